This is an optimization exercise on Yosys and OpenROAD, whose aim is small area, a short achievable clock period and few clock cycles per item, not a production implementation.
At most, simulation tests tie the RTL to the original design; equivalence was not proved.
The runs stand in the order in which they began. Some may have run side by side, so a run need not build on the results above it, and the first need not be the original design.
Not every run is shown, and edits may drop behaviour that the tests do not exercise.
Only the layout flow was run in runs 3 to 10, 14 to 18, 29 to 31, 34 and 35; the RTL was not checked for function there.

`run.sh`:
```
#!/bin/bash
# synth_recipe.tcl (not shown) runs the flow's synth.tcl, then flattens the netlist and writes it again
# the make line also repeats each setting of config.mk as NAME=value (left out here)
make -C /OpenROAD-flow-scripts/flow DESIGN_CONFIG=/design/flow/config.mk WORK_HOME=/design/flow/orfs CLKGATE_MAP_FILE= SYNTH_SCRIPT=/design/flow/synth_recipe.tcl finish
```
`config.mk`:
```
export PLATFORM = sky130hd
export DESIGN_NAME = SQRTLOG
export DESIGN_NICKNAME = SQRTLOG
export VERILOG_FILES = /design/flow/design.v
export SDC_FILE = /design/flow/constraint.sdc
export NUM_CORES = 4
export LEC_CHECK = 0
export CAP_MARGIN = 20
export CORE_MARGIN = 2
export CORE_UTILIZATION = 40
export SLEW_MARGIN = 20
```
`constraint.sdc`:
```
create_clock -name core_clock -period 8.0 [get_ports {clock}]
set_input_delay 1.6000 -clock core_clock [delete_from_list [all_inputs] [get_ports {clock}]]
set_output_delay 1.6000 -clock core_clock [all_outputs]
set_load 0.01 [all_outputs]
```
`design.v`:
```
module sqrt #(parameter NBITS = 20, PRECISION = 20)
                (input logic [NBITS-1:0] A,
                 input logic clock, reset, oReady, iValid,
                 output logic iReady, oValid,
                 output logic [NBITS-1:0]result);
    enum logic [1:0] {INIT, SET, CALC, SEND} state; 
    logic [NBITS+NBITS-1:0] A_aux, Y, P;
    logic [6:0] m;
    always_ff @(posedge clock)begin
        if(reset)begin
            A_aux <= '0;
            result <= '0;
            m <= NBITS-1;
            state <= INIT;
            iReady <= 0;
            oValid <= 0;
        end
        else begin
            case(state)
                INIT: begin
                        iReady <= 1;
                        oValid <= 0;
                        A_aux <= A<<<PRECISION;
                        Y <= '0;
                        P <= '0;
                        m <= NBITS-1;
                        state <= SET;       
                end
                SET: begin
                       if(m < NBITS)begin
                         Y <= ((P<<<(m+1)) + (1 <<< (m+m)));
                         state <= CALC;
                       end
                       else begin
                         oValid <= 1;
                         state <= SEND;
                       end
                end
                CALC: begin
                    if(Y < A_aux || Y == A_aux)begin
                        A_aux <= A_aux - Y;
                        P <= P + (1 <<< m);
                        result[m] <= 1;
                    end  
                    else result[m] <= 0;
                        m <= m-1;
                        state <= SET;
                end
                SEND: begin
                    if(oReady)begin
                        result <= result >>>(PRECISION-1);
                        oValid <= 0;
                        state <= INIT;
                    end
                end
            endcase
        end
    end
endmodule
module LOG2 #(parameter M=10,
                       N=10) 
            (output logic [M+N: 0] logNumber,
             output logic iReady, oValid, 
             input logic [M+N-1: 0] number, 
             input logic reset, clock, oReady, iValid
             );
    logic signed [M+N-1: 0] floorNumber, index;
    logic [M+M+N+N-1:0] x, a, b; 
    logic [5:0] count;
    enum logic [2:0] {INIT,WAIT_AND_PREPARE,SCALE,PEASANT_PREP,PEASANT,CALC,SEND} state;
    always_ff @(posedge clock)
        if(reset) begin
            iReady <= 0;
            logNumber <= '0;
            oValid <= 0;
            state <= INIT;
        end
        else case(state)
                INIT: begin
                    logNumber <= '0;
                    iReady <= 1;
                    oValid <= 0;
                    count <= N-1;
                    index <= 0;
                    state <= WAIT_AND_PREPARE;
                end
                WAIT_AND_PREPARE: begin
                    if(iValid) begin
                        iReady <= 0;
                        x <= number; 
                        state <= SCALE;
                    end
                    else begin
                        state <= WAIT_AND_PREPARE;
                    end
                end
                SCALE: begin
                    if((x>>N) > 1) begin
                        x <= x >> 1;
                        index <= index+1;
                    end
                    else if(!(x>>N)) begin
                        x <= x << 1;
                        index <= index-1;
                    end
                    else begin
                        index <= index<<<N; 
                        state <= PEASANT_PREP;                     
                    end
                end
                PEASANT_PREP: begin
                    a <= x;
                    b <= x;
                    x <= 0;
                    state <= PEASANT;
                end
                PEASANT: begin
                    if(a>=1) begin
                        x <= (a[0])?(x+b):x;
                        a <= a >> 1;
                        b <= b << 1;
                    end
                    else begin
                        x <= x>>N; 
                        state <= CALC;
                    end
                end
                CALC: begin
                  if(count<=N-1) begin
                        if((x>>N) >= 2) begin
                            logNumber[count] <= 1;
                            x <= x>>1;
                        end
                        else logNumber[count] <= 0;
                        count <= count-1;
                        state <= PEASANT_PREP;
                    end
                    else begin 
                        state <= SEND;
                        logNumber <= index+logNumber;
                        oValid <= 1;
                    end
                end
                SEND: begin
                    if(oReady) begin
                        oValid <= 0;
                        state <= INIT;
                    end
                    else state <= SEND;
                end
        endcase
endmodule: LOG2
module SQRTLOG #(parameter NBITS = 20, M = 10, N = 10)
              (input logic clock, reset,
               input logic [1:0] op,
                 input logic [NBITS-1:0] data_in,
                 output logic done,
                 output logic [NBITS-1:0] data_out);
        logic [NBITS-1:0] A;
        logic [NBITS-1:0]result;
        logic iReady, iValid, oReady, oValid;
        logic iReady2, iValid2, oReady2, oValid2;
        enum logic [1:0]{S1, S2, S3} state;
  logic signed [M+N: 0] number, logNumber, base;
        sqrt #(NBITS) SQRT(.clock(clock), .reset(reset), .iReady(iReady), .iValid(iValid), 
                           .oReady(oReady), .oValid(oValid), .A(data_in), .result(result));
        LOG2#(M,N) myLog(.clock(clock), .reset(reset), .iReady(iReady2), .iValid(iValid2), 
                          .oReady(oReady2), .oValid(oValid2), .number(data_in), .logNumber(logNumber));
         always_ff @(posedge clock)begin
           if(reset)begin
             iValid <= 0;
             oReady <= 0;
             iValid2 <= 0;
             oReady2 <= 0;
             done <= 0;
             state <= S1;
           end
           else case(state)
             S1: begin
               case(op)
                 0: begin
                   A = data_in;
                   iValid <= 1;
                   oReady <= 1;    
                   if(iReady)
                     state <= S2;
                 end
                 1: begin
                   number = data_in;
                   iValid2 <= 1;
                   oReady2 <= 1;    
                   if(iReady2)
                     state <= S2;
                 end
                 2: begin
                   number = data_in;
                   iValid2 <= 1;
                   oReady2 <= 1;    
                   if(iReady2)
                     state <= S2;
                 end
                 3: begin
                   number = data_in;
                   iValid2 <= 1;
                   oReady2 <= 1;    
                   if(iReady2)
                     state <= S2;
                 end
               endcase
             end
             S2: begin
               case(op)
                 0: begin
                   if(oValid)begin
                     data_out <= (result>>5);
                     state <= S3;
                   end
                 end
                 1: begin
                   if(oValid2)begin
                     data_out <= logNumber;
                     state <= S3;
                   end
                 end
                 2: begin
                   if(oValid2)begin
                     data_out <= ((308*$signed(logNumber[M+N-1:0]))>>>10);
                     state <= S3;
                   end
                 end
                 3: begin
                   if(oValid2)begin
                     data_out <= ((710*$signed(logNumber[M+N-1:0]))>>>10);
                     state <= S3;
                   end
                 end
               endcase
             end
             S3: begin
               done <= 1;
             end
           endcase
         end
endmodule                          
```
==> results of run 1 <==
[layout make-up]
type                    instances  area [sq um]  share of cell area
clock inverters                25           300             0.00833
repair buffers                 86           753              0.0209
multi-input cells            3021         21900               0.608
inverters                     302          1130              0.0314
flip-flops and latches        342          9310               0.258
clock buffers                  61          1300              0.0361
well taps                    1070          1340              0.0371
[worst paths after layout]
check / start / endpoint / slack (ps) / cells past startpoint
setup / recovery: myLog.logNumber[8] / data_out[19] / 990 / 19
hold / removal: SQRT.A_aux[6] / SQRT.A_aux[6] / 450 / 2
setup reg to reg: myLog.logNumber[8] / data_out[19] / 990 / 19
hold reg to reg: SQRT.A_aux[6] / SQRT.A_aux[6] / 450 / 2
[flip-flops by register name (all words and copies together) (netlist names), 2 cells and up]
signal / count
data_out: 20
myLog.a: 40
myLog.logNumber: 20
SQRT.A_aux: 40
SQRT.m: 7
SQRT.P: 40
myLog.b: 40
SQRT.state: 2
SQRT.Y: 40
SQRT.result: 15
state: 2
myLog.x: 40
myLog.count: 6
myLog.state: 3
myLog.index: 20
[cells in the mapped netlist, drive strengths merged, types with 14 or more instances]
master	n
nand2	475
nor2	407
ha	316
inv	300
a21oi	290
edfxtp	246
o21ai	190
clkbuf	135
xnor2	117
nor3	102
dfxtp	96
fa	95
xor2	93
a21o	84
mux2i	73
a211oi	68
nand3	62
mux4	48
buf	44
a31oi	40
nand2b	39
and2	38
and3	37
nor4	34
nor2b	33
o21a	32
nand4	28
a22oi	22
or3	20
a221oi	19
or2	19
o211ai	17
a2111oi	14
a311oi	14
[metrics by stage]
stage / setup slack [ps] / area, sq um / hold slack, ps / utilization / instances
floorplan: 1390 / 33000 / 436 / - / 3844
global placement: 1130 / 34500 / 444 / 0.421 / 4821
detailed placement: 1130 / 34500 / 448 / 0.421 / 4821
CTS: 1080 / 36100 / 456 / 0.441 / 4907
global route: 557 / 36100 / 471 / 0.441 / 4907
finish: 987 / 36100 / 452 / 0.441 / 4907
[critical path: cells and delay by family (launching register included)]
| family | cells | cell delay (ps) |
|---|---|---|
| buffers and inverters | 2 | 90 |
| AO/OA/AOI/OAI | 7 | 2780 |
| AND/OR/NAND/NOR | 3 | 440 |
| flip-flops | 1 | 700 |
| XOR/XNOR | 1 | 140 |
| adder cells (fa/ha/maj) | 6 | 2600 |
[per-layer routing]
layer	up-vias	wire length, um	global-route usage
met5	-	0	0
met2	820	42800	0.348
met4	0	3620	0.0811
met3	172	5470	0.0305
li1	13700	-	-
met1	13325	43600	0.311
[kinds of logic (layout without fill, tap and decap cells)]
kind of cell               after synthesis  count (layout)  share of synthesized area
AOI/OAI and AO/OA                      929             929                      0.184
and+or+nand+nor                       1337            1337                      0.184
adders and majority gates              411             411                      0.177
muxes                                  134             134                     0.0598
DFF                                    342             342                      0.282
buffers and inverters                  481             474                     0.0575
xor gates and xnor gates               210             210                     0.0559
==> results.ini, run 1 <==
[global_route]
track_usage=0.222
grt_pass1_vias=26821
antenna_found_initial=0
grt_pass1_wl_um=152000
grt_max_degree=85
grt_overflow=0

[timing]
tns_ps=0
maxClockFrequency_ghz=0.143
worst_slew_pin_slew_ps=1100
timing.slew.headroom=0.263
skew_ps=29.3
report.final.slew_viol_count=0
final-setup-viol-count=0
min_period_over_period=0.877
rsz0062_at_grt=false
hold_viol_final=0
final.min_clock_period_ps=7010

[detailed_routing]
dr.first_iter.drc_count=2241
route.detailed.drc=0
wirelength_um=95500
firstDrtPassIters=6
drt-vias-per-instance=5.71
wire_per_inst_um=19.5
vias=28017
antenna_left=0

[clocking]
htree_num_levels=2
cts-root-buf=clkbuf_16
post_cts_buffers=0
clk_pin_slew_worst_paths_ps=60
cts_tree=done
hold_buffers=0
cts_made_buffers=46
cts.sinks=342
worstSkewPairLatency_ps=610
cts_resized=0
clk_path_buf_depth=3

[synth]
yosysWarnings=3
synth_edf_count=246
synthFlopType=edfxtp_1
synth-seq-cells=342
avgSynthCellArea_sq_um=8.59
netlist_instances=3844
yosys-top-cells-area=edfxtp_1 (22%), ha_1 (12%), dfxtp_1 (5.8%)
yosysTopAreaCellShare=0.224
synth_cell_types=101
synth_top_area_cell=edfxtp_1
netlist_area_sq_um=33000
synth-seq-area-share=0.282
synthesis.nets=4279
synthArstFlopShare=0

[die]
row_count=105
die_x_um=291
core_area_sq_um=81800
io-pin-count=45
die_area_sq_um=84900
die_height_um=291
initial_core_util=0.403

[critical_path]
start_kind=register
arrival_ps=7360
cp_max_fo=11
worst_setup_path_end_kind=register
path_cells=ha_1 > ha_1 > fa_1 > fa_1 > inv_1 > fa_1 > inv_1 > ha_1 > and3_1 > and2_1 > a311oi_1 > a21oi_1 > a2111oi_1 > a21oi_1 > a211oi_1 > o21ai_1 > xnor2_1 > nor2_1 > a211o_1
cpPeakStageDelay_ps=960
cp.required_ps=8350
cp_slowest_cell=a2111oi_1
worstSetupPathType=register to register

[finish]
final_common_cell=nand2_1
fin_nets=4234
mostFrequentLayoutCells=nand2_1 (472), nor2_1 (403), ha_1 (314)
n_antenna_cell=0
area_delta_synth_final_pct=9.22
drive_above_1_share=0.0639
fillers=8114

[placement]
hpwl_um=71100
numPortBuffers=44
gp_congestion=0.938

[status]
outcome=finished clean

[run]
maxCapViolations=0

[hold_path]
hold_class=register to register

Testbench counts, summed over its fixed seeds: cycles 257,490, ops 1,920.
Power of run 1 is not shown: the default activity estimate is doubtful for this run.
==> run 2, diff against run 1 <==
==> design.v (replaced) <==
module SQRTLOG #(parameter NBITS = 20, M = 10, N = 10)
              (input logic clock, reset,
               input logic [1:0] op,
               input logic [NBITS-1:0] data_in,
               output logic done,
               output logic [NBITS-1:0] data_out);
  logic [9:0]  f;       
  logic [3:0]  ext;     
  logic [16:0] r;       
  logic [3:0]  cnt;     
  logic [4:0] p;
  always_comb begin
    p = '0;
    for (int i = 0; i < 20; i++)
      if (data_in[i]) p = i[4:0];
  end
  logic [29:0] win;
  logic [9:0]  f0;
  assign win = {data_in, 10'b0} >> p;
  assign f0  = win[9:0];                        
  logic signed [5:0]  e0;
  logic signed [23:0] a0;
  assign e0 = $signed({1'b0, p}) - 6'sd10;
  always_comb begin
    case (op)
      2'd2:    a0 = 24'(e0 * 12'sd308);
      2'd3:    a0 = 24'(e0 * 12'sd710);
      default: a0 = 24'(e0);
    endcase
  end
  logic [3:0] cnt_sq0;
  assign cnt_sq0 = 4'd4 + {1'b0, p[4:1]};          
  logic        nz;
  assign nz = |data_in;
  logic [16:0] r0;
  assign r0 = p[0] ? {15'd0, f0[9], ~f0[9]} : 17'd0;
  logic [4:0]  jj;
  logic [1:0]  pair;
  logic [18:0] cur, diff;
  logic        qb;
  assign jj   = {1'b0, cnt} - 5'd5;
  assign pair = (cnt >= 4'd5) ? data_in[2*jj +: 2] : 2'b00;
  assign cur  = {r, pair};
  assign diff = cur - {data_out[16:0], 2'b01};
  assign qb   = ~diff[18];
  logic [21:0] sq;
  logic [11:0] s;
  logic        b;
  logic [9:0]  fn;
  assign sq = f * f + {1'b0, f, 11'b0};
  assign s  = sq[21:10];
  assign b  = s[11] | s[10];
  assign fn = b ? {s[11], s[9:1]} : s[9:0];
  logic [23:0] acc, a2, a2k, an;
  logic [9:0]  kk;
  assign kk  = (op == 2'd2) ? 10'd308 : (op == 2'd3) ? 10'd710 : 10'd1;
  assign acc = {ext, data_out};
  assign a2  = {acc[22:0], 1'b0};
  assign a2k = a2 + {14'd0, kk};
  assign an  = b ? a2k : a2;
  always_ff @(posedge clock) begin
    if (reset) begin
      done <= 1'b0;
      if (op == 2'd0) begin
        data_out <= {19'd0, nz};
        r        <= r0;
        cnt      <= cnt_sq0;
      end else begin
        {ext, data_out} <= a0;
        f        <= f0;
        cnt      <= 4'd9;
      end
    end else if (!done) begin
      cnt <= cnt - 4'd1;
      if (cnt == 4'd0) done <= 1'b1;
      if (op == 2'd0) begin
        data_out <= {data_out[18:0], qb};
        r        <= qb ? diff[16:0] : cur[16:0];
      end else begin
        f <= fn;
        if (cnt == 4'd0)
          data_out <= (op == 2'd1) ? an[19:0] : {{6{an[23]}}, an[23:10]};
        else
          {ext, data_out} <= an;
      end
    end
  end
endmodule
==> run 2 against run 1 <==
- still clean
- clock skew decreased by 21 ps
- count of clock-buffer cells in the layout decreased by 55
- wire length decreased by 72%
- non-clock buffer count decreased by 10
- synthesized cell count decreased by 71%
- global-route usage decreased by 1.7 points
- worst setup slack got worse by 570 ps
- first-iteration DRC count decreased by 71%
==> results.ini, run 2 <==
[timing]
skew_ps=8.29  ; -21.0 ps
final-setup-viol-count=0  ; unchanged
maxClockFrequency_ghz=0.132  ; -7.5%
worst_slew_pin_slew_ps=1010  ; -91.5 ps
hold_viol_final=0  ; unchanged
rsz0062_at_grt=false
final.min_clock_period_ps=7580  ; +569 ps
tns_ps=0  ; unchanged
timing.slew.headroom=0.325  ; +0.0612
min_period_over_period=0.948  ; +0.0711
report.final.slew_viol_count=0  ; unchanged

[critical_path]
worstSetupPathType=input port to register
critical_path.startpoint=data_in[2]
worst_setup_path_end_kind=register
cp.required_ps=8040  ; -310 ps
reg2reg_to=data_out[14]
start_kind=input port
arrival_ps=7620  ; +260 ps
crit_family=adder cells
crit_path_end=data_out[16]
cpPeakStageDelay_ps=580  ; -380 ps
r2r_cells=19  ; unchanged
cp_max_fo=7  ; -4
r2r-start=f[6]
cp.depth=26  ; +7
cp_common_cell=ha_1
reg2reg_slack_ps=1170  ; +180 ps
cp_slowest_cell=clkdlybuf4s50_1
cp_num_buf_inv=5  ; +3

[die]
initial_core_util=0.406  ; +0.00228
die_area_sq_um=26800  ; -68%
die_x_um=164  ; -44%
die_height_um=164  ; -44%
core_area_sq_um=25100  ; -69%
io-pin-count=45  ; unchanged
row_count=58  ; -45%

[synth]
synth_top_area_cell=ha_1
yosysMostFrequentCell=inv_1
synthesis.nets=1356  ; -68%
synth_edf_count=54  ; -78%
yosys-top-cells-area=ha_1 (16%), edfxtp_1 (16%), fa_1 (14%)
netlist_area_sq_um=10200  ; -69%
synth-seq-cells=55  ; -84%
yosys-top-cells-count=inv_1 (134), ha_1 (132), nor2_1 (82)
synth-seq-area-share=0.161  ; -0.121
synthArstFlopShare=0  ; unchanged
synth_cell_types=98  ; -3.0%
netlist_instances=1131  ; -71%
yosysWarnings=1  ; -2
synthFlopType=edfxtp_1
avgSynthCellArea_sq_um=9.01  ; +4.9%
yosysTopAreaCellShare=0.162  ; -0.0616

[finish]
largest_reg_flops=20
fin_nets=1379  ; -67%
utilization=0.442  ; +0.00166
largestRegisters=data_out: 20 flops, r: 17 flops, f: 10 flops
multi_input_comb_area_sq_um=7690  ; -65%
drive_above_1_share=0.0952  ; +0.0314
fillers=2532  ; -69%
n_antenna_cell=0  ; unchanged
final-seq-area_sq_um=1640  ; -82%
regMostFlops=data_out
mostFrequentLayoutCells=inv_1 (134), ha_1 (132), nor2_1 (82)
final_common_cell=inv_1
area_delta_synth_final_pct=9.02

[detailed_routing]
drt-vias-per-instance=5.71  ; about the same
route.detailed.drc=0  ; unchanged
firstDrtPassIters=5  ; -1
wire_per_inst_um=17.7  ; -8.8%
dr.first_iter.drc_count=656  ; -71%
wirelength_um=26300  ; -72%
vias=8473  ; -70%
antenna_left=0  ; unchanged

[clocking]
worstSkewPairLatency_ps=310  ; -300 ps
cts-root-buf=clkbuf_16
clk_pin_slew_worst_paths_ps=80  ; +20 ps
cts_made_buffers=5  ; -89%
htree_num_levels=2  ; unchanged
post_cts_buffers=0  ; unchanged
hold_buffers=0  ; unchanged
cts_tree=done
clk_path_buf_depth=2  ; -1
cts.sinks=55  ; -84%
cts_resized=0  ; unchanged

[status]
outcome=finished clean

[placement]
numPortBuffers=44  ; unchanged
hpwl_um=20800  ; -71%
gp_congestion=0.940  ; +0.21%

[run]
maxCapViolations=0  ; unchanged

[global_route]
grt_pass1_vias=8512  ; -68%
track_usage=0.205  ; -0.0167
antenna_found_initial=0  ; unchanged
grt_overflow=0  ; unchanged
grt_pass1_wl_um=43800  ; -71%
grt_max_degree=65  ; -24%

[hold_path]
hold_class=register to register

run 2: cell types whose count changed after synthesis, moves of 76 or more:
cell / before / now
edfxtp_1: 246 / 54
nor2_1: 407 / 82
ha_1: 316 / 132
a21oi_1: 287 / 50
inv_1: 299 / 134
xnor2_1: 116 / 38
dfxtp_1: 96 / 1
nand2_1: 473 / 81
nor3_1: 100 / 20
clkbuf_1: 135 / 26
xor2_1: 93 / 17
o21ai_0: 186 / 57
run 2: metal layers:
| metal | track usage | share of wire | vias to the layer above |
|---|---|---|---|
| met4 | 0.0431 | 0.014 | 0 |
| met5 | 0 | 0 | - |
| met3 | 0.0193 | 0.040 | 29 |
| li1 | - | - | 4079 |
| met2 | 0.346 | 0.48 | 234 |
| met1 | 0.286 | 0.47 | 4131 |
run 2: tightest hold or removal path, cell delays in order (launching register included):
cell     delay [ps]
dfxtp_1         360
nor2_1          110
nor2_1           40
run 2: per-stage QoR:
stage / hold WS, ps / instance area (sq um) / std cells / setup slack, ps
6_report: 547 / 11100 / 1485 / 418
5_1_grt: 562 / 11100 / 1485 / 15.1
4_1_cts: 551 / 11100 / 1484 / 372
3_5_place_dp: 537 / 10900 / 1476 / 76.1
3_3_place_gp: 530 / 10900 / 1476 / 214
2_1_floorplan: 512 / 10200 / 1131 / 649
run 2: area by class of cell:
type / count / share of cell area
Timing Repair Buffer: 76 / 0.0626
Multi-Input combinational cell: 877 / 0.692
Inverter: 139 / 0.0474
Clock buffer: 6 / 0.0116
Tap cell: 330 / 0.0372
Sequential cell: 55 / 0.148
Clock inverter: 2 / 0.00113
run 2: kinds of logic after synthesis:
logic type      after synthesis  share of synthesized area
fa+ha+maj                   201                      0.298
mux                          49                     0.0700
flops                        55                      0.161
buf+inv                     199                     0.0855
xor+xnor                     55                     0.0473
simple gates                300                      0.149
compound gates              272                      0.190
run 2: worst min-delay path by stage:
stage / startpoint / endpoint / slack, ps / cells after the start
CTS: done / done / 550 / 2
detailed placement: done / done / 540 / 2
global placement: done / done / 530 / 2
finish: done / done / 550 / 2
global route: done / done / 560 / 2
floorplan: done / done / 510 / 2
Testbench counts for the RTL of run 2, summed over its fixed seeds: cycles 20,952, ops 1,920.
Power of run 2 is left out: the tool's default activity adds up to more than one toggle a clock period on the data nets, which glitch-free logic cannot reach.
==> run 3, diff against run 2 <==
==> design.v (replaced) <==
module SQRTLOG #(parameter NBITS = 20, M = 10, N = 10)
              (input logic clock, reset,
               input logic [1:0] op,
               input logic [NBITS-1:0] data_in,
               output logic done,
               output logic [NBITS-1:0] data_out);
  logic [9:0]  f;       
  logic [3:0]  ext;     
  logic [16:0] r;       
  logic [1:0]  pr;      
  logic [3:0]  cnt;     
  logic [19:0] n16, n8, n4, n2, n1;
  logic [4:0]  lz;
  always_comb begin
    lz[4] = ~|data_in[19:4];
    n16   = lz[4] ? {data_in[3:0], 16'd0} : data_in;
    lz[3] = ~|n16[19:12];
    n8    = lz[3] ? {n16[11:0], 8'd0} : n16;
    lz[2] = ~|n8[19:16];
    n4    = lz[2] ? {n8[15:0], 4'd0} : n8;
    lz[1] = ~|n4[19:18];
    n2    = lz[1] ? {n4[17:0], 2'd0} : n4;
    lz[0] = ~n2[19];
    n1    = lz[0] ? {n2[18:0], 1'b0} : n2;
  end
  logic [9:0] f0;
  assign f0 = n1[18:9];                         
  logic [23:0] a0;
  logic [13:0] t308, t710;
  always_comb begin
    case (lz)
      5'd0: begin t308 = 14'h0ad4; t710 = 14'h18f6; end
      5'd1: begin t308 = 14'h09a0; t710 = 14'h1630; end
      5'd2: begin t308 = 14'h086c; t710 = 14'h136a; end
      5'd3: begin t308 = 14'h0738; t710 = 14'h10a4; end
      5'd4: begin t308 = 14'h0604; t710 = 14'h0dde; end
      5'd5: begin t308 = 14'h04d0; t710 = 14'h0b18; end
      5'd6: begin t308 = 14'h039c; t710 = 14'h0852; end
      5'd7: begin t308 = 14'h0268; t710 = 14'h058c; end
      5'd8: begin t308 = 14'h0134; t710 = 14'h02c6; end
      5'd9: begin t308 = 14'h0000; t710 = 14'h0000; end
      5'd10: begin t308 = 14'h3ecc; t710 = 14'h3d3a; end
      5'd11: begin t308 = 14'h3d98; t710 = 14'h3a74; end
      5'd12: begin t308 = 14'h3c64; t710 = 14'h37ae; end
      5'd13: begin t308 = 14'h3b30; t710 = 14'h34e8; end
      5'd14: begin t308 = 14'h39fc; t710 = 14'h3222; end
      5'd15: begin t308 = 14'h38c8; t710 = 14'h2f5c; end
      5'd16: begin t308 = 14'h3794; t710 = 14'h2c96; end
      5'd17: begin t308 = 14'h3660; t710 = 14'h29d0; end
      5'd18: begin t308 = 14'h352c; t710 = 14'h270a; end
      5'd19: begin t308 = 14'h33f8; t710 = 14'h2444; end
      default: begin t308 = 'x; t710 = 'x; end
    endcase
    case (op)
      2'd2:    a0 = {{10{t308[13]}}, t308};
      2'd3:    a0 = {{10{t710[13]}}, t710};
      default: a0 = 24'($signed(6'sd9 - $signed({1'b0, lz})));
    endcase
  end
  logic        podd, nz;
  logic [3:0]  cnt_sq0;
  assign podd    = ~lz[0];
  assign nz      = n1[19];
  logic [4:0]  pos;
  assign pos     = 5'd19 - lz;
  assign cnt_sq0 = 4'd4 + {1'b0, pos[4:2], pos[1]};
  logic [18:0] cur, diff;
  logic        qb;
  assign cur  = {r, pr};
  assign diff = cur - {data_out[16:0], 2'b01};
  assign qb   = ~diff[18];
  logic [1:0] prn;
  always_comb begin
    prn = 2'b00;
    for (int j = 5; j < 15; j++)
      if (cnt == 4'(j + 1)) prn = data_in[2*j-9 -: 2];
  end
  logic [11:0] s;
  logic        b;
  logic [9:0]  fn;
  sqstep u_sq (.f(f), .s(s));
  assign b  = s[11] | s[10];
  assign fn = b ? {s[11], s[9:1]} : s[9:0];
  logic [23:0] acc, a2, a2k, an;
  logic [9:0]  kk;
  logic [10:0] c;
  logic [24:10] ic;
  assign kk  = (op == 2'd2) ? 10'd308 : (op == 2'd3) ? 10'd710 : 10'd1;
  assign acc = {ext, data_out};
  assign a2  = {acc[22:0], 1'b0};
  always_comb begin
    c[0] = 1'b0;
    for (int i = 0; i < 10; i++) begin
      a2k[i] = a2[i] ^ kk[i] ^ c[i];
      c[i+1] = kk[i] ? (a2[i] | c[i]) : (a2[i] & c[i]);
    end
    ic[10] = c[10];
    for (int i = 10; i < 24; i++) begin
      a2k[i] = a2[i] ^ ic[i];
      ic[i+1] = ic[i] & a2[i];
    end
  end
  assign an = b ? a2k : a2;
  always_ff @(posedge clock) begin
    if (reset) begin
      done <= 1'b0;
      f    <= f0;
      r    <= podd ? {15'd0, f0[9], ~f0[9]} : 17'd0;
      pr   <= podd ? f0[8:7] : f0[9:8];
      if (op == 2'd0) begin
        data_out <= {19'd0, nz};
        cnt      <= cnt_sq0;
      end else begin
        {ext, data_out} <= a0;
        cnt      <= 4'd9;
      end
    end else begin
      cnt <= cnt - 4'd1;
      pr  <= prn;
      f   <= fn;
      r   <= qb ? diff[16:0] : cur[16:0];
      ext <= an[23:20];
      if (!done) begin
        if (cnt == 4'd0) done <= 1'b1;
        if (op == 2'd0)
          data_out <= {data_out[18:0], qb};
        else if (cnt == 4'd0)
          data_out <= (op == 2'd1) ? an[19:0] : {{6{an[23]}}, an[23:10]};
        else
          data_out <= an[19:0];
      end
    end
  end
endmodule
module sqstep (input logic [9:0] f, output logic [11:0] s);
  logic t1;
  logic t2;
  logic t3;
  logic t4;
  logic t5;
  logic t6;
  logic t7;
  logic t8;
  logic t9;
  logic t10;
  logic t11;
  logic t12;
  logic t13;
  logic t14;
  logic t15;
  logic t16;
  logic t17;
  logic t18;
  logic t19;
  logic t20;
  logic t21;
  logic t22;
  logic t23;
  logic t24;
  logic t25;
  logic t26;
  logic t27;
  logic t28;
  logic t29;
  logic t30;
  logic t31;
  logic t32;
  logic t33;
  logic t34;
  logic t35;
  logic t36;
  logic t37;
  logic t38;
  logic t39;
  logic t40;
  logic t41;
  logic t42;
  logic t43;
  logic t44;
  logic t45;
  logic t46;
  logic t47;
  logic t48;
  logic t49;
  logic t50;
  logic t51;
  logic t52;
  logic t53;
  logic t54;
  logic t55;
  logic t56;
  logic t57;
  logic t58;
  logic t59;
  logic t60;
  logic t61;
  logic t62;
  logic t63;
  logic t64;
  logic t65;
  logic t66;
  logic t67;
  logic t68;
  logic t69;
  logic t70;
  logic t71;
  logic t72;
  assign t1 = (f[0] & f[7]) ^ (f[1] & f[6]);
  assign t2 = (f[0] & f[7]) & (f[1] & f[6]);
  assign t3 = (f[0] & f[8]) ^ (f[1] & f[7]);
  assign t4 = (f[0] & f[8]) & (f[1] & f[7]);
  assign t5 = (f[0] & f[9]) ^ (f[1] & f[8]) ^ (f[2] & f[7]);
  assign t6 = ((f[0] & f[9]) & (f[1] & f[8])) | ((f[0] & f[9]) & (f[2] & f[7])) | ((f[1] & f[8]) & (f[2] & f[7]));
  assign t7 = (f[3] & f[6]) ^ (f[4] & f[5]);
  assign t8 = (f[3] & f[6]) & (f[4] & f[5]);
  assign t9 = f[0] ^ (f[1] & f[9]) ^ (f[2] & f[8]);
  assign t10 = (f[0] & (f[1] & f[9])) | (f[0] & (f[2] & f[8])) | ((f[1] & f[9]) & (f[2] & f[8]));
  assign t11 = (f[3] & f[7]) ^ (f[4] & f[6]);
  assign t12 = (f[3] & f[7]) & (f[4] & f[6]);
  assign t13 = f[1] ^ (f[2] & f[9]) ^ (f[3] & f[8]);
  assign t14 = (f[1] & (f[2] & f[9])) | (f[1] & (f[3] & f[8])) | ((f[2] & f[9]) & (f[3] & f[8]));
  assign t15 = (f[4] & f[7]) ^ (f[5] & f[6]) ^ f[6];
  assign t16 = ((f[4] & f[7]) & (f[5] & f[6])) | ((f[4] & f[7]) & f[6]) | ((f[5] & f[6]) & f[6]);
  assign t17 = f[2] ^ (f[3] & f[9]) ^ (f[4] & f[8]);
  assign t18 = (f[2] & (f[3] & f[9])) | (f[2] & (f[4] & f[8])) | ((f[3] & f[9]) & (f[4] & f[8]));
  assign t19 = f[3] ^ (f[4] & f[9]) ^ (f[5] & f[8]);
  assign t20 = (f[3] & (f[4] & f[9])) | (f[3] & (f[5] & f[8])) | ((f[4] & f[9]) & (f[5] & f[8]));
  assign t21 = (f[0] & f[5]) ^ (f[1] & f[4]);
  assign t22 = (f[0] & f[5]) & (f[1] & f[4]);
  assign t23 = (f[0] & f[6]) ^ (f[1] & f[5]);
  assign t24 = (f[0] & f[6]) & (f[1] & f[5]);
  assign t25 = t1 ^ (f[2] & f[5]) ^ (f[3] & f[4]);
  assign t26 = (t1 & (f[2] & f[5])) | (t1 & (f[3] & f[4])) | ((f[2] & f[5]) & (f[3] & f[4]));
  assign t27 = t3 ^ (f[2] & f[6]) ^ (f[3] & f[5]);
  assign t28 = (t3 & (f[2] & f[6])) | (t3 & (f[3] & f[5])) | ((f[2] & f[6]) & (f[3] & f[5]));
  assign t29 = t5 ^ t7 ^ f[5];
  assign t30 = (t5 & t7) | (t5 & f[5]) | (t7 & f[5]);
  assign t31 = t9 ^ t11 ^ t6;
  assign t32 = (t9 & t11) | (t9 & t6) | (t11 & t6);
  assign t33 = t13 ^ t15 ^ t10;
  assign t34 = (t13 & t15) | (t13 & t10) | (t15 & t10);
  assign t35 = t17 ^ (f[5] & f[7]) ^ t14;
  assign t36 = (t17 & (f[5] & f[7])) | (t17 & t14) | ((f[5] & f[7]) & t14);
  assign t37 = t19 ^ (f[6] & f[7]) ^ f[7];
  assign t38 = (t19 & (f[6] & f[7])) | (t19 & f[7]) | ((f[6] & f[7]) & f[7]);
  assign t39 = f[4] ^ (f[5] & f[9]) ^ (f[6] & f[8]);
  assign t40 = (f[4] & (f[5] & f[9])) | (f[4] & (f[6] & f[8])) | ((f[5] & f[9]) & (f[6] & f[8]));
  assign t41 = f[5] ^ (f[6] & f[9]) ^ (f[7] & f[8]);
  assign t42 = (f[5] & (f[6] & f[9])) | (f[5] & (f[7] & f[8])) | ((f[6] & f[9]) & (f[7] & f[8]));
  assign t43 = (f[0] & f[3]) ^ (f[1] & f[2]);
  assign t44 = (f[0] & f[3]) & (f[1] & f[2]);
  assign t45 = (f[0] & f[4]) ^ (f[1] & f[3]);
  assign t46 = (f[0] & f[4]) & (f[1] & f[3]);
  assign t47 = t21 ^ (f[2] & f[3]) ^ f[3];
  assign t48 = (t21 & (f[2] & f[3])) | (t21 & f[3]) | ((f[2] & f[3]) & f[3]);
  assign t49 = t23 ^ (f[2] & f[4]) ^ t22;
  assign t50 = (t23 & (f[2] & f[4])) | (t23 & t22) | ((f[2] & f[4]) & t22);
  assign t51 = t25 ^ f[4] ^ t24;
  assign t52 = (t25 & f[4]) | (t25 & t24) | (f[4] & t24);
  assign t53 = t27 ^ t2 ^ t26;
  assign t54 = (t27 & t2) | (t27 & t26) | (t2 & t26);
  assign t55 = t29 ^ t4 ^ t28;
  assign t56 = (t29 & t4) | (t29 & t28) | (t4 & t28);
  assign t57 = t31 ^ t8 ^ t30;
  assign t58 = (t31 & t8) | (t31 & t30) | (t8 & t30);
  assign t59 = t33 ^ t12 ^ t32;
  assign t60 = (t33 & t12) | (t33 & t32) | (t12 & t32);
  assign t61 = t35 ^ t16 ^ t34;
  assign t62 = (t35 & t16) | (t35 & t34) | (t16 & t34);
  assign t63 = t37 ^ t18 ^ t36;
  assign t64 = (t37 & t18) | (t37 & t36) | (t18 & t36);
  assign t65 = t39 ^ t20 ^ t38;
  assign t66 = (t39 & t20) | (t39 & t38) | (t20 & t38);
  assign t67 = t41 ^ f[8] ^ t40;
  assign t68 = (t41 & f[8]) | (t41 & t40) | (f[8] & t40);
  assign t69 = f[6] ^ (f[7] & f[9]) ^ t42;
  assign t70 = (f[6] & (f[7] & f[9])) | (f[6] & t42) | ((f[7] & f[9]) & t42);
  assign t71 = f[7] ^ (f[8] & f[9]) ^ f[9];
  assign t72 = (f[7] & (f[8] & f[9])) | (f[7] & f[9]) | ((f[8] & f[9]) & f[9]);
  logic [20:0] ra, rb;
  logic [21:0] sum;
  assign ra = {f[9], f[8], t71, t69, t67, t65, t63, t61, t59, t57, t55, t53, t51, t49, t47, t45, t43, (f[0] & f[2]), (f[0] & f[1]), 1'b0, f[0]};
  assign rb = {1'b0, t72, t70, t68, t66, t64, t62, t60, t58, t56, t54, t52, t50, t48, t46, t44, f[2], 1'b0, f[1], 1'b0, 1'b0};
  assign sum = ra + rb;
  assign s = sum[21:10];
endmodule
--- a/config.mk
+++ b/config.mk
@@ -6,6 +6,8 @@
 export NUM_CORES = 4
 export LEC_CHECK = 0
+export ABC_CLOCK_PERIOD_IN_PS = 3000
 export CAP_MARGIN = 20
 export CORE_MARGIN = 2
 export CORE_UTILIZATION = 40
+export SETUP_SLACK_MARGIN = 5
 export SLEW_MARGIN = 20
==> run 3 against run 2 <==
- still clean on timing, DRC and antenna
- cell count fell by 5.3%
- global-route usage rose by 5.6 points
- critical path depth is 5 higher
- first-iteration DRC count grew 21%
- clock skew hardly changed
- core utilization is 12 points higher
- flip-flop and latch count up 2
- non-clock buffer count up 118
- area after synthesis shrank 22%
- largest cell class unchanged
==> results.ini, run 3 <==
[timing]
hold_viol_final=0  ; unchanged
worst_slew_pin_slew_ps=1170  ; +159 ps
tns_ps=0  ; unchanged
final.min_clock_period_ps=6010  ; -1570 ps
report.final.slew_viol_count=0  ; unchanged
skew_ps=8.57  ; +0.281 ps
timing.slew.headroom=0.218  ; -0.106
rsz0062_at_grt=true
min_period_over_period=0.752  ; -0.196
final-setup-viol-count=0  ; unchanged
maxClockFrequency_ghz=0.166  ; +26%

[critical_path]
start_kind=input port
r2r_cells=28  ; +9
cp_max_fo=7  ; unchanged
worstSetupPathType=input port to register
cpPeakStageDelay_ps=340  ; -240 ps
worst_setup_path_end_kind=register
arrival_ps=6060  ; -1560 ps
cp_common_cell=ha_4
cp_slowest_cell=maj3_2
cp.required_ps=8050  ; about the same

[die]
die_height_um=145  ; -12%
core_area_sq_um=19400  ; -23%
initial_core_util=0.408  ; +0.00190
die_x_um=145  ; -12%
row_count=51  ; -12%
io-pin-count=45  ; unchanged
die_area_sq_um=20900  ; -22%

[synth]
netlist_area_sq_um=7910  ; -22%
yosysTopAreaCellShare=0.123  ; -0.0387
yosysWarnings=1  ; unchanged
synth-seq-cells=57  ; +3.6%
synthArstFlopShare=0  ; unchanged
synth-seq-area-share=0.173  ; +0.0123
synth_cell_types=93  ; -5.1%
yosys-top-cells-count=nand2_1 (90), ha_1 (78), a21oi_1 (73)
avgSynthCellArea_sq_um=7.82  ; -13%
yosysMostFrequentCell=nand2_1
yosys-top-cells-area=ha_1 (12%), edfxtp_1 (8.7%), dfxtp_1 (8.6%)
netlist_instances=1011  ; -11%
synth_top_area_cell=ha_1
synthFlopType=dfxtp_1
synth_edf_count=23  ; -57%
synthesis.nets=1137  ; -16%

[global_route]
grt_pass1_wl_um=42700  ; -2.5%
grt_overflow=0  ; unchanged
track_usage=0.261  ; +0.0561
grt_pass1_vias=7989  ; -6.1%
grt_max_degree=64  ; -1.5%
antenna_found_initial=0  ; unchanged

[detailed_routing]
route.detailed.drc=0  ; unchanged
antenna_left=0  ; unchanged
vias=8325  ; -1.7%
drt-vias-per-instance=5.92  ; +3.8%
wirelength_um=27200  ; +3.2%
firstDrtPassIters=6  ; +1
wire_per_inst_um=19.3  ; +9.0%
dr.first_iter.drc_count=796  ; +21%

[run]
maxCapViolations=0  ; unchanged

[clocking]
hold_buffers=0  ; unchanged
worstSkewPairLatency_ps=340  ; +30 ps
cts-root-buf=clkbuf_16
htree_num_levels=3  ; +1
cts.sinks=57  ; +3.6%
cts_made_buffers=9  ; +4
clk_pin_slew_worst_paths_ps=60  ; -20 ps
clk_path_buf_depth=2  ; unchanged
cts_tree=done

[finish]
final_common_cell=buf_4
largest_reg_flops=20  ; unchanged
fillers=1741  ; -31%
fin_nets=1262  ; -8.5%
regMostFlops=data_out
mostFrequentLayoutCells=buf_4 (114), nand2_1 (85), nor2_1 (65)
area_delta_synth_final_pct=38.5
design_area_sq_um=11000  ; -1.4%
n_antenna_cell=0  ; unchanged
largestRegisters=data_out: 20 flops, r: 17 flops, f: 10 flops
drive_above_1_share=0.320  ; +0.225

[hold_path]
hold_path_depth=2  ; unchanged
hold_class=register to register

[placement]
numPortBuffers=44  ; unchanged
gp_congestion=0.930  ; -1.1%
hpwl_um=17400  ; -16%
place_area_sq_um=8740  ; -20%

[status]
outcome=finished clean

-- run 3: final timing paths --
path / from / end / slack, ps
hold reg to reg: r[1] / r[3] / 460
setup / recovery: op[0] / data_out[15] / 1990
hold / removal: r[1] / r[3] / 460
setup reg to reg: data_out[0] / data_out[15] / 2970
-- run 3: logic make-up (layout without fill, tap and decap cells) --
family / after synthesis / count (layout) / share of synthesized area
and+or+nand+nor: 319 / 320 / 0.210
AOI/OAI and AO/OA: 322 / 322 / 0.274
buffers and inverters: 149 / 278 / 0.0842
muxes: 23 / 23 / 0.0312
DFF: 57 / 57 / 0.173
adders and majority gates: 103 / 103 / 0.185
xor gates and xnor gates: 38 / 38 / 0.0421
-- run 3: final cells by class --
class,count,area [sq um],area share
Tap cell,265,332,0.0303
Clock inverter,6,58.8,0.00537
Timing Repair inverter,1,3.75,0.000343
Multi-Input combinational cell,806,6910,0.631
Clock buffer,10,229,0.0209
Sequential cell,57,1410,0.128
Timing Repair Buffer,194,1720,0.157
Inverter,67,294,0.0268
-- run 3: routing by layer --
metal,vias up,track usage,wire [um],part of all wire
met1,3940,0.364,12200,0.45
li1,3927,-,-,-
met3,64,0.0510,1990,0.073
met4,0,0.0746,667,0.025
met2,394,0.411,12400,0.45
met5,-,0,0,0
-- run 3: what timing repair did --
item                                    CTS  global route
resized for setup                       260            61
endpoints found under the setup margin   95            50
buffers inserted                        108            31
pin swaps                                73            58
cloned                                    4             0
-- run 3: metrics by stage --
step	utilization	hold slack [ps]	worst slack (ps)	cells
2_1_floorplan	-	436	1840	1011
3_3_place_gp	0.451	444	1090	1247
3_5_place_dp	0.451	450	1010	1247
4_1_cts	0.540	458	1940	1375
5_1_grt	0.565	471	1860	1406
6_report	0.565	457	1990	1406
-- run 3: worst max-delay path, delay by kind of cell --
kind / cells / cell delay [ps]
fa+ha+maj: 16 / 2660
compound gates: 10 / 1270
simple gates: 2 / 250
buf+inv: 2 / 130
xor+xnor: 1 / 100
Power of run 3 is left out for the same reason.
==> run 4, diff against run 3 <==
--- a/config.mk
+++ b/config.mk
@@ -6,8 +6,8 @@
 export NUM_CORES = 4
 export LEC_CHECK = 0
-export ABC_CLOCK_PERIOD_IN_PS = 3000
+export ABC_CLOCK_PERIOD_IN_PS = 4000
 export CAP_MARGIN = 20
 export CORE_MARGIN = 2
 export CORE_UTILIZATION = 40
-export SETUP_SLACK_MARGIN = 5
+export SETUP_SLACK_MARGIN = 3.5
 export SLEW_MARGIN = 20
==> run 4 against run 3 <==
- global-route usage fell by 1.9 points
- area after synthesis unchanged
- highest routed layer unchanged
- wire length decreased by 7.3%
- critical path depth unchanged
- maximum frequency down 0.48%
- clock skew rose by 2.1 ps
==> results.ini, run 4 <==
[synth]
synth_cell_types=93  ; unchanged
netlist_instances=1011  ; unchanged
synth_top_family_by_area=compound AO/OA/AOI/OAI gates
synthesis.nets=1137  ; unchanged
netlist_area_sq_um=7910  ; unchanged
synth_xor_area_frac=0.0421  ; unchanged
yosys-top-cells-area=ha_1 (12%), edfxtp_1 (8.7%), dfxtp_1 (8.6%)
synthAdderAreaFrac=0.185  ; unchanged
yosys.area_share.simple=0.210  ; unchanged
synth_edf_count=23  ; unchanged
avgSynthCellArea_sq_um=7.82  ; unchanged
synthArstFlopShare=0  ; unchanged
synth_compound_area_frac=0.274  ; unchanged
synth_top_area_cell=ha_1
synth-seq-area-share=0.173  ; unchanged
yosysMostFrequentCell=nand2_1
yosys-top-cells-count=nand2_1 (90), ha_1 (78), a21oi_1 (73)
synth-seq-cells=57  ; unchanged
yosysTopAreaCellShare=0.123  ; unchanged
yosysWarnings=1  ; unchanged
synth_mux_area_frac=0.0312  ; unchanged
synthFlopType=dfxtp_1

[die]
core_area_sq_um=19400  ; unchanged
row_count=51  ; unchanged
io-pin-count=45  ; unchanged
die_x_um=145  ; unchanged
die_height_um=145  ; unchanged
initial_core_util=0.408  ; unchanged
die_area_sq_um=20900  ; unchanged

[critical_path]
cp.required_ps=8050  ; about the same
cpPeakStageDelay_ps=340  ; about the same
arrival_ps=6090  ; +30 ps
start_kind=input port
reg2reg_to=data_out[15]
worstSetupPathType=input port to register
r2r_cells=28  ; unchanged
reg2reg_slack_ps=2810  ; -160 ps
cp_slowest_cell=maj3_2
r2r-start=data_out[0]
worst_setup_path_end_kind=register
cp_common_cell=ha_4
cp_max_fo=7  ; unchanged

[detailed_routing]
route.detailed.drc=0  ; unchanged
wire_per_inst_um=19.0  ; -1.7%
vias=7850  ; -5.7%
firstDrtPassIters=6  ; unchanged
dr.first_iter.drc_count=723  ; -9.2%
antenna_left=0  ; unchanged
drt-vias-per-instance=5.92  ; about the same
wirelength_um=25200  ; -7.3%

[timing]
timing.slew.headroom=0.215  ; -0.00390
rsz0062_at_grt=true
final.min_clock_period_ps=6040  ; +29.2 ps
skew_ps=10.7  ; +2.14 ps
worst_slack_ps=1960  ; -29.2 ps
report.final.slew_viol_count=0  ; unchanged
final-setup-viol-count=0  ; unchanged
tns_ps=0  ; unchanged
worst_slew_pin_slew_ps=1170  ; +5.83 ps
min_period_over_period=0.755  ; +0.00365
maxClockFrequency_ghz=0.166  ; -0.48%
hold_viol_final=0  ; unchanged

[placement]
pre_cts_ws_ps=973  ; -34.2 ps
gp_congestion=0.931  ; +0.12%
hpwl_um=17400  ; about the same
numPortBuffers=44  ; unchanged

[clocking]
clk_pin_slew_worst_paths_ps=50  ; about the same
worstSkewPairLatency_ps=350  ; about the same
cts_tree=done
htree_num_levels=3  ; unchanged
clk_path_buf_depth=2  ; unchanged
cts-root-buf=clkbuf_16
cts.sinks=57  ; unchanged
cts_made_buffers=9  ; unchanged

[global_route]
grt_overflow=0  ; unchanged
grt_max_degree=42  ; -34%
grt_pass1_wl_um=39600  ; -7.4%
track_usage=0.242  ; -0.0188
grt_pass1_vias=7415  ; -7.2%
antenna_found_initial=0  ; unchanged

[finish]
drive_above_1_share=0.209  ; -0.111
fin_nets=1182  ; -6.3%
mostFrequentLayoutCells=nand2_1 (87), nor2_1 (67), a21oi_1 (64)
largest_reg_flops=20  ; unchanged
regMostFlops=data_out
largestRegisters=data_out: 20 flops, r: 17 flops, f: 10 flops
n_antenna_cell=0  ; unchanged
fillers=1851  ; +6.3%
final_common_cell=nand2_1
multi_input_comb_area_sq_um=6590  ; -4.5%
final-seq-area_sq_um=1400  ; -0.36%
area_delta_synth_final_pct=25.4

[run]
maxCapViolations=0  ; unchanged

[hold_path]
min_to=r[3]
hold_class=register to register
hold_start=r[1]
hold_path_depth=2  ; unchanged

[status]
outcome=finished clean

run 4: kinds of logic after synthesis:
kind of cell | Yosys count
buffers and inverters | 149
xor gates and xnor gates | 38
adders and majority gates | 103
AOI/OAI and AO/OA | 322
muxes | 23
and+or+nand+nor | 319
DFF | 57
run 4: repair_timing:
item                                    in CTS  in global routing
gates resized for setup                     94                 62
pin swaps                                   39                 35
hold buffers                                 0                  0
cloned                                       1                  1
setup buffers                               37                 24
hold endpoints to repair                     0                  0
endpoints found under the setup margin      38                 31
run 4: how the worst max path moves through the flow:
stage          slack (ps)  depth (start not counted)  startpoint      endpoint
6_report             1960                         31       op[1]  data_out[15]
5_1_grt              1800                         31       op[1]  data_out[15]
3_3_place_gp         1110                         28       op[0]  data_out[14]
2_1_floorplan        1840                         29       op[1]  data_out[14]
4_1_cts              1920                         31       op[1]  data_out[15]
3_5_place_dp          970                         28       op[0]  data_out[15]
run 4: cell type report:
cell class	instances	share of cell area
Timing Repair Buffer	115	0.106
Multi-Input combinational cell	806	0.665
Tap cell	265	0.0334
Sequential cell	57	0.141
Clock inverter	7	0.00379
Clock buffer	9	0.0227
Inverter	67	0.0274
run 4: worst max-delay path, delay by kind of cell:
kind            cells  cell delay [ps]
compound gates      9             1130
xor+xnor            1              100
fa+ha+maj          16             2720
buf+inv             2              140
simple gates        3              360
run 4: metrics by stage:
step                hold slack (ps)  cell area [sq um]  utilization  cells
finish                          458               9920        0.511   1326
global route                    471               9920        0.511   1326
CTS                             460               9440        0.486   1301
detailed placement              450               8660        0.447   1247
global placement                444               8660        0.447   1247
floorplan                       436               8330            -   1011
run 4: per-layer routing:
| metal | track usage | wire, um |
|---|---|---|
| met1 | 0.345 | 11500 |
| met2 | 0.379 | 11400 |
| met3 | 0.0394 | 1770 |
| met5 | 0 | 0 |
| met4 | 0.0669 | 533 |
Power of run 4 is left out for the same reason.
==> run 5, diff against run 4 <==
--- a/design.v
+++ b/design.v
@@ -5,8 +5,13 @@
                output logic done,
                output logic [NBITS-1:0] data_out);
-  logic [9:0]  f;       
-  logic [3:0]  ext;     
-  logic [16:0] r;       
+  logic [16:0] w;
+  logic [9:0]  f;
+  logic [4:0]  ext;
+  logic [16:0] r;
+  assign f   = w[9:0];
+  assign ext = w[14:10];
+  assign r   = w;
   logic [1:0]  pr;      
+  logic [1:0]  opr;     
   logic [3:0]  cnt;     
   logic [19:0] n16, n8, n4, n2, n1;
@@ -26,5 +31,5 @@
   logic [9:0] f0;
   assign f0 = n1[18:9];                         
-  logic [23:0] a0;
+  logic [24:0] a0;
   logic [13:0] t308, t710;
   always_comb begin
@@ -53,7 +58,7 @@
     endcase
     case (op)
-      2'd2:    a0 = {{10{t308[13]}}, t308};
-      2'd3:    a0 = {{10{t710[13]}}, t710};
-      default: a0 = 24'($signed(6'sd9 - $signed({1'b0, lz})));
+      2'd2:    a0 = {{11{t308[13]}}, t308};
+      2'd3:    a0 = {{11{t710[13]}}, t710};
+      default: a0 = {15'($signed(6'sd9 - $signed({1'b0, lz}))), 10'd0};
     endcase
   end
@@ -82,11 +87,11 @@
   assign b  = s[11] | s[10];
   assign fn = b ? {s[11], s[9:1]} : s[9:0];
-  logic [23:0] acc, a2, a2k, an;
+  logic [24:0] acc, a2, a2k, an;
   logic [9:0]  kk;
   logic [10:0] c;
-  logic [24:10] ic;
-  assign kk  = (op == 2'd2) ? 10'd308 : (op == 2'd3) ? 10'd710 : 10'd1;
+  logic [10:10] ic;
+  assign kk  = (opr == 2'd2) ? 10'd308 : (opr == 2'd3) ? 10'd710 : 10'd0;
   assign acc = {ext, data_out};
-  assign a2  = {acc[22:0], 1'b0};
+  assign a2  = {acc[23:0], 1'b0};
   always_comb begin
     c[0] = 1'b0;
@@ -95,22 +100,21 @@
       c[i+1] = kk[i] ? (a2[i] | c[i]) : (a2[i] & c[i]);
     end
-    ic[10] = c[10];
-    for (int i = 10; i < 24; i++) begin
-      a2k[i] = a2[i] ^ ic[i];
-      ic[i+1] = ic[i] & a2[i];
-    end
+    ic[10] = c[10] | (opr == 2'd1);
+    for (int i = 10; i < 25; i++)
+      a2k[i] = a2[i] ^ (ic[10] & (&(a2[24:10] | (15'h7fff << (i - 10)))));
   end
   assign an = b ? a2k : a2;
   always_ff @(posedge clock) begin
     if (reset) begin
-      done <= 1'b0;
-      f    <= f0;
-      r    <= podd ? {15'd0, f0[9], ~f0[9]} : 17'd0;
+      done <= (op != 2'd0) && (f0 == 10'd0);
       pr   <= podd ? f0[8:7] : f0[9:8];
+      opr  <= op;
       if (op == 2'd0) begin
+        w        <= podd ? {15'd0, f0[9], ~f0[9]} : 17'd0;
         data_out <= {19'd0, nz};
         cnt      <= cnt_sq0;
       end else begin
-        {ext, data_out} <= a0;
+        w        <= {2'b00, a0[24:20], f0};
+        data_out <= a0[19:0];
         cnt      <= 4'd9;
       end
@@ -118,13 +122,14 @@
       cnt <= cnt - 4'd1;
       pr  <= prn;
-      f   <= fn;
-      r   <= qb ? diff[16:0] : cur[16:0];
-      ext <= an[23:20];
+      if (opr == 2'd0)
+        w <= qb ? diff[16:0] : cur[16:0];
+      else
+        w <= {2'b00, an[24:20], fn};
       if (!done) begin
         if (cnt == 4'd0) done <= 1'b1;
-        if (op == 2'd0)
+        if (opr == 2'd0)
           data_out <= {data_out[18:0], qb};
         else if (cnt == 4'd0)
-          data_out <= (op == 2'd1) ? an[19:0] : {{6{an[23]}}, an[23:10]};
+          data_out <= {{5{an[24]}}, an[24:10]};
         else
           data_out <= an[19:0];
--- a/config.mk
+++ b/config.mk
@@ -10,4 +10,4 @@
 export CORE_MARGIN = 2
 export CORE_UTILIZATION = 40
-export SETUP_SLACK_MARGIN = 3.5
+export SETUP_SLACK_MARGIN = 4
 export SLEW_MARGIN = 20
==> run 5 against run 4 <==
- synthesized cell count is the same
- clock skew is essentially flat
- worst hold slack gained 94 ps
- register-to-register slack gained 540 ps
- area after synthesis shrank 3.0%
- worst setup slack gained 1400 ps
- critical path type is now register to register
==> results.ini, run 5 <==
[clocking]
clk_path_buf_depth=2  ; unchanged
cts-root-buf=clkbuf_16
htree_num_levels=2  ; -1
cts_tree=done
clk_pin_slew_worst_paths_ps=80  ; +30 ps
worstSkewPairLatency_ps=310  ; -40 ps
cts_made_buffers=5  ; -4
hold_buffers=0  ; unchanged
cts.sinks=46  ; -19%

[timing]
min_period_over_period=0.581  ; -0.174
report.final.slew_viol_count=0  ; unchanged
rsz0062_at_grt=true
skew_ps=10.9  ; +0.169 ps
final-setup-viol-count=0  ; unchanged
hold_viol_final=0  ; unchanged
final.min_clock_period_ps=4650  ; -1390 ps
worst_slew_pin_slew_ps=944  ; -230 ps
timing.slew.headroom=0.369  ; +0.155
tns_ps=0  ; unchanged
maxClockFrequency_ghz=0.215  ; +30%

[detailed_routing]
drt-vias-per-instance=6.36  ; +7.5%
wire_per_inst_um=21.3  ; +12%
firstDrtPassIters=6  ; unchanged
antenna_left=0  ; unchanged
wirelength_um=28500  ; +13%
dr.first_iter.drc_count=852  ; +18%
vias=8494  ; +8.2%
route.detailed.drc=0  ; unchanged

[die]
core_area_sq_um=18800  ; -3.3%
die_x_um=142  ; -1.4%
row_count=50  ; -2.0%
initial_core_util=0.409  ; +0.00123
die_area_sq_um=20300  ; -2.9%
die_height_um=142  ; -1.4%
io-pin-count=45  ; unchanged

[synth]
synth-seq-cells=46  ; -19%
avgSynthCellArea_sq_um=7.59  ; -3.0%
yosysWarnings=1  ; unchanged
synth_top_area_cell=ha_1
synth_edf_count=22  ; -4.3%
synth-seq-area-share=0.149  ; -0.0247
netlist_area_sq_um=7670  ; -3.0%
synth_xor_area_frac=0.0491  ; +0.00699
yosys.area_share.simple=0.223  ; +0.0131
synth_cell_types=80  ; -14%
synthFlopType=dfxtp_1
yosys-top-cells-count=nand2_1 (102), nor2_1 (75), inv_1 (67)
netlist_instances=1011  ; unchanged
yosysTopAreaCellShare=0.0995  ; -0.0240
synthesis.nets=1120  ; -1.5%
synthArstFlopShare=0  ; unchanged
yosysMostFrequentCell=nand2_1
yosys-top-cells-area=ha_1 (9.9%), edfxtp_1 (8.6%), dfxtp_1 (6.3%)
synth_top_family_by_area=compound AO/OA/AOI/OAI gates
synthAdderAreaFrac=0.163  ; -0.0221
synth_compound_area_frac=0.290  ; +0.0165
synth_mux_area_frac=0.0426  ; +0.0114

[finish]
final-seq-area_sq_um=1180  ; -16%
design_area_sq_um=10200  ; +2.5%
final_common_cell=nand2_1
n_antenna_cell=0  ; unchanged
fin_nets=1209  ; +2.3%
largest_reg_flops=20  ; unchanged
area_delta_synth_final_pct=32.5
regMostFlops=data_out
fillers=1738  ; -6.1%
largestRegisters=data_out: 20 flops, w: 17 flops, cnt: 4 flops
mostFrequentLayoutCells=nand2_1 (94), buf_4 (86), nor2_1 (68)
drive_above_1_share=0.270  ; +0.0605
multi_input_comb_area_sq_um=6780  ; +2.8%

[hold_path]
min_to=w[16]
hold_path_depth=2  ; unchanged
hold_start=w[14]
hold_class=register to register

[global_route]
grt_pass1_wl_um=45000  ; +14%
grt_overflow=0  ; unchanged
grt_util_met2=0.446  ; +0.0670
grtUsageMet1=0.383  ; +0.0384
grt_busiest_layer=met2
antenna_found_initial=0  ; unchanged
gr-usage-met3=0.0367  ; -0.00273
grt_pass1_vias=8118  ; +9.5%
grt_max_degree=28  ; -33%
track_usage=0.277  ; +0.0344

[critical_path]
r2r_cells=18  ; -36%
arrival_ps=4690  ; -1400 ps
reg2reg_to=data_out[12]
r2r-start=w[3]
cpPeakStageDelay_ps=490  ; +150 ps
start_kind=register
reg2reg_slack_ps=3350  ; +540 ps
cp_max_fo=9  ; +2
path_cells=clkinvlp_4 > fa_1 > inv_1 > ha_4 > xor2_1 > fa_1 > ha_4 > and2_4 > a221o_1 > a21o_1 > a21oi_2 > nor3b_4 > a211oi_2 > buf_6 > nand3_1 > xor2_2 > nor2_1 > or4_1
cp.required_ps=8040  ; about the same
worstSetupPathType=register to register
cp_slowest_cell=fa_1
worst_setup_path_end_kind=register

[placement]
gp_congestion=0.941  ; +1.1%
hpwl_um=18800  ; +7.8%
place_area_sq_um=8270  ; -4.5%
numPortBuffers=44  ; unchanged

[status]
outcome=finished clean

[run]
maxCapViolations=0  ; unchanged

-- run 5: changes by cell type in the layout (fill, tap and decap cells not counted), sizes merged, moves of 9 or more --
cell	previous run	this run
a221oi	3	13
a31oi	21	11
a21oi	73	59
ha	78	61
nand2	92	103
dfxtp	34	24
nand3	31	21
o221ai	8	17
buf	73	124
-- run 5: how the worst max path moves through the flow --
stage                          start            to  slack [ps]  cells past startpoint
after floorplan                 w[9]  data_out[13]        3440                     20
after global placement    data_in[5]  data_out[10]        1890                     15
after detailed placement  data_in[7]  data_out[10]        1700                     15
after CTS                       w[3]  data_out[18]        3410                     19
after global routing            w[9]  data_out[16]        3170                     20
final                           w[3]  data_out[12]        3350                     18
-- run 5: area by class of cell --
class | count | share of cell area
repair buffers | 157 | 0.146
clock buffers | 5 | 0.0123
inverters | 69 | 0.0276
well taps | 234 | 0.0288
multi-input cells | 821 | 0.667
flip-flops and latches | 46 | 0.116
clock inverters | 3 | 0.00246
-- run 5: cell families after synthesis --
kind of cell             count (synthesis)
AND/OR/NAND/NOR                        341
adder cells (fa/ha/maj)                 86
flip-flops                              46
XOR/XNOR                                43
multiplexers                            31
buffers and inverters                  145
AO/OA/AOI/OAI                          319
-- run 5: routing by layer --
| layer | vias to the layer above | share of wire |
|---|---|---|
| met5 | - | 0 |
| met4 | 0 | 0.031 |
| met3 | 83 | 0.075 |
| met2 | 461 | 0.46 |
| met1 | 4052 | 0.43 |
| li1 | 3898 | - |
-- run 5: through the flow --
step / util / instances / setup WS (ps) / hold WS [ps]
after global placement: 0.441 / 1223 / 1890 / 533
after CTS: 0.516 / 1314 / 3410 / 556
after floorplan: - / 1011 / 3440 / 468
after detailed placement: 0.441 / 1223 / 1700 / 544
after global routing: 0.542 / 1335 / 3170 / 578
final: 0.542 / 1335 / 3350 / 552
-- run 5: worst max-delay path, delay by kind of cell, from the launching register on --
family          cells  cell delay (ps)
xor+xnor            2              360
compound gates      4              760
buf+inv             3              400
fa+ha+maj           4             1470
flops               1              390
simple gates        5             1000
-- run 5: timing repair --
action / 4_1_cts / 5_1_grt
pin swaps: 58 / 34
endpoints found under the setup margin: 41 / 38
resized for setup: 228 / 70
cloned: 7 / 1
setup buffers: 76 / 20
Power of run 5 is not shown: the default activity estimate is doubtful for this run.
==> run 6, diff against run 5 <==
--- a/config.mk
+++ b/config.mk
@@ -6,5 +6,4 @@
 export NUM_CORES = 4
 export LEC_CHECK = 0
-export ABC_CLOCK_PERIOD_IN_PS = 4000
 export CAP_MARGIN = 20
 export CORE_MARGIN = 2
==> run 6 against run 5 <==
- still clean on timing, DRC and antenna
- critical endpoint unchanged
- wire length did not move
- largest cell class unchanged
- cell count did not move
- non-clock buffer count did not move
- highest routed layer unchanged
- core utilization did not move
- count of clock-buffer cells in the layout did not move
==> results.ini, run 6 <==
[finish]
largest_reg_flops=20  ; unchanged
regMostFlops=data_out
final_common_cell=nand2_1
n_antenna_cell=0  ; unchanged
area_delta_synth_final_pct=32.5  ; unchanged
largestRegisters=data_out: 20 flops, w: 17 flops, cnt: 4 flops
utilization=0.542  ; unchanged
drive_above_1_share=0.270  ; unchanged
fin_nets=1209  ; unchanged
mostFrequentLayoutCells=nand2_1 (94), buf_4 (86), nor2_1 (68)

[synth]
yosys-top-cells-area=ha_1 (9.9%), edfxtp_1 (8.6%), dfxtp_1 (6.3%)
synth_top_area_cell=ha_1
synth-seq-cells=46  ; unchanged
yosys-top-cells-count=nand2_1 (102), nor2_1 (75), inv_1 (67)
netlist_area_sq_um=7670  ; unchanged
synthesis.nets=1120  ; unchanged
yosysWarnings=1  ; unchanged
synth_edf_count=22  ; unchanged
yosysMostFrequentCell=nand2_1
synthFlopType=dfxtp_1
synthArstFlopShare=0  ; unchanged
netlist_instances=1011  ; unchanged
synth_cell_types=80  ; unchanged
avgSynthCellArea_sq_um=7.59  ; unchanged
yosysTopAreaCellShare=0.0995  ; unchanged
synth-seq-area-share=0.149  ; unchanged

[timing]
hold_viol_final=0  ; unchanged
min_period_over_period=0.581  ; unchanged
timing.slew.headroom=0.369  ; unchanged
report.final.slew_viol_count=0  ; unchanged
final-setup-viol-count=0  ; unchanged
worst_slew_pin_slew_ps=944  ; unchanged
rsz0062_at_grt=true
final.min_clock_period_ps=4650  ; unchanged
skew_ps=10.9  ; unchanged
tns_ps=0  ; unchanged
maxClockFrequency_ghz=0.215  ; unchanged
whs_ps=552  ; unchanged

[clocking]
htree_num_levels=2  ; unchanged
cts_made_buffers=5  ; unchanged
clk_path_buf_depth=2  ; unchanged
clk_pin_slew_worst_paths_ps=80  ; about the same
worstSkewPairLatency_ps=310  ; about the same
cts.sinks=46  ; unchanged
hold_buffers=0  ; unchanged
cts_tree=done
cts-root-buf=clkbuf_16

[die]
die_height_um=142  ; unchanged
io-pin-count=45  ; unchanged
die_x_um=142  ; unchanged
die_area_sq_um=20300  ; unchanged
row_count=50  ; unchanged
core_area_sq_um=18800  ; unchanged
initial_core_util=0.409  ; unchanged

[global_route]
antenna_found_initial=0  ; unchanged
grt_pass1_vias=8118  ; unchanged
grt_pass1_wl_um=45000  ; unchanged
grt_overflow=0  ; unchanged
grt_max_degree=28  ; unchanged
track_usage=0.277  ; unchanged

[status]
outcome=finished clean

[placement]
numPortBuffers=44  ; unchanged
hpwl_um=18800  ; unchanged
gp_congestion=0.941  ; unchanged

[critical_path]
cp_num_buf_inv=3  ; unchanged
cpPeakStageDelay_ps=490  ; about the same
cp_max_fo=9  ; unchanged
cp_slowest_cell=fa_1
path_cells=clkinvlp_4 > fa_1 > inv_1 > ha_4 > xor2_1 > fa_1 > ha_4 > and2_4 > a221o_1 > a21o_1 > a21oi_2 > nor3b_4 > a211oi_2 > buf_6 > nand3_1 > xor2_2 > nor2_1 > or4_1
worst_setup_path_end_kind=register
worstSetupPathType=register to register
cp.required_ps=8040  ; about the same
arrival_ps=4690  ; about the same
crit_family=adder cells
start_kind=register

[detailed_routing]
antenna_left=0  ; unchanged
wirelength_um=28500  ; unchanged
dr.first_iter.drc_count=852  ; unchanged
drt-vias-per-instance=6.36  ; unchanged
firstDrtPassIters=6  ; unchanged
vias=8494  ; unchanged
route.detailed.drc=0  ; unchanged
wire_per_inst_um=21.3  ; unchanged

[hold_path]
hold_class=register to register

[run]
maxCapViolations=0  ; unchanged

==> run 6: worst paths after layout <==
check        startpoint  cells after the start           end  slack, ps
max                w[3]                     18  data_out[12]       3350
min               w[14]                      2         w[16]        550
max reg2reg        w[3]                     18  data_out[12]       3350
min reg2reg       w[14]                      2         w[16]        550
==> run 6: worst reg2reg max path: cells and delay by family (launching register included) <==
family                     cells  cell delay [ps]
adders and majority gates      4             1480
buffers and inverters          3              400
and+or+nand+nor                5             1000
xor gates and xnor gates       2              360
AOI/OAI and AO/OA              4              760
DFF                            1              390
==> run 6: what timing repair did <==
action                     CTS  global route
setup endpoints to repair   41            38
setup buffers               76            20
pin swaps                   58            34
resized for setup          228            70
cloned                       7             1
==> run 6: final cells by class <==
cell class                 instances  area [sq um]
clock buffer                       5           125
sequential                        46          1180
fill                            1738          8600
multi-input combinational        821          6780
timing repair buffer             157          1480
tap                              234           293
clock inverter                     3          25.0
inverter                          69           280
==> run 6: layer usage <==
metal,global-route usage,routed length (um),part of all wire
met4,0.0875,889,0.031
met3,0.0367,2140,0.075
met5,0,0,0
met2,0.446,13200,0.46
met1,0.383,12200,0.43
==> run 6: stage by stage <==
| stage | cell area [sq um] | worst slack [ps] | instances |
|---|---|---|---|
| floorplan | 7920 | 3440 | 1011 |
| global placement | 8270 | 1890 | 1223 |
| detailed placement | 8270 | 1700 | 1223 |
| CTS | 9690 | 3410 | 1314 |
| global route | 10200 | 3170 | 1335 |
| finish | 10200 | 3350 | 1335 |
==> run 6: kinds of logic after synthesis <==
logic type      count (synthesis)  synth area share
xor+xnor                       43            0.0491
buf+inv                       145            0.0830
flops                          46             0.149
compound gates                319             0.290
mux                            31            0.0426
simple gates                  341             0.223
fa+ha+maj                      86             0.163
Power of run 6 is not shown: the default activity estimate is doubtful for this run.
==> run 7, diff against run 6 <==
--- a/config.mk
+++ b/config.mk
@@ -9,4 +9,3 @@
 export CORE_MARGIN = 2
 export CORE_UTILIZATION = 40
-export SETUP_SLACK_MARGIN = 4
 export SLEW_MARGIN = 20
==> run 7 against run 6 <==
- cell count fell by 7.7%
- die area did not move
- highest routed layer unchanged
- flip-flop and latch count did not move
- critical endpoint is now data_out[10]
- first-iteration DRC count fell by 22%
- global-route usage fell by 2.8 points
==> results.ini, run 7 <==
[status]
outcome=finished clean

[detailed_routing]
wire_per_inst_um=20.2  ; -5.2%
vias=7668  ; -9.7%
maxUsedRoutingLayer=met4
wl_met2_um=11000  ; -17%
drt-vias-per-instance=6.22  ; -2.2%
route.detailed.drc=0  ; unchanged
wirelength_um=24900  ; -13%
firstDrtPassIters=5  ; -1
antenna_left=0  ; unchanged
met3_length_um=1830  ; -15%
met1_length_um=11700  ; -4.4%
dr.first_iter.drc_count=665  ; -22%

[clocking]
htree_num_levels=2  ; unchanged
clk_path_buf_depth=2  ; unchanged
post_cts_buffers=0  ; -100%
cts_tree=done
worstSkewPairLatency_ps=300  ; about the same
cts_made_buffers=5  ; unchanged
clk_pin_slew_worst_paths_ps=70  ; about the same
cts-root-buf=clkbuf_16
cts.sinks=46  ; unchanged
cts_resized=0  ; -100%
hold_buffers=0  ; unchanged

[timing]
skew_ps=6.24  ; -4.64 ps
report.final.slew_viol_count=0  ; unchanged
hold_viol_final=0  ; unchanged
maxClockFrequency_ghz=0.158  ; -26%
rsz0062_at_grt=false
final.min_clock_period_ps=6320  ; +1670 ps
worst_slew_pin_slew_ps=920  ; -24.3 ps
final-setup-viol-count=0  ; unchanged
min_period_over_period=0.790  ; +0.209
tns_ps=0  ; unchanged
timing.slew.headroom=0.382  ; +0.0130

[finish]
final_common_cell=nand2_1
utilization=0.441  ; -0.100
n_antenna_cell=0  ; unchanged
regMostFlops=data_out
fin_nets=1106  ; -8.5%
design_area_sq_um=8280  ; -19%
largest_reg_flops=20  ; unchanged
largestRegisters=data_out: 20 flops, w: 17 flops, cnt: 4 flops
fin_cells=1232  ; -7.7%
area_delta_synth_final_pct=7.91
drive_above_1_share=0.0471  ; -0.223
mostFrequentLayoutCells=nand2_1 (102), nor2_1 (75), inv_1 (67)

[critical_path]
arrival_ps=6360  ; +1670 ps
start_kind=input port
cp_max_fo=16  ; +7
worst_setup_path_end_kind=register
cp.required_ps=8040  ; about the same
worstSetupPathType=input port to register

[synth]
synth_top_area_cell=ha_1
synth_cell_types=80  ; unchanged
synth-seq-area-share=0.149  ; unchanged
synthAdderAreaFrac=0.163  ; unchanged
avgSynthCellArea_sq_um=7.59  ; unchanged
yosysWarnings=1  ; unchanged
synthesis.nets=1120  ; unchanged
synth-seq-cells=46  ; unchanged
synth_top_family_by_area=compound AO/OA/AOI/OAI gates
synth_edf_count=22  ; unchanged
synth_compound_area_frac=0.290  ; unchanged
netlist_area_sq_um=7670  ; unchanged
yosys-top-cells-count=nand2_1 (102), nor2_1 (75), inv_1 (67)
yosysMostFrequentCell=nand2_1
netlist_instances=1011  ; unchanged
yosys-top-cells-area=ha_1 (9.9%), edfxtp_1 (8.6%), dfxtp_1 (6.3%)
yosys.area_share.simple=0.223  ; unchanged
yosysTopAreaCellShare=0.0995  ; unchanged
synth_mux_area_frac=0.0426  ; unchanged
synthArstFlopShare=0  ; unchanged
synthFlopType=dfxtp_1
synth_xor_area_frac=0.0491  ; unchanged

[global_route]
grt_max_degree=33  ; +18%
grt_pass1_vias=7133  ; -12%
antenna_found_initial=0  ; unchanged
grt_pass1_wl_um=40100  ; -11%
track_usage=0.249  ; -0.0275
grt_overflow=0  ; unchanged

[die]
row_count=50  ; unchanged
die_height_um=142  ; unchanged
core_area_sq_um=18800  ; unchanged
initial_core_util=0.409  ; unchanged
io-pin-count=45  ; unchanged
die_area_sq_um=20300  ; unchanged
die_x_um=142  ; unchanged

[placement]
numPortBuffers=44  ; unchanged
dp.cells=1224  ; +0.082%
place_area_sq_um=8110  ; -2.0%
hpwl_um=19300  ; +2.7%
gp_congestion=0.946  ; +0.58%

[run]
maxCapViolations=0  ; unchanged

[hold_path]
hold_class=register to register

-- run 7: kinds of logic (layout without fill, tap and decap cells) --
group / after synthesis / count (layout)
AO/OA/AOI/OAI: 319 / 319
XOR/XNOR: 43 / 43
adder cells (fa/ha/maj): 86 / 86
buffers and inverters: 145 / 132
flip-flops: 46 / 46
multiplexers: 31 / 31
AND/OR/NAND/NOR: 341 / 341
-- run 7: path summary, 6_finish.rpt --
| kind | startpoint | slack (ps) | to | cells past startpoint |
|---|---|---|---|---|
| setup / recovery | data_in[9] | 1680 | data_out[10] | 15 |
| hold / removal | w[14] | 530 | w[16] | 2 |
| setup reg to reg | w[2] | 2000 | data_out[18] | 16 |
| hold reg to reg | w[14] | 530 | w[16] | 2 |
-- run 7: layer usage --
| layer | up-vias | GRT usage |
|---|---|---|
| met1 | 3632 | 0.361 |
| met4 | 0 | 0.0500 |
| met5 | - | 0 |
| met3 | 37 | 0.0340 |
| met2 | 322 | 0.396 |
| li1 | 3677 | - |
-- run 7: area by class of cell --
cell class              count  area (sq um)
clock buffers               5           125
clock inverters             3          43.8
fillers                  1931         10500
inverters                  69           259
multi-input cells         820          5890
flip-flops and latches     46          1140
well taps                 234           293
repair buffers             55           523
-- run 7: worst max-delay path: stages --
cell             delay, ps
clkdlybuf4s50_1        630
nor4_2                 600
and4_1                 750
a211oi_2               250
a31oi_1                500
o31ai_2                160
a21oi_4                490
inv_2                  240
ha_1                   300
nand2_1                100
nand2_1                 90
a22oi_1                210
a221oi_1               100
o221ai_1               200
o211ai_1               110
-- run 7: metrics by stage --
step / hold WS [ps] / setup slack, ps
after floorplan: 468 / 2790
after global placement: 513 / 1620
after detailed placement: 513 / 1510
after CTS: 526 / 1830
after global routing: 591 / 1390
final: 526 / 1680
Power of run 7 is not shown: the default activity estimate is doubtful for this run.
==> run 8, diff against run 7 <==
--- a/design.v
+++ b/design.v
@@ -6,10 +6,4 @@
                output logic [NBITS-1:0] data_out);
   logic [16:0] w;
-  logic [9:0]  f;
-  logic [4:0]  ext;
-  logic [16:0] r;
-  assign f   = w[9:0];
-  assign ext = w[14:10];
-  assign r   = w;
   logic [1:0]  pr;      
   logic [1:0]  opr;     
@@ -64,15 +58,28 @@
   end
   logic        podd, nz;
+  logic [3:0]  top4, cur2;
+  logic [4:0]  pos;
   logic [3:0]  cnt_sq0;
+  logic [16:0] r0;
+  logic [19:0] q0;
   assign podd    = ~lz[0];
   assign nz      = n1[19];
-  logic [4:0]  pos;
+  assign top4    = podd ? {1'b1, f0[9:7]} : {2'b01, f0[9:8]};
+  assign cur2    = {top4[3:2] - 2'd1, top4[1:0]};
   assign pos     = 5'd19 - lz;
-  assign cnt_sq0 = 4'd4 + {1'b0, pos[4:2], pos[1]};
-  logic [18:0] cur, diff;
+  assign cnt_sq0 = 4'd3 + {1'b0, pos[4:2], pos[1]};
+  always_comb begin
+    if (!nz) begin
+      r0 = '0; q0 = '0;
+    end else if (cur2 >= 4'd5) begin
+      r0 = {13'd0, cur2 - 4'd5}; q0 = 20'd3;
+    end else begin
+      r0 = {13'd0, cur2}; q0 = 20'd2;
+    end
+  end
+  logic [16:0] rn;
   logic        qb;
-  assign cur  = {r, pr};
-  assign diff = cur - {data_out[16:0], 2'b01};
-  assign qb   = ~diff[18];
+  assign rn = {w[14:0], pr} + {data_out[14:0] ^ {15{~w[16]}}, 2'b11};
+  assign qb = ~rn[16];
   logic [1:0] prn;
   always_comb begin
@@ -83,15 +90,12 @@
   logic [11:0] s;
   logic        b;
-  logic [9:0]  fn;
-  sqstep u_sq (.f(f), .s(s));
-  assign b  = s[11] | s[10];
-  assign fn = b ? {s[11], s[9:1]} : s[9:0];
-  logic [24:0] acc, a2, a2k, an;
+  sqstep u_sq (.f(w[9:0]), .s(s));
+  assign b = s[11] | s[10];
+  logic [24:0] a2, a2k;
   logic [9:0]  kk;
   logic [10:0] c;
-  logic [10:10] ic;
-  assign kk  = (opr == 2'd2) ? 10'd308 : (opr == 2'd3) ? 10'd710 : 10'd0;
-  assign acc = {ext, data_out};
-  assign a2  = {acc[23:0], 1'b0};
+  logic        ci;
+  assign kk = (opr == 2'd2) ? 10'd308 : (opr == 2'd3) ? 10'd710 : 10'd0;
+  assign a2 = {w[13:10], data_out, 1'b0};
   always_comb begin
     c[0] = 1'b0;
@@ -100,39 +104,52 @@
       c[i+1] = kk[i] ? (a2[i] | c[i]) : (a2[i] & c[i]);
     end
-    ic[10] = c[10] | (opr == 2'd1);
+    ci = c[10] | (opr == 2'd1);
     for (int i = 10; i < 25; i++)
-      a2k[i] = a2[i] ^ (ic[10] & (&(a2[24:10] | (15'h7fff << (i - 10)))));
-  end
-  assign an = b ? a2k : a2;
+      a2k[i] = a2[i] ^ (ci & (&(a2[24:10] | (15'h7fff << (i - 10)))));
+  end
+  logic [19:0] d0, d1;
+  logic [16:0] w0, w1;
+  always_comb begin
+    if (reset) begin
+      if (op == 2'd0) begin
+        w0 = r0;
+        d0 = q0;
+      end else begin
+        w0 = {2'b00, a0[24:20], f0};
+        d0 = a0[19:0];
+      end
+      w1 = w0; d1 = d0;
+    end else if (opr == 2'd0) begin
+      w0 = rn;
+      w1 = rn;
+      d0 = done ? data_out : {data_out[18:0], qb};
+      d1 = d0;
+    end else begin
+      w0 = {2'b00, a2[24:20],  s[9:0]};
+      w1 = {2'b00, a2k[24:20], s[11], s[9:1]};
+      if (done) begin
+        d0 = data_out;
+        d1 = data_out;
+      end else if (cnt == 4'd0) begin
+        d0 = {{5{a2[24]}}, a2[24:10]};
+        d1 = {{5{a2k[24]}}, a2k[24:10]};
+      end else begin
+        d0 = a2[19:0];
+        d1 = a2k[19:0];
+      end
+    end
+  end
   always_ff @(posedge clock) begin
+    w        <= b ? w1 : w0;
+    data_out <= b ? d1 : d0;
     if (reset) begin
       done <= (op != 2'd0) && (f0 == 10'd0);
-      pr   <= podd ? f0[8:7] : f0[9:8];
+      pr   <= podd ? f0[6:5] : f0[7:6];
       opr  <= op;
-      if (op == 2'd0) begin
-        w        <= podd ? {15'd0, f0[9], ~f0[9]} : 17'd0;
-        data_out <= {19'd0, nz};
-        cnt      <= cnt_sq0;
-      end else begin
-        w        <= {2'b00, a0[24:20], f0};
-        data_out <= a0[19:0];
-        cnt      <= 4'd9;
-      end
+      cnt  <= (op == 2'd0) ? cnt_sq0 : 4'd9;
     end else begin
       cnt <= cnt - 4'd1;
       pr  <= prn;
-      if (opr == 2'd0)
-        w <= qb ? diff[16:0] : cur[16:0];
-      else
-        w <= {2'b00, an[24:20], fn};
-      if (!done) begin
-        if (cnt == 4'd0) done <= 1'b1;
-        if (opr == 2'd0)
-          data_out <= {data_out[18:0], qb};
-        else if (cnt == 4'd0)
-          data_out <= {{5{an[24]}}, an[24:10]};
-        else
-          data_out <= an[19:0];
-      end
+      if (cnt == 4'd0) done <= 1'b1;
     end
   end
--- a/config.mk
+++ b/config.mk
@@ -9,3 +9,4 @@
 export CORE_MARGIN = 2
 export CORE_UTILIZATION = 40
+export SETUP_SLACK_MARGIN = 4
 export SLEW_MARGIN = 20
==> run 8 against run 7 <==
- via count grew 21%
- final area increased by 35%
- critical path depth increased by 2
- critical endpoint is now w[0]
- highest routed layer unchanged
==> results.ini, run 8 <==
[critical_path]
cp_common_cell=nor4_4
path_cells=buf_8 > or4_4 > nor4_4 > buf_6 > a221o_2 > nor4_4 > buf_4 > nor3_4 > and2_4 > mux2i_4 > a221o_1 > inv_2 > ha_4 > nor2b_4 > a41oi_4 > xnor2_1 > o211ai_1
cp_max_fo=6  ; -10
cp.required_ps=8180  ; +140 ps
cpPeakStageDelay_ps=570  ; -180 ps
worst_setup_path_end_kind=register
reg2reg_slack_ps=3300  ; +1300 ps
arrival_ps=4930  ; -1430 ps
worstSetupPathType=input port to register
cp_slowest_cell=or4_4
start_kind=input port

[timing]
hold_viol_final=0  ; unchanged
timing.slew.headroom=0.388  ; +0.00549
worst_slew_pin_slew_ps=916  ; -3.38 ps
maxClockFrequency_ghz=0.211  ; +33%
worst_slack_ps=3250  ; +1570 ps
tns_ps=0  ; unchanged
final-setup-viol-count=0  ; unchanged
min_period_over_period=0.593  ; -0.197
rsz0062_at_grt=true
skew_ps=7.46  ; +1.22 ps
final.min_clock_period_ps=4750  ; -1570 ps
report.final.slew_viol_count=0  ; unchanged

[synth]
netlist_area_sq_um=8150  ; +6.2%
synthArstFlopShare=0  ; unchanged
synthesis.nets=1192  ; +6.4%
synth-seq-area-share=0.139  ; -0.00995
yosysMostFrequentCell=nor2_1
synth_edf_count=23  ; +4.5%
avgSynthCellArea_sq_um=7.52  ; -0.92%
yosys-top-cells-area=ha_1 (9.2%), edfxtp_1 (8.5%), fa_1 (5.9%)
synth-seq-cells=45  ; -2.2%
netlist_instances=1084  ; +7.2%
yosysWarnings=1  ; unchanged
synthFlopType=edfxtp_1
yosysTopAreaCellShare=0.0921  ; -0.00737
synth_cell_types=93  ; +16%
synth_top_area_cell=ha_1
yosys-top-cells-count=nor2_1 (100), nand2_1 (94), a21oi_1 (79)

[clocking]
htree_num_levels=2  ; unchanged
cts.sinks=45  ; -2.2%
cts_tree=done
hold_buffers=0  ; unchanged
clk_path_buf_depth=2  ; unchanged
clk_pin_slew_worst_paths_ps=80  ; about the same
cts_made_buffers=5  ; unchanged
worstSkewPairLatency_ps=310  ; about the same
cts-root-buf=clkbuf_16

[detailed_routing]
wire_per_inst_um=21.6  ; +6.6%
drt-vias-per-instance=6.36  ; +2.2%
firstDrtPassIters=6  ; +1
dr.first_iter.drc_count=1133  ; +70%
route.detailed.drc=0  ; unchanged
vias=9244  ; +21%
wirelength_um=31300  ; +26%
antenna_left=0  ; unchanged

[finish]
largest_reg_flops=20  ; unchanged
drive_above_1_share=0.308  ; +0.261
regMostFlops=data_out
design_area_sq_um=11100  ; +35%
largestRegisters=data_out: 20 flops, w: 16 flops, cnt: 4 flops
mostFrequentLayoutCells=buf_4 (99), nand2_1 (90), nor2_1 (86)
area_delta_synth_final_pct=36.7
n_antenna_cell=0  ; unchanged
final_common_cell=buf_4
fin_cells=1453  ; +18%
fin_nets=1290  ; +17%

[global_route]
grt_max_degree=32  ; -3.0%
antenna_found_initial=0  ; unchanged
grt_overflow=0  ; unchanged
track_usage=0.276  ; +0.0267
grt_pass1_vias=8568  ; +20%
grt_pass1_wl_um=47500  ; +18%

[placement]
pre_cts_ws_ps=1620  ; +110 ps
numPortBuffers=44  ; unchanged
gp_congestion=0.927  ; -2.1%
dp.cells=1311  ; +7.1%
hpwl_um=20400  ; +6.0%
place_area_sq_um=8650  ; +6.6%

[die]
die_x_um=147  ; +3.0%
core_area_sq_um=20100  ; +7.1%
row_count=52  ; +4.0%
io-pin-count=45  ; unchanged
die_area_sq_um=21500  ; +6.1%
die_height_um=147  ; +3.0%
initial_core_util=0.405  ; -0.00340

[status]
outcome=finished clean

[hold_path]
hold_class=register to register

[run]
maxCapViolations=0  ; unchanged

## run 8: final cells by class
class	count	area (sq um)
Timing Repair Buffer	186	1780
Multi-Input combinational cell	895	7490
Clock buffer	6	139
Clock inverter	2	36.3
Tap cell	270	338
Sequential cell	45	1170
Fill cell	1736	8960
Inverter	49	199
## run 8: worst max-delay path, delay by kind of cell
| kind | cells | cell delay, ps |
|---|---|---|
| compound gates | 4 | 790 |
| xor+xnor | 1 | 160 |
| fa+ha+maj | 1 | 160 |
| buf+inv | 4 | 480 |
| mux | 1 | 280 |
| simple gates | 6 | 1450 |
## run 8: logic make-up (layout without fill, tap and decap cells)
group	Yosys count	after routing	synth area share
AO/OA/AOI/OAI	312	312	0.263
XOR/XNOR	73	73	0.0784
adder cells (fa/ha/maj)	85	85	0.152
buffers and inverters	146	243	0.0817
flip-flops	45	45	0.139
multiplexers	33	33	0.0418
AND/OR/NAND/NOR	390	392	0.244
## run 8: path summary, 6_finish.rpt
check	endpoint	from	cells after the start
worst min register to register	cnt[0]	cnt[0]	2
worst min-delay path	cnt[0]	cnt[0]	2
worst max-delay path	w[0]	data_in[12]	17
worst max register to register	data_out[8]	w[8]	16
## run 8: layer usage
metal	wire, um	track usage
met4	1530	0.101
met3	3010	0.0553
met2	14000	0.445
met5	0	0
met1	12700	0.367
## run 8: timing repair
action / CTS / global route
gates resized for setup: 255 / 121
cloned: 6 / 1
setup endpoints to repair: 42 / 41
setup buffers: 94 / 33
pin swaps: 80 / 81
## run 8: per-stage QoR
stage	hold slack (ps)	utilization
final	618	0.554
after global routing	635	0.554
after CTS	625	0.516
after detailed placement	608	0.430
after global placement	599	0.430
after floorplan	550	-
Power of run 8 is not shown: the default activity estimate is doubtful for this run.
==> run 9, diff against run 8 <==
--- a/design.v
+++ b/design.v
@@ -6,7 +6,6 @@
                output logic [NBITS-1:0] data_out);
   logic [16:0] w;
-  logic [1:0]  pr;      
   logic [1:0]  opr;     
-  logic [3:0]  cnt;     
+  logic [2:0]  cnt;     
   logic [19:0] n16, n8, n4, n2, n1;
   logic [4:0]  lz;
@@ -57,101 +56,95 @@
     endcase
   end
-  logic        podd, nz;
-  logic [3:0]  top4, cur2;
-  logic [4:0]  pos;
-  logic [3:0]  cnt_sq0;
-  logic [16:0] r0;
-  logic [19:0] q0;
-  assign podd    = ~lz[0];
-  assign nz      = n1[19];
-  assign top4    = podd ? {1'b1, f0[9:7]} : {2'b01, f0[9:8]};
-  assign cur2    = {top4[3:2] - 2'd1, top4[1:0]};
-  assign pos     = 5'd19 - lz;
-  assign cnt_sq0 = 4'd3 + {1'b0, pos[4:2], pos[1]};
+  logic [2:0] cnt_sq0;
   always_comb begin
-    if (!nz) begin
-      r0 = '0; q0 = '0;
-    end else if (cur2 >= 4'd5) begin
-      r0 = {13'd0, cur2 - 4'd5}; q0 = 20'd3;
-    end else begin
-      r0 = {13'd0, cur2}; q0 = 20'd2;
-    end
+    case (lz)
+      5'd0, 5'd1, 5'd2, 5'd3, 5'd4, 5'd5:     cnt_sq0 = 3'd4;
+      5'd6, 5'd7, 5'd8, 5'd9, 5'd10, 5'd11:   cnt_sq0 = 3'd3;
+      5'd12, 5'd13, 5'd14, 5'd15, 5'd16, 5'd17: cnt_sq0 = 3'd2;
+      default:                                cnt_sq0 = 3'd1;
+    endcase
   end
-  logic [16:0] rn;
-  logic        qb;
-  assign rn = {w[14:0], pr} + {data_out[14:0] ^ {15{~w[16]}}, 2'b11};
-  assign qb = ~rn[16];
-  logic [1:0] prn;
-  always_comb begin
-    prn = 2'b00;
-    for (int j = 5; j < 15; j++)
-      if (cnt == 4'(j + 1)) prn = data_in[2*j-9 -: 2];
-  end
-  logic [11:0] s;
-  logic        b;
-  sqstep u_sq (.f(w[9:0]), .s(s));
-  assign b = s[11] | s[10];
-  logic [24:0] a2, a2k;
-  logic [9:0]  kk;
-  logic [10:0] c;
-  logic        ci;
-  assign kk = (opr == 2'd2) ? 10'd308 : (opr == 2'd3) ? 10'd710 : 10'd0;
-  assign a2 = {w[13:10], data_out, 1'b0};
+  logic [5:0] prs;
   always_comb begin
+    prs = '0;
+    for (int c = 0; c < 5; c++)
+      if (cnt == 3'(c))
+        for (int k = 0; k < 3; k++)
+          if (3*c + k >= 5)
+            prs[2*k +: 2] = data_in[2*(3*c+k)-10 +: 2];
+  end
+  function automatic logic [16:0] nrstep(input logic [16:0] r, input logic [1:0] pair,
+                                         input logic [14:0] q);
+    nrstep = {r[14:0], pair} + {q ^ {15{~r[16]}}, 2'b11};
+  endfunction
+  logic [16:0] r1, r2, r3;
+  logic [19:0] q1, q2, q3;
+  assign r1 = nrstep(w,  prs[5:4], data_out[14:0]);
+  assign q1 = {data_out[18:0], ~r1[16]};
+  assign r2 = nrstep(r1, prs[3:2], q1[14:0]);
+  assign q2 = {q1[18:0], ~r2[16]};
+  assign r3 = nrstep(r2, prs[1:0], q2[14:0]);
+  assign q3 = {q2[18:0], ~r3[16]};
+  logic [9:0] kk;
+  logic       k10;
+  assign kk  = (opr == 2'd2) ? 10'd308 : (opr == 2'd3) ? 10'd710 : 10'd0;
+  assign k10 = (opr == 2'd1);
+  function automatic logic [24:0] addk(input logic [24:0] a);
+    logic [10:0] c;
+    logic        ci;
+    logic [24:0] y;
     c[0] = 1'b0;
     for (int i = 0; i < 10; i++) begin
-      a2k[i] = a2[i] ^ kk[i] ^ c[i];
-      c[i+1] = kk[i] ? (a2[i] | c[i]) : (a2[i] & c[i]);
+      y[i]   = a[i] ^ kk[i] ^ c[i];
+      c[i+1] = kk[i] ? (a[i] | c[i]) : (a[i] & c[i]);
     end
-    ci = c[10] | (opr == 2'd1);
+    ci = c[10] | k10;
     for (int i = 10; i < 25; i++)
-      a2k[i] = a2[i] ^ (ci & (&(a2[24:10] | (15'h7fff << (i - 10)))));
-  end
-  logic [19:0] d0, d1;
-  logic [16:0] w0, w1;
-  always_comb begin
+      y[i] = a[i] ^ (ci & (&(a[24:10] | (15'h7fff << (i - 10)))));
+    addk = y;
+  endfunction
+  logic [11:0] s1, s2;
+  logic        b1, b2;
+  logic [9:0]  fm;
+  logic [24:0] a2, t1, t2, an;
+  sqstep u_sq1 (.f(w[9:0]), .s(s1));
+  assign b1 = s1[11] | s1[10];
+  assign fm = b1 ? {s1[11], s1[9:1]} : s1[9:0];
+  sqstep u_sq2 (.f(fm), .s(s2));
+  assign b2 = s2[11] | s2[10];
+  assign a2 = {w[13:10], data_out, 1'b0};
+  assign t1 = b1 ? addk(a2) : a2;
+  assign t2 = {t1[23:0], 1'b0};
+  assign an = b2 ? addk(t2) : t2;
+  always_ff @(posedge clock) begin
     if (reset) begin
+      done <= (op != 2'd0) && (f0 == 10'd0);
+      opr  <= op;
       if (op == 2'd0) begin
-        w0 = r0;
-        d0 = q0;
+        w        <= '0;
+        data_out <= '0;
+        cnt      <= cnt_sq0;
       end else begin
-        w0 = {2'b00, a0[24:20], f0};
-        d0 = a0[19:0];
+        w        <= {2'b00, a0[24:20], f0};
+        data_out <= a0[19:0];
+        cnt      <= 3'd4;
       end
-      w1 = w0; d1 = d0;
-    end else if (opr == 2'd0) begin
-      w0 = rn;
-      w1 = rn;
-      d0 = done ? data_out : {data_out[18:0], qb};
-      d1 = d0;
     end else begin
-      w0 = {2'b00, a2[24:20],  s[9:0]};
-      w1 = {2'b00, a2k[24:20], s[11], s[9:1]};
-      if (done) begin
-        d0 = data_out;
-        d1 = data_out;
-      end else if (cnt == 4'd0) begin
-        d0 = {{5{a2[24]}}, a2[24:10]};
-        d1 = {{5{a2k[24]}}, a2k[24:10]};
-      end else begin
-        d0 = a2[19:0];
-        d1 = a2k[19:0];
+      cnt <= cnt - 3'd1;
+      if (opr == 2'd0)
+        w <= r3;
+      else
+        w <= {2'b00, an[24:20], b2 ? {s2[11], s2[9:1]} : s2[9:0]};
+      if (!done) begin
+        if (cnt == 3'd0) done <= 1'b1;
+        if (opr == 2'd0)
+          data_out <= q3;
+        else if (cnt == 3'd0)
+          data_out <= {{5{an[24]}}, an[24:10]};
+        else
+          data_out <= an[19:0];
       end
     end
   end
-  always_ff @(posedge clock) begin
-    w        <= b ? w1 : w0;
-    data_out <= b ? d1 : d0;
-    if (reset) begin
-      done <= (op != 2'd0) && (f0 == 10'd0);
-      pr   <= podd ? f0[6:5] : f0[7:6];
-      opr  <= op;
-      cnt  <= (op == 2'd0) ? cnt_sq0 : 4'd9;
-    end else begin
-      cnt <= cnt - 4'd1;
-      pr  <= prn;
-      if (cnt == 4'd0) done <= 1'b1;
-    end
-  end
 endmodule
 module sqstep (input logic [9:0] f, output logic [11:0] s);
--- a/config.mk
+++ b/config.mk
@@ -9,4 +9,3 @@
 export CORE_MARGIN = 2
 export CORE_UTILIZATION = 40
-export SETUP_SLACK_MARGIN = 4
 export SLEW_MARGIN = 20
==> run 9 against run 8 <==
- the layout now fails its checks (negative setup slack)
- critical path depth increased by 23
- final area grew 41%
- wire length increased by 30%
- area after synthesis up 40%
- sequential share of layout area decreased by 3.5 points
- worst hold slack worse by 120 ps
- count of clock-buffer cells in the layout rose by 1
- clock skew rose by 7.7 ps
- global-route usage decreased by 0.93 points
- critical endpoint is now data_out[0]
- largest cell class unchanged
==> results.ini, run 9 <==
[status]
outcome=complete, but fails checks
so.violations=negative setup slack

[timing]
skew_ps=15.2  ; +7.74 ps
report.final.slew_viol_count=0  ; unchanged
min_period_over_period=1.11  ; +0.515
maxClockFrequency_ghz=0.113  ; -46%
rsz0062_at_grt=true
timing.slew.headroom=0.274  ; -0.114
worst_slack_ps=-865  ; -4120 ps
whs_ps=498  ; -120 ps
worst_slew_pin_slew_ps=1090  ; +173 ps
final.min_clock_period_ps=8870  ; +4120 ps
hold_viol_final=0  ; unchanged
final-setup-viol-count=33  ; +33

[synth]
avgSynthCellArea_sq_um=7.50  ; -0.20%
yosys-top-cells-count=nor2_1 (146), nand2_1 (129), ha_1 (113)
synthesis.nets=1701  ; +43%
synth_top_family_by_area=compound AO/OA/AOI/OAI gates
netlist_area_sq_um=11400  ; +40%
yosysTopAreaCellShare=0.124  ; +0.0322
synth_xor_area_frac=0.106  ; +0.0280
synthFlopType=edfxtp_1
synthArstFlopShare=0  ; unchanged
synth-seq-area-share=0.0933  ; -0.0455
synth_edf_count=22  ; -4.3%
synth_mux_area_frac=0.0224  ; -0.0193
synthAdderAreaFrac=0.210  ; +0.0573
synth_cell_types=104  ; +12%
synth_top_area_cell=ha_1
yosysWarnings=1  ; unchanged
yosys-top-cells-area=ha_1 (12%), fa_1 (8.4%), xnor2_1 (6.9%)
synth_compound_area_frac=0.278  ; +0.0143
synth-seq-cells=42  ; -6.7%
netlist_instances=1516  ; +40%
yosys.area_share.simple=0.215  ; -0.0283
yosysMostFrequentCell=nor2_1

[clocking]
clk_path_buf_depth=2  ; unchanged
htree_num_levels=2  ; unchanged
cts-root-buf=clkbuf_16
cts_tree=done
clk_pin_slew_worst_paths_ps=70  ; about the same
worstSkewPairLatency_ps=300  ; about the same
cts_made_buffers=5  ; unchanged
cts.sinks=42  ; -6.7%

[finish]
mostFrequentLayoutCells=buf_4 (291), nor2_1 (128), nand2_1 (124)
final_common_cell=buf_4
largest_reg_flops=20  ; unchanged
area_delta_synth_final_pct=37.7
regMostFlops=data_out
n_antenna_cell=0  ; unchanged
fin_nets=1979  ; +53%
largestRegisters=data_out: 20 flops, w: 16 flops, cnt: 3 flops
drive_above_1_share=0.309  ; +0.000943
fillers=2540  ; +46%

[global_route]
grt_pass1_vias=12410  ; +45%
track_usage=0.266  ; -0.00934
grt_pass1_wl_um=65200  ; +37%
grt_overflow=0  ; unchanged
antenna_found_initial=0  ; unchanged
grt_max_degree=44  ; +38%

[critical_path]
arrival_ps=8870  ; +3940 ps
r2r-start=w[0]
worstSetupPathType=input port to register
cp.required_ps=8010  ; -170 ps
worst_setup_path_end_kind=register
reg2reg_to=data_out[15]
cpPeakStageDelay_ps=490  ; -80 ps
cp_slowest_cell=or4_4
r2r_cells=33  ; +17
critical_path.startpoint=data_in[1]
start_kind=input port
reg2reg_slack_ps=-640  ; -3940 ps
crit_path_end=data_out[0]
cp_max_fo=6  ; unchanged

[hold_path]
hold_class=register to register

[die]
io-pin-count=45  ; unchanged
die_height_um=173  ; +18%
initial_core_util=0.408  ; +0.00295
core_area_sq_um=27900  ; +39%
die_x_um=173  ; +18%
row_count=61  ; +17%
die_area_sq_um=29800  ; +38%

[detailed_routing]
dr.first_iter.drc_count=1023  ; -9.7%
wire_per_inst_um=18.8  ; -13%
wirelength_um=40800  ; +30%
vias=12496  ; +35%
route.detailed.drc=0  ; unchanged
antenna_left=0  ; unchanged
drt-vias-per-instance=5.75  ; -9.6%
firstDrtPassIters=5  ; -1

[run]
maxCapViolations=0  ; unchanged

[placement]
hpwl_um=31100  ; +52%
numPortBuffers=44  ; unchanged
gp_congestion=0.955  ; +3.0%

-- run 9: stage by stage --
step                      setup slack [ps]  setup TNS (ps)   util  area [sq um]  std cells
after global routing                 -1200          -24720  0.562         15700       2173
final                                 -865          -14340  0.562         15700       2173
after floorplan                       -776           -9980      -         11700       1516
after detailed placement             -1590          -30420  0.502         14000       2095
after global placement               -1450          -29000  0.502         14000       2095
after CTS                             -886          -12060  0.547         15300       2152
-- run 9: worst min path at each step --
stage / start / end / cells after the start
6_report: cnt[0] / cnt[0] / 1
3_3_place_gp: cnt[0] / cnt[0] / 1
4_1_cts: cnt[0] / cnt[0] / 1
5_1_grt: cnt[0] / cnt[0] / 1
3_5_place_dp: cnt[0] / cnt[0] / 1
2_1_floorplan: cnt[0] / cnt[0] / 1
-- run 9: final cells by class --
type	instances	area, sq um	area share
clock buffers	7	175	0.0112
clock inverters	1	8.76	0.000559
inverters	93	352	0.0224
multi-input cells	1276	10400	0.667
flip-flops and latches	42	1100	0.0701
well taps	378	473	0.0302
repair buffers	376	3110	0.199
-- run 9: kinds of logic (layout without fill, tap and decap cells) --
kind of cell               after synthesis  in the layout
AOI/OAI and AO/OA                      448            448
adders and majority gates              162            162
xor gates and xnor gates               135            135
DFF                                     42             42
muxes                                   25             25
buffers and inverters                  198            477
and+or+nand+nor                        506            506
-- run 9: critical path: cells and delay by family --
family                   cells  cell delay, ps
AO/OA/AOI/OAI               20            3810
XOR/XNOR                     7             980
adder cells (fa/ha/maj)      3             710
buffers and inverters        6             810
AND/OR/NAND/NOR              4             940
-- run 9: timing repair --
| action | CTS | global route |
|---|---|---|
| cloned | 1 | 0 |
| hold buffers | 0 | 0 |
| endpoints found under the setup margin | 36 | 36 |
| resized for setup | 180 | 49 |
| pin swaps | 130 | 82 |
| buffers inserted | 54 | 22 |
-- run 9: metal layers --
metal,vias up,wire length [um],track usage,share of wire
met2,369,19800,0.473,0.49
met4,0,1200,0.0730,0.030
li1,5999,-,-,-
met1,6043,18000,0.345,0.44
met3,85,1810,0.0235,0.044
met5,-,0,0,0
Power of run 9 is not shown: default switching activity piles up to over one toggle a cycle in this logic, so the estimate is an artifact.
==> run 10, diff against run 9 <==
--- a/config.mk
+++ b/config.mk
@@ -9,3 +9,4 @@
 export CORE_MARGIN = 2
 export CORE_UTILIZATION = 40
+export SETUP_SLACK_MARGIN = 1
 export SLEW_MARGIN = 20
==> run 10 against run 9 <==
- still fails the layout checks on negative setup slack
- flip-flop and latch count stayed put
- register-to-register slack better by 200 ps
- sequential share of layout area is 0.081 points lower
- die area stayed put
- worst setup slack better by 15 ps
- critical path type unchanged
- largest cell class unchanged
==> results.ini, run 10 <==
[status]
outcome=complete, but fails checks
so.violations=negative setup slack

[detailed_routing]
wirelength_um=41100  ; +0.65%
wire_per_inst_um=18.8  ; +0.33%
vias=12597  ; +0.81%
drt-vias-per-instance=5.78  ; +0.48%
route.detailed.drc=0  ; unchanged
antenna_left=0  ; unchanged
dr.first_iter.drc_count=1209  ; +18%
firstDrtPassIters=6  ; +1

[synth]
netlist_area_sq_um=11400  ; unchanged
synthFlopType=edfxtp_1
synthesis.nets=1701  ; unchanged
netlist_instances=1516  ; unchanged
synth-seq-cells=42  ; unchanged
synth_top_area_cell=ha_1
synth_cell_types=104  ; unchanged
yosys-top-cells-area=ha_1 (12%), fa_1 (8.4%), xnor2_1 (6.9%)
synthArstFlopShare=0  ; unchanged
yosysTopAreaCellShare=0.124  ; unchanged
synth-seq-area-share=0.0933  ; unchanged
synth_edf_count=22  ; unchanged
avgSynthCellArea_sq_um=7.50  ; unchanged
yosysWarnings=1  ; unchanged
yosys-top-cells-count=nor2_1 (146), nand2_1 (129), ha_1 (113)
yosysMostFrequentCell=nor2_1

[die]
row_count=61  ; unchanged
die_area_sq_um=29800  ; unchanged
die_x_um=173  ; unchanged
die_height_um=173  ; unchanged
core_area_sq_um=27900  ; unchanged
io-pin-count=45  ; unchanged
initial_core_util=0.408  ; unchanged

[global_route]
grt_pass1_wl_um=64900  ; -0.45%
grt_pass1_vias=12420  ; +0.081%
grt_overflow=0  ; unchanged
gr-usage-met3=0.0193  ; -0.00418
grt_busiest_layer=met2
grt_max_degree=44  ; unchanged
grt_util_met2=0.471  ; -0.00201
track_usage=0.265  ; -0.00162
grtUsageMet1=0.342  ; -0.00298
antenna_found_initial=0  ; unchanged

[critical_path]
cpPeakStageDelay_ps=490  ; about the same
cp_slowest_cell=or4_4
start_kind=input port
r2r_cells=33  ; unchanged
r2r-start=w[2]
arrival_ps=8870  ; about the same
reg2reg_to=data_out[19]
cp_common_cell=a21oi_2
worstSetupPathType=input port to register
reg2reg_slack_ps=-440  ; +200 ps
cp.required_ps=8020  ; about the same
worst_setup_path_end_kind=register
cp_max_fo=6  ; unchanged

[finish]
regMostFlops=data_out
largestRegisters=data_out: 20 flops, w: 16 flops, cnt: 3 flops
final_common_cell=buf_4
drive_above_1_share=0.316  ; +0.00713
fillers=2542  ; +0.079%
area_delta_synth_final_pct=38.7
largest_reg_flops=20  ; unchanged
fin_cells=2180  ; +0.32%
n_antenna_cell=0  ; unchanged
multi_input_comb_area_sq_um=10500  ; +0.71%
final-seq-area_sq_um=1090  ; -0.46%
design_area_sq_um=15800  ; +0.70%
mostFrequentLayoutCells=buf_4 (290), nor2_1 (132), nand2_1 (121)
fin_nets=1986  ; +0.35%

[placement]
hpwl_um=31200  ; +0.34%
place_area_sq_um=14000  ; about the same
gp_congestion=0.954  ; about the same
dp.cells=2093  ; -0.095%
numPortBuffers=44  ; unchanged

[timing]
timing.slew.headroom=0.233  ; -0.0408
report.final.slew_viol_count=0  ; unchanged
whs_ps=495  ; -2.43 ps
rsz0062_at_grt=true
final-setup-viol-count=33  ; unchanged
worst_slack_ps=-851  ; +14.6 ps
final.min_clock_period_ps=8850  ; -14.6 ps
maxClockFrequency_ghz=0.113  ; +0.16%
min_period_over_period=1.11  ; -0.00182
hold_viol_final=0  ; unchanged
skew_ps=5.02  ; -10.2 ps
worst_slew_pin_slew_ps=1150  ; +61.2 ps

[clocking]
hold_buffers=0  ; unchanged
clk_pin_slew_worst_paths_ps=70  ; about the same
cts_tree=done
clk_path_buf_depth=2  ; unchanged
cts_made_buffers=5  ; unchanged
worstSkewPairLatency_ps=290  ; about the same
cts.sinks=42  ; unchanged
htree_num_levels=2  ; unchanged
cts-root-buf=clkbuf_16

[hold_path]
hold_path_depth=1  ; unchanged
hold_start=cnt[0]
min_to=cnt[0]
hold_class=register to register

[run]
maxCapViolations=0  ; unchanged

run 10: cell counts after synthesis:
No cell type changed its count.
run 10: layout make-up:
class                      instances  area share
clock buffer                       5     0.00793
clock inverter                     3     0.00143
inverter                          93      0.0221
multi-input combinational       1276       0.667
sequential                        42      0.0693
tap                              378      0.0300
timing repair buffer             383       0.202
run 10: cell families after synthesis:
family | after synthesis | synth area share
and+or+nand+nor | 506 | 0.215
AOI/OAI and AO/OA | 448 | 0.278
buffers and inverters | 198 | 0.0751
adders and majority gates | 162 | 0.210
xor gates and xnor gates | 135 | 0.106
DFF | 42 | 0.0933
muxes | 25 | 0.0224
run 10: per-layer routing:
metal	vias up	part of all wire
li1	6012	-
met1	6038	0.43
met2	457	0.48
met3	90	0.054
met4	0	0.031
met5	-	0
run 10: per-stage QoR:
step / setup TNS [ps] / setup slack, ps / utilization
floorplan: -10010 / -776 / -
global placement: -25130 / -1480 / 0.503
detailed placement: -26430 / -1620 / 0.503
CTS: -11280 / -851 / 0.552
global route: -24290 / -1160 / 0.566
finish: -12270 / -851 / 0.566
run 10: worst max-delay path, delay by kind of cell:
family / cells / cell delay, ps
xor gates and xnor gates: 7 / 1060
and+or+nand+nor: 5 / 1090
buffers and inverters: 3 / 360
AOI/OAI and AO/OA: 22 / 3930
adders and majority gates: 3 / 820
run 10: worst max path at each step:
stage               start           to  depth (start not counted)
6_report       data_in[1]  data_out[0]                         40
4_1_cts        data_in[1]  data_out[0]                         40
2_1_floorplan  data_in[1]  data_out[0]                         37
3_3_place_gp   data_in[1]  data_out[0]                         40
5_1_grt        data_in[1]  data_out[0]                         41
3_5_place_dp   data_in[1]  data_out[0]                         38
run 10: what timing repair did:
item,4_1_cts,5_1_grt
gates resized for setup,184,64
pin swaps,114,80
gates cloned,1,0
endpoints found under the setup margin,36,36
setup buffers,67,11
Power of run 10 is left out for the same reason.
==> run 11, diff against run 10 <==
--- a/design.v
+++ b/design.v
@@ -6,6 +6,13 @@
                output logic [NBITS-1:0] data_out);
   logic [16:0] w;
+  logic [9:0]  f;
+  logic [4:0]  ext;
+  logic [16:0] r;
+  assign f   = w[9:0];
+  assign ext = w[14:10];
+  assign r   = w;
+  logic [1:0]  pr;      
   logic [1:0]  opr;     
-  logic [2:0]  cnt;     
+  logic [3:0]  cnt;     
   logic [19:0] n16, n8, n4, n2, n1;
   logic [4:0]  lz;
@@ -56,89 +63,85 @@
     endcase
   end
-  logic [2:0] cnt_sq0;
+  logic        podd, nz;
+  logic [3:0]  top4, cur2;
+  logic [4:0]  pos;
+  logic [3:0]  cnt_sq0;
+  logic [16:0] r0;
+  logic [19:0] q0;
+  assign podd    = ~lz[0];
+  assign nz      = n1[19];
+  assign top4    = podd ? {1'b1, f0[9:7]} : {2'b01, f0[9:8]};
+  assign cur2    = {top4[3:2] - 2'd1, top4[1:0]};
+  assign pos     = 5'd19 - lz;
+  assign cnt_sq0 = 4'd3 + {1'b0, pos[4:2], pos[1]};
   always_comb begin
-    case (lz)
-      5'd0, 5'd1, 5'd2, 5'd3, 5'd4, 5'd5:     cnt_sq0 = 3'd4;
-      5'd6, 5'd7, 5'd8, 5'd9, 5'd10, 5'd11:   cnt_sq0 = 3'd3;
-      5'd12, 5'd13, 5'd14, 5'd15, 5'd16, 5'd17: cnt_sq0 = 3'd2;
-      default:                                cnt_sq0 = 3'd1;
-    endcase
+    if (!nz) begin
+      r0 = '0; q0 = '0;
+    end else if (cur2 >= 4'd5) begin
+      r0 = {13'd0, cur2 - 4'd5}; q0 = 20'd3;
+    end else begin
+      r0 = {13'd0, cur2}; q0 = 20'd2;
+    end
   end
-  logic [5:0] prs;
+  logic [16:0] rn;
+  logic        qb;
+  assign rn = {r[14:0], pr} + {data_out[14:0] ^ {15{~r[16]}}, 2'b11};
+  assign qb = ~rn[16];
+  logic [1:0] prn;
   always_comb begin
-    prs = '0;
-    for (int c = 0; c < 5; c++)
-      if (cnt == 3'(c))
-        for (int k = 0; k < 3; k++)
-          if (3*c + k >= 5)
-            prs[2*k +: 2] = data_in[2*(3*c+k)-10 +: 2];
+    prn = 2'b00;
+    for (int j = 5; j < 15; j++)
+      if (cnt == 4'(j + 1)) prn = data_in[2*j-9 -: 2];
   end
-  function automatic logic [16:0] nrstep(input logic [16:0] r, input logic [1:0] pair,
-                                         input logic [14:0] q);
-    nrstep = {r[14:0], pair} + {q ^ {15{~r[16]}}, 2'b11};
-  endfunction
-  logic [16:0] r1, r2, r3;
-  logic [19:0] q1, q2, q3;
-  assign r1 = nrstep(w,  prs[5:4], data_out[14:0]);
-  assign q1 = {data_out[18:0], ~r1[16]};
-  assign r2 = nrstep(r1, prs[3:2], q1[14:0]);
-  assign q2 = {q1[18:0], ~r2[16]};
-  assign r3 = nrstep(r2, prs[1:0], q2[14:0]);
-  assign q3 = {q2[18:0], ~r3[16]};
-  logic [9:0] kk;
-  logic       k10;
+  logic [11:0] s;
+  logic        b;
+  logic [9:0]  fn;
+  sqstep u_sq (.f(f), .s(s));
+  assign b  = s[11] | s[10];
+  assign fn = b ? {s[11], s[9:1]} : s[9:0];
+  logic [24:0] acc, a2, a2k, an;
+  logic [9:0]  kk;
+  logic [10:0] c;
+  logic [10:10] ic;
   assign kk  = (opr == 2'd2) ? 10'd308 : (opr == 2'd3) ? 10'd710 : 10'd0;
-  assign k10 = (opr == 2'd1);
-  function automatic logic [24:0] addk(input logic [24:0] a);
-    logic [10:0] c;
-    logic        ci;
-    logic [24:0] y;
+  assign acc = {ext, data_out};
+  assign a2  = {acc[23:0], 1'b0};
+  always_comb begin
     c[0] = 1'b0;
     for (int i = 0; i < 10; i++) begin
-      y[i]   = a[i] ^ kk[i] ^ c[i];
-      c[i+1] = kk[i] ? (a[i] | c[i]) : (a[i] & c[i]);
+      a2k[i] = a2[i] ^ kk[i] ^ c[i];
+      c[i+1] = kk[i] ? (a2[i] | c[i]) : (a2[i] & c[i]);
     end
-    ci = c[10] | k10;
+    ic[10] = c[10] | (opr == 2'd1);
     for (int i = 10; i < 25; i++)
-      y[i] = a[i] ^ (ci & (&(a[24:10] | (15'h7fff << (i - 10)))));
-    addk = y;
-  endfunction
-  logic [11:0] s1, s2;
-  logic        b1, b2;
-  logic [9:0]  fm;
-  logic [24:0] a2, t1, t2, an;
-  sqstep u_sq1 (.f(w[9:0]), .s(s1));
-  assign b1 = s1[11] | s1[10];
-  assign fm = b1 ? {s1[11], s1[9:1]} : s1[9:0];
-  sqstep u_sq2 (.f(fm), .s(s2));
-  assign b2 = s2[11] | s2[10];
-  assign a2 = {w[13:10], data_out, 1'b0};
-  assign t1 = b1 ? addk(a2) : a2;
-  assign t2 = {t1[23:0], 1'b0};
-  assign an = b2 ? addk(t2) : t2;
+      a2k[i] = a2[i] ^ (ic[10] & (&(a2[24:10] | (15'h7fff << (i - 10)))));
+  end
+  assign an = b ? a2k : a2;
   always_ff @(posedge clock) begin
     if (reset) begin
       done <= (op != 2'd0) && (f0 == 10'd0);
+      pr   <= podd ? f0[6:5] : f0[7:6];
       opr  <= op;
       if (op == 2'd0) begin
-        w        <= '0;
-        data_out <= '0;
+        w        <= r0;
+        data_out <= q0;
         cnt      <= cnt_sq0;
       end else begin
         w        <= {2'b00, a0[24:20], f0};
         data_out <= a0[19:0];
-        cnt      <= 3'd4;
+        cnt      <= 4'd9;
       end
     end else begin
-      cnt <= cnt - 3'd1;
+      cnt <= cnt - 4'd1;
+      pr  <= prn;
       if (opr == 2'd0)
-        w <= r3;
+        w <= rn;
       else
-        w <= {2'b00, an[24:20], b2 ? {s2[11], s2[9:1]} : s2[9:0]};
+        w <= {2'b00, an[24:20], fn};
       if (!done) begin
-        if (cnt == 3'd0) done <= 1'b1;
+        if (cnt == 4'd0) done <= 1'b1;
         if (opr == 2'd0)
-          data_out <= q3;
-        else if (cnt == 3'd0)
+          data_out <= {data_out[18:0], qb};
+        else if (cnt == 4'd0)
           data_out <= {{5{an[24]}}, an[24:10]};
         else
--- a/config.mk
+++ b/config.mk
@@ -9,4 +9,4 @@
 export CORE_MARGIN = 2
 export CORE_UTILIZATION = 40
-export SETUP_SLACK_MARGIN = 1
+export SETUP_SLACK_MARGIN = 4
 export SLEW_MARGIN = 20
==> run 11 against run 10 <==
- now clean on timing, DRC and antenna
- largest cell class unchanged
- worst setup slack improved by 4200 ps
- count of clock-buffer cells in the layout stayed put
- critical path depth shrank 25
- area after synthesis down 32%
- non-clock buffer count decreased by 207
- cell count shrank 37%
==> results.ini, run 11 <==
[finish]
design_area_sq_um=10400  ; -34%
mostFrequentLayoutCells=buf_4 (114), nand2_1 (75), nor2_1 (73)
fin_nets=1224  ; -38%
regMostFlops=data_out
drive_above_1_share=0.304  ; -0.0115
fillers=1779  ; -30%
final_common_cell=buf_4
n_antenna_cell=0  ; unchanged
area_delta_synth_final_pct=34.0
largest_reg_flops=20  ; unchanged
largestRegisters=data_out: 20 flops, w: 16 flops, cnt: 4 flops

[clocking]
cts-root-buf=clkbuf_16
cts.sinks=45  ; +7.1%
worstSkewPairLatency_ps=300  ; about the same
cts_made_buffers=5  ; unchanged
clk_path_buf_depth=2  ; unchanged
clk_pin_slew_worst_paths_ps=70  ; about the same
htree_num_levels=2  ; unchanged
hold_buffers=0  ; unchanged
cts_tree=done

[timing]
tns_ps=0  ; +12,270 ps
skew_ps=9.44  ; +4.42 ps
worst_slew_pin_slew_ps=978  ; -172 ps
min_period_over_period=0.582  ; -0.525
rsz0062_at_grt=true
report.final.slew_viol_count=0  ; unchanged
maxClockFrequency_ghz=0.215  ; +90%
hold_viol_final=0  ; unchanged
final-setup-viol-count=0  ; -100%
final.min_clock_period_ps=4650  ; -4200 ps
timing.slew.headroom=0.346  ; +0.113

[detailed_routing]
met1_length_um=12400  ; -30%
met3_length_um=2050  ; -6.9%
maxUsedRoutingLayer=met4
antenna_left=0  ; unchanged
wire_per_inst_um=21.0  ; +12%
firstDrtPassIters=7  ; +1
route.detailed.drc=0  ; unchanged
wl_met2_um=13600  ; -31%
dr.first_iter.drc_count=870  ; -28%
wirelength_um=28900  ; -30%
drt-vias-per-instance=6.26  ; +8.4%
vias=8605  ; -32%

[global_route]
antenna_found_initial=0  ; unchanged
grt_pass1_wl_um=44800  ; -31%
grt_pass1_vias=8159  ; -34%
track_usage=0.276  ; +0.0113
grt_max_degree=41  ; -6.8%
grt_overflow=0  ; unchanged

[critical_path]
worstSetupPathType=register to register
cp_slowest_cell=fa_2
path_cells=and2_4 > fa_2 > fa_1 > fa_2 > ha_4 > or2_4 > or3_4 > nor4_4 > or4_4 > and2_4 > buf_6 > nor3_4 > xor2_2 > a221o_1 > o311a_1
start_kind=register
cp.required_ps=8050  ; +30 ps
crit_family=adder cells
cpPeakStageDelay_ps=580  ; +90 ps
worst_setup_path_end_kind=register
arrival_ps=4710  ; -4160 ps
cp_max_fo=7  ; +1
cp_num_buf_inv=1  ; -2

[synth]
synthesis.nets=1119  ; -34%
synthFlopType=dfxtp_1
yosysWarnings=1  ; unchanged
synth_top_area_cell=ha_1
netlist_instances=1008  ; -34%
synth_edf_count=22  ; unchanged
synth_cell_types=99  ; -4.8%
yosys-top-cells-area=ha_1 (10%), edfxtp_1 (8.5%), fa_1 (6.2%)
yosysMostFrequentCell=nand2_1
yosysTopAreaCellShare=0.101  ; -0.0228
synth-seq-cells=45  ; +7.1%
synthArstFlopShare=0  ; unchanged
yosys-top-cells-count=nand2_1 (82), nor2_1 (78), a21oi_1 (77)
avgSynthCellArea_sq_um=7.71  ; +2.7%
netlist_area_sq_um=7770  ; -32%
synth-seq-area-share=0.144  ; +0.0511

[placement]
place_area_sq_um=8540  ; -39%
numPortBuffers=44  ; unchanged
hpwl_um=19100  ; -39%
gp_congestion=0.941  ; -1.4%

[hold_path]
hold_class=register to register

[run]
maxCapViolations=0  ; unchanged

[die]
io-pin-count=45  ; unchanged
initial_core_util=0.411  ; +0.00277
die_area_sq_um=20500  ; -31%
core_area_sq_um=18900  ; -32%
die_x_um=143  ; -17%
die_height_um=143  ; -17%
row_count=50  ; -18%

[status]
outcome=finished clean

## run 11: cell types whose count changed after synthesis, sizes merged, moves of 24 or more
cell   delta
nand2    -48
fa       -24
nor2     -68
inv      -44
ha       -50
a21oi    -25
xnor2    -54
o21ai    -28
## run 11: worst paths after layout
kind,start,to,slack [ps],cells past startpoint
min,cnt[0],cnt[0],550,1
max,w[9],data_out[10],3350,15
min reg2reg,cnt[0],cnt[0],550,1
max reg2reg,w[9],data_out[10],3350,15
## run 11: logic make-up (layout without fill, tap and decap cells)
kind of cell / after synthesis / count (layout) / share of synthesized area
AO/OA/AOI/OAI: 324 / 325 / 0.289
XOR/XNOR: 59 / 59 / 0.0665
adder cells (fa/ha/maj): 89 / 89 / 0.166
buffers and inverters: 131 / 235 / 0.0780
flip-flops: 45 / 45 / 0.144
multiplexers: 20 / 20 / 0.0292
AND/OR/NAND/NOR: 340 / 341 / 0.227
## run 11: cell type report
class	count	area [sq um]	share of cell area
Sequential cell	45	1160	0.111
Inverter	50	218	0.0209
Tap cell	260	325	0.0313
Timing Repair inverter	1	3.75	0.000361
Clock buffer	5	125	0.0120
Clock inverter	3	21.3	0.00204
Timing Repair Buffer	176	1550	0.148
Multi-Input combinational cell	834	7010	0.674
## run 11: per-layer routing
metal,vias up,track usage
li1,3954,-
met1,4160,0.382
met2,412,0.463
met3,79,0.0250
met4,0,0.0712
met5,-,0
## run 11: timing repair
item,in CTS,in global routing
pin swaps,61,51
hold endpoints to repair,0,0
gates cloned,3,0
gates resized for setup,217,66
setup buffers,97,26
setup endpoints to repair,42,58
## run 11: per-stage QoR
stage                     std cells  setup slack, ps   util  hold WS (ps)
after CTS                      1348             3450  0.526           554
after global routing           1374             3230  0.551           574
after detailed placement       1240             1960  0.452           541
final                          1374             3350  0.551           553
after floorplan                1008             3390      -           488
after global placement         1240             2000  0.452           546
Testbench counts for the RTL of run 11, summed over its fixed seeds: cycles 19,259, ops 1,920.
Power of run 11 is not shown: the default activity estimate is doubtful for this run.
==> run 12, diff against run 11 <==
--- a/config.mk
+++ b/config.mk
@@ -9,4 +9,4 @@
 export CORE_MARGIN = 2
 export CORE_UTILIZATION = 40
-export SETUP_SLACK_MARGIN = 4
+export SETUP_SLACK_MARGIN = 3
 export SLEW_MARGIN = 20
==> run 12 against run 11 <==
- first-iteration DRC count shrank 18%
- critical path type is now input port to register
- flip-flop and latch count is the same
- cell count shrank 6.5%
- critical path depth shrank 2
- highest routed layer unchanged
- final area shrank 13%
- worst hold slack lost 8.8 ps
==> results.ini, run 12 <==
[status]
outcome=finished clean

[synth]
synth_edf_count=22  ; unchanged
netlist_instances=1008  ; unchanged
netlist_area_sq_um=7770  ; unchanged
synth-seq-area-share=0.144  ; unchanged
synth_cell_types=99  ; unchanged
synth-seq-cells=45  ; unchanged
synth_top_area_cell=ha_1
synthesis.nets=1119  ; unchanged
synthFlopType=dfxtp_1
yosys-top-cells-count=nand2_1 (82), nor2_1 (78), a21oi_1 (77)
yosys-top-cells-area=ha_1 (10%), edfxtp_1 (8.5%), fa_1 (6.2%)
yosysWarnings=1  ; unchanged
avgSynthCellArea_sq_um=7.71  ; unchanged
yosysMostFrequentCell=nand2_1
yosysTopAreaCellShare=0.101  ; unchanged
synthArstFlopShare=0  ; unchanged

[placement]
dp.cells=1240  ; unchanged
hpwl_um=18600  ; -2.6%
numPortBuffers=44  ; unchanged
gp_congestion=0.954  ; +1.4%

[detailed_routing]
vias=8058  ; -6.4%
dr.first_iter.drc_count=710  ; -18%
drt-vias-per-instance=6.27  ; +0.13%
antenna_left=0  ; unchanged
wire_per_inst_um=20.5  ; -2.6%
firstDrtPassIters=5  ; -2
wirelength_um=26300  ; -8.9%
route.detailed.drc=0  ; unchanged

[finish]
drive_above_1_share=0.144  ; -0.160
fillers=1904  ; +7.0%
fin_cells=1285  ; -6.5%
largestRegisters=data_out: 20 flops, w: 16 flops, cnt: 4 flops
regMostFlops=data_out
area_delta_synth_final_pct=16.4
utilization=0.479  ; -0.0721
n_antenna_cell=0  ; unchanged
mostFrequentLayoutCells=nand2_1 (81), nor2_1 (77), a21oi_1 (73)
largest_reg_flops=20  ; unchanged
fin_nets=1135  ; -7.3%
final_common_cell=nand2_1

[critical_path]
crit_family=compound AO/OA/AOI/OAI gates
cp_num_buf_inv=3  ; +2
start_kind=input port
cpPeakStageDelay_ps=690  ; +110 ps
cp_slowest_cell=nor3_1
cp_max_fo=10  ; +3
worst_setup_path_end_kind=register
path_cells=dlygate4sd2_1 > nor3_1 > o211ai_1 > a2111o_1 > and3_4 > inv_4 > ha_1 > inv_1 > ha_1 > a21oi_2 > a21oi_4 > a21oi_4 > a21bo_1
cp.required_ps=8070  ; +20 ps
arrival_ps=4980  ; +270 ps
worstSetupPathType=input port to register
reg2reg_slack_ps=3130  ; -220 ps

[run]
maxCapViolations=0  ; unchanged

[timing]
final.min_clock_period_ps=4910  ; +253 ps
report.final.slew_viol_count=0  ; unchanged
timing.slew.headroom=0.288  ; -0.0576
final-setup-viol-count=0  ; unchanged
maxClockFrequency_ghz=0.204  ; -5.2%
tns_ps=0  ; unchanged
hold_viol_final=0  ; unchanged
min_period_over_period=0.613  ; +0.0316
worst_slew_pin_slew_ps=1060  ; +83.6 ps
skew_ps=11.3  ; +1.87 ps
rsz0062_at_grt=true

[die]
die_area_sq_um=20500  ; unchanged
die_height_um=143  ; unchanged
core_area_sq_um=18900  ; unchanged
die_x_um=143  ; unchanged
io-pin-count=45  ; unchanged
initial_core_util=0.411  ; unchanged
row_count=50  ; unchanged

[clocking]
cts_made_buffers=5  ; unchanged
clk_pin_slew_worst_paths_ps=70  ; about the same
cts_tree=done
worstSkewPairLatency_ps=310  ; about the same
htree_num_levels=2  ; unchanged
cts-root-buf=clkbuf_16
hold_buffers=0  ; unchanged
clk_path_buf_depth=2  ; unchanged
cts.sinks=45  ; unchanged

[global_route]
grt_overflow=0  ; unchanged
grt_max_degree=41  ; unchanged
grt_pass1_wl_um=41500  ; -7.3%
grt_pass1_vias=7543  ; -7.5%
track_usage=0.253  ; -0.0230
antenna_found_initial=0  ; unchanged

[hold_path]
hold_class=register to register

## run 12: cell types whose count changed in the layout (fill, tap and decap cells not counted), sizes merged
cell           before  now
dlymetal6s2s        0    4
clkdlybuf4s50      24   27
inv                49   50
and2               39   40
dlygate4sd2         2   13
nand2              83   82
buf               147   42
clkdlybuf4s15       1    0
clkinvlp            3    1
## run 12: layer usage
layer,vias up,part of all wire,GRT usage
li1,3763,-,-
met1,3835,0.46,0.359
met2,386,0.45,0.399
met3,74,0.069,0.0370
met4,0,0.030,0.0753
met5,-,0,0
## run 12: area by class of cell
| class | count | area, sq um | area share |
|---|---|---|---|
| multi-input combinational | 834 | 6420 | 0.709 |
| sequential | 45 | 1160 | 0.128 |
| timing repair buffer | 88 | 796 | 0.0880 |
| tap | 260 | 325 | 0.0360 |
| inverter | 50 | 203 | 0.0224 |
| clock buffer | 5 | 125 | 0.0138 |
| clock inverter | 3 | 21.3 | 0.00235 |
## run 12: kinds of logic after synthesis
family | share of synthesized area
and+or+nand+nor | 0.227
AOI/OAI and AO/OA | 0.289
DFF | 0.144
buffers and inverters | 0.0780
muxes | 0.0292
xor gates and xnor gates | 0.0665
adders and majority gates | 0.166
## run 12: timing repair
action / in CTS / in global routing
gates cloned: 1 / 2
resized for setup: 57 / 55
endpoints found under the setup margin: 41 / 22
pin swaps: 8 / 16
setup buffers: 18 / 16
## run 12: per-stage QoR
stage               setup slack, ps  cell area, sq um  hold WS (ps)
finish                         3090              9040           544
global route                   2990              9040           573
CTS                            3010              8630           552
detailed placement             1310              8190           541
global placement               1470              8190           537
floorplan                      3050              7770           488
## run 12: final timing paths
path	startpoint	to	cells past startpoint
max	data_in[16]	data_out[18]	13
min reg2reg	cnt[0]	cnt[0]	1
min	cnt[0]	cnt[0]	1
max reg2reg	w[1]	data_out[18]	15
Power of run 12 is not shown: the default activity estimate is doubtful for this run.
==> run 13, diff against run 12 <==
--- a/config.mk
+++ b/config.mk
@@ -9,4 +9,4 @@
 export CORE_MARGIN = 2
 export CORE_UTILIZATION = 40
-export SETUP_SLACK_MARGIN = 3
+export SETUP_SLACK_MARGIN = 2.5
 export SLEW_MARGIN = 20
==> run 13 against run 12 <==
- worst hold slack better by 1.3 ps
- count of clock-buffer cells in the layout unchanged
- first-iteration DRC count is 17% higher
- synthesized cell count unchanged
- worst setup slack lost 460 ps
- core utilization decreased by 2.6 points
- sequential share of layout area grew 0.36 points
- highest routed layer unchanged
==> results.ini, run 13 <==
[clocking]
worstSkewPairLatency_ps=310  ; about the same
cts.sinks=45  ; unchanged
htree_num_levels=2  ; unchanged
hold_buffers=0  ; unchanged
cts_tree=done
clk_pin_slew_worst_paths_ps=80  ; about the same
cts-root-buf=clkbuf_16
clk_path_buf_depth=2  ; unchanged
cts_made_buffers=5  ; unchanged

[timing]
min_period_over_period=0.671  ; +0.0580
worst_slack_ps=2630  ; -464 ps
report.final.slew_viol_count=0  ; unchanged
final-setup-viol-count=0  ; unchanged
maxClockFrequency_ghz=0.186  ; -8.6%
hold_viol_final=0  ; unchanged
final.min_clock_period_ps=5370  ; +464 ps
worst_slew_pin_slew_ps=1010  ; -54.9 ps
tns_ps=0  ; unchanged
timing.slew.headroom=0.325  ; +0.0368
rsz0062_at_grt=true
skew_ps=17.4  ; +6.04 ps

[finish]
mostFrequentLayoutCells=nand2_1 (82), nor2_1 (78), a21oi_1 (76)
fin_nets=1116  ; -1.7%
area_delta_synth_final_pct=10.2
regMostFlops=data_out
largest_reg_flops=20  ; unchanged
design_area_sq_um=8560  ; -5.4%
largestRegisters=data_out: 20 flops, w: 16 flops, cnt: 4 flops
final_common_cell=nand2_1
drive_above_1_share=0.0875  ; -0.0569
n_antenna_cell=0  ; unchanged

[die]
io-pin-count=45  ; unchanged
initial_core_util=0.411  ; unchanged
die_height_um=143  ; unchanged
row_count=50  ; unchanged
die_x_um=143  ; unchanged
core_area_sq_um=18900  ; unchanged
die_area_sq_um=20500  ; unchanged

[synth]
netlist_instances=1008  ; unchanged
synthAdderAreaFrac=0.166  ; unchanged
synth_xor_area_frac=0.0665  ; unchanged
synth_edf_count=22  ; unchanged
synth_compound_area_frac=0.289  ; unchanged
yosysMostFrequentCell=nand2_1
synth_mux_area_frac=0.0292  ; unchanged
synth-seq-area-share=0.144  ; unchanged
synthesis.nets=1119  ; unchanged
yosysTopAreaCellShare=0.101  ; unchanged
synth-seq-cells=45  ; unchanged
avgSynthCellArea_sq_um=7.71  ; unchanged
synth_top_area_cell=ha_1
synthArstFlopShare=0  ; unchanged
yosys-top-cells-count=nand2_1 (82), nor2_1 (78), a21oi_1 (77)
synthFlopType=dfxtp_1
netlist_area_sq_um=7770  ; unchanged
yosys.area_share.simple=0.227  ; unchanged
synth_cell_types=99  ; unchanged
yosys-top-cells-area=ha_1 (10%), edfxtp_1 (8.5%), fa_1 (6.2%)
yosysWarnings=1  ; unchanged
synth_top_family_by_area=compound AO/OA/AOI/OAI gates

[critical_path]
cp_slowest_cell=clkdlybuf4s50_1
crit_family=compound AO/OA/AOI/OAI gates
cp.required_ps=8050  ; -20 ps
start_kind=input port
path_cells=clkdlybuf4s50_1 > nor4_4 > nand4_1 > o211ai_1 > a2111o_1 > o211ai_2 > a21oi_4 > inv_4 > ha_1 > a221oi_1 > a2111oi_0 > a211oi_1 > o22ai_1
r2r-start=w[1]
cp_max_fo=20  ; +10
worst_setup_path_end_kind=register
critical_path.startpoint=data_in[5]
arrival_ps=5420  ; +440 ps
worstSetupPathType=input port to register
cp_num_buf_inv=2  ; -1
cpPeakStageDelay_ps=580  ; -110 ps

[detailed_routing]
wire_per_inst_um=20.0  ; -2.3%
antenna_left=0  ; unchanged
wirelength_um=25300  ; -3.8%
drt-vias-per-instance=6.21  ; -1.0%
dr.first_iter.drc_count=829  ; +17%
vias=7856  ; -2.5%
route.detailed.drc=0  ; unchanged
firstDrtPassIters=6  ; +1

[status]
outcome=finished clean

[global_route]
track_usage=0.249  ; -0.00382
antenna_found_initial=0  ; unchanged
grt_overflow=0  ; unchanged
grt_pass1_vias=7402  ; -1.9%
grt_pass1_wl_um=40800  ; -1.7%
grt_max_degree=41  ; unchanged

[placement]
pre_cts_ws_ps=1590  ; +281 ps
place_area_sq_um=8200  ; about the same
hpwl_um=19100  ; +2.4%
gp_congestion=0.959  ; +0.57%
numPortBuffers=44  ; unchanged

[hold_path]
hold_start=cnt[0]
hold_class=register to register

[run]
maxCapViolations=0  ; unchanged

-- run 13: cell types whose count changed in the layout (fill, tap and decap cells not counted), sizes merged --
| cell | change |
|---|---|
| and2 | -1 |
| buf | -16 |
| clkbuf | -2 |
| clkdlybuf4s50 | +12 |
| dlygate4sd2 | -12 |
-- run 13: path summary, 6_finish.rpt --
path            endpoint  slack [ps]  cells past startpoint
min reg2reg       cnt[0]         550                      1
min               cnt[0]         550                      1
max reg2reg  data_out[7]        2710                     14
max          data_out[9]        2630                     13
-- run 13: layer usage --
layer | GRT usage | part of all wire | vias to the layer above
li1 | - | - | 3740
met1 | 0.358 | 0.46 | 3673
met2 | 0.395 | 0.45 | 380
met3 | 0.0283 | 0.072 | 63
met4 | 0.0702 | 0.026 | 0
met5 | 0 | 0 | -
-- run 13: stage by stage --
| step | util | instances | hold slack [ps] |
|---|---|---|---|
| global placement | 0.434 | 1241 | 535 |
| global route | 0.453 | 1266 | 575 |
| finish | 0.453 | 1266 | 545 |
| CTS | 0.447 | 1256 | 551 |
| floorplan | - | 1008 | 488 |
| detailed placement | 0.434 | 1241 | 539 |
-- run 13: repair_timing --
action / CTS / global route
buffers inserted: 6 / 10
pin swaps: 4 / 4
cloned: 1 / 0
setup endpoints to repair: 31 / 16
gates resized for setup: 10 / 13
-- run 13: worst reg2reg max path: cells and delay by family, from the launching register on --
family	cells	cell delay [ps]
adder cells (fa/ha/maj)	4	1740
AND/OR/NAND/NOR	6	1430
AO/OA/AOI/OAI	4	1370
flip-flops	1	620
-- run 13: cells by family (layout without fill, tap and decap cells) --
| kind of cell | Yosys count | in the layout |
|---|---|---|
| fa+ha+maj | 89 | 89 |
| mux | 20 | 20 |
| simple gates | 340 | 340 |
| flops | 45 | 45 |
| buf+inv | 131 | 128 |
| xor+xnor | 59 | 59 |
| compound gates | 324 | 325 |
-- run 13: layout make-up --
type,count,area (sq um)
Tap cell,260,325
Clock inverter,3,25.0
Timing Repair Buffer,70,644
Inverter,50,193
Fill cell,1984,10300
Sequential cell,45,1130
Multi-Input combinational cell,833,6120
Clock buffer,5,125
Power of run 13 is not shown: the default activity estimate is doubtful for this run.
==> run 14, diff against run 13 <==
--- a/design.v
+++ b/design.v
@@ -31,8 +31,14 @@
   logic [9:0] f0;
   assign f0 = n1[18:9];                         
+  logic [4:0] lzp;
+  always_comb begin
+    lzp = 5'd31;
+    for (int i = 0; i < 20; i++)
+      if (data_in[i]) lzp = 5'(19 - i);
+  end
   logic [24:0] a0;
   logic [13:0] t308, t710;
   always_comb begin
-    case (lz)
+    case (lzp)
       5'd0: begin t308 = 14'h0ad4; t710 = 14'h18f6; end
       5'd1: begin t308 = 14'h09a0; t710 = 14'h1630; end
@@ -60,19 +66,26 @@
       2'd2:    a0 = {{11{t308[13]}}, t308};
       2'd3:    a0 = {{11{t710[13]}}, t710};
-      default: a0 = {15'($signed(6'sd9 - $signed({1'b0, lz}))), 10'd0};
+      default: a0 = {15'($signed(6'sd9 - $signed({1'b0, lzp}))), 10'd0};
     endcase
   end
-  logic        podd, nz;
+  logic [21:0] dx;
   logic [3:0]  top4, cur2;
-  logic [4:0]  pos;
+  logic [1:0]  pr0;
   logic [3:0]  cnt_sq0;
   logic [16:0] r0;
   logic [19:0] q0;
-  assign podd    = ~lz[0];
-  assign nz      = n1[19];
-  assign top4    = podd ? {1'b1, f0[9:7]} : {2'b01, f0[9:8]};
-  assign cur2    = {top4[3:2] - 2'd1, top4[1:0]};
-  assign pos     = 5'd19 - lz;
-  assign cnt_sq0 = 4'd3 + {1'b0, pos[4:2], pos[1]};
+  logic        nz;
+  assign dx = {data_in, 2'b00};                 
+  always_comb begin
+    top4 = '0; pr0 = '0; cnt_sq0 = 4'd3;
+    for (int k = 0; k < 10; k++)
+      if (data_in[2*k+1 -: 2] != 2'b00) begin
+        top4    = dx[2*k+3 -: 4];
+        pr0     = (k >= 2) ? dx[2*k-1 -: 2] : 2'b00;
+        cnt_sq0 = 4'(3 + k);
+      end
+  end
+  assign nz   = |data_in;
+  assign cur2 = {top4[3:2] - 2'd1, top4[1:0]};
   always_comb begin
     if (!nz) begin
@@ -121,5 +134,5 @@
     if (reset) begin
       done <= (op != 2'd0) && (f0 == 10'd0);
-      pr   <= podd ? f0[6:5] : f0[7:6];
+      pr   <= pr0;
       opr  <= op;
       if (op == 2'd0) begin
--- a/config.mk
+++ b/config.mk
@@ -9,4 +9,4 @@
 export CORE_MARGIN = 2
 export CORE_UTILIZATION = 40
-export SETUP_SLACK_MARGIN = 2.5
+export SETUP_SLACK_MARGIN = 3
 export SLEW_MARGIN = 20
==> run 14 against run 13 <==
- core utilization is 0.56 points lower
- final area increased by 5.4%
- non-clock buffer count down 3
- via count increased by 9.6%
- largest cell class unchanged
- die area rose by 5.0%
- first-iteration DRC count decreased by 10%
- sequential share of layout area down 0.42 points
- cell count rose by 7.5%
==> results.ini, run 14 <==
[critical_path]
start_kind=register
cp_max_fo=12  ; -40%
path_cells=buf_4 > and2_1 > fa_1 > inv_1 > fa_1 > inv_1 > fa_1 > ha_1 > nand2_1 > o21a_1 > a311oi_4 > o211ai_1 > xor2_2 > and2_4 > o21ai_0 > a211o_1
cp_slowest_cell=fa_1
cp_common_cell=fa_1
arrival_ps=4970  ; -450 ps
cpPeakStageDelay_ps=490  ; -90 ps
cp.required_ps=8050  ; about the same
worstSetupPathType=register to register
r2r_cells=16  ; +2
cp_num_buf_inv=3  ; +1
reg2reg_slack_ps=3080  ; +370 ps
crit_family=adder cells
cp.depth=16  ; +3
worst_setup_path_end_kind=register

[finish]
final_common_cell=nand2_1
regMostFlops=data_out
drive_above_1_share=0.0917  ; +0.00418
area_delta_synth_final_pct=10.5
mostFrequentLayoutCells=nand2_1 (101), a21oi_1 (92), nor2_1 (84)
largestRegisters=data_out: 20 flops, w: 16 flops, cnt: 4 flops
n_antenna_cell=0  ; unchanged
fin_nets=1198  ; +7.3%
largest_reg_flops=20  ; unchanged

[synth]
yosys-top-cells-area=ha_1 (9.2%), edfxtp_1 (8.1%), fa_1 (5.9%)
netlist_area_sq_um=8170  ; +5.2%
synth_top_family_by_area=compound AO/OA/AOI/OAI gates
synth_compound_area_frac=0.291  ; +0.00156
synth-seq-cells=45  ; unchanged
synthArstFlopShare=0  ; unchanged
yosys-top-cells-count=nand2_1 (102), a21oi_1 (92), nor2_1 (88)
synth_cell_types=84  ; -15%
netlist_instances=1119  ; +11%
synthAdderAreaFrac=0.151  ; -0.0152
synth_mux_area_frac=0.0340  ; +0.00485
synth_edf_count=22  ; unchanged
yosysTopAreaCellShare=0.0919  ; -0.00958
synth_xor_area_frac=0.0611  ; -0.00542
yosysMostFrequentCell=nand2_1
synth_top_area_cell=ha_1
synthesis.nets=1227  ; +9.7%
synthFlopType=dfxtp_1
synth-seq-area-share=0.137  ; -0.00710
avgSynthCellArea_sq_um=7.30  ; -5.3%
yosys.area_share.simple=0.237  ; +0.0101
yosysWarnings=1  ; unchanged

[timing]
min_period_over_period=0.615  ; -0.0566
timing.slew.headroom=0.317  ; -0.00755
hold_viol_final=0  ; unchanged
report.final.slew_viol_count=0  ; unchanged
whs_ps=604  ; +58.4 ps
final.min_clock_period_ps=4920  ; -452 ps
skew_ps=11.0  ; -6.39 ps
worst_slew_pin_slew_ps=1020  ; +14.9 ps
final-setup-viol-count=0  ; unchanged
rsz0062_at_grt=true
maxClockFrequency_ghz=0.203  ; +9.2%
tns_ps=0  ; unchanged

[clocking]
cts_made_buffers=5  ; unchanged
cts-root-buf=clkbuf_16
clk_pin_slew_worst_paths_ps=70  ; about the same
worstSkewPairLatency_ps=300  ; about the same
htree_num_levels=2  ; unchanged
cts.sinks=45  ; unchanged
cts_tree=done
clk_path_buf_depth=2  ; unchanged

[global_route]
track_usage=0.256  ; +0.00675
grt_pass1_wl_um=44500  ; +9.0%
grt_pass1_vias=7951  ; +7.4%
grt_max_degree=44  ; +7.3%
grt_overflow=0  ; unchanged
antenna_found_initial=0  ; unchanged

[die]
core_area_sq_um=20200  ; +6.8%
io-pin-count=45  ; unchanged
die_height_um=147  ; +2.5%
die_x_um=147  ; +2.5%
initial_core_util=0.405  ; -0.00610
die_area_sq_um=21600  ; +5.0%
row_count=52  ; +4.0%

[detailed_routing]
antenna_left=0  ; unchanged
vias=8610  ; +9.6%
firstDrtPassIters=5  ; -1
wirelength_um=28400  ; +12%
wire_per_inst_um=20.9  ; +4.5%
drt-vias-per-instance=6.33  ; +1.9%
route.detailed.drc=0  ; unchanged
dr.first_iter.drc_count=745  ; -10%

[placement]
gp_congestion=0.974  ; +1.6%
numPortBuffers=44  ; unchanged
hpwl_um=20600  ; +7.8%

[status]
outcome=finished clean

[hold_path]
hold_class=register to register
hold_path_depth=2  ; +1

[run]
maxCapViolations=0  ; unchanged

-- run 14: cell count changes in the layout (fill, tap and decap cells not counted), sizes merged, moves of 6 or more --
cell | previous run | this run
o21ai | 57 | 89
or2 | 4 | 13
a31oi | 12 | 18
a21oi | 79 | 92
inv | 50 | 59
o31ai | 5 | 12
mux2i | 15 | 21
nand2 | 82 | 102
or3 | 4 | 15
and3 | 6 | 15
nor3 | 30 | 22
nor2 | 79 | 88
-- run 14: cell type report --
class	count	area [sq um]
fill	2091	11100
multi-input combinational	913	6500
sequential	45	1150
timing repair buffer	67	643
tap	270	338
inverter	58	220
clock buffer	5	125
clock inverter	3	43.8
-- run 14: worst paths after layout --
path         startpoint            to
min                done          done
min reg2reg        done          done
max reg2reg        w[9]  data_out[19]
max                w[9]  data_out[19]
-- run 14: per-stage QoR --
stage               instances   util  worst slack (ps)  area, sq um
floorplan                1119      -              3230         8170
finish                   1361  0.447              3080         9020
CTS                      1346  0.436              2910         8780
detailed placement       1337  0.422              2050         8510
global placement         1337  0.422              2170         8510
global route             1361  0.447              2880         9020
-- run 14: worst reg2reg max path, delay by kind of cell (launching register included) --
| family | cells | cell delay [ps] |
|---|---|---|
| and+or+nand+nor | 3 | 430 |
| xor gates and xnor gates | 1 | 360 |
| buffers and inverters | 3 | 250 |
| adders and majority gates | 4 | 1820 |
| DFF | 1 | 390 |
| AOI/OAI and AO/OA | 5 | 1440 |
-- run 14: timing repair --
action | CTS | global route
setup endpoints to repair | 33 | 25
cloned | 1 | 1
buffers inserted | 0 | 14
hold buffers | 0 | 0
gates resized for setup | 31 | 28
pin swaps | 3 | 7
-- run 14: cell families (layout without fill, tap and decap cells) --
kind of cell / count (synthesis) / in the layout
buf+inv: 163 / 133
simple gates: 383 / 385
mux: 27 / 27
fa+ha+maj: 84 / 84
compound gates: 360 / 360
xor+xnor: 57 / 57
flops: 45 / 45
-- run 14: metal layers --
layer  part of all wire  GRT usage  wire (um)  vias up
met3              0.084     0.0351       2380       56
li1                   -          -          -     3997
met1               0.44      0.362      12600     4139
met2               0.45      0.409      12800      418
met5                  0          0          0        -
met4              0.023     0.0731        641        0
Power of run 14 is not shown: the default activity estimate is doubtful for this run.
==> run 15, diff against run 14 <==
--- a/design.v
+++ b/design.v
@@ -6,9 +6,9 @@
                output logic [NBITS-1:0] data_out);
   logic [16:0] w;
-  logic [9:0]  f;
+  logic [11:0] sr;
   logic [4:0]  ext;
   logic [16:0] r;
-  assign f   = w[9:0];
-  assign ext = w[14:10];
+  assign sr  = w[11:0];
+  assign ext = w[16:12];
   assign r   = w;
   logic [1:0]  pr;      
@@ -38,33 +38,29 @@
   end
   logic [24:0] a0;
-  logic [13:0] t308, t710;
+  logic [4:0]  lzr;
+  assign lzr = data_out[4:0];
   always_comb begin
-    case (lzp)
-      5'd0: begin t308 = 14'h0ad4; t710 = 14'h18f6; end
-      5'd1: begin t308 = 14'h09a0; t710 = 14'h1630; end
-      5'd2: begin t308 = 14'h086c; t710 = 14'h136a; end
-      5'd3: begin t308 = 14'h0738; t710 = 14'h10a4; end
-      5'd4: begin t308 = 14'h0604; t710 = 14'h0dde; end
-      5'd5: begin t308 = 14'h04d0; t710 = 14'h0b18; end
-      5'd6: begin t308 = 14'h039c; t710 = 14'h0852; end
-      5'd7: begin t308 = 14'h0268; t710 = 14'h058c; end
-      5'd8: begin t308 = 14'h0134; t710 = 14'h02c6; end
-      5'd9: begin t308 = 14'h0000; t710 = 14'h0000; end
-      5'd10: begin t308 = 14'h3ecc; t710 = 14'h3d3a; end
-      5'd11: begin t308 = 14'h3d98; t710 = 14'h3a74; end
-      5'd12: begin t308 = 14'h3c64; t710 = 14'h37ae; end
-      5'd13: begin t308 = 14'h3b30; t710 = 14'h34e8; end
-      5'd14: begin t308 = 14'h39fc; t710 = 14'h3222; end
-      5'd15: begin t308 = 14'h38c8; t710 = 14'h2f5c; end
-      5'd16: begin t308 = 14'h3794; t710 = 14'h2c96; end
-      5'd17: begin t308 = 14'h3660; t710 = 14'h29d0; end
-      5'd18: begin t308 = 14'h352c; t710 = 14'h270a; end
-      5'd19: begin t308 = 14'h33f8; t710 = 14'h2444; end
-      default: begin t308 = 'x; t710 = 'x; end
-    endcase
-    case (op)
-      2'd2:    a0 = {{11{t308[13]}}, t308};
-      2'd3:    a0 = {{11{t710[13]}}, t710};
-      default: a0 = {15'($signed(6'sd9 - $signed({1'b0, lzp}))), 10'd0};
+    case (lzr)
+      5'd0: a0 = (opr == 2'd2) ? 25'h0000ad4 : (opr == 2'd3) ? 25'h00018f6 : 25'h0002400;
+      5'd1: a0 = (opr == 2'd2) ? 25'h00009a0 : (opr == 2'd3) ? 25'h0001630 : 25'h0002000;
+      5'd2: a0 = (opr == 2'd2) ? 25'h000086c : (opr == 2'd3) ? 25'h000136a : 25'h0001c00;
+      5'd3: a0 = (opr == 2'd2) ? 25'h0000738 : (opr == 2'd3) ? 25'h00010a4 : 25'h0001800;
+      5'd4: a0 = (opr == 2'd2) ? 25'h0000604 : (opr == 2'd3) ? 25'h0000dde : 25'h0001400;
+      5'd5: a0 = (opr == 2'd2) ? 25'h00004d0 : (opr == 2'd3) ? 25'h0000b18 : 25'h0001000;
+      5'd6: a0 = (opr == 2'd2) ? 25'h000039c : (opr == 2'd3) ? 25'h0000852 : 25'h0000c00;
+      5'd7: a0 = (opr == 2'd2) ? 25'h0000268 : (opr == 2'd3) ? 25'h000058c : 25'h0000800;
+      5'd8: a0 = (opr == 2'd2) ? 25'h0000134 : (opr == 2'd3) ? 25'h00002c6 : 25'h0000400;
+      5'd9: a0 = (opr == 2'd2) ? 25'h0000000 : (opr == 2'd3) ? 25'h0000000 : 25'h0000000;
+      5'd10: a0 = (opr == 2'd2) ? 25'h1fffecc : (opr == 2'd3) ? 25'h1fffd3a : 25'h1fffc00;
+      5'd11: a0 = (opr == 2'd2) ? 25'h1fffd98 : (opr == 2'd3) ? 25'h1fffa74 : 25'h1fff800;
+      5'd12: a0 = (opr == 2'd2) ? 25'h1fffc64 : (opr == 2'd3) ? 25'h1fff7ae : 25'h1fff400;
+      5'd13: a0 = (opr == 2'd2) ? 25'h1fffb30 : (opr == 2'd3) ? 25'h1fff4e8 : 25'h1fff000;
+      5'd14: a0 = (opr == 2'd2) ? 25'h1fff9fc : (opr == 2'd3) ? 25'h1fff222 : 25'h1ffec00;
+      5'd15: a0 = (opr == 2'd2) ? 25'h1fff8c8 : (opr == 2'd3) ? 25'h1ffef5c : 25'h1ffe800;
+      5'd16: a0 = (opr == 2'd2) ? 25'h1fff794 : (opr == 2'd3) ? 25'h1ffec96 : 25'h1ffe400;
+      5'd17: a0 = (opr == 2'd2) ? 25'h1fff660 : (opr == 2'd3) ? 25'h1ffe9d0 : 25'h1ffe000;
+      5'd18: a0 = (opr == 2'd2) ? 25'h1fff52c : (opr == 2'd3) ? 25'h1ffe70a : 25'h1ffdc00;
+      5'd19: a0 = (opr == 2'd2) ? 25'h1fff3f8 : (opr == 2'd3) ? 25'h1ffe444 : 25'h1ffd800;
+      default: a0 = 'x;
     endcase
   end
@@ -109,9 +105,9 @@
   logic [11:0] s;
   logic        b;
-  logic [9:0]  fn;
+  logic [9:0]  f;
+  assign b = sr[11] | sr[10];
+  assign f = b ? {sr[11], sr[9:1]} : sr[9:0];
   sqstep u_sq (.f(f), .s(s));
-  assign b  = s[11] | s[10];
-  assign fn = b ? {s[11], s[9:1]} : s[9:0];
-  logic [24:0] acc, a2, a2k, an;
+  logic [24:0] acc, a2, a2k, an, anx;
   logic [9:0]  kk;
   logic [10:0] c;
@@ -130,8 +126,9 @@
       a2k[i] = a2[i] ^ (ic[10] & (&(a2[24:10] | (15'h7fff << (i - 10)))));
   end
-  assign an = b ? a2k : a2;
+  assign an  = b ? a2k : a2;
+  assign anx = (cnt == 4'd10) ? a0 : an;
   always_ff @(posedge clock) begin
     if (reset) begin
-      done <= (op != 2'd0) && (f0 == 10'd0);
+      done <= 1'b0;
       pr   <= pr0;
       opr  <= op;
@@ -141,7 +138,7 @@
         cnt      <= cnt_sq0;
       end else begin
-        w        <= {2'b00, a0[24:20], f0};
-        data_out <= a0[19:0];
-        cnt      <= 4'd9;
+        w        <= {7'd0, f0};
+        data_out <= {15'd0, lzp};
+        cnt      <= 4'd10;
       end
     end else begin
@@ -151,7 +148,8 @@
         w <= rn;
       else
-        w <= {2'b00, an[24:20], fn};
+        w <= {anx[24:20], s};
       if (!done) begin
-        if (cnt == 4'd0) done <= 1'b1;
+        if (cnt == 4'd0 || (opr != 2'd0 && cnt == 4'd10 && sr == 12'd0))
+          done <= 1'b1;
         if (opr == 2'd0)
           data_out <= {data_out[18:0], qb};
@@ -159,5 +157,5 @@
           data_out <= {{5{an[24]}}, an[24:10]};
         else
-          data_out <= an[19:0];
+          data_out <= anx[19:0];
       end
     end
--- a/config.mk
+++ b/config.mk
@@ -9,4 +9,4 @@
 export CORE_MARGIN = 2
 export CORE_UTILIZATION = 40
-export SETUP_SLACK_MARGIN = 3
+export SETUP_SLACK_MARGIN = 3.5
 export SLEW_MARGIN = 20
==> run 15 against run 14 <==
- core utilization rose by 1.8 points
- register-to-register slack better by 400 ps
- global-route usage down 0.71 points
- synthesized cell count increased by 2.6%
- clock skew decreased by 4.0 ps
==> results.ini, run 15 <==
[finish]
final_common_cell=nor2_1
regMostFlops=data_out
fin_nets=1240  ; +3.5%
largestRegisters=data_out: 20 flops, w: 17 flops, cnt: 4 flops
fillers=2024  ; -3.2%
drive_above_1_share=0.114  ; +0.0222
n_antenna_cell=0  ; unchanged
mostFrequentLayoutCells=nor2_1 (120), nand2_1 (98), a21oi_1 (88)
area_delta_synth_final_pct=13.5
fin_cells=1412  ; +3.7%
largest_reg_flops=20  ; unchanged

[global_route]
grt_pass1_wl_um=44400  ; -0.19%
track_usage=0.249  ; -0.00707
grt_max_degree=43  ; -2.3%
grt_overflow=0  ; unchanged
grt_pass1_vias=8247  ; +3.7%
antenna_found_initial=0  ; unchanged

[placement]
pre_cts_ws_ps=2700  ; +651 ps
hpwl_um=20000  ; -2.7%
numPortBuffers=44  ; unchanged
dp.cells=1374  ; +2.8%
gp_congestion=0.937  ; -3.9%

[timing]
whs_ps=534  ; -69.5 ps
skew_ps=6.97  ; -3.99 ps
tns_ps=0  ; unchanged
maxClockFrequency_ghz=0.222  ; +8.9%
report.final.slew_viol_count=0  ; unchanged
min_period_over_period=0.564  ; -0.0504
final.min_clock_period_ps=4510  ; -403 ps
final-setup-viol-count=0  ; unchanged
timing.slew.headroom=0.243  ; -0.0746
hold_viol_final=0  ; unchanged
worst_slew_pin_slew_ps=1120  ; +103 ps
worst_slack_ps=3490  ; +403 ps
rsz0062_at_grt=true

[synth]
synthArstFlopShare=0  ; unchanged
yosysWarnings=1  ; unchanged
synth_xor_area_frac=0.0747  ; +0.0136
synthesis.nets=1247  ; +1.6%
synth_mux_area_frac=0.0244  ; -0.00964
synth-seq-cells=46  ; +2.2%
yosysTopAreaCellShare=0.0794  ; -0.0125
synthAdderAreaFrac=0.136  ; -0.0148
yosys-top-cells-count=nor2_1 (123), nand2_1 (101), a21oi_1 (96)
netlist_area_sq_um=8320  ; +1.9%
yosys.area_share.simple=0.233  ; -0.00360
synth_top_area_cell=edfxtp_1
synth_top_family_by_area=compound AO/OA/AOI/OAI gates
synth_edf_count=22  ; unchanged
synth_compound_area_frac=0.308  ; +0.0177
synth_cell_types=87  ; +3.6%
synthFlopType=dfxtp_1
yosysMostFrequentCell=nor2_1
netlist_instances=1148  ; +2.6%
yosys-top-cells-area=edfxtp_1 (7.9%), ha_1 (7.8%), a21oi_1 (5.8%)
avgSynthCellArea_sq_um=7.25  ; -0.70%
synth-seq-area-share=0.137  ; about the same

[hold_path]
hold_class=register to register
hold_start=done
hold_path_depth=2  ; unchanged
min_to=done

[clocking]
clk_pin_slew_worst_paths_ps=70  ; about the same
cts_tree=done
htree_num_levels=2  ; unchanged
clk_path_buf_depth=2  ; unchanged
cts_made_buffers=5  ; unchanged
cts.sinks=46  ; +2.2%
cts-root-buf=clkbuf_16
worstSkewPairLatency_ps=300  ; about the same

[critical_path]
cp_max_fo=7  ; -5
critical_path.startpoint=w[11]
cpPeakStageDelay_ps=520  ; +30 ps
cp.required_ps=8190  ; +140 ps
path_cells=nor2_4 > buf_12 > buf_12 > mux2i_4 > buf_6 > nor2_1 > fa_1 > ha_1 > xnor2_2 > fa_1 > ha_4 > a21o_1 > a21o_1 > a21o_1 > a21oi_2 > o211a_1 > o21a_1 > a21oi_2 > a221oi_2
cp.depth=19  ; +3
worstSetupPathType=register to register
reg2reg_to=w[10]
worst_setup_path_end_kind=register
r2r-start=w[11]
start_kind=register
cp_common_cell=a21o_1
r2r_cells=19  ; +3
cp_slowest_cell=fa_1
reg2reg_slack_ps=3490  ; +400 ps
crit_family=adder cells
cp_num_buf_inv=3  ; unchanged
arrival_ps=4710  ; -260 ps

[detailed_routing]
met1_length_um=11900  ; -5.4%
met3_length_um=2180  ; -8.3%
firstDrtPassIters=5  ; unchanged
dr.first_iter.drc_count=850  ; +14%
wirelength_um=27800  ; -2.3%
wl_met2_um=12800  ; -0.72%
antenna_left=0  ; unchanged
wire_per_inst_um=19.7  ; -5.8%
route.detailed.drc=0  ; unchanged
maxUsedRoutingLayer=met4
drt-vias-per-instance=6.32  ; -0.15%
vias=8919  ; +3.6%

[run]
maxCapViolations=0  ; unchanged

[die]
die_area_sq_um=22000  ; +1.8%
io-pin-count=45  ; unchanged
row_count=52  ; unchanged
initial_core_util=0.410  ; +0.00492
die_x_um=148  ; +0.90%
die_height_um=148  ; +0.90%
core_area_sq_um=20300  ; +0.65%

[status]
outcome=finished clean

-- run 15: changes by cell type in the layout (fill, tap and decap cells not counted), moves of 7 or more --
cell and delta:
o21ai_1 -9, mux2i_1 -9, a211oi_1 +7, nor2b_1 +7, buf_4 +16, o22ai_1 +10
and2_1 -37, ha_1 -8, xor2_1 +8, a21o_1 +8, nor2_1 +36, dfxtp_1 +8
nor4_1 +8
-- run 15: cells by family after synthesis --
| kind of cell | count (synthesis) |
|---|---|
| AND/OR/NAND/NOR | 396 |
| AO/OA/AOI/OAI | 380 |
| buffers and inverters | 158 |
| adder cells (fa/ha/maj) | 77 |
| XOR/XNOR | 71 |
| flip-flops | 46 |
| multiplexers | 20 |
-- run 15: area by class of cell --
type	instances	area, sq um	share of cell area
Sequential cell	46	1150	0.122
Multi-Input combinational cell	944	6750	0.714
Inverter	57	219	0.0232
Clock inverter	3	43.8	0.00464
Clock buffer	5	125	0.0132
Tap cell	270	338	0.0358
Timing Repair Buffer	87	822	0.0870
-- run 15: worst max path at each step --
| stage | end | slack (ps) |
|---|---|---|
| after floorplan | w[10] | 3490 |
| after global placement | w[7] | 2850 |
| after detailed placement | w[7] | 2700 |
| after CTS | w[10] | 3460 |
| after global routing | w[10] | 3320 |
| final | w[10] | 3490 |
-- run 15: layer usage --
layer	global-route usage	up-vias
met5	0	-
met4	0.0929	0
met3	0.0291	71
met2	0.404	432
met1	0.341	4234
li1	-	4182
-- run 15: worst min-delay path: cells and delay by family (launching register included) --
family           cells  cell delay [ps]
flip-flops           1              330
AND/OR/NAND/NOR      1              100
AO/OA/AOI/OAI        1               60
-- run 15: per-stage QoR --
stage / area [sq um] / util
2_1_floorplan: 8370 / -
3_3_place_gp: 8740 / 0.430
3_5_place_dp: 8740 / 0.430
4_1_cts: 9210 / 0.454
5_1_grt: 9450 / 0.465
6_report: 9450 / 0.465
-- run 15: repair_timing --
action,4_1_cts,5_1_grt
pin swaps,2,19
endpoints found under the setup margin,13,15
resized for setup,25,45
buffers inserted,21,9
hold buffers,0,0
Power of run 15 is not shown: the default activity estimate is doubtful for this run.
==> run 16, diff against run 15 <==
==> design.v: back to that of run 14 <==
==> run 16 against run 15 <==
- clock skew is 3.0 ps lower
- die area is 1.8% lower
- maximum frequency is 2.4% lower
- worst hold slack better by 77 ps
- sequential share of layout area is 0.39 points lower
- final area is 4.1% higher
- first-iteration DRC count is 1.4% lower
- highest routed layer unchanged
- register-to-register slack worse by 110 ps
- critical path depth is 3 lower
- wire length is 5.9% higher
- cell count hardly changed
==> results.ini, run 16 <==
[finish]
n_antenna_cell=0  ; unchanged
fillers=1990  ; -1.7%
final_common_cell=nand2_1
regMostFlops=data_out
largest_reg_flops=20  ; unchanged
mostFrequentLayoutCells=nand2_1 (97), a21oi_1 (85), nor2_1 (74)
drive_above_1_share=0.196  ; +0.0825
largestRegisters=data_out: 20 flops, w: 16 flops, cnt: 4 flops
area_delta_synth_final_pct=20.4
fin_nets=1248  ; +0.65%

[synth]
yosys-top-cells-area=ha_1 (9.2%), edfxtp_1 (8.1%), fa_1 (5.9%)
synthArstFlopShare=0  ; unchanged
synth-seq-area-share=0.137  ; about the same
synthesis.nets=1227  ; -1.6%
synth_edf_count=22  ; unchanged
synth-seq-cells=45  ; -2.2%
synthFlopType=dfxtp_1
netlist_area_sq_um=8170  ; -1.8%
avgSynthCellArea_sq_um=7.30  ; +0.71%
synth_top_area_cell=ha_1
synth_cell_types=84  ; -3.4%
yosys-top-cells-count=nand2_1 (102), a21oi_1 (92), nor2_1 (88)
yosysWarnings=1  ; unchanged
yosysMostFrequentCell=nand2_1
yosysTopAreaCellShare=0.0919  ; +0.0125
netlist_instances=1119  ; -2.5%

[detailed_routing]
route.detailed.drc=0  ; unchanged
antenna_left=0  ; unchanged
wire_per_inst_um=20.9  ; +6.0%
drt-vias-per-instance=6.29  ; -0.47%
vias=8871  ; -0.54%
wirelength_um=29400  ; +5.9%
firstDrtPassIters=8  ; +3
dr.first_iter.drc_count=838  ; -1.4%

[global_route]
grt_max_degree=44  ; +2.3%
antenna_found_initial=0  ; unchanged
grt_pass1_vias=8278  ; +0.38%
track_usage=0.264  ; +0.0148
grt_pass1_wl_um=45900  ; +3.4%
grt_overflow=0  ; unchanged

[placement]
hpwl_um=20100  ; +0.69%
gp_congestion=0.977  ; +4.3%
numPortBuffers=44  ; unchanged

[timing]
final-setup-viol-count=0  ; unchanged
hold_viol_final=0  ; unchanged
final.min_clock_period_ps=4620  ; +110 ps
rsz0062_at_grt=true
min_period_over_period=0.578  ; +0.0137
report.final.slew_viol_count=0  ; unchanged
timing.slew.headroom=0.312  ; +0.0688
maxClockFrequency_ghz=0.216  ; -2.4%
worst_slew_pin_slew_ps=1030  ; -93.9 ps
tns_ps=0  ; unchanged
skew_ps=4.00  ; -2.97 ps

[die]
die_height_um=147  ; -0.89%
die_x_um=147  ; -0.89%
row_count=52  ; unchanged
initial_core_util=0.405  ; -0.00492
die_area_sq_um=21600  ; -1.8%
io-pin-count=45  ; unchanged
core_area_sq_um=20200  ; -0.64%

[clocking]
clk_path_buf_depth=2  ; unchanged
clk_pin_slew_worst_paths_ps=70  ; about the same
worstSkewPairLatency_ps=300  ; about the same
htree_num_levels=2  ; unchanged
cts-root-buf=clkbuf_16
cts_made_buffers=5  ; unchanged
cts.sinks=45  ; -2.2%
cts_tree=done

[run]
maxCapViolations=0  ; unchanged

[critical_path]
cp_num_buf_inv=3  ; unchanged
cp_slowest_cell=fa_1
cp_max_fo=5  ; -2
arrival_ps=4680  ; -30 ps
cpPeakStageDelay_ps=550  ; +30 ps
path_cells=buf_6 > nand2_4 > fa_2 > inv_2 > fa_1 > fa_1 > ha_4 > a21oi_2 > o21a_2 > a311oi_4 > buf_12 > or2_4 > nand4_1 > xor2_1 > nand2_1 > a32o_1
worst_setup_path_end_kind=register
worstSetupPathType=register to register
cp_common_cell=fa_1
start_kind=register
cp.required_ps=8060  ; -130 ps
crit_family=adder cells

[hold_path]
hold_class=register to register

[status]
outcome=finished clean

-- run 16: changes by cell type after synthesis, sizes merged, moves of 8 or more --
| cell | delta |
|---|---|
| a211oi | -8 |
| a21o | -8 |
| and2 | +39 |
| clkbuf | +9 |
| ha | +8 |
| nor2 | -36 |
| nor4 | -9 |
| o21ai | +12 |
| o22ai | -11 |
-- run 16: path summary, 6_finish.rpt --
| path | startpoint | end | slack, ps | depth (start not counted) |
|---|---|---|---|---|
| setup reg to reg | w[2] | data_out[11] | 3380 | 16 |
| setup / recovery | w[2] | data_out[11] | 3380 | 16 |
| hold reg to reg | pr[0] | w[0] | 610 | 3 |
| hold / removal | pr[0] | w[0] | 610 | 3 |
-- run 16: cell type report --
cell class | count | area, sq um | area share
clock inverters | 2 | 13.8 | 0.00140
well taps | 270 | 338 | 0.0344
inverters | 58 | 228 | 0.0232
flip-flops and latches | 45 | 1160 | 0.118
multi-input cells | 914 | 6910 | 0.703
clock buffers | 6 | 139 | 0.0141
repair buffers | 116 | 1050 | 0.107
-- run 16: logic make-up after synthesis --
family                     synth area share
muxes                                0.0340
buffers and inverters                0.0891
AOI/OAI and AO/OA                     0.291
xor gates and xnor gates             0.0611
DFF                                   0.137
and+or+nand+nor                       0.237
adders and majority gates             0.151
-- run 16: tightest hold or removal path, delay by kind of cell, from the launching register on --
kind               cells  cell delay (ps)
DFF                    1              330
AOI/OAI and AO/OA      2              150
and+or+nand+nor        1              110
-- run 16: timing repair --
action / in CTS / in global routing
endpoints found under the setup margin: 36 / 32
cloned: 3 / 2
hold buffers: 0 / 0
gates resized for setup: 94 / 87
pin swaps: 29 / 44
buffers inserted: 43 / 20
-- run 16: stage by stage --
| stage | hold WS, ps | util | cell area [sq um] | setup WS [ps] | std cells |
|---|---|---|---|---|---|
| 2_1_floorplan | 552 | - | 8240 | 3500 | 1119 |
| 3_3_place_gp | 591 | 0.422 | 8510 | 2270 | 1335 |
| 3_5_place_dp | 589 | 0.422 | 8510 | 2120 | 1335 |
| 4_1_cts | 612 | 0.463 | 9350 | 3490 | 1389 |
| 5_1_grt | 643 | 0.488 | 9830 | 3180 | 1411 |
| 6_report | 611 | 0.488 | 9830 | 3380 | 1411 |
-- run 16: routing by layer --
layer	part of all wire	global-route usage	wire length, um
met1	0.43	0.373	12600
met2	0.47	0.421	13700
met3	0.082	0.0422	2420
met4	0.025	0.0688	744
met5	0	0	0
Power of run 16 is not shown: the default activity estimate is doubtful for this run.
==> run 17, diff against run 16 <==
--- a/config.mk
+++ b/config.mk
@@ -8,5 +8,6 @@
 export CAP_MARGIN = 20
 export CORE_MARGIN = 2
-export CORE_UTILIZATION = 40
-export SETUP_SLACK_MARGIN = 3.5
+export CORE_UTILIZATION = 70
+export PLACE_DENSITY = 0.8
+export SETUP_SLACK_MARGIN = 3
 export SLEW_MARGIN = 20
==> run 17 against run 16 <==
- still clean
- register-to-register slack worse by 300 ps
- maximum frequency is 6.2% lower
- core utilization is 28 points higher
- clock skew is 0.70 ps higher
- global-route usage is 13 points higher
- worst hold slack worse by 13 ps
- die area is 42% lower
- wire length is 14% lower
- worst setup slack worse by 300 ps
- critical endpoint unchanged
==> results.ini, run 17 <==
[status]
outcome=finished clean

[synth]
synth_compound_area_frac=0.291  ; unchanged
yosysTopAreaCellShare=0.0919  ; unchanged
synth_cell_types=84  ; unchanged
synthAdderAreaFrac=0.151  ; unchanged
yosys-top-cells-count=nand2_1 (102), a21oi_1 (92), nor2_1 (88)
yosysMostFrequentCell=nand2_1
synth_top_area_cell=ha_1
synthArstFlopShare=0  ; unchanged
synth_edf_count=22  ; unchanged
synth-seq-cells=45  ; unchanged
synth-seq-area-share=0.137  ; unchanged
synth_mux_area_frac=0.0340  ; unchanged
synthesis.nets=1227  ; unchanged
synth_top_family_by_area=compound AO/OA/AOI/OAI gates
yosys.area_share.simple=0.237  ; unchanged
yosys-top-cells-area=ha_1 (9.2%), edfxtp_1 (8.1%), fa_1 (5.9%)
netlist_instances=1119  ; unchanged
yosysWarnings=1  ; unchanged
synth_xor_area_frac=0.0611  ; unchanged
synthFlopType=dfxtp_1
netlist_area_sq_um=8170  ; unchanged
avgSynthCellArea_sq_um=7.30  ; unchanged

[finish]
final-seq-area_sq_um=1140  ; -1.3%
fillers=903  ; -55%
mostFrequentLayoutCells=nand2_1 (101), a21oi_1 (92), nor2_1 (86)
area_delta_synth_final_pct=6.72
multi_input_comb_area_sq_um=6450  ; -6.7%
final_common_cell=nand2_1
largestRegisters=data_out: 20 flops, w: 16 flops, cnt: 4 flops
fin_nets=1193  ; -4.4%
n_antenna_cell=0  ; unchanged
largest_reg_flops=20  ; unchanged
regMostFlops=data_out
drive_above_1_share=0.0829  ; -0.113
design_area_sq_um=8720  ; -11%

[critical_path]
arrival_ps=4990  ; +310 ps
path_cells=clkdlybuf4s50_1 > or4_4 > a21boi_1 > o21a_2 > inv_4 > a211oi_4 > a211oi_1 > o21ai_0 > o311ai_0 > a32o_1
worstSetupPathType=input port to register
cpPeakStageDelay_ps=660  ; +110 ps
worst_setup_path_end_kind=register
start_kind=input port
cp.required_ps=8060  ; about the same
cp_max_fo=35  ; +30
cp_slowest_cell=or4_4

[placement]
numPortBuffers=44  ; unchanged
gp_congestion=0.964  ; -1.3%
place_area_sq_um=8340  ; -2.1%
pre_cts_ws_ps=2210  ; +82.1 ps
hpwl_um=18200  ; -9.6%

[detailed_routing]
firstDrtPassIters=8  ; unchanged
wire_per_inst_um=20.7  ; -0.77%
dr.first_iter.drc_count=1311  ; +56%
drt-vias-per-instance=7.03  ; +12%
wirelength_um=25400  ; -14%
antenna_left=0  ; unchanged
vias=8638  ; -2.6%
route.detailed.drc=0  ; unchanged

[global_route]
track_usage=0.395  ; +0.131
grt_pass1_vias=7759  ; -6.3%
grt_max_degree=44  ; unchanged
grt_pass1_wl_um=40100  ; -13%
antenna_found_initial=0  ; unchanged
grt_overflow=0  ; unchanged

[die]
die_x_um=112  ; -24%
io-pin-count=45  ; unchanged
row_count=39  ; -25%
core_area_sq_um=11400  ; -43%
die_height_um=112  ; -24%
die_area_sq_um=12600  ; -42%
initial_core_util=0.715  ; +0.310

[timing]
worst_slew_pin_slew_ps=1120  ; +94.9 ps
timing.slew.headroom=0.247  ; -0.0644
tns_ps=0  ; unchanged
rsz0062_at_grt=true
maxClockFrequency_ghz=0.203  ; -6.2%
skew_ps=4.71  ; +0.704 ps
worst_slack_ps=3070  ; -303 ps
final.min_clock_period_ps=4930  ; +303 ps
hold_viol_final=0  ; unchanged
final-setup-viol-count=0  ; unchanged
report.final.slew_viol_count=0  ; unchanged
min_period_over_period=0.616  ; +0.0379

[clocking]
clk_pin_slew_worst_paths_ps=70  ; about the same
hold_buffers=0  ; unchanged
cts_made_buffers=5  ; unchanged
cts-root-buf=clkbuf_16
cts_tree=done
clk_path_buf_depth=2  ; unchanged
cts.sinks=45  ; unchanged
worstSkewPairLatency_ps=300  ; about the same
htree_num_levels=2  ; unchanged

[run]
maxCapViolations=0  ; unchanged

[hold_path]
hold_class=register to register

==> run 17: area by class of cell <==
type | instances | area share
sequential | 45 | 0.131
clock inverter | 3 | 0.00244
clock buffer | 5 | 0.0144
inverter | 58 | 0.0253
timing repair buffer | 62 | 0.0667
tap | 143 | 0.0205
multi-input combinational | 913 | 0.740
==> run 17: stage by stage <==
stage | instances | utilization | hold slack, ps
4_1_cts | 1218 | 0.748 | 596
5_1_grt | 1229 | 0.764 | 645
2_1_floorplan | 1119 | - | 552
3_3_place_gp | 1208 | 0.730 | 572
3_5_place_dp | 1208 | 0.730 | 576
6_report | 1229 | 0.764 | 598
==> run 17: logic make-up after synthesis <==
| group | count (synthesis) |
|---|---|
| AND/OR/NAND/NOR | 383 |
| AO/OA/AOI/OAI | 360 |
| buffers and inverters | 163 |
| adder cells (fa/ha/maj) | 84 |
| XOR/XNOR | 57 |
| flip-flops | 45 |
| multiplexers | 27 |
==> run 17: repair_timing <==
action | CTS | global route
cloned | 0 | 2
pin swaps | 1 | 6
buffers inserted | 2 | 9
resized for setup | 18 | 26
setup endpoints to repair | 27 | 32
==> run 17: worst paths after layout <==
path / start / to / slack (ps) / cells after the start
min reg2reg: pr[0] / w[0] / 600 / 3
max: data_in[3] / data_out[11] / 3070 / 10
max reg2reg: w[3] / data_out[14] / 3080 / 16
min: pr[0] / w[0] / 600 / 3
==> run 17: worst max-delay path: cells and delay by family <==
kind / cells / cell delay [ps]
AND/OR/NAND/NOR: 1 / 660
AO/OA/AOI/OAI: 7 / 1820
buffers and inverters: 2 / 870
==> run 17: routing by layer <==
metal | vias to the layer above | routed length [um] | GRT usage
met3 | 113 | 3370 | 0.125
met4 | 0 | 1060 | 0.152
met1 | 3944 | 10100 | 0.535
met2 | 592 | 11000 | 0.591
li1 | 3989 | - | -
met5 | - | 0 | 0.0235
Power of run 17 is not shown: the default activity estimate is doubtful for this run.
==> run 18, diff against run 17 <==
--- a/design.v
+++ b/design.v
@@ -12,5 +12,5 @@
   assign ext = w[14:10];
   assign r   = w;
-  logic [1:0]  pr;      
+  logic [3:0]  pr;      
   logic [1:0]  opr;     
   logic [3:0]  cnt;     
@@ -69,26 +69,31 @@
     endcase
   end
-  logic [21:0] dx;
-  logic [3:0]  top4, cur2;
-  logic [1:0]  pr0;
+  logic [25:0] dx;
+  logic [7:0]  win;
+  logic        kodd;
+  logic [3:0]  cur2;
+  logic [3:0]  pr0;
   logic [3:0]  cnt_sq0;
   logic [16:0] r0;
   logic [19:0] q0;
   logic        nz;
-  assign dx = {data_in, 2'b00};                 
+  assign dx = {data_in, 6'b00};                 
   always_comb begin
-    top4 = '0; pr0 = '0; cnt_sq0 = 4'd3;
+    win = '0; kodd = 1'b0; cnt_sq0 = 4'd1;
     for (int k = 0; k < 10; k++)
       if (data_in[2*k+1 -: 2] != 2'b00) begin
-        top4    = dx[2*k+3 -: 4];
-        pr0     = (k >= 2) ? dx[2*k-1 -: 2] : 2'b00;
-        cnt_sq0 = 4'(3 + k);
+        win     = dx[2*k+7 -: 8];                 
+        kodd    = k[0];
+        cnt_sq0 = 4'((k + 2 + k % 2) / 2);
       end
   end
   assign nz   = |data_in;
-  assign cur2 = {top4[3:2] - 2'd1, top4[1:0]};
+  assign cur2 = {win[7:6] - 2'd1, win[5:4]};
+  assign pr0  = kodd ? win[5:2] : win[3:0];
   always_comb begin
     if (!nz) begin
       r0 = '0; q0 = '0;
+    end else if (kodd) begin
+      r0 = {15'd0, win[7:6] - 2'd1}; q0 = 20'd1;
     end else if (cur2 >= 4'd5) begin
       r0 = {13'd0, cur2 - 4'd5}; q0 = 20'd3;
@@ -97,13 +102,22 @@
     end
   end
-  logic [16:0] rn;
-  logic        qb;
-  assign rn = {r[14:0], pr} + {data_out[14:0] ^ {15{~r[16]}}, 2'b11};
-  assign qb = ~rn[16];
-  logic [1:0] prn;
-  always_comb begin
-    prn = 2'b00;
-    for (int j = 5; j < 15; j++)
-      if (cnt == 4'(j + 1)) prn = data_in[2*j-9 -: 2];
+  function automatic logic [16:0] nrstep(input logic [16:0] rr, input logic [1:0] pair,
+                                         input logic [14:0] q);
+    nrstep = {rr[14:0], pair} + {q ^ {15{~rr[16]}}, 2'b11};
+  endfunction
+  logic [16:0] r1, r2;
+  logic        qb1, qb2;
+  assign r1  = nrstep(r, pr[3:2], data_out[14:0]);
+  assign qb1 = ~r1[16];
+  assign r2  = nrstep(r1, pr[1:0], {data_out[13:0], qb1});
+  assign qb2 = ~r2[16];
+  logic [3:0] prn;
+  always_comb begin
+    prn = 4'b0000;
+    for (int c = 1; c < 8; c++)
+      if (cnt == 4'(c)) begin
+        if (2*c - 1 >= 5) prn[3:2] = data_in[2*(2*c-1)-9 -: 2];
+        if (2*c - 2 >= 5) prn[1:0] = data_in[2*(2*c-2)-9 -: 2];
+      end
   end
   logic [11:0] s;
@@ -149,5 +163,5 @@
       pr  <= prn;
       if (opr == 2'd0)
-        w <= rn;
+        w <= r2;
       else
         w <= {2'b00, an[24:20], fn};
@@ -155,5 +169,5 @@
         if (cnt == 4'd0) done <= 1'b1;
         if (opr == 2'd0)
-          data_out <= {data_out[18:0], qb};
+          data_out <= {data_out[17:0], qb1, qb2};
         else if (cnt == 4'd0)
           data_out <= {{5{an[24]}}, an[24:10]};
--- a/config.mk
+++ b/config.mk
@@ -8,6 +8,5 @@
 export CAP_MARGIN = 20
 export CORE_MARGIN = 2
-export CORE_UTILIZATION = 70
-export PLACE_DENSITY = 0.8
+export CORE_UTILIZATION = 40
 export SETUP_SLACK_MARGIN = 3
 export SLEW_MARGIN = 20
==> run 18 against run 17 <==
- still clean on timing, DRC and antenna
- via count up 6.6%
- worst setup slack worse by 320 ps
- cell count grew 21%
- global-route usage fell by 15 points
- count of clock-buffer cells in the layout did not move
- core utilization is 31 points lower
- flip-flop and latch count increased by 2
- maximum frequency decreased by 6.1%
- wire length increased by 17%
- critical endpoint is now data_out[0]
- largest cell class unchanged
- highest routed layer is now met5
==> results.ini, run 18 <==
[hold_path]
hold_class=register to register
hold_path_depth=2  ; -1

[critical_path]
arrival_ps=5290  ; +300 ps
cp_common_cell=o21ai_2
r2r_cells=23  ; +7
cpPeakStageDelay_ps=540  ; -120 ps
cp_slowest_cell=or4_4
cp_max_fo=6  ; -83%
worst_setup_path_end_kind=register
start_kind=register
path_cells=xnor2_1 > ha_1 > nor2b_4 > o31a_1 > o31a_1 > o21ai_2 > a31oi_2 > o21ai_2 > o21ai_2 > xnor2_2 > buf_6 > xnor2_2 > ha_1 > or4_4 > o21ai_2 > a31oi_2 > a41o_1 > a221o_1 > a21o_1 > a21oi_2 > xnor2_1 > xnor2_1 > a221o_1
reg2reg_slack_ps=2760  ; -320 ps
worstSetupPathType=register to register
cp.required_ps=8050  ; about the same

[synth]
synth_edf_count=22  ; unchanged
netlist_area_sq_um=8900  ; +8.9%
synth_top_family_by_area=compound AO/OA/AOI/OAI gates
yosysWarnings=1  ; unchanged
yosys.area_share.simple=0.207  ; -0.0297
yosys-top-cells-count=nand2_1 (120), a21oi_1 (100), nor2_1 (100)
synthesis.nets=1343  ; +9.5%
synth-seq-cells=47  ; +4.4%
synth_compound_area_frac=0.301  ; +0.0101
synth_mux_area_frac=0.0184  ; -0.0156
synth_xor_area_frac=0.0953  ; +0.0342
yosysTopAreaCellShare=0.104  ; +0.0122
avgSynthCellArea_sq_um=7.29  ; -0.17%
yosysMostFrequentCell=nand2_1
netlist_instances=1221  ; +9.1%
synth-seq-area-share=0.130  ; -0.00675
synthFlopType=dfxtp_1
yosys-top-cells-area=ha_1 (10%), edfxtp_1 (7.4%), xnor2_1 (6.1%)
synthAdderAreaFrac=0.160  ; +0.00958
synth_top_area_cell=ha_1
synthArstFlopShare=0  ; unchanged
synth_cell_types=84  ; unchanged

[clocking]
hold_buffers=0  ; unchanged
cts_tree=done
worstSkewPairLatency_ps=300  ; about the same
clk_pin_slew_worst_paths_ps=70  ; about the same
htree_num_levels=2  ; unchanged
cts-root-buf=clkbuf_16
clk_path_buf_depth=2  ; unchanged
cts_made_buffers=5  ; unchanged
cts.sinks=47  ; +4.4%

[timing]
rsz0062_at_grt=true
final-setup-viol-count=0  ; unchanged
timing.slew.headroom=0.333  ; +0.0857
final.min_clock_period_ps=5240  ; +317 ps
report.final.slew_viol_count=0  ; unchanged
worst_slew_pin_slew_ps=998  ; -127 ps
tns_ps=0  ; unchanged
maxClockFrequency_ghz=0.191  ; -6.1%
min_period_over_period=0.656  ; +0.0397
hold_viol_final=0  ; unchanged
skew_ps=7.11  ; +2.40 ps

[placement]
hpwl_um=21300  ; +17%
dp.cells=1443  ; +19%
gp_congestion=0.888  ; -7.9%
numPortBuffers=44  ; unchanged

[detailed_routing]
route.detailed.drc=0  ; unchanged
drt-vias-per-instance=6.17  ; -12%
antenna_left=0  ; unchanged
wire_per_inst_um=19.9  ; -3.7%
firstDrtPassIters=6  ; -2
vias=9212  ; +6.6%
dr.first_iter.drc_count=913  ; -30%
wirelength_um=29800  ; +17%

[finish]
largestRegisters=data_out: 20 flops, w: 16 flops
mostFrequentLayoutCells=nand2_1 (120), a21oi_1 (95), nor2_1 (94)
final_common_cell=nand2_1
fillers=2230  ; +150%
area_delta_synth_final_pct=12.4
fin_cells=1493  ; +21%
fin_nets=1334  ; +12%
drive_above_1_share=0.122  ; +0.0391
regMostFlops=data_out
n_antenna_cell=0  ; unchanged
largest_reg_flops=20  ; unchanged

[global_route]
antenna_found_initial=1  ; +1
grt_pass1_wl_um=46500  ; +16%
track_usage=0.243  ; -0.153
grt_pass1_vias=8359  ; +7.7%
grt_max_degree=28  ; -36%
grt_overflow=0  ; unchanged

[die]
core_area_sq_um=21800  ; +91%
die_area_sq_um=23500  ; +87%
die_height_um=153  ; +37%
initial_core_util=0.408  ; -0.308
row_count=54  ; +38%
io-pin-count=45  ; unchanged
die_x_um=153  ; +37%

[status]
outcome=finished clean

[run]
maxCapViolations=0  ; unchanged

-- run 18: routing by layer --
layer  wire length [um]  vias to the layer above  track usage
li1                   -                     4380            -
met1              13700                     4400        0.351
met2              13300                      385        0.386
met3               2190                       45       0.0320
met5                  8                        -            0
met4                555                        2       0.0511
-- run 18: what timing repair did --
action,CTS,global route
resized for setup,43,42
pin swaps,5,9
endpoints found under the setup margin,36,29
buffers inserted,18,21
cloned,1,2
-- run 18: worst paths after layout --
| kind | from | endpoint |
|---|---|---|
| min | done | done |
| min reg2reg | done | done |
| max reg2reg | data_out[0] | data_out[0] |
| max | data_out[0] | data_out[0] |
-- run 18: stage by stage --
step                worst slack [ps]  cell area [sq um]  hold WS (ps)  utilization
floorplan                       2740               8910           574            -
global placement                2140               9250           601        0.424
detailed placement              2070               9250           602        0.424
CTS                             2770               9660           621        0.443
global route                    2500              10000           636        0.458
finish                          2760              10000           626        0.458
-- run 18: critical path, delay by kind of cell, from the launching register on --
kind                     cells  cell delay [ps]
buffers and inverters        1              140
XOR/XNOR                     5              690
flip-flops                   1              440
AND/OR/NAND/NOR              2              670
adder cells (fa/ha/maj)      2              600
AO/OA/AOI/OAI               13             2420
-- run 18: cells by family (layout without fill, tap and decap cells) --
kind of cell / after synthesis / count (layout)
buffers and inverters: 176 / 166
multiplexers: 16 / 16
adder cells (fa/ha/maj): 100 / 100
XOR/XNOR: 96 / 96
flip-flops: 47 / 47
AND/OR/NAND/NOR: 384 / 386
AO/OA/AOI/OAI: 402 / 402
-- run 18: area by class of cell --
cell class / instances / area, sq um / share of cell area
Timing Repair Buffer: 95 / 870 / 0.0869
Multi-Input combinational cell: 1000 / 7200 / 0.720
Sequential cell: 47 / 1190 / 0.119
Timing Repair inverter: 1 / 7.51 / 0.000750
Tap cell: 280 / 350 / 0.0350
Clock inverter: 3 / 15.0 / 0.00150
Clock buffer: 5 / 125 / 0.0125
Inverter: 62 / 239 / 0.0239
Power of run 18 is not shown: default switching activity piles up to over one toggle a cycle in this logic, so the estimate is an artifact.
==> run 19, diff against run 18 <==
--- a/design.v
+++ b/design.v
@@ -12,5 +12,5 @@
   assign ext = w[14:10];
   assign r   = w;
-  logic [3:0]  pr;      
+  logic [1:0]  pr;      
   logic [1:0]  opr;     
   logic [3:0]  cnt;     
@@ -39,110 +39,116 @@
   logic [24:0] a0;
   logic [13:0] t308, t710;
+  logic [14:0] te;
   always_comb begin
     case (lzp)
-      5'd0: begin t308 = 14'h0ad4; t710 = 14'h18f6; end
-      5'd1: begin t308 = 14'h09a0; t710 = 14'h1630; end
-      5'd2: begin t308 = 14'h086c; t710 = 14'h136a; end
-      5'd3: begin t308 = 14'h0738; t710 = 14'h10a4; end
-      5'd4: begin t308 = 14'h0604; t710 = 14'h0dde; end
-      5'd5: begin t308 = 14'h04d0; t710 = 14'h0b18; end
-      5'd6: begin t308 = 14'h039c; t710 = 14'h0852; end
-      5'd7: begin t308 = 14'h0268; t710 = 14'h058c; end
-      5'd8: begin t308 = 14'h0134; t710 = 14'h02c6; end
-      5'd9: begin t308 = 14'h0000; t710 = 14'h0000; end
-      5'd10: begin t308 = 14'h3ecc; t710 = 14'h3d3a; end
-      5'd11: begin t308 = 14'h3d98; t710 = 14'h3a74; end
-      5'd12: begin t308 = 14'h3c64; t710 = 14'h37ae; end
-      5'd13: begin t308 = 14'h3b30; t710 = 14'h34e8; end
-      5'd14: begin t308 = 14'h39fc; t710 = 14'h3222; end
-      5'd15: begin t308 = 14'h38c8; t710 = 14'h2f5c; end
-      5'd16: begin t308 = 14'h3794; t710 = 14'h2c96; end
-      5'd17: begin t308 = 14'h3660; t710 = 14'h29d0; end
-      5'd18: begin t308 = 14'h352c; t710 = 14'h270a; end
-      5'd19: begin t308 = 14'h33f8; t710 = 14'h2444; end
-      default: begin t308 = 'x; t710 = 'x; end
+      5'd0: begin te = 15'h0009; t308 = 14'h0ad4; t710 = 14'h18f6; end
+      5'd1: begin te = 15'h0008; t308 = 14'h09a0; t710 = 14'h1630; end
+      5'd2: begin te = 15'h0007; t308 = 14'h086c; t710 = 14'h136a; end
+      5'd3: begin te = 15'h0006; t308 = 14'h0738; t710 = 14'h10a4; end
+      5'd4: begin te = 15'h0005; t308 = 14'h0604; t710 = 14'h0dde; end
+      5'd5: begin te = 15'h0004; t308 = 14'h04d0; t710 = 14'h0b18; end
+      5'd6: begin te = 15'h0003; t308 = 14'h039c; t710 = 14'h0852; end
+      5'd7: begin te = 15'h0002; t308 = 14'h0268; t710 = 14'h058c; end
+      5'd8: begin te = 15'h0001; t308 = 14'h0134; t710 = 14'h02c6; end
+      5'd9: begin te = 15'h0000; t308 = 14'h0000; t710 = 14'h0000; end
+      5'd10: begin te = 15'h7fff; t308 = 14'h3ecc; t710 = 14'h3d3a; end
+      5'd11: begin te = 15'h7ffe; t308 = 14'h3d98; t710 = 14'h3a74; end
+      5'd12: begin te = 15'h7ffd; t308 = 14'h3c64; t710 = 14'h37ae; end
+      5'd13: begin te = 15'h7ffc; t308 = 14'h3b30; t710 = 14'h34e8; end
+      5'd14: begin te = 15'h7ffb; t308 = 14'h39fc; t710 = 14'h3222; end
+      5'd15: begin te = 15'h7ffa; t308 = 14'h38c8; t710 = 14'h2f5c; end
+      5'd16: begin te = 15'h7ff9; t308 = 14'h3794; t710 = 14'h2c96; end
+      5'd17: begin te = 15'h7ff8; t308 = 14'h3660; t710 = 14'h29d0; end
+      5'd18: begin te = 15'h7ff7; t308 = 14'h352c; t710 = 14'h270a; end
+      5'd19: begin te = 15'h7ff6; t308 = 14'h33f8; t710 = 14'h2444; end
+      default: begin te = 'x; t308 = 'x; t710 = 'x; end
     endcase
     case (op)
       2'd2:    a0 = {{11{t308[13]}}, t308};
       2'd3:    a0 = {{11{t710[13]}}, t710};
-      default: a0 = {15'($signed(6'sd9 - $signed({1'b0, lzp}))), 10'd0};
+      default: a0 = {te, 10'd0};
     endcase
   end
-  logic [25:0] dx;
-  logic [7:0]  win;
-  logic        kodd;
-  logic [3:0]  cur2;
-  logic [3:0]  pr0;
+  logic [21:0] dx;
+  logic [3:0]  top4;
+  logic [1:0]  pr0;
   logic [3:0]  cnt_sq0;
   logic [16:0] r0;
   logic [19:0] q0;
   logic        nz;
-  assign dx = {data_in, 6'b00};                 
+  assign dx = {data_in, 2'b00};                 
   always_comb begin
-    win = '0; kodd = 1'b0; cnt_sq0 = 4'd1;
+    top4 = '0; pr0 = '0; cnt_sq0 = 4'd3;
     for (int k = 0; k < 10; k++)
       if (data_in[2*k+1 -: 2] != 2'b00) begin
-        win     = dx[2*k+7 -: 8];                 
-        kodd    = k[0];
-        cnt_sq0 = 4'((k + 2 + k % 2) / 2);
+        top4    = dx[2*k+3 -: 4];
+        pr0     = (k >= 2) ? dx[2*k-1 -: 2] : 2'b00;
+        cnt_sq0 = 4'(3 + k);
       end
   end
   assign nz   = |data_in;
-  assign cur2 = {win[7:6] - 2'd1, win[5:4]};
-  assign pr0  = kodd ? win[5:2] : win[3:0];
+  logic [4:0] rq;
   always_comb begin
-    if (!nz) begin
-      r0 = '0; q0 = '0;
-    end else if (kodd) begin
-      r0 = {15'd0, win[7:6] - 2'd1}; q0 = 20'd1;
-    end else if (cur2 >= 4'd5) begin
-      r0 = {13'd0, cur2 - 4'd5}; q0 = 20'd3;
-    end else begin
-      r0 = {13'd0, cur2}; q0 = 20'd2;
-    end
+    case (top4)
+      4'd0: rq = 5'bxxxxx;
+      4'd1: rq = 5'bxxxxx;
+      4'd2: rq = 5'bxxxxx;
+      4'd3: rq = 5'bxxxxx;
+      4'd4: rq = 5'd0;
+      4'd5: rq = 5'd2;
+      4'd6: rq = 5'd4;
+      4'd7: rq = 5'd6;
+      4'd8: rq = 5'd8;
+      4'd9: rq = 5'd1;
+      4'd10: rq = 5'd3;
+      4'd11: rq = 5'd5;
+      4'd12: rq = 5'd7;
+      4'd13: rq = 5'd9;
+      4'd14: rq = 5'd11;
+      4'd15: rq = 5'd13;
+    endcase
+    r0 = nz ? {13'd0, rq[4:1]} : 17'd0;
+    q0 = nz ? {18'd0, 1'b1, rq[0]} : 20'd0;
   end
-  function automatic logic [16:0] nrstep(input logic [16:0] rr, input logic [1:0] pair,
-                                         input logic [14:0] q);
-    nrstep = {rr[14:0], pair} + {q ^ {15{~rr[16]}}, 2'b11};
-  endfunction
-  logic [16:0] r1, r2;
-  logic        qb1, qb2;
-  assign r1  = nrstep(r, pr[3:2], data_out[14:0]);
-  assign qb1 = ~r1[16];
-  assign r2  = nrstep(r1, pr[1:0], {data_out[13:0], qb1});
-  assign qb2 = ~r2[16];
-  logic [3:0] prn;
-  always_comb begin
-    prn = 4'b0000;
-    for (int c = 1; c < 8; c++)
-      if (cnt == 4'(c)) begin
-        if (2*c - 1 >= 5) prn[3:2] = data_in[2*(2*c-1)-9 -: 2];
-        if (2*c - 2 >= 5) prn[1:0] = data_in[2*(2*c-2)-9 -: 2];
-      end
+  logic [16:0] rn;
+  logic        qb;
+  assign rn = {r[14:0], pr} + {data_out[14:0] ^ {15{~r[16]}}, 2'b11};
+  assign qb = ~rn[16];
+  logic [1:0] prn;
+  always_comb begin
+    prn = 2'b00;
+    for (int j = 5; j < 15; j++)
+      if (cnt == 4'(j + 1)) prn = data_in[2*j-9 -: 2];
   end
+  logic        b, b0;
   logic [11:0] s;
-  logic        b;
   logic [9:0]  fn;
+  assign b  = f >= 10'd425;
+  assign b0 = b ? (f >= 10'd699) : (f >= 10'd195);
   sqstep u_sq (.f(f), .s(s));
-  assign b  = s[11] | s[10];
   assign fn = b ? {s[11], s[9:1]} : s[9:0];
-  logic [24:0] acc, a2, a2k, an;
-  logic [9:0]  kk;
-  logic [10:0] c;
-  logic [10:10] ic;
+  logic [9:0] kk;
+  logic       k10;
   assign kk  = (opr == 2'd2) ? 10'd308 : (opr == 2'd3) ? 10'd710 : 10'd0;
-  assign acc = {ext, data_out};
-  assign a2  = {acc[23:0], 1'b0};
-  always_comb begin
+  assign k10 = (opr == 2'd1);
+  function automatic logic [24:0] addk(input logic [24:0] a);
+    logic [10:0] c;
+    logic        ci;
+    logic [24:0] y;
     c[0] = 1'b0;
     for (int i = 0; i < 10; i++) begin
-      a2k[i] = a2[i] ^ kk[i] ^ c[i];
-      c[i+1] = kk[i] ? (a2[i] | c[i]) : (a2[i] & c[i]);
+      y[i]   = a[i] ^ kk[i] ^ c[i];
+      c[i+1] = kk[i] ? (a[i] | c[i]) : (a[i] & c[i]);
     end
-    ic[10] = c[10] | (opr == 2'd1);
+    ci = c[10] | k10;
     for (int i = 10; i < 25; i++)
-      a2k[i] = a2[i] ^ (ic[10] & (&(a2[24:10] | (15'h7fff << (i - 10)))));
-  end
-  assign an = b ? a2k : a2;
+      y[i] = a[i] ^ (ci & (&(a[24:10] | (15'h7fff << (i - 10)))));
+    addk = y;
+  endfunction
+  logic [24:0] a2, an, a4, af;
+  assign a2 = {ext[3:0], data_out, 1'b0};
+  assign an = b ? addk(a2) : a2;
+  assign a4 = {an[23:0], 1'b0};
+  assign af = b0 ? addk(a4) : a4;
   always_ff @(posedge clock) begin
     if (reset) begin
@@ -157,5 +163,5 @@
         w        <= {2'b00, a0[24:20], f0};
         data_out <= a0[19:0];
-        cnt      <= 4'd9;
+        cnt      <= 4'd8;
       end
     end else begin
@@ -163,5 +169,5 @@
       pr  <= prn;
       if (opr == 2'd0)
-        w <= r2;
+        w <= rn;
       else
         w <= {2'b00, an[24:20], fn};
@@ -169,7 +175,7 @@
         if (cnt == 4'd0) done <= 1'b1;
         if (opr == 2'd0)
-          data_out <= {data_out[17:0], qb1, qb2};
+          data_out <= {data_out[18:0], qb};
         else if (cnt == 4'd0)
-          data_out <= {{5{an[24]}}, an[24:10]};
+          data_out <= {{5{af[24]}}, af[24:10]};
         else
           data_out <= an[19:0];
==> run 19 against run 18 <==
- worst hold slack got worse by 82 ps
- global-route usage grew 0.32 points
- highest routed layer is now met4
- first-iteration DRC count is 8.1% lower
- clock skew grew 3.4 ps
- via count decreased by 2.8%
- maximum frequency grew 9.6%
==> results.ini, run 19 <==
[timing]
skew_ps=10.5  ; +3.43 ps
report.final.slew_viol_count=0  ; unchanged
min_period_over_period=0.598  ; -0.0576
timing.slew.headroom=0.299  ; -0.0342
final-setup-viol-count=0  ; unchanged
tns_ps=0  ; unchanged
rsz0062_at_grt=true
maxClockFrequency_ghz=0.209  ; +9.6%
final.min_clock_period_ps=4780  ; -461 ps
hold_viol_final=0  ; unchanged
worst_slew_pin_slew_ps=1050  ; +53.8 ps

[global_route]
track_usage=0.246  ; +0.00322
grt_pass1_wl_um=44400  ; -4.5%
grtUsageMet1=0.357  ; +0.00556
grt_overflow=0  ; unchanged
grt_max_degree=41  ; +46%
grt_busiest_layer=met2
gr-usage-met3=0.0312  ; -0.000826
antenna_found_initial=0  ; -1
grt_util_met2=0.390  ; +0.00460
grt_pass1_vias=8113  ; -2.9%

[finish]
largestRegisters=data_out: 20 flops, w: 16 flops, cnt: 4 flops
mostFrequentLayoutCells=nand2_1 (116), a21oi_1 (96), nor2_1 (94)
final_common_cell=nand2_1
fin_cells=1436  ; -3.8%
utilization=0.442  ; -0.0163
regMostFlops=data_out
fillers=2183  ; -2.1%
area_delta_synth_final_pct=8.30
largest_reg_flops=20  ; unchanged
drive_above_1_share=0.0655  ; -0.0565
fin_nets=1271  ; -4.7%

[synth]
yosysTopAreaCellShare=0.0933  ; -0.0107
avgSynthCellArea_sq_um=7.10  ; -2.6%
synth_cell_types=82  ; -2.4%
yosysWarnings=1  ; unchanged
synth_top_area_cell=ha_1
synth_edf_count=22  ; unchanged
yosys-top-cells-area=ha_1 (9.3%), edfxtp_1 (7.7%), a21oi_1 (5.6%)
yosysMostFrequentCell=nand2_1
synth-seq-cells=45  ; -4.3%
netlist_instances=1209  ; -0.98%
synthArstFlopShare=0  ; unchanged
netlist_area_sq_um=8580  ; -3.6%
synth-seq-area-share=0.131  ; +0.000148
synthFlopType=dfxtp_1
synthesis.nets=1321  ; -1.6%
yosys-top-cells-count=nand2_1 (116), nor2_1 (98), a21oi_1 (96)

[critical_path]
cpPeakStageDelay_ps=660  ; +120 ps
crit_family=compound AO/OA/AOI/OAI gates
r2r-start=w[1]
cp_common_cell=o21ai_0
worstSetupPathType=input port to register
worst_setup_path_end_kind=register
cp_max_fo=14  ; +8
path_cells=clkdlybuf4s50_1 > nor4_2 > and3_2 > nand3_2 > a31oi_1 > o21ai_0 > o21ai_0 > mux2i_1 > a221oi_1 > o21ai_0
cp_slowest_cell=clkdlybuf4s50_1
arrival_ps=4940  ; -350 ps
cp_num_buf_inv=1  ; unchanged
cp.required_ps=8160  ; +110 ps
start_kind=input port
critical_path.startpoint=data_in[16]

[detailed_routing]
drt-vias-per-instance=6.23  ; +1.0%
firstDrtPassIters=6  ; unchanged
vias=8952  ; -2.8%
wire_per_inst_um=19.7  ; -0.95%
dr.first_iter.drc_count=839  ; -8.1%
antenna_left=0  ; unchanged
wirelength_um=28400  ; -4.7%
route.detailed.drc=0  ; unchanged

[placement]
dp.cells=1422  ; -1.5%
numPortBuffers=44  ; unchanged
hpwl_um=20500  ; -3.9%
gp_congestion=0.937  ; +5.6%

[status]
outcome=finished clean

[hold_path]
hold_start=cnt[0]
hold_class=register to register

[clocking]
htree_num_levels=2  ; unchanged
clk_path_buf_depth=2  ; unchanged
cts_tree=done
cts-root-buf=clkbuf_16
clk_pin_slew_worst_paths_ps=60  ; about the same
cts_made_buffers=5  ; unchanged
cts.sinks=45  ; -4.3%
worstSkewPairLatency_ps=290  ; about the same
hold_buffers=0  ; unchanged

[die]
die_area_sq_um=22600  ; -3.5%
io-pin-count=45  ; unchanged
core_area_sq_um=21000  ; -3.7%
die_x_um=150  ; -1.7%
initial_core_util=0.408  ; +0.000498
row_count=53  ; -1.9%
die_height_um=150  ; -1.7%

[run]
maxCapViolations=0  ; unchanged

## run 19: area by class of cell
cell class / count / area (sq um) / area share
timing repair inverter: 1 / 5.00 / 0.000539
clock buffer: 5 / 125 / 0.0135
multi-input combinational: 987 / 6830 / 0.735
clock inverter: 3 / 41.3 / 0.00444
timing repair buffer: 59 / 578 / 0.0622
sequential: 45 / 1130 / 0.122
antenna: 1 / 2.50 / 0.000269
inverter: 60 / 233 / 0.0250
tap: 275 / 344 / 0.0370
## run 19: metal layers
metal  wire, um  vias to the layer above
li1           -                     4305
met1      13100                     4197
met2      12600                      410
met3       2180                       40
met4        457                        0
met5          0                        -
## run 19: metrics by stage
| step | cell area, sq um | worst slack, ps | hold WS (ps) |
|---|---|---|---|
| finish | 9290 | 3220 | 544 |
| global route | 9290 | 2940 | 585 |
| CTS | 9170 | 3000 | 546 |
| detailed placement | 8940 | 2390 | 532 |
| global placement | 8940 | 2350 | 528 |
| floorplan | 8580 | 3300 | 494 |
## run 19: path summary, 6_finish.rpt
check / end / slack [ps] / cells past startpoint
min reg2reg: cnt[0] / 540 / 1
max: w[2] / 3220 / 10
min: cnt[0] / 540 / 1
max reg2reg: w[8] / 3310 / 17
## run 19: what timing repair did
item,4_1_cts,5_1_grt
resized for setup,11,33
buffers inserted,2,1
cloned,0,2
pin swaps,0,2
endpoints found under the setup margin,21,32
## run 19: cells by family after synthesis
| kind of cell | Yosys count | share of synthesized area |
|---|---|---|
| AND/OR/NAND/NOR | 417 | 0.239 |
| flip-flops | 45 | 0.131 |
| AO/OA/AOI/OAI | 394 | 0.301 |
| buffers and inverters | 178 | 0.0875 |
| multiplexers | 26 | 0.0308 |
| XOR/XNOR | 61 | 0.0623 |
| adder cells (fa/ha/maj) | 88 | 0.149 |
Testbench counts for the RTL of run 19, summed over its fixed seeds: cycles 17,952, ops 1,920.
Power of run 19 is not shown: the default activity estimate is doubtful for this run.
==> run 20, diff against run 19 <==
--- a/config.mk
+++ b/config.mk
@@ -9,4 +9,4 @@
 export CORE_MARGIN = 2
 export CORE_UTILIZATION = 40
-export SETUP_SLACK_MARGIN = 3
+export SETUP_SLACK_MARGIN = 4
 export SLEW_MARGIN = 20
==> run 20 against run 19 <==
- worst setup slack improved by 420 ps
- critical path depth rose by 7
- first-iteration DRC count rose by 2.1%
- maximum frequency rose by 9.7%
- synthesized cell count unchanged
- worst hold slack improved by 21 ps
- sequential share of layout area is 1.2 points lower
- via count increased by 6.2%
==> results.ini, run 20 <==
[status]
outcome=finished clean

[detailed_routing]
antenna_left=0  ; unchanged
wirelength_um=30000  ; +5.9%
wire_per_inst_um=19.8  ; about the same
route.detailed.drc=0  ; unchanged
drt-vias-per-instance=6.26  ; +0.42%
vias=9509  ; +6.2%
firstDrtPassIters=5  ; -1
dr.first_iter.drc_count=857  ; +2.1%

[synth]
yosys-top-cells-count=nand2_1 (116), nor2_1 (98), a21oi_1 (96)
synth-seq-area-share=0.131  ; unchanged
synth_edf_count=22  ; unchanged
synth-seq-cells=45  ; unchanged
synthArstFlopShare=0  ; unchanged
yosysWarnings=1  ; unchanged
netlist_area_sq_um=8580  ; unchanged
synthFlopType=dfxtp_1
synth_cell_types=82  ; unchanged
netlist_instances=1209  ; unchanged
yosys-top-cells-area=ha_1 (9.3%), edfxtp_1 (7.7%), a21oi_1 (5.6%)
avgSynthCellArea_sq_um=7.10  ; unchanged
synthesis.nets=1321  ; unchanged
yosysMostFrequentCell=nand2_1
synth_top_area_cell=ha_1
yosysTopAreaCellShare=0.0933  ; unchanged

[timing]
hold_viol_final=0  ; unchanged
report.final.slew_viol_count=0  ; unchanged
tns_ps=0  ; unchanged
final-setup-viol-count=0  ; unchanged
min_period_over_period=0.545  ; -0.0528
worst_slew_pin_slew_ps=1280  ; +224 ps
timing.slew.headroom=0.147  ; -0.152
final.min_clock_period_ps=4360  ; -423 ps
maxClockFrequency_ghz=0.229  ; +9.7%
skew_ps=13.7  ; +3.18 ps
rsz0062_at_grt=true

[critical_path]
worstSetupPathType=register to register
worst_setup_path_end_kind=register
cp_num_buf_inv=2  ; +1
reg2reg_slack_ps=3640  ; +330 ps
arrival_ps=4520  ; -420 ps
cp.required_ps=8160  ; about the same
r2r_cells=17  ; unchanged
reg2reg_to=w[8]
path_cells=and2_4 > fa_1 > inv_1 > fa_1 > inv_2 > fa_1 > ha_4 > o21a_1 > o21a_1 > o21a_1 > o31a_1 > o311a_4 > o31a_1 > nor2_2 > mux2i_1 > o211ai_1 > o221ai_2
cpPeakStageDelay_ps=530  ; -130 ps
r2r-start=w[1]
cp_max_fo=5  ; -9
cp.depth=17  ; +7
crit_family=adder cells
cp_slowest_cell=fa_1
start_kind=register
crit_path_end=w[8]
critical_path.startpoint=w[1]

[placement]
place_area_sq_um=9050  ; +1.2%
numPortBuffers=44  ; unchanged
hpwl_um=20200  ; -1.6%
gp_congestion=0.942  ; +0.54%

[finish]
fin_nets=1353  ; +6.5%
design_area_sq_um=10600  ; +14%
utilization=0.504  ; +0.0616
regMostFlops=data_out
drive_above_1_share=0.216  ; +0.150
final-seq-area_sq_um=1160  ; +2.3%
final_common_cell=nand2_1
multi_input_comb_area_sq_um=7460  ; +9.2%
fillers=2000  ; -8.4%
largestRegisters=data_out: 20 flops, w: 16 flops, cnt: 4 flops
area_delta_synth_final_pct=23.4
largest_reg_flops=20  ; unchanged
mostFrequentLayoutCells=nand2_1 (113), buf_4 (88), a21oi_1 (87)

[clocking]
clk_path_buf_depth=2  ; unchanged
hold_buffers=0  ; unchanged
htree_num_levels=2  ; unchanged
clk_pin_slew_worst_paths_ps=70  ; about the same
worstSkewPairLatency_ps=310  ; +20 ps
cts_made_buffers=5  ; unchanged
cts_tree=done
cts.sinks=45  ; unchanged
cts-root-buf=clkbuf_16

[die]
row_count=53  ; unchanged
die_area_sq_um=22600  ; unchanged
die_height_um=150  ; unchanged
io-pin-count=45  ; unchanged
die_x_um=150  ; unchanged
initial_core_util=0.408  ; unchanged
core_area_sq_um=21000  ; unchanged

[global_route]
grt_max_degree=41  ; unchanged
grt_overflow=0  ; unchanged
track_usage=0.259  ; +0.0129
antenna_found_initial=2  ; +2
grt_pass1_vias=8373  ; +3.2%
grt_pass1_wl_um=46200  ; +3.9%

[hold_path]
hold_class=register to register

[run]
maxCapViolations=0  ; unchanged

==> run 20: area by class of cell <==
class,instances,share of cell area
multi-input cells,987,0.704
repair buffers,142,0.115
flip-flops and latches,45,0.110
well taps,275,0.0325
inverters,60,0.0240
clock buffers,5,0.0118
clock inverters,3,0.00272
diodes,2,0.000473
==> run 20: worst min-delay path by stage <==
stage,from,endpoint,cells after the start
floorplan,cnt[0],cnt[0],1
global placement,cnt[0],cnt[0],1
detailed placement,cnt[0],cnt[0],1
CTS,cnt[0],cnt[0],1
global route,cnt[0],cnt[0],1
finish,cnt[0],cnt[0],1
==> run 20: cell families (layout without fill, tap and decap cells) <==
family | after synthesis | in the layout | share of synthesized area
and+or+nand+nor | 417 | 418 | 0.239
AOI/OAI and AO/OA | 394 | 394 | 0.301
buffers and inverters | 178 | 210 | 0.0875
adders and majority gates | 88 | 88 | 0.149
xor gates and xnor gates | 61 | 61 | 0.0623
DFF | 45 | 45 | 0.131
muxes | 26 | 26 | 0.0308
other | 0 | 2 | 0
==> run 20: repair_timing <==
action | CTS | global route
buffers inserted | 55 | 33
resized for setup | 152 | 114
pin swaps | 25 | 43
cloned | 1 | 1
setup endpoints to repair | 38 | 34
==> run 20: metrics by stage <==
| stage | cells | hold slack, ps | setup slack [ps] |
|---|---|---|---|
| finish | 1519 | 565 | 3640 |
| global route | 1517 | 576 | 3500 |
| CTS | 1483 | 562 | 3620 |
| detailed placement | 1419 | 546 | 2320 |
| global placement | 1419 | 537 | 2390 |
| floorplan | 1209 | 494 | 3640 |
==> run 20: per-layer routing <==
metal / vias to the layer above / wire length, um / track usage
met4: 0 / 718 / 0.0642
met2: 480 / 13300 / 0.389
met1: 4499 / 13200 / 0.378
li1: 4461 / - / -
met3: 69 / 2810 / 0.0497
met5: - / 0 / 0
==> run 20: worst reg2reg max path: cells and delay by family, from the launching register on <==
family	cells	cell delay, ps
flip-flops	1	370
buffers and inverters	2	90
adder cells (fa/ha/maj)	4	1740
multiplexers	1	90
AND/OR/NAND/NOR	2	280
AO/OA/AOI/OAI	8	1660
Power of run 20 is not shown: the default activity estimate is doubtful for this run.
==> run 21, diff against run 20 <==
--- a/config.mk
+++ b/config.mk
@@ -9,4 +9,4 @@
 export CORE_MARGIN = 2
 export CORE_UTILIZATION = 40
-export SETUP_SLACK_MARGIN = 4
+export SETUP_SLACK_MARGIN = 4.5
 export SLEW_MARGIN = 20
==> run 21 against run 20 <==
- register-to-register slack improved by 150 ps
- cell count increased by 4.5%
- maximum frequency increased by 3.5%
- synthesized cell count unchanged
- die area unchanged
- still clean on timing, DRC and antenna
- non-clock buffer count rose by 67
- clock skew fell by 1.7 ps
- core utilization grew 6.3 points
- worst setup slack gained 150 ps
- count of clock-buffer cells in the layout unchanged
==> results.ini, run 21 <==
[synth]
synth_compound_area_frac=0.301  ; unchanged
synth-seq-cells=45  ; unchanged
synth_mux_area_frac=0.0308  ; unchanged
synth_edf_count=22  ; unchanged
netlist_area_sq_um=8580  ; unchanged
yosys-top-cells-area=ha_1 (9.3%), edfxtp_1 (7.7%), a21oi_1 (5.6%)
synth_xor_area_frac=0.0623  ; unchanged
netlist_instances=1209  ; unchanged
synthArstFlopShare=0  ; unchanged
yosysWarnings=1  ; unchanged
yosys.area_share.simple=0.239  ; unchanged
synth-seq-area-share=0.131  ; unchanged
synthesis.nets=1321  ; unchanged
avgSynthCellArea_sq_um=7.10  ; unchanged
yosys-top-cells-count=nand2_1 (116), nor2_1 (98), a21oi_1 (96)
synth_top_family_by_area=compound AO/OA/AOI/OAI gates
yosysMostFrequentCell=nand2_1
synthAdderAreaFrac=0.149  ; unchanged
synth_cell_types=82  ; unchanged
synth_top_area_cell=ha_1
yosysTopAreaCellShare=0.0933  ; unchanged
synthFlopType=dfxtp_1

[critical_path]
start_kind=register
arrival_ps=4370  ; -150 ps
reg2reg_to=w[8]
worst_setup_path_end_kind=register
worstSetupPathType=register to register
cp.required_ps=8150  ; about the same
reg2reg_slack_ps=3780  ; +150 ps
r2r_cells=15  ; -2
cp_max_fo=6  ; +1
r2r-start=w[9]

[placement]
dp.cells=1419  ; unchanged
gp_congestion=0.942  ; about the same
hpwl_um=20700  ; +2.7%
numPortBuffers=44  ; unchanged

[die]
core_area_sq_um=21000  ; unchanged
row_count=53  ; unchanged
die_height_um=150  ; unchanged
initial_core_util=0.408  ; unchanged
die_x_um=150  ; unchanged
die_area_sq_um=22600  ; unchanged
io-pin-count=45  ; unchanged

[detailed_routing]
wire_per_inst_um=21.4  ; +8.2%
drt-vias-per-instance=6.36  ; +1.6%
route.detailed.drc=0  ; unchanged
vias=10098  ; +6.2%
antenna_left=0  ; unchanged
wirelength_um=33900  ; +13%
dr.first_iter.drc_count=1146  ; +34%
firstDrtPassIters=6  ; +1

[clocking]
htree_num_levels=2  ; unchanged
cts_made_buffers=5  ; unchanged
clk_pin_slew_worst_paths_ps=70  ; about the same
cts-root-buf=clkbuf_16
worstSkewPairLatency_ps=300  ; about the same
hold_buffers=0  ; unchanged
clk_path_buf_depth=2  ; unchanged
cts_tree=done
cts.sinks=45  ; unchanged

[global_route]
track_usage=0.288  ; +0.0288
grt_max_degree=41  ; unchanged
antenna_found_initial=0  ; -2
grt_overflow=0  ; unchanged
grt_pass1_vias=9228  ; +10%
grt_pass1_wl_um=51800  ; +12%

[finish]
fin_nets=1424  ; +5.2%
largest_reg_flops=20  ; unchanged
mostFrequentLayoutCells=buf_4 (143), nand2_1 (108), nor2_1 (76)
n_antenna_cell=0  ; -2
drive_above_1_share=0.311  ; +0.0950
largestRegisters=data_out: 20 flops, w: 16 flops, cnt: 4 flops
final_common_cell=buf_4
fin_cells=1588  ; +4.5%
area_delta_synth_final_pct=38.8
regMostFlops=data_out

[timing]
hold_viol_final=0  ; unchanged
maxClockFrequency_ghz=0.237  ; +3.5%
worst_slew_pin_slew_ps=1030  ; -244 ps
skew_ps=12.0  ; -1.72 ps
tns_ps=0  ; unchanged
rsz0062_at_grt=true
final-setup-viol-count=0  ; unchanged
min_period_over_period=0.527  ; -0.0183
report.final.slew_viol_count=0  ; unchanged
timing.slew.headroom=0.312  ; +0.165
final.min_clock_period_ps=4220  ; -146 ps

[hold_path]
hold_start=cnt[0]
hold_path_depth=1  ; unchanged
hold_class=register to register
min_to=cnt[0]

[status]
outcome=finished clean

[run]
maxCapViolations=0  ; unchanged

run 21: worst max-delay path by stage:
stage               startpoint      endpoint  cells after the start
floorplan                 w[9]          w[8]                     20
global placement    data_in[6]  data_out[10]                     15
detailed placement  data_in[6]  data_out[10]                     15
CTS                       w[2]          w[8]                     17
global route              w[4]          w[8]                     14
finish                    w[9]          w[8]                     15
run 21: final cells by class:
cell class	count	area (sq um)
Tap cell	275	344
Fill cell	1850	9110
Clock buffer	5	125
Inverter	60	263
Multi-Input combinational cell	990	8080
Timing Repair Buffer	209	1910
Clock inverter	3	25.0
Sequential cell	45	1160
Timing Repair inverter	1	3.75
run 21: per-layer routing:
layer  track usage  vias to the layer above  wire (um)
li1              -                     4611          -
met1         0.416                     4824      14600
met2         0.458                      565      15400
met3        0.0276                       98       2910
met4        0.0712                        0       1040
met5             0                        -          0
run 21: timing repair:
item	4_1_cts	5_1_grt
buffers inserted	113	41
gates resized for setup	302	92
cloned	7	0
endpoints found under the setup margin	40	33
pin swaps	75	68
run 21: metrics by stage:
stage	worst slack (ps)	hold WS, ps	instance area (sq um)	utilization
detailed placement	2490	548	9280	0.441
CTS	3730	563	11200	0.532
global route	3620	602	11900	0.567
floorplan	3640	494	9240	-
finish	3780	565	11900	0.567
global placement	2490	548	9280	0.441
run 21: cells by family (layout without fill, tap and decap cells):
kind of cell,after synthesis,count (layout)
multiplexers,26,26
buffers and inverters,178,278
XOR/XNOR,61,61
AO/OA/AOI/OAI,394,396
flip-flops,45,45
adder cells (fa/ha/maj),88,88
AND/OR/NAND/NOR,417,419
run 21: critical path, cell delays in order (launching register included):
cell,delay (ps)
dfxtp_4,370
buf_4,150
inv_2,110
nor2_2,60
fa_1,490
ha_1,340
xor2_2,160
fa_1,490
ha_2,210
or4_4,490
o311a_4,380
o31a_1,270
nor2_2,110
mux2i_1,90
o211ai_1,200
o221ai_1,130
Power of run 21 is not shown: the default activity estimate is doubtful for this run.
==> run 22, diff against run 21 <==
--- a/config.mk
+++ b/config.mk
@@ -9,4 +9,4 @@
 export CORE_MARGIN = 2
 export CORE_UTILIZATION = 40
-export SETUP_SLACK_MARGIN = 4.5
+export SETUP_SLACK_MARGIN = 3.5
 export SLEW_MARGIN = 20
==> run 22 against run 21 <==
- maximum frequency decreased by 2.5%
- final area decreased by 18%
- sequential share of layout area increased by 2.1 points
- flip-flop and latch count unchanged
- wire length decreased by 15%
- first-iteration DRC count decreased by 14%
- core utilization decreased by 10 points
- still clean
==> results.ini, run 22 <==
[clocking]
worstSkewPairLatency_ps=300  ; about the same
htree_num_levels=2  ; unchanged
hold_buffers=0  ; unchanged
cts-root-buf=clkbuf_16
clk_path_buf_depth=2  ; unchanged
cts_made_buffers=5  ; unchanged
cts.sinks=45  ; unchanged
clk_pin_slew_worst_paths_ps=70  ; about the same
cts_tree=done

[detailed_routing]
antenna_left=0  ; unchanged
wirelength_um=29000  ; -15%
dr.first_iter.drc_count=988  ; -14%
met1_length_um=13400  ; -8.0%
met3_length_um=2380  ; -18%
route.detailed.drc=0  ; unchanged
wire_per_inst_um=19.6  ; -8.4%
vias=9125  ; -9.6%
drt-vias-per-instance=6.17  ; -3.0%
maxUsedRoutingLayer=met4
wl_met2_um=12600  ; -18%
firstDrtPassIters=5  ; -1

[die]
core_area_sq_um=21000  ; unchanged
io-pin-count=45  ; unchanged
row_count=53  ; unchanged
die_area_sq_um=22600  ; unchanged
die_x_um=150  ; unchanged
initial_core_util=0.408  ; unchanged
die_height_um=150  ; unchanged

[critical_path]
arrival_ps=4360  ; about the same
cp_common_cell=nor2_1
worst_setup_path_end_kind=register
path_cells=dlygate4sd2_1 > or2_2 > a21oi_1 > o31a_1 > o21ai_4 > buf_4 > ha_1 > nor2_1 > a2111oi_1 > nor2_1 > a22oi_1 > o2bb2ai_1
cp_num_buf_inv=2  ; unchanged
cp_max_fo=9  ; +3
worstSetupPathType=input port to register
cp_slowest_cell=dlygate4sd2_1
cpPeakStageDelay_ps=520  ; +30 ps
cp.required_ps=8040  ; -110 ps
reg2reg_slack_ps=3680  ; -110 ps
start_kind=input port
crit_family=compound AO/OA/AOI/OAI gates

[finish]
area_delta_synth_final_pct=14.3
mostFrequentLayoutCells=nand2_1 (115), a21oi_1 (95), o21ai_0 (89)
largest_reg_flops=20  ; unchanged
fin_nets=1314  ; -7.7%
largestRegisters=data_out: 20 flops, w: 16 flops, cnt: 4 flops
final_common_cell=nand2_1
drive_above_1_share=0.126  ; -0.185
regMostFlops=data_out

[timing]
final.min_clock_period_ps=4320  ; +110 ps
skew_ps=8.23  ; -3.78 ps
report.final.slew_viol_count=0  ; unchanged
min_period_over_period=0.541  ; +0.0137
final-setup-viol-count=0  ; unchanged
hold_viol_final=0  ; unchanged
rsz0062_at_grt=false
tns_ps=0  ; unchanged
maxClockFrequency_ghz=0.231  ; -2.5%
timing.slew.headroom=0.290  ; -0.0224
worst_slew_pin_slew_ps=1070  ; +33.6 ps

[synth]
synth_top_area_cell=ha_1
netlist_area_sq_um=8580  ; unchanged
yosysTopAreaCellShare=0.0933  ; unchanged
synth_edf_count=22  ; unchanged
yosys-top-cells-count=nand2_1 (116), nor2_1 (98), a21oi_1 (96)
synth_cell_types=82  ; unchanged
synthesis.nets=1321  ; unchanged
yosys-top-cells-area=ha_1 (9.3%), edfxtp_1 (7.7%), a21oi_1 (5.6%)
yosysMostFrequentCell=nand2_1
synth-seq-area-share=0.131  ; unchanged
synthFlopType=dfxtp_1
yosysWarnings=1  ; unchanged
synth-seq-cells=45  ; unchanged
netlist_instances=1209  ; unchanged
avgSynthCellArea_sq_um=7.10  ; unchanged
synthArstFlopShare=0  ; unchanged

[placement]
hpwl_um=20400  ; -1.5%
numPortBuffers=44  ; unchanged
gp_congestion=0.933  ; -0.99%

[run]
maxCapViolations=0  ; unchanged

[global_route]
grt_max_degree=41  ; unchanged
grt_overflow=0  ; unchanged
track_usage=0.252  ; -0.0354
antenna_found_initial=1  ; +1
grt_pass1_wl_um=45800  ; -12%
grt_pass1_vias=8300  ; -10%

[status]
outcome=finished clean

[hold_path]
hold_class=register to register

## run 22: kinds of logic (layout without fill, tap and decap cells)
logic type	count (synthesis)	after routing	share of synthesized area
flip-flops	45	45	0.131
AO/OA/AOI/OAI	394	394	0.301
AND/OR/NAND/NOR	417	418	0.239
adder cells (fa/ha/maj)	88	88	0.149
buffers and inverters	178	171	0.0875
multiplexers	26	26	0.0308
XOR/XNOR	61	61	0.0623
other	0	1	0
## run 22: worst register-to-register path, cell delays in order (launching register included)
cell,delay [ps]
dfxtp_4,360
and2_1,170
fa_1,500
inv_1,50
fa_1,530
inv_1,60
fa_1,530
ha_4,240
o21a_1,170
o21a_1,160
o21a_1,190
o31a_1,250
o311a_4,140
o21a_4,210
or2_2,270
a31oi_1,170
o211ai_1,110
o221ai_1,100
## run 22: what timing repair did
| item | CTS | global route |
|---|---|---|
| buffers inserted | 20 | 25 |
| resized for setup | 61 | 68 |
| pin swaps | 2 | 12 |
| endpoints found under the hold margin | 0 | 0 |
| endpoints found under the setup margin | 37 | 33 |
| cloned | 2 | 1 |
## run 22: cell type report
class                   count  area (sq um)
flip-flops and latches     45          1160
well taps                 275           344
clock inverters             2          33.8
repair inverters            2          12.5
inverters                  60           239
repair buffers            101           851
multi-input cells         987          7040
clock buffers               6           129
diodes                      1          2.50
fillers                  2093         11200
## run 22: through the flow
step | utilization | hold slack [ps] | worst slack, ps | cells | area, sq um
final | 0.467 | 548 | 3680 | 1479 | 9810
after global routing | 0.467 | 593 | 3480 | 1478 | 9810
after CTS | 0.449 | 554 | 3440 | 1452 | 9440
after detailed placement | 0.425 | 543 | 2260 | 1422 | 8940
after global placement | 0.425 | 541 | 2050 | 1422 | 8940
after floorplan | - | 494 | 3500 | 1209 | 8630
## run 22: routing by layer
layer,vias up,GRT usage
li1,4377,-
met1,4295,0.374
met2,402,0.381
met3,51,0.0424
met4,0,0.0552
met5,-,0
## run 22: worst paths after layout
path | startpoint | end | cells past startpoint
hold reg to reg | cnt[0] | cnt[0] | 1
hold / removal | cnt[0] | cnt[0] | 1
setup reg to reg | w[1] | w[8] | 17
setup / recovery | data_in[11] | data_out[6] | 12
Power of run 22 is not shown: the default activity estimate is doubtful for this run.
==> run 23, diff against run 22 <==
--- a/config.mk
+++ b/config.mk
@@ -8,5 +8,6 @@
 export CAP_MARGIN = 20
 export CORE_MARGIN = 2
-export CORE_UTILIZATION = 40
+export CORE_UTILIZATION = 60
+export PLACE_DENSITY = 0.7
 export SETUP_SLACK_MARGIN = 3.5
 export SLEW_MARGIN = 20
==> run 23 against run 22 <==
- clock skew is 5.5 ps higher
- global-route usage is 11 points higher
- via count is 3.2% higher
- count of clock-buffer cells in the layout is 1 lower
- non-clock buffer count is 1 higher
- critical path depth is 3 higher
- die area is 33% lower
- synthesized cell count stayed put
- first-iteration DRC count is 7.6% higher
- largest cell class unchanged
==> results.ini, run 23 <==
[status]
outcome=finished clean

[critical_path]
reg2reg_slack_ps=3620  ; -60 ps
worst_setup_path_end_kind=register
critical_path.startpoint=data_in[9]
r2r-start=w[1]
path_cells=dlygate4sd2_1 > nor2_4 > a21oi_1 > o31a_1 > o21ai_1 > buf_6 > inv_4 > ha_1 > mux2_2 > o22ai_1 > o21ai_0 > a21oi_1 > o41ai_2 > and3_1 > o21ai_0
reg2reg_to=w[8]
cp_max_fo=13  ; +4
worstSetupPathType=input port to register
arrival_ps=4540  ; +180 ps
cp.required_ps=8140  ; +100 ps
cp_slowest_cell=dlygate4sd2_1
r2r_cells=14  ; -3
cpPeakStageDelay_ps=430  ; -90 ps
start_kind=input port
crit_path_end=data_out[10]

[timing]
tns_ps=0  ; unchanged
maxClockFrequency_ghz=0.227  ; -1.7%
timing.slew.headroom=0.297  ; +0.00708
worst_slew_pin_slew_ps=1050  ; -10.6 ps
skew_ps=13.7  ; +5.50 ps
report.final.slew_viol_count=0  ; unchanged
hold_viol_final=0  ; unchanged
rsz0062_at_grt=true
final-setup-viol-count=0  ; unchanged
final.min_clock_period_ps=4400  ; +74.9 ps
min_period_over_period=0.550  ; +0.00936

[synth]
yosysMostFrequentCell=nand2_1
yosys-top-cells-count=nand2_1 (116), nor2_1 (98), a21oi_1 (96)
netlist_area_sq_um=8580  ; unchanged
synth_cell_types=82  ; unchanged
synth_edf_count=22  ; unchanged
synthArstFlopShare=0  ; unchanged
yosys-top-cells-area=ha_1 (9.3%), edfxtp_1 (7.7%), a21oi_1 (5.6%)
yosysTopAreaCellShare=0.0933  ; unchanged
synthesis.nets=1321  ; unchanged
yosysWarnings=1  ; unchanged
avgSynthCellArea_sq_um=7.10  ; unchanged
netlist_instances=1209  ; unchanged
synth-seq-area-share=0.131  ; unchanged
synthFlopType=dfxtp_1
synth_top_area_cell=ha_1
synth-seq-cells=45  ; unchanged

[hold_path]
hold_class=register to register

[detailed_routing]
antenna_left=0  ; unchanged
wirelength_um=27900  ; -3.6%
drt-vias-per-instance=6.81  ; +10%
firstDrtPassIters=6  ; +1
wire_per_inst_um=20.2  ; +3.1%
vias=9417  ; +3.2%
route.detailed.drc=0  ; unchanged
dr.first_iter.drc_count=1063  ; +7.6%

[clocking]
cts_tree=done
cts-root-buf=clkbuf_16
worstSkewPairLatency_ps=300  ; about the same
clk_path_buf_depth=2  ; unchanged
htree_num_levels=2  ; unchanged
cts.sinks=45  ; unchanged
clk_pin_slew_worst_paths_ps=70  ; about the same
cts_made_buffers=5  ; unchanged

[placement]
numPortBuffers=44  ; unchanged
dp.cells=1326  ; -6.8%
hpwl_um=19100  ; -6.2%
gp_congestion=1.01  ; +8.5%

[global_route]
grt_max_degree=41  ; unchanged
antenna_found_initial=0  ; -1
grt_pass1_vias=8265  ; -0.42%
track_usage=0.360  ; +0.108
grt_overflow=0  ; unchanged
grt_pass1_wl_um=43500  ; -4.9%

[die]
core_area_sq_um=13900  ; -34%
io-pin-count=45  ; unchanged
die_height_um=124  ; -18%
die_x_um=124  ; -18%
row_count=43  ; -19%
die_area_sq_um=15300  ; -33%
initial_core_util=0.616  ; +0.208

[finish]
drive_above_1_share=0.129  ; +0.00333
n_antenna_cell=0  ; -1
final_common_cell=nand2_1
area_delta_synth_final_pct=12.9
fin_cells=1383  ; -6.5%
fillers=1229  ; -41%
largest_reg_flops=20  ; unchanged
mostFrequentLayoutCells=nand2_1 (116), a21oi_1 (93), o21ai_0 (89)
largestRegisters=data_out: 20 flops, w: 16 flops, cnt: 4 flops
fin_nets=1314  ; unchanged
multi_input_comb_area_sq_um=7040  ; about the same
final-seq-area_sq_um=1160  ; unchanged
regMostFlops=data_out

[run]
maxCapViolations=0  ; unchanged

-- run 23: cells by family (layout without fill, tap and decap cells) --
logic type                 after synthesis  after routing  share of synthesized area
AOI/OAI and AO/OA                      394            394                      0.301
xor gates and xnor gates                61             61                     0.0623
adders and majority gates               88             88                      0.149
buffers and inverters                  178            171                     0.0875
DFF                                     45             45                      0.131
muxes                                   26             26                     0.0308
and+or+nand+nor                        417            418                      0.239
-- run 23: through the flow --
step,hold slack [ps],instance area [sq um],util,setup slack (ps)
3_3_place_gp,519,8820,0.633,2530
4_1_cts,547,9250,0.664,3480
6_report,547,9690,0.696,3600
5_1_grt,566,9690,0.696,3460
3_5_place_dp,533,8820,0.633,2470
2_1_floorplan,494,8630,-,3500
-- run 23: how the worst min path moves through the flow --
stage | start | to | slack (ps) | depth (start not counted)
floorplan | cnt[0] | cnt[0] | 490 | 1
global placement | cnt[0] | cnt[0] | 520 | 1
detailed placement | cnt[0] | cnt[0] | 530 | 1
CTS | cnt[0] | cnt[0] | 550 | 1
global route | cnt[0] | cnt[0] | 570 | 1
finish | cnt[0] | cnt[0] | 550 | 1
-- run 23: worst max-delay path: cells and delay by family --
kind	cells	cell delay (ps)
compound gates	8	1230
buf+inv	3	720
fa+ha+maj	1	250
simple gates	2	440
mux	1	280
-- run 23: cell type report --
cell class / instances / area share
timing repair inverter: 1 / 0.000516
multi-input combinational: 987 / 0.726
clock buffer: 5 / 0.0129
inverter: 60 / 0.0247
tap: 180 / 0.0232
clock inverter: 3 / 0.00181
sequential: 45 / 0.120
timing repair buffer: 102 / 0.0910
-- run 23: repair_timing --
| action | in CTS | in global routing |
|---|---|---|
| hold buffers | 0 | 0 |
| cloned | 2 | 0 |
| setup endpoints to repair | 37 | 31 |
| resized for setup | 70 | 62 |
| buffers inserted | 13 | 34 |
| pin swaps | 3 | 17 |
-- run 23: routing by layer --
layer | routed length [um] | share of wire | global-route usage | vias to the layer above
met4 | 786 | 0.028 | 0.0902 | 0
met2 | 12100 | 0.43 | 0.557 | 580
met3 | 3270 | 0.12 | 0.0691 | 82
li1 | - | - | - | 4383
met1 | 11800 | 0.42 | 0.516 | 4372
met5 | 0 | 0 | 0 | -
Power of run 23 is not shown: the default activity estimate is doubtful for this run.
==> run 24, diff against run 23 <==
==> flow/run.sh (new file) <==
#!/bin/bash
cp standard.sh standard_sh.log
export BUFFER_PORTS_ARGS="-buffer_cell sky130_fd_sc_hd__buf_2"
bash standard.sh > standard.log 2>&1
==> standard.sh (new file) <==
#!/bin/bash
# synth_recipe.tcl (not shown) runs the flow's synth.tcl, then flattens the netlist and writes it again
# the make line also repeats each setting of config.mk as NAME=value (left out here)
make -C /OpenROAD-flow-scripts/flow DESIGN_CONFIG=/design/flow/config.mk WORK_HOME=/design/flow/orfs CLKGATE_MAP_FILE= SYNTH_SCRIPT=/design/flow/synth_recipe.tcl "${@:-finish}"
--- a/config.mk
+++ b/config.mk
@@ -8,6 +8,5 @@
 export CAP_MARGIN = 20
 export CORE_MARGIN = 2
-export CORE_UTILIZATION = 60
-export PLACE_DENSITY = 0.7
+export CORE_UTILIZATION = 40
 export SETUP_SLACK_MARGIN = 3.5
 export SLEW_MARGIN = 20
removed: run.sh
==> run 24 against run 23 <==
- still clean
- first-iteration DRC count shrank 2.8%
- flip-flop and latch count unchanged
- non-clock buffer count is 2 higher
- worst setup slack lost 47 ps
- count of clock-buffer cells in the layout is the same
- core utilization shrank 24 points
- global-route usage down 11 points
- critical endpoint is now data_out[12]
- largest cell class unchanged
==> results.ini, run 24 <==
[status]
outcome=finished clean

[finish]
largest_reg_flops=20  ; unchanged
n_antenna_cell=0  ; unchanged
area_delta_synth_final_pct=11.3
fin_cells=1480  ; +7.0%
largestRegisters=data_out: 20 flops, w: 16 flops, cnt: 4 flops
drive_above_1_share=0.155  ; +0.0263
final_common_cell=nand2_1
regMostFlops=data_out
fin_nets=1316  ; +0.15%
mostFrequentLayoutCells=nand2_1 (116), a21oi_1 (94), nor2_1 (93)

[synth]
netlist_instances=1209  ; unchanged
synthFlopType=dfxtp_1
yosysWarnings=1  ; unchanged
synth_top_area_cell=ha_1
synthArstFlopShare=0  ; unchanged
avgSynthCellArea_sq_um=7.10  ; unchanged
yosys-top-cells-area=ha_1 (9.3%), edfxtp_1 (7.7%), a21oi_1 (5.6%)
yosysMostFrequentCell=nand2_1
yosysTopAreaCellShare=0.0933  ; unchanged
synth-seq-area-share=0.131  ; unchanged
synth_edf_count=22  ; unchanged
synth_cell_types=82  ; unchanged
synthesis.nets=1321  ; unchanged
synth-seq-cells=45  ; unchanged
yosys-top-cells-count=nand2_1 (116), nor2_1 (98), a21oi_1 (96)
netlist_area_sq_um=8580  ; unchanged

[clocking]
worstSkewPairLatency_ps=300  ; about the same
htree_num_levels=2  ; unchanged
cts_made_buffers=5  ; unchanged
clk_pin_slew_worst_paths_ps=70  ; about the same
clk_path_buf_depth=2  ; unchanged
cts.sinks=45  ; unchanged
cts-root-buf=clkbuf_16
cts_tree=done
hold_buffers=0  ; unchanged

[placement]
gp_congestion=0.944  ; -6.6%
hpwl_um=20600  ; +7.4%
numPortBuffers=44  ; unchanged
dp.cells=1420  ; +7.1%

[timing]
final-setup-viol-count=0  ; unchanged
whs_ps=547  ; -0.548 ps
final.min_clock_period_ps=4450  ; +47.1 ps
skew_ps=9.83  ; -3.90 ps
hold_viol_final=0  ; unchanged
timing.slew.headroom=0.307  ; +0.0100
report.final.slew_viol_count=0  ; unchanged
rsz0062_at_grt=true
worst_slew_pin_slew_ps=1040  ; -15.0 ps
tns_ps=0  ; unchanged
maxClockFrequency_ghz=0.225  ; -1.1%
min_period_over_period=0.556  ; +0.00589

[die]
die_area_sq_um=22600  ; +48%
row_count=53  ; +23%
io-pin-count=45  ; unchanged
die_x_um=150  ; +22%
initial_core_util=0.408  ; -0.208
core_area_sq_um=21000  ; +51%
die_height_um=150  ; +22%

[detailed_routing]
vias=9141  ; -2.9%
antenna_left=0  ; unchanged
wirelength_um=28700  ; +2.8%
firstDrtPassIters=6  ; unchanged
drt-vias-per-instance=6.18  ; -9.3%
route.detailed.drc=0  ; unchanged
dr.first_iter.drc_count=1033  ; -2.8%
wire_per_inst_um=19.4  ; -4.0%

[critical_path]
arrival_ps=4490  ; -50 ps
worstSetupPathType=input port to register
worst_setup_path_end_kind=register
cp_common_cell=buf_4
crit_family=compound AO/OA/AOI/OAI gates
cpPeakStageDelay_ps=510  ; +80 ps
cp_max_fo=25  ; +12
cp_slowest_cell=nor4_4
critical_path.startpoint=data_in[8]
path_cells=buf_2 > nor4_4 > o21ai_0 > a31oi_2 > buf_4 > clkinvlp_4 > buf_4 > ha_1 > a211oi_1 > a311oi_1 > a221oi_1 > o21ai_1
r2r-start=w[1]
cp.required_ps=8040  ; -100 ps
start_kind=input port
cp_num_buf_inv=4  ; +1

[global_route]
grt_pass1_wl_um=45200  ; +3.8%
track_usage=0.249  ; -0.112
grt_max_degree=41  ; unchanged
grt_overflow=0  ; unchanged
grt_pass1_vias=8290  ; +0.30%
antenna_found_initial=0  ; unchanged

[run]
maxCapViolations=0  ; unchanged

[hold_path]
hold_start=cnt[0]
hold_class=register to register

run 24: cell count changes in the layout (fill, tap and decap cells not counted), sizes merged:
cell / delta
dlymetal6s2s: -9
clkdlybuf4s15: -3
buf: +45
clkdlybuf4s18: -1
clkbuf: -4
clkdlybuf4s50: -24
dlygate4sd2: -2
bufinv: +1
clkinv: -2
clkinvlp: +1
run 24: logic make-up (layout without fill, tap and decap cells):
family / after synthesis / in the layout / share of synthesized area
simple gates: 417 / 418 / 0.239
mux: 26 / 26 / 0.0308
buf+inv: 178 / 173 / 0.0875
xor+xnor: 61 / 61 / 0.0623
fa+ha+maj: 88 / 88 / 0.149
flops: 45 / 45 / 0.131
compound gates: 394 / 394 / 0.301
run 24: repair_timing:
action | 4_1_cts | 5_1_grt
setup buffers | 13 | 37
resized for setup | 31 | 43
pin swaps | 3 | 14
setup endpoints to repair | 33 | 29
cloned | 0 | 2
run 24: final cells by class:
| type | count | area (sq um) |
|---|---|---|
| Inverter | 60 | 236 |
| Sequential cell | 45 | 1160 |
| Timing Repair Buffer | 104 | 678 |
| Fill cell | 2165 | 11500 |
| Timing Repair inverter | 1 | 5.00 |
| Clock inverter | 3 | 46.3 |
| Tap cell | 275 | 344 |
| Multi-Input combinational cell | 987 | 6960 |
| Clock buffer | 5 | 125 |
run 24: path summary, 6_finish.rpt:
path	slack, ps	end	cells past startpoint
setup / recovery	3550	data_out[12]	12
hold / removal	550	cnt[0]	1
setup reg to reg	3670	w[8]	16
hold reg to reg	550	cnt[0]	1
run 24: routing by layer:
| metal | global-route usage | vias up | wire length [um] |
|---|---|---|---|
| li1 | - | 4388 | - |
| met1 | 0.366 | 4300 | 13200 |
| met2 | 0.392 | 398 | 12800 |
| met3 | 0.0230 | 55 | 2140 |
| met4 | 0.0575 | 0 | 616 |
| met5 | 0 | - | 0 |
run 24: through the flow:
| step | setup slack [ps] | area, sq um | util |
|---|---|---|---|
| final | 3550 | 9550 | 0.454 |
| after CTS | 3500 | 9060 | 0.431 |
| after floorplan | 3500 | 8630 | - |
| after detailed placement | 2770 | 8710 | 0.414 |
| after global placement | 2680 | 8710 | 0.414 |
| after global routing | 3470 | 9550 | 0.454 |
Power of run 24 is not shown: the default activity estimate is doubtful for this run.
==> run 25, diff against run 24 <==
--- a/config.mk
+++ b/config.mk
@@ -9,4 +9,4 @@
 export CORE_MARGIN = 2
 export CORE_UTILIZATION = 40
-export SETUP_SLACK_MARGIN = 3.5
+export SETUP_SLACK_MARGIN = 4.2
 export SLEW_MARGIN = 20
==> run 25 against run 24 <==
- still clean on timing, DRC and antenna
- register-to-register slack better by 20 ps
- die area stayed put
- worst hold slack better by 7.2 ps
- critical path type is now register to register
- critical endpoint is now w[8]
==> results.ini, run 25 <==
[placement]
numPortBuffers=44  ; unchanged
place_area_sq_um=8980  ; +3.1%
dp.cells=1420  ; unchanged
gp_congestion=0.973  ; +3.0%
hpwl_um=20400  ; -0.99%

[timing]
timing.slew.headroom=0.311  ; +0.00440
maxClockFrequency_ghz=0.232  ; +3.1%
final-setup-viol-count=0  ; unchanged
hold_viol_final=0  ; unchanged
final.min_clock_period_ps=4310  ; -134 ps
skew_ps=6.11  ; -3.71 ps
rsz0062_at_grt=true
report.final.slew_viol_count=0  ; unchanged
whs_ps=554  ; +7.20 ps
tns_ps=0  ; unchanged
worst_slew_pin_slew_ps=1030  ; -6.61 ps
min_period_over_period=0.539  ; -0.0168

[synth]
synth-seq-area-share=0.131  ; unchanged
synthFlopType=dfxtp_1
synth_edf_count=22  ; unchanged
yosysMostFrequentCell=nand2_1
synth_cell_types=82  ; unchanged
yosys-top-cells-area=ha_1 (9.3%), edfxtp_1 (7.7%), a21oi_1 (5.6%)
synth-seq-cells=45  ; unchanged
synthArstFlopShare=0  ; unchanged
yosys-top-cells-count=nand2_1 (116), nor2_1 (98), a21oi_1 (96)
yosysTopAreaCellShare=0.0933  ; unchanged
avgSynthCellArea_sq_um=7.10  ; unchanged
synthesis.nets=1321  ; unchanged
netlist_instances=1209  ; unchanged
synth_top_area_cell=ha_1
yosysWarnings=1  ; unchanged
netlist_area_sq_um=8580  ; unchanged

[finish]
final_common_cell=buf_4
final-seq-area_sq_um=1160  ; +0.11%
mostFrequentLayoutCells=buf_4 (114), nand2_1 (111), nor2_1 (83)
drive_above_1_share=0.295  ; +0.140
area_delta_synth_final_pct=30.2
largest_reg_flops=20  ; unchanged
design_area_sq_um=11200  ; +17%
regMostFlops=data_out
fillers=1931  ; -11%
fin_nets=1386  ; +5.3%
multi_input_comb_area_sq_um=7860  ; +13%
n_antenna_cell=0  ; unchanged
largestRegisters=data_out: 20 flops, w: 16 flops, cnt: 4 flops
fin_cells=1550  ; +4.7%

[detailed_routing]
antenna_left=0  ; unchanged
drt-vias-per-instance=6.26  ; +1.3%
dr.first_iter.drc_count=969  ; -6.2%
wire_per_inst_um=20.2  ; +4.2%
wirelength_um=31300  ; +9.1%
vias=9699  ; +6.1%
route.detailed.drc=0  ; unchanged
firstDrtPassIters=7  ; +1

[critical_path]
cp_num_buf_inv=2  ; -2
worstSetupPathType=register to register
arrival_ps=4450  ; -40 ps
crit_family=adder cells
cp_max_fo=5  ; -80%
cp_slowest_cell=fa_1
cp.required_ps=8140  ; +100 ps
path_cells=and2_4 > fa_1 > inv_1 > fa_1 > inv_1 > fa_1 > ha_4 > o21a_1 > o21a_1 > o21a_1 > o31a_1 > o311a_1 > o31a_1 > nor2_2 > mux2i_1 > o211ai_1 > o221ai_1
cpPeakStageDelay_ps=530  ; +20 ps
worst_setup_path_end_kind=register
start_kind=register

[die]
die_area_sq_um=22600  ; unchanged
core_area_sq_um=21000  ; unchanged
io-pin-count=45  ; unchanged
initial_core_util=0.408  ; unchanged
die_height_um=150  ; unchanged
row_count=53  ; unchanged
die_x_um=150  ; unchanged

[clocking]
htree_num_levels=2  ; unchanged
cts_tree=done
worstSkewPairLatency_ps=290  ; about the same
cts_made_buffers=5  ; unchanged
hold_buffers=0  ; unchanged
cts.sinks=45  ; unchanged
clk_path_buf_depth=2  ; unchanged
clk_pin_slew_worst_paths_ps=60  ; about the same
cts-root-buf=clkbuf_16

[global_route]
antenna_found_initial=0  ; unchanged
grt_pass1_wl_um=48100  ; +6.5%
grt_pass1_vias=8656  ; +4.4%
track_usage=0.266  ; +0.0177
grt_overflow=0  ; unchanged
grt_max_degree=41  ; unchanged

[run]
maxCapViolations=0  ; unchanged

[status]
outcome=finished clean

[hold_path]
hold_class=register to register

## run 25: through the flow
stage / util / worst slack [ps]
6_report: 0.532 / 3690
4_1_cts: 0.492 / 3730
3_3_place_gp: 0.427 / 3060
2_1_floorplan: - / 3640
5_1_grt: 0.532 / 3470
3_5_place_dp: 0.427 / 2990
## run 25: timing repair
item	CTS	global route
setup buffers	72	45
pin swaps	38	45
cloned	5	0
gates resized for setup	156	96
setup endpoints to repair	35	32
## run 25: cell families after synthesis
logic type / after synthesis / synth area share
adders and majority gates: 88 / 0.149
DFF: 45 / 0.131
xor gates and xnor gates: 61 / 0.0623
AOI/OAI and AO/OA: 394 / 0.301
and+or+nand+nor: 417 / 0.239
buffers and inverters: 178 / 0.0875
muxes: 26 / 0.0308
## run 25: path summary, 6_finish.rpt
check | startpoint | slack (ps) | endpoint | depth (start not counted)
worst min register to register | cnt[0] | 550 | cnt[0] | 1
worst max-delay path | w[1] | 3690 | w[8] | 17
worst max register to register | w[1] | 3690 | w[8] | 17
worst min-delay path | cnt[0] | 550 | cnt[0] | 1
## run 25: cell type report
class / count / share of cell area
repair buffers: 172 / 0.123
well taps: 275 / 0.0308
clock inverters: 2 / 0.00302
repair inverters: 1 / 0.00101
flip-flops and latches: 45 / 0.104
inverters: 60 / 0.0236
clock buffers: 6 / 0.0115
multi-input cells: 989 / 0.703
## run 25: routing by layer
| layer | track usage | wire, um | vias up |
|---|---|---|---|
| met2 | 0.406 | 14100 | 436 |
| met4 | 0.0646 | 681 | 0 |
| met1 | 0.394 | 14000 | 4671 |
| met3 | 0.0376 | 2520 | 60 |
| li1 | - | - | 4532 |
| met5 | 0 | 0 | - |
Power of run 25 is not shown: the default activity estimate is doubtful for this run.
==> run 26, diff against run 25 <==
--- a/config.mk
+++ b/config.mk
@@ -9,4 +9,4 @@
 export CORE_MARGIN = 2
 export CORE_UTILIZATION = 40
-export SETUP_SLACK_MARGIN = 4.2
+export SETUP_SLACK_MARGIN = 3.8
 export SLEW_MARGIN = 20
==> run 26 against run 25 <==
- cell count fell by 3.5%
- highest routed layer unchanged
- critical path type unchanged
- non-clock buffer count down 53
- worst hold slack gained 16 ps
- core utilization decreased by 6.1 points
- maximum frequency down 0.54%
==> results.ini, run 26 <==
[die]
die_area_sq_um=22600  ; unchanged
initial_core_util=0.408  ; unchanged
io-pin-count=45  ; unchanged
die_height_um=150  ; unchanged
core_area_sq_um=21000  ; unchanged
die_x_um=150  ; unchanged
row_count=53  ; unchanged

[detailed_routing]
wirelength_um=30300  ; -3.2%
wire_per_inst_um=20.3  ; +0.30%
drt-vias-per-instance=6.30  ; +0.73%
vias=9429  ; -2.8%
route.detailed.drc=0  ; unchanged
antenna_left=0  ; unchanged
firstDrtPassIters=5  ; -2
dr.first_iter.drc_count=953  ; -1.7%

[timing]
rsz0062_at_grt=true
final.min_clock_period_ps=4340  ; +23.4 ps
timing.slew.headroom=0.257  ; -0.0541
worst_slew_pin_slew_ps=1110  ; +81.1 ps
final-setup-viol-count=0  ; unchanged
min_period_over_period=0.542  ; +0.00293
hold_viol_final=0  ; unchanged
report.final.slew_viol_count=0  ; unchanged
tns_ps=0  ; unchanged
skew_ps=7.87  ; +1.75 ps
maxClockFrequency_ghz=0.231  ; -0.54%

[global_route]
track_usage=0.263  ; -0.00375
grt_max_degree=41  ; unchanged
antenna_found_initial=0  ; unchanged
grt_overflow=0  ; unchanged
grt_pass1_vias=8412  ; -2.8%
grt_pass1_wl_um=47100  ; -2.1%

[critical_path]
cp.depth=17  ; unchanged
cp_slowest_cell=fa_1
worst_setup_path_end_kind=register
critical_path.startpoint=w[1]
cp_max_fo=5  ; unchanged
crit_path_end=w[8]
r2r_cells=17  ; unchanged
arrival_ps=4470  ; +20 ps
cp_num_buf_inv=2  ; unchanged
cpPeakStageDelay_ps=540  ; about the same
crit_family=adder cells
reg2reg_to=w[8]
start_kind=register
worstSetupPathType=register to register
reg2reg_slack_ps=3660  ; -20 ps
r2r-start=w[1]
path_cells=and2_4 > fa_1 > inv_1 > fa_1 > inv_1 > fa_1 > ha_4 > o21a_1 > o21a_1 > o21a_1 > o31a_1 > o311a_4 > o31a_1 > nor2_2 > mux2i_1 > o211ai_1 > o221ai_1
cp.required_ps=8130  ; about the same

[synth]
synth-seq-area-share=0.131  ; unchanged
netlist_area_sq_um=8580  ; unchanged
yosysMostFrequentCell=nand2_1
yosysWarnings=1  ; unchanged
synth-seq-cells=45  ; unchanged
synthFlopType=dfxtp_1
synthesis.nets=1321  ; unchanged
synth_top_area_cell=ha_1
yosysTopAreaCellShare=0.0933  ; unchanged
synthArstFlopShare=0  ; unchanged
netlist_instances=1209  ; unchanged
yosys-top-cells-count=nand2_1 (116), nor2_1 (98), a21oi_1 (96)
yosys-top-cells-area=ha_1 (9.3%), edfxtp_1 (7.7%), a21oi_1 (5.6%)
synth_cell_types=82  ; unchanged
avgSynthCellArea_sq_um=7.10  ; unchanged
synth_edf_count=22  ; unchanged

[finish]
drive_above_1_share=0.197  ; -0.0975
regMostFlops=data_out
mostFrequentLayoutCells=nand2_1 (115), a21oi_1 (89), nor2_1 (89)
n_antenna_cell=0  ; unchanged
area_delta_synth_final_pct=15.2
largest_reg_flops=20  ; unchanged
largestRegisters=data_out: 20 flops, w: 16 flops, cnt: 4 flops
final_common_cell=nand2_1
design_area_sq_um=9890  ; -12%
fin_nets=1332  ; -3.9%

[hold_path]
hold_class=register to register
hold_start=done

[clocking]
clk_pin_slew_worst_paths_ps=70  ; about the same
cts_made_buffers=5  ; unchanged
cts-root-buf=clkbuf_16
htree_num_levels=2  ; unchanged
cts.sinks=45  ; unchanged
cts_tree=done
worstSkewPairLatency_ps=300  ; about the same
clk_path_buf_depth=2  ; unchanged

[placement]
numPortBuffers=44  ; unchanged
gp_congestion=0.954  ; -2.0%
hpwl_um=20900  ; +2.7%
place_area_sq_um=8750  ; -2.5%

[run]
maxCapViolations=0  ; unchanged

[status]
outcome=finished clean

-- run 26: cell counts after synthesis --
No cell type changed its count.
-- run 26: routing by layer --
metal | track usage | share of wire | vias up
met5 | 0 | 0 | -
met3 | 0.0318 | 0.089 | 65
met2 | 0.402 | 0.45 | 489
met1 | 0.389 | 0.44 | 4458
met4 | 0.0675 | 0.025 | 0
li1 | - | - | 4417
-- run 26: worst min path at each step --
stage	endpoint	slack (ps)	cells after the start
2_1_floorplan	cnt[0]	490	1
5_1_grt	done	580	2
6_report	done	570	2
4_1_cts	done	560	2
3_3_place_gp	done	550	2
3_5_place_dp	done	550	2
-- run 26: stage by stage --
stage	std cells	hold WS [ps]	util	setup WS [ps]
finish	1496	570	0.470	3660
global route	1496	585	0.470	3460
CTS	1479	564	0.449	3690
detailed placement	1421	550	0.416	2850
global placement	1421	550	0.416	2840
floorplan	1209	494	-	3640
-- run 26: logic make-up after synthesis --
group                    after synthesis  share of synthesized area
adder cells (fa/ha/maj)               88                      0.149
flip-flops                            45                      0.131
AO/OA/AOI/OAI                        394                      0.301
AND/OR/NAND/NOR                      417                      0.239
buffers and inverters                178                     0.0875
multiplexers                          26                     0.0308
XOR/XNOR                              61                     0.0623
-- run 26: final cells by class --
cell class                      count  area, sq um
Timing Repair Buffer              119          827
Timing Repair inverter              2         12.5
Multi-Input combinational cell    987         7160
Sequential cell                    45         1160
Fill cell                        2118        11100
Tap cell                          275          344
Clock inverter                      3         22.5
Inverter                           60          239
Clock buffer                        5          125
-- run 26: worst reg2reg max path: stages (launching register included) --
cell	delay [ps]
dfxtp_4	370
and2_4	160
fa_1	490
inv_1	50
fa_1	480
inv_1	60
fa_1	540
ha_4	220
o21a_1	170
o21a_1	170
o21a_1	180
o31a_1	240
o311a_4	140
o31a_1	330
nor2_2	110
mux2i_1	90
o211ai_1	220
o221ai_1	160
-- run 26: timing repair --
action | in CTS | in global routing
cloned | 3 | 0
hold buffers | 0 | 0
setup endpoints to repair | 34 | 30
setup buffers | 47 | 17
pin swaps | 8 | 43
gates resized for setup | 50 | 82
Power of run 26 is not shown: the default activity estimate is doubtful for this run.
==> run 27, diff against run 26 <==
==> run.sh (new file) <==
#!/bin/bash
# synth_recipe.tcl (not shown) runs the flow's synth.tcl, then flattens the netlist and writes it again
# the make line also repeats each setting of config.mk as NAME=value (left out here)
make -C /OpenROAD-flow-scripts/flow DESIGN_CONFIG=/design/flow/config.mk WORK_HOME=/design/flow/orfs CLKGATE_MAP_FILE= SYNTH_SCRIPT=/design/flow/synth_recipe.tcl finish
--- a/config.mk
+++ b/config.mk
@@ -9,4 +9,5 @@
 export CORE_MARGIN = 2
 export CORE_UTILIZATION = 40
-export SETUP_SLACK_MARGIN = 3.8
+export SETUP_SLACK_MARGIN = 3.5
 export SLEW_MARGIN = 20
+export TNS_END_PERCENT = 10
removed: flow/run.sh
removed: standard.sh
==> run 27 against run 26 <==
- non-clock buffer count down 37
- critical path depth decreased by 1
- core utilization decreased by 1.4 points
- synthesized cell count did not move
- first-iteration DRC count fell by 1.8%
- clock skew increased by 1.3 ps
- area after synthesis unchanged
- via count is 3.9% lower
- flip-flop and latch count is the same
- final area decreased by 3.1%
- global-route usage shrank 0.65 points
==> results.ini, run 27 <==
[status]
outcome=finished clean

[detailed_routing]
firstDrtPassIters=6  ; +1
drt-vias-per-instance=6.21  ; -1.5%
antenna_left=0  ; unchanged
wirelength_um=28800  ; -5.0%
wire_per_inst_um=19.7  ; -2.6%
dr.first_iter.drc_count=936  ; -1.8%
vias=9062  ; -3.9%
route.detailed.drc=0  ; unchanged

[hold_path]
hold_path_depth=2  ; unchanged
hold_start=done
hold_class=register to register
min_to=done

[critical_path]
arrival_ps=4650  ; +180 ps
r2r-start=w[1]
cp_slowest_cell=fa_1
cp_common_cell=o21a_1
r2r_cells=16  ; -1
path_cells=buf_4 > and2_1 > fa_1 > fa_1 > fa_1 > ha_4 > o21a_1 > o21a_1 > o21a_1 > o31a_1 > o311a_1 > o21a_1 > or2_2 > a31oi_2 > o211ai_1 > o221ai_1
cpPeakStageDelay_ps=590  ; +50 ps
cp_max_fo=8  ; +3
worst_setup_path_end_kind=register
reg2reg_to=w[8]
worstSetupPathType=register to register
start_kind=register
cp.required_ps=8200  ; +70 ps
reg2reg_slack_ps=3550  ; -110 ps

[synth]
synth-seq-area-share=0.131  ; unchanged
synthesis.nets=1321  ; unchanged
avgSynthCellArea_sq_um=7.10  ; unchanged
netlist_area_sq_um=8580  ; unchanged
synth_top_area_cell=ha_1
yosysWarnings=1  ; unchanged
synthArstFlopShare=0  ; unchanged
yosys-top-cells-area=ha_1 (9.3%), edfxtp_1 (7.7%), a21oi_1 (5.6%)
synth-seq-cells=45  ; unchanged
yosysTopAreaCellShare=0.0933  ; unchanged
yosysMostFrequentCell=nand2_1
synth_edf_count=22  ; unchanged
netlist_instances=1209  ; unchanged
yosys-top-cells-count=nand2_1 (116), nor2_1 (98), a21oi_1 (96)
synth_cell_types=82  ; unchanged
synthFlopType=dfxtp_1

[global_route]
grt_pass1_vias=8380  ; -0.38%
track_usage=0.256  ; -0.00650
antenna_found_initial=0  ; unchanged
grt_max_degree=40  ; -2.4%
grt_pass1_wl_um=46100  ; -2.1%
grt_overflow=0  ; unchanged

[clocking]
clk_pin_slew_worst_paths_ps=70  ; about the same
cts.sinks=45  ; unchanged
htree_num_levels=2  ; unchanged
cts-root-buf=clkbuf_16
cts_made_buffers=5  ; unchanged
cts_tree=done
hold_buffers=0  ; unchanged
worstSkewPairLatency_ps=300  ; about the same
clk_path_buf_depth=2  ; unchanged

[placement]
gp_congestion=0.895  ; -6.2%
numPortBuffers=44  ; unchanged
place_area_sq_um=8940  ; +2.2%
hpwl_um=20600  ; -1.6%

[finish]
largest_reg_flops=20  ; unchanged
regMostFlops=data_out
design_area_sq_um=9590  ; -3.1%
fin_nets=1295  ; -2.8%
final_common_cell=nand2_1
utilization=0.456  ; -0.0144
area_delta_synth_final_pct=11.7
mostFrequentLayoutCells=nand2_1 (116), a21oi_1 (95), nor2_1 (89), o21ai_0 (89), ha_1 (61)
largestRegisters=data_out: 20 flops, w: 16 flops, cnt: 4 flops
drive_above_1_share=0.106  ; -0.0910
n_antenna_cell=0  ; unchanged

[timing]
report.final.slew_viol_count=0  ; unchanged
maxClockFrequency_ghz=0.225  ; -2.5%
skew_ps=9.21  ; +1.34 ps
final-setup-viol-count=0  ; unchanged
min_period_over_period=0.556  ; +0.0137
whs_ps=560  ; -9.28 ps
tns_ps=0  ; unchanged
timing.slew.headroom=0.325  ; +0.0683
hold_viol_final=0  ; unchanged
final.min_clock_period_ps=4450  ; +109 ps
rsz0062_at_grt=true
worst_slew_pin_slew_ps=1010  ; -102 ps

[die]
io-pin-count=45  ; unchanged
row_count=53  ; unchanged
die_x_um=150  ; unchanged
core_area_sq_um=21000  ; unchanged
die_area_sq_um=22600  ; unchanged
die_height_um=150  ; unchanged
initial_core_util=0.408  ; unchanged

[run]
maxCapViolations=0  ; unchanged

## run 27: changes by cell type in the layout (fill, tap and decap cells not counted), sizes merged
| cell | change |
|---|---|
| dlymetal6s2s | +7 |
| buf | -76 |
| inv | +2 |
| clkdlybuf4s50 | +27 |
| dlygate4sd2 | +2 |
| clkinvlp | -4 |
| clkinv | +2 |
| clkdlybuf4s15 | +3 |
## run 27: per-layer routing
layer,vias to the layer above,GRT usage,share of wire
li1,4344,-,-
met1,4319,0.379,0.47
met2,366,0.394,0.45
met3,33,0.0406,0.073
met4,0,0.0486,0.014
met5,-,0,0
## run 27: logic make-up after synthesis
logic type	after synthesis	share of synthesized area
DFF	45	0.131
adders and majority gates	88	0.149
and+or+nand+nor	417	0.239
AOI/OAI and AO/OA	394	0.301
xor gates and xnor gates	61	0.0623
buffers and inverters	178	0.0875
muxes	26	0.0308
## run 27: layout make-up
type	instances	area, sq um
clock inverter	3	26.3
multi-input combinational	987	6950
timing repair inverter	2	10.0
timing repair buffer	82	732
clock buffer	5	125
inverter	60	235
tap	275	344
sequential	45	1160
fill	2136	11400
## run 27: timing repair
action | CTS | global route
gates resized for setup | 67 | 42
gates cloned | 3 | 0
hold endpoints to repair | 0 | 0
pin swaps | 3 | 5
buffers inserted | 15 | 11
setup endpoints to repair | 37 | 32
## run 27: worst max-delay path, delay by kind of cell (launching register included)
kind,cells,cell delay (ps)
simple gates,2,470
fa+ha+maj,4,1770
flops,1,370
buf+inv,1,160
compound gates,9,1570
## run 27: through the flow
stage | cells | setup slack [ps]
CTS | 1448 | 3470
finish | 1459 | 3550
global placement | 1422 | 2280
global route | 1459 | 3350
detailed placement | 1422 | 2390
floorplan | 1209 | 3490
## run 27: worst max path at each step
stage | startpoint | end | slack, ps | cells past startpoint
2_1_floorplan | w[9] | w[8] | 3490 | 20
3_3_place_gp | data_in[6] | done | 2280 | 11
3_5_place_dp | data_in[4] | data_out[4] | 2390 | 14
4_1_cts | w[6] | w[8] | 3470 | 17
5_1_grt | w[1] | w[8] | 3350 | 16
6_report | w[1] | w[8] | 3550 | 16
Power of run 27 is not shown: the default activity estimate is doubtful for this run.
==> run 28, diff against run 27 <==
--- a/config.mk
+++ b/config.mk
@@ -6,8 +6,7 @@
 export NUM_CORES = 4
 export LEC_CHECK = 0
-export CAP_MARGIN = 20
+export CAP_MARGIN = 0
 export CORE_MARGIN = 2
 export CORE_UTILIZATION = 40
 export SETUP_SLACK_MARGIN = 3.5
-export SLEW_MARGIN = 20
-export TNS_END_PERCENT = 10
+export SLEW_MARGIN = 0
==> run 28 against run 27 <==
- still clean
- clock skew down 0.98 ps
- sequential share of layout area down 0.28 points
- via count up 0.70%
- critical path depth down 4
- cell count up 1.4%
- die area unchanged
- worst hold slack worse by 13 ps
- flip-flop and latch count unchanged
- area after synthesis unchanged
- synthesized cell count unchanged
- wire length up 0.54%
- non-clock buffer count up 19
==> results.ini, run 28 <==
[status]
outcome=finished clean

[die]
io-pin-count=45  ; unchanged
core_area_sq_um=21000  ; unchanged
initial_core_util=0.408  ; unchanged
die_area_sq_um=22600  ; unchanged
row_count=53  ; unchanged
die_height_um=150  ; unchanged
die_x_um=150  ; unchanged

[finish]
final-seq-area_sq_um=1160  ; unchanged
fin_cells=1479  ; +1.4%
largestRegisters=data_out: 20 flops, w: 16 flops, cnt: 4 flops
area_delta_synth_final_pct=14.3
mostFrequentLayoutCells=nand2_1 (115), a21oi_1 (95), o21ai_0 (89)
fin_nets=1314  ; +1.5%
multi_input_comb_area_sq_um=7040  ; +1.3%
drive_above_1_share=0.126  ; +0.0191
fillers=2093  ; -2.0%
largest_reg_flops=20  ; unchanged
regMostFlops=data_out
final_common_cell=nand2_1

[timing]
maxClockFrequency_ghz=0.231  ; +2.8%
worst_slack_ps=3680  ; +121 ps
final.min_clock_period_ps=4320  ; -121 ps
worst_slew_pin_slew_ps=1070  ; +53.6 ps
report.final.slew_viol_count=0  ; unchanged
final-setup-viol-count=0  ; unchanged
rsz0062_at_grt=false
whs_ps=548  ; -12.9 ps
hold_viol_final=0  ; unchanged
skew_ps=8.23  ; -0.982 ps
timing.slew.headroom=0.290  ; -0.0357
tns_ps=0  ; unchanged
min_period_over_period=0.541  ; -0.0151

[global_route]
grt_max_degree=41  ; +2.5%
track_usage=0.252  ; -0.00398
antenna_found_initial=1  ; +1
grt_pass1_vias=8300  ; -0.95%
grt_pass1_wl_um=45800  ; -0.85%
grt_overflow=0  ; unchanged

[clocking]
clk_path_buf_depth=2  ; unchanged
htree_num_levels=2  ; unchanged
worstSkewPairLatency_ps=300  ; about the same
cts_tree=done
clk_pin_slew_worst_paths_ps=70  ; about the same
cts_made_buffers=5  ; unchanged
cts-root-buf=clkbuf_16
hold_buffers=0  ; unchanged
cts.sinks=45  ; unchanged

[synth]
synth-seq-cells=45  ; unchanged
synthesis.nets=1321  ; unchanged
yosys-top-cells-area=ha_1 (9.3%), edfxtp_1 (7.7%), a21oi_1 (5.6%)
synth_compound_area_frac=0.301  ; unchanged
synth_top_family_by_area=compound AO/OA/AOI/OAI gates
synthFlopType=dfxtp_1
yosys-top-cells-count=nand2_1 (116), nor2_1 (98), a21oi_1 (96)
avgSynthCellArea_sq_um=7.10  ; unchanged
synth_mux_area_frac=0.0308  ; unchanged
yosysTopAreaCellShare=0.0933  ; unchanged
synth_xor_area_frac=0.0623  ; unchanged
synth-seq-area-share=0.131  ; unchanged
netlist_area_sq_um=8580  ; unchanged
synthAdderAreaFrac=0.149  ; unchanged
yosysWarnings=1  ; unchanged
synth_top_area_cell=ha_1
yosysMostFrequentCell=nand2_1
netlist_instances=1209  ; unchanged
synthArstFlopShare=0  ; unchanged
synth_edf_count=22  ; unchanged
synth_cell_types=82  ; unchanged
yosys.area_share.simple=0.239  ; unchanged

[placement]
dp.cells=1422  ; unchanged
numPortBuffers=44  ; unchanged
pre_cts_ws_ps=2260  ; -125 ps
hpwl_um=20400  ; -0.85%
gp_congestion=0.933  ; +4.2%

[critical_path]
cpPeakStageDelay_ps=520  ; -70 ps
path_cells=dlygate4sd2_1 > or2_2 > a21oi_1 > o31a_1 > o21ai_4 > buf_4 > ha_1 > nor2_1 > a2111oi_1 > nor2_1 > a22oi_1 > o2bb2ai_1
start_kind=input port
cp_common_cell=nor2_1
worst_setup_path_end_kind=register
arrival_ps=4360  ; -290 ps
cp_num_buf_inv=2  ; +1
cp_max_fo=9  ; +1
worstSetupPathType=input port to register
crit_family=compound AO/OA/AOI/OAI gates
cp_slowest_cell=dlygate4sd2_1
cp.required_ps=8040  ; -160 ps

[detailed_routing]
wire_per_inst_um=19.6  ; -0.82%
vias=9125  ; +0.70%
firstDrtPassIters=5  ; -1
antenna_left=0  ; unchanged
drt-vias-per-instance=6.17  ; -0.67%
route.detailed.drc=0  ; unchanged
dr.first_iter.drc_count=988  ; +5.6%
wirelength_um=29000  ; +0.54%

[hold_path]
hold_class=register to register

[run]
maxCapViolations=0  ; unchanged

run 28: cell counts after synthesis:
Identical to the previous run, type by type.
run 28: metrics by stage:
stage,utilization,cell area [sq um]
final,0.467,9810
after global routing,0.467,9810
after CTS,0.449,9440
after detailed placement,0.425,8940
after global placement,0.425,8940
after floorplan,-,8630
run 28: cell families (layout without fill, tap and decap cells):
logic type                 count (synthesis)  in the layout
and+or+nand+nor                          417            418
AOI/OAI and AO/OA                        394            394
buffers and inverters                    178            171
adders and majority gates                 88             88
xor gates and xnor gates                  61             61
DFF                                       45             45
muxes                                     26             26
other                                      0              1
run 28: area by class of cell:
| cell class | count | area share |
|---|---|---|
| diodes | 1 | 0.000255 |
| clock buffers | 6 | 0.0131 |
| clock inverters | 2 | 0.00344 |
| inverters | 60 | 0.0244 |
| multi-input cells | 987 | 0.718 |
| flip-flops and latches | 45 | 0.118 |
| well taps | 275 | 0.0351 |
| repair buffers | 101 | 0.0867 |
| repair inverters | 2 | 0.00128 |
run 28: what timing repair did:
item / 4_1_cts / 5_1_grt
setup buffers: 20 / 25
resized for setup: 61 / 68
cloned: 2 / 1
pin swaps: 2 / 12
endpoints found under the setup margin: 37 / 33
run 28: worst reg2reg max path: stages, from the launching register on:
cell and delay [ps]:
dfxtp_4 360, and2_1 170, fa_1 500, inv_1 50, fa_1 530, inv_1 60, fa_1 530, ha_4 240
o21a_1 170, o21a_1 160, o21a_1 190, o31a_1 250, o311a_4 140, o21a_4 210, or2_2 270, a31oi_1 170
o211ai_1 110, o221ai_1 100
run 28: path summary, 6_finish.rpt:
path | depth (start not counted) | endpoint | startpoint | slack [ps]
hold reg to reg | 1 | cnt[0] | cnt[0] | 550
setup / recovery | 12 | data_out[6] | data_in[11] | 3680
setup reg to reg | 17 | w[8] | w[1] | 3680
hold / removal | 1 | cnt[0] | cnt[0] | 550
run 28: routing by layer:
layer	track usage	wire length [um]	vias to the layer above
met2	0.381	12600	402
li1	-	-	4377
met1	0.374	13400	4295
met4	0.0552	565	0
met5	0	0	-
met3	0.0424	2380	51
Power of run 28 is not shown: the default activity estimate is doubtful for this run.
==> run 29, diff against run 28 <==
--- a/design.v
+++ b/design.v
@@ -330,8 +330,11 @@
   assign t72 = (f[7] & (f[8] & f[9])) | (f[7] & f[9]) | ((f[8] & f[9]) & f[9]);
   logic [20:0] ra, rb;
-  logic [21:0] sum;
   assign ra = {f[9], f[8], t71, t69, t67, t65, t63, t61, t59, t57, t55, t53, t51, t49, t47, t45, t43, (f[0] & f[2]), (f[0] & f[1]), 1'b0, f[0]};
   assign rb = {1'b0, t72, t70, t68, t66, t64, t62, t60, t58, t56, t54, t52, t50, t48, t46, t44, f[2], 1'b0, f[1], 1'b0, 1'b0};
-  assign sum = ra + rb;
-  assign s = sum[21:10];
+  logic [10:0] lo;
+  logic [11:0] hi0, hi1;
+  assign lo  = {1'b0, ra[9:0]} + {1'b0, rb[9:0]};
+  assign hi0 = {1'b0, ra[20:10]} + {1'b0, rb[20:10]};
+  assign hi1 = {1'b0, ra[20:10]} + {1'b0, rb[20:10]} + 12'd1;
+  assign s   = lo[10] ? hi1 : hi0;
 endmodule
--- a/config.mk
+++ b/config.mk
@@ -6,7 +6,7 @@
 export NUM_CORES = 4
 export LEC_CHECK = 0
-export CAP_MARGIN = 0
+export CAP_MARGIN = 20
 export CORE_MARGIN = 2
 export CORE_UTILIZATION = 40
 export SETUP_SLACK_MARGIN = 3.5
-export SLEW_MARGIN = 0
+export SLEW_MARGIN = 20
==> run 29 against run 28 <==
- area after synthesis decreased by 0.63%
- critical path depth increased by 7
- worst hold slack got worse by 7.4 ps
- wire length decreased by 0.73%
- global-route usage about the same
- register-to-register slack got worse by 130 ps
- final area decreased by 0.75%
- highest routed layer unchanged
- count of clock-buffer cells in the layout decreased by 1
- cell count decreased by 0.95%
- still clean
- clock skew increased by 0.55 ps
- flip-flop and latch count unchanged
- core utilization decreased by 0.20 points
==> results.ini, run 29 <==
[status]
outcome=finished clean

[global_route]
grt_max_degree=42  ; +2.4%
grt_pass1_vias=8479  ; +2.2%
grt_pass1_wl_um=45700  ; about the same
track_usage=0.252  ; about the same
grt_overflow=0  ; unchanged
antenna_found_initial=0  ; -1

[critical_path]
path_cells=buf_12 > and2_4 > fa_1 > inv_2 > fa_1 > inv_1 > fa_2 > ha_4 > a21o_1 > a21oi_2 > buf_4 > xnor2_2 > nand2_2 > nor3_2 > buf_4 > nand4_1 > xnor2_2 > mux2i_1 > o221ai_1
cp_slowest_cell=fa_2
cp_max_fo=6  ; -3
reg2reg_slack_ps=3550  ; -130 ps
arrival_ps=4610  ; +250 ps
worst_setup_path_end_kind=register
reg2reg_to=w[8]
r2r-start=w[8]
start_kind=register
cp.required_ps=8160  ; +120 ps
worstSetupPathType=register to register
r2r_cells=19  ; +2
cpPeakStageDelay_ps=550  ; +30 ps

[hold_path]
hold_class=register to register
hold_path_depth=1  ; unchanged
min_to=cnt[0]
hold_start=cnt[0]

[synth]
yosysMostFrequentCell=nor2_1
synth-seq-cells=45  ; unchanged
netlist_area_sq_um=8530  ; -0.63%
synthFlopType=dfxtp_1
synth_top_area_cell=ha_1
avgSynthCellArea_sq_um=7.21  ; +1.6%
synth-seq-area-share=0.131  ; +0.000824
synthesis.nets=1297  ; -1.8%
synth_edf_count=22  ; unchanged
yosysTopAreaCellShare=0.0954  ; +0.00206
synth_cell_types=78  ; -4.9%
yosysWarnings=1  ; unchanged
synthArstFlopShare=0  ; unchanged
yosys-top-cells-count=nor2_1 (111), nand2_1 (106), a21oi_1 (93)
netlist_instances=1183  ; -2.2%
yosys-top-cells-area=ha_1 (9.5%), edfxtp_1 (7.7%), fa_1 (5.9%)

[detailed_routing]
firstDrtPassIters=8  ; +3
dr.first_iter.drc_count=770  ; -22%
route.detailed.drc=0  ; unchanged
antenna_left=0  ; unchanged
wire_per_inst_um=19.6  ; +0.22%
wirelength_um=28700  ; -0.73%
drt-vias-per-instance=6.18  ; +0.10%
vias=9048  ; -0.84%

[timing]
hold_viol_final=0  ; unchanged
worst_slew_pin_slew_ps=991  ; -74.7 ps
min_period_over_period=0.556  ; +0.0156
timing.slew.headroom=0.338  ; +0.0482
final-setup-viol-count=0  ; unchanged
maxClockFrequency_ghz=0.225  ; -2.8%
report.final.slew_viol_count=0  ; unchanged
tns_ps=0  ; unchanged
final.min_clock_period_ps=4450  ; +125 ps
skew_ps=8.78  ; +0.547 ps
rsz0062_at_grt=true

[die]
row_count=53  ; unchanged
die_area_sq_um=22500  ; -0.61%
core_area_sq_um=21000  ; -0.32%
io-pin-count=45  ; unchanged
initial_core_util=0.407  ; -0.00128
die_x_um=150  ; -0.31%
die_height_um=150  ; -0.31%

[placement]
numPortBuffers=44  ; unchanged
gp_congestion=0.917  ; -1.7%
hpwl_um=20300  ; -0.70%

[finish]
mostFrequentLayoutCells=nor2_1 (104), nand2_1 (102), a21oi_1 (86)
n_antenna_cell=0  ; -1
largestRegisters=data_out: 20 flops, w: 16 flops, cnt: 4 flops
largest_reg_flops=20  ; unchanged
fillers=2160  ; +3.2%
drive_above_1_share=0.144  ; +0.0182
final_common_cell=nor2_1
utilization=0.465  ; -0.00204
regMostFlops=data_out
area_delta_synth_final_pct=14.2
fin_nets=1303  ; -0.84%

[clocking]
clk_pin_slew_worst_paths_ps=70  ; about the same
cts.sinks=45  ; unchanged
clk_path_buf_depth=2  ; unchanged
worstSkewPairLatency_ps=300  ; about the same
cts_made_buffers=5  ; unchanged
htree_num_levels=2  ; unchanged
cts-root-buf=clkbuf_16
cts_tree=done
hold_buffers=0  ; unchanged

[run]
maxCapViolations=0  ; unchanged

-- run 29: cell count changes after synthesis, moves of 7 or more --
cell      previous run  this run
xnor2_1             40        48
clkbuf_1            87        80
nand3_1             36        22
mux2i_1             23        16
or3_1               11         4
nor2_1              98       111
o21a_1              16         8
nand2_1            116       106
-- run 29: critical path: cells and delay by family, from the launching register on --
| family | cells | cell delay, ps |
|---|---|---|
| multiplexers | 1 | 200 |
| XOR/XNOR | 2 | 310 |
| AND/OR/NAND/NOR | 4 | 660 |
| AO/OA/AOI/OAI | 3 | 490 |
| adder cells (fa/ha/maj) | 4 | 1770 |
| flip-flops | 1 | 370 |
| buffers and inverters | 5 | 510 |
-- run 29: final cells by class --
| type | count | area, sq um | share of cell area |
|---|---|---|---|
| multi-input combinational | 969 | 6960 | 0.715 |
| tap | 275 | 344 | 0.0353 |
| clock buffer | 5 | 125 | 0.0128 |
| sequential | 45 | 1160 | 0.119 |
| timing repair inverter | 2 | 10.0 | 0.00103 |
| inverter | 57 | 226 | 0.0233 |
| timing repair buffer | 109 | 873 | 0.0897 |
| clock inverter | 3 | 41.3 | 0.00424 |
-- run 29: worst max-delay path by stage --
| stage | start | endpoint | slack, ps | depth (start not counted) |
|---|---|---|---|---|
| 3_5_place_dp | data_in[4] | data_out[10] | 1870 | 17 |
| 5_1_grt | w[7] | w[6] | 3370 | 19 |
| 4_1_cts | data_in[14] | data_out[10] | 3460 | 15 |
| 2_1_floorplan | w[2] | w[6] | 3460 | 18 |
| 6_report | w[8] | w[8] | 3550 | 19 |
| 3_3_place_gp | data_in[4] | data_out[10] | 1800 | 17 |
-- run 29: timing repair --
action / CTS / global route
gates cloned: 2 / 1
buffers inserted: 30 / 21
pin swaps: 12 / 20
resized for setup: 75 / 58
setup endpoints to repair: 37 / 27
-- run 29: through the flow --
stage	cell area, sq um	std cells	setup WS (ps)	hold WS (ps)
after floorplan	8540	1183	3460	495
after global placement	8910	1403	1800	517
after detailed placement	8910	1403	1870	525
after CTS	9520	1443	3460	542
after global routing	9740	1465	3370	588
final	9740	1465	3550	540
-- run 29: kinds of logic (layout without fill, tap and decap cells) --
group / count (synthesis) / in the layout / synth area share
multiplexers: 18 / 18 / 0.0219
flip-flops: 45 / 45 / 0.131
XOR/XNOR: 73 / 73 / 0.0750
AO/OA/AOI/OAI: 386 / 386 / 0.300
AND/OR/NAND/NOR: 401 / 401 / 0.230
adder cells (fa/ha/maj): 91 / 91 / 0.156
buffers and inverters: 169 / 176 / 0.0854
-- run 29: metal layers --
layer / track usage / share of wire / vias to the layer above
met1: 0.358 / 0.45 / 4255
met2: 0.405 / 0.45 / 419
li1: - / - / 4300
met4: 0.0698 / 0.029 / 0
met3: 0.0262 / 0.070 / 74
met5: 0 / 0 / -
Power of run 29 is not shown: the default activity estimate is doubtful for this run.
==> run 30, diff against run 29 <==
--- a/design.v
+++ b/design.v
@@ -70,6 +70,6 @@
     endcase
   end
-  logic [21:0] dx;
-  logic [3:0]  top4;
+  logic [23:0] dx;
+  logic [5:0]  top6;
   logic [1:0]  pr0;
   logic [3:0]  cnt_sq0;
@@ -77,37 +77,85 @@
   logic [19:0] q0;
   logic        nz;
-  assign dx = {data_in, 2'b00};                 
+  assign dx = {data_in, 4'b0000};               
   always_comb begin
-    top4 = '0; pr0 = '0; cnt_sq0 = 4'd3;
+    top6 = '0; pr0 = '0; cnt_sq0 = 4'd2;
     for (int k = 0; k < 10; k++)
       if (data_in[2*k+1 -: 2] != 2'b00) begin
-        top4    = dx[2*k+3 -: 4];
-        pr0     = (k >= 2) ? dx[2*k-1 -: 2] : 2'b00;
-        cnt_sq0 = 4'(3 + k);
+        top6    = dx[2*k+5 -: 6];
+        pr0     = (k >= 3) ? dx[2*k-1 -: 2] : 2'b00;
+        cnt_sq0 = 4'(2 + k);
       end
   end
-  assign nz   = |data_in;
-  logic [4:0] rq;
+  assign nz = |data_in;
+  logic [5:0] rq;
   always_comb begin
-    case (top4)
-      4'd0: rq = 5'bxxxxx;
-      4'd1: rq = 5'bxxxxx;
-      4'd2: rq = 5'bxxxxx;
-      4'd3: rq = 5'bxxxxx;
-      4'd4: rq = 5'd0;
-      4'd5: rq = 5'd2;
-      4'd6: rq = 5'd4;
-      4'd7: rq = 5'd6;
-      4'd8: rq = 5'd8;
-      4'd9: rq = 5'd1;
-      4'd10: rq = 5'd3;
-      4'd11: rq = 5'd5;
-      4'd12: rq = 5'd7;
-      4'd13: rq = 5'd9;
-      4'd14: rq = 5'd11;
-      4'd15: rq = 5'd13;
+    case (top6)
+      6'd0: rq = 6'bxxxxxx;
+      6'd1: rq = 6'bxxxxxx;
+      6'd2: rq = 6'bxxxxxx;
+      6'd3: rq = 6'bxxxxxx;
+      6'd4: rq = 6'bxxxxxx;
+      6'd5: rq = 6'bxxxxxx;
+      6'd6: rq = 6'bxxxxxx;
+      6'd7: rq = 6'bxxxxxx;
+      6'd8: rq = 6'bxxxxxx;
+      6'd9: rq = 6'bxxxxxx;
+      6'd10: rq = 6'bxxxxxx;
+      6'd11: rq = 6'bxxxxxx;
+      6'd12: rq = 6'bxxxxxx;
+      6'd13: rq = 6'bxxxxxx;
+      6'd14: rq = 6'bxxxxxx;
+      6'd15: rq = 6'bxxxxxx;
+      6'd16: rq = 6'd0;
+      6'd17: rq = 6'd4;
+      6'd18: rq = 6'd8;
+      6'd19: rq = 6'd12;
+      6'd20: rq = 6'd16;
+      6'd21: rq = 6'd20;
+      6'd22: rq = 6'd24;
+      6'd23: rq = 6'd28;
+      6'd24: rq = 6'd32;
+      6'd25: rq = 6'd1;
+      6'd26: rq = 6'd5;
+      6'd27: rq = 6'd9;
+      6'd28: rq = 6'd13;
+      6'd29: rq = 6'd17;
+      6'd30: rq = 6'd21;
+      6'd31: rq = 6'd25;
+      6'd32: rq = 6'd29;
+      6'd33: rq = 6'd33;
+      6'd34: rq = 6'd37;
+      6'd35: rq = 6'd41;
+      6'd36: rq = 6'd2;
+      6'd37: rq = 6'd6;
+      6'd38: rq = 6'd10;
+      6'd39: rq = 6'd14;
+      6'd40: rq = 6'd18;
+      6'd41: rq = 6'd22;
+      6'd42: rq = 6'd26;
+      6'd43: rq = 6'd30;
+      6'd44: rq = 6'd34;
+      6'd45: rq = 6'd38;
+      6'd46: rq = 6'd42;
+      6'd47: rq = 6'd46;
+      6'd48: rq = 6'd50;
+      6'd49: rq = 6'd3;
+      6'd50: rq = 6'd7;
+      6'd51: rq = 6'd11;
+      6'd52: rq = 6'd15;
+      6'd53: rq = 6'd19;
+      6'd54: rq = 6'd23;
+      6'd55: rq = 6'd27;
+      6'd56: rq = 6'd31;
+      6'd57: rq = 6'd35;
+      6'd58: rq = 6'd39;
+      6'd59: rq = 6'd43;
+      6'd60: rq = 6'd47;
+      6'd61: rq = 6'd51;
+      6'd62: rq = 6'd55;
+      6'd63: rq = 6'd59;
     endcase
-    r0 = nz ? {13'd0, rq[4:1]} : 17'd0;
-    q0 = nz ? {18'd0, 1'b1, rq[0]} : 20'd0;
+    r0 = nz ? {13'd0, rq[5:2]} : 17'd0;
+    q0 = nz ? {17'd0, 1'b1, rq[1:0]} : 20'd0;
   end
   logic [16:0] rn;
==> run 30 against run 29 <==
- area after synthesis grew 2.9%
- still clean
- cell count is 1.6% higher
- maximum frequency rose by 0.56%
- clock skew rose by 2.2 ps
==> results.ini, run 30 <==
[critical_path]
path_cells=and2_1 > fa_1 > fa_1 > fa_2 > ha_2 > fa_2 > a21o_1 > a21oi_2 > o21bai_1 > a2111o_1 > nand2_2 > xnor2_2 > nand4_1 > xor2_2 > a211oi_2 > a21oi_1
cp_max_fo=3  ; -3
cpPeakStageDelay_ps=520  ; -30 ps
arrival_ps=4620  ; about the same
cp_slowest_cell=fa_1
worstSetupPathType=register to register
worst_setup_path_end_kind=register
cp.required_ps=8190  ; +30 ps
start_kind=register

[clocking]
cts.sinks=45  ; unchanged
cts-root-buf=clkbuf_16
hold_buffers=0  ; unchanged
worstSkewPairLatency_ps=310  ; about the same
cts_tree=done
htree_num_levels=2  ; unchanged
clk_pin_slew_worst_paths_ps=70  ; about the same
clk_path_buf_depth=2  ; unchanged
cts_made_buffers=5  ; unchanged

[detailed_routing]
dr.first_iter.drc_count=751  ; -2.5%
vias=9050  ; +0.022%
wirelength_um=28900  ; +0.60%
firstDrtPassIters=5  ; -3
drt-vias-per-instance=6.08  ; -1.5%
antenna_left=0  ; unchanged
route.detailed.drc=0  ; unchanged
wire_per_inst_um=19.4  ; -0.95%

[timing]
report.final.slew_viol_count=0  ; unchanged
hold_viol_final=0  ; unchanged
maxClockFrequency_ghz=0.226  ; +0.56%
whs_ps=550  ; +10.3 ps
final-setup-viol-count=0  ; unchanged
skew_ps=11.0  ; +2.22 ps
rsz0062_at_grt=true
worst_slew_pin_slew_ps=964  ; -26.3 ps
final.min_clock_period_ps=4430  ; -24.7 ps
tns_ps=0  ; unchanged
min_period_over_period=0.553  ; -0.00309
timing.slew.headroom=0.356  ; +0.0175

[synth]
yosys-top-cells-area=ha_1 (9.3%), edfxtp_1 (7.5%), xnor2_1 (6.0%)
yosysWarnings=1  ; unchanged
synth-seq-area-share=0.128  ; -0.00367
synthesis.nets=1321  ; +1.9%
synth_top_area_cell=ha_1
netlist_area_sq_um=8770  ; +2.9%
avgSynthCellArea_sq_um=7.27  ; +0.83%
synthArstFlopShare=0  ; unchanged
synth-seq-cells=45  ; unchanged
yosys-top-cells-count=nor2_1 (116), nand2_1 (98), a21oi_1 (85)
synthFlopType=dfxtp_1
synth_edf_count=22  ; unchanged
yosysMostFrequentCell=nor2_1
yosysTopAreaCellShare=0.0927  ; -0.00267
synth_cell_types=83  ; +6.4%
netlist_instances=1207  ; +2.0%

[finish]
final_common_cell=nor2_1
drive_above_1_share=0.135  ; -0.00876
largest_reg_flops=20  ; unchanged
regMostFlops=data_out
area_delta_synth_final_pct=12.9
fillers=2212  ; +2.4%
largestRegisters=data_out: 20 flops, w: 16 flops, cnt: 4 flops
n_antenna_cell=0  ; unchanged
fin_nets=1321  ; +1.4%
mostFrequentLayoutCells=nor2_1 (109), nand2_1 (95), a21oi_1 (82)

[global_route]
track_usage=0.242  ; -0.00976
antenna_found_initial=0  ; unchanged
grt_pass1_wl_um=46000  ; +0.53%
grt_max_degree=32  ; -24%
grt_pass1_vias=8403  ; -0.90%
grt_overflow=0  ; unchanged

[die]
die_height_um=152  ; +1.4%
io-pin-count=45  ; unchanged
core_area_sq_um=21700  ; +3.5%
die_x_um=152  ; +1.4%
initial_core_util=0.405  ; -0.00245
row_count=54  ; +1.9%
die_area_sq_um=23100  ; +2.8%

[run]
maxCapViolations=0  ; unchanged

[status]
outcome=finished clean

[placement]
hpwl_um=20700  ; +2.2%
numPortBuffers=44  ; unchanged
gp_congestion=0.924  ; +0.71%

[hold_path]
hold_class=register to register

-- run 30: changes by cell type after synthesis, sizes merged, moves of 6 or more --
| cell | before | now |
|---|---|---|
| a31oi | 19 | 13 |
| o211ai | 25 | 17 |
| nand3 | 22 | 32 |
| xnor2 | 48 | 60 |
| or3 | 4 | 15 |
| mux2i | 16 | 26 |
| nand2 | 107 | 98 |
| xor2 | 25 | 18 |
| a21oi | 93 | 85 |
| a211oi | 15 | 29 |
| o21ai | 94 | 85 |
-- run 30: what timing repair did --
action                     4_1_cts  5_1_grt
setup endpoints to repair       37       29
pin swaps                        9       17
resized for setup               72       53
setup buffers                   19       24
gates cloned                     2        0
-- run 30: kinds of logic (layout without fill, tap and decap cells) --
logic type	after synthesis	count (layout)	share of synthesized area
AND/OR/NAND/NOR	431	431	0.244
AO/OA/AOI/OAI	364	364	0.280
buffers and inverters	167	168	0.0813
adder cells (fa/ha/maj)	91	91	0.151
XOR/XNOR	78	78	0.0779
flip-flops	45	45	0.128
multiplexers	31	31	0.0374
-- run 30: worst max-delay path, delay by kind of cell (launching register included) --
family | cells | cell delay [ps]
AOI/OAI and AO/OA | 6 | 1150
xor gates and xnor gates | 2 | 360
adders and majority gates | 5 | 2000
DFF | 1 | 370
and+or+nand+nor | 3 | 440
-- run 30: routing by layer --
layer  track usage  routed length, um
met2         0.391              13200
met3        0.0337               2040
met5             0                  0
met4        0.0895               1090
met1         0.330              12600
-- run 30: layout make-up --
cell class	instances	area (sq um)	share of cell area
clock buffers	6	129	0.0130
well taps	280	350	0.0354
repair inverters	1	7.51	0.000758
multi-input cells	995	7200	0.727
inverters	58	233	0.0235
clock inverters	2	11.3	0.00114
repair buffers	101	820	0.0827
flip-flops and latches	45	1160	0.117
-- run 30: metrics by stage --
stage               cell area (sq um)  setup slack, ps  utilization  instances
floorplan                        8830             3430            -       1207
global placement                 9210             2330        0.425       1435
detailed placement               9210             2320        0.425       1435
CTS                              9650             3500        0.445       1464
global route                     9910             3390        0.457       1488
finish                           9910             3570        0.457       1488
-- run 30: final timing paths --
| path | startpoint | endpoint | slack [ps] | cells after the start |
|---|---|---|---|---|
| max | w[7] | w[9] | 3570 | 16 |
| min | cnt[0] | cnt[0] | 550 | 1 |
| max reg2reg | w[7] | w[9] | 3570 | 16 |
| min reg2reg | cnt[0] | cnt[0] | 550 | 1 |
Power of run 30 is not shown: the default activity estimate is doubtful for this run.
==> run 31, diff against run 30 <==
--- a/design.v
+++ b/design.v
@@ -31,15 +31,9 @@
   logic [9:0] f0;
   assign f0 = n1[18:9];                         
-  logic [4:0] lzp;
-  always_comb begin
-    lzp = 5'd31;
-    for (int i = 0; i < 20; i++)
-      if (data_in[i]) lzp = 5'(19 - i);
-  end
   logic [24:0] a0;
   logic [13:0] t308, t710;
   logic [14:0] te;
   always_comb begin
-    case (lzp)
+    case (lz)
       5'd0: begin te = 15'h0009; t308 = 14'h0ad4; t710 = 14'h18f6; end
       5'd1: begin te = 15'h0008; t308 = 14'h09a0; t710 = 14'h1630; end
@@ -70,6 +64,5 @@
     endcase
   end
-  logic [23:0] dx;
-  logic [5:0]  top6;
+  logic [3:0]  top4;
   logic [1:0]  pr0;
   logic [3:0]  cnt_sq0;
@@ -77,85 +70,30 @@
   logic [19:0] q0;
   logic        nz;
-  assign dx = {data_in, 4'b0000};               
-  always_comb begin
-    top6 = '0; pr0 = '0; cnt_sq0 = 4'd2;
-    for (int k = 0; k < 10; k++)
-      if (data_in[2*k+1 -: 2] != 2'b00) begin
-        top6    = dx[2*k+5 -: 6];
-        pr0     = (k >= 3) ? dx[2*k-1 -: 2] : 2'b00;
-        cnt_sq0 = 4'(2 + k);
-      end
-  end
-  assign nz = |data_in;
-  logic [5:0] rq;
+  assign top4    = n2[19:16];
+  assign pr0     = n2[15:14];
+  assign cnt_sq0 = 4'd12 - {1'b0, lz[4:2], lz[1]};
+  assign nz      = |n2[19:18];
+  logic [4:0] rq;
   always_comb begin
-    case (top6)
-      6'd0: rq = 6'bxxxxxx;
-      6'd1: rq = 6'bxxxxxx;
-      6'd2: rq = 6'bxxxxxx;
-      6'd3: rq = 6'bxxxxxx;
-      6'd4: rq = 6'bxxxxxx;
-      6'd5: rq = 6'bxxxxxx;
-      6'd6: rq = 6'bxxxxxx;
-      6'd7: rq = 6'bxxxxxx;
-      6'd8: rq = 6'bxxxxxx;
-      6'd9: rq = 6'bxxxxxx;
-      6'd10: rq = 6'bxxxxxx;
-      6'd11: rq = 6'bxxxxxx;
-      6'd12: rq = 6'bxxxxxx;
-      6'd13: rq = 6'bxxxxxx;
-      6'd14: rq = 6'bxxxxxx;
-      6'd15: rq = 6'bxxxxxx;
-      6'd16: rq = 6'd0;
-      6'd17: rq = 6'd4;
-      6'd18: rq = 6'd8;
-      6'd19: rq = 6'd12;
-      6'd20: rq = 6'd16;
-      6'd21: rq = 6'd20;
-      6'd22: rq = 6'd24;
-      6'd23: rq = 6'd28;
-      6'd24: rq = 6'd32;
-      6'd25: rq = 6'd1;
-      6'd26: rq = 6'd5;
-      6'd27: rq = 6'd9;
-      6'd28: rq = 6'd13;
-      6'd29: rq = 6'd17;
-      6'd30: rq = 6'd21;
-      6'd31: rq = 6'd25;
-      6'd32: rq = 6'd29;
-      6'd33: rq = 6'd33;
-      6'd34: rq = 6'd37;
-      6'd35: rq = 6'd41;
-      6'd36: rq = 6'd2;
-      6'd37: rq = 6'd6;
-      6'd38: rq = 6'd10;
-      6'd39: rq = 6'd14;
-      6'd40: rq = 6'd18;
-      6'd41: rq = 6'd22;
-      6'd42: rq = 6'd26;
-      6'd43: rq = 6'd30;
-      6'd44: rq = 6'd34;
-      6'd45: rq = 6'd38;
-      6'd46: rq = 6'd42;
-      6'd47: rq = 6'd46;
-      6'd48: rq = 6'd50;
-      6'd49: rq = 6'd3;
-      6'd50: rq = 6'd7;
-      6'd51: rq = 6'd11;
-      6'd52: rq = 6'd15;
-      6'd53: rq = 6'd19;
-      6'd54: rq = 6'd23;
-      6'd55: rq = 6'd27;
-      6'd56: rq = 6'd31;
-      6'd57: rq = 6'd35;
-      6'd58: rq = 6'd39;
-      6'd59: rq = 6'd43;
-      6'd60: rq = 6'd47;
-      6'd61: rq = 6'd51;
-      6'd62: rq = 6'd55;
-      6'd63: rq = 6'd59;
+    case (top4)
+      4'd0: rq = 5'bxxxxx;
+      4'd1: rq = 5'bxxxxx;
+      4'd2: rq = 5'bxxxxx;
+      4'd3: rq = 5'bxxxxx;
+      4'd4: rq = 5'd0;
+      4'd5: rq = 5'd2;
+      4'd6: rq = 5'd4;
+      4'd7: rq = 5'd6;
+      4'd8: rq = 5'd8;
+      4'd9: rq = 5'd1;
+      4'd10: rq = 5'd3;
+      4'd11: rq = 5'd5;
+      4'd12: rq = 5'd7;
+      4'd13: rq = 5'd9;
+      4'd14: rq = 5'd11;
+      4'd15: rq = 5'd13;
     endcase
-    r0 = nz ? {13'd0, rq[5:2]} : 17'd0;
-    q0 = nz ? {17'd0, 1'b1, rq[1:0]} : 20'd0;
+    r0 = nz ? {13'd0, rq[4:1]} : 17'd0;
+    q0 = nz ? {18'd0, 1'b1, rq[0]} : 20'd0;
   end
   logic [16:0] rn;
@@ -378,11 +316,8 @@
   assign t72 = (f[7] & (f[8] & f[9])) | (f[7] & f[9]) | ((f[8] & f[9]) & f[9]);
   logic [20:0] ra, rb;
+  logic [21:0] sum;
   assign ra = {f[9], f[8], t71, t69, t67, t65, t63, t61, t59, t57, t55, t53, t51, t49, t47, t45, t43, (f[0] & f[2]), (f[0] & f[1]), 1'b0, f[0]};
   assign rb = {1'b0, t72, t70, t68, t66, t64, t62, t60, t58, t56, t54, t52, t50, t48, t46, t44, f[2], 1'b0, f[1], 1'b0, 1'b0};
-  logic [10:0] lo;
-  logic [11:0] hi0, hi1;
-  assign lo  = {1'b0, ra[9:0]} + {1'b0, rb[9:0]};
-  assign hi0 = {1'b0, ra[20:10]} + {1'b0, rb[20:10]};
-  assign hi1 = {1'b0, ra[20:10]} + {1'b0, rb[20:10]} + 12'd1;
-  assign s   = lo[10] ? hi1 : hi0;
+  assign sum = ra + rb;
+  assign s = sum[21:10];
 endmodule
==> run 31 against run 30 <==
- critical endpoint is now data_out[7]
- synthesized cell count fell by 5.6%
- highest routed layer unchanged
- area after synthesis fell by 5.8%
- flip-flop and latch count did not move
- count of clock-buffer cells in the layout fell by 1
- largest cell class unchanged
- via count barely moved
- maximum frequency rose by 0.15%
- still clean
- critical path depth fell by 4
==> results.ini, run 31 <==
[timing]
min_period_over_period=0.552  ; -0.000839
timing.slew.headroom=0.380  ; +0.0246
final-setup-viol-count=0  ; unchanged
rsz0062_at_grt=false
final.min_clock_period_ps=4420  ; -6.71 ps
report.final.slew_viol_count=0  ; unchanged
hold_viol_final=0  ; unchanged
skew_ps=10.7  ; -0.249 ps
tns_ps=0  ; unchanged
maxClockFrequency_ghz=0.226  ; +0.15%
worst_slew_pin_slew_ps=929  ; -35.8 ps

[global_route]
grt_pass1_wl_um=46500  ; +1.2%
grt_max_degree=42  ; +31%
grt_overflow=0  ; unchanged
antenna_found_initial=0  ; unchanged
track_usage=0.264  ; +0.0217
grt_pass1_vias=8545  ; +1.7%

[critical_path]
arrival_ps=4490  ; -130 ps
worstSetupPathType=input port to register
worst_setup_path_end_kind=register
start_kind=input port
cp_max_fo=8  ; +5
cp.required_ps=8070  ; -120 ps
r2r_cells=14  ; -2

[synth]
synth_cell_types=85  ; +2.4%
avgSynthCellArea_sq_um=7.26  ; -0.18%
netlist_instances=1139  ; -5.6%
synthArstFlopShare=0  ; unchanged
synth_top_family_by_area=compound AO/OA/AOI/OAI gates
synth_mux_area_frac=0.0245  ; -0.0128
yosysTopAreaCellShare=0.0878  ; -0.00489
synth_edf_count=22  ; unchanged
synth_xor_area_frac=0.0657  ; -0.0122
synth-seq-cells=45  ; unchanged
synthesis.nets=1245  ; -5.8%
synthAdderAreaFrac=0.146  ; -0.00508
yosysWarnings=1  ; unchanged
yosys.area_share.simple=0.235  ; -0.00992
netlist_area_sq_um=8260  ; -5.8%
synth_compound_area_frac=0.313  ; +0.0329
synthFlopType=dfxtp_1
yosysMostFrequentCell=nor2_1
yosys-top-cells-count=nor2_1 (110), nand2_1 (100), a21oi_1 (97)
synth-seq-area-share=0.136  ; +0.00787
synth_top_area_cell=ha_1
yosys-top-cells-area=ha_1 (8.8%), edfxtp_1 (8.0%), a21oi_1 (5.9%)

[detailed_routing]
vias=9055  ; +0.055%
wl_met2_um=13600  ; +3.3%
dr.first_iter.drc_count=1032  ; +37%
antenna_left=0  ; unchanged
maxUsedRoutingLayer=met4
met1_length_um=12900  ; +2.2%
met3_length_um=2050  ; +0.49%
wire_per_inst_um=20.7  ; +6.6%
wirelength_um=29400  ; +1.8%
route.detailed.drc=0  ; unchanged
drt-vias-per-instance=6.37  ; +4.7%
firstDrtPassIters=6  ; +1

[finish]
drive_above_1_share=0.172  ; +0.0369
mostFrequentLayoutCells=nor2_1 (105), nand2_1 (95), a21oi_1 (85)
fillers=1976  ; -11%
largestRegisters=data_out: 20 flops, w: 16 flops, cnt: 4 flops
n_antenna_cell=0  ; unchanged
utilization=0.483  ; +0.0261
largest_reg_flops=20  ; unchanged
area_delta_synth_final_pct=18.2
final_common_cell=nor2_1
regMostFlops=data_out
fin_nets=1257  ; -4.8%

[placement]
numPortBuffers=44  ; unchanged
gp_congestion=0.936  ; +1.3%
hpwl_um=20300  ; -2.1%

[die]
die_x_um=148  ; -2.9%
core_area_sq_um=20200  ; -6.7%
row_count=52  ; -3.7%
io-pin-count=45  ; unchanged
die_height_um=148  ; -2.9%
die_area_sq_um=21800  ; -5.7%
initial_core_util=0.408  ; +0.00390

[clocking]
cts_made_buffers=5  ; unchanged
htree_num_levels=2  ; unchanged
cts_tree=done
cts.sinks=45  ; unchanged
clk_pin_slew_worst_paths_ps=80  ; about the same
hold_buffers=0  ; unchanged
clk_path_buf_depth=2  ; unchanged
worstSkewPairLatency_ps=310  ; about the same
cts-root-buf=clkbuf_16

[hold_path]
hold_class=register to register
hold_path_depth=1  ; unchanged

[run]
maxCapViolations=0  ; unchanged

[status]
outcome=finished clean

## run 31: cells by family (layout without fill, tap and decap cells)
group / after synthesis / count (layout)
multiplexers: 19 / 19
AND/OR/NAND/NOR: 394 / 396
XOR/XNOR: 62 / 62
AO/OA/AOI/OAI: 383 / 383
adder cells (fa/ha/maj): 82 / 82
flip-flops: 45 / 45
buffers and inverters: 154 / 165
## run 31: per-layer routing
metal	track usage	up-vias
li1	-	4195
met1	0.363	4359
met2	0.430	428
met3	0.0309	73
met4	0.0909	0
met5	0	-
## run 31: critical path: stages
cell      delay, ps
buf_2           180
or4_4           600
nor4_4          390
a21oi_2         120
a311o_2         470
a211oi_4        250
buf_6           160
nor2_1           50
nor2_1           90
o32ai_1         100
a221o_1         350
o211a_1         130
## run 31: final cells by class
cell class | count | area [sq um] | area share
clock buffers | 5 | 125 | 0.0128
well taps | 270 | 338 | 0.0346
inverters | 56 | 221 | 0.0227
clock inverters | 3 | 46.3 | 0.00474
multi-input cells | 942 | 7080 | 0.725
repair buffers | 100 | 808 | 0.0827
repair inverters | 1 | 3.75 | 0.000384
flip-flops and latches | 45 | 1140 | 0.117
## run 31: final timing paths
| check | startpoint | endpoint | slack, ps |
|---|---|---|---|
| setup / recovery | data_in[15] | data_out[7] | 3580 |
| hold reg to reg | cnt[0] | cnt[0] | 570 |
| hold / removal | cnt[0] | cnt[0] | 570 |
| setup reg to reg | w[8] | w[8] | 3720 |
## run 31: repair_timing
item | 4_1_cts | 5_1_grt
pin swaps | 19 | 25
buffers inserted | 28 | 18
gates cloned | 3 | 0
setup endpoints to repair | 39 | 36
resized for setup | 84 | 88
## run 31: metrics by stage
stage / hold slack, ps / setup slack (ps) / instances / instance area (sq um)
finish: 574 / 3580 / 1422 / 9770
global route: 611 / 3480 / 1422 / 9770
CTS: 574 / 3500 / 1404 / 9410
detailed placement: 552 / 1650 / 1365 / 8710
global placement: 548 / 1760 / 1365 / 8710
floorplan: 495 / 3450 / 1139 / 8300
Power of run 31 is not shown: the default activity estimate is doubtful for this run.
==> run 32, diff against run 31 <==
--- a/design.v
+++ b/design.v
@@ -31,9 +31,15 @@
   logic [9:0] f0;
   assign f0 = n1[18:9];                         
+  logic [4:0] lzp;
+  always_comb begin
+    lzp = 5'd31;
+    for (int i = 0; i < 20; i++)
+      if (data_in[i]) lzp = 5'(19 - i);
+  end
   logic [24:0] a0;
   logic [13:0] t308, t710;
   logic [14:0] te;
   always_comb begin
-    case (lz)
+    case (lzp)
       5'd0: begin te = 15'h0009; t308 = 14'h0ad4; t710 = 14'h18f6; end
       5'd1: begin te = 15'h0008; t308 = 14'h09a0; t710 = 14'h1630; end
==> run 32 against run 31 <==
- critical path type unchanged
- wire length down 7.7%
- register-to-register slack worse by 50 ps
- global-route usage fell by 2.4 points
- worst setup slack better by 31 ps
==> results.ini, run 32 <==
[status]
outcome=finished clean

[detailed_routing]
vias=8665  ; -4.3%
antenna_left=0  ; unchanged
dr.first_iter.drc_count=708  ; -31%
wirelength_um=27200  ; -7.7%
wire_per_inst_um=19.1  ; -7.8%
firstDrtPassIters=5  ; -1
drt-vias-per-instance=6.08  ; -4.4%
route.detailed.drc=0  ; unchanged

[finish]
largestRegisters=data_out: 20 flops, w: 16 flops, cnt: 4 flops
regMostFlops=data_out
final_common_cell=nand2_1
drive_above_1_share=0.156  ; -0.0159
mostFrequentLayoutCells=nand2_1 (105), a21oi_1 (101), nor2_1 (96)
largest_reg_flops=20  ; unchanged
n_antenna_cell=0  ; unchanged
fin_nets=1265  ; +0.64%
area_delta_synth_final_pct=15.1

[synth]
synth_cell_types=95  ; +12%
synth_top_area_cell=ha_1
netlist_instances=1142  ; +0.26%
yosys-top-cells-area=ha_1 (9.6%), edfxtp_1 (7.9%), a21oi_1 (6.7%)
synth_edf_count=22  ; unchanged
synthFlopType=dfxtp_1
yosys-top-cells-count=a21oi_1 (112), nand2_1 (106), nor2_1 (98)
yosysTopAreaCellShare=0.0961  ; +0.00830
yosysWarnings=1  ; unchanged
synthesis.nets=1254  ; +0.72%
synthArstFlopShare=0  ; unchanged
yosysMostFrequentCell=a21oi_1
avgSynthCellArea_sq_um=7.30  ; +0.55%
synth-seq-area-share=0.135  ; -0.00110
netlist_area_sq_um=8330  ; +0.82%
synth-seq-cells=45  ; unchanged

[critical_path]
arrival_ps=4560  ; +70 ps
cp_max_fo=6  ; -2
start_kind=input port
worstSetupPathType=input port to register
r2r_cells=16  ; +2
cp.required_ps=8180  ; +110 ps
worst_setup_path_end_kind=register

[clocking]
htree_num_levels=2  ; unchanged
clk_path_buf_depth=2  ; unchanged
cts.sinks=45  ; unchanged
worstSkewPairLatency_ps=290  ; -20 ps
clk_pin_slew_worst_paths_ps=60  ; -20 ps
hold_buffers=0  ; unchanged
cts_made_buffers=5  ; unchanged
cts-root-buf=clkbuf_16
cts_tree=done

[timing]
whs_ps=557  ; -16.9 ps
hold_viol_final=0  ; unchanged
worst_slew_pin_slew_ps=1040  ; +111 ps
rsz0062_at_grt=true
min_period_over_period=0.548  ; -0.00389
final.min_clock_period_ps=4390  ; -31.1 ps
report.final.slew_viol_count=0  ; unchanged
timing.slew.headroom=0.305  ; -0.0749
tns_ps=0  ; unchanged
final-setup-viol-count=0  ; unchanged
maxClockFrequency_ghz=0.228  ; +0.71%
skew_ps=2.32  ; -8.42 ps

[die]
initial_core_util=0.409  ; +0.000708
die_area_sq_um=22000  ; +0.80%
die_height_um=148  ; +0.40%
io-pin-count=45  ; unchanged
core_area_sq_um=20400  ; +0.64%
row_count=52  ; unchanged
die_x_um=148  ; +0.40%

[global_route]
grt_pass1_vias=7979  ; -6.6%
grt_overflow=0  ; unchanged
track_usage=0.240  ; -0.0241
grt_pass1_wl_um=42900  ; -7.7%
antenna_found_initial=0  ; unchanged
grt_max_degree=40  ; -4.8%

[placement]
numPortBuffers=44  ; unchanged
hpwl_um=18700  ; -7.9%
gp_congestion=0.925  ; -1.1%

[hold_path]
hold_path_depth=2  ; +1
hold_class=register to register

[run]
maxCapViolations=0  ; unchanged

[run 32: changes by cell type in the layout (fill, tap and decap cells not counted), sizes merged, moves of 6 or more]
cell / previous run / this run
ha: 58 / 64
o21ai: 75 / 96
o21a: 11 / 5
nor2: 110 / 101
o211ai: 23 / 17
dlygate4sd2: 1 / 7
buf: 57 / 64
inv: 56 / 50
a21oi: 99 / 114
[run 32: stage by stage]
| stage | worst slack [ps] | std cells | cell area, sq um | util |
|---|---|---|---|---|
| after detailed placement | 2070 | 1363 | 8690 | 0.427 |
| final | 3610 | 1424 | 9590 | 0.471 |
| after global routing | 3470 | 1424 | 9590 | 0.471 |
| after global placement | 2040 | 1363 | 8690 | 0.427 |
| after floorplan | 3510 | 1142 | 8350 | - |
| after CTS | 3440 | 1404 | 9320 | 0.457 |
[run 32: kinds of logic after synthesis]
| family | Yosys count | synth area share |
|---|---|---|
| xor gates and xnor gates | 59 | 0.0620 |
| DFF | 45 | 0.135 |
| AOI/OAI and AO/OA | 376 | 0.291 |
| muxes | 25 | 0.0306 |
| adders and majority gates | 88 | 0.154 |
| and+or+nand+nor | 393 | 0.242 |
| buffers and inverters | 156 | 0.0859 |
[run 32: worst paths after layout]
| path | startpoint | end | slack (ps) |
|---|---|---|---|
| max | data_in[4] | w[1] | 3610 |
| min reg2reg | done | done | 560 |
| min | done | done | 560 |
| max reg2reg | w[7] | w[6] | 3670 |
[run 32: cell type report]
type	count	area, sq um
clock inverter	1	5.00
timing repair buffer	107	888
multi-input combinational	942	6840
tap	270	338
fill	2013	10800
sequential	45	1150
inverter	52	210
clock buffer	7	153
[run 32: timing repair]
action                                  4_1_cts  5_1_grt
buffers inserted                             33       18
endpoints found under the setup margin       39       30
gates cloned                                  0        2
pin swaps                                    12       21
resized for setup                            76       62
[run 32: worst max-delay path, cell delays in order]
cell and delay (ps):
clkbuf_2 140, or4_4 600, buf_4 170, nor4_4 370
o21ai_1 120, o211ai_1 140, nor2_1 80, a211o_1 300
o21a_2 160, ha_1 290, nand2_1 50, o211ai_1 110
a21oi_1 110, or3_1 340
[run 32: routing by layer]
layer	vias to the layer above	wire length, um	global-route usage
li1	4174	-	-
met2	347	12300	0.386
met4	0	522	0.0571
met1	4095	12400	0.346
met5	-	0	0
met3	49	1970	0.0248
Testbench counts for the RTL of run 32, summed over its fixed seeds: cycles 17,952, ops 1,920.
Power of run 32 is not shown: the default activity estimate is doubtful for this run.
==> run 33, diff against run 32 <==
--- a/config.mk
+++ b/config.mk
@@ -11,2 +11,3 @@
 export SETUP_SLACK_MARGIN = 3.5
 export SLEW_MARGIN = 20
+export TNS_END_PERCENT = 10
==> run 33 against run 32 <==
- non-clock buffer count is 3 lower
- synthesized cell count unchanged
- die area is the same
- core utilization is 0.31 points lower
- area after synthesis unchanged
- flip-flop and latch count unchanged
- maximum frequency down 1.3%
- register-to-register slack got worse by 40 ps
- worst setup slack got worse by 59 ps
- sequential share of layout area rose by 0.081 points
- wire length down 0.67%
==> results.ini, run 33 <==
[status]
outcome=finished clean

[synth]
synth_edf_count=22  ; unchanged
synthArstFlopShare=0  ; unchanged
synthFlopType=dfxtp_1
synth-seq-area-share=0.135  ; unchanged
yosysWarnings=1  ; unchanged
yosysMostFrequentCell=a21oi_1
yosysTopAreaCellShare=0.0961  ; unchanged
synth-seq-cells=45  ; unchanged
synth_cell_types=95  ; unchanged
synthesis.nets=1254  ; unchanged
netlist_area_sq_um=8330  ; unchanged
synth_top_area_cell=ha_1
yosys-top-cells-area=ha_1 (9.6%), edfxtp_1 (7.9%), a21oi_1 (6.7%)
avgSynthCellArea_sq_um=7.30  ; unchanged
netlist_instances=1142  ; unchanged
yosys-top-cells-count=a21oi_1 (112), nand2_1 (106), nor2_1 (98)

[die]
io-pin-count=45  ; unchanged
initial_core_util=0.409  ; unchanged
die_x_um=148  ; unchanged
die_height_um=148  ; unchanged
core_area_sq_um=20400  ; unchanged
die_area_sq_um=22000  ; unchanged
row_count=52  ; unchanged

[finish]
largestRegisters=data_out: 20 flops, w: 16 flops, cnt: 4 flops
largest_reg_flops=20  ; unchanged
final_common_cell=nand2_1
fin_cells=1421  ; -0.21%
mostFrequentLayoutCells=nand2_1 (105), a21oi_1 (103), nor2_1 (97)
fin_nets=1262  ; -0.24%
drive_above_1_share=0.142  ; -0.0135
area_delta_synth_final_pct=14.4
n_antenna_cell=0  ; unchanged
regMostFlops=data_out

[placement]
hpwl_um=18600  ; -0.32%
gp_congestion=0.949  ; +2.6%
numPortBuffers=44  ; unchanged
dp.cells=1362  ; -0.073%

[clocking]
clk_path_buf_depth=2  ; unchanged
clk_pin_slew_worst_paths_ps=70  ; about the same
cts_tree=done
cts-root-buf=clkbuf_16
worstSkewPairLatency_ps=300  ; about the same
cts.sinks=45  ; unchanged
htree_num_levels=2  ; unchanged
cts_made_buffers=5  ; unchanged

[timing]
hold_viol_final=0  ; unchanged
skew_ps=8.41  ; +6.09 ps
rsz0062_at_grt=true
worst_slew_pin_slew_ps=1090  ; +46.6 ps
maxClockFrequency_ghz=0.225  ; -1.3%
timing.slew.headroom=0.274  ; -0.0311
min_period_over_period=0.556  ; +0.00743
tns_ps=0  ; unchanged
report.final.slew_viol_count=0  ; unchanged
whs_ps=573  ; +15.5 ps
final-setup-viol-count=0  ; unchanged
final.min_clock_period_ps=4450  ; +59.5 ps

[hold_path]
hold_start=done
min_to=done
hold_path_depth=2  ; unchanged
hold_class=register to register

[global_route]
grt_pass1_vias=7859  ; -1.5%
grt_max_degree=40  ; unchanged
grt_pass1_wl_um=42700  ; -0.42%
grt_overflow=0  ; unchanged
track_usage=0.239  ; -0.000878
antenna_found_initial=0  ; unchanged

[detailed_routing]
dr.first_iter.drc_count=821  ; +16%
drt-vias-per-instance=6.12  ; +0.55%
vias=8694  ; +0.33%
antenna_left=0  ; unchanged
route.detailed.drc=0  ; unchanged
wirelength_um=27000  ; -0.67%
wire_per_inst_um=19.0  ; -0.46%
firstDrtPassIters=5  ; unchanged

[critical_path]
worst_setup_path_end_kind=register
path_cells=clkdlybuf4s15_2 > or4_4 > or2_4 > or2_4 > and3_1 > a21oi_1 > mux2i_1 > o21a_2 > ha_1 > nand2_1 > o211ai_1 > a21oi_1 > or3_1
reg2reg_slack_ps=3630  ; -40 ps
cp_max_fo=8  ; +2
arrival_ps=4630  ; +70 ps
r2r_cells=17  ; +1
reg2reg_to=data_out[6]
cpPeakStageDelay_ps=590  ; about the same
worstSetupPathType=input port to register
r2r-start=opr[0]
cp_slowest_cell=or4_4
cp.required_ps=8190  ; about the same
start_kind=input port

[run]
maxCapViolations=0  ; unchanged

==> run 33: cell counts after synthesis <==
Identical to the previous run, type by type.
==> run 33: logic make-up after synthesis <==
family | synth area share
multiplexers | 0.0306
AO/OA/AOI/OAI | 0.291
flip-flops | 0.135
AND/OR/NAND/NOR | 0.242
adder cells (fa/ha/maj) | 0.154
buffers and inverters | 0.0859
XOR/XNOR | 0.0620
==> run 33: final cells by class <==
type | instances | area (sq um)
Multi-Input combinational cell | 942 | 6800
Tap cell | 270 | 338
Inverter | 52 | 204
Sequential cell | 45 | 1150
Clock buffer | 7 | 164
Timing Repair Buffer | 104 | 866
Clock inverter | 1 | 6.26
Fill cell | 2038 | 10800
==> run 33: through the flow <==
stage	utilization	cell area (sq um)	worst slack (ps)
6_report	0.468	9530	3550
5_1_grt	0.468	9530	3420
4_1_cts	0.452	9200	3420
3_5_place_dp	0.426	8680	2080
3_3_place_gp	0.426	8680	2020
2_1_floorplan	-	8340	3460
==> run 33: worst max path at each step <==
stage                     start   end  slack [ps]
floorplan                  w[7]  w[6]        3460
global placement    data_in[13]  w[1]        2020
detailed placement  data_in[19]  w[0]        2080
CTS                        w[7]  w[6]        3420
global route        data_in[19]  done        3420
finish               data_in[9]  w[1]        3550
==> run 33: per-layer routing <==
metal  track usage  part of all wire  routed length (um)
met5             0                 0                   0
met4        0.0619             0.020                 542
met3        0.0236             0.068                1850
met2         0.376              0.45               12200
met1         0.350              0.46               12400
==> run 33: repair_timing <==
action,CTS,global route
pin swaps,9,15
buffers inserted,21,29
setup endpoints to repair,39,29
hold buffers,0,0
resized for setup,67,51
gates cloned,0,1
==> run 33: worst max-delay path: cells and delay by family <==
| family | cells | cell delay [ps] |
|---|---|---|
| buffers and inverters | 1 | 280 |
| adder cells (fa/ha/maj) | 1 | 290 |
| AO/OA/AOI/OAI | 4 | 650 |
| AND/OR/NAND/NOR | 6 | 1680 |
| multiplexers | 1 | 140 |
Power of run 33 is not shown: the default activity estimate is doubtful for this run.
==> run 34, diff against run 33 <==
--- a/design.v
+++ b/design.v
@@ -120,27 +120,23 @@
   sqstep u_sq (.f(f), .s(s));
   assign fn = b ? {s[11], s[9:1]} : s[9:0];
-  logic [9:0] kk;
-  logic       k10;
-  assign kk  = (opr == 2'd2) ? 10'd308 : (opr == 2'd3) ? 10'd710 : 10'd0;
-  assign k10 = (opr == 2'd1);
-  function automatic logic [24:0] addk(input logic [24:0] a);
-    logic [10:0] c;
-    logic        ci;
-    logic [24:0] y;
-    c[0] = 1'b0;
-    for (int i = 0; i < 10; i++) begin
-      y[i]   = a[i] ^ kk[i] ^ c[i];
-      c[i+1] = kk[i] ? (a[i] | c[i]) : (a[i] & c[i]);
-    end
-    ci = c[10] | k10;
-    for (int i = 10; i < 25; i++)
-      y[i] = a[i] ^ (ci & (&(a[24:10] | (15'h7fff << (i - 10)))));
-    addk = y;
-  endfunction
-  logic [24:0] a2, an, a4, af;
-  assign a2 = {ext[3:0], data_out, 1'b0};
-  assign an = b ? addk(a2) : a2;
-  assign a4 = {an[23:0], 1'b0};
-  assign af = b0 ? addk(a4) : a4;
+  logic [1:0]  m;
+  logic [11:0] mk;
+  logic [24:0] ax, an;
+  logic [12:0] lo;
+  assign m = (cnt == 4'd0) ? {b, b0} : {1'b0, b};
+  always_comb begin
+    case (opr)
+      2'd2:    mk = 12'(m * 10'd308);
+      2'd3:    mk = 12'(m * 10'd710);
+      default: mk = {m, 10'd0};
+    endcase
+  end
+  assign ax = (cnt == 4'd0) ? {ext[2:0], data_out, 2'b00} : {ext[3:0], data_out, 1'b0};
+  assign lo = {1'b0, ax[11:0]} + {1'b0, mk};
+  always_comb begin
+    an[11:0] = lo[11:0];
+    for (int i = 12; i < 25; i++)
+      an[i] = ax[i] ^ (lo[12] & (&(ax[24:12] | (13'h1fff << (i - 12)))));
+  end
   always_ff @(posedge clock) begin
     if (reset) begin
@@ -169,5 +165,5 @@
           data_out <= {data_out[18:0], qb};
         else if (cnt == 4'd0)
-          data_out <= {{5{af[24]}}, af[24:10]};
+          data_out <= {{5{an[24]}}, an[24:10]};
         else
           data_out <= an[19:0];
--- a/config.mk
+++ b/config.mk
@@ -11,3 +11,2 @@
 export SETUP_SLACK_MARGIN = 3.5
 export SLEW_MARGIN = 20
-export TNS_END_PERCENT = 10
==> run 34 against run 33 <==
- critical path depth down 2
- synthesized cell count fell by 2.2%
- critical path type unchanged
- worst setup slack better by 49 ps
- first-iteration DRC count grew 7.4%
- largest cell class unchanged
- maximum frequency grew 1.1%
==> results.ini, run 34 <==
[status]
outcome=finished clean

[timing]
timing.slew.headroom=0.299  ; +0.0245
tns_ps=0  ; unchanged
final-setup-viol-count=0  ; unchanged
final.min_clock_period_ps=4400  ; -49.2 ps
report.final.slew_viol_count=0  ; unchanged
maxClockFrequency_ghz=0.227  ; +1.1%
hold_viol_final=0  ; unchanged
worst_slew_pin_slew_ps=1050  ; -38.1 ps
rsz0062_at_grt=true
worst_slack_ps=3600  ; +49.2 ps
min_period_over_period=0.550  ; -0.00615
skew_ps=7.88  ; -0.526 ps

[synth]
synthArstFlopShare=0  ; unchanged
yosysMostFrequentCell=nand2_1
yosysWarnings=1  ; unchanged
yosysTopAreaCellShare=0.112  ; +0.0162
yosys-top-cells-count=nand2_1 (137), a21oi_1 (94), nor2_1 (84)
synthFlopType=dfxtp_1
synthesis.nets=1240  ; -1.1%
netlist_instances=1117  ; -2.2%
synth_edf_count=22  ; unchanged
synth_cell_types=85  ; -11%
netlist_area_sq_um=8240  ; -1.1%
avgSynthCellArea_sq_um=7.38  ; +1.2%
synth-seq-cells=45  ; unchanged
synth_top_area_cell=ha_1
synth-seq-area-share=0.136  ; +0.00143
yosys-top-cells-area=ha_1 (11%), edfxtp_1 (8.0%), nand2_1 (6.2%)

[global_route]
grt_pass1_vias=8163  ; +3.9%
grt_overflow=0  ; unchanged
grt_max_degree=46  ; +15%
track_usage=0.250  ; +0.0110
grt_pass1_wl_um=44000  ; +3.0%
antenna_found_initial=0  ; unchanged

[placement]
pre_cts_ws_ps=2310  ; +234 ps
hpwl_um=19700  ; +5.7%
gp_congestion=0.987  ; +4.0%
numPortBuffers=44  ; unchanged

[die]
die_area_sq_um=21800  ; -1.0%
core_area_sq_um=20200  ; -0.64%
io-pin-count=45  ; unchanged
die_x_um=148  ; -0.51%
row_count=52  ; unchanged
die_height_um=148  ; -0.51%
initial_core_util=0.407  ; -0.00170

[finish]
regMostFlops=data_out
area_delta_synth_final_pct=20.8
drive_above_1_share=0.166  ; +0.0236
fillers=2009  ; -1.4%
n_antenna_cell=0  ; unchanged
mostFrequentLayoutCells=nand2_1 (133), a21oi_1 (88), nor2_1 (82)
largestRegisters=data_out: 20 flops, w: 16 flops, cnt: 4 flops
final_common_cell=nand2_1
fin_nets=1302  ; +3.2%
largest_reg_flops=20  ; unchanged

[detailed_routing]
vias=8833  ; +1.6%
route.detailed.drc=0  ; unchanged
antenna_left=0  ; unchanged
wire_per_inst_um=19.6  ; +3.1%
wirelength_um=28400  ; +5.2%
firstDrtPassIters=6  ; +1
drt-vias-per-instance=6.09  ; -0.43%
dr.first_iter.drc_count=882  ; +7.4%

[critical_path]
arrival_ps=4430  ; -200 ps
start_kind=input port
cp_max_fo=11  ; +3
cp.required_ps=8030  ; -160 ps
worst_setup_path_end_kind=register
worstSetupPathType=input port to register

[clocking]
clk_path_buf_depth=2  ; unchanged
cts_tree=done
htree_num_levels=2  ; unchanged
worstSkewPairLatency_ps=300  ; about the same
cts-root-buf=clkbuf_16
cts.sinks=45  ; unchanged
clk_pin_slew_worst_paths_ps=60  ; about the same
cts_made_buffers=5  ; unchanged

[run]
maxCapViolations=0  ; unchanged

[hold_path]
hold_class=register to register

run 34: changes by cell type after synthesis, moves of 14 or more:
cell / previous run / this run
buf_4: 25 / 1
nor2_1: 98 / 84
a21oi_1: 112 / 94
nand2_1: 106 / 137
run 34: path summary, 6_finish.rpt:
check | start | end | slack, ps | cells past startpoint
min | cnt[0] | cnt[0] | 550 | 1
max reg2reg | w[2] | data_out[6] | 3640 | 23
max | data_in[10] | data_out[9] | 3600 | 11
min reg2reg | cnt[0] | cnt[0] | 550 | 1
run 34: area by class of cell:
cell class	instances	area, sq um	area share
well taps	270	338	0.0339
repair inverters	1	5.00	0.000503
flip-flops and latches	45	1150	0.115
multi-input cells	945	7010	0.703
clock buffers	6	139	0.0139
inverters	62	249	0.0250
clock inverters	2	8.76	0.000879
repair buffers	119	1070	0.107
run 34: worst max-delay path: stages:
cell and delay [ps]:
clkdlybuf4s50_1 700, a21oi_1 90, o31ai_2 310, o21a_2 260, nor2_4 60, buf_6 150
ha_2 430, a211oi_1 100, a31o_2 220, o41ai_1 370, o32ai_1 130
run 34: what timing repair did:
item,4_1_cts,5_1_grt
gates cloned,2,2
pin swaps,12,40
buffers inserted,27,38
endpoints found under the setup margin,36,36
hold buffers,0,0
resized for setup,67,70
run 34: per-stage QoR:
| stage | hold slack [ps] | std cells | area, sq um | util |
|---|---|---|---|---|
| global route | 600 | 1450 | 9960 | 0.492 |
| CTS | 552 | 1410 | 9360 | 0.463 |
| detailed placement | 541 | 1373 | 8800 | 0.435 |
| floorplan | 495 | 1117 | 8250 | - |
| global placement | 539 | 1373 | 8800 | 0.435 |
| finish | 548 | 1450 | 9960 | 0.492 |
run 34: cells by family after synthesis:
kind of cell,count (synthesis),share of synthesized area
fa+ha+maj,99,0.173
xor+xnor,60,0.0637
flops,45,0.136
buf+inv,128,0.0628
compound gates,379,0.306
simple gates,387,0.232
mux,19,0.0270
run 34: metal layers:
| metal | track usage | part of all wire | up-vias |
|---|---|---|---|
| li1 | - | - | 4194 |
| met1 | 0.348 | 0.44 | 4179 |
| met2 | 0.414 | 0.47 | 404 |
| met3 | 0.0321 | 0.073 | 56 |
| met4 | 0.0572 | 0.020 | 0 |
| met5 | 0 | 0 | - |
Power of run 34 is not shown: the default activity estimate is doubtful for this run.
==> run 35, diff against run 34 <==
--- a/config.mk
+++ b/config.mk
@@ -9,4 +9,4 @@
 export CORE_MARGIN = 2
 export CORE_UTILIZATION = 40
-export SETUP_SLACK_MARGIN = 3.5
+export SETUP_SLACK_MARGIN = 3.3
 export SLEW_MARGIN = 20
==> run 35 against run 34 <==
- still clean on timing, DRC and antenna
- worst setup slack worse by 200 ps
- cell count down 2.5%
- wire length shrank 4.1%
- maximum frequency down 4.3%
==> results.ini, run 35 <==
[critical_path]
critical_path.startpoint=data_in[13]
worstSetupPathType=input port to register
reg2reg_slack_ps=3450  ; -190 ps
r2r-start=w[3]
r2r_cells=24  ; +4.3%
arrival_ps=4750  ; +320 ps
crit_path_end=data_out[0]
cp.required_ps=8150  ; +120 ps
worst_setup_path_end_kind=register
start_kind=input port
reg2reg_to=data_out[3]
cp_max_fo=6  ; -5

[clocking]
worstSkewPairLatency_ps=300  ; about the same
clk_path_buf_depth=2  ; unchanged
htree_num_levels=2  ; unchanged
cts_tree=done
cts.sinks=45  ; unchanged
hold_buffers=0  ; unchanged
cts-root-buf=clkbuf_16
clk_pin_slew_worst_paths_ps=70  ; about the same
cts_made_buffers=5  ; unchanged

[finish]
fin_cells=1414  ; -2.5%
largest_reg_flops=20  ; unchanged
drive_above_1_share=0.113  ; -0.0533
n_antenna_cell=0  ; unchanged
regMostFlops=data_out
multi_input_comb_area_sq_um=6800  ; -2.9%
largestRegisters=data_out: 20 flops, w: 16 flops, cnt: 4 flops
final-seq-area_sq_um=1140  ; -0.98%
mostFrequentLayoutCells=nand2_1 (135), a21oi_1 (91), nor2_1 (82)
fin_nets=1266  ; -2.8%
fillers=2069  ; +3.0%
area_delta_synth_final_pct=15.1
final_common_cell=nand2_1
design_area_sq_um=9490  ; -4.7%

[synth]
netlist_instances=1117  ; unchanged
synth-seq-area-share=0.136  ; unchanged
synthArstFlopShare=0  ; unchanged
yosys-top-cells-count=nand2_1 (137), a21oi_1 (94), nor2_1 (84)
yosysMostFrequentCell=nand2_1
synthAdderAreaFrac=0.173  ; unchanged
synth_xor_area_frac=0.0637  ; unchanged
yosysTopAreaCellShare=0.112  ; unchanged
avgSynthCellArea_sq_um=7.38  ; unchanged
synth_top_family_by_area=compound AO/OA/AOI/OAI gates
yosysWarnings=1  ; unchanged
synth-seq-cells=45  ; unchanged
synth_edf_count=22  ; unchanged
yosys.area_share.simple=0.232  ; unchanged
synth_top_area_cell=ha_1
synth_mux_area_frac=0.0270  ; unchanged
synth_cell_types=85  ; unchanged
synthesis.nets=1240  ; unchanged
netlist_area_sq_um=8240  ; unchanged
yosys-top-cells-area=ha_1 (11%), edfxtp_1 (8.0%), nand2_1 (6.2%)
synth_compound_area_frac=0.306  ; unchanged
synthFlopType=dfxtp_1

[detailed_routing]
route.detailed.drc=0  ; unchanged
dr.first_iter.drc_count=663  ; -25%
drt-vias-per-instance=6.03  ; -0.98%
antenna_left=0  ; unchanged
vias=8529  ; -3.4%
firstDrtPassIters=7  ; +1
wirelength_um=27200  ; -4.1%
wire_per_inst_um=19.3  ; -1.6%

[status]
outcome=finished clean

[global_route]
grt_overflow=0  ; unchanged
antenna_found_initial=1  ; +1
grt_pass1_vias=7912  ; -3.1%
grt_max_degree=46  ; unchanged
track_usage=0.242  ; -0.00785
grt_pass1_wl_um=42700  ; -3.0%

[die]
io-pin-count=45  ; unchanged
initial_core_util=0.407  ; unchanged
core_area_sq_um=20200  ; unchanged
die_area_sq_um=21800  ; unchanged
die_x_um=148  ; unchanged
die_height_um=148  ; unchanged
row_count=52  ; unchanged

[timing]
timing.slew.headroom=0.310  ; +0.0116
final-setup-viol-count=0  ; unchanged
report.final.slew_viol_count=0  ; unchanged
min_period_over_period=0.574  ; +0.0245
maxClockFrequency_ghz=0.218  ; -4.3%
rsz0062_at_grt=true
skew_ps=10.4  ; +2.53 ps
tns_ps=0  ; unchanged
worst_slew_pin_slew_ps=1030  ; -16.0 ps
final.min_clock_period_ps=4590  ; +196 ps
hold_viol_final=0  ; unchanged

[placement]
gp_congestion=0.955  ; -3.3%
dp.cells=1372  ; -0.073%
place_area_sq_um=8790  ; -0.14%
numPortBuffers=44  ; unchanged
hpwl_um=19700  ; +0.35%

[hold_path]
hold_class=register to register

[run]
maxCapViolations=0  ; unchanged

==> run 35: changes by cell type in the layout (fill, tap and decap cells not counted), moves of 6 or more <==
cell | previous run | this run
buf_4 | 63 | 31
dlygate4sd2_1 | 10 | 0
ha_1 | 64 | 71
clkdlybuf4s50_1 | 28 | 34
==> run 35: cell type report <==
class	instances	share of cell area
Timing Repair Buffer	81	0.0804
Sequential cell	45	0.120
Clock inverter	3	0.00686
Inverter	62	0.0261
Tap cell	270	0.0356
Clock buffer	5	0.0132
Timing Repair inverter	2	0.00105
Multi-Input combinational cell	946	0.717
==> run 35: per-stage QoR <==
step | hold WS [ps] | setup slack, ps | util
finish | 557 | 3410 | 0.469
global route | 588 | 3240 | 0.469
CTS | 564 | 3320 | 0.455
detailed placement | 554 | 2220 | 0.434
global placement | 561 | 2370 | 0.434
floorplan | 495 | 3470 | -
==> run 35: timing repair <==
item / in CTS / in global routing
cloned: 3 / 3
pin swaps: 5 / 12
resized for setup: 29 / 43
buffers inserted: 14 / 14
endpoints found under the setup margin: 32 / 34
==> run 35: logic make-up after synthesis <==
family                   Yosys count
AND/OR/NAND/NOR                  387
flip-flops                        45
adder cells (fa/ha/maj)           99
XOR/XNOR                          60
buffers and inverters            128
AO/OA/AOI/OAI                    379
multiplexers                      19
==> run 35: how the worst min path moves through the flow <==
| stage | to | startpoint | slack [ps] | depth (start not counted) |
|---|---|---|---|---|
| 4_1_cts | cnt[0] | cnt[0] | 560 | 1 |
| 5_1_grt | cnt[0] | cnt[0] | 590 | 1 |
| 3_5_place_dp | cnt[0] | cnt[0] | 550 | 1 |
| 3_3_place_gp | cnt[0] | cnt[0] | 560 | 1 |
| 2_1_floorplan | cnt[0] | cnt[0] | 490 | 1 |
| 6_report | cnt[0] | cnt[0] | 560 | 1 |
==> run 35: critical path, stage by stage <==
cell and delay [ps]:
clkdlybuf4s50_1 540, or4_4 640, buf_4 190, a211oi_4 380, a22oi_2 180, mux2i_1 260, mux2_2 260, inv_2 80
ha_1 200, a21oi_1 130, a21oi_1 120, a31oi_1 160
==> run 35: per-layer routing <==
metal / global-route usage / share of wire / routed length, um
met2: 0.393 / 0.45 / 12400
met1: 0.336 / 0.45 / 12300
met3: 0.0407 / 0.072 / 1950
met5: 0 / 0.00037 / 10
met4: 0.0587 / 0.023 / 614
Power of run 35 is not shown: the default activity estimate is doubtful for this run.
==> run 36, diff against run 35 <==
--- a/design.v
+++ b/design.v
@@ -120,23 +120,27 @@
   sqstep u_sq (.f(f), .s(s));
   assign fn = b ? {s[11], s[9:1]} : s[9:0];
-  logic [1:0]  m;
-  logic [11:0] mk;
-  logic [24:0] ax, an;
-  logic [12:0] lo;
-  assign m = (cnt == 4'd0) ? {b, b0} : {1'b0, b};
-  always_comb begin
-    case (opr)
-      2'd2:    mk = 12'(m * 10'd308);
-      2'd3:    mk = 12'(m * 10'd710);
-      default: mk = {m, 10'd0};
-    endcase
-  end
-  assign ax = (cnt == 4'd0) ? {ext[2:0], data_out, 2'b00} : {ext[3:0], data_out, 1'b0};
-  assign lo = {1'b0, ax[11:0]} + {1'b0, mk};
-  always_comb begin
-    an[11:0] = lo[11:0];
-    for (int i = 12; i < 25; i++)
-      an[i] = ax[i] ^ (lo[12] & (&(ax[24:12] | (13'h1fff << (i - 12)))));
-  end
+  logic [9:0] kk;
+  logic       k10;
+  assign kk  = (opr == 2'd2) ? 10'd308 : (opr == 2'd3) ? 10'd710 : 10'd0;
+  assign k10 = (opr == 2'd1);
+  function automatic logic [24:0] addk(input logic [24:0] a);
+    logic [10:0] c;
+    logic        ci;
+    logic [24:0] y;
+    c[0] = 1'b0;
+    for (int i = 0; i < 10; i++) begin
+      y[i]   = a[i] ^ kk[i] ^ c[i];
+      c[i+1] = kk[i] ? (a[i] | c[i]) : (a[i] & c[i]);
+    end
+    ci = c[10] | k10;
+    for (int i = 10; i < 25; i++)
+      y[i] = a[i] ^ (ci & (&(a[24:10] | (15'h7fff << (i - 10)))));
+    addk = y;
+  endfunction
+  logic [24:0] a2, an, a4, af;
+  assign a2 = {ext[3:0], data_out, 1'b0};
+  assign an = b ? addk(a2) : a2;
+  assign a4 = {an[23:0], 1'b0};
+  assign af = b0 ? addk(a4) : a4;
   always_ff @(posedge clock) begin
     if (reset) begin
@@ -165,5 +169,5 @@
           data_out <= {data_out[18:0], qb};
         else if (cnt == 4'd0)
-          data_out <= {{5{an[24]}}, an[24:10]};
+          data_out <= {{5{af[24]}}, af[24:10]};
         else
           data_out <= an[19:0];
--- a/config.mk
+++ b/config.mk
@@ -9,4 +9,4 @@
 export CORE_MARGIN = 2
 export CORE_UTILIZATION = 40
-export SETUP_SLACK_MARGIN = 3.3
+export SETUP_SLACK_MARGIN = 3.4
 export SLEW_MARGIN = 20
==> run 36 against run 35 <==
- worst setup slack improved by 130 ps
- critical endpoint is now w[1]
- still clean
- core utilization decreased by 0.58 points
- flip-flop and latch count is the same
- die area rose by 1.0%
- first-iteration DRC count rose by 11%
==> results.ini, run 36 <==
[timing]
timing.slew.headroom=0.290  ; -0.0202
report.final.slew_viol_count=0  ; unchanged
final-setup-viol-count=0  ; unchanged
rsz0062_at_grt=false
tns_ps=0  ; unchanged
maxClockFrequency_ghz=0.224  ; +2.9%
worst_slack_ps=3540  ; +130 ps
skew_ps=4.10  ; -6.31 ps
hold_viol_final=0  ; unchanged
final.min_clock_period_ps=4460  ; -130 ps
min_period_over_period=0.558  ; -0.0163
worst_slew_pin_slew_ps=1060  ; +30.2 ps

[finish]
drive_above_1_share=0.138  ; +0.0254
fin_nets=1262  ; -0.32%
fin_cells=1421  ; +0.50%
mostFrequentLayoutCells=a21oi_1 (106), nand2_1 (105), nor2_1 (97)
regMostFlops=data_out
largest_reg_flops=20  ; unchanged
largestRegisters=data_out: 20 flops, w: 16 flops, cnt: 4 flops
n_antenna_cell=0  ; unchanged
design_area_sq_um=9430  ; -0.59%
final_common_cell=a21oi_1
fillers=2026  ; -2.1%
area_delta_synth_final_pct=13.2

[status]
outcome=finished clean

[synth]
yosys-top-cells-area=ha_1 (9.6%), edfxtp_1 (7.9%), a21oi_1 (6.7%)
synth_top_area_cell=ha_1
yosys-top-cells-count=a21oi_1 (112), nand2_1 (106), nor2_1 (98)
avgSynthCellArea_sq_um=7.30  ; -1.2%
yosysTopAreaCellShare=0.0961  ; -0.0162
synthArstFlopShare=0  ; unchanged
synthesis.nets=1254  ; +1.1%
synth-seq-area-share=0.135  ; -0.00143
netlist_instances=1142  ; +2.2%
yosysMostFrequentCell=a21oi_1
synthFlopType=dfxtp_1
synth_cell_types=95  ; +12%
synth_edf_count=22  ; unchanged
yosysWarnings=1  ; unchanged
netlist_area_sq_um=8330  ; +1.1%
synth-seq-cells=45  ; unchanged

[detailed_routing]
drt-vias-per-instance=6.12  ; +1.4%
wirelength_um=26900  ; -1.3%
route.detailed.drc=0  ; unchanged
wire_per_inst_um=18.9  ; -1.8%
vias=8690  ; +1.9%
dr.first_iter.drc_count=738  ; +11%
firstDrtPassIters=5  ; -2
antenna_left=0  ; unchanged

[die]
die_x_um=148  ; +0.52%
initial_core_util=0.409  ; +0.00170
die_area_sq_um=22000  ; +1.0%
row_count=52  ; unchanged
die_height_um=148  ; +0.52%
core_area_sq_um=20400  ; +0.64%
io-pin-count=45  ; unchanged

[critical_path]
worst_setup_path_end_kind=register
r2r-start=w[1]
critical_path.startpoint=data_in[8]
r2r_cells=17  ; -29%
crit_path_end=w[1]
reg2reg_slack_ps=3580  ; +130 ps
cp_max_fo=13  ; +7
reg2reg_to=w[6]
cp.required_ps=8180  ; +30 ps
start_kind=input port
worstSetupPathType=input port to register
arrival_ps=4640  ; -110 ps

[global_route]
grt_max_degree=40  ; -13%
grt_overflow=0  ; unchanged
track_usage=0.242  ; about the same
antenna_found_initial=0  ; -1
grt_pass1_vias=8042  ; +1.6%
grt_pass1_wl_um=43400  ; +1.5%

[clocking]
clk_path_buf_depth=2  ; unchanged
cts-root-buf=clkbuf_16
worstSkewPairLatency_ps=290  ; about the same
cts_made_buffers=5  ; unchanged
clk_pin_slew_worst_paths_ps=70  ; about the same
hold_buffers=0  ; unchanged
htree_num_levels=2  ; unchanged
cts.sinks=45  ; unchanged
cts_tree=done

[placement]
gp_congestion=0.922  ; -3.4%
hpwl_um=18800  ; -5.0%
pre_cts_ws_ps=1960  ; -262 ps
place_area_sq_um=8690  ; -1.2%
dp.cells=1363  ; -0.66%
numPortBuffers=44  ; unchanged

[hold_path]
hold_class=register to register

[run]
maxCapViolations=0  ; unchanged

-- run 36: how the worst min path moves through the flow --
stage                      start      to  slack, ps  cells past startpoint
after global routing        done    done        590                      2
after CTS                   done    done        560                      2
final                       done    done        570                      2
after floorplan           cnt[0]  cnt[0]        490                      1
after global placement      done    done        550                      2
after detailed placement    done    done        550                      2
-- run 36: metal layers --
layer	vias to the layer above	share of wire	track usage
met5	-	0	0
li1	4164	-	-
met1	4109	0.45	0.343
met2	373	0.45	0.385
met4	0	0.022	0.0624
met3	44	0.084	0.0380
-- run 36: critical path, stage by stage --
cell	delay [ps]
clkbuf_2	190
or4_4	620
or2_1	270
or2_4	310
and3_1	180
a21oi_1	170
mux2i_1	130
o21a_2	260
ha_1	280
nand2_1	50
o211ai_1	130
a21oi_1	100
or3_1	330
-- run 36: kinds of logic (layout without fill, tap and decap cells) --
| logic type | Yosys count | count (layout) | synth area share |
|---|---|---|---|
| and+or+nand+nor | 393 | 393 | 0.242 |
| AOI/OAI and AO/OA | 376 | 377 | 0.291 |
| buffers and inverters | 156 | 164 | 0.0859 |
| adders and majority gates | 88 | 88 | 0.154 |
| xor gates and xnor gates | 59 | 59 | 0.0620 |
| DFF | 45 | 45 | 0.135 |
| muxes | 25 | 25 | 0.0306 |
-- run 36: stage by stage --
step / util / hold slack [ps]
final: 0.463 / 566
after global routing: 0.463 / 586
after floorplan: - / 495
after CTS: 0.448 / 562
after global placement: 0.427 / 551
after detailed placement: 0.427 / 550
-- run 36: final cells by class --
type	instances	area, sq um	area share
multi-input cells	942	6730	0.713
flip-flops and latches	45	1150	0.122
repair buffers	104	853	0.0905
well taps	270	338	0.0358
inverters	52	204	0.0216
clock buffers	7	153	0.0162
clock inverters	1	5.00	0.000531
-- run 36: timing repair --
action                     in CTS  in global routing
setup endpoints to repair      39                 28
pin swaps                       8                 10
buffers inserted               19                 29
cloned                          1                  1
gates resized for setup        56                 51
Testbench counts for the RTL of run 36, summed over its fixed seeds: cycles 17,952, ops 1,920.
Power of run 36 is not shown: the default activity estimate is doubtful for this run.
==> run 37, diff against run 36 <==
--- a/config.mk
+++ b/config.mk
@@ -9,4 +9,4 @@
 export CORE_MARGIN = 2
 export CORE_UTILIZATION = 40
-export SETUP_SLACK_MARGIN = 3.4
+export SETUP_SLACK_MARGIN = 3.6
 export SLEW_MARGIN = 20
==> run 37 against run 36 <==
- cell count rose by 0.56%
- worst setup slack improved by 130 ps
- sequential share of layout area fell by 0.13 points
- critical path depth up 3
- wire length increased by 1.4%
- area after synthesis stayed put
- synthesized cell count unchanged
- worst hold slack improved by 15 ps
- maximum frequency increased by 3.1%
- critical endpoint is now w[6]
==> results.ini, run 37 <==
[detailed_routing]
firstDrtPassIters=6  ; +1
dr.first_iter.drc_count=881  ; +19%
route.detailed.drc=0  ; unchanged
wire_per_inst_um=19.1  ; +0.85%
drt-vias-per-instance=6.15  ; +0.60%
wirelength_um=27300  ; +1.4%
antenna_left=0  ; unchanged
vias=8791  ; +1.2%

[clocking]
worstSkewPairLatency_ps=290  ; about the same
cts_made_buffers=5  ; unchanged
clk_path_buf_depth=2  ; unchanged
cts_tree=done
clk_pin_slew_worst_paths_ps=60  ; about the same
htree_num_levels=2  ; unchanged
cts-root-buf=clkbuf_16
cts.sinks=45  ; unchanged
hold_buffers=0  ; unchanged

[placement]
hpwl_um=18600  ; -0.62%
gp_congestion=0.960  ; +4.1%
numPortBuffers=44  ; unchanged
place_area_sq_um=8730  ; +0.49%

[die]
row_count=52  ; unchanged
io-pin-count=45  ; unchanged
die_x_um=148  ; unchanged
die_area_sq_um=22000  ; unchanged
die_height_um=148  ; unchanged
core_area_sq_um=20400  ; unchanged
initial_core_util=0.409  ; unchanged

[hold_path]
hold_path_depth=2  ; unchanged
hold_start=done
hold_class=register to register
min_to=done

[critical_path]
worstSetupPathType=register to register
arrival_ps=4510  ; -130 ps
r2r_cells=16  ; -1
cp.required_ps=8180  ; about the same
r2r-start=w[0]
reg2reg_to=w[6]
cp_max_fo=7  ; -6
cp_slowest_cell=fa_1
start_kind=register
path_cells=and2_4 > ha_4 > inv_2 > fa_1 > fa_1 > inv_2 > ha_4 > a2111oi_4 > a21oi_2 > o41a_1 > a211oi_2 > nor2b_1 > or3_4 > a21oi_2 > nor3_2 > a221o_1
worst_setup_path_end_kind=register
cpPeakStageDelay_ps=510  ; -110 ps
reg2reg_slack_ps=3670  ; +90 ps

[timing]
tns_ps=0  ; unchanged
final.min_clock_period_ps=4330  ; -133 ps
min_period_over_period=0.541  ; -0.0166
final-setup-viol-count=0  ; unchanged
report.final.slew_viol_count=0  ; unchanged
hold_viol_final=0  ; unchanged
timing.slew.headroom=0.290  ; about the same
rsz0062_at_grt=true
maxClockFrequency_ghz=0.231  ; +3.1%
worst_slew_pin_slew_ps=1060  ; -0.207 ps
skew_ps=4.75  ; +0.644 ps
whs_ps=582  ; +15.1 ps

[finish]
final_common_cell=nand2_1
largestRegisters=data_out: 20 flops, w: 16 flops, cnt: 4 flops
fin_nets=1270  ; +0.63%
regMostFlops=data_out
drive_above_1_share=0.167  ; +0.0292
utilization=0.468  ; +0.00504
largest_reg_flops=20  ; unchanged
area_delta_synth_final_pct=14.4
design_area_sq_um=9530  ; +1.1%
mostFrequentLayoutCells=nand2_1 (105), a21oi_1 (104), nor2_1 (96)
n_antenna_cell=0  ; unchanged

[global_route]
antenna_found_initial=0  ; unchanged
track_usage=0.243  ; +0.000360
grt_pass1_vias=7941  ; -1.3%
grt_pass1_wl_um=43600  ; +0.59%
grt_overflow=0  ; unchanged
grt_max_degree=40  ; unchanged

[synth]
yosysTopAreaCellShare=0.0961  ; unchanged
avgSynthCellArea_sq_um=7.30  ; unchanged
synth_edf_count=22  ; unchanged
yosys-top-cells-count=a21oi_1 (112), nand2_1 (106), nor2_1 (98)
yosysWarnings=1  ; unchanged
synthesis.nets=1254  ; unchanged
yosys.area_share.simple=0.242  ; unchanged
synth_mux_area_frac=0.0306  ; unchanged
yosys-top-cells-area=ha_1 (9.6%), edfxtp_1 (7.9%), a21oi_1 (6.7%)
synth_cell_types=95  ; unchanged
synth-seq-cells=45  ; unchanged
synth-seq-area-share=0.135  ; unchanged
yosysMostFrequentCell=a21oi_1
synth_xor_area_frac=0.0620  ; unchanged
synthAdderAreaFrac=0.154  ; unchanged
netlist_area_sq_um=8330  ; unchanged
synth_top_area_cell=ha_1
synthArstFlopShare=0  ; unchanged
synthFlopType=dfxtp_1
synth_compound_area_frac=0.291  ; unchanged
netlist_instances=1142  ; unchanged
synth_top_family_by_area=compound AO/OA/AOI/OAI gates

[run]
maxCapViolations=0  ; unchanged

[status]
outcome=finished clean

run 37: cell types whose count changed in the layout (fill, tap and decap cells not counted), sizes merged:
cell / change
buf: +17
dlygate4sd2: -5
dlymetal6s2s: -4
clkdlybuf4s50: -1
clkdlybuf4s15: +1
run 37: through the flow:
step           cells  setup slack [ps]
4_1_cts         1397              3610
2_1_floorplan   1142              3590
6_report        1429              3670
3_3_place_gp    1363              2120
3_5_place_dp    1363              2040
5_1_grt         1429              3500
run 37: critical path, delay by kind of cell (launching register included):
family | cells | cell delay, ps
compound gates | 6 | 1640
fa+ha+maj | 4 | 1430
simple gates | 4 | 700
flops | 1 | 370
buf+inv | 2 | 80
run 37: worst max path at each step:
stage | from | endpoint | slack (ps) | cells past startpoint
global route | w[2] | w[6] | 3500 | 17
CTS | opr[0] | data_out[18] | 3610 | 17
detailed placement | data_in[19] | w[2] | 2040 | 13
floorplan | w[1] | w[6] | 3590 | 17
global placement | data_in[8] | w[2] | 2120 | 14
finish | w[0] | w[6] | 3670 | 16
run 37: cells by family (layout without fill, tap and decap cells):
family,count (synthesis),after routing
buf+inv,156,172
xor+xnor,59,59
mux,25,25
compound gates,376,377
simple gates,393,393
fa+ha+maj,88,88
flops,45,45
run 37: cell type report:
type / count / area (sq um)
fill: 2017 / 10800
clock buffer: 7 / 153
inverter: 52 / 204
timing repair buffer: 112 / 870
tap: 270 / 338
multi-input combinational: 942 / 6810
clock inverter: 1 / 5.00
sequential: 45 / 1150
run 37: timing repair:
item                                    in CTS  in global routing
endpoints found under the setup margin      39                 31
buffers inserted                            24                 32
pin swaps                                   14                 31
gates resized for setup                     87                 77
cloned                                       2                  0
run 37: routing by layer:
metal,up-vias,global-route usage,part of all wire
met5,-,0,0
met4,0,0.0595,0.023
met3,65,0.0288,0.082
met2,429,0.384,0.44
met1,4106,0.352,0.45
li1,4191,-,-
Power of run 37 is not shown: the default activity estimate is doubtful for this run.

## separate check: timing with driven ports
The flow's constraints put no driver on any port. The routed layouts listed below were extracted and timed again, unchanged, in two steps.
Step 1 assumes that a clkbuf_16 drives the clock port and a buf_2 every other input.
Step 2 also shifts input and output timing later by t, the mid clock arrival at the registers, as if the neighbouring blocks saw the same clock.
a / b / c = ideal ports / drivers / drivers and shift; a / b = the first two.
run	t (ns)	setup slack, ns	hold WS [ns]	clock arrival spread, ns	worst data-port slew with drivers (ns)
run 1	0.661	0.987 / 0.987 / 0.987	0.452 / 0.452 / 0.452	0.034 / 0.034	0.06
run 2	0.350	0.418 / 0.441 / 0.091	0.547 / 0.547 / 0.547	0.008 / 0.009	0.03
run 3	0.379	1.987 / 2.000 / 1.622	0.457 / 0.457 / 0.457	0.009 / 0.009	0.04
run 4	0.386	1.958 / 1.959 / 1.573	0.458 / 0.458 / 0.458	0.011 / 0.010	0.05
run 5	0.344	3.351 / 3.351 / 3.120	0.552 / 0.552 / 0.552	0.011 / 0.011	0.05
run 6	0.344	3.351 / 3.351 / 3.120	0.552 / 0.552 / 0.552	0.011 / 0.011	0.05
run 7	0.338	1.679 / 1.699 / 1.361	0.526 / 0.526 / 0.526	0.006 / 0.006	0.03
run 8	0.350	3.253 / 3.259 / 2.908	0.618 / 0.618 / 0.618	0.008 / 0.007	0.05
run 9	0.329	-0.865 / -0.861 / -1.189	0.498 / 0.498 / 0.498	0.015 / 0.015	0.04
run 10	0.333	-0.851 / -0.842 / -1.174	0.495 / 0.495 / 0.495	0.005 / 0.005	0.04
run 11	0.334	3.347 / 3.347 / 3.130	0.553 / 0.553 / 0.553	0.010 / 0.010	0.06
run 12	0.344	3.094 / 3.115 / 2.772	0.544 / 0.544 / 0.544	0.011 / 0.011	0.03
run 13	0.343	2.630 / 2.650 / 2.307	0.545 / 0.545 / 0.545	0.018 / 0.017	0.03
run 14	0.337	3.083 / 3.083 / 2.813	0.604 / 0.604 / 0.604	0.011 / 0.011	0.04
run 15	0.334	3.486 / 3.486 / 3.331	0.534 / 0.534 / 0.534	0.007 / 0.007	0.03
run 16	0.345	3.376 / 3.376 / 3.231	0.611 / 0.611 / 0.611	0.004 / 0.004	0.04
run 17	0.347	3.073 / 3.079 / 2.750	0.598 / 0.598 / 0.598	0.004 / 0.004	0.03
run 18	0.339	2.755 / 2.755 / 2.755	0.626 / 0.626 / 0.626	0.008 / 0.007	0.03
run 19	0.332	3.216 / 3.236 / 2.905	0.544 / 0.544 / 0.544	0.010 / 0.011	0.03
run 20	0.351	3.639 / 3.639 / 3.639	0.565 / 0.565 / 0.565	0.014 / 0.014	0.05
run 21	0.330	3.785 / 3.785 / 3.785	0.565 / 0.565 / 0.565	0.012 / 0.012	0.10
run 22	0.338	3.675 / 3.680 / 3.358	0.548 / 0.548 / 0.548	0.008 / 0.009	0.03
run 23	0.329	3.600 / 3.618 / 3.293	0.547 / 0.547 / 0.547	0.014 / 0.014	0.03
run 24	0.331	3.553 / 3.575 / 3.244	0.547 / 0.547 / 0.547	0.009 / 0.010	0.05
run 25	0.331	3.687 / 3.687 / 3.687	0.554 / 0.554 / 0.554	0.006 / 0.006	0.06
run 26	0.338	3.664 / 3.664 / 3.565	0.570 / 0.570 / 0.570	0.008 / 0.008	0.06
run 27	0.343	3.554 / 3.554 / 3.306	0.560 / 0.560 / 0.560	0.010 / 0.009	0.03
run 28	0.338	3.675 / 3.680 / 3.358	0.548 / 0.548 / 0.548	0.008 / 0.009	0.03
run 29	0.336	3.550 / 3.550 / 3.267	0.540 / 0.540 / 0.540	0.009 / 0.009	0.03
run 30	0.342	3.575 / 3.575 / 3.332	0.550 / 0.550 / 0.550	0.011 / 0.011	0.04
run 31	0.344	3.581 / 3.600 / 3.257	0.574 / 0.574 / 0.574	0.011 / 0.011	0.04
run 32	0.329	3.612 / 3.631 / 3.302	0.557 / 0.557 / 0.557	0.002 / 0.002	0.03
run 33	0.341	3.553 / 3.575 / 3.234	0.573 / 0.573 / 0.573	0.008 / 0.008	0.03
run 34	0.340	3.602 / 3.620 / 3.280	0.548 / 0.548 / 0.548	0.008 / 0.008	0.04
run 35	0.335	3.406 / 3.425 / 3.091	0.557 / 0.557 / 0.557	0.011 / 0.011	0.04
run 36	0.325	3.537 / 3.551 / 3.226	0.566 / 0.566 / 0.566	0.005 / 0.004	0.04
run 37	0.332	3.670 / 3.670 / 3.416	0.582 / 0.582 / 0.582	0.004 / 0.005	0.03
The setup slack of run 4, which loses most, moves by +0.001 ns with the drivers and by -0.385 ns with both steps.
